This is an optimization exercise on Yosys and OpenROAD, whose aim is small area, a short achievable clock period and few clock cycles, not a production implementation.
The RTL was checked by simulation tests, not by an equivalence proof against the original design.
Runs are listed by start time; runs that overlapped did not see each other's results, and the first one shown may already differ from the original design.
Some runs may be left out. An edit can pass the tests and still lose a function that they never use.
No activity file was given, so power comes from the tool's default toggle rates.

### config.mk
export PLATFORM = sky130hd
export DESIGN_NAME = CPU
export DESIGN_NICKNAME = CPU
export VERILOG_FILES = /design/flow/design.v
export SDC_FILE = /design/flow/constraint.sdc
export NUM_CORES = 4
export LEC_CHECK = 0
export CAP_MARGIN = 20
export CORE_MARGIN = 2
export CORE_UTILIZATION = 40
export PLACE_DENSITY = 0.6
export SETUP_SLACK_MARGIN = 0.5
export SLEW_MARGIN = 20
### constraint.sdc
create_clock -name core_clock -period 10.0 [get_ports {clk}]
set_input_delay 2.0000 -clock core_clock [delete_from_list [all_inputs] [get_ports {clk}]]
set_output_delay 2.0000 -clock core_clock [all_outputs]
set_load 0.01 [all_outputs]
### design.v
module CPU(
	input clk,
	input rst,
	output reg [15 : 0]PC,
	input  [31 : 0]instr,
	output [15 : 0]mem_addr,
	output [15 : 0]mem_data,
	output write,
	input  [15 : 0]mem_rdata,
	output reg [255 : 0]REGS,
	output halted
);
	reg [2 : 0]CPU_state;
	localparam fetch = 0, decode = 1, execute = 2, memory = 3,
		write_back = 4, PCupdate = 5, stop = 6, error = 7;
	localparam halt = 0, nop = 1, rrmov = 2, irmov = 3, rmmov = 4, mrmov = 5, OPq = 6,
		jxx = 7, call = 8, ret = 9, push = 10, pop = 11;
	localparam aluAdd = 0, aluSub = 1, aluAnd = 2, aluXor = 3;
	localparam jmp = 0, jl = 1, je = 2, jnz = 3;
	localparam irax = 0, irbx = 1, ircx = 2, irdx = 3, irsp = 4, irbp = 5,
    irsi = 6, irdi = 7, ir8 = 8, ir9 = 9, ir10 = 10, ir11 = 11,
    ir12 = 12, ir13 = 13, ir14 = 14, irno = 15;
	wire [3 : 0]icode, ifun, rA, rB;
	wire [15: 0]valC, valP;
	wire instr_valid, need_regids, need_valC;
	wire [3 : 0]srcA, srcB;
	wire [15 : 0]valA, valB;
	wire [15: 0]aluA, aluB;
	wire [3 : 0]alufun;
	wire setCC;
	reg ZF, SF;
	wire [15: 0]valE;
	wire read;
	wire [15: 0]valM;
	wire [3 : 0]dstE, dstM;
	assign halted = CPU_state == stop;
	assign instr_valid = icode > 12 ? 1 : 0;
	assign need_regids = ((icode >= 2 && icode <= 6) || (icode == 10 || icode == 11)) ? 1 : 0;
	assign need_valC = ((icode >= 3 && icode <= 8) && icode != 6) ? 1 : 0;
	assign icode = instr[0+: 4];
	assign ifun = instr[4+: 4];
	assign rA = instr[8+: 4];
	assign rB = instr[12+: 4];
	assign valC = need_regids? instr[16+: 16] : instr[8+: 16];
	assign valP = PC + need_regids * 8 + need_valC * 16 + 8;
	assign srcA = ((icode == rrmov) || (icode == rmmov) || (icode == OPq) || (icode == push)) ? rA :
					((icode == ret || icode == pop)? irsp : 15);
	assign srcB = ((icode == rmmov) || (icode == mrmov) || (icode == OPq)) ? rB :
					(((icode == push) || (icode == pop) || (icode == call) || (icode == ret))? irsp : 15);
	assign valA =  srcA == irno ? 16'd0 : REGS[(srcA * 16)+: 16];
	assign valB =  srcB == irno ? 16'd0 : REGS[(srcB * 16)+: 16];
	assign aluA = ((icode == rrmov)|| (icode == OPq))? valA :
					((icode == irmov || icode == rmmov || icode == mrmov)? valC:
						((icode == call || icode == push)? -8 :
							((icode == pop || icode == ret)? 8 : 1)));
	assign aluB = (icode == rmmov || icode == mrmov || icode == OPq || icode == call || icode == push ||
					icode == ret || icode == pop)? valB : ((icode == rrmov || icode == irmov) ? 0 : 1);
	assign alufun = icode == OPq? ifun : 0;
	assign setCC = icode == OPq? 1 : 0;
	assign valE = alufun == aluAdd? aluA + aluB :
		(alufun == aluSub? aluB - aluA :
			(alufun == aluAnd? aluA & aluB :
				(alufun == aluXor? aluA ^ aluB : 1)));
	assign mem_addr = (icode == rmmov || icode == mrmov || icode == call || icode == push)? valE :
					((icode == pop || icode == ret) ? valA : 1);
	assign mem_data = (icode == rmmov || icode == push)? valA :
					(icode == call? valP : 1);
	assign read = (icode == mrmov || icode == pop || icode == ret)? 1 : 0;
	assign write = (CPU_state == memory) && (icode == rmmov || icode == push || icode == call);
	assign valM = read? mem_rdata : 15;
	assign dstM = (icode == mrmov || icode == pop)? rA : 15;
	assign dstE = (icode == rrmov || icode == irmov || icode == OPq)? rB :
					((icode == push || icode == pop || icode == call || icode == ret)? irsp : 15);
	reg [15 : 0]valM_r;
	always @(posedge clk) begin
		if (rst) begin
			PC <= 0;
			CPU_state <= fetch;
			REGS <= 0;
			ZF <= 0;
			SF <= 0;
			valM_r <= 0;
		end else
		case (CPU_state)
			fetch : begin
				CPU_state <= instr_valid? error : decode;
			end
			decode : begin
				CPU_state <= (icode == halt)? stop : execute;
			end
			execute : begin
				if (setCC) begin
					ZF <= valE == 0;
					SF <= valE[15];
				end
				CPU_state <= memory;
			end
			memory : begin
				valM_r <= valM;
				CPU_state <= write_back;
			end
			write_back : begin
				if (dstE != irno)
					REGS[(dstE * 16)+: 16] <= valE;
				if (dstM != irno)
					REGS[(dstM * 16)+: 16] <= valM_r;
				CPU_state <= PCupdate;
			end
			PCupdate : begin
				PC <= (icode == call ||
					(icode == jxx && (ifun == jmp || (ifun == jnz && ZF == 0) || (ifun == je && ZF == 1) || (ifun == jl && SF == 1))))?
					valC : (icode == ret? valM_r : valP);
				CPU_state <= fetch;
			end
			error : begin
				CPU_state <= fetch;
			end
			default : begin
				CPU_state <= CPU_state;
			end
		endcase
	end
endmodule
### run.sh
#!/bin/bash
# synth_recipe.tcl (not shown) runs the flow's synth.tcl, then flattens the netlist and writes it again
# the make line also repeats each setting of config.mk as NAME=value (left out here)
make -C /OpenROAD-flow-scripts/flow DESIGN_CONFIG=/design/flow/config.mk WORK_HOME=/design/flow/orfs CLKGATE_MAP_FILE= SYNTH_SCRIPT=/design/flow/synth_recipe.tcl finish
==> impl_metrics.json, run 1 <==
{
  "start_util": 0.406,
  "hpwl_mm": 118,
  "detail_route.wl_per_cell_um": 34.3,
  "final.setup_skew_ps": 29.6,
  "setup_viol": 0,
  "period_share": 0.962,
  "netSwitchingPower_mw": 1.79,
  "ctsRootBufferMaster": "clkbuf_16",
  "numClockSinks": 293,
  "r2r_slack_ps": 4270,
  "nets": 3923,
  "numCtsBuffers": 38,
  "grt_pass1_vias": 30822,
  "gp_congestion": 1.08,
  "worst_slew_pin_slew_ps": 1190,
  "drv_cap": 0,
  "areaGrowthSynthToFinish_pct": 35.0,
  "finalNonFillerCells": 4621,
  "die_w_um": 246,
  "pwr-share-comb": 0.357,
  "worstReg2RegStart": "REGS[229]",
  "yosys-top-cells-count": "nand2_1, nor2_1, clkbuf_1",
  "fill_cells": 5436,
  "grt_overflow": 0,
  "start_kind": "primary input",
  "r2r-end": "ZF",
  "pwr_density_cell_nw_per_um2": 141,
  "ff_latch_area_um2": 5870,
  "whs_path_depth": 2,
  "crit_fanout": 8,
  "swShare": 0.402,
  "yosysMostFrequentCell": "nand2_1",
  "leakagePower_nw": 11.3,
  "vias": 33634,
  "path_clk_slew_ps": 60,
  "antenna_found_initial": 6,
  "grt_pass1_wl_mm": 221,
  "syn_avg_cell_area_um2": 6.83,
  "slew_headroom": 0.198,
  "synth_top_cell_by_area": "dfxtp_1",
  "critical_path_class": "primary input to output pin",
  "die-area_um2": 60600,
  "synth_top_area_frac": 0.250,
  "ff2ff_path_depth": 24,
  "first_pass_iters": 9,
  "min_period_ps": 9620,
  "synth_edf_count": 0,
  "die_h_um": 246,
  "synth_area_um2": 23400,
  "crit_required_ps": 8000,
  "antenna_left": 0,
  "peakVddDrop_mv": 0.129,
  "status": "complete, no violations",
  "drive_gt1_frac": 0.151,
  "clock_latency_ps": 590,
  "syn_inst": 3435,
  "ys_seq_area_frac": 0.250,
  "seq_power_share": 0.310,
  "dp_cells": 4533,
  "hp-start": "SF",
  "whs_endpoint": "SF",
  "multi_input_area_um2": 16900,
  "cp_data_arrival_time_ps": 7620,
  "drc": 0,
  "hold_viol": 0,
  "synth-main-ff-cell": "dfxtp_1",
  "netlist_top_cells_area": "dfxtp_1, nand2_1, nor2_1",
  "grt_use_total": 0.499,
  "grt_max_degree": 176,
  "placeableCoreArea_um2": 57800,
  "endpoint_kind": "output pin",
  "port_buffers": 355,
  "clock_path_buffers": 3,
  "io_pins": 356,
  "fmax_mhz": 104,
  "power_mw": 4.45,
  "vias_per_cell": 7.28,
  "ys_async_sr_fraction": 0,
  "rsz0062_at_grt": "true",
  "cts_tree": "done",
  "std_cell_rows": 88,
  "whs_ps": 510,
  "drtIter0Drc": 5867,
  "p_int_mw": 2.67,
  "yosysUniqueCellTypes": 96,
  "yosys_warnings": 1,
  "clock_power_share": 0.333,
  "slew_violations": 0,
  "post-route-util": 0.548,
  "synth_seq_cells": 293,
  "ctsHtreeMaxLevel": 2,
  "hold_class": "register to register",
  "routed_wl_mm": 159
}
-- per-stage QoR --
step / setup WS (ps) / instance area (µm²) / setup TNS [ps]
after floorplan: 661 / 23400 / 0
after global placement: -386 / 29400 / -2890
after detailed placement: -493 / 29400 / -3660
after CTS: 355 / 31100 / 0
after global routing: 270 / 31600 / 0
final: 383 / 31700 / 0
-- flip-flops by register name, indices dropped and copies added, names as in the netlist --
signal / flops
PC: 16
SF: 1
CPU_state: 3
ZF: 1
REGS: 256
valM_r: 16
-- worst max-delay path, stage by stage --
cell and delay (ps):
clkdlybuf4s50_1 460, buf_4 170, or3_4 360, and2_4 230, buf_6 150, buf_4 130, nand2_1 70, a21oi_2 60
a221oi_2 330, nand2_1 100, a31oi_1 200, buf_4 160, o22ai_1 70, a22o_1 220, nor2b_4 130, buf_4 140
fa_2 390, buf_4 170, maj3_1 370, a221oi_2 300, buf_4 160, o31a_1 150, o2111ai_1 100, a32o_1 280
nand2_1 90, o21ai_0 230, dlygate4sd2_1 390
-- cell families after synthesis --
logic type,Yosys count,share of synthesized area
and+or+nand+nor,1377,0.258
AOI/OAI and AO/OA,1250,0.373
buffers and inverters,408,0.0669
DFF,293,0.250
adders and majority gates,51,0.0281
muxes,35,0.0150
xor gates and xnor gates,21,0.00902
-- routing by layer --
layer  routed length [µm]  up-vias  GRT usage
met1                56000    15715      0.612
met2                64200     3313      0.735
met3                24200      977      0.176
met4                14100        8      0.323
li1                     -    13621          -
met5                  118        -          0
-- power groups by stage --
stage / Clock (mW) / Combinational [mW] / Sequential [mW]
CTS: 1.47 / 1.46 / 1.36
global placement: 0 / 1.42 / 1.38
global route: 1.52 / 1.63 / 1.37
floorplan: 0 / 0.713 / 1.32
finish: 1.48 / 1.59 / 1.38
detailed placement: 0 / 1.43 / 1.38
-- cells in the final DEF (no fill, tap or decap), drive strengths merged, types with 62 or more instances in the layout --
master,Yosys,final
clkdlybuf4s50,0,339
inv,60,62
nor2,435,435
a211oi,94,94
o21ai,170,170
buf,44,340
a221oi,71,71
nor3,138,138
dfxtp,293,293
o22ai,107,107
a21oi,279,279
a31oi,87,87
nand2,492,492
nand3,125,125
-- layout make-up --
class | count | share of cell area
multi-input combinational | 2734 | 0.532
antenna | 4 | 0.000316
sequential | 293 | 0.185
clock buffer | 48 | 0.0331
tap | 765 | 0.0302
timing repair buffer | 693 | 0.202
clock inverter | 21 | 0.00850
inverter | 63 | 0.00747
-- worst max path at each step --
stage / cells after the start / from / to
2_1_floorplan: 27 / instr[2] / mem_addr[13]
3_3_place_gp: 27 / instr[1] / mem_addr[12]
3_5_place_dp: 27 / instr[1] / mem_addr[12]
4_1_cts: 31 / instr[2] / mem_addr[13]
5_1_grt: 25 / instr[1] / mem_addr[13]
6_report: 27 / instr[9] / mem_addr[6]
-- what timing repair did --
action / in CTS / in global routing
endpoints found under the setup margin: 14 / 12
pin swaps: 6 / 30
resized for setup: 81 / 92
buffers inserted: 2 / 12
hold buffers: 0 / 0
gates cloned: 0 / 1
Testbench counts, summed over its fixed seeds: cycles 912,238.
==> run 2, diff against run 1 <==
==> design.v (replaced) <==
module CPU(
	input clk,
	input rst,
	output reg [15 : 0]PC,
	input  [31 : 0]instr,
	output [15 : 0]mem_addr,
	output [15 : 0]mem_data,
	output write,
	input  [15 : 0]mem_rdata,
	output [255 : 0]REGS,
	output halted
);
	reg [15 : 0] R [0 : 14];
	reg ZF, SF;
	reg halt_r, stuck_r;
	genvar gi;
	generate
		for (gi = 0; gi < 15; gi = gi + 1) begin : g_regs
			assign REGS[gi*16 +: 16] = R[gi];
		end
	endgenerate
	assign REGS[255 : 240] = 16'd0;
	assign halted = halt_r;
	reg        e_we1, e_we2, e_store, e_usesum, e_setcc, e_cin, e_w4;
	reg [1 : 0] e_op;              
	reg [3 : 0] e_d1, e_d2;
	reg [15 : 0] e_x, e_b, e_d;
	wire [15 : 0] sum = e_x + e_b + {15'd0, e_cin};
	reg  [15 : 0] v1;
	always @(*) begin
		case (e_op)
			2'd0: v1 = sum;
			2'd1: v1 = e_x & e_b;
			2'd2: v1 = e_x ^ e_b;
			default: v1 = 16'd1;
		endcase
	end
	assign mem_addr = e_usesum ? sum : R[4];
	assign mem_data = e_d;
	assign write = e_store;
	wire zf_l = e_setcc ? (v1 == 16'd0) : ZF;
	wire sf_l = e_setcc ? v1[15] : SF;
	wire [3 : 0] icode = instr[3 : 0];
	wire [3 : 0] ifun  = instr[7 : 4];
	wire [3 : 0] rA    = instr[11 : 8];
	wire [3 : 0] rB    = instr[15 : 12];
	wire [15 : 0] valC_r = instr[31 : 16];
	wire [15 : 0] valC_j = instr[23 : 8];
	wire i_halt  = icode == 4'd0;
	wire i_rrmov = icode == 4'd2;
	wire i_irmov = icode == 4'd3;
	wire i_rmmov = icode == 4'd4;
	wire i_mrmov = icode == 4'd5;
	wire i_opq   = icode == 4'd6;
	wire i_jxx   = icode == 4'd7;
	wire i_call  = icode == 4'd8;
	wire i_ret   = icode == 4'd9;
	wire i_push  = icode == 4'd10;
	wire i_pop   = icode == 4'd11;
	wire i_inv   = icode >= 4'd13;
	function [15 : 0] rd;
		input [3 : 0] idx;
		begin
			rd = (idx == 4'd15) ? 16'd0 : R[idx];
		end
	endfunction
	wire [15 : 0] a_eff = (e_we2 && e_d2 == rA) ? mem_rdata :
	                      (e_we1 && e_d1 == rA) ? v1 : rd(rA);
	wire [15 : 0] b_eff = (e_we2 && e_d2 == rB) ? mem_rdata :
	                      (e_we1 && e_d1 == rB) ? v1 : rd(rB);
	wire [15 : 0] s_eff = (e_we2 && e_d2 == 4'd4) ? mem_rdata :
	                      (e_we1 && e_d1 == 4'd4) ? v1 : R[4];
	wire cond = (ifun == 4'd0) || (ifun == 4'd1 && sf_l) ||
	            (ifun == 4'd2 && zf_l) || (ifun == 4'd3 && !zf_l);
	wire ret_stall = i_ret && (e_usesum || e_w4);
	wire run = !halt_r && !stuck_r;
	wire go  = run && !ret_stall;    
	wire [15 : 0] p8  = PC + 16'd8;
	wire [15 : 0] p16 = PC + 16'd16;
	wire [15 : 0] p24 = PC + 16'd24;
	wire [15 : 0] p32 = PC + 16'd32;
	reg  [15 : 0] valP;
	always @(*) begin
		case (icode)
			4'd2, 4'd6, 4'd10, 4'd11: valP = p16;
			4'd3, 4'd4, 4'd5:         valP = p32;
			4'd7, 4'd8:               valP = p24;
			default:                  valP = p8;
		endcase
	end
	wire [15 : 0] pc_next = i_ret ? mem_rdata :
	                        (i_call || (i_jxx && cond)) ? valC_j : valP;
	wire f_sub = i_opq && ifun == 4'd1;
	wire f_we1 = ((i_rrmov || i_irmov || i_opq) && rB != 4'd15) ||
	             i_push || i_pop || i_call || i_ret;
	wire [3 : 0] f_d1 = (i_push || i_pop || i_call || i_ret) ? 4'd4 : rB;
	wire f_we2 = (i_mrmov || i_pop) && rA != 4'd15;
	wire f_store = i_rmmov || i_push || i_call;
	wire f_usesum = i_rmmov || i_mrmov || i_push || i_call;
	wire f_w4 = (f_we1 && f_d1 == 4'd4) || (f_we2 && rA == 4'd4);
	reg [1 : 0] f_op;
	always @(*) begin
		if (i_opq)
			case (ifun)
				4'd0, 4'd1: f_op = 2'd0;
				4'd2: f_op = 2'd1;
				4'd3: f_op = 2'd2;
				default: f_op = 2'd3;
			endcase
		else
			f_op = 2'd0;
	end
	wire [15 : 0] f_x = (i_rrmov || i_opq) ? (a_eff ^ {16{f_sub}}) :
	                    (i_push || i_call) ? 16'hFFF8 :
	                    (i_pop || i_ret) ? 16'd8 : valC_r;
	wire [15 : 0] f_b = (i_rmmov || i_mrmov || i_opq) ? b_eff :
	                    (i_push || i_pop || i_call || i_ret) ? s_eff : 16'd0;
	wire [15 : 0] f_dd = i_call ? p24 : a_eff;
	integer k;
	always @(posedge clk) begin
		if (rst) begin
			PC <= 16'd0;
			halt_r <= 1'b0;
			stuck_r <= 1'b0;
			ZF <= 1'b0;
			SF <= 1'b0;
			e_we1 <= 1'b0;
			e_we2 <= 1'b0;
			e_store <= 1'b0;
			e_usesum <= 1'b0;
			e_setcc <= 1'b0;
			e_w4 <= 1'b0;
			for (k = 0; k < 15; k = k + 1)
				R[k] <= 16'd0;
		end else begin
			if (e_we1)
				R[e_d1] <= v1;
			if (e_we2)
				R[e_d2] <= mem_rdata;
			if (e_setcc) begin
				ZF <= v1 == 16'd0;
				SF <= v1[15];
			end
			if (go) begin
				if (i_halt)
					halt_r <= 1'b1;
				else if (i_inv)
					stuck_r <= 1'b1;
				else
					PC <= pc_next;
			end
			e_we1 <= go && f_we1;
			e_we2 <= go && f_we2;
			e_store <= go && f_store;
			e_usesum <= go && f_usesum;
			e_setcc <= go && i_opq;
			e_w4 <= go && f_w4;
		end
		e_op <= f_op;
		e_cin <= f_sub;
		e_d1 <= f_d1;
		e_d2 <= rA;
		e_x <= f_x;
		e_b <= f_b;
		e_d <= f_dd;
	end
endmodule
==> run 2 against run 1 <==
  * Still clean on timing, DRC and antenna
  * Count of clock-buffer cells in the layout rose by 4
  * Combinational power fell by about 40%
  * Clock power rose by 3%
  * Hold slack got worse by 15 ps
  * Die area fell by 6.0%
  * Largest power group is now sequential cells
  * Highest routed layer is now met4
==> impl_metrics.json, run 2 <==
{
  "clock_path_buffers": 3,
  "vias": 20796,
  "placeableCoreArea_um2": 54100,
  "synth_top_cell_by_area": "edfxtp_1",
  "std_cell_rows": 85,
  "finalInstanceArea_um2": 27300,
  "pwr_density_cell_nw_per_um2": 153,
  "largest_reg_flops": 256,
  "ff2ff_path_depth": 13,
  "ys_seq_area_frac": 0.426,
  "synth-main-ff-cell": "edfxtp_1",
  "synth_area_um2": 22000,
  "ctsRootBufferMaster": "clkbuf_16",
  "slew_violations": 0,
  "regMostFlops": "R",
  "die_w_um": 239,
  "slew_headroom": 0.171,
  "synth_seq_cells": 341,
  "ctsResizeCount": 0,
  "io_pins": 356,
  "grt_pass1_vias": 19666,
  "path_clk_slew_ps": 60,
  "routed_wl_mm": 100,
  "die_h_um": 239,
  "grt_use_total": 0.345,
  "yosysMostFrequentCell": "nand2_1",
  "clock_latency_ps": 590,
  "period_share": 0.577,
  "nets": 2446,
  "cts_setup_buffers": 0,
  "drv_cap": 0,
  "setup_viol": 0,
  "worst_slew_pin_slew_ps": 1240,
  "cp_data_arrival_time_ps": 3770,
  "final.setup_skew_ps": 25.9,
  "areaGrowthSynthToFinish_pct": 23.9,
  "endpoint_kind": "output pin",
  "die-area_um2": 56900,
  "detail_route.wl_per_cell_um": 32.3,
  "hpwl_mm": 71.7,
  "worst_slack_ps": 4230,
  "drc": 0,
  "status": "complete, no violations",
  "yosysUniqueCellTypes": 88,
  "syn_avg_cell_area_um2": 10.2,
  "ctsHtreeMaxLevel": 2,
  "critPathCapture": "mem_addr[14]",
  "numClockSinks": 341,
  "ys_async_sr_fraction": 0,
  "yosys-top-cells-count": "nand2_1, o21ai_0, edfxtp_1",
  "rsz0062_at_grt": "false",
  "vias_per_cell": 6.71,
  "power_mw": 4.18,
  "critical_path_class": "register to output pin",
  "fmax_mhz": 173,
  "antenna_left": 0,
  "start_util": 0.407,
  "antenna_found_initial": 4,
  "drive_gt1_frac": 0.148,
  "fin_setup_tns_ps": 0,
  "syn_inst": 2162,
  "crit_fanout": 4,
  "hp-start": "stuck_r",
  "synth_edf_count": 256,
  "hold_buffers": 0,
  "post-route-util": 0.504,
  "hold_viol": 0,
  "port_buffers": 339,
  "netlist_top_cells_area": "edfxtp_1, mux4_2, dfxtp_1",
  "crit_start": "e_x[0]",
  "yosys_warnings": 1,
  "synth_top_area_frac": 0.349,
  "final_cell_mix": "clkdlybuf4s50_1, nand2_1, o21ai_0",
  "cts_tree": "done",
  "crit_required_ps": 8000,
  "start_kind": "register",
  "numCtsBuffers": 38,
  "r2r_slack_ps": 4970,
  "place_ws_ps": 3900,
  "leakagePower_nw": 9.21,
  "worstReg2RegStart": "e_x[0]",
  "peakVddDrop_mv": 0.119,
  "mostFrequentLayoutCell": "clkdlybuf4s50_1",
  "grt_overflow": 0,
  "gp_congestion": 0.960,
  "placed_area_um2": 25900,
  "min_period_ps": 5770,
  "hold_class": "register to register",
  "r2r-end": "PC[7]",
  "drtIter0Drc": 3385,
  "first_pass_iters": 6,
  "grt_pass1_wl_mm": 142,
  "grt_max_degree": 57
}
[run 2: final cells by class]
class	count	area, µm²
diodes	2	5.00
clock buffers	52	1070
clock inverters	18	259
fillers	4874	26900
inverters	56	210
multi-input cells	1542	11700
flip-flops and latches	341	9390
well taps	696	871
repair buffers	394	3800
[run 2: worst min-delay path by stage]
stage / endpoint / cells after the start
floorplan: stuck_r / 2
global placement: stuck_r / 2
detailed placement: stuck_r / 2
CTS: stuck_r / 2
global route: stuck_r / 2
finish: stuck_r / 2
[run 2: critical path, stage by stage, from the launching register on]
cell and delay, ps:
dfxtp_1 420, fa_1 270, inv_1 70, fa_1 440
nor2b_1 250, o31a_1 270, o2111ai_1 220, o31a_1 350
xnor2_1 150, mux2_2 280, clkdlybuf4s50_1 480
[run 2: metal layers]
metal	global-route usage	share of wire
met4	0.153	0.046
met2	0.533	0.45
met3	0.0784	0.13
met1	0.465	0.37
met5	0	0
[run 2: cell families after synthesis]
| kind of cell | share of synthesized area |
|---|---|
| simple gates | 0.129 |
| flops | 0.426 |
| mux | 0.188 |
| compound gates | 0.165 |
| other cells | 0.000170 |
| buf+inv | 0.0539 |
| fa+ha+maj | 0.0138 |
| xor+xnor | 0.0243 |
[run 2: per-stage QoR]
step,cells,hold WS (ps)
global placement,3027,458
CTS,3097,483
finish,3101,495
floorplan,2177,445
detailed placement,3027,471
global route,3099,534
[run 2: power by group]
| group | switching, mW | internal [mW] |
|---|---|---|
| registers | 0.108 | 1.60 |
| clock network | 0.632 | 0.892 |
| logic | 0.579 | 0.376 |
Testbench counts for the RTL of run 2, summed over its fixed seeds: cycles 157,411.
==> run 3, diff against run 2 <==
--- a/design.v
+++ b/design.v
@@ -23,5 +23,5 @@
 	assign halted = halt_r;
-	reg        e_we1, e_we2, e_store, e_usesum, e_setcc, e_cin, e_w4;
+	reg        e_we1, e_wmem, e_wsp, e_store, e_usesum, e_setcc, e_cin, e_w4;
 	reg [1 : 0] e_op;              
-	reg [3 : 0] e_d1, e_d2;
+	reg [3 : 0] e_d1;
 	reg [15 : 0] e_x, e_b, e_d;
@@ -60,2 +60,3 @@
 	wire i_inv   = icode >= 4'd13;
+	wire [15 : 0] r4v = e_wsp ? sum : R[4];
 	function [15 : 0] rd;
@@ -63,11 +64,9 @@
 		begin
-			rd = (idx == 4'd15) ? 16'd0 : R[idx];
+			rd = (idx == 4'd15) ? 16'd0 : (idx == 4'd4) ? r4v : R[idx];
 		end
 	endfunction
-	wire [15 : 0] a_eff = (e_we2 && e_d2 == rA) ? mem_rdata :
-	                      (e_we1 && e_d1 == rA) ? v1 : rd(rA);
-	wire [15 : 0] b_eff = (e_we2 && e_d2 == rB) ? mem_rdata :
-	                      (e_we1 && e_d1 == rB) ? v1 : rd(rB);
-	wire [15 : 0] s_eff = (e_we2 && e_d2 == 4'd4) ? mem_rdata :
-	                      (e_we1 && e_d1 == 4'd4) ? v1 : R[4];
+	wire [15 : 0] wv = e_wmem ? mem_rdata : v1;
+	wire [15 : 0] a_eff = (e_we1 && e_d1 == rA) ? wv : rd(rA);
+	wire [15 : 0] b_eff = (e_we1 && e_d1 == rB) ? wv : rd(rB);
+	wire [15 : 0] s_eff = (e_we1 && e_d1 == 4'd4) ? wv : r4v;
 	wire cond = (ifun == 4'd0) || (ifun == 4'd1 && sf_l) ||
@@ -93,9 +92,9 @@
 	wire f_sub = i_opq && ifun == 4'd1;
+	wire f_wmem = i_mrmov || i_pop;
 	wire f_we1 = ((i_rrmov || i_irmov || i_opq) && rB != 4'd15) ||
-	             i_push || i_pop || i_call || i_ret;
-	wire [3 : 0] f_d1 = (i_push || i_pop || i_call || i_ret) ? 4'd4 : rB;
-	wire f_we2 = (i_mrmov || i_pop) && rA != 4'd15;
+	             (f_wmem && rA != 4'd15) || i_push || i_call || i_ret;
+	wire [3 : 0] f_d1 = (i_push || i_call || i_ret) ? 4'd4 : f_wmem ? rA : rB;
 	wire f_store = i_rmmov || i_push || i_call;
 	wire f_usesum = i_rmmov || i_mrmov || i_push || i_call;
-	wire f_w4 = (f_we1 && f_d1 == 4'd4) || (f_we2 && rA == 4'd4);
+	wire f_w4 = (f_we1 && f_d1 == 4'd4) || i_pop;
 	reg [1 : 0] f_op;
@@ -118,3 +117,11 @@
 	wire [15 : 0] f_dd = i_call ? p24 : a_eff;
+	wire [15 : 0] wbus = rst ? 16'd0 : wv;
 	integer k;
+	always @(posedge clk) begin
+		for (k = 0; k < 15; k = k + 1)
+			if (rst || (e_we1 && e_d1 == k))
+				R[k] <= wbus;
+			else if (k == 4 && e_wsp)
+				R[k] <= sum;
+	end
 	always @(posedge clk) begin
@@ -127,3 +134,3 @@
 			e_we1 <= 1'b0;
-			e_we2 <= 1'b0;
+			e_wsp <= 1'b0;
 			e_store <= 1'b0;
@@ -132,9 +139,3 @@
 			e_w4 <= 1'b0;
-			for (k = 0; k < 15; k = k + 1)
-				R[k] <= 16'd0;
 		end else begin
-			if (e_we1)
-				R[e_d1] <= v1;
-			if (e_we2)
-				R[e_d2] <= mem_rdata;
 			if (e_setcc) begin
@@ -152,3 +153,3 @@
 			e_we1 <= go && f_we1;
-			e_we2 <= go && f_we2;
+			e_wsp <= go && i_pop;
 			e_store <= go && f_store;
@@ -161,3 +162,3 @@
 		e_d1 <= f_d1;
-		e_d2 <= rA;
+		e_wmem <= f_wmem;
 		e_x <= f_x;
==> run 3 against run 2 <==
  * Setup slack lost 340 ps
  * Clock power shrank 7%
  * Count of clock-buffer cells in the layout shrank 7
  * Combinational power grew 7%
  * Flip-flop and latch count shrank 19
  * Utilization grew 2.9 points
  * Via count shrank 13%
  * Critical path type unchanged
  * Largest cell class is now sequential cells
==> impl_metrics.json, run 3 <==
{
  "vias": 18060,
  "worstReg2RegStart": "e_x[0]",
  "start_kind": "register",
  "netlist_top_cells_area": "edfxtp_1, dfxtp_1, a22oi_1",
  "leakagePower_nw": 8.23,
  "std_cell_rows": 76,
  "place_ws_ps": 4040,
  "whs_ps": 502,
  "ys_async_sr_fraction": 0,
  "synth_edf_count": 224,
  "cp_common_cell": "fa_1",
  "fmax_mhz": 163,
  "ys_seq_area_frac": 0.492,
  "grt_overflow": 0,
  "synth_seq_cells": 322,
  "yosys-top-cells-count": "edfxtp_1, nor2_1, nand2_1",
  "drtIter0Drc": 2992,
  "synth_top_area_frac": 0.381,
  "clock_latency_ps": 600,
  "use_met1": 0.496,
  "slew_violations": 0,
  "met2_usage": 0.600,
  "antenna_left": 0,
  "drv_cap": 0,
  "max_stage_delay_ps": 770,
  "ctsRootBufferMaster": "clkbuf_16",
  "fill_cells": 3976,
  "top_usage_layer": "met2",
  "cts_tree": "done",
  "regMostFlops": "R",
  "period_share": 0.612,
  "io_pins": 356,
  "final.setup_skew_ps": 39.5,
  "critPathSlowestCell": "o41ai_1",
  "cp_cell_sequence": "fa_1, inv_1, fa_1, nor2b_4, o21a_1, o21ai_0, o41ai_1, xor2_1, mux2_2, clkdlybuf4s50_1",
  "crit_fanout": 4,
  "drive_gt1_frac": 0.0940,
  "final_cell_mix": "clkdlybuf4s50_1, edfxtp_1, nor2_1",
  "clock_path_buffers": 3,
  "critical_path_class": "register to output pin",
  "mostFrequentLayoutCell": "clkdlybuf4s50_1",
  "post-route-util": 0.533,
  "peakVddDrop_mv": 0.171,
  "power_mw": 4.24,
  "dp_cells": 2616,
  "worst_slew_pin_slew_ps": 1150,
  "r2r_slack_ps": 5120,
  "port_buffers": 339,
  "grt_pass1_vias": 17110,
  "ctsResizeCount": 0,
  "detail_route.wl_per_cell_um": 33.8,
  "syn_inst": 1769,
  "largest_reg_flops": 240,
  "first_pass_iters": 6,
  "whs_endpoint": "halt_r",
  "die_w_um": 214,
  "crit_required_ps": 8000,
  "syn_avg_cell_area_um2": 9.98,
  "hold_viol": 0,
  "numCtsBuffers": 37,
  "setup_viol": 0,
  "areaGrowthSynthToFinish_pct": 30.9,
  "vias_per_cell": 6.73,
  "grt_use_total": 0.379,
  "grt_pass1_wl_mm": 127,
  "finalNonFillerCells": 2682,
  "hold_class": "register to register",
  "fin_setup_tns_ps": 0,
  "whs_path_depth": 1,
  "antenna_found_initial": 3,
  "min_period_ps": 6120,
  "synth_area_um2": 17700,
  "placeableCoreArea_um2": 43400,
  "hp-start": "halt_r",
  "endpoint_kind": "output pin",
  "start_util": 0.407,
  "cts_setup_buffers": 0,
  "r2r-end": "PC[6]",
  "hold_buffers": 0,
  "placed_area_um2": 21900,
  "routed_wl_mm": 90.7,
  "pwr_density_cell_nw_per_um2": 184,
  "ctsHtreeMaxLevel": 2,
  "drc": 0,
  "met3_usage": 0.0855,
  "die_h_um": 214,
  "die-area_um2": 45900,
  "rsz0062_at_grt": "false",
  "numClockSinks": 322,
  "ff2ff_path_depth": 13,
  "gp_congestion": 0.994,
  "synth_top_cell_by_area": "edfxtp_1",
  "yosysUniqueCellTypes": 88,
  "nets": 2143,
  "grt_max_degree": 44,
  "synth-main-ff-cell": "edfxtp_1",
  "finalInstanceArea_um2": 23100,
  "path_clk_slew_ps": 60,
  "hpwl_mm": 66.6,
  "status": "complete, no violations",
  "slew_headroom": 0.231,
  "worst_slack_ps": 3880,
  "yosysMostFrequentCell": "edfxtp_1",
  "cp_data_arrival_time_ps": 4120,
  "yosys_warnings": 2
}
run 3: cell type report:
cell class / instances / area, µm² / share of cell area
clock inverters: 20 / 274 / 0.0119
repair buffers: 394 / 3800 / 0.164
multi-input cells: 1286 / 8540 / 0.370
diodes: 1 / 2.50 / 0.000108
clock buffers: 45 / 966 / 0.0418
well taps: 585 / 732 / 0.0317
inverters: 29 / 109 / 0.00471
flip-flops and latches: 322 / 8690 / 0.376
run 3: layer usage:
layer  share of wire  up-vias
met1            0.38     8793
met3            0.12      306
met2            0.45     1500
met4           0.054        0
met5               0        -
li1                -     7461
run 3: logic make-up (layout without fill, tap and decap cells):
kind of cell | after synthesis | count (layout) | synth area share
compound gates | 626 | 626 | 0.246
xor+xnor | 51 | 51 | 0.0253
fa+ha+maj | 23 | 23 | 0.0171
buf+inv | 176 | 488 | 0.0412
flops | 322 | 322 | 0.492
mux | 69 | 69 | 0.0412
other cells | 1 | 17 | 0.000212
simple gates | 501 | 501 | 0.137
run 3: where the power goes:
| part | total (mW) | switching, mW | internal [mW] |
|---|---|---|---|
| clock | 1.41 | 0.597 | 0.808 |
| combinational | 1.02 | 0.598 | 0.423 |
| sequential | 1.82 | 0.206 | 1.61 |
run 3: how the worst max path moves through the flow:
stage,end,slack [ps],from,cells past startpoint
after floorplan,e_x[3],5580,instr[8],8
after global placement,e_x[8],4130,instr[9],10
after detailed placement,e_x[8],4040,instr[9],10
after CTS,mem_addr[14],3930,e_x[0],10
after global routing,mem_addr[14],3790,e_cin,10
final,mem_addr[14],3880,e_x[0],10
run 3: worst max-delay path: cells and delay by family (launching register included):
kind	cells	cell delay [ps]
AO/OA/AOI/OAI	3	1170
XOR/XNOR	1	210
adder cells (fa/ha/maj)	2	760
buffers and inverters	2	550
flip-flops	1	360
multiplexers	1	330
AND/OR/NAND/NOR	1	160
Testbench counts for the RTL of run 3, summed over its fixed seeds: cycles 157,411.
==> run 4, diff against run 3 <==
--- a/config.mk
+++ b/config.mk
@@ -10,4 +10,5 @@
 export CORE_UTILIZATION = 40
+export CTS_BUF_LIST = sky130_fd_sc_hd__clkbuf_4 sky130_fd_sc_hd__clkbuf_8
 export PLACE_DENSITY = 0.6
-export SETUP_SLACK_MARGIN = 0.5
+export SETUP_SLACK_MARGIN = 5
 export SLEW_MARGIN = 20
==> run 4 against run 3 <==
  * Still clean on timing, DRC and antenna
  * Clock skew up 10 ps
  * Global-route usage up 0.21 points
  * Die area unchanged
  * Cell count up 1.9%
  * Power down 2.8%
  * Synthesized cell count unchanged
  * Setup slack better by 970 ps
  * Combinational power up 4%
  * Count of clock-buffer cells in the layout up 30
  * Maximum frequency up 19%
  * Via count up 1.2%
  * Final area up 1.3%
  * Largest cell class is now multi-input combinational cells
  * Largest power group unchanged
==> impl_metrics.json, run 4 <==
{
  "numClockSinks": 322,
  "grt_max_degree": 44,
  "grt_use_total": 0.382,
  "crit_start": "e_x[0]",
  "numCtsBuffers": 54,
  "power_mw": 4.12,
  "antennaDiodeCount": 0,
  "use_met1": 0.494,
  "start_util": 0.407,
  "netlist_top_cells_area": "edfxtp_1, dfxtp_1, a22oi_1",
  "drc": 0,
  "port_buffers": 339,
  "pwr_density_cell_nw_per_um2": 176,
  "endpoint_kind": "output pin",
  "cts_tree": "done",
  "first_pass_iters": 7,
  "worstReg2RegStart": "e_x[0]",
  "synth_edf_count": 224,
  "placeableCoreArea_um2": 43400,
  "antenna_found_initial": 3,
  "hold_viol": 0,
  "dp_cells": 2616,
  "largest_reg_flops": 240,
  "detail_route.wl_per_cell_um": 33.4,
  "ctsHtreeMaxLevel": 2,
  "finalNonFillerCells": 2734,
  "final_cell_mix": "clkdlybuf4s50_1, edfxtp_1, nor2_1",
  "leakagePower_nw": 8.45,
  "clock_path_buffers": 3,
  "worst_slew_pin_slew_ps": 1100,
  "start_kind": "register",
  "clock_latency_ps": 670,
  "hold_class": "register to register",
  "synth_top_area_frac": 0.381,
  "crit_required_ps": 8000,
  "die_w_um": 214,
  "antenna_left": 0,
  "placed_area_um2": 21900,
  "synth-main-ff-cell": "edfxtp_1",
  "cp_data_arrival_time_ps": 3150,
  "place_ws_ps": 4040,
  "drtIter0Drc": 2802,
  "drv_cap": 0,
  "final.setup_skew_ps": 49.7,
  "vias_per_cell": 6.69,
  "areaGrowthSynthToFinish_pct": 32.6,
  "yosysMostFrequentCell": "edfxtp_1",
  "grt_pass1_wl_mm": 128,
  "ys_async_sr_fraction": 0,
  "die-area_um2": 45900,
  "syn_inst": 1769,
  "slew_violations": 0,
  "fin_setup_tns_ps": 0,
  "std_cell_rows": 76,
  "io_pins": 356,
  "synth_area_um2": 17700,
  "nets": 2180,
  "ctsRootBufferMaster": "clkbuf_8",
  "fmax_mhz": 194,
  "routed_wl_mm": 91.4,
  "peakVddDrop_mv": 0.129,
  "gp_congestion": 0.994,
  "met3_usage": 0.0854,
  "fill_cells": 3951,
  "crit_fanout": 3,
  "drive_gt1_frac": 0.140,
  "rsz0062_at_grt": "true",
  "top_usage_layer": "met2",
  "grt_overflow": 0,
  "mostFrequentLayoutCell": "clkdlybuf4s50_1",
  "hpwl_mm": 66.6,
  "yosysUniqueCellTypes": 88,
  "synth_seq_cells": 322,
  "slew_headroom": 0.263,
  "worst_slack_ps": 4850,
  "critical_path_class": "register to output pin",
  "finalInstanceArea_um2": 23400,
  "period_share": 0.515,
  "r2r_slack_ps": 5700,
  "regMostFlops": "R",
  "hold_buffers": 0,
  "syn_avg_cell_area_um2": 9.98,
  "path_clk_slew_ps": 60,
  "synth_top_cell_by_area": "edfxtp_1",
  "setup_viol": 0,
  "die_h_um": 214,
  "yosys_warnings": 2,
  "hp-start": "halt_r",
  "met2_usage": 0.598,
  "grt_pass1_vias": 17494,
  "yosys-top-cells-count": "edfxtp_1, nor2_1, nand2_1",
  "ys_seq_area_frac": 0.492,
  "min_period_ps": 5150,
  "status": "complete, no violations",
  "vias": 18278
}
## run 4: cell counts after synthesis
Identical to the previous run, type by type.
## run 4: worst paths after layout
kind                        to  depth (start not counted)
setup / recovery  mem_addr[14]                         11
hold / removal          halt_r                          1
setup reg to reg         PC[6]                         13
hold reg to reg         halt_r                          1
## run 4: logic make-up after synthesis
kind of cell	Yosys count	synth area share
compound gates	626	0.246
simple gates	501	0.137
flops	322	0.492
buf+inv	176	0.0412
mux	69	0.0412
xor+xnor	51	0.0253
fa+ha+maj	23	0.0171
other cells	1	0.000212
## run 4: power by group
group,switching (mW),internal (mW),leakage [nW]
clock network,0.569,0.677,0.579
registers,0.209,1.61,3.10
logic,0.614,0.446,4.77
total,1.39,2.73,8.45
## run 4: per-layer routing
layer  routed length (µm)  vias to the layer above
li1                     -                     7540
met1                34600                     8809
met3                10600                      343
met2                40600                     1582
met4                 5640                        4
met5                   23                        -
## run 4: stage by stage
| stage | hold slack, ps | utilization |
|---|---|---|
| global placement | 492 | 0.504 |
| detailed placement | 496 | 0.504 |
| CTS | 515 | 0.538 |
| finish | 501 | 0.540 |
| global route | 546 | 0.540 |
| floorplan | 460 | - |
## run 4: final cells by class
class | instances | area [µm²] | share of cell area
inverters | 29 | 109 | 0.00465
clock buffers | 75 | 926 | 0.0395
well taps | 585 | 732 | 0.0313
multi-input cells | 1286 | 8830 | 0.377
repair buffers | 414 | 3930 | 0.168
clock inverters | 23 | 194 | 0.00828
flip-flops and latches | 322 | 8700 | 0.371
## run 4: critical path: stages, from the launching register on
cell           delay [ps]
dfxtp_2               350
fa_2                  230
inv_2                  40
fa_2                  390
nor2b_4               150
o21a_4                170
o21ai_4                70
o41ai_2               280
buf_4                 190
xor2_2                 80
mux2_2                270
dlygate4sd2_1         280
## run 4: what timing repair did
| item | 4_1_cts | 5_1_grt |
|---|---|---|
| buffers inserted | 16 | 3 |
| pin swaps | 17 | 9 |
| endpoints found under the setup margin | 21 | 31 |
| gates resized for setup | 80 | 21 |
==> run 5, diff against run 4 <==
--- a/design.v
+++ b/design.v
@@ -23,21 +23,32 @@
 	assign halted = halt_r;
-	reg        e_we1, e_wmem, e_wsp, e_store, e_usesum, e_setcc, e_cin, e_w4;
-	reg [1 : 0] e_op;              
-	reg [3 : 0] e_d1;
+	reg        e_we;        
+	reg        e_wmem;      
+	reg        e_wsp;       
+	reg        e_store;     
+	reg        e_usesum;    
+	reg        e_pop;       
+	reg        e_w4;        
+	reg        e_setcc, e_cin;
+	reg [1 : 0] e_op;       
+	reg [3 : 0] e_dst;
 	reg [15 : 0] e_x, e_b, e_d;
+	reg        m_we, m_wmem, m_wsp, m_store, m_mem, m_rspv;
+	reg [3 : 0] m_dst;
+	reg [15 : 0] m_addr, m_data, m_res;
 	wire [15 : 0] sum = e_x + e_b + {15'd0, e_cin};
-	reg  [15 : 0] v1;
+	reg  [15 : 0] v;
 	always @(*) begin
 		case (e_op)
-			2'd0: v1 = sum;
-			2'd1: v1 = e_x & e_b;
-			2'd2: v1 = e_x ^ e_b;
-			default: v1 = 16'd1;
+			2'd0: v = sum;
+			2'd1: v = e_x & e_b;
+			2'd2: v = e_x ^ e_b;
+			default: v = 16'd1;
 		endcase
 	end
-	assign mem_addr = e_usesum ? sum : R[4];
-	assign mem_data = e_d;
-	assign write = e_store;
-	wire zf_l = e_setcc ? (v1 == 16'd0) : ZF;
-	wire sf_l = e_setcc ? v1[15] : SF;
+	wire zf_l = e_setcc ? (v == 16'd0) : ZF;
+	wire sf_l = e_setcc ? v[15] : SF;
+	assign mem_addr = m_addr;
+	assign mem_data = m_data;
+	assign write = m_store;
+	wire [15 : 0] wv = m_wmem ? mem_rdata : m_res;
 	wire [3 : 0] icode = instr[3 : 0];
@@ -60,18 +71,37 @@
 	wire i_inv   = icode >= 4'd13;
-	wire [15 : 0] r4v = e_wsp ? sum : R[4];
-	function [15 : 0] rd;
+	function [15 : 0] byp;
 		input [3 : 0] idx;
 		begin
-			rd = (idx == 4'd15) ? 16'd0 : (idx == 4'd4) ? r4v : R[idx];
+			if (e_we && !e_wmem && e_dst == idx)
+				byp = v;
+			else if (e_wsp && idx == 4'd4)
+				byp = sum;
+			else if (m_we && m_dst == idx)
+				byp = wv;
+			else if (m_wsp && idx == 4'd4)
+				byp = m_res;
+			else if (idx == 4'd15)
+				byp = 16'd0;
+			else
+				byp = R[idx];
 		end
 	endfunction
-	wire [15 : 0] wv = e_wmem ? mem_rdata : v1;
-	wire [15 : 0] a_eff = (e_we1 && e_d1 == rA) ? wv : rd(rA);
-	wire [15 : 0] b_eff = (e_we1 && e_d1 == rB) ? wv : rd(rB);
-	wire [15 : 0] s_eff = (e_we1 && e_d1 == 4'd4) ? wv : r4v;
+	wire [15 : 0] a_eff = byp(rA);
+	wire [15 : 0] b_eff = byp(rB);
+	wire [15 : 0] s_eff = byp(4'd4);
+	wire e_load = e_we && e_wmem;
+	wire hz_a = e_load && e_dst == rA;
+	wire hz_b = e_load && e_dst == rB;
+	wire hz_s = e_load && e_dst == 4'd4;
+	wire use_a = i_rrmov || i_rmmov || i_opq || i_push;
+	wire use_b = i_rmmov || i_mrmov || i_opq;
+	wire use_s = i_push || i_pop || i_call;
+	wire ret_ok = !m_mem && m_rspv && !e_w4 && !e_store;
+	wire stall = (use_a && hz_a) || (use_b && hz_b) || (use_s && hz_s) ||
+	             (i_ret && !ret_ok) ||
+	             (i_halt && (e_we || e_wsp || e_store));
+	wire run = !halt_r && !stuck_r;
+	wire go  = run && !stall;    
 	wire cond = (ifun == 4'd0) || (ifun == 4'd1 && sf_l) ||
 	            (ifun == 4'd2 && zf_l) || (ifun == 4'd3 && !zf_l);
-	wire ret_stall = i_ret && (e_usesum || e_w4);
-	wire run = !halt_r && !stuck_r;
-	wire go  = run && !ret_stall;    
 	wire [15 : 0] p8  = PC + 16'd8;
@@ -93,8 +123,6 @@
 	wire f_wmem = i_mrmov || i_pop;
-	wire f_we1 = ((i_rrmov || i_irmov || i_opq) && rB != 4'd15) ||
-	             (f_wmem && rA != 4'd15) || i_push || i_call || i_ret;
-	wire [3 : 0] f_d1 = (i_push || i_call || i_ret) ? 4'd4 : f_wmem ? rA : rB;
-	wire f_store = i_rmmov || i_push || i_call;
-	wire f_usesum = i_rmmov || i_mrmov || i_push || i_call;
-	wire f_w4 = (f_we1 && f_d1 == 4'd4) || i_pop;
+	wire f_we = ((i_rrmov || i_irmov || i_opq) && rB != 4'd15) ||
+	            (f_wmem && rA != 4'd15) || i_push || i_call || i_ret;
+	wire [3 : 0] f_dst = (i_push || i_call || i_ret) ? 4'd4 : f_wmem ? rA : rB;
+	wire f_w4 = (f_we && f_dst == 4'd4) || i_pop;
 	reg [1 : 0] f_op;
@@ -121,6 +149,6 @@
 		for (k = 0; k < 15; k = k + 1)
-			if (rst || (e_we1 && e_d1 == k))
+			if (rst || (m_we && m_dst == k))
 				R[k] <= wbus;
-			else if (k == 4 && e_wsp)
-				R[k] <= sum;
+			else if (k == 4 && m_wsp)
+				R[k] <= m_res;
 	end
@@ -133,3 +161,3 @@
 			SF <= 1'b0;
-			e_we1 <= 1'b0;
+			e_we <= 1'b0;
 			e_wsp <= 1'b0;
@@ -137,9 +165,20 @@
 			e_usesum <= 1'b0;
+			e_pop <= 1'b0;
 			e_setcc <= 1'b0;
 			e_w4 <= 1'b0;
+			m_we <= 1'b0;
+			m_wsp <= 1'b0;
+			m_store <= 1'b0;
+			m_mem <= 1'b0;
+			m_rspv <= 1'b0;
 		end else begin
 			if (e_setcc) begin
-				ZF <= v1 == 16'd0;
-				SF <= v1[15];
+				ZF <= v == 16'd0;
+				SF <= v[15];
 			end
+			m_we <= e_we;
+			m_wsp <= e_wsp;
+			m_store <= e_store;
+			m_mem <= e_usesum || e_pop;
+			m_rspv <= !hz_s;
 			if (go) begin
@@ -152,6 +191,7 @@
 			end
-			e_we1 <= go && f_we1;
+			e_we <= go && f_we;
 			e_wsp <= go && i_pop;
-			e_store <= go && f_store;
-			e_usesum <= go && f_usesum;
+			e_store <= go && (i_rmmov || i_push || i_call);
+			e_usesum <= go && (i_rmmov || i_mrmov || i_push || i_call);
+			e_pop <= go && i_pop;
 			e_setcc <= go && i_opq;
@@ -161,3 +201,3 @@
 		e_cin <= f_sub;
-		e_d1 <= f_d1;
+		e_dst <= f_dst;
 		e_wmem <= f_wmem;
@@ -166,2 +206,7 @@
 		e_d <= f_dd;
+		m_dst <= e_dst;
+		m_wmem <= e_wmem;
+		m_res <= v;
+		m_data <= e_d;
+		m_addr <= e_pop ? e_b : e_usesum ? sum : s_eff;
 	end
==> run 5 against run 4 <==
  * Hold slack got worse by 180 ps
  * Combinational power barely moved
  * Power rose by 14%
  * Critical endpoint is now e_x[9]
  * Clock skew fell by 14 ps
  * Global-route usage fell by 2.4 points
  * Critical path depth rose by 1
  * Die area rose by 13%
  * Utilization fell by 1.8 points
  * Final area rose by 11%
  * Clock power rose by 23%
  * Sequential share of layout area rose by 0.70 points
==> impl_metrics.json, run 5 <==
{
  "setup_viol": 0,
  "synth_edf_count": 224,
  "synth_top_area_frac": 0.335,
  "synth-main-ff-cell": "edfxtp_1",
  "ctsHtreeMaxLevel": 3,
  "hold_viol": 0,
  "grt_use_total": 0.358,
  "grt_pass1_vias": 19488,
  "syn_inst": 2070,
  "cp_data_arrival_time_ps": 5460,
  "synth_area_um2": 20100,
  "slew_violations": 0,
  "power_mw": 4.69,
  "critical_path_class": "primary input to register",
  "std_cell_rows": 82,
  "grt_overflow": 0,
  "io_pins": 356,
  "fmax_mhz": 203,
  "detail_route.wl_per_cell_um": 31.1,
  "final.setup_skew_ps": 36.0,
  "gp_congestion": 0.999,
  "r2r-end": "PC[5]",
  "antenna_left": 0,
  "mostFrequentLayoutCell": "clkdlybuf4s50_1",
  "period_share": 0.493,
  "yosysUniqueCellTypes": 92,
  "leakagePower_nw": 9.37,
  "ff2ff_path_depth": 12,
  "ctsRootBufferMaster": "clkbuf_8",
  "grt_pass1_wl_mm": 137,
  "pwr_density_cell_nw_per_um2": 180,
  "path_clk_slew_ps": 60,
  "ys_async_sr_fraction": 0,
  "placeableCoreArea_um2": 49900,
  "crit_start": "instr[8]",
  "worstReg2RegStart": "e_b[0]",
  "vias": 20481,
  "yosysMostFrequentCell": "edfxtp_1",
  "start_kind": "primary input",
  "yosys-top-cells-count": "edfxtp_1, nand2_1, nor2_1",
  "min_period_ps": 4930,
  "endpoint_kind": "register",
  "first_pass_iters": 11,
  "yosys_warnings": 2,
  "fin_setup_tns_ps": 0,
  "hold_class": "register to register",
  "die_w_um": 228,
  "slew_headroom": 0.197,
  "netlist_top_cells_area": "edfxtp_1, dfxtp_1, a22oi_1",
  "r2r_slack_ps": 5420,
  "numClockSinks": 380,
  "synth_top_cell_by_area": "edfxtp_1",
  "numCtsBuffers": 69,
  "hpwl_mm": 68.3,
  "die_h_um": 228,
  "final_cell_mix": "clkdlybuf4s50_1, edfxtp_1, nand2_1",
  "clock_path_buffers": 3,
  "nets": 2465,
  "vias_per_cell": 6.56,
  "peakVddDrop_mv": 0.113,
  "syn_avg_cell_area_um2": 9.69,
  "drive_gt1_frac": 0.123,
  "largest_reg_flops": 240,
  "grt_max_degree": 68,
  "drc": 0,
  "antenna_found_initial": 2,
  "die-area_um2": 51900,
  "clock_latency_ps": 680,
  "worst_slew_pin_slew_ps": 1200,
  "status": "complete, no violations",
  "areaGrowthSynthToFinish_pct": 29.8,
  "port_buffers": 339,
  "ys_seq_area_frac": 0.491,
  "routed_wl_mm": 97.1,
  "cts_tree": "done",
  "rsz0062_at_grt": "false",
  "critPathCapture": "e_x[9]",
  "crit_fanout": 23,
  "regMostFlops": "R",
  "synth_seq_cells": 380,
  "drtIter0Drc": 4082,
  "drv_cap": 0,
  "start_util": 0.402,
  "crit_required_ps": 10540
}
[run 5: cell count changes after synthesis, sizes merged, moves of 19 or more]
cell,previous run,this run
a22oi,106,160
a22o,41,10
a21oi,118,145
buf,30,54
a221oi,40,8
inv,28,47
nor2,142,176
o21ai,119,139
nor3,30,52
nand2,126,191
dfxtp,98,156
[run 5: cell families after synthesis]
| logic type | after synthesis | synth area share |
|---|---|---|
| AO/OA/AOI/OAI | 707 | 0.245 |
| XOR/XNOR | 62 | 0.0271 |
| adder cells (fa/ha/maj) | 23 | 0.0151 |
| buffers and inverters | 230 | 0.0485 |
| flip-flops | 380 | 0.491 |
| multiplexers | 50 | 0.0261 |
| other | 1 | 0.000187 |
| AND/OR/NAND/NOR | 617 | 0.147 |
[run 5: worst min path at each step]
| stage | from | end | cells after the start | slack [ps] |
|---|---|---|---|---|
| floorplan | e_d[0] | m_data[0] | 0 | 310 |
| global placement | e_d[10] | m_data[10] | 0 | 310 |
| detailed placement | e_d[2] | m_data[2] | 0 | 310 |
| CTS | e_d[2] | m_data[2] | 0 | 330 |
| global route | e_d[9] | m_data[9] | 0 | 330 |
| finish | e_d[2] | m_data[2] | 0 | 330 |
[run 5: per-stage QoR]
stage               utilization  setup WS, ps  hold slack [ps]  cells  cell area [µm²]
finish                    0.522          5070              326   3122            26000
global route              0.522          5010              327   3120            26000
CTS                       0.518          4950              326   3104            25800
detailed placement        0.488          3790              312   2973            24400
global placement          0.488          3950              314   2972            24300
floorplan                     -          5570              310   2085            20100
[run 5: critical path, cell delays in order]
cell and delay [ps]:
clkdlybuf4s50_1 460, buf_4 340, and4b_2 520, a22oi_1 270
nand3_1 130, o221ai_2 310, o21ai_0 130, o21ai_0 290
a21oi_1 120, mux2_2 400, xnor2_1 160, a21oi_1 300
[run 5: final cells by class]
class / instances / area, µm²
inverters: 47 / 176
well taps: 672 / 841
repair buffers: 419 / 4070
clock inverters: 38 / 262
clock buffers: 89 / 1140
fillers: 4565 / 23800
flip-flops and latches: 380 / 9850
multi-input cells: 1475 / 9690
diodes: 2 / 5.00
[run 5: what timing repair did]
action | CTS | global route
pin swaps | 1 | 5
setup endpoints to repair | 35 | 29
hold buffers | 0 | 0
resized for setup | 11 | 17
buffers inserted | 4 | 14
[run 5: where the power goes]
part,switching [mW],internal [mW]
Sequential,0.197,1.87
Combinational,0.643,0.435
Clock,0.728,0.813
[run 5: metal layers]
layer | track usage | vias to the layer above | part of all wire
met2 | 0.534 | 1763 | 0.42
met5 | 0 | - | 0.000093
li1 | - | 8578 | -
met1 | 0.472 | 9741 | 0.39
met3 | 0.112 | 397 | 0.13
met4 | 0.168 | 2 | 0.056
Testbench counts for the RTL of run 5, summed over its fixed seeds: cycles 160,804.
==> run 6, diff against run 5 <==
==> flow/run.sh (new file) <==
#!/bin/bash
# Layout flow: the standard ORFS flow, with the port buffers made from
# the smallest buffer cell (instead of the resizer's default pick) and
# smaller clock-tree buffers. Each tool's full output goes to make.log here
# and to the ORFS logs under orfs/logs.
set -euo pipefail
bash standard.sh \
  "BUFFER_PORTS_ARGS=-buffer_cell sky130_fd_sc_hd__buf_1" \
  "CTS_BUF_LIST=sky130_fd_sc_hd__clkbuf_4 sky130_fd_sc_hd__clkbuf_8" \
  SETUP_SLACK_MARGIN=5 \
  finish > make.log 2>&1
==> standard.sh (new file) <==
#!/bin/bash
# synth_recipe.tcl (not shown) runs the flow's synth.tcl, then flattens the netlist and writes it again
# the make line also repeats each setting of config.mk as NAME=value (left out here)
make -C /OpenROAD-flow-scripts/flow DESIGN_CONFIG=/design/flow/config.mk WORK_HOME=/design/flow/orfs CLKGATE_MAP_FILE= SYNTH_SCRIPT=/design/flow/synth_recipe.tcl "${@:-finish}"
--- a/config.mk
+++ b/config.mk
@@ -10,5 +10,3 @@
 export CORE_UTILIZATION = 40
-export CTS_BUF_LIST = sky130_fd_sc_hd__clkbuf_4 sky130_fd_sc_hd__clkbuf_8
 export PLACE_DENSITY = 0.6
-export SETUP_SLACK_MARGIN = 5
 export SLEW_MARGIN = 20
removed: run.sh
==> run 6 against run 5 <==
  * Still clean on timing, DRC and antenna
  * Sequential share of layout area is 3.5 points higher
  * Cell count is 0.70% lower
  * Die area stayed put
  * Critical path depth is 1 lower
  * Via count is 0.98% lower
  * Hold slack better by 1.6 ps
  * First-iteration DRC count is 12% lower
  * Critical endpoint is now PC[8]
==> impl_metrics.json, run 6 <==
{
  "status": "complete, no violations",
  "top_usage_layer": "met2",
  "detail_route.wl_per_cell_um": 29.9,
  "areaGrowthSynthToFinish_pct": 18.8,
  "leakagePower_nw": 8.39,
  "regMostFlops": "R",
  "fill_cells": 4855,
  "hpwl_mm": 65.5,
  "synth_top_area_frac": 0.335,
  "endpoint_kind": "register",
  "synth_area_um2": 20100,
  "largest_reg_flops": 240,
  "whs_ps": 327,
  "power_mw": 4.67,
  "worst_slew_pin_slew_ps": 1270,
  "start_util": 0.402,
  "setup_viol": 0,
  "die_w_um": 228,
  "drive_gt1_frac": 0.112,
  "vias_per_cell": 6.54,
  "clock_latency_ps": 700,
  "die_h_um": 228,
  "met2_usage": 0.508,
  "antennaDiodeCount": 0,
  "drv_cap": 0,
  "cp_data_arrival_time_ps": 5410,
  "first_pass_iters": 10,
  "cts_setup_buffers": 0,
  "grt_pass1_wl_mm": 132,
  "cp_common_cell": "nor3_1",
  "numCtsBuffers": 69,
  "grt_use_total": 0.342,
  "ys_async_sr_fraction": 0,
  "antenna_left": 0,
  "grt_overflow": 0,
  "clock_path_buffers": 3,
  "critPathSlowestCell": "clkdlybuf4s15_1",
  "grt_max_degree": 68,
  "met3_usage": 0.109,
  "grt_pass1_vias": 19049,
  "synth_top_cell_by_area": "edfxtp_1",
  "hold_viol": 0,
  "vias": 20281,
  "pwr_density_cell_nw_per_um2": 196,
  "io_pins": 356,
  "rsz0062_at_grt": "false",
  "period_share": 0.483,
  "synth-main-ff-cell": "edfxtp_1",
  "syn_inst": 2070,
  "hold_buffers": 0,
  "final.setup_skew_ps": 54.6,
  "critical_path_class": "primary input to register",
  "cts_tree": "done",
  "drc": 0,
  "yosysMostFrequentCell": "edfxtp_1",
  "synth_seq_cells": 380,
  "fmax_mhz": 207,
  "antenna_found_initial": 2,
  "syn_avg_cell_area_um2": 9.69,
  "yosys-top-cells-count": "edfxtp_1, nand2_1, nor2_1",
  "min_period_ps": 4830,
  "nets": 2445,
  "gp_congestion": 0.971,
  "hold_class": "register to register",
  "fin_setup_tns_ps": 0,
  "synth_edf_count": 224,
  "netlist_top_cells_area": "edfxtp_1, dfxtp_1, a22oi_1",
  "cp_cell_sequence": "clkdlybuf4s15_1, inv_1, nand2_1, nor3_1, o311a_1, nor3_1, nand2_2, nor2_1, o21a_1, o21ai_1, o211ai_1",
  "port_buffers": 339,
  "std_cell_rows": 82,
  "final_cell_mix": "buf_1, edfxtp_1, nand2_1",
  "path_clk_slew_ps": 70,
  "drtIter0Drc": 3612,
  "ys_seq_area_frac": 0.491,
  "routed_wl_mm": 92.6,
  "finalNonFillerCells": 3100,
  "crit_required_ps": 10580,
  "start_kind": "primary input",
  "max_stage_delay_ps": 630,
  "crit_fanout": 20,
  "placeableCoreArea_um2": 49900,
  "yosysUniqueCellTypes": 92,
  "yosys_warnings": 2,
  "slew_violations": 0,
  "peakVddDrop_mv": 0.112,
  "slew_headroom": 0.151,
  "mostFrequentLayoutCell": "buf_1",
  "die-area_um2": 51900,
  "use_met1": 0.455,
  "numClockSinks": 380,
  "dp_cells": 2973,
  "ctsRootBufferMaster": "clkbuf_8",
  "ctsHtreeMaxLevel": 3
}
run 6: cell counts after synthesis:
Identical to the previous run, type by type.
run 6: worst paths after layout:
| check | start | end | slack, ps | cells past startpoint |
|---|---|---|---|---|
| setup / recovery | instr[0] | PC[8] | 5170 | 11 |
| hold / removal | e_d[0] | m_data[0] | 330 | 0 |
| setup reg to reg | e_b[0] | PC[13] | 5490 | 13 |
| hold reg to reg | e_d[0] | m_data[0] | 330 | 0 |
run 6: metrics by stage:
stage          worst slack [ps]  utilization  area, µm²
6_report                   5170        0.478      23800
2_1_floorplan              5570            -      20100
3_3_place_gp               4430        0.446      22200
4_1_cts                    5060        0.477      23800
3_5_place_dp               4360        0.446      22200
5_1_grt                    5030        0.478      23800
run 6: final cells by class:
cell class              instances  area, µm²  share of cell area
inverters                      47        176             0.00740
flip-flops and latches        380       9850               0.413
well taps                     672        841              0.0353
repair buffers                399       1730              0.0726
multi-input cells            1475       9650               0.405
clock buffers                  87       1130              0.0474
clock inverters                40        450              0.0189
run 6: timing repair:
| item | in CTS | in global routing |
|---|---|---|
| endpoints found under the hold margin | 0 | 0 |
| resized for setup | 0 | 5 |
| endpoints found under the setup margin | 0 | 26 |
run 6: critical path, delay by kind of cell:
family                 cells  cell delay (ps)
buffers and inverters      2              950
AO/OA/AOI/OAI              4              860
AND/OR/NAND/NOR            5             1590
run 6: cell families after synthesis:
group,count (synthesis),synth area share
fa+ha+maj,23,0.0151
mux,50,0.0261
buf+inv,230,0.0485
xor+xnor,62,0.0271
flops,380,0.491
other cells,1,0.000187
simple gates,617,0.147
compound gates,707,0.245
run 6: report_power, final:
group,switching (mW),internal (mW)
combinational,0.634,0.270
clock,0.746,0.965
sequential,0.184,1.87
run 6: per-layer routing:
metal  vias to the layer above  share of wire
met1                      9772           0.39
met3                       316           0.13
met4                         2          0.052
met5                         -        0.00014
met2                      1663           0.43
li1                       8528              -
==> run 7, diff against run 6 <==
--- a/flow/run.sh
+++ b/flow/run.sh
@@ -9,3 +9,3 @@
   "CTS_BUF_LIST=sky130_fd_sc_hd__clkbuf_4 sky130_fd_sc_hd__clkbuf_8" \
-  SETUP_SLACK_MARGIN=5 \
+  SETUP_SLACK_MARGIN=6.6 \
   finish > make.log 2>&1
==> run 7 against run 6 <==
  * Wire length up 16%
  * Global-route usage up 5.3 points
  * Utilization up 9.7 points
  * Critical path type unchanged
  * Sequential power about the same
  * Sequential share of layout area down 6.9 points
  * Still clean on timing, DRC and antenna
  * Critical path depth up 4
  * Count of clock-buffer cells in the layout up 6
==> impl_metrics.json, run 7 <==
{
  "place_ws_ps": 4430,
  "yosys_warnings": 2,
  "netlist_top_cells_area": "edfxtp_1, dfxtp_1, a22oi_1",
  "slew_violations": 0,
  "synthAdderAreaFrac": 0.0151,
  "first_pass_iters": 12,
  "grt_overflow": 0,
  "start_kind": "primary input",
  "rsz0062_at_grt": "true",
  "grt_max_degree": 68,
  "areaGrowthSynthToFinish_pct": 43.1,
  "period_share": 0.388,
  "synth-main-ff-cell": "edfxtp_1",
  "whs_path_depth": 0,
  "port_buffers": 339,
  "worstReg2RegStart": "e_b[0]",
  "critical_path_class": "primary input to register",
  "synth_top_cell_by_area": "edfxtp_1",
  "ys_seq_area_frac": 0.491,
  "synth_top_family_by_area": "compound AO/OA/AOI/OAI gates",
  "pwr_density_cell_nw_per_um2": 172,
  "syn_avg_cell_area_um2": 9.69,
  "final.setup_skew_ps": 60.1,
  "grt_pass1_vias": 21272,
  "path_buf_inv": 6,
  "std_cell_rows": 82,
  "fmax_mhz": 258,
  "antenna_left": 0,
  "min_period_ps": 3880,
  "synth_xor_area_frac": 0.0271,
  "vias_per_cell": 6.74,
  "ys_async_sr_fraction": 0,
  "routed_wl_mm": 107,
  "yosysUniqueCellTypes": 92,
  "detail_route.wl_per_cell_um": 32.1,
  "placeableCoreArea_um2": 49900,
  "drtIter0Drc": 4736,
  "cp_data_arrival_time_ps": 4360,
  "die_w_um": 228,
  "hp-start": "e_d[15]",
  "cp_cell_sequence": "buf_6, buf_12, clkinvlp_4, buf_12, buf_4, nor4b_4, buf_6, a222oi_1, nand3_1, o221ai_2, o21ai_2, o21ai_2, a21oi_1, a21oi_1, o22ai_2",
  "peakVddDrop_mv": 0.150,
  "drive_gt1_frac": 0.299,
  "whs_endpoint": "m_data[15]",
  "die_h_um": 228,
  "hpwl_mm": 67.4,
  "drc": 0,
  "syn_inst": 2070,
  "synth-simple-area-share": 0.147,
  "drv_cap": 0,
  "yosys-top-cells-count": "edfxtp_1, nand2_1, nor2_1",
  "numClockSinks": 380,
  "synth_edf_count": 224,
  "final_cell_mix": "buf_1, edfxtp_1, buf_4",
  "worst_slew_pin_slew_ps": 1180,
  "path_clk_slew_ps": 60,
  "ctsHtreeMaxLevel": 3,
  "grt_pass1_wl_mm": 151,
  "regMostFlops": "R",
  "synth_mux_area_frac": 0.0261,
  "die-area_um2": 51900,
  "synth_seq_cells": 380,
  "post-route-util": 0.575,
  "clock_path_buffers": 3,
  "cts_tree": "done",
  "synth_top_area_frac": 0.335,
  "start_util": 0.402,
  "hold_class": "register to register",
  "crit_fanout": 10,
  "hold_viol": 0,
  "setup_viol": 0,
  "vias": 22549,
  "yosysMostFrequentCell": "edfxtp_1",
  "r2r_slack_ps": 6280,
  "grt_use_total": 0.395,
  "ff2ff_path_depth": 16,
  "critPathSlowestCell": "a222oi_1",
  "worst_slack_ps": 6120,
  "status": "complete, no violations",
  "io_pins": 356,
  "clock_latency_ps": 680,
  "hold_buffers": 0,
  "ctsRootBufferMaster": "clkbuf_8",
  "largest_reg_flops": 240,
  "cp_top_family": "compound AO/OA/AOI/OAI gates",
  "synth-compound-area-share": 0.245,
  "power_mw": 4.94,
  "max_stage_delay_ps": 330,
  "numCtsBuffers": 71,
  "slew_headroom": 0.210,
  "fin_setup_tns_ps": 0,
  "mostFrequentLayoutCell": "buf_1",
  "r2r-end": "PC[6]",
  "crit_required_ps": 10490,
  "synth_area_um2": 20100,
  "nets": 2691,
  "antenna_found_initial": 7,
  "leakagePower_nw": 10.5,
  "gp_congestion": 1.02,
  "endpoint_kind": "register"
}
run 7: cell counts after synthesis:
Identical to the previous run, type by type.
run 7: worst max-delay path by stage:
stage	from	endpoint	slack (ps)	cells past startpoint
finish	instr[14]	e_b[9]	6120	15
global route	instr[10]	e_x[9]	6110	13
CTS	instr[8]	e_x[15]	6280	13
detailed placement	instr[9]	e_x[13]	4430	11
global placement	instr[11]	e_x[13]	4490	11
floorplan	instr[9]	PC[1]	6010	11
run 7: kinds of logic (layout without fill, tap and decap cells):
group / after synthesis / after routing
and+or+nand+nor: 617 / 619
DFF: 380 / 380
buffers and inverters: 230 / 811
muxes: 50 / 50
xor gates and xnor gates: 62 / 62
adders and majority gates: 23 / 23
AOI/OAI and AO/OA: 707 / 708
other: 1 / 19
run 7: cell type report:
class / instances / area [µm²]
inverter: 47 / 188
fill: 4262 / 21200
antenna: 3 / 7.51
clock buffer: 93 / 1190
sequential: 380 / 9880
timing repair buffer: 640 / 4810
multi-input combinational: 1478 / 11500
tap: 672 / 841
clock inverter: 31 / 319
run 7: power breakdown:
group	internal [mW]	switching, mW	total [mW]
clock	0.938	0.746	1.68
combinational	0.426	0.758	1.18
sequential	1.87	0.198	2.07
total	3.24	1.70	4.94
run 7: through the flow:
stage                     instances  area [µm²]  hold slack [ps]
after floorplan                2085       21300              310
after global placement         2970       22700              310
after detailed placement       2970       22700              317
after CTS                      3304       27900              320
after global routing           3344       28700              331
final                          3344       28700              324
run 7: per-layer routing:
metal | track usage | vias up | wire length, µm
met3 | 0.138 | 650 | 15300
met5 | 0 | - | 27
li1 | - | 9045 | -
met4 | 0.247 | 4 | 9070
met1 | 0.489 | 10667 | 37500
met2 | 0.591 | 2183 | 45500
run 7: repair_timing:
| item | 4_1_cts | 5_1_grt |
|---|---|---|
| setup endpoints to repair | 253 | 133 |
| gates resized for setup | 360 | 111 |
| gates cloned | 21 | 1 |
| setup buffers | 189 | 36 |
| pin swaps | 212 | 131 |
| endpoints found under the hold margin | 0 | 0 |
==> run 8, diff against run 7 <==
--- a/design.v
+++ b/design.v
@@ -15,2 +15,3 @@
 	reg halt_r, stuck_r;
+	reg [15 : 0] ras;           
 	genvar gi;
@@ -28,12 +29,22 @@
 	reg        e_usesum;    
-	reg        e_pop;       
-	reg        e_w4;        
-	reg        e_setcc, e_cin;
+	reg        e_addrb;     
+	reg        e_ret;       
+	reg        e_setcc, e_sub;
+	reg        e_m8, e_p8;  
+	reg        e_usec;      
+	reg        e_dc;        
 	reg [1 : 0] e_op;       
 	reg [3 : 0] e_dst;
-	reg [15 : 0] e_x, e_b, e_d;
-	reg        m_we, m_wmem, m_wsp, m_store, m_mem, m_rspv;
+	reg [15 : 0] e_a, e_b, e_c;
+	reg        m_we, m_wmem, m_wsp, m_store, m_ret;
 	reg [3 : 0] m_dst;
 	reg [15 : 0] m_addr, m_data, m_res;
-	wire [15 : 0] sum = e_x + e_b + {15'd0, e_cin};
+	assign mem_addr = m_addr;
+	assign mem_data = m_data;
+	assign write = m_store;
+	wire [15 : 0] wv = m_wmem ? mem_rdata : m_res;
+	wire flush = m_ret && (mem_rdata != m_data);
+	wire [15 : 0] x = e_m8 ? 16'hFFF8 : e_p8 ? 16'h0008 :
+	                  e_usec ? e_c : (e_a ^ {16{e_sub}});
+	wire [15 : 0] sum = x + e_b + {15'd0, e_sub};
 	reg  [15 : 0] v;
@@ -42,4 +53,4 @@
 			2'd0: v = sum;
-			2'd1: v = e_x & e_b;
-			2'd2: v = e_x ^ e_b;
+			2'd1: v = x & e_b;
+			2'd2: v = x ^ e_b;
 			default: v = 16'd1;
@@ -49,6 +60,2 @@
 	wire sf_l = e_setcc ? v[15] : SF;
-	assign mem_addr = m_addr;
-	assign mem_data = m_data;
-	assign write = m_store;
-	wire [15 : 0] wv = m_wmem ? mem_rdata : m_res;
 	wire [3 : 0] icode = instr[3 : 0];
@@ -71,3 +78,3 @@
 	wire i_inv   = icode >= 4'd13;
-	function [15 : 0] byp;
+	function [16 : 0] fwd;    
 		input [3 : 0] idx;
@@ -75,18 +82,25 @@
 			if (e_we && !e_wmem && e_dst == idx)
-				byp = v;
+				fwd = {1'b1, v};
 			else if (e_wsp && idx == 4'd4)
-				byp = sum;
+				fwd = {1'b1, sum};
 			else if (m_we && m_dst == idx)
-				byp = wv;
+				fwd = {1'b1, wv};
 			else if (m_wsp && idx == 4'd4)
-				byp = m_res;
-			else if (idx == 4'd15)
-				byp = 16'd0;
+				fwd = {1'b1, m_res};
 			else
-				byp = R[idx];
+				fwd = 17'd0;
 		end
 	endfunction
-	wire [15 : 0] a_eff = byp(rA);
-	wire [15 : 0] b_eff = byp(rB);
-	wire [15 : 0] s_eff = byp(4'd4);
+	function [15 : 0] rd;
+		input [3 : 0] idx;
+		begin
+			rd = (idx == 4'd15) ? 16'd0 : R[idx];
+		end
+	endfunction
+	wire [16 : 0] fa = fwd(rA);
+	wire [16 : 0] fb = fwd(rB);
+	wire [16 : 0] fs = fwd(4'd4);
+	wire [15 : 0] a_eff = fa[16] ? fa[15 : 0] : rd(rA);
+	wire [15 : 0] b_eff = fb[16] ? fb[15 : 0] : rd(rB);
+	wire [15 : 0] s_eff = fs[16] ? fs[15 : 0] : R[4];
 	wire e_load = e_we && e_wmem;
@@ -97,9 +111,8 @@
 	wire use_b = i_rmmov || i_mrmov || i_opq;
-	wire use_s = i_push || i_pop || i_call;
-	wire ret_ok = !m_mem && m_rspv && !e_w4 && !e_store;
+	wire use_s = i_push || i_pop || i_call || i_ret;
 	wire stall = (use_a && hz_a) || (use_b && hz_b) || (use_s && hz_s) ||
-	             (i_ret && !ret_ok) ||
-	             (i_halt && (e_we || e_wsp || e_store));
+	             (i_halt && (e_we || e_wsp || e_store)) ||
+	             (i_inv && e_ret);
 	wire run = !halt_r && !stuck_r;
-	wire go  = run && !stall;    
+	wire go  = run && !stall && !flush;    
 	wire cond = (ifun == 4'd0) || (ifun == 4'd1 && sf_l) ||
@@ -119,5 +132,4 @@
 	end
-	wire [15 : 0] pc_next = i_ret ? mem_rdata :
+	wire [15 : 0] pc_next = i_ret ? ras :
 	                        (i_call || (i_jxx && cond)) ? valC_j : valP;
-	wire f_sub = i_opq && ifun == 4'd1;
 	wire f_wmem = i_mrmov || i_pop;
@@ -126,3 +138,2 @@
 	wire [3 : 0] f_dst = (i_push || i_call || i_ret) ? 4'd4 : f_wmem ? rA : rB;
-	wire f_w4 = (f_we && f_dst == 4'd4) || i_pop;
 	reg [1 : 0] f_op;
@@ -139,8 +150,5 @@
 	end
-	wire [15 : 0] f_x = (i_rrmov || i_opq) ? (a_eff ^ {16{f_sub}}) :
-	                    (i_push || i_call) ? 16'hFFF8 :
-	                    (i_pop || i_ret) ? 16'd8 : valC_r;
 	wire [15 : 0] f_b = (i_rmmov || i_mrmov || i_opq) ? b_eff :
-	                    (i_push || i_pop || i_call || i_ret) ? s_eff : 16'd0;
-	wire [15 : 0] f_dd = i_call ? p24 : a_eff;
+	                    use_s ? s_eff : 16'd0;
+	wire [15 : 0] f_c = i_call ? p24 : i_ret ? ras : valC_r;
 	wire [15 : 0] wbus = rst ? 16'd0 : wv;
@@ -165,5 +173,5 @@
 			e_usesum <= 1'b0;
-			e_pop <= 1'b0;
+			e_addrb <= 1'b0;
+			e_ret <= 1'b0;
 			e_setcc <= 1'b0;
-			e_w4 <= 1'b0;
 			m_we <= 1'b0;
@@ -171,6 +179,5 @@
 			m_store <= 1'b0;
-			m_mem <= 1'b0;
-			m_rspv <= 1'b0;
+			m_ret <= 1'b0;
 		end else begin
-			if (e_setcc) begin
+			if (e_setcc && !flush) begin
 				ZF <= v == 16'd0;
@@ -178,8 +185,9 @@
 			end
-			m_we <= e_we;
-			m_wsp <= e_wsp;
-			m_store <= e_store;
-			m_mem <= e_usesum || e_pop;
-			m_rspv <= !hz_s;
-			if (go) begin
+			m_we <= e_we && !flush;
+			m_wsp <= e_wsp && !flush;
+			m_store <= e_store && !flush;
+			m_ret <= e_ret && !flush;
+			if (flush)
+				PC <= mem_rdata;
+			else if (go) begin
 				if (i_halt)
@@ -195,13 +203,19 @@
 			e_usesum <= go && (i_rmmov || i_mrmov || i_push || i_call);
-			e_pop <= go && i_pop;
+			e_addrb <= go && (i_pop || i_ret);
+			e_ret <= go && i_ret;
 			e_setcc <= go && i_opq;
-			e_w4 <= go && f_w4;
-		end
+		end
+		if (!rst && go && i_call)
+			ras <= p24;
 		e_op <= f_op;
-		e_cin <= f_sub;
+		e_sub <= i_opq && ifun == 4'd1;
+		e_m8 <= i_push || i_call;
+		e_p8 <= i_pop || i_ret;
+		e_usec <= i_irmov || i_rmmov || i_mrmov;
+		e_dc <= i_call || i_ret;
 		e_dst <= f_dst;
 		e_wmem <= f_wmem;
-		e_x <= f_x;
+		e_a <= a_eff;
 		e_b <= f_b;
-		e_d <= f_dd;
+		e_c <= f_c;
 		m_dst <= e_dst;
@@ -209,4 +223,4 @@
 		m_res <= v;
-		m_data <= e_d;
-		m_addr <= e_pop ? e_b : e_usesum ? sum : s_eff;
+		m_data <= e_dc ? e_c : e_a;
+		m_addr <= e_addrb ? e_b : sum;
 	end
==> run 8 against run 7 <==
  * Combinational power up 25%
  * Synthesized cell count is 1.1% lower
  * Global-route usage fell by 4.1 points
  * Via count decreased by 5.5%
  * Highest routed layer unchanged
==> impl_metrics.json, run 8 <==
{
  "status": "complete, no violations",
  "synth_mux_area_frac": 0.0428,
  "place_ws_ps": 4230,
  "hpwl_mm": 66.9,
  "numCtsBuffers": 72,
  "synth_top_area_frac": 0.366,
  "ys_seq_area_frac": 0.502,
  "crit_fanout": 13,
  "placed_area_um2": 23200,
  "finalInstanceArea_um2": 27300,
  "hold_class": "register to register",
  "placeableCoreArea_um2": 51600,
  "ctsRootBufferMaster": "clkbuf_8",
  "die_h_um": 233,
  "syn_avg_cell_area_um2": 10.3,
  "port_buffers": 339,
  "critical_path_class": "primary input to register",
  "synth_seq_cells": 399,
  "drc": 0,
  "gp_congestion": 0.987,
  "start_kind": "primary input",
  "pwr_density_cell_nw_per_um2": 209,
  "largest_reg_flops": 240,
  "peakVddDrop_mv": 0.149,
  "crit_required_ps": 10500,
  "synth_top_cell_by_area": "edfxtp_1",
  "yosysUniqueCellTypes": 97,
  "slew_violations": 0,
  "antenna_left": 0,
  "synth_xor_area_frac": 0.0342,
  "hold_buffers": 0,
  "fill_cells": 4552,
  "syn_inst": 2047,
  "io_pins": 356,
  "final_cell_mix": "buf_1, edfxtp_1, buf_4",
  "period_share": 0.447,
  "slew_headroom": 0.158,
  "whs_path_depth": 0,
  "vias_per_cell": 6.61,
  "grt_pass1_vias": 20170,
  "grt_max_degree": 59,
  "vias": 21313,
  "drive_gt1_frac": 0.244,
  "fmax_mhz": 224,
  "clock_path_buffers": 3,
  "synth-compound-area-share": 0.232,
  "final.setup_skew_ps": 47.2,
  "yosysMostFrequentCell": "edfxtp_1",
  "ys_async_sr_fraction": 0,
  "power_mw": 5.71,
  "synth-simple-area-share": 0.126,
  "detail_route.wl_per_cell_um": 31.2,
  "nets": 2558,
  "worst_slack_ps": 5530,
  "endpoint_kind": "register",
  "ff_latch_area_um2": 10600,
  "leakagePower_nw": 9.82,
  "netlist_top_cells_area": "edfxtp_1, dfxtp_1, a22oi_1",
  "synth-main-ff-cell": "edfxtp_1",
  "yosys-top-cells-count": "edfxtp_1, nor2_1, a22oi_1",
  "hold_viol": 0,
  "min_period_ps": 4470,
  "grt_pass1_wl_mm": 140,
  "drtIter0Drc": 3690,
  "synth_area_um2": 21000,
  "routed_wl_mm": 101,
  "ctsHtreeMaxLevel": 3,
  "cts_tree": "done",
  "std_cell_rows": 83,
  "clock_latency_ps": 690,
  "start_util": 0.407,
  "numClockSinks": 399,
  "synth_top_family_by_area": "compound AO/OA/AOI/OAI gates",
  "cp_data_arrival_time_ps": 4970,
  "grt_use_total": 0.354,
  "ff2ff_path_depth": 20,
  "multi_input_area_um2": 11000,
  "regMostFlops": "R",
  "rsz0062_at_grt": "true",
  "first_pass_iters": 9,
  "synth_edf_count": 256,
  "worst_slew_pin_slew_ps": 1260,
  "die_w_um": 233,
  "die-area_um2": 54300,
  "antenna_found_initial": 2,
  "yosys_warnings": 2,
  "setup_viol": 0,
  "fin_setup_tns_ps": 0,
  "path_clk_slew_ps": 60,
  "areaGrowthSynthToFinish_pct": 30.2,
  "mostFrequentLayoutCell": "buf_1",
  "grt_overflow": 0,
  "drv_cap": 0,
  "synthAdderAreaFrac": 0.0144
}
[run 8: cell types whose count changed after synthesis, sizes merged, moves of 18 or more]
cell    change
o221ai     -19
nand3      -18
o21ai      -36
edfxtp     +32
nand2      -47
o22ai      +29
mux2i      +22
xor2       +24
[run 8: area by class of cell]
cell class | instances | share of cell area
clock buffers | 88 | 0.0413
diodes | 1 | 0.0000915
well taps | 680 | 0.0311
clock inverters | 45 | 0.0196
flip-flops and latches | 399 | 0.387
multi-input cells | 1458 | 0.401
repair buffers | 520 | 0.114
inverters | 34 | 0.00481
[run 8: worst max-delay path, cell delays in order]
cell	delay [ps]
buf_2	220
nor2b_1	570
nand2_1	330
nand2_1	500
nand4_1	180
or2b_1	260
o211a_4	300
buf_4	150
buf_6	110
a21oi_2	130
nand2b_4	150
a221oi_2	60
[run 8: final timing paths]
| check | slack [ps] | start | to |
|---|---|---|---|
| worst max register to register | 5540 | e_usec | PC[11] |
| worst min-delay path | 360 | e_wmem | m_wmem |
| worst min register to register | 360 | e_wmem | m_wmem |
| worst max-delay path | 5530 | instr[3] | PC[11] |
[run 8: what timing repair did]
| item | 4_1_cts | 5_1_grt |
|---|---|---|
| endpoints found under the setup margin | 130 | 85 |
| resized for setup | 200 | 137 |
| gates cloned | 2 | 3 |
| pin swaps | 55 | 60 |
| setup buffers | 96 | 34 |
[run 8: metal layers]
metal / vias to the layer above / part of all wire / global-route usage
li1: 8806 / - / -
met1: 10147 / 0.37 / 0.464
met2: 1922 / 0.43 / 0.529
met3: 436 / 0.15 / 0.116
met4: 2 / 0.057 / 0.163
met5: - / 0.00018 / 0.00919
[run 8: cells by family (layout without fill, tap and decap cells)]
logic type      after synthesis  in the layout
flops                       399            399
mux                          86             86
buf+inv                     206            687
compound gates              697            697
xor+xnor                     82             82
fa+ha+maj                    23             23
other cells                   1             17
simple gates                553            554
[run 8: metrics by stage]
stage,util,instances,hold slack (ps)
finish,0.530,3225,365
global route,0.530,3224,377
CTS,0.510,3186,369
detailed placement,0.449,2955,366
global placement,0.449,2955,368
floorplan,-,2062,346
[run 8: where the power goes]
group	internal, mW	leakage [nW]	switching, mW
registers	2.09	3.80	0.335
logic	0.517	5.15	0.949
clock network	1.05	0.865	0.767
Testbench counts for the RTL of run 8, summed over its fixed seeds: cycles 154,279.
==> run 9, diff against run 8 <==
--- a/design.v
+++ b/design.v
@@ -48,3 +48,17 @@
 	                  e_usec ? e_c : (e_a ^ {16{e_sub}});
-	wire [15 : 0] sum = x + e_b + {15'd0, e_sub};
+	reg [15 : 0] sum, gk, pk, pp;
+	integer j, d;
+	always @(*) begin
+		pp = x ^ e_b;
+		gk = x & e_b;
+		gk[0] = gk[0] | (pp[0] & e_sub);
+		pk = pp;
+		for (d = 1; d < 16; d = d * 2)
+			for (j = 15; j >= d; j = j - 1) begin
+				gk[j] = gk[j] | (pk[j] & gk[j - d]);
+				pk[j] = pk[j] & pk[j - d];
+			end
+		sum = pp ^ {gk[14 : 0], e_sub};
+	end
+	wire sum_zero = (pp == {x[14 : 0] | e_b[14 : 0], e_sub});
 	reg  [15 : 0] v;
@@ -58,3 +72,12 @@
 	end
-	wire zf_l = e_setcc ? (v == 16'd0) : ZF;
+	reg v_zero;
+	always @(*) begin
+		case (e_op)
+			2'd0: v_zero = sum_zero;
+			2'd1: v_zero = (x & e_b) == 16'd0;
+			2'd2: v_zero = x == e_b;
+			default: v_zero = 1'b0;
+		endcase
+	end
+	wire zf_l = e_setcc ? v_zero : ZF;
 	wire sf_l = e_setcc ? v[15] : SF;
@@ -182,3 +205,3 @@
 			if (e_setcc && !flush) begin
-				ZF <= v == 16'd0;
+				ZF <= v_zero;
 				SF <= v[15];
@@ -207,3 +230,3 @@
 		end
-		if (!rst && go && i_call)
+		if (i_call)
 			ras <= p24;
==> run 9 against run 8 <==
  * Utilization up 1.1 points
  * Flip-flop and latch count did not move
  * First-iteration DRC count grew 1.2%
  * Wire length rose by 3.5%
  * Combinational power up 12%
  * Critical endpoint is now e_b[11]
  * Synthesized cell count is 3.4% higher
  * Power fell by 0.20%
  * Clock power is 9.9% lower
  * Sequential power barely moved
==> impl_metrics.json, run 9 <==
{
  "clock_latency_ps": 690,
  "seq_power_share": 0.425,
  "nets": 2687,
  "yosysMostFrequentCell": "edfxtp_1",
  "period_share": 0.393,
  "pwr-share-comb": 0.288,
  "path_clk_slew_ps": 60,
  "start_util": 0.404,
  "grt_max_degree": 44,
  "std_cell_rows": 84,
  "antenna_found_initial": 4,
  "numClockSinks": 399,
  "synth_edf_count": 256,
  "syn_inst": 2117,
  "status": "complete, no violations",
  "areaGrowthSynthToFinish_pct": 33.9,
  "yosys-top-cells-count": "edfxtp_1, nor2_1, a22oi_1",
  "post-route-util": 0.541,
  "p_int_mw": 3.59,
  "placeableCoreArea_um2": 52600,
  "drive_gt1_frac": 0.270,
  "final.setup_skew_ps": 50.0,
  "min_period_ps": 3930,
  "fin_setup_tns_ps": 0,
  "crit_fanout": 4,
  "endpoint_kind": "register",
  "yosysUniqueCellTypes": 78,
  "grt_overflow": 0,
  "netlist_top_cells_area": "edfxtp_1, dfxtp_1, a22oi_1",
  "hold_viol": 0,
  "synth_seq_cells": 399,
  "hold_buffers": 0,
  "ys_seq_area_frac": 0.497,
  "cp_data_arrival_time_ps": 4420,
  "start_kind": "register",
  "critical_path_class": "register to register",
  "worst_slew_pin_slew_ps": 1210,
  "hpwl_mm": 69.5,
  "ctsRootBufferMaster": "clkbuf_8",
  "die_w_um": 234,
  "synth-main-ff-cell": "edfxtp_1",
  "cts_tree": "done",
  "detail_route.wl_per_cell_um": 31.1,
  "hold_class": "register to register",
  "ctsHtreeMaxLevel": 3,
  "yosys_warnings": 2,
  "die_h_um": 234,
  "crit_required_ps": 10490,
  "first_pass_iters": 13,
  "largest_reg_flops": 240,
  "leakagePower_nw": 10.5,
  "port_buffers": 339,
  "slew_headroom": 0.192,
  "gp_congestion": 0.983,
  "rsz0062_at_grt": "true",
  "drv_cap": 0,
  "pwr_density_cell_nw_per_um2": 200,
  "synth_area_um2": 21200,
  "final_cell_mix": "buf_1, edfxtp_1, buf_4",
  "mostFrequentLayoutCell": "buf_1",
  "die-area_um2": 55000,
  "synth_top_cell_by_area": "edfxtp_1",
  "grt_use_total": 0.367,
  "regMostFlops": "R",
  "drc": 0,
  "ys_async_sr_fraction": 0,
  "netSwitchingPower_mw": 2.11,
  "clock_path_buffers": 3,
  "numCtsBuffers": 71,
  "swShare": 0.370,
  "antenna_left": 0,
  "fmax_mhz": 254,
  "synth_top_area_frac": 0.362,
  "grt_pass1_vias": 20757,
  "grt_pass1_wl_mm": 146,
  "slew_violations": 0,
  "peakVddDrop_mv": 0.127,
  "clock_power_share": 0.287,
  "routed_wl_mm": 104,
  "io_pins": 356,
  "setup_viol": 0,
  "drtIter0Drc": 3733,
  "vias_per_cell": 6.55,
  "syn_avg_cell_area_um2": 10.0,
  "vias": 21884
}
==> run 9: cell types whose count changed after synthesis, sizes merged, moves of 14 or more <==
cell    delta
ha        +15
nand3     +17
inv       +29
mux2i     -14
a221oi    +14
a21oi     -35
a222oi    -18
==> run 9: power by group through the flow <==
stage / clock [mW] / combinational, mW / sequential (mW)
global placement: 0 / 1.24 / 2.43
CTS: 1.65 / 1.46 / 2.40
detailed placement: 0 / 1.24 / 2.43
finish: 1.63 / 1.64 / 2.42
global route: 1.72 / 1.73 / 2.43
floorplan: 0 / 0.681 / 2.37
==> run 9: repair_timing <==
item                                    CTS  global route
endpoints found under the setup margin  102            85
resized for setup                       250           144
gates cloned                              1             1
pin swaps                                98           100
buffers inserted                        122            50
==> run 9: final timing paths <==
kind,depth (start not counted),slack [ps],endpoint,from
worst max-delay path,21,6070,e_b[11],e_sub
worst min-delay path,0,420,m_dst[0],e_dst[0]
worst max register to register,21,6070,e_b[11],e_sub
worst min register to register,0,420,m_dst[0],e_dst[0]
==> run 9: kinds of logic after synthesis <==
family                     Yosys count  share of synthesized area
and+or+nand+nor                    603                      0.135
xor gates and xnor gates            97                     0.0400
DFF                                399                      0.497
AOI/OAI and AO/OA                  667                      0.222
muxes                               69                     0.0341
other                                1                   0.000177
buffers and inverters              243                     0.0487
adders and majority gates           38                     0.0231
==> run 9: final cells by class <==
type | instances | area (µm²)
clock buffers | 97 | 1220
clock inverters | 31 | 269
repair buffers | 575 | 3620
diodes | 1 | 2.50
well taps | 688 | 861
multi-input cells | 1490 | 11600
fillers | 4707 | 24100
inverters | 62 | 244
flip-flops and latches | 399 | 10600
==> run 9: per-stage QoR <==
stage	hold WS [ps]	instances	setup slack [ps]	total power [mW]	area, µm²
floorplan	382	2132	5910	3.05	22100
global placement	403	3039	4790	3.67	23700
detailed placement	401	3040	4780	3.68	23700
CTS	417	3291	6120	5.50	27300
global route	430	3342	5970	5.88	28400
finish	417	3343	6070	5.70	28400
==> run 9: routing by layer <==
layer,wire length [µm],GRT usage,vias up,share of wire
li1,-,-,9049,-
met1,38900,0.479,10543,0.37
met2,45300,0.558,1843,0.44
met3,13800,0.116,447,0.13
met4,5840,0.163,2,0.056
met5,75,0,-,0.00072
==> run 9: critical path: stages, from the launching register on <==
cell      delay, ps
dfxtp_4         370
buf_12          130
buf_6           110
xnor2_2         130
nor2_1           50
a21oi_1         130
nor2_1           60
or2_4           280
inv_4            70
ha_4            210
and2_4          150
a221o_1         360
o211ai_4        250
buf_6           140
buf_6            90
a21oi_4          60
o21a_1          200
nor2_4          200
nor4_2           70
a211o_1         400
o22ai_2         190
o22ai_2         100
Testbench counts for the RTL of run 9, summed over its fixed seeds: cycles 154,279.
==> run 10, diff against run 9 <==
--- a/design.v
+++ b/design.v
@@ -15,2 +15,3 @@
 	reg halt_r, stuck_r;
+	reg halt_p;                 
 	reg [15 : 0] ras;           
@@ -129,12 +130,5 @@
 	wire e_load = e_we && e_wmem;
-	wire hz_a = e_load && e_dst == rA;
-	wire hz_b = e_load && e_dst == rB;
-	wire hz_s = e_load && e_dst == 4'd4;
-	wire use_a = i_rrmov || i_rmmov || i_opq || i_push;
-	wire use_b = i_rmmov || i_mrmov || i_opq;
+	wire stall = e_load && (e_dst == rA || e_dst == rB || e_dst == 4'd4);
 	wire use_s = i_push || i_pop || i_call || i_ret;
-	wire stall = (use_a && hz_a) || (use_b && hz_b) || (use_s && hz_s) ||
-	             (i_halt && (e_we || e_wsp || e_store)) ||
-	             (i_inv && e_ret);
-	wire run = !halt_r && !stuck_r;
+	wire run = !halt_r && !halt_p && !stuck_r;
 	wire go  = run && !stall && !flush;    
@@ -189,2 +183,3 @@
 			halt_r <= 1'b0;
+			halt_p <= 1'b0;
 			stuck_r <= 1'b0;
@@ -214,9 +209,18 @@
 				PC <= mem_rdata;
-			else if (go) begin
-				if (i_halt)
+			else if (go)
+				PC <= pc_next;
+			if (flush) begin
+				halt_p <= 1'b0;
+				stuck_r <= 1'b0;
+			end else begin
+				if (go && i_halt) begin
+					if (e_we || e_wsp || e_store)
+						halt_p <= 1'b1;
+					else
+						halt_r <= 1'b1;
+				end
+				if (halt_p)
 					halt_r <= 1'b1;
-				else if (i_inv)
+				if (go && i_inv)
 					stuck_r <= 1'b1;
-				else
-					PC <= pc_next;
 			end
==> run 10 against run 9 <==
  * Largest cell class unchanged
  * Critical path depth down 8
  * Wire length up 4.8%
  * Sequential share of layout area down 1.1 points
  * Utilization up 1.6 points
  * Combinational power up 7%
==> impl_metrics.json, run 10 <==
{
  "status": "complete, no violations",
  "seq_power_share": 0.403,
  "routed_wl_mm": 109,
  "fin_setup_tns_ps": 0,
  "hold_class": "register to register",
  "worst_slew_pin_slew_ps": 1210,
  "clock_power_share": 0.309,
  "period_share": 0.359,
  "slew_violations": 0,
  "multi_input_area_um2": 11800,
  "netSwitchingPower_mw": 2.24,
  "ys_async_sr_fraction": 0,
  "grt_max_degree": 44,
  "port_buffers": 339,
  "endpoint_kind": "register",
  "vias_per_cell": 6.72,
  "swShare": 0.365,
  "synth_edf_count": 256,
  "drtIter0Drc": 3809,
  "pwr-share-comb": 0.288,
  "cp_data_arrival_time_ps": 4110,
  "nets": 2719,
  "cp_top_family": "buffers and inverters",
  "std_cell_rows": 84,
  "numCtsBuffers": 73,
  "fmax_mhz": 278,
  "io_pins": 356,
  "crit_fanout": 6,
  "synth_top_cell_by_area": "edfxtp_1",
  "gp_congestion": 0.973,
  "areaGrowthSynthToFinish_pct": 36.9,
  "final.setup_skew_ps": 52.3,
  "pwr_density_cell_nw_per_um2": 208,
  "start_kind": "primary input",
  "min_period_ps": 3590,
  "final_cell_mix": "buf_1, edfxtp_1, buf_4",
  "mostFrequentLayoutCell": "buf_1",
  "max_stage_delay_ps": 370,
  "antennaDiodeCount": 0,
  "vias": 22707,
  "syn_avg_cell_area_um2": 10.1,
  "numClockSinks": 400,
  "fill_cells": 4600,
  "setup_viol": 0,
  "grt_use_total": 0.369,
  "die_w_um": 236,
  "hold_viol": 0,
  "cp_cell_sequence": "buf_12, buf_12, buf_12, xor2_4, nor4_4, mux2i_2, buf_4, buf_6, buf_4, a221oi_2, nor3_1, a211oi_1, o22ai_1",
  "hpwl_mm": 70.5,
  "worst_slack_ps": 6410,
  "critical_path_class": "primary input to register",
  "ff_latch_area_um2": 10600,
  "crit_required_ps": 10520,
  "finalNonFillerCells": 3377,
  "yosys-top-cells-count": "edfxtp_1, nor2_1, dfxtp_1",
  "p_int_mw": 3.88,
  "regMostFlops": "R",
  "first_pass_iters": 12,
  "slew_headroom": 0.188,
  "synth-main-ff-cell": "edfxtp_1",
  "yosysUniqueCellTypes": 86,
  "die_h_um": 236,
  "netlist_top_cells_area": "edfxtp_1, dfxtp_1, a22oi_1",
  "cts_tree": "done",
  "antenna_found_initial": 3,
  "cp_common_cell": "buf_12",
  "drive_gt1_frac": 0.284,
  "antenna_left": 0,
  "grt_pass1_vias": 21278,
  "largest_reg_flops": 240,
  "peakVddDrop_mv": 0.139,
  "yosys_warnings": 2,
  "ys_seq_area_frac": 0.492,
  "synth_area_um2": 21500,
  "ctsHtreeMaxLevel": 3,
  "clock_latency_ps": 700,
  "drc": 0,
  "synth_seq_cells": 400,
  "path_buf_inv": 6,
  "dp_cells": 3040,
  "critPathSlowestCell": "nor4_4",
  "detail_route.wl_per_cell_um": 32.3,
  "ctsRootBufferMaster": "clkbuf_8",
  "leakagePower_nw": 11.0,
  "yosysMostFrequentCell": "edfxtp_1",
  "grt_pass1_wl_mm": 151,
  "clock_path_buffers": 3,
  "syn_inst": 2124,
  "grt_overflow": 0,
  "die-area_um2": 55500,
  "synth_top_area_frac": 0.358,
  "place_ws_ps": 4670,
  "placeableCoreArea_um2": 52800,
  "drv_cap": 0,
  "rsz0062_at_grt": "true",
  "path_clk_slew_ps": 70,
  "start_util": 0.407
}
run 10: changes by cell type in the layout (fill, tap and decap cells not counted), sizes merged, moves of 9 or more:
cell	delta
buf	+35
a22oi	-19
nand2	-14
a221oi	+13
nand2b	-12
o22ai	-12
nand3	-11
nor3	-11
bufinv	+10
a21oi	+9
clkbuf	-9
xnor2	-9
run 10: worst register-to-register path: stages, from the launching register on:
cell	delay, ps
dfxtp_4	420
buf_6	150
buf_6	100
xnor2_2	90
nor2_1	60
a21oi_1	130
nor2_1	60
or2_4	270
inv_4	60
ha_4	230
xor2_2	130
nand4_1	190
nor4_4	360
nor4_2	100
o31a_2	340
a21oi_4	170
buf_12	150
buf_6	110
nor3_4	40
a221oi_2	180
o31ai_1	100
run 10: cells by family (layout without fill, tap and decap cells):
| logic type | count (synthesis) | after routing | share of synthesized area |
|---|---|---|---|
| DFF | 400 | 400 | 0.492 |
| xor gates and xnor gates | 92 | 92 | 0.0375 |
| muxes | 74 | 74 | 0.0360 |
| and+or+nand+nor | 592 | 595 | 0.139 |
| buffers and inverters | 252 | 799 | 0.0508 |
| other | 1 | 16 | 0.000175 |
| adders and majority gates | 38 | 38 | 0.0229 |
| AOI/OAI and AO/OA | 675 | 675 | 0.222 |
run 10: final cells by class:
type,instances,area share
clock inverter,39,0.0183
inverter,62,0.00877
sequential,400,0.361
tap,688,0.0293
timing repair buffer,604,0.141
multi-input combinational,1490,0.402
clock buffer,94,0.0404
run 10: path summary, 6_finish.rpt:
| check | startpoint | end | slack, ps | depth (start not counted) |
|---|---|---|---|---|
| min | e_wmem | m_wmem | 410 | 0 |
| max reg2reg | e_sub | PC[3] | 6440 | 20 |
| min reg2reg | e_wmem | m_wmem | 410 | 0 |
| max | instr[15] | e_b[4] | 6410 | 13 |
run 10: power groups by stage:
stage	registers [mW]	logic, mW	clock network (mW)
2_1_floorplan	2.41	0.752	0
3_5_place_dp	2.47	1.36	0
5_1_grt	2.48	1.84	1.97
6_report	2.47	1.76	1.89
4_1_cts	2.44	1.58	1.90
3_3_place_gp	2.46	1.35	0
run 10: repair_timing:
action | 4_1_cts | 5_1_grt
pin swaps | 93 | 113
setup endpoints to repair | 134 | 77
hold endpoints to repair | 0 | 0
resized for setup | 317 | 182
hold buffers | 0 | 0
setup buffers | 124 | 63
gates cloned | 10 | 7
run 10: metal layers:
metal	vias up	GRT usage	wire length (µm)
met5	-	0	25
met3	525	0.119	15300
li1	9192	-	-
met2	2135	0.563	47100
met4	4	0.183	7170
met1	10851	0.471	39300
run 10: through the flow:
step | util | power, mW | hold slack (ps) | cell area, µm²
after detailed placement | 0.449 | 3.82 | 387 | 23700
after CTS | 0.531 | 5.91 | 402 | 28000
after floorplan | - | 3.16 | 352 | 21900
after global placement | 0.449 | 3.81 | 389 | 23700
after global routing | 0.557 | 6.30 | 418 | 29400
final | 0.557 | 6.12 | 410 | 29400
Testbench counts for the RTL of run 10, summed over its fixed seeds: cycles 155,526.
==> run 11, diff against run 10 <==
--- a/design.v
+++ b/design.v
@@ -36,2 +36,3 @@
 	reg        e_dc;        
+	reg        e_fa, e_fb;  
 	reg [1 : 0] e_op;       
@@ -47,4 +48,6 @@
 	wire flush = m_ret && (mem_rdata != m_data);
+	wire [15 : 0] a_op = e_fa ? m_res : e_a;
+	wire [15 : 0] b_op = e_fb ? m_res : e_b;
 	wire [15 : 0] x = e_m8 ? 16'hFFF8 : e_p8 ? 16'h0008 :
-	                  e_usec ? e_c : (e_a ^ {16{e_sub}});
+	                  e_usec ? e_c : (a_op ^ {16{e_sub}});
 	reg [15 : 0] sum, gk, pk, pp;
@@ -52,4 +55,4 @@
 	always @(*) begin
-		pp = x ^ e_b;
-		gk = x & e_b;
+		pp = x ^ b_op;
+		gk = x & b_op;
 		gk[0] = gk[0] | (pp[0] & e_sub);
@@ -63,3 +66,3 @@
 	end
-	wire sum_zero = (pp == {x[14 : 0] | e_b[14 : 0], e_sub});
+	wire sum_zero = (pp == {x[14 : 0] | b_op[14 : 0], e_sub});
 	reg  [15 : 0] v;
@@ -68,4 +71,4 @@
 			2'd0: v = sum;
-			2'd1: v = x & e_b;
-			2'd2: v = x ^ e_b;
+			2'd1: v = x & b_op;
+			2'd2: v = x ^ b_op;
 			default: v = 16'd1;
@@ -77,4 +80,4 @@
 			2'd0: v_zero = sum_zero;
-			2'd1: v_zero = (x & e_b) == 16'd0;
-			2'd2: v_zero = x == e_b;
+			2'd1: v_zero = (x & b_op) == 16'd0;
+			2'd2: v_zero = x == b_op;
 			default: v_zero = 1'b0;
@@ -102,2 +105,8 @@
 	wire i_inv   = icode >= 4'd13;
+	function e_hit;
+		input [3 : 0] idx;
+		begin
+			e_hit = (e_we && !e_wmem && e_dst == idx) || (e_wsp && idx == 4'd4);
+		end
+	endfunction
 	function [16 : 0] fwd;    
@@ -105,7 +114,3 @@
 		begin
-			if (e_we && !e_wmem && e_dst == idx)
-				fwd = {1'b1, v};
-			else if (e_wsp && idx == 4'd4)
-				fwd = {1'b1, sum};
-			else if (m_we && m_dst == idx)
+			if (m_we && m_dst == idx)
 				fwd = {1'b1, wv};
@@ -129,5 +134,8 @@
 	wire [15 : 0] s_eff = fs[16] ? fs[15 : 0] : R[4];
+	wire use_a = i_rrmov || i_rmmov || i_opq || i_push;
+	wire use_b = i_rmmov || i_mrmov || i_opq;
+	wire use_s = i_push || i_pop || i_call || i_ret;
 	wire e_load = e_we && e_wmem;
-	wire stall = e_load && (e_dst == rA || e_dst == rB || e_dst == 4'd4);
-	wire use_s = i_push || i_pop || i_call || i_ret;
+	wire stall = e_load && ((use_a && e_dst == rA) || (use_b && e_dst == rB) ||
+	                        (use_s && e_dst == 4'd4));
 	wire run = !halt_r && !halt_p && !stuck_r;
@@ -245,2 +253,4 @@
 		e_a <= a_eff;
+		e_fa <= e_hit(rA);
+		e_fb <= ((i_rmmov || i_mrmov || i_opq) && e_hit(rB)) || (use_s && e_hit(4'd4));
 		e_b <= f_b;
@@ -250,4 +260,4 @@
 		m_res <= v;
-		m_data <= e_dc ? e_c : e_a;
-		m_addr <= e_addrb ? e_b : sum;
+		m_data <= e_dc ? e_c : a_op;
+		m_addr <= e_addrb ? b_op : sum;
 	end
==> run 11 against run 10 <==
  * Still clean on timing, DRC and antenna
  * Register-to-register slack worse by 330 ps
  * Utilization down 4.3 points
  * Sequential power about the same
  * Via count down 9.4%
  * Wire length down 10%
==> impl_metrics.json, run 11 <==
{
  "placeableCoreArea_um2": 52300,
  "p_int_mw": 3.44,
  "hp-start": "e_wmem",
  "port_buffers": 339,
  "cp_cell_sequence": "buf_12, mux2i_4, xnor2_1, o21ai_1, and2_4, inv_4, fa_2, nor3b_2, nand4_1, nor4_4, buf_4, nor4_4, nor3_4, o31ai_4, buf_12, a21o_1, a32o_1",
  "die_h_um": 233,
  "start_util": 0.402,
  "seq_power_share": 0.451,
  "path_buf_inv": 4,
  "largest_reg_flops": 240,
  "drv_cap": 0,
  "antenna_found_initial": 4,
  "max_stage_delay_ps": 530,
  "nets": 2516,
  "path_clk_slew_ps": 60,
  "hold_viol": 0,
  "netSwitchingPower_mw": 1.96,
  "fin_setup_tns_ps": 0,
  "grt_max_degree": 72,
  "ctsHtreeMaxLevel": 3,
  "status": "complete, no violations",
  "regMostFlops": "R",
  "fmax_mhz": 257,
  "syn_avg_cell_area_um2": 10.3,
  "worstReg2RegStart": "e_fa",
  "clock_power_share": 0.286,
  "whs_endpoint": "m_wmem",
  "die_w_um": 233,
  "whs_ps": 401,
  "ctsRootBufferMaster": "clkbuf_8",
  "r2r_slack_ps": 6110,
  "grt_overflow": 0,
  "numCtsBuffers": 71,
  "yosys_warnings": 2,
  "crit_fanout": 7,
  "clock_latency_ps": 690,
  "hold_class": "register to register",
  "synth_seq_cells": 402,
  "synth_top_cell_by_area": "edfxtp_1",
  "rsz0062_at_grt": "true",
  "antenna_left": 0,
  "grt_use_total": 0.348,
  "start_kind": "register",
  "drc": 0,
  "leakagePower_nw": 9.91,
  "slew_violations": 0,
  "synth_edf_count": 256,
  "yosys-top-cells-count": "edfxtp_1, a22oi_1, nand2_1, nor2_1, dfxtp_1",
  "yosysMostFrequentCell": "edfxtp_1",
  "pwr_density_cell_nw_per_um2": 201,
  "multi_input_area_um2": 10900,
  "peakVddDrop_mv": 0.142,
  "critPathSlowestCell": "fa_2",
  "final_cell_mix": "buf_1, edfxtp_1, a22oi_1",
  "pwr-share-comb": 0.263,
  "ys_async_sr_fraction": 0,
  "grt_pass1_vias": 19519,
  "clock_path_buffers": 3,
  "ff2ff_path_depth": 17,
  "critical_path_class": "register to register",
  "synth_top_area_frac": 0.365,
  "worst_slew_pin_slew_ps": 1220,
  "netlist_top_cells_area": "edfxtp_1, dfxtp_1, a22oi_1",
  "ff_latch_area_um2": 10600,
  "slew_headroom": 0.190,
  "whs_path_depth": 0,
  "first_pass_iters": 10,
  "mostFrequentLayoutCell": "buf_1",
  "drive_gt1_frac": 0.226,
  "swShare": 0.363,
  "crit_start": "e_fa",
  "hold_buffers": 0,
  "endpoint_kind": "register",
  "areaGrowthSynthToFinish_pct": 27.6,
  "gp_congestion": 0.992,
  "synth_area_um2": 21100,
  "fill_cells": 4718,
  "vias": 20566,
  "std_cell_rows": 84,
  "hpwl_mm": 65.8,
  "dp_cells": 2957,
  "final.setup_skew_ps": 54.8,
  "finalNonFillerCells": 3175,
  "vias_per_cell": 6.48,
  "die-area_um2": 54500,
  "min_period_ps": 3890,
  "cp_data_arrival_time_ps": 4450,
  "grt_pass1_wl_mm": 137,
  "crit_required_ps": 10560,
  "yosysUniqueCellTypes": 83,
  "detail_route.wl_per_cell_um": 30.8,
  "routed_wl_mm": 97.7,
  "synth-main-ff-cell": "edfxtp_1",
  "numClockSinks": 402,
  "drtIter0Drc": 3272,
  "cp_top_family": "simple AND/OR/NAND/NOR gates",
  "setup_viol": 0,
  "io_pins": 356,
  "cts_tree": "done",
  "period_share": 0.389,
  "r2r-end": "PC[2]",
  "syn_inst": 2046,
  "ys_seq_area_frac": 0.504
}
## run 11: cell types whose count changed after synthesis, moves of 15 or more
cell	previous run	this run
mux2_2	25	9
a21oi_1	125	110
o221ai_1	17	35
o211ai_1	24	9
o22ai_1	42	24
mux2i_1	49	80
o21ai_0	95	61
nor2_1	168	150
a221oi_1	44	22
a211oi_1	32	1
a22oi_1	138	174
inv_1	60	80
## run 11: cells by family after synthesis
logic type	count (synthesis)	share of synthesized area
other	1	0.000178
multiplexers	89	0.0428
flip-flops	402	0.504
AND/OR/NAND/NOR	558	0.129
AO/OA/AOI/OAI	609	0.211
buffers and inverters	256	0.0514
XOR/XNOR	93	0.0387
adder cells (fa/ha/maj)	38	0.0233
## run 11: what timing repair did
item / in CTS / in global routing
pin swaps: 64 / 37
gates resized for setup: 214 / 94
endpoints found under the setup margin: 112 / 109
setup buffers: 54 / 29
gates cloned: 3 / 0
## run 11: how the worst max path moves through the flow
stage	end	slack [ps]	cells after the start
finish	PC[2]	6110	17
detailed placement	PC[13]	4590	9
floorplan	PC[15]	5830	9
global placement	PC[6]	4740	9
CTS	PC[0]	6190	16
global route	PC[2]	5960	19
## run 11: cell type report
cell class              count  share of cell area
multi-input cells        1403               0.407
flip-flops and latches    402               0.396
repair buffers            467               0.101
clock buffers              98              0.0455
well taps                 688              0.0320
inverters                  83              0.0120
clock inverters            31             0.00694
diodes                      3            0.000279
## run 11: routing by layer
| metal | track usage | up-vias | routed length (µm) |
|---|---|---|---|
| met2 | 0.515 | 1740 | 41600 |
| met4 | 0.189 | 4 | 6590 |
| li1 | - | 8527 | - |
| met1 | 0.443 | 9848 | 36100 |
| met3 | 0.123 | 447 | 13400 |
| met5 | 0 | - | 23 |
## run 11: through the flow
step / worst slack, ps / utilization / power, mW / cell area [µm²]
floorplan: 5830 / - / 3.04 / 21900
detailed placement: 4590 / 0.446 / 3.60 / 23300
global route: 5960 / 0.513 / 5.58 / 26900
CTS: 6190 / 0.501 / 5.29 / 26200
global placement: 4740 / 0.445 / 3.59 / 23300
finish: 6110 / 0.513 / 5.40 / 26900
## run 11: power groups by stage
stage,Combinational [mW],Sequential [mW],Clock [mW]
2_1_floorplan,0.657,2.39,0
3_3_place_gp,1.16,2.43,0
3_5_place_dp,1.16,2.43,0
4_1_cts,1.31,2.42,1.56
5_1_grt,1.51,2.45,1.63
6_report,1.42,2.44,1.55
Testbench counts for the RTL of run 11, summed over its fixed seeds: cycles 154,279.
==> run 12, diff against run 11 <==
--- a/design.v
+++ b/design.v
@@ -33,5 +33,3 @@
 	reg        e_setcc, e_sub;
-	reg        e_m8, e_p8;  
 	reg        e_usec;      
-	reg        e_dc;        
 	reg        e_fa, e_fb;  
@@ -50,4 +48,3 @@
 	wire [15 : 0] b_op = e_fb ? m_res : e_b;
-	wire [15 : 0] x = e_m8 ? 16'hFFF8 : e_p8 ? 16'h0008 :
-	                  e_usec ? e_c : (a_op ^ {16{e_sub}});
+	wire [15 : 0] x = e_usec ? e_c : (a_op ^ {16{e_sub}});
 	reg [15 : 0] sum, gk, pk, pp;
@@ -66,3 +63,5 @@
 	end
-	wire sum_zero = (pp == {x[14 : 0] | b_op[14 : 0], e_sub});
+	wire [15 : 0] ab_x = a_op ^ b_op;
+	wire add_zero = (ab_x == {a_op[14 : 0] | b_op[14 : 0], 1'b0});
+	wire eq_zero = ab_x == 16'd0;
 	reg  [15 : 0] v;
@@ -79,5 +78,5 @@
 		case (e_op)
-			2'd0: v_zero = sum_zero;
-			2'd1: v_zero = (x & b_op) == 16'd0;
-			2'd2: v_zero = x == b_op;
+			2'd0: v_zero = e_sub ? eq_zero : add_zero;
+			2'd1: v_zero = (a_op & b_op) == 16'd0;
+			2'd2: v_zero = eq_zero;
 			default: v_zero = 1'b0;
@@ -144,6 +143,8 @@
 	            (ifun == 4'd2 && zf_l) || (ifun == 4'd3 && !zf_l);
-	wire [15 : 0] p8  = PC + 16'd8;
-	wire [15 : 0] p16 = PC + 16'd16;
-	wire [15 : 0] p24 = PC + 16'd24;
-	wire [15 : 0] p32 = PC + 16'd32;
+	wire [11 : 0] inc4 = PC[15 : 4] + 12'd1;
+	wire [10 : 0] inc5 = PC[15 : 5] + 11'd1;
+	wire [15 : 0] p16 = {inc4, PC[3 : 0]};
+	wire [15 : 0] p32 = {inc5, PC[4 : 0]};
+	wire [15 : 0] p8  = PC[3] ? {inc4, 1'b0, PC[2 : 0]} : {PC[15 : 4], 1'b1, PC[2 : 0]};
+	wire [15 : 0] p24 = PC[3] ? {inc5, PC[4], 1'b0, PC[2 : 0]} : {inc4, 1'b1, PC[2 : 0]};
 	reg  [15 : 0] valP;
@@ -177,3 +178,4 @@
 	                    use_s ? s_eff : 16'd0;
-	wire [15 : 0] f_c = i_call ? p24 : i_ret ? ras : valC_r;
+	wire [15 : 0] f_c = (i_push || i_call) ? 16'hFFF8 : (i_pop || i_ret) ? 16'h0008 : valC_r;
+	wire [15 : 0] f_a = i_call ? p24 : i_ret ? ras : a_eff;
 	wire [15 : 0] wbus = rst ? 16'd0 : wv;
@@ -246,10 +248,7 @@
 		e_sub <= i_opq && ifun == 4'd1;
-		e_m8 <= i_push || i_call;
-		e_p8 <= i_pop || i_ret;
-		e_usec <= i_irmov || i_rmmov || i_mrmov;
-		e_dc <= i_call || i_ret;
+		e_usec <= i_irmov || i_rmmov || i_mrmov || i_push || i_call || i_pop || i_ret;
 		e_dst <= f_dst;
 		e_wmem <= f_wmem;
-		e_a <= a_eff;
-		e_fa <= e_hit(rA);
+		e_a <= f_a;
+		e_fa <= use_a && e_hit(rA);
 		e_fb <= ((i_rmmov || i_mrmov || i_opq) && e_hit(rB)) || (use_s && e_hit(4'd4));
@@ -260,3 +259,3 @@
 		m_res <= v;
-		m_data <= e_dc ? e_c : a_op;
+		m_data <= a_op;
 		m_addr <= e_addrb ? b_op : sum;
==> run 12 against run 11 <==
  * Synthesized area down 0.35%
  * Critical path depth decreased by 3
  * Maximum frequency increased by 4.4%
  * Register-to-register slack better by 160 ps
  * Cell count increased by 0.22%
  * Die area shrank 0.35%
  * Setup slack improved by 160 ps
  * Count of clock-buffer cells in the layout grew 7
  * Critical endpoint is now PC[4]
  * Largest cell class unchanged
  * Highest routed layer unchanged
==> impl_metrics.json, run 12 <==
{
  "final.setup_skew_ps": 39.7,
  "synth_top_area_frac": 0.366,
  "mostFrequentLayoutCell": "buf_1",
  "synth_edf_count": 256,
  "rsz0062_at_grt": "true",
  "use_met1": 0.454,
  "endpoint_kind": "register",
  "multi_input_area_um2": 11100,
  "pwr_density_cell_nw_per_um2": 195,
  "regMostFlops": "R",
  "critical_path_class": "register to register",
  "cp_data_arrival_time_ps": 4300,
  "cts_tree": "done",
  "ys_seq_area_frac": 0.503,
  "slew_headroom": 0.271,
  "std_cell_rows": 83,
  "period_share": 0.373,
  "status": "complete, no violations",
  "synth-main-ff-cell": "edfxtp_1",
  "routed_wl_mm": 102,
  "netlist_top_cells_area": "edfxtp_1, dfxtp_1, a22oi_1",
  "clock_path_buffers": 3,
  "numCtsBuffers": 72,
  "ctsHtreeMaxLevel": 3,
  "power_mw": 5.38,
  "die_w_um": 233,
  "drtIter0Drc": 3452,
  "clock_latency_ps": 690,
  "hold_viol": 0,
  "drv_cap": 0,
  "vias_per_cell": 6.68,
  "fill_cells": 4573,
  "grt_overflow": 0,
  "port_buffers": 339,
  "first_pass_iters": 12,
  "antenna_left": 0,
  "hold_class": "register to register",
  "grt_use_total": 0.362,
  "met3_usage": 0.123,
  "slew_violations": 0,
  "start_util": 0.407,
  "final_cell_mix": "buf_1, edfxtp_1, a22oi_1",
  "synth_top_cell_by_area": "edfxtp_1",
  "die_h_um": 233,
  "detail_route.wl_per_cell_um": 32.1,
  "gp_congestion": 1.00,
  "io_pins": 356,
  "r2r_slack_ps": 6270,
  "synth_area_um2": 21000,
  "crit_fanout": 8,
  "peakVddDrop_mv": 0.127,
  "yosysUniqueCellTypes": 90,
  "grt_pass1_wl_mm": 142,
  "met2_usage": 0.554,
  "drive_gt1_frac": 0.249,
  "grt_pass1_vias": 20229,
  "hpwl_mm": 68.2,
  "antenna_found_initial": 1,
  "top_usage_layer": "met2",
  "synth_seq_cells": 399,
  "numClockSinks": 399,
  "fmax_mhz": 268,
  "ctsRootBufferMaster": "clkbuf_8",
  "ys_async_sr_fraction": 0,
  "yosys-top-cells-count": "edfxtp_1, a22oi_1, dfxtp_1",
  "ff_latch_area_um2": 10600,
  "worst_slew_pin_slew_ps": 1090,
  "vias": 21246,
  "fin_setup_tns_ps": 0,
  "yosys_warnings": 2,
  "min_period_ps": 3730,
  "yosysMostFrequentCell": "edfxtp_1",
  "setup_viol": 0,
  "placeableCoreArea_um2": 51600,
  "path_clk_slew_ps": 70,
  "start_kind": "register",
  "leakagePower_nw": 10.1,
  "syn_avg_cell_area_um2": 10.5,
  "drc": 0,
  "areaGrowthSynthToFinish_pct": 31.4,
  "hold_buffers": 0,
  "crit_required_ps": 10570,
  "grt_max_degree": 53,
  "syn_inst": 1999,
  "largest_reg_flops": 240,
  "nets": 2546,
  "die-area_um2": 54300
}
-- run 12: changes by cell type in the layout (fill, tap and decap cells not counted), moves of 12 or more --
| cell | previous run | this run |
|---|---|---|
| inv_1 | 74 | 53 |
| ha_4 | 16 | 3 |
| mux2i_1 | 60 | 22 |
| nand2_1 | 136 | 122 |
| buf_12 | 20 | 32 |
| buf_4 | 97 | 133 |
| ha_1 | 16 | 41 |
| nor2_1 | 135 | 118 |
| xnor2_1 | 45 | 65 |
-- run 12: path summary, 6_finish.rpt --
check             startpoint  cells past startpoint  endpoint
setup / recovery        e_fa                     14     PC[4]
hold / removal        e_wmem                      0    m_wmem
setup reg to reg        e_fa                     14     PC[4]
hold reg to reg       e_wmem                      0    m_wmem
-- run 12: where the power goes --
group / internal (mW) / leakage (nW) / switching [mW] / total [mW]
clock: 0.832 / 0.763 / 0.750 / 1.58
combinational: 0.512 / 5.54 / 0.831 / 1.34
sequential: 2.08 / 3.80 / 0.375 / 2.46
-- run 12: routing by layer --
metal	routed length [µm]	up-vias
met5	13	-
met1	37100	10285
li1	-	8650
met4	6380	2
met3	13600	426
met2	45000	1883
-- run 12: cell families (layout without fill, tap and decap cells) --
| family | Yosys count | in the layout | share of synthesized area |
|---|---|---|---|
| AO/OA/AOI/OAI | 640 | 641 | 0.224 |
| XOR/XNOR | 86 | 86 | 0.0359 |
| adder cells (fa/ha/maj) | 52 | 52 | 0.0317 |
| buffers and inverters | 235 | 719 | 0.0483 |
| flip-flops | 399 | 399 | 0.503 |
| multiplexers | 62 | 62 | 0.0315 |
| other | 1 | 17 | 0.000179 |
| AND/OR/NAND/NOR | 524 | 526 | 0.126 |
-- run 12: repair_timing --
action                     CTS  global route
gates resized for setup    194           107
cloned                       4             3
buffers inserted            93            42
pin swaps                   49            62
setup endpoints to repair  242           126
-- run 12: final cells by class --
type,count,share of cell area
multi-input cells,1383,0.402
flip-flops and latches,399,0.384
repair buffers,532,0.124
clock buffers,105,0.0467
well taps,680,0.0308
inverters,56,0.00771
clock inverters,26,0.00494
diodes,1,0.0000907
-- run 12: per-stage QoR --
step | instances | hold slack, ps | cell area (µm²) | utilization | setup slack (ps)
final | 3182 | 380 | 27600 | 0.534 | 6270
after global routing | 3181 | 391 | 27600 | 0.534 | 6210
after detailed placement | 2908 | 369 | 23500 | 0.455 | 4700
after global placement | 2905 | 369 | 23400 | 0.454 | 4790
after floorplan | 2014 | 352 | 22100 | - | 6000
after CTS | 3136 | 378 | 26700 | 0.517 | 6280
-- run 12: critical path: stages (launching register included) --
cell and delay, ps:
dfxtp_4 370, buf_12 140, mux2i_4 250, xnor2_1 140, nor2_1 60, a21o_1 210
ha_4 220, nor2b_4 130, o31a_4 300, o221a_4 250, o211ai_4 280, mux2i_4 410
a31oi_4 190, or3_4 420, a311oi_2 230
Testbench counts for the RTL of run 12, summed over its fixed seeds: cycles 154,279.
==> run 13, diff against run 12 <==
==> flow/run.sh (replaced) <==
#!/bin/bash
# Layout flow: the standard ORFS flow, with the port buffers made from
# the smallest buffer cell (instead of the resizer's default pick), smaller
# clock-tree buffers without dummy loads, and timing repair aimed below the
# clock period. Each tool's full output goes to make.log here and to the
# ORFS logs under orfs/logs.
set -euo pipefail
bash standard.sh \
  "BUFFER_PORTS_ARGS=-buffer_cell sky130_fd_sc_hd__buf_1" \
  "CTS_ARGS=-sink_clustering_enable -repair_clock_nets -dont_use_dummy_load -buf_list {sky130_fd_sc_hd__clkbuf_4 sky130_fd_sc_hd__clkbuf_8}" \
  SETUP_SLACK_MARGIN=6.6 \
  finish > make.log 2>&1
==> run 13 against run 12 <==
  * Clock power is 18% lower
  * Register-to-register slack worse by 50 ps
  * Hold slack worse by 3.5 ps
  * Utilization is 0.10 points lower
  * Combinational power hardly changed
  * First-iteration DRC count is 3.5% higher
==> impl_metrics.json, run 13 <==
{
  "crit_required_ps": 10520,
  "synth_top_area_frac": 0.366,
  "worstReg2RegStart": "e_fa",
  "port_buffers": 339,
  "rsz0062_at_grt": "true",
  "die-area_um2": 54300,
  "drv_cap": 0,
  "die_w_um": 233,
  "final.setup_skew_ps": 77.2,
  "path_clk_slew_ps": 60,
  "top_usage_layer": "met2",
  "drtIter0Drc": 3573,
  "cts_tree": "done",
  "r2r_slack_ps": 6220,
  "synth_seq_cells": 399,
  "grt_max_degree": 53,
  "yosys_warnings": 2,
  "start_util": 0.407,
  "numClockSinks": 399,
  "syn_avg_cell_area_um2": 10.5,
  "cp_data_arrival_time_ps": 4300,
  "power_mw": 5.10,
  "placeableCoreArea_um2": 51600,
  "drive_gt1_frac": 0.245,
  "ff2ff_path_depth": 15,
  "detail_route.wl_per_cell_um": 33.0,
  "slew_violations": 0,
  "fin_setup_tns_ps": 0,
  "pwr_density_cell_nw_per_um2": 185,
  "yosys-top-cells-count": "edfxtp_1, a22oi_1, dfxtp_1",
  "nets": 2571,
  "min_period_ps": 3780,
  "synth_area_um2": 21000,
  "worst_slew_pin_slew_ps": 1110,
  "placed_area_um2": 23500,
  "hpwl_mm": 68.2,
  "max_stage_delay_ps": 380,
  "yosysMostFrequentCell": "edfxtp_1",
  "slew_headroom": 0.257,
  "netlist_top_cells_area": "edfxtp_1, dfxtp_1, a22oi_1",
  "final_cell_mix": "buf_1, edfxtp_1, a22oi_1",
  "grt_overflow": 0,
  "critical_path_class": "register to register",
  "peakVddDrop_mv": 0.126,
  "hold_class": "register to register",
  "hp-start": "e_wmem",
  "setup_viol": 0,
  "grt_pass1_wl_mm": 143,
  "r2r-end": "PC[2]",
  "ctsHtreeMaxLevel": 3,
  "grt_use_total": 0.364,
  "die_h_um": 233,
  "drc": 0,
  "numCtsBuffers": 72,
  "syn_inst": 1999,
  "whs_ps": 376,
  "period_share": 0.378,
  "whs_path_depth": 0,
  "ctsRootBufferMaster": "clkbuf_8",
  "largest_reg_flops": 240,
  "grt_pass1_vias": 20124,
  "synth_edf_count": 256,
  "gp_congestion": 1.00,
  "ys_async_sr_fraction": 0,
  "cp_cell_sequence": "buf_12, mux2i_4, xnor2_1, nor2_1, a21o_1, ha_4, nor2b_4, o31a_4, o221a_4, o211ai_4, mux2_4, o31ai_4, buf_6, a21oi_2, o311a_1",
  "yosysUniqueCellTypes": 90,
  "critPathSlowestCell": "mux2_4",
  "antennaDiodeCount": 0,
  "fill_cells": 4521,
  "crit_fanout": 6,
  "antenna_found_initial": 2,
  "clock_path_buffers": 3,
  "status": "complete, no violations",
  "vias": 21353,
  "routed_wl_mm": 104,
  "synth_top_cell_by_area": "edfxtp_1",
  "regMostFlops": "R",
  "hold_buffers": 0,
  "fmax_mhz": 265,
  "met3_usage": 0.122,
  "start_kind": "register",
  "met2_usage": 0.559,
  "cp_top_family": "compound AO/OA/AOI/OAI gates",
  "antenna_left": 0,
  "whs_endpoint": "m_wmem",
  "areaGrowthSynthToFinish_pct": 31.2,
  "path_buf_inv": 2,
  "hold_viol": 0,
  "finalInstanceArea_um2": 27500,
  "std_cell_rows": 83,
  "ys_seq_area_frac": 0.503,
  "mostFrequentLayoutCell": "buf_1",
  "vias_per_cell": 6.79,
  "endpoint_kind": "register",
  "leakagePower_nw": 10.1,
  "use_met1": 0.457,
  "io_pins": 356,
  "first_pass_iters": 13,
  "clock_latency_ps": 680,
  "synth-main-ff-cell": "edfxtp_1"
}
run 13: cell counts after synthesis:
Identical to the previous run, type by type.
run 13: kinds of logic after synthesis:
kind of cell | synth area share
AO/OA/AOI/OAI | 0.224
XOR/XNOR | 0.0359
multiplexers | 0.0315
buffers and inverters | 0.0483
adder cells (fa/ha/maj) | 0.0317
other | 0.000179
flip-flops | 0.503
AND/OR/NAND/NOR | 0.126
run 13: area by class of cell:
type                            count  area (µm²)  share of cell area
Sequential cell                   399       10600               0.384
Multi-Input combinational cell   1384       11200               0.405
Tap cell                          680         851              0.0309
Clock buffer                       72         991              0.0360
Inverter                           56         213             0.00773
Timing Repair Buffer              556        3750               0.136
run 13: report_power, final:
group | switching, mW | internal [mW]
clock network | 0.658 | 0.634
registers | 0.379 | 2.08
logic | 0.833 | 0.516
total | 1.87 | 3.23
run 13: how the worst max path moves through the flow:
| stage | to | slack (ps) | cells past startpoint | start |
|---|---|---|---|---|
| 6_report | PC[2] | 6220 | 15 | e_fa |
| 5_1_grt | PC[7] | 6160 | 15 | e_fa |
| 4_1_cts | PC[14] | 6250 | 8 | instr[4] |
| 3_5_place_dp | PC[2] | 4700 | 8 | instr[2] |
| 3_3_place_gp | PC[0] | 4790 | 8 | instr[2] |
| 2_1_floorplan | PC[8] | 6000 | 9 | instr[4] |
run 13: metrics by stage:
step | worst slack [ps] | util | std cells
finish | 6220 | 0.533 | 3147
global placement | 4790 | 0.454 | 2905
detailed placement | 4700 | 0.455 | 2908
global route | 6160 | 0.533 | 3147
floorplan | 6000 | - | 2014
CTS | 6250 | 0.512 | 3087
run 13: repair_timing:
action,in CTS,in global routing
gates cloned,7,6
pin swaps,49,85
setup buffers,100,54
setup endpoints to repair,242,199
resized for setup,207,119
run 13: metal layers:
metal | wire (µm) | vias to the layer above
li1 | - | 8633
met1 | 37300 | 10310
met2 | 45400 | 1924
met3 | 14200 | 482
met4 | 6780 | 4
met5 | 27 | -
==> run 14, diff against run 13 <==
--- a/design.v
+++ b/design.v
@@ -3,3 +3,3 @@
 	input rst,
-	output reg [15 : 0]PC,
+	output [15 : 0]PC,
 	input  [31 : 0]instr,
@@ -17,2 +17,5 @@
 	reg [15 : 0] ras;           
+	reg [15 : 0] pc_t, pc_n;
+	reg pc_tk;
+	assign PC = pc_tk ? pc_t : pc_n;
 	genvar gi;
@@ -158,4 +161,4 @@
 	end
-	wire [15 : 0] pc_next = i_ret ? ras :
-	                        (i_call || (i_jxx && cond)) ? valC_j : valP;
+	wire [15 : 0] pc_seq = i_ret ? ras : valP;
+	wire take = i_call || (i_jxx && cond);
 	wire f_wmem = i_mrmov || i_pop;
@@ -191,3 +194,4 @@
 		if (rst) begin
-			PC <= 16'd0;
+			pc_n <= 16'd0;
+			pc_tk <= 1'b0;
 			halt_r <= 1'b0;
@@ -218,5 +222,8 @@
 			if (flush)
-				PC <= mem_rdata;
+				pc_n <= mem_rdata;
 			else if (go)
-				PC <= pc_next;
+				pc_n <= pc_seq;
+			else
+				pc_n <= PC;
+			pc_tk <= go && take;
 			if (flush) begin
@@ -246,2 +253,3 @@
 			ras <= p24;
+		pc_t <= valC_j;
 		e_op <= f_op;
==> flow/run.sh (replaced) <==
#!/bin/bash
# Layout flow: the standard ORFS flow, with the port buffers made from
# the smallest buffer cell (instead of the resizer's default pick) and
# smaller clock-tree buffers. Each tool's full output goes to make.log here
# and to the ORFS logs under orfs/logs.
set -euo pipefail
bash standard.sh \
  "BUFFER_PORTS_ARGS=-buffer_cell sky130_fd_sc_hd__buf_1" \
  "CTS_BUF_LIST=sky130_fd_sc_hd__clkbuf_4 sky130_fd_sc_hd__clkbuf_8" \
  SETUP_SLACK_MARGIN=6.6 \
  finish > make.log 2>&1
==> run 14 against run 13 <==
  * Still clean
  * Sequential power up 2%
  * Final area is 1.2% higher
  * Highest routed layer unchanged
  * Wire length down 1.7%
  * Largest cell class unchanged
==> impl_metrics.json, run 14 <==
{
  "ff2ff_path_depth": 13,
  "synthAdderAreaFrac": 0.0297,
  "placeableCoreArea_um2": 54100,
  "peakVddDrop_mv": 0.104,
  "first_pass_iters": 11,
  "r2r_slack_ps": 6730,
  "setup_viol": 0,
  "final_cell_mix": "buf_1, edfxtp_1, a22oi_1",
  "yosys-top-cells-count": "edfxtp_1, a22oi_1, dfxtp_1",
  "synth_xor_area_frac": 0.0401,
  "numClockSinks": 416,
  "die_h_um": 239,
  "ys_async_sr_fraction": 0,
  "finalInstanceArea_um2": 27900,
  "grt_pass1_vias": 20533,
  "grt_pass1_wl_mm": 144,
  "worstReg2RegStart": "e_fa",
  "antenna_found_initial": 4,
  "placed_area_um2": 24200,
  "synth_seq_cells": 416,
  "synth_top_area_frac": 0.349,
  "vias": 21352,
  "grt_use_total": 0.347,
  "crit_required_ps": 8000,
  "drtIter0Drc": 3591,
  "leakagePower_nw": 10.2,
  "crit_fanout": 7,
  "whs_ps": 391,
  "synth_area_um2": 22000,
  "detail_route.wl_per_cell_um": 31.9,
  "grt_max_degree": 50,
  "endpoint_kind": "output pin",
  "ctsHtreeMaxLevel": 3,
  "start_kind": "register",
  "synth-simple-area-share": 0.124,
  "multi_input_area_um2": 11200,
  "netlist_top_cells_area": "edfxtp_1, dfxtp_1, a22oi_1",
  "antenna_left": 0,
  "mostFrequentLayoutCell": "buf_1",
  "fin_setup_tns_ps": 0,
  "slew_violations": 0,
  "hold_class": "register to register",
  "final.setup_skew_ps": 47.8,
  "synth-compound-area-share": 0.217,
  "die-area_um2": 56900,
  "areaGrowthSynthToFinish_pct": 26.6,
  "port_buffers": 339,
  "synth_top_family_by_area": "compound AO/OA/AOI/OAI gates",
  "rsz0062_at_grt": "true",
  "start_util": 0.407,
  "synth_mux_area_frac": 0.0402,
  "cp_data_arrival_time_ps": 1800,
  "antennaDiodeCount": 0,
  "ctsRootBufferMaster": "clkbuf_8",
  "critical_path_class": "register to output pin",
  "nets": 2545,
  "hp-start": "e_wmem",
  "fill_cells": 4877,
  "synth_top_cell_by_area": "edfxtp_1",
  "yosys_warnings": 2,
  "hold_viol": 0,
  "syn_inst": 2009,
  "slew_headroom": 0.211,
  "hpwl_mm": 69.1,
  "period_share": 0.380,
  "clock_path_buffers": 3,
  "synth_edf_count": 256,
  "syn_avg_cell_area_um2": 11.0,
  "die_w_um": 239,
  "drc": 0,
  "drv_cap": 0,
  "numCtsBuffers": 75,
  "ff_latch_area_um2": 10900,
  "clock_latency_ps": 690,
  "status": "complete, no violations",
  "largest_reg_flops": 240,
  "regMostFlops": "R",
  "pwr_density_cell_nw_per_um2": 199,
  "gp_congestion": 0.970,
  "drive_gt1_frac": 0.240,
  "grt_overflow": 0,
  "whs_path_depth": 0,
  "vias_per_cell": 6.67,
  "path_clk_slew_ps": 70,
  "r2r-end": "m_res[13]",
  "fmax_mhz": 263,
  "io_pins": 356,
  "worst_slew_pin_slew_ps": 1180,
  "whs_endpoint": "m_wmem",
  "cts_tree": "done",
  "synth-main-ff-cell": "edfxtp_1",
  "routed_wl_mm": 102,
  "yosysMostFrequentCell": "edfxtp_1",
  "std_cell_rows": 85,
  "min_period_ps": 3800,
  "ys_seq_area_frac": 0.495,
  "yosysUniqueCellTypes": 97
}
## run 14: power by group
part           internal [mW]  total (mW)  switching, mW
clock                  0.900        1.67          0.770
combinational          0.507        1.38          0.877
sequential              2.15        2.50          0.345
total                   3.56        5.55           1.99
## run 14: final cells by class
type                       count  area share
clock inverter                30     0.00804
tap                          696      0.0313
sequential                   416       0.392
timing repair buffer         514       0.111
clock buffer                 106      0.0468
inverter                      58     0.00871
multi-input combinational   1379       0.402
## run 14: worst max-delay path by stage
stage                   start       end
floorplan           instr[13]   e_b[14]
global placement     instr[2]   pc_n[9]
detailed placement   instr[2]  pc_n[10]
CTS                     pc_tk     PC[5]
global route            pc_tk    PC[12]
finish                  pc_tk     PC[5]
## run 14: per-stage QoR
step	std cells	worst slack, ps	utilization	power, mW
floorplan	2024	6350	-	3.11
global placement	2956	4280	0.448	3.70
detailed placement	2956	4130	0.448	3.71
CTS	3164	6180	0.501	5.46
global route	3199	6170	0.515	5.73
finish	3199	6200	0.515	5.55
## run 14: per-layer routing
metal	vias to the layer above	global-route usage	part of all wire
li1	8705	-	-
met1	10256	0.445	0.37
met2	1901	0.532	0.43
met3	488	0.113	0.14
met4	2	0.160	0.058
met5	-	0	0.00013
## run 14: cells by family after synthesis
kind of cell	count (synthesis)
and+or+nand+nor	485
xor gates and xnor gates	94
muxes	79
adders and majority gates	51
buffers and inverters	232
other	1
DFF	416
AOI/OAI and AO/OA	651
## run 14: what timing repair did
item | CTS | global route
pin swaps | 15 | 28
hold endpoints to repair | 0 | 0
resized for setup | 175 | 114
cloned | 4 | 1
endpoints found under the setup margin | 147 | 79
hold buffers | 0 | 0
setup buffers | 68 | 34
## run 14: critical path, stage by stage (launching register included)
cell and delay, ps:
dfxtp_4 410, buf_12 120, buf_16 140, mux2_4 330
buf_6 130
Testbench counts for the RTL of run 14, summed over its fixed seeds: cycles 154,279.
==> run 15, diff against run 14 <==
--- a/design.v
+++ b/design.v
@@ -3,3 +3,3 @@
 	input rst,
-	output [15 : 0]PC,
+	output reg [15 : 0]PC,
 	input  [31 : 0]instr,
@@ -17,5 +17,2 @@
 	reg [15 : 0] ras;           
-	reg [15 : 0] pc_t, pc_n;
-	reg pc_tk;
-	assign PC = pc_tk ? pc_t : pc_n;
 	genvar gi;
@@ -88,3 +85,2 @@
 	wire zf_l = e_setcc ? v_zero : ZF;
-	wire sf_l = e_setcc ? v[15] : SF;
 	wire [3 : 0] icode = instr[3 : 0];
@@ -140,7 +136,8 @@
 	wire e_load = e_we && e_wmem;
-	wire stall = e_load && ((use_a && e_dst == rA) || (use_b && e_dst == rB) ||
-	                        (use_s && e_dst == 4'd4));
+	wire stall = (e_load && ((use_a && e_dst == rA) || (use_b && e_dst == rB) ||
+	                         (use_s && e_dst == 4'd4))) ||
+	             (i_jxx && ifun == 4'd1 && e_setcc);
 	wire run = !halt_r && !halt_p && !stuck_r;
 	wire go  = run && !stall && !flush;    
-	wire cond = (ifun == 4'd0) || (ifun == 4'd1 && sf_l) ||
+	wire cond = (ifun == 4'd0) || (ifun == 4'd1 && SF) ||
 	            (ifun == 4'd2 && zf_l) || (ifun == 4'd3 && !zf_l);
@@ -161,4 +158,4 @@
 	end
-	wire [15 : 0] pc_seq = i_ret ? ras : valP;
-	wire take = i_call || (i_jxx && cond);
+	wire [15 : 0] pc_next = i_ret ? ras :
+	                        (i_call || (i_jxx && cond)) ? valC_j : valP;
 	wire f_wmem = i_mrmov || i_pop;
@@ -194,4 +191,3 @@
 		if (rst) begin
-			pc_n <= 16'd0;
-			pc_tk <= 1'b0;
+			PC <= 16'd0;
 			halt_r <= 1'b0;
@@ -222,8 +218,5 @@
 			if (flush)
-				pc_n <= mem_rdata;
+				PC <= mem_rdata;
 			else if (go)
-				pc_n <= pc_seq;
-			else
-				pc_n <= PC;
-			pc_tk <= go && take;
+				PC <= pc_next;
 			if (flush) begin
@@ -253,3 +246,2 @@
 			ras <= p24;
-		pc_t <= valC_j;
 		e_op <= f_op;
==> run 15 against run 14 <==
  * Setup slack got worse by 180 ps
  * Flip-flop and latch count is 17 lower
  * Synthesized cell count shrank 3.1%
  * Clock power is 6% higher
  * Hold slack lost 3.9 ps
  * Final area is 0.66% lower
  * Non-clock buffer count grew 24
  * Largest power group unchanged
==> impl_metrics.json, run 15 <==
{
  "status": "complete, no violations",
  "yosysUniqueCellTypes": 76,
  "yosys_warnings": 2,
  "whs_path_depth": 0,
  "hold_class": "register to register",
  "setup_viol": 0,
  "finalInstanceArea_um2": 27700,
  "worstReg2RegStart": "e_fa",
  "yosys-top-cells-count": "edfxtp_1, a22oi_1, dfxtp_1, nand2_1, nor2_1",
  "placeableCoreArea_um2": 51000,
  "finalNonFillerCells": 3156,
  "start_util": 0.403,
  "grt_max_degree": 39,
  "place_ws_ps": 4710,
  "dp_cells": 2873,
  "die_h_um": 231,
  "ys_seq_area_frac": 0.514,
  "min_period_ps": 3980,
  "hp-start": "e_wmem",
  "fill_cells": 4372,
  "peakVddDrop_mv": 0.147,
  "swShare": 0.360,
  "clock_power_share": 0.309,
  "gp_congestion": 0.948,
  "synth_seq_cells": 399,
  "routed_wl_mm": 98.9,
  "rsz0062_at_grt": "true",
  "pwr_density_cell_nw_per_um2": 207,
  "std_cell_rows": 83,
  "period_share": 0.398,
  "nets": 2517,
  "pwr-share-comb": 0.263,
  "drv_cap": 0,
  "path_clk_slew_ps": 60,
  "hpwl_mm": 65.2,
  "grt_pass1_wl_mm": 138,
  "port_buffers": 339,
  "regMostFlops": "R",
  "slew_violations": 0,
  "antenna_found_initial": 5,
  "post-route-util": 0.543,
  "cp_data_arrival_time_ps": 4530,
  "drc": 0,
  "ys_async_sr_fraction": 0,
  "die-area_um2": 53100,
  "worst_slack_ps": 6020,
  "clock_latency_ps": 700,
  "vias_per_cell": 6.60,
  "synth-main-ff-cell": "edfxtp_1",
  "clock_path_buffers": 3,
  "synth_area_um2": 20500,
  "seq_power_share": 0.428,
  "leakagePower_nw": 10.2,
  "grt_pass1_vias": 19654,
  "detail_route.wl_per_cell_um": 31.3,
  "synth_edf_count": 256,
  "antenna_left": 0,
  "power_mw": 5.72,
  "netSwitchingPower_mw": 2.06,
  "r2r-end": "PC[4]",
  "areaGrowthSynthToFinish_pct": 34.8,
  "first_pass_iters": 9,
  "whs_ps": 387,
  "placed_area_um2": 23200,
  "netlist_top_cells_area": "edfxtp_1, dfxtp_1, a22oi_1",
  "critical_path_class": "register to register",
  "ff_latch_area_um2": 10600,
  "die_w_um": 231,
  "ctsRootBufferMaster": "clkbuf_8",
  "r2r_slack_ps": 6020,
  "fmax_mhz": 252,
  "synth_top_area_frac": 0.375,
  "syn_avg_cell_area_um2": 10.5,
  "grt_use_total": 0.355,
  "cts_tree": "done",
  "numClockSinks": 399,
  "worst_slew_pin_slew_ps": 1150,
  "final_cell_mix": "buf_1, edfxtp_1, a22oi_1",
  "hold_buffers": 0,
  "multi_input_area_um2": 11000,
  "synth_top_cell_by_area": "edfxtp_1",
  "start_kind": "register",
  "crit_required_ps": 10550,
  "numCtsBuffers": 71,
  "final.setup_skew_ps": 52.1,
  "whs_endpoint": "m_wmem",
  "ff2ff_path_depth": 16,
  "ctsHtreeMaxLevel": 3,
  "largest_reg_flops": 240,
  "drive_gt1_frac": 0.266,
  "grt_overflow": 0,
  "slew_headroom": 0.228,
  "vias": 20841,
  "crit_start": "e_fa",
  "endpoint_kind": "register",
  "p_int_mw": 3.66,
  "yosysMostFrequentCell": "edfxtp_1",
  "mostFrequentLayoutCell": "buf_1",
  "drtIter0Drc": 3449,
  "hold_viol": 0,
  "crit_fanout": 7,
  "fin_setup_tns_ps": 0,
  "syn_inst": 1946,
  "io_pins": 356
}
run 15: changes by cell type in the layout (fill, tap and decap cells not counted), moves of 10 or more:
| cell | before | now |
|---|---|---|
| a22oi_1 | 171 | 158 |
| mux2_2 | 20 | 9 |
| o21ai_0 | 70 | 47 |
| xor2_1 | 27 | 43 |
| nor4b_4 | 11 | 0 |
| dfxtp_1 | 152 | 125 |
| xnor2_1 | 54 | 38 |
| buf_12 | 18 | 31 |
| o21ai_1 | 9 | 22 |
| xor2_2 | 0 | 12 |
| nor2_2 | 2 | 12 |
| o221ai_1 | 20 | 34 |
| ha_4 | 0 | 12 |
run 15: timing repair:
action,4_1_cts,5_1_grt
setup buffers,71,74
resized for setup,172,139
pin swaps,40,70
cloned,4,0
endpoints found under the setup margin,345,96
run 15: worst max path at each step:
| stage | to | slack [ps] |
|---|---|---|
| after floorplan | PC[7] | 6150 |
| after global placement | PC[5] | 4810 |
| after detailed placement | PC[5] | 4710 |
| after CTS | m_addr[14] | 6150 |
| after global routing | PC[4] | 5940 |
| final | PC[4] | 6020 |
run 15: layout make-up:
class,count,share of cell area
well taps,680,0.0307
diodes,3,0.000271
multi-input cells,1347,0.396
inverters,57,0.00859
clock inverters,26,0.0114
flip-flops and latches,399,0.382
repair inverters,1,0.000316
repair buffers,538,0.123
clock buffers,105,0.0472
run 15: routing by layer:
layer / track usage / wire [µm] / vias to the layer above
met2: 0.544 / 43000 / 1871
met4: 0.172 / 6110 / 4
met5: 0 / 26 / -
met1: 0.443 / 35700 / 10015
met3: 0.129 / 14100 / 495
li1: - / - / 8456
run 15: logic make-up after synthesis:
group,Yosys count,share of synthesized area
mux,64,0.0326
other cells,1,0.000183
buf+inv,217,0.0449
xor+xnor,98,0.0418
compound gates,625,0.218
fa+ha+maj,52,0.0324
simple gates,490,0.116
flops,399,0.514
run 15: power groups by stage:
stage	Combinational (mW)	Clock [mW]	Sequential [mW]
2_1_floorplan	0.659	0	2.39
3_3_place_gp	1.18	0	2.43
3_5_place_dp	1.19	0	2.43
4_1_cts	1.33	1.77	2.42
5_1_grt	1.58	1.85	2.46
6_report	1.51	1.77	2.45
run 15: worst max-delay path: stages, from the launching register on:
cell and delay [ps]:
dfxtp_4 350, buf_12 120, buf_6 110, buf_12 130, buf_12 150, mux2i_4 200, ha_4 350, xor2_4 180
nand4_1 140, or4_4 560, o2111a_2 300, mux2i_4 280, buf_6 150, nand3_4 180, mux2i_1 190, a21o_1 200
o31ai_2 260
Testbench counts for the RTL of run 15, summed over its fixed seeds: cycles 154,407.
==> run 16, diff against run 15 <==
--- a/flow/run.sh
+++ b/flow/run.sh
@@ -9,3 +9,3 @@
   "CTS_BUF_LIST=sky130_fd_sc_hd__clkbuf_4 sky130_fd_sc_hd__clkbuf_8" \
-  SETUP_SLACK_MARGIN=6.6 \
+  SETUP_SLACK_MARGIN=7.0 \
   finish > make.log 2>&1
==> run 16 against run 15 <==
  * Flip-flop and latch count did not move
  * First-iteration DRC count rose by 16%
  * Clock power fell by 6%
  * Largest cell class unchanged
  * Non-clock buffer count rose by 370
  * Via count rose by 9.1%
  * Critical path depth fell by 2
  * Wire length rose by 11%
==> impl_metrics.json, run 16 <==
{
  "leakagePower_nw": 13.2,
  "ctsHtreeMaxLevel": 3,
  "gp_congestion": 0.973,
  "start_kind": "register",
  "highest_layer": "met5",
  "start_util": 0.403,
  "critPathSlowestCell": "or4_1",
  "path_clk_slew_ps": 60,
  "detail_route.wl_per_cell_um": 31.0,
  "cp_top_family": "simple AND/OR/NAND/NOR gates",
  "regMostFlops": "R",
  "antenna_left": 0,
  "grt_use_total": 0.389,
  "r2r_slack_ps": 6140,
  "endpoint_kind": "register",
  "status": "complete, no violations",
  "ys_seq_area_frac": 0.514,
  "placeableCoreArea_um2": 51000,
  "wl_met2_mm": 46.3,
  "hpwl_mm": 67.0,
  "largest_reg_flops": 240,
  "worst_slack_ps": 6140,
  "drtIter0Drc": 4009,
  "io_pins": 356,
  "worstReg2RegStart": "e_fa",
  "drc": 0,
  "port_buffers": 339,
  "period_share": 0.386,
  "cts_tree": "done",
  "syn_avg_cell_area_um2": 10.5,
  "ff2ff_path_depth": 14,
  "syn_inst": 1946,
  "hold_class": "register to register",
  "grt_pass1_vias": 21660,
  "drive_gt1_frac": 0.462,
  "final_cell_mix": "buf_4, edfxtp_1, a22oi_1",
  "max_stage_delay_ps": 540,
  "fmax_mhz": 259,
  "path_buf_inv": 3,
  "slew_violations": 0,
  "wl_met3_mm": 16.1,
  "crit_start": "e_fa",
  "synth_seq_cells": 399,
  "synth_top_area_frac": 0.375,
  "die-area_um2": 53100,
  "std_cell_rows": 83,
  "synth-main-ff-cell": "edfxtp_1",
  "yosys_warnings": 2,
  "cp_data_arrival_time_ps": 4420,
  "final.setup_skew_ps": 64.4,
  "peakVddDrop_mv": 0.124,
  "routed_wl_mm": 109,
  "ys_async_sr_fraction": 0,
  "die_w_um": 231,
  "crit_required_ps": 10560,
  "fill_cells": 3914,
  "yosysMostFrequentCell": "edfxtp_1",
  "ctsRootBufferMaster": "clkbuf_8",
  "synth_edf_count": 256,
  "numCtsBuffers": 73,
  "numClockSinks": 399,
  "yosysUniqueCellTypes": 76,
  "cp_num_cells": 14,
  "critical_path_class": "register to register",
  "first_pass_iters": 13,
  "setup_viol": 0,
  "vias": 22736,
  "netlist_top_cells_area": "edfxtp_1, dfxtp_1, a22oi_1",
  "clock_path_buffers": 3,
  "clock_latency_ps": 710,
  "drv_cap": 0,
  "slew_headroom": 0.435,
  "mostFrequentLayoutCell": "buf_4",
  "areaGrowthSynthToFinish_pct": 55.4,
  "fin_setup_tns_ps": 0,
  "hold_buffers": 0,
  "die_h_um": 231,
  "min_period_ps": 3860,
  "crit_fanout": 7,
  "grt_max_degree": 39,
  "synth_top_cell_by_area": "edfxtp_1",
  "nets": 2889,
  "power_mw": 5.99,
  "yosys-top-cells-count": "edfxtp_1, a22oi_1, dfxtp_1, nand2_1, nor2_1",
  "pwr_density_cell_nw_per_um2": 188,
  "wl_met1_mm": 38.6,
  "hold_viol": 0,
  "antenna_found_initial": 7,
  "grt_pass1_wl_mm": 151,
  "grt_overflow": 0,
  "place_ws_ps": 4670,
  "vias_per_cell": 6.44,
  "synth_area_um2": 20500,
  "r2r-end": "PC[4]",
  "cp_cell_sequence": "buf_12, buf_6, mux2i_4, ha_2, nor4_2, nand3_1, or4_1, o2111a_1, mux2i_4, nand3_4, buf_12, mux2i_1, a21o_1, o31ai_1",
  "worst_slew_pin_slew_ps": 838,
  "critPathCapture": "PC[4]",
  "rsz0062_at_grt": "true"
}
==> run 16: cell counts after synthesis <==
Identical to the previous run, type by type.
==> run 16: worst min-delay path by stage <==
stage / end / slack [ps] / start / cells past startpoint
2_1_floorplan: m_wmem / 340 / e_wmem / 0
3_3_place_gp: m_wmem / 360 / e_wmem / 0
3_5_place_dp: m_wmem / 360 / e_wmem / 0
4_1_cts: m_wmem / 370 / e_wmem / 0
5_1_grt: m_wmem / 380 / e_wmem / 0
6_report: m_wmem / 370 / e_wmem / 0
==> run 16: where the power goes <==
part | switching, mW | internal, mW
clock | 0.775 | 0.885
sequential | 0.307 | 2.09
combinational | 1.07 | 0.859
==> run 16: through the flow <==
step           hold slack (ps)   util  instances  instance area, µm²
3_3_place_gp               362  0.456       2863               23300
3_5_place_dp               360  0.456       2863               23300
5_1_grt                    379  0.625       3527               31900
4_1_cts                    370  0.589       3398               30000
6_report                   372  0.625       3529               31900
2_1_floorplan              343      -       1961               22000
==> run 16: layer usage <==
metal,vias to the layer above,global-route usage
met1,10750,0.478
met5,-,0
met2,2106,0.588
met3,644,0.149
li1,9230,-
met4,6,0.213
==> run 16: area by class of cell <==
type	count	area (µm²)	share of cell area
Timing Repair Buffer	908	7540	0.236
Sequential cell	399	10700	0.334
Clock buffer	104	1270	0.0400
Inverter	57	233	0.00730
Tap cell	680	851	0.0267
Antenna cell	4	10.0	0.000314
Multi-Input combinational cell	1348	11100	0.348
Clock inverter	29	229	0.00718
==> run 16: cell families after synthesis <==
kind of cell             share of synthesized area
AO/OA/AOI/OAI                                0.218
other                                     0.000183
XOR/XNOR                                    0.0418
AND/OR/NAND/NOR                              0.116
flip-flops                                   0.514
buffers and inverters                       0.0449
adder cells (fa/ha/maj)                     0.0324
multiplexers                                0.0326
==> run 16: repair_timing <==
| action | in CTS | in global routing |
|---|---|---|
| pin swaps | 82 | 96 |
| buffers inserted | 395 | 124 |
| gates resized for setup | 556 | 289 |
| gates cloned | 7 | 3 |
| endpoints found under the setup margin | 652 | 489 |
==> run 17, diff against run 16 <==
--- a/design.v
+++ b/design.v
@@ -35,2 +35,3 @@
 	reg        e_fa, e_fb;  
+	reg        e_wa, e_wb;  
 	reg [1 : 0] e_op;       
@@ -41,2 +42,3 @@
 	reg [15 : 0] m_addr, m_data, m_res;
+	reg [15 : 0] w1;            
 	assign mem_addr = m_addr;
@@ -46,4 +48,4 @@
 	wire flush = m_ret && (mem_rdata != m_data);
-	wire [15 : 0] a_op = e_fa ? m_res : e_a;
-	wire [15 : 0] b_op = e_fb ? m_res : e_b;
+	wire [15 : 0] a_op = e_fa ? m_res : e_wa ? w1 : e_a;
+	wire [15 : 0] b_op = e_fb ? m_res : e_wb ? w1 : e_b;
 	wire [15 : 0] x = e_usec ? e_c : (a_op ^ {16{e_sub}});
@@ -109,13 +111,9 @@
 	endfunction
-	function [16 : 0] fwd;    
+	function m_hit;
 		input [3 : 0] idx;
 		begin
-			if (m_we && m_dst == idx)
-				fwd = {1'b1, wv};
-			else if (m_wsp && idx == 4'd4)
-				fwd = {1'b1, m_res};
-			else
-				fwd = 17'd0;
+			m_hit = m_we && m_dst == idx && idx != 4'd4;
 		end
 	endfunction
+	wire [15 : 0] s_eff = (m_we && m_dst == 4'd4) ? wv : m_wsp ? m_res : R[4];
 	function [15 : 0] rd;
@@ -123,11 +121,7 @@
 		begin
-			rd = (idx == 4'd15) ? 16'd0 : R[idx];
+			rd = (idx == 4'd15) ? 16'd0 : (idx == 4'd4) ? s_eff : R[idx];
 		end
 	endfunction
-	wire [16 : 0] fa = fwd(rA);
-	wire [16 : 0] fb = fwd(rB);
-	wire [16 : 0] fs = fwd(4'd4);
-	wire [15 : 0] a_eff = fa[16] ? fa[15 : 0] : rd(rA);
-	wire [15 : 0] b_eff = fb[16] ? fb[15 : 0] : rd(rB);
-	wire [15 : 0] s_eff = fs[16] ? fs[15 : 0] : R[4];
+	wire [15 : 0] a_eff = rd(rA);
+	wire [15 : 0] b_eff = rd(rB);
 	wire use_a = i_rrmov || i_rmmov || i_opq || i_push;
@@ -254,2 +248,5 @@
 		e_fb <= ((i_rmmov || i_mrmov || i_opq) && e_hit(rB)) || (use_s && e_hit(4'd4));
+		e_wa <= use_a && m_hit(rA);
+		e_wb <= (i_rmmov || i_mrmov || i_opq) && m_hit(rB);
+		w1 <= wv;
 		e_b <= f_b;
--- a/flow/run.sh
+++ b/flow/run.sh
@@ -9,3 +9,3 @@
   "CTS_BUF_LIST=sky130_fd_sc_hd__clkbuf_4 sky130_fd_sc_hd__clkbuf_8" \
-  SETUP_SLACK_MARGIN=7.0 \
+  SETUP_SLACK_MARGIN=6.6 \
   finish > make.log 2>&1
==> run 17 against run 16 <==
  * Wire length decreased by 9.3%
  * Maximum frequency is 6.7% higher
  * Critical endpoint is now PC[10]
  * Sequential share of layout area is 6.1 points higher
  * Clock power is 2% lower
  * Final area is 15% lower
  * Critical path depth shrank 3
==> impl_metrics.json, run 17 <==
{
  "status": "complete, no violations",
  "synth_top_area_frac": 0.343,
  "vias_per_cell": 6.37,
  "start_util": 0.403,
  "antenna_left": 0,
  "seq_power_share": 0.456,
  "placed_area_um2": 23200,
  "synth_edf_count": 240,
  "ctsRootBufferMaster": "clkbuf_8",
  "drive_gt1_frac": 0.230,
  "ys_seq_area_frac": 0.511,
  "netSwitchingPower_mw": 1.77,
  "largest_reg_flops": 240,
  "antenna_found_initial": 2,
  "vias": 20710,
  "yosysUniqueCellTypes": 97,
  "clock_latency_ps": 660,
  "port_buffers": 339,
  "die-area_um2": 54400,
  "die_w_um": 233,
  "synth_top_cell_by_area": "edfxtp_1",
  "endpoint_kind": "register",
  "worst_slack_ps": 6380,
  "whs_ps": 400,
  "slew_headroom": 0.258,
  "post-route-util": 0.522,
  "clock_power_share": 0.315,
  "slew_violations": 0,
  "path_clk_slew_ps": 60,
  "detail_route.wl_per_cell_um": 30.6,
  "cp_data_arrival_time_ps": 4130,
  "areaGrowthSynthToFinish_pct": 29.6,
  "yosys_warnings": 2,
  "rsz0062_at_grt": "true",
  "grt_pass1_vias": 19935,
  "min_period_ps": 3620,
  "ys_async_sr_fraction": 0,
  "first_pass_iters": 13,
  "start_kind": "primary input",
  "synth-main-ff-cell": "edfxtp_1",
  "routed_wl_mm": 99.4,
  "final_cell_mix": "buf_1, edfxtp_1, nor2_1",
  "leakagePower_nw": 10.4,
  "hold_class": "register to register",
  "mostFrequentLayoutCell": "buf_1",
  "hpwl_mm": 67.6,
  "std_cell_rows": 84,
  "peakVddDrop_mv": 0.111,
  "place_ws_ps": 4870,
  "syn_inst": 2032,
  "wl_met1_mm": 37.3,
  "io_pins": 356,
  "drtIter0Drc": 3547,
  "gp_congestion": 0.962,
  "fmax_mhz": 276,
  "pwr_density_cell_nw_per_um2": 189,
  "grt_max_degree": 47,
  "regMostFlops": "R",
  "critPathSlowestCell": "or4b_4",
  "netlist_top_cells_area": "edfxtp_1, dfxtp_1, a22oi_1",
  "nets": 2607,
  "synth_area_um2": 21000,
  "wl_met3_mm": 12.9,
  "p_int_mw": 3.39,
  "numCtsBuffers": 72,
  "grt_use_total": 0.350,
  "synth_seq_cells": 417,
  "yosys-top-cells-count": "edfxtp_1, dfxtp_1, nor2_1",
  "fin_setup_tns_ps": 0,
  "final.setup_skew_ps": 41.7,
  "drv_cap": 0,
  "syn_avg_cell_area_um2": 10.4,
  "swShare": 0.343,
  "hold_buffers": 0,
  "crit_required_ps": 10510,
  "max_stage_delay_ps": 560,
  "critical_path_class": "primary input to register",
  "period_share": 0.362,
  "grt_pass1_wl_mm": 138,
  "finalInstanceArea_um2": 27300,
  "crit_fanout": 7,
  "cts_tree": "done",
  "cp_cell_sequence": "buf_8, buf_8, or4b_4, buf_12, o21a_4, a21oi_4, o21a_1, o221ai_1, a22o_1, o211ai_2, a311oi_2",
  "die_h_um": 233,
  "placeableCoreArea_um2": 52200,
  "ctsHtreeMaxLevel": 3,
  "highest_layer": "met4",
  "hold_viol": 0,
  "setup_viol": 0,
  "pwr-share-comb": 0.229,
  "drc": 0,
  "numClockSinks": 417,
  "worst_slew_pin_slew_ps": 1110,
  "yosysMostFrequentCell": "edfxtp_1",
  "cp_common_cell": "buf_8",
  "grt_overflow": 0,
  "clock_path_buffers": 3,
  "wl_met2_mm": 43.4
}
==> run 17: cell count changes in the layout (fill, tap and decap cells not counted), moves of 30 or more <==
cell,before,now
buf_4,466,155
nand4_1,42,12
nor2_1,84,166
a22oi_1,148,116
buf_1,58,310
clkbuf_2,143,6
buf_6,142,13
dfxtp_1,97,165
o221ai_1,37,4
buf_12,52,15
==> run 17: logic make-up (layout without fill, tap and decap cells) <==
group | after synthesis | in the layout | share of synthesized area
AO/OA/AOI/OAI | 617 | 617 | 0.207
XOR/XNOR | 93 | 93 | 0.0387
adder cells (fa/ha/maj) | 52 | 52 | 0.0316
buffers and inverters | 218 | 731 | 0.0434
flip-flops | 417 | 417 | 0.511
multiplexers | 76 | 76 | 0.0374
other | 1 | 18 | 0.000178
AND/OR/NAND/NOR | 558 | 559 | 0.130
==> run 17: power groups by stage <==
stage          logic [mW]  clock network, mW  registers [mW]
6_report             1.18               1.62            2.35
4_1_cts              1.09               1.63            2.33
5_1_grt              1.25               1.71            2.36
2_1_floorplan       0.552                  0            2.31
3_3_place_gp        0.992                  0            2.36
3_5_place_dp        0.992                  0            2.36
==> run 17: final cells by class <==
class / instances / area (µm²)
Fill cell: 4703 / 25000
Timing Repair inverter: 1 / 11.3
Clock inverter: 36 / 268
Tap cell: 688 / 861
Inverter: 66 / 284
Sequential cell: 417 / 10800
Clock buffer: 94 / 1190
Antenna cell: 2 / 5.00
Timing Repair Buffer: 534 / 3350
Multi-Input combinational cell: 1413 / 10500
==> run 17: repair_timing <==
item / in CTS / in global routing
pin swaps: 47 / 48
resized for setup: 207 / 117
setup endpoints to repair: 272 / 71
gates cloned: 8 / 7
setup buffers: 84 / 55
==> run 17: critical path, delay by kind of cell <==
| family | cells | cell delay (ps) |
|---|---|---|
| compound gates | 7 | 1200 |
| simple gates | 1 | 560 |
| buf+inv | 3 | 360 |
==> run 17: routing by layer <==
metal / vias to the layer above / GRT usage
li1: 8648 / -
met1: 9876 / 0.458
met2: 1782 / 0.543
met3: 404 / 0.0837
met4: 0 / 0.164
met5: - / 0
==> run 17: worst paths after layout <==
| check | from | endpoint | slack, ps | cells past startpoint |
|---|---|---|---|---|
| min | e_wmem | m_wmem | 400 | 0 |
| max | instr[1] | PC[10] | 6380 | 11 |
| min reg2reg | e_wmem | m_wmem | 400 | 0 |
| max reg2reg | e_wa | PC[7] | 6540 | 16 |
==> run 17: per-stage QoR <==
stage,std cells,power [mW]
CTS,3187,5.06
global route,3249,5.32
global placement,2965,3.35
finish,3251,5.16
detailed placement,2965,3.35
floorplan,2047,2.86
Testbench counts for the RTL of run 17, summed over its fixed seeds: cycles 154,407.
==> run 18, diff against run 17 <==
--- a/design.v
+++ b/design.v
@@ -32,2 +32,5 @@
 	reg        e_ret;       
+	reg        e_jx;        
+	reg [1 : 0] e_jfun;
+	reg        e_zp, e_zpv;  
 	reg        e_setcc, e_sub;
@@ -86,3 +89,4 @@
 	end
-	wire zf_l = e_setcc ? v_zero : ZF;
+	wire mis = e_jx && !((e_jfun == 2'd1 && SF) || (e_jfun == 2'd2 && ZF) ||
+	                     (e_jfun == 2'd3 && !ZF));
 	wire [3 : 0] icode = instr[3 : 0];
@@ -130,9 +134,22 @@
 	wire e_load = e_we && e_wmem;
-	wire stall = (e_load && ((use_a && e_dst == rA) || (use_b && e_dst == rB) ||
-	                         (use_s && e_dst == 4'd4))) ||
-	             (i_jxx && ifun == 4'd1 && e_setcc);
+	wire stall = e_load && ((use_a && e_dst == rA) || (use_b && e_dst == rB) ||
+	                        (use_s && e_dst == 4'd4));
 	wire run = !halt_r && !halt_p && !stuck_r;
-	wire go  = run && !stall && !flush;    
-	wire cond = (ifun == 4'd0) || (ifun == 4'd1 && SF) ||
+	wire go  = run && !stall && !flush && !mis;    
+	wire jcond = ifun == 4'd1 || ifun == 4'd2 || ifun == 4'd3;
+	wire zknown = e_zpv && (ifun == 4'd2 || ifun == 4'd3);
+	wire predict = i_jxx && jcond && e_setcc && !zknown;
+	wire zf_l = e_setcc ? e_zp : ZF;
+	wire cond = (ifun == 4'd0) || predict || (ifun == 4'd1 && SF) ||
 	            (ifun == 4'd2 && zf_l) || (ifun == 4'd3 && !zf_l);
+	wire [15 : 0] fab_x = a_eff ^ b_eff;
+	reg f_zp;
+	always @(*) begin
+		case (ifun)
+			4'd0: f_zp = fab_x == {a_eff[14 : 0] | b_eff[14 : 0], 1'b0};
+			4'd1, 4'd3: f_zp = fab_x == 16'd0;
+			4'd2: f_zp = (a_eff & b_eff) == 16'd0;
+			default: f_zp = 1'b0;
+		endcase
+	end
 	wire [11 : 0] inc4 = PC[15 : 4] + 12'd1;
@@ -172,3 +189,4 @@
 	                    use_s ? s_eff : 16'd0;
-	wire [15 : 0] f_c = (i_push || i_call) ? 16'hFFF8 : (i_pop || i_ret) ? 16'h0008 : valC_r;
+	wire [15 : 0] f_c = (i_push || i_call) ? 16'hFFF8 : (i_pop || i_ret) ? 16'h0008 :
+	                    i_jxx ? valP : valC_r;
 	wire [15 : 0] f_a = i_call ? p24 : i_ret ? ras : a_eff;
@@ -197,2 +215,3 @@
 			e_ret <= 1'b0;
+			e_jx <= 1'b0;
 			e_setcc <= 1'b0;
@@ -213,2 +232,4 @@
 				PC <= mem_rdata;
+			else if (mis)
+				PC <= e_c;
 			else if (go)
@@ -236,2 +257,3 @@
 			e_ret <= go && i_ret;
+			e_jx <= go && predict;
 			e_setcc <= go && i_opq;
@@ -253,2 +275,5 @@
 		e_c <= f_c;
+		e_jfun <= ifun[1 : 0];
+		e_zp <= f_zp;
+		e_zpv <= !(e_hit(rA) || m_hit(rA) || e_hit(rB) || m_hit(rB));
 		m_dst <= e_dst;
==> run 18 against run 17 <==
  * Still clean
  * Die area grew 8.4%
  * Combinational power grew 34%
  * Synthesized cell count grew 9.8%
  * Setup slack lost 730 ps
  * Non-clock buffer count grew 134
  * Clock skew grew 2.0 ps
  * Via count grew 12%
  * Global-route usage grew 1.7 points
  * Wire length grew 17%
  * Utilization grew 2.9 points
  * Cell count grew 11%
  * Synthesized area grew 8.6%
  * Critical path type unchanged
  * Largest cell class is now multi-input combinational cells
  * Highest routed layer is now met5
==> impl_metrics.json, run 18 <==
{
  "areaGrowthSynthToFinish_pct": 36.1,
  "grt_pass1_wl_mm": 157,
  "final_cell_mix": "buf_1, edfxtp_1, buf_4",
  "hold_buffers": 0,
  "setup_viol": 0,
  "syn_avg_cell_area_um2": 10.2,
  "grt_pass1_vias": 21608,
  "finalNonFillerCells": 3623,
  "synth_edf_count": 240,
  "endpoint_kind": "register",
  "synth-main-ff-cell": "edfxtp_1",
  "post-route-util": 0.551,
  "yosysUniqueCellTypes": 97,
  "start_kind": "primary input",
  "pwr_density_cell_nw_per_um2": 179,
  "dp_cells": 3217,
  "min_period_ps": 4340,
  "antenna_left": 0,
  "r2r-end": "e_zp",
  "peakVddDrop_mv": 0.129,
  "numCtsBuffers": 74,
  "critical_path_class": "primary input to register",
  "slew_violations": 0,
  "drc": 0,
  "power_mw": 5.58,
  "synth_seq_cells": 422,
  "cp_data_arrival_time_ps": 4940,
  "clock_path_buffers": 3,
  "yosys-top-cells-count": "edfxtp_1, nand2_1, dfxtp_1",
  "final.setup_skew_ps": 43.8,
  "grt_max_degree": 64,
  "numClockSinks": 422,
  "vias": 23172,
  "placed_area_um2": 25100,
  "ys_async_sr_fraction": 0,
  "hold_class": "register to register",
  "hpwl_mm": 77.7,
  "std_cell_rows": 87,
  "path_clk_slew_ps": 60,
  "grt_overflow": 0,
  "crit_fanout": 7,
  "worstReg2RegStart": "m_we",
  "ys_seq_area_frac": 0.475,
  "rsz0062_at_grt": "true",
  "worst_slack_ps": 5660,
  "nets": 2951,
  "hold_viol": 0,
  "slew_headroom": 0.258,
  "netlist_top_cells_area": "edfxtp_1, dfxtp_1, ha_1",
  "drv_cap": 0,
  "vias_per_cell": 6.40,
  "ctsRootBufferMaster": "clkbuf_8",
  "first_pass_iters": 9,
  "ctsHtreeMaxLevel": 3,
  "port_buffers": 339,
  "finalInstanceArea_um2": 31100,
  "drtIter0Drc": 3503,
  "yosys_warnings": 2,
  "crit_start": "instr[15]",
  "routed_wl_mm": 117,
  "place_ws_ps": 3760,
  "whs_ps": 424,
  "fin_setup_tns_ps": 0,
  "synth_area_um2": 22800,
  "drive_gt1_frac": 0.286,
  "period_share": 0.434,
  "fmax_mhz": 230,
  "critPathCapture": "e_zp",
  "cts_tree": "done",
  "ff2ff_path_depth": 11,
  "largest_reg_flops": 240,
  "die-area_um2": 59000,
  "gp_congestion": 1.01,
  "detail_route.wl_per_cell_um": 32.2,
  "synth_top_area_frac": 0.316,
  "fill_cells": 5021,
  "worst_slew_pin_slew_ps": 1100,
  "r2r_slack_ps": 6510,
  "regMostFlops": "R",
  "status": "complete, no violations",
  "grt_use_total": 0.367,
  "mostFrequentLayoutCell": "buf_1",
  "die_h_um": 243,
  "clock_latency_ps": 700,
  "yosysMostFrequentCell": "edfxtp_1",
  "syn_inst": 2231,
  "io_pins": 356,
  "die_w_um": 243,
  "crit_required_ps": 10590,
  "start_util": 0.405,
  "synth_top_cell_by_area": "edfxtp_1",
  "antenna_found_initial": 1,
  "placeableCoreArea_um2": 56400,
  "leakagePower_nw": 12.1
}
[run 18: changes by cell type in the layout (fill, tap and decap cells not counted), sizes merged, moves of 17 or more]
| cell | before | now |
|---|---|---|
| buf | 512 | 639 |
| xnor2 | 62 | 88 |
| a222oi | 42 | 18 |
| nand3 | 78 | 37 |
| nor2 | 177 | 148 |
| nand2 | 130 | 187 |
| a221oi | 26 | 54 |
| inv | 66 | 85 |
| mux2i | 56 | 73 |
| a22oi | 117 | 95 |
| ha | 50 | 80 |
[run 18: how the worst min path moves through the flow]
stage / to / start / slack (ps) / depth (start not counted)
detailed placement: m_dst[3] / e_dst[3] / 390 / 0
finish: m_dst[3] / e_dst[3] / 420 / 0
global placement: m_dst[3] / e_dst[3] / 390 / 0
floorplan: m_dst[3] / e_dst[3] / 380 / 0
CTS: m_dst[3] / e_dst[3] / 400 / 0
global route: m_ret / e_ret / 440 / 1
[run 18: cell families (layout without fill, tap and decap cells)]
| family | Yosys count | count (layout) | synth area share |
|---|---|---|---|
| AO/OA/AOI/OAI | 635 | 637 | 0.196 |
| XOR/XNOR | 117 | 117 | 0.0449 |
| adder cells (fa/ha/maj) | 83 | 83 | 0.0461 |
| buffers and inverters | 264 | 874 | 0.0533 |
| flip-flops | 422 | 422 | 0.475 |
| multiplexers | 98 | 98 | 0.0443 |
| other | 1 | 17 | 0.000164 |
| AND/OR/NAND/NOR | 611 | 619 | 0.140 |
[run 18: layout make-up]
cell class	count	area, µm²	area share
inverter	83	340	0.0109
sequential	422	10900	0.350
antenna	1	2.50	0.0000805
timing repair buffer	668	4950	0.159
clock inverter	22	121	0.00390
multi-input combinational	1570	12600	0.405
clock buffer	101	1280	0.0411
tap	756	946	0.0304
[run 18: power by group]
group | total, mW | leakage [nW] | internal (mW) | switching [mW]
sequential | 2.41 | 3.96 | 2.12 | 0.286
combinational | 1.58 | 7.42 | 0.643 | 0.939
clock | 1.59 | 0.747 | 0.826 | 0.760
[run 18: critical path, stage by stage]
cell and delay, ps:
buf_12 120, buf_12 130, buf_12 150, nor4b_4 290, buf_6 230, a22o_1 170
a221oi_1 50, and3_4 200, a221oi_4 330, inv_2 80, ha_4 250, or4_4 540
nor3_2 190, nand4_1 110, o211ai_1 100
[run 18: repair_timing]
item	4_1_cts	5_1_grt
pin swaps	68	105
buffers inserted	143	102
endpoints found under the setup margin	119	85
resized for setup	255	240
gates cloned	17	19
[run 18: layer usage]
layer / wire, µm / part of all wire / global-route usage
met1: 43000 / 0.37 / 0.461
met3: 13300 / 0.11 / 0.0881
met2: 52500 / 0.45 / 0.583
met5: 15 / 0.00013 / 0
met4: 8020 / 0.069 / 0.198
Testbench counts for the RTL of run 18, summed over its fixed seeds: cycles 154,530.
==> run 19, diff against run 18 <==
--- a/design.v
+++ b/design.v
@@ -34,3 +34,2 @@
 	reg [1 : 0] e_jfun;
-	reg        e_zp, e_zpv;  
 	reg        e_setcc, e_sub;
@@ -139,17 +138,5 @@
 	wire jcond = ifun == 4'd1 || ifun == 4'd2 || ifun == 4'd3;
-	wire zknown = e_zpv && (ifun == 4'd2 || ifun == 4'd3);
-	wire predict = i_jxx && jcond && e_setcc && !zknown;
-	wire zf_l = e_setcc ? e_zp : ZF;
+	wire predict = i_jxx && jcond && e_setcc;
 	wire cond = (ifun == 4'd0) || predict || (ifun == 4'd1 && SF) ||
-	            (ifun == 4'd2 && zf_l) || (ifun == 4'd3 && !zf_l);
-	wire [15 : 0] fab_x = a_eff ^ b_eff;
-	reg f_zp;
-	always @(*) begin
-		case (ifun)
-			4'd0: f_zp = fab_x == {a_eff[14 : 0] | b_eff[14 : 0], 1'b0};
-			4'd1, 4'd3: f_zp = fab_x == 16'd0;
-			4'd2: f_zp = (a_eff & b_eff) == 16'd0;
-			default: f_zp = 1'b0;
-		endcase
-	end
+	            (ifun == 4'd2 && ZF) || (ifun == 4'd3 && !ZF);
 	wire [11 : 0] inc4 = PC[15 : 4] + 12'd1;
@@ -276,4 +263,2 @@
 		e_jfun <= ifun[1 : 0];
-		e_zp <= f_zp;
-		e_zpv <= !(e_hit(rA) || m_hit(rA) || e_hit(rB) || m_hit(rB));
 		m_dst <= e_dst;
==> run 19 against run 18 <==
  * Hold slack better by 5.0 ps
  * Largest power group unchanged
  * Count of clock-buffer cells in the layout is 10 higher
  * Sequential share of layout area is 4.2 points higher
  * Power is 4.6% lower
  * Still clean on timing, DRC and antenna
  * Register-to-register slack worse by 40 ps
  * Die area is 7.0% lower
==> impl_metrics.json, run 19 <==
{
  "status": "complete, no violations",
  "hold_viol": 0,
  "vias_per_cell": 6.47,
  "ctsRootBufferMaster": "clkbuf_8",
  "ys_async_sr_fraction": 0,
  "final.setup_skew_ps": 48.7,
  "final_cell_mix": "buf_1, edfxtp_1, dfxtp_1, buf_4, nand2_1",
  "mostFrequentLayoutCell": "buf_1",
  "grt_overflow": 0,
  "drive_gt1_frac": 0.221,
  "endpoint_kind": "register",
  "die_w_um": 234,
  "slew_headroom": 0.166,
  "hp-start": "e_dst[2]",
  "std_cell_rows": 84,
  "post-route-util": 0.526,
  "path_clk_slew_ps": 60,
  "yosys_warnings": 2,
  "antenna_found_initial": 3,
  "placeableCoreArea_um2": 52600,
  "whs_path_depth": 0,
  "routed_wl_mm": 102,
  "synth-main-ff-cell": "edfxtp_1",
  "largest_reg_flops": 240,
  "synth_seq_cells": 420,
  "synth_edf_count": 240,
  "port_buffers": 339,
  "yosys-top-cells-count": "edfxtp_1, dfxtp_1, nor2_1",
  "die-area_um2": 54900,
  "hpwl_mm": 68.1,
  "slew_violations": 0,
  "die_h_um": 234,
  "vias": 21323,
  "netlist_top_cells_area": "edfxtp_1, dfxtp_1, a22oi_1",
  "crit_start": "e_wa",
  "grt_use_total": 0.355,
  "grt_pass1_wl_mm": 140,
  "yosysMostFrequentCell": "edfxtp_1",
  "clock_path_buffers": 3,
  "setup_viol": 0,
  "synth_top_area_frac": 0.340,
  "drc": 0,
  "nets": 2648,
  "whs_ps": 429,
  "rsz0062_at_grt": "true",
  "cp_data_arrival_time_ps": 4070,
  "numCtsBuffers": 77,
  "yosysUniqueCellTypes": 86,
  "synth_area_um2": 21200,
  "drtIter0Drc": 3441,
  "areaGrowthSynthToFinish_pct": 30.3,
  "cts_tree": "done",
  "crit_required_ps": 10540,
  "fmax_mhz": 284,
  "clock_latency_ps": 690,
  "start_kind": "register",
  "critical_path_class": "register to register",
  "synth_top_cell_by_area": "edfxtp_1",
  "worstReg2RegStart": "e_wa",
  "grt_max_degree": 42,
  "regMostFlops": "R",
  "crit_fanout": 5,
  "syn_inst": 2057,
  "hold_class": "register to register",
  "min_period_ps": 3530,
  "grt_pass1_vias": 20022,
  "detail_route.wl_per_cell_um": 31.0,
  "numClockSinks": 420,
  "period_share": 0.353,
  "syn_avg_cell_area_um2": 10.3,
  "worst_slew_pin_slew_ps": 1250,
  "leakagePower_nw": 10.6,
  "hold_buffers": 0,
  "antenna_left": 0,
  "antennaDiodeCount": 0,
  "ff2ff_path_depth": 15,
  "io_pins": 356,
  "ys_seq_area_frac": 0.510,
  "gp_congestion": 0.978,
  "peakVddDrop_mv": 0.113,
  "start_util": 0.404,
  "pwr_density_cell_nw_per_um2": 192,
  "ctsHtreeMaxLevel": 3,
  "fin_setup_tns_ps": 0,
  "first_pass_iters": 7,
  "drv_cap": 0
}
-- run 19: area by class of cell --
class / instances / area, µm²
fillers: 4779 / 24900
flip-flops and latches: 420 / 10800
well taps: 688 / 861
inverters: 62 / 259
multi-input cells: 1432 / 10500
clock buffers: 111 / 1350
repair inverters: 2 / 27.5
repair buffers: 551 / 3520
clock inverters: 28 / 256
-- run 19: kinds of logic after synthesis --
logic type	Yosys count	synth area share
simple gates	569	0.135
mux	85	0.0410
flops	420	0.510
xor+xnor	100	0.0413
buf+inv	222	0.0465
compound gates	607	0.195
fa+ha+maj	53	0.0318
other cells	1	0.000177
-- run 19: repair_timing --
item,in CTS,in global routing
setup buffers,61,80
cloned,10,5
pin swaps,44,81
endpoints found under the setup margin,159,84
gates resized for setup,174,119
-- run 19: power breakdown --
| part | total, mW | leakage, nW | switching, mW | internal (mW) |
|---|---|---|---|---|
| combinational | 1.19 | 5.76 | 0.754 | 0.437 |
| sequential | 2.38 | 3.94 | 0.269 | 2.11 |
| clock | 1.75 | 0.848 | 0.779 | 0.975 |
| total | 5.32 | 10.6 | 1.80 | 3.52 |
-- run 19: worst max-delay path, cell delays in order, from the launching register on --
cell and delay (ps):
dfxtp_2 340, buf_12 110, buf_4 150, mux2i_1 270
nor2_1 90, a21oi_2 200, xor2_1 190, o21ai_2 80
ha_2 360, a211o_1 320, o21bai_4 210, a211oi_4 100
or4_1 490, a31o_2 270, xnor2_1 140, o21ai_1 70
-- run 19: worst paths after layout --
path	slack, ps	endpoint
max	6470	m_addr[15]
min	430	m_dst[2]
max reg2reg	6470	m_addr[15]
min reg2reg	430	m_dst[2]
-- run 19: per-stage QoR --
stage	std cells	cell area [µm²]	total power, mW	setup slack, ps
floorplan	2072	21700	2.90	6390
global placement	2999	23500	3.39	4980
detailed placement	2999	23500	3.40	4910
CTS	3209	26500	5.21	6390
global route	3294	27700	5.48	6350
finish	3294	27700	5.32	6470
-- run 19: layer usage --
metal,GRT usage,part of all wire,routed length (µm),up-vias
met3,0.102,0.13,13000,487
met2,0.553,0.44,45000,1875
met1,0.448,0.37,37400,10169
li1,-,-,-,8788
met5,0,0.00026,27,-
met4,0.187,0.066,6790,4
Testbench counts for the RTL of run 19, summed over its fixed seeds: cycles 159,259.
==> run 20, diff against run 19 <==
--- a/design.v
+++ b/design.v
@@ -32,4 +32,2 @@
 	reg        e_ret;       
-	reg        e_jx;        
-	reg [1 : 0] e_jfun;
 	reg        e_setcc, e_sub;
@@ -88,4 +86,3 @@
 	end
-	wire mis = e_jx && !((e_jfun == 2'd1 && SF) || (e_jfun == 2'd2 && ZF) ||
-	                     (e_jfun == 2'd3 && !ZF));
+	wire zf_l = e_setcc ? v_zero : ZF;
 	wire [3 : 0] icode = instr[3 : 0];
@@ -133,10 +130,9 @@
 	wire e_load = e_we && e_wmem;
-	wire stall = e_load && ((use_a && e_dst == rA) || (use_b && e_dst == rB) ||
-	                        (use_s && e_dst == 4'd4));
+	wire stall = (e_load && ((use_a && e_dst == rA) || (use_b && e_dst == rB) ||
+	                         (use_s && e_dst == 4'd4))) ||
+	             (i_jxx && ifun == 4'd1 && e_setcc);
 	wire run = !halt_r && !halt_p && !stuck_r;
-	wire go  = run && !stall && !flush && !mis;    
-	wire jcond = ifun == 4'd1 || ifun == 4'd2 || ifun == 4'd3;
-	wire predict = i_jxx && jcond && e_setcc;
-	wire cond = (ifun == 4'd0) || predict || (ifun == 4'd1 && SF) ||
-	            (ifun == 4'd2 && ZF) || (ifun == 4'd3 && !ZF);
+	wire go  = run && !stall && !flush;    
+	wire cond = (ifun == 4'd0) || (ifun == 4'd1 && SF) ||
+	            (ifun == 4'd2 && zf_l) || (ifun == 4'd3 && !zf_l);
 	wire [11 : 0] inc4 = PC[15 : 4] + 12'd1;
@@ -176,4 +172,3 @@
 	                    use_s ? s_eff : 16'd0;
-	wire [15 : 0] f_c = (i_push || i_call) ? 16'hFFF8 : (i_pop || i_ret) ? 16'h0008 :
-	                    i_jxx ? valP : valC_r;
+	wire [15 : 0] f_c = (i_push || i_call) ? 16'hFFF8 : (i_pop || i_ret) ? 16'h0008 : valC_r;
 	wire [15 : 0] f_a = i_call ? p24 : i_ret ? ras : a_eff;
@@ -202,3 +197,2 @@
 			e_ret <= 1'b0;
-			e_jx <= 1'b0;
 			e_setcc <= 1'b0;
@@ -219,4 +213,2 @@
 				PC <= mem_rdata;
-			else if (mis)
-				PC <= e_c;
 			else if (go)
@@ -244,3 +236,2 @@
 			e_ret <= go && i_ret;
-			e_jx <= go && predict;
 			e_setcc <= go && i_opq;
@@ -262,3 +253,2 @@
 		e_c <= f_c;
-		e_jfun <= ifun[1 : 0];
 		m_dst <= e_dst;
--- a/flow/run.sh
+++ b/flow/run.sh
@@ -9,3 +9,3 @@
   "CTS_BUF_LIST=sky130_fd_sc_hd__clkbuf_4 sky130_fd_sc_hd__clkbuf_8" \
-  SETUP_SLACK_MARGIN=6.6 \
+  SETUP_SLACK_MARGIN=6.2 \
   finish > make.log 2>&1
==> run 20 against run 19 <==
  * Still clean
  * First-iteration DRC count shrank 0.55%
  * Final area decreased by 9.1%
  * Die area decreased by 0.83%
  * Cell count is 5.2% lower
  * Critical path type is now register to output pin
  * Highest routed layer unchanged
==> impl_metrics.json, run 20 <==
{
  "status": "complete, no violations",
  "whs_path_depth": 0,
  "synth_seq_cells": 417,
  "leakagePower_nw": 9.35,
  "regMostFlops": "R",
  "areaGrowthSynthToFinish_pct": 19.5,
  "slew_violations": 0,
  "gp_congestion": 0.967,
  "numCtsBuffers": 74,
  "vias_per_cell": 6.37,
  "crit_fanout": 17,
  "yosys-top-cells-count": "edfxtp_1, dfxtp_1, nor2_1",
  "std_cell_rows": 84,
  "worst_slew_pin_slew_ps": 1130,
  "netSwitchingPower_mw": 1.73,
  "antenna_found_initial": 3,
  "grt_pass1_vias": 18901,
  "syn_avg_cell_area_um2": 10.4,
  "first_pass_iters": 8,
  "setup_viol": 0,
  "clock_latency_ps": 680,
  "synth-simple-area-share": 0.130,
  "final_cell_mix": "buf_1, edfxtp_1, dfxtp_1",
  "finalInstanceArea_um2": 25100,
  "peakVddDrop_mv": 0.0937,
  "hold_buffers": 0,
  "port_buffers": 339,
  "die_w_um": 233,
  "synth_area_um2": 21000,
  "worstReg2RegStart": "e_wa",
  "min_period_ps": 3760,
  "synth_top_area_frac": 0.343,
  "slew_headroom": 0.241,
  "die_h_um": 233,
  "clock_power_share": 0.334,
  "netlist_top_cells_area": "edfxtp_1, dfxtp_1, a22oi_1",
  "start_util": 0.403,
  "yosysUniqueCellTypes": 97,
  "synth-main-ff-cell": "edfxtp_1",
  "synth-compound-area-share": 0.207,
  "critical_path_class": "register to output pin",
  "cp_top_family": "flip-flops",
  "drv_cap": 0,
  "synth_top_family_by_area": "compound AO/OA/AOI/OAI gates",
  "p_int_mw": 3.36,
  "ff2ff_path_depth": 15,
  "io_pins": 356,
  "dp_cells": 2970,
  "power_mw": 5.09,
  "largest_reg_flops": 240,
  "hold_class": "register to register",
  "critPathSlowestCell": "dfxtp_1",
  "cp_data_arrival_time_ps": 1760,
  "antennaDiodeCount": 0,
  "drtIter0Drc": 3422,
  "grt_use_total": 0.338,
  "hpwl_mm": 67.3,
  "ys_async_sr_fraction": 0,
  "detail_route.wl_per_cell_um": 30.2,
  "period_share": 0.376,
  "whs_ps": 396,
  "hold_viol": 0,
  "mostFrequentLayoutCell": "buf_1",
  "start_kind": "register",
  "rsz0062_at_grt": "true",
  "synthAdderAreaFrac": 0.0316,
  "clock_path_buffers": 3,
  "cp_cell_sequence": "buf_1",
  "synth_top_cell_by_area": "edfxtp_1",
  "yosys_warnings": 2,
  "fmax_mhz": 266,
  "whs_endpoint": "m_dst[2]",
  "crit_required_ps": 8000,
  "syn_inst": 2032,
  "multi_input_area_um2": 9820,
  "ctsHtreeMaxLevel": 3,
  "routed_wl_mm": 94.5,
  "endpoint_kind": "output pin",
  "seq_power_share": 0.460,
  "fin_setup_tns_ps": 0,
  "vias": 19897,
  "final.setup_skew_ps": 46.1,
  "grt_overflow": 0,
  "finalNonFillerCells": 3124,
  "r2r-end": "SF",
  "nets": 2480,
  "max_stage_delay_ps": 860,
  "drive_gt1_frac": 0.135,
  "synth_mux_area_frac": 0.0374,
  "synth_edf_count": 240,
  "fill_cells": 4914,
  "placed_area_um2": 23100,
  "ff_latch_area_um2": 10800,
  "cts_tree": "done",
  "path_clk_slew_ps": 60,
  "r2r_slack_ps": 6330,
  "die-area_um2": 54400,
  "grt_max_degree": 72,
  "grt_pass1_wl_mm": 133,
  "pwr_density_cell_nw_per_um2": 203,
  "ys_seq_area_frac": 0.511,
  "drc": 0,
  "swShare": 0.340,
  "synth_xor_area_frac": 0.0387,
  "yosysMostFrequentCell": "edfxtp_1",
  "placeableCoreArea_um2": 52200,
  "hp-start": "e_dst[2]",
  "antenna_left": 0,
  "pwr-share-comb": 0.206,
  "path_buf_inv": 1,
  "numClockSinks": 417,
  "ctsRootBufferMaster": "clkbuf_8"
}
run 20: kinds of logic (layout without fill, tap and decap cells):
logic type / after synthesis / in the layout
flip-flops: 417 / 417
other: 1 / 16
multiplexers: 76 / 76
XOR/XNOR: 93 / 93
AND/OR/NAND/NOR: 558 / 558
buffers and inverters: 218 / 607
adder cells (fa/ha/maj): 52 / 52
AO/OA/AOI/OAI: 617 / 617
run 20: worst max-delay path by stage:
stage | from | endpoint | slack [ps] | depth (start not counted)
2_1_floorplan | instr[1] | PC[10] | 6070 | 10
3_3_place_gp | instr[11] | e_a[4] | 4970 | 10
3_5_place_dp | instr[11] | e_a[4] | 4940 | 10
4_1_cts | e_wa | SF | 6150 | 15
5_1_grt | e_wa | m_res[12] | 6110 | 18
6_report | PC[3] | PC[3] | 6240 | 1
run 20: worst register-to-register path: cells and delay by family, from the launching register on:
family	cells	cell delay, ps
simple gates	2	240
buf+inv	1	180
xor+xnor	1	130
fa+ha+maj	1	280
mux	2	560
compound gates	8	1760
flops	1	360
run 20: cell type report:
type                            count  share of cell area
Inverter                           66             0.00985
Clock buffer                      104              0.0520
Timing Repair Buffer              407              0.0755
Sequential cell                   417               0.428
Clock inverter                     30             0.00995
Multi-Input combinational cell   1412               0.391
Tap cell                          688              0.0342
run 20: what timing repair did:
item | CTS | global route
endpoints found under the setup margin | 56 | 53
gates resized for setup | 43 | 56
setup buffers | 10 | 10
pin swaps | 6 | 7
run 20: through the flow:
| step | utilization | setup WS, ps |
|---|---|---|
| finish | 0.481 | 6240 |
| global route | 0.481 | 6110 |
| CTS | 0.476 | 6150 |
| detailed placement | 0.442 | 4940 |
| global placement | 0.442 | 4970 |
| floorplan | - | 6070 |
run 20: layer usage:
metal  share of wire  wire length, µm  track usage
met4           0.044             4120        0.148
met2            0.44            41700        0.514
met5         0.00014               13            0
met1            0.39            36900        0.455
met3            0.12            11700       0.0830
run 20: power by group through the flow:
stage | clock [mW] | combinational, mW | sequential, mW
after floorplan | 0 | 0.535 | 2.31
after global routing | 1.79 | 1.12 | 2.35
final | 1.70 | 1.05 | 2.34
after global placement | 0 | 0.992 | 2.36
after CTS | 1.71 | 1.01 | 2.33
after detailed placement | 0 | 0.992 | 2.36
Testbench counts for the RTL of run 20, summed over its fixed seeds: cycles 154,407.
==> run 21, diff against run 20 <==
--- a/flow/run.sh
+++ b/flow/run.sh
@@ -9,3 +9,3 @@
   "CTS_BUF_LIST=sky130_fd_sc_hd__clkbuf_4 sky130_fd_sc_hd__clkbuf_8" \
-  SETUP_SLACK_MARGIN=6.2 \
+  SETUP_SLACK_MARGIN=5.8 \
   finish > make.log 2>&1
==> run 21 against run 20 <==
  * Synthesized cell count unchanged
  * Register-to-register slack worse by 360 ps
  * Combinational power about the same
  * Setup slack worse by 520 ps
  * Critical path depth up 10
  * Via count up 1.4%
  * Hold slack worse by 11 ps
  * Sequential share of layout area up 0.55 points
  * Final area down 1.3%
  * First-iteration DRC count down 7.3%
==> impl_metrics.json, run 21 <==
{
  "mostFrequentLayoutCell": "buf_1",
  "path_buf_inv": 5,
  "placeableCoreArea_um2": 52200,
  "setup_viol": 0,
  "final_cell_mix": "buf_1, edfxtp_1, nor2_1",
  "path_clk_slew_ps": 60,
  "numClockSinks": 417,
  "status": "complete, no violations",
  "drv_cap": 0,
  "die_h_um": 233,
  "ff_latch_area_um2": 10800,
  "hpwl_mm": 68.1,
  "synth_edf_count": 240,
  "netlist_top_cells_area": "edfxtp_1, dfxtp_1, a22oi_1",
  "detail_route.wl_per_cell_um": 30.9,
  "gp_congestion": 0.978,
  "endpoint_kind": "register",
  "crit_fanout": 38,
  "hold_buffers": 0,
  "die_w_um": 233,
  "yosys_warnings": 2,
  "finalInstanceArea_um2": 24800,
  "numCtsBuffers": 75,
  "crit_required_ps": 10550,
  "peakVddDrop_mv": 0.113,
  "largest_reg_flops": 240,
  "first_pass_iters": 13,
  "drtIter0Drc": 3172,
  "rsz0062_at_grt": "false",
  "hold_viol": 0,
  "min_period_ps": 4280,
  "syn_avg_cell_area_um2": 10.4,
  "placed_area_um2": 23100,
  "clock_path_buffers": 3,
  "drive_gt1_frac": 0.114,
  "yosys-top-cells-count": "edfxtp_1, dfxtp_1, nor2_1",
  "io_pins": 356,
  "slew_violations": 0,
  "port_buffers": 339,
  "cp_top_family": "buffers and inverters",
  "synth-main-ff-cell": "edfxtp_1",
  "fin_setup_tns_ps": 0,
  "synth_seq_cells": 417,
  "yosysUniqueCellTypes": 97,
  "ys_seq_area_frac": 0.511,
  "cts_tree": "done",
  "cp_data_arrival_time_ps": 4820,
  "clock_latency_ps": 720,
  "grt_pass1_wl_mm": 135,
  "routed_wl_mm": 96.3,
  "multi_input_area_um2": 9630,
  "grt_overflow": 0,
  "hold_class": "register to register",
  "fill_cells": 4888,
  "pwr_density_cell_nw_per_um2": 204,
  "std_cell_rows": 84,
  "max_stage_delay_ps": 420,
  "areaGrowthSynthToFinish_pct": 18.0,
  "post-route-util": 0.475,
  "drc": 0,
  "cp_common_cell": "buf_4",
  "final.setup_skew_ps": 45.5,
  "syn_inst": 2032,
  "worst_slew_pin_slew_ps": 1220,
  "cp_cell_sequence": "clkbuf_2, buf_4, inv_1, buf_4, nor4b_4, buf_4, a22o_1, a221oi_1, nand3_1, nand2_1, a31oi_1",
  "critPathSlowestCell": "buf_4",
  "grt_max_degree": 50,
  "antenna_found_initial": 1,
  "ctsHtreeMaxLevel": 3,
  "grt_pass1_vias": 19359,
  "slew_headroom": 0.185,
  "leakagePower_nw": 9.26,
  "whs_ps": 385,
  "die-area_um2": 54400,
  "start_kind": "primary input",
  "synth_top_area_frac": 0.343,
  "synth_area_um2": 21000,
  "period_share": 0.428,
  "ctsRootBufferMaster": "clkbuf_8",
  "synth_top_cell_by_area": "edfxtp_1",
  "critical_path_class": "primary input to register",
  "nets": 2474,
  "vias_per_cell": 6.48,
  "start_util": 0.403,
  "grt_use_total": 0.345,
  "vias": 20173,
  "yosysMostFrequentCell": "edfxtp_1",
  "ys_async_sr_fraction": 0,
  "regMostFlops": "R",
  "antenna_left": 0,
  "fmax_mhz": 234
}
## run 21: changes by cell type in the layout (fill, tap and decap cells not counted), moves of 4 or more
| cell | delta |
|---|---|
| a21oi_1 | +12 |
| a21oi_2 | -9 |
| buf_12 | -4 |
| buf_6 | -4 |
| clkbuf_2 | -4 |
| o21ai_0 | +13 |
| o21ai_1 | -9 |
| o21ai_2 | -4 |
## run 21: area by class of cell
| type | count | area share |
|---|---|---|
| antenna | 1 | 0.000101 |
| clock buffer | 104 | 0.0524 |
| clock inverter | 24 | 0.00943 |
| inverter | 66 | 0.0102 |
| multi-input combinational | 1412 | 0.388 |
| sequential | 417 | 0.433 |
| tap | 688 | 0.0347 |
| timing repair buffer | 400 | 0.0721 |
## run 21: repair_timing
action,CTS,global route
pin swaps,3,1
gates resized for setup,12,13
endpoints found under the setup margin,25,23
buffers inserted,9,2
## run 21: power by group
group | internal, mW | leakage (nW) | total (mW) | switching [mW]
Clock | 0.925 | 0.804 | 1.69 | 0.768
Sequential | 2.08 | 3.91 | 2.33 | 0.248
Combinational | 0.335 | 4.54 | 1.04 | 0.707
Total | 3.34 | 9.26 | 5.07 | 1.72
## run 21: through the flow
| stage | instances | setup WS (ps) | power (mW) |
|---|---|---|---|
| final | 3112 | 5720 | 5.07 |
| after global routing | 3112 | 5790 | 5.23 |
| after CTS | 3109 | 5820 | 5.03 |
| after detailed placement | 2972 | 4660 | 3.35 |
| after global placement | 2971 | 4890 | 3.35 |
| after floorplan | 2047 | 6020 | 2.84 |
## run 21: metal layers
metal	part of all wire	vias up	track usage
met1	0.37	9752	0.438
met2	0.44	1728	0.533
met4	0.051	0	0.155
li1	-	8350	-
met5	0	-	0
met3	0.14	343	0.114
## run 21: cells by family (layout without fill, tap and decap cells)
family / after synthesis / after routing / synth area share
adder cells (fa/ha/maj): 52 / 52 / 0.0316
AO/OA/AOI/OAI: 617 / 617 / 0.207
other: 1 / 17 / 0.000178
AND/OR/NAND/NOR: 558 / 558 / 0.130
buffers and inverters: 218 / 594 / 0.0434
XOR/XNOR: 93 / 93 / 0.0387
multiplexers: 76 / 76 / 0.0374
flip-flops: 417 / 417 / 0.511
## run 21: final timing paths
check,end,slack [ps],from,cells past startpoint
hold / removal,m_wmem,390,e_wmem,0
setup / recovery,e_a[8],5720,instr[10],11
setup reg to reg,PC[8],5970,e_wb,13
hold reg to reg,m_wmem,390,e_wmem,0
==> run 22, diff against run 21 <==
--- a/design.v
+++ b/design.v
@@ -152,4 +152,19 @@
 	end
-	wire [15 : 0] pc_next = i_ret ? ras :
-	                        (i_call || (i_jxx && cond)) ? valC_j : valP;
+	wire take = i_call || (i_jxx && cond);
+	wire s_fl  = flush;
+	wire s_hd  = !flush && !go;
+	wire s_adv = !flush && go;
+	wire s_ret = s_adv && i_ret;
+	wire s_tk  = s_adv && take;
+	wire s_seq = s_adv && !i_ret && !take;
+	wire s_16 = s_seq && (icode == 4'd2 || icode == 4'd6 || icode == 4'd10 || icode == 4'd11);
+	wire s_32 = s_seq && (icode == 4'd3 || icode == 4'd4 || icode == 4'd5);
+	wire s_24 = s_seq && (icode == 4'd7 || icode == 4'd8);
+	wire s_8  = s_seq && !(icode == 4'd2 || icode == 4'd6 || icode == 4'd10 || icode == 4'd11 ||
+	                       icode == 4'd3 || icode == 4'd4 || icode == 4'd5 || icode == 4'd7 ||
+	                       icode == 4'd8);
+	wire [15 : 0] pc_d = ({16{s_fl}} & mem_rdata) | ({16{s_hd}} & PC) |
+	                     ({16{s_ret}} & ras) | ({16{s_tk}} & valC_j) |
+	                     ({16{s_8}} & p8) | ({16{s_16}} & p16) |
+	                     ({16{s_24}} & p24) | ({16{s_32}} & p32);
 	wire f_wmem = i_mrmov || i_pop;
@@ -211,6 +226,3 @@
 			m_ret <= e_ret && !flush;
-			if (flush)
-				PC <= mem_rdata;
-			else if (go)
-				PC <= pc_next;
+			PC <= pc_d;
 			if (flush) begin
--- a/flow/run.sh
+++ b/flow/run.sh
@@ -9,3 +9,3 @@
   "CTS_BUF_LIST=sky130_fd_sc_hd__clkbuf_4 sky130_fd_sc_hd__clkbuf_8" \
-  SETUP_SLACK_MARGIN=5.8 \
+  SETUP_SLACK_MARGIN=6.2 \
   finish > make.log 2>&1
==> run 22 against run 21 <==
  * Final area grew 4.5%
  * Combinational power shrank 7%
  * Critical path type unchanged
  * First-iteration DRC count grew 20%
  * Synthesized cell count grew 1.9%
  * Highest routed layer is now met5
==> impl_metrics.json, run 22 <==
{
  "final_cell_mix": "buf_1, edfxtp_1, nand2_1",
  "whs_endpoint": "m_wmem",
  "critical_path_class": "primary input to register",
  "ys_async_sr_fraction": 0,
  "start_util": 0.406,
  "power_mw": 4.91,
  "min_period_ps": 3830,
  "worstReg2RegStart": "e_wa",
  "use_met1": 0.449,
  "first_pass_iters": 14,
  "r2r-end": "m_res[15]",
  "r2r_slack_ps": 6220,
  "yosysMostFrequentCell": "edfxtp_1",
  "grt_pass1_wl_mm": 135,
  "endpoint_kind": "register",
  "drive_gt1_frac": 0.170,
  "drtIter0Drc": 3819,
  "hold_class": "register to register",
  "met2_usage": 0.530,
  "std_cell_rows": 83,
  "io_pins": 356,
  "grt_max_degree": 39,
  "met3_usage": 0.0991,
  "vias": 20667,
  "clock_latency_ps": 670,
  "synth_edf_count": 240,
  "worst_slew_pin_slew_ps": 1040,
  "period_share": 0.383,
  "numClockSinks": 417,
  "synth_area_um2": 20900,
  "nets": 2571,
  "antenna_found_initial": 4,
  "finalInstanceArea_um2": 25900,
  "drv_cap": 0,
  "syn_avg_cell_area_um2": 10.1,
  "yosys_warnings": 2,
  "yosysUniqueCellTypes": 76,
  "ys_seq_area_frac": 0.514,
  "drc": 0,
  "synth_seq_cells": 417,
  "areaGrowthSynthToFinish_pct": 23.9,
  "hpwl_mm": 68.4,
  "vias_per_cell": 6.45,
  "hp-start": "e_wmem",
  "peakVddDrop_mv": 0.116,
  "start_kind": "primary input",
  "fmax_mhz": 261,
  "pwr_density_cell_nw_per_um2": 189,
  "largest_reg_flops": 240,
  "synth-main-ff-cell": "edfxtp_1",
  "top_usage_layer": "met2",
  "die-area_um2": 54200,
  "cp_data_arrival_time_ps": 4410,
  "antenna_left": 0,
  "detail_route.wl_per_cell_um": 30.4,
  "slew_headroom": 0.306,
  "clock_path_buffers": 3,
  "placeableCoreArea_um2": 51500,
  "grt_pass1_vias": 19355,
  "hold_buffers": 0,
  "grt_use_total": 0.344,
  "port_buffers": 339,
  "cts_tree": "done",
  "whs_path_depth": 0,
  "numCtsBuffers": 73,
  "slew_violations": 0,
  "setup_viol": 0,
  "worst_slack_ps": 6170,
  "netlist_top_cells_area": "edfxtp_1, dfxtp_1, a22oi_1",
  "leakagePower_nw": 9.61,
  "die_h_um": 233,
  "crit_fanout": 8,
  "routed_wl_mm": 97.5,
  "rsz0062_at_grt": "true",
  "die_w_um": 233,
  "status": "complete, no violations",
  "fin_setup_tns_ps": 0,
  "syn_inst": 2071,
  "crit_required_ps": 10580,
  "synth_top_area_frac": 0.344,
  "place_ws_ps": 4550,
  "ctsHtreeMaxLevel": 3,
  "yosys-top-cells-count": "edfxtp_1, nand2_1, nor2_1",
  "final.setup_skew_ps": 27.3,
  "regMostFlops": "R",
  "ff2ff_path_depth": 16,
  "grt_overflow": 0,
  "synth_top_cell_by_area": "edfxtp_1",
  "path_clk_slew_ps": 60,
  "placed_area_um2": 23100,
  "hold_viol": 0,
  "ctsRootBufferMaster": "clkbuf_8",
  "mostFrequentLayoutCell": "buf_1",
  "gp_congestion": 0.990
}
-- run 22: how the worst max path moves through the flow --
stage                           end  cells past startpoint          from  slack, ps
after floorplan               PC[4]                     11  mem_rdata[3]       6180
after global placement       e_a[7]                      9      instr[3]       4160
after detailed placement     PC[13]                     10      instr[3]       4550
after CTS                    PC[12]                     13          e_wa       6050
after global routing      m_res[15]                     16          e_wa       6080
final                         PC[8]                     12  mem_rdata[8]       6170
-- run 22: metrics by stage --
stage,instances,hold WS [ps],utilization
after floorplan,2086,365,-
final,3204,401,0.504
after global placement,3013,387,0.449
after detailed placement,3013,386,0.449
after global routing,3203,406,0.504
after CTS,3156,396,0.485
-- run 22: routing by layer --
| metal | up-vias | share of wire |
|---|---|---|
| met5 | - | 0.00024 |
| met2 | 1823 | 0.44 |
| met1 | 9839 | 0.37 |
| met3 | 433 | 0.14 |
| met4 | 4 | 0.053 |
| li1 | 8568 | - |
-- run 22: layout make-up --
cell class                 count  area [µm²]
timing repair buffer         456        2480
fill                        4837       25600
antenna                        1        2.50
clock buffer                 106        1290
tap                          680         851
multi-input combinational   1472       10200
inverter                      50         188
sequential                   417       10800
clock inverter                22         191
-- run 22: cells by family after synthesis --
| kind of cell | Yosys count | synth area share |
|---|---|---|
| and+or+nand+nor | 612 | 0.134 |
| AOI/OAI and AO/OA | 609 | 0.197 |
| DFF | 417 | 0.514 |
| buffers and inverters | 199 | 0.0421 |
| xor gates and xnor gates | 106 | 0.0443 |
| muxes | 76 | 0.0377 |
| adders and majority gates | 51 | 0.0312 |
| other | 1 | 0.000179 |
-- run 22: critical path, stage by stage --
cell       delay, ps
clkbuf_4         170
xnor2_2          170
nand4_1          100
o41a_1           430
buf_12           170
nor4_4           380
buf_12           190
nand2_4           60
a21oi_4          230
clkbuf_16        210
a31oi_4           80
a31oi_1          190
-- run 22: repair_timing --
action,4_1_cts,5_1_grt
endpoints found under the setup margin,91,55
endpoints found under the hold margin,0,0
pin swaps,5,37
resized for setup,83,139
setup buffers,15,41
cloned,0,6
-- run 22: power by group --
| group | leakage, nW | switching, mW | total, mW | internal (mW) |
|---|---|---|---|---|
| registers | 3.91 | 0.227 | 2.28 | 2.05 |
| clock network | 0.781 | 0.747 | 1.65 | 0.907 |
| logic | 4.92 | 0.648 | 0.972 | 0.324 |
| total | 9.61 | 1.62 | 4.91 | 3.28 |
Testbench counts for the RTL of run 22, summed over its fixed seeds: cycles 154,407.
==> run 23, diff against run 22 <==
--- a/design.v
+++ b/design.v
@@ -152,19 +152,4 @@
 	end
-	wire take = i_call || (i_jxx && cond);
-	wire s_fl  = flush;
-	wire s_hd  = !flush && !go;
-	wire s_adv = !flush && go;
-	wire s_ret = s_adv && i_ret;
-	wire s_tk  = s_adv && take;
-	wire s_seq = s_adv && !i_ret && !take;
-	wire s_16 = s_seq && (icode == 4'd2 || icode == 4'd6 || icode == 4'd10 || icode == 4'd11);
-	wire s_32 = s_seq && (icode == 4'd3 || icode == 4'd4 || icode == 4'd5);
-	wire s_24 = s_seq && (icode == 4'd7 || icode == 4'd8);
-	wire s_8  = s_seq && !(icode == 4'd2 || icode == 4'd6 || icode == 4'd10 || icode == 4'd11 ||
-	                       icode == 4'd3 || icode == 4'd4 || icode == 4'd5 || icode == 4'd7 ||
-	                       icode == 4'd8);
-	wire [15 : 0] pc_d = ({16{s_fl}} & mem_rdata) | ({16{s_hd}} & PC) |
-	                     ({16{s_ret}} & ras) | ({16{s_tk}} & valC_j) |
-	                     ({16{s_8}} & p8) | ({16{s_16}} & p16) |
-	                     ({16{s_24}} & p24) | ({16{s_32}} & p32);
+	wire [15 : 0] pc_next = i_ret ? ras :
+	                        (i_call || (i_jxx && cond)) ? valC_j : valP;
 	wire f_wmem = i_mrmov || i_pop;
@@ -226,3 +211,6 @@
 			m_ret <= e_ret && !flush;
-			PC <= pc_d;
+			if (flush)
+				PC <= mem_rdata;
+			else if (go)
+				PC <= pc_next;
 			if (flush) begin
--- a/flow/run.sh
+++ b/flow/run.sh
@@ -9,3 +9,3 @@
   "CTS_BUF_LIST=sky130_fd_sc_hd__clkbuf_4 sky130_fd_sc_hd__clkbuf_8" \
-  SETUP_SLACK_MARGIN=6.2 \
+  SETUP_SLACK_MARGIN=6.4 \
   finish > make.log 2>&1
==> run 23 against run 22 <==
  * Cell count down 0.78%
  * Largest power group unchanged
  * Clock power rose by 4%
  * Largest cell class unchanged
  * Synthesized area up 0.48%
  * Critical endpoint is now e_b[14]
  * Still clean
  * Critical path depth fell by 3
  * Synthesized cell count down 1.9%
  * Count of clock-buffer cells in the layout is 8 lower
  * Flip-flop and latch count unchanged
  * Combinational power up 13%
  * First-iteration DRC count down 15%
  * Critical path type unchanged
  * Hold slack got worse by 9.6 ps
  * Power up 5.0%
==> impl_metrics.json, run 23 <==
{
  "die_w_um": 233,
  "cts_tree": "done",
  "fin_setup_tns_ps": 0,
  "yosys_warnings": 2,
  "grt_max_degree": 72,
  "final.setup_skew_ps": 40.5,
  "yosys-top-cells-count": "edfxtp_1, dfxtp_1, nor2_1",
  "ctsRootBufferMaster": "clkbuf_8",
  "detail_route.wl_per_cell_um": 30.0,
  "post-route-util": 0.497,
  "max_stage_delay_ps": 970,
  "slew_headroom": 0.175,
  "vias_per_cell": 6.34,
  "cp_top_family": "simple AND/OR/NAND/NOR gates",
  "wl_met3_mm": 12.3,
  "fill_cells": 4898,
  "fmax_mhz": 268,
  "mostFrequentLayoutCell": "buf_1",
  "final_cell_mix": "buf_1, edfxtp_1, dfxtp_1",
  "status": "complete, no violations",
  "antennaDiodeCount": 0,
  "areaGrowthSynthToFinish_pct": 23.3,
  "drtIter0Drc": 3262,
  "regMostFlops": "R",
  "ys_seq_area_frac": 0.511,
  "syn_inst": 2032,
  "synth_area_um2": 21000,
  "port_buffers": 339,
  "ys_async_sr_fraction": 0,
  "synth_top_cell_by_area": "edfxtp_1",
  "setup_viol": 0,
  "slew_violations": 0,
  "min_period_ps": 3730,
  "peakVddDrop_mv": 0.123,
  "placeableCoreArea_um2": 52200,
  "nets": 2540,
  "hpwl_mm": 66.9,
  "routed_wl_mm": 95.4,
  "grt_pass1_vias": 19450,
  "crit_fanout": 16,
  "wl_met2_mm": 42.1,
  "multi_input_area_um2": 10100,
  "synth_edf_count": 240,
  "drc": 0,
  "vias": 20169,
  "wl_met1_mm": 36.3,
  "die-area_um2": 54400,
  "path_clk_slew_ps": 70,
  "critPathSlowestCell": "nor3_4",
  "synth-main-ff-cell": "edfxtp_1",
  "hold_class": "register to register",
  "antenna_left": 0,
  "start_kind": "primary input",
  "numClockSinks": 417,
  "synth_top_area_frac": 0.343,
  "leakagePower_nw": 9.75,
  "first_pass_iters": 14,
  "grt_overflow": 0,
  "drv_cap": 0,
  "io_pins": 356,
  "grt_pass1_wl_mm": 134,
  "yosysMostFrequentCell": "edfxtp_1",
  "crit_required_ps": 10620,
  "syn_avg_cell_area_um2": 10.4,
  "rsz0062_at_grt": "true",
  "yosysUniqueCellTypes": 97,
  "path_buf_inv": 2,
  "ff_latch_area_um2": 10800,
  "clock_path_buffers": 3,
  "period_share": 0.373,
  "numCtsBuffers": 73,
  "highest_layer": "met5",
  "start_util": 0.403,
  "cp_cell_sequence": "buf_1, buf_4, nand2b_1, nor3_4, a222oi_1, nand3_1, o211ai_1, o21a_1, a21oi_1",
  "std_cell_rows": 84,
  "cp_data_arrival_time_ps": 4360,
  "drive_gt1_frac": 0.174,
  "hold_viol": 0,
  "clock_latency_ps": 690,
  "synth_seq_cells": 417,
  "endpoint_kind": "register",
  "die_h_um": 233,
  "ctsHtreeMaxLevel": 3,
  "antenna_found_initial": 2,
  "grt_use_total": 0.339,
  "largest_reg_flops": 240,
  "worst_slew_pin_slew_ps": 1230,
  "critical_path_class": "primary input to register",
  "pwr_density_cell_nw_per_um2": 199,
  "netlist_top_cells_area": "edfxtp_1, dfxtp_1, a22oi_1",
  "gp_congestion": 0.966
}
run 23: area by class of cell:
type,count,area share
sequential,417,0.415
multi-input combinational,1413,0.388
timing repair buffer,467,0.0945
clock buffer,98,0.0486
tap,688,0.0332
clock inverter,30,0.0107
inverter,66,0.0100
run 23: where the power goes:
| part | switching [mW] | internal (mW) |
|---|---|---|
| Clock | 0.783 | 0.931 |
| Sequential | 0.256 | 2.08 |
| Combinational | 0.711 | 0.388 |
run 23: per-stage QoR:
step	instances	setup slack (ps)	instance area, µm²	power [mW]	hold WS (ps)
after floorplan	2047	6110	21200	2.85	364
after global placement	2970	5050	23100	3.33	383
after detailed placement	2970	4950	23100	3.34	380
after CTS	3133	6380	25300	5.07	388
after global routing	3179	6330	25900	5.31	395
final	3179	6270	25900	5.15	391
run 23: path summary, 6_finish.rpt:
path | from | end | slack, ps | cells past startpoint
worst max-delay path | instr[12] | e_b[14] | 6270 | 9
worst min-delay path | e_wmem | m_wmem | 390 | 0
worst max register to register | e_wa | m_addr[12] | 6460 | 19
worst min register to register | e_wmem | m_wmem | 390 | 0
run 23: timing repair:
item / 4_1_cts / 5_1_grt
setup buffers: 32 / 43
setup endpoints to repair: 74 / 55
hold endpoints to repair: 0 / 0
hold buffers: 0 / 0
pin swaps: 13 / 32
gates cloned: 3 / 3
resized for setup: 97 / 88
run 23: worst reg2reg max path: stages (launching register included):
cell      delay [ps]
dfxtp_4          390
buf_12           140
mux2i_4          270
nor2_2            60
a21oi_2          180
xnor2_1           90
o21ai_1          170
inv_1             80
fa_2             370
inv_2             70
fa_2             210
a21o_1           180
a21oi_4           80
o21a_1           210
o211ai_1         300
a31oi_1          170
buf_4            170
xnor2_2          120
nor2_1            90
a21oi_1           50
run 23: logic make-up (layout without fill, tap and decap cells):
kind of cell | after synthesis | count (layout) | share of synthesized area
mux | 76 | 76 | 0.0374
fa+ha+maj | 52 | 52 | 0.0316
simple gates | 558 | 559 | 0.130
compound gates | 617 | 617 | 0.207
xor+xnor | 93 | 93 | 0.0387
other cells | 1 | 16 | 0.000178
flops | 417 | 417 | 0.511
buf+inv | 218 | 661 | 0.0434
run 23: routing by layer:
metal / track usage / vias to the layer above
met2: 0.523 / 1648
met4: 0.136 / 2
li1: - / 8495
met5: 0 / -
met1: 0.445 / 9665
met3: 0.0984 / 359
Testbench counts for the RTL of run 23, summed over its fixed seeds: cycles 154,407.
==> run 24, diff against run 23 <==
--- a/flow/run.sh
+++ b/flow/run.sh
@@ -9,3 +9,3 @@
   "CTS_BUF_LIST=sky130_fd_sc_hd__clkbuf_4 sky130_fd_sc_hd__clkbuf_8" \
-  SETUP_SLACK_MARGIN=6.4 \
+  SETUP_SLACK_MARGIN=6.6 TNS_END_PERCENT=10 \
   finish > make.log 2>&1
==> run 24 against run 23 <==
  * Synthesized area unchanged
  * Sequential power about the same
  * Sequential share of layout area down 0.66 points
  * Clock power about the same
  * Critical path type unchanged
  * Largest cell class unchanged
==> impl_metrics.json, run 24 <==
{
  "synth_seq_cells": 417,
  "std_cell_rows": 84,
  "io_pins": 356,
  "final.setup_skew_ps": 40.2,
  "grt_pass1_vias": 19369,
  "post-route-util": 0.505,
  "crit_required_ps": 10540,
  "netSwitchingPower_mw": 1.76,
  "slew_violations": 0,
  "start_util": 0.403,
  "pwr_density_cell_nw_per_um2": 197,
  "r2r_slack_ps": 6440,
  "leakagePower_nw": 9.97,
  "nets": 2564,
  "pwr-share-comb": 0.218,
  "swShare": 0.338,
  "grt_use_total": 0.343,
  "first_pass_iters": 10,
  "grt_max_degree": 50,
  "netlist_top_cells_area": "edfxtp_1, dfxtp_1, a22oi_1",
  "critical_path_class": "primary input to register",
  "seq_power_share": 0.449,
  "start_kind": "primary input",
  "synth_top_area_frac": 0.343,
  "synth_area_um2": 21000,
  "worst_slew_pin_slew_ps": 1090,
  "regMostFlops": "R",
  "die-area_um2": 54400,
  "syn_inst": 2032,
  "grt_overflow": 0,
  "r2r-end": "m_res[14]",
  "syn_avg_cell_area_um2": 10.4,
  "ys_seq_area_frac": 0.511,
  "clock_power_share": 0.333,
  "synth_top_cell_by_area": "edfxtp_1",
  "yosys-top-cells-count": "edfxtp_1, dfxtp_1, nor2_1",
  "multi_input_area_um2": 10100,
  "peakVddDrop_mv": 0.108,
  "crit_fanout": 12,
  "finalNonFillerCells": 3209,
  "status": "complete, no violations",
  "hold_viol": 0,
  "vias": 20569,
  "min_period_ps": 3660,
  "rsz0062_at_grt": "true",
  "antenna_left": 0,
  "synth-main-ff-cell": "edfxtp_1",
  "numCtsBuffers": 73,
  "path_clk_slew_ps": 60,
  "placeableCoreArea_um2": 52200,
  "final_cell_mix": "buf_1, edfxtp_1, dfxtp_1, nor2_1, buf_4",
  "numClockSinks": 417,
  "largest_reg_flops": 240,
  "ff_latch_area_um2": 10800,
  "worstReg2RegStart": "e_wa",
  "crit_start": "instr[11]",
  "drive_gt1_frac": 0.192,
  "p_int_mw": 3.44,
  "fmax_mhz": 273,
  "fill_cells": 4847,
  "period_share": 0.366,
  "ctsRootBufferMaster": "clkbuf_8",
  "cp_data_arrival_time_ps": 4210,
  "endpoint_kind": "register",
  "ff2ff_path_depth": 18,
  "dp_cells": 2964,
  "hold_class": "register to register",
  "clock_path_buffers": 3,
  "setup_viol": 0,
  "mostFrequentLayoutCell": "buf_1",
  "antenna_found_initial": 1,
  "hpwl_mm": 66.7,
  "fin_setup_tns_ps": 0,
  "yosys_warnings": 2,
  "grt_pass1_wl_mm": 135,
  "ys_async_sr_fraction": 0,
  "areaGrowthSynthToFinish_pct": 25.4,
  "die_w_um": 233,
  "cts_tree": "done",
  "vias_per_cell": 6.41,
  "die_h_um": 233,
  "whs_ps": 387,
  "yosysMostFrequentCell": "edfxtp_1",
  "hp-start": "e_wmem",
  "yosysUniqueCellTypes": 97,
  "drv_cap": 0,
  "drtIter0Drc": 3498,
  "clock_latency_ps": 670,
  "ctsHtreeMaxLevel": 3,
  "critPathCapture": "e_a[8]",
  "detail_route.wl_per_cell_um": 30.2,
  "hold_buffers": 0,
  "power_mw": 5.20,
  "synth_edf_count": 240,
  "slew_headroom": 0.269,
  "gp_congestion": 0.954,
  "routed_wl_mm": 97.0,
  "drc": 0,
  "antennaDiodeCount": 0,
  "port_buffers": 339
}
## run 24: cell counts after synthesis
No cell type changed its count.
## run 24: critical path, stage by stage
cell and delay [ps]:
clkbuf_4 180, buf_12 180, nor4b_4 460, buf_4 360, a221o_1 220, a221oi_1 50, nand3_1 220, nand2_1 180
a31oi_1 330
## run 24: repair_timing
item | in CTS | in global routing
setup buffers | 70 | 34
cloned | 3 | 4
endpoints found under the setup margin | 147 | 101
resized for setup | 180 | 53
pin swaps | 34 | 32
## run 24: layer usage
layer,up-vias,global-route usage,wire length (µm),part of all wire
met2,1781,0.530,42500,0.44
met3,388,0.0925,12800,0.13
met5,-,0.00184,0,0
met4,0,0.144,4990,0.051
li1,8539,-,-,-
met1,9861,0.454,36700,0.38
## run 24: cell families (layout without fill, tap and decap cells)
group                      after synthesis  in the layout  share of synthesized area
AOI/OAI and AO/OA                      617            617                      0.207
and+or+nand+nor                        558            558                      0.130
DFF                                    417            417                      0.511
buffers and inverters                  218            692                     0.0434
xor gates and xnor gates                93             93                     0.0387
muxes                                   76             76                     0.0374
adders and majority gates               52             52                     0.0316
other                                    1             16                   0.000178
## run 24: area by class of cell
| cell class | instances | area share |
|---|---|---|
| Sequential cell | 417 | 0.408 |
| Tap cell | 688 | 0.0326 |
| Clock buffer | 106 | 0.0494 |
| Multi-Input combinational cell | 1412 | 0.384 |
| Inverter | 66 | 0.0100 |
| Timing Repair Buffer | 492 | 0.105 |
| Clock inverter | 28 | 0.0104 |
## run 24: worst min-delay path by stage
stage	endpoint	slack (ps)	depth (start not counted)
global placement	m_wmem	380	0
detailed placement	m_wmem	380	0
CTS	m_wmem	380	0
finish	m_wmem	390	0
floorplan	m_wmem	360	0
global route	m_wmem	390	0
## run 24: power by group through the flow
stage	Sequential, mW	Clock [mW]	Combinational [mW]
floorplan	2.31	0	0.538
global placement	2.35	0	0.985
detailed placement	2.35	0	0.985
CTS	2.32	1.74	1.06
global route	2.35	1.82	1.20
finish	2.33	1.73	1.13
## run 24: stage by stage
| stage | area, µm² | setup slack [ps] |
|---|---|---|
| 2_1_floorplan | 21200 | 6110 |
| 3_3_place_gp | 23100 | 4800 |
| 3_5_place_dp | 23100 | 4660 |
| 4_1_cts | 25800 | 6410 |
| 5_1_grt | 26400 | 6280 |
| 6_report | 26400 | 6340 |
==> run 25, diff against run 24 <==
--- a/flow/run.sh
+++ b/flow/run.sh
@@ -9,3 +9,3 @@
   "CTS_BUF_LIST=sky130_fd_sc_hd__clkbuf_4 sky130_fd_sc_hd__clkbuf_8" \
-  SETUP_SLACK_MARGIN=6.6 TNS_END_PERCENT=10 \
+  SETUP_SLACK_MARGIN=6.2 TNS_END_PERCENT=10 \
   finish > make.log 2>&1
==> run 25 against run 24 <==
  * Still clean
  * Register-to-register slack got worse by 280 ps
  * Utilization decreased by 2.5 points
  * Hold slack better by 15 ps
  * Critical path type unchanged
  * Largest power group unchanged
==> impl_metrics.json, run 25 <==
{
  "largest_reg_flops": 240,
  "grt_overflow": 0,
  "met2_usage": 0.494,
  "ctsHtreeMaxLevel": 3,
  "die_w_um": 233,
  "detail_route.wl_per_cell_um": 30.0,
  "mostFrequentLayoutCell": "buf_1",
  "antenna_left": 0,
  "numCtsBuffers": 71,
  "yosys_warnings": 2,
  "synth_seq_cells": 417,
  "grt_use_total": 0.335,
  "std_cell_rows": 84,
  "synth_top_area_frac": 0.343,
  "vias_per_cell": 6.39,
  "drv_cap": 0,
  "cp_data_arrival_time_ps": 4380,
  "port_buffers": 339,
  "drive_gt1_frac": 0.134,
  "use_met1": 0.464,
  "die_h_um": 233,
  "hold_class": "register to register",
  "critical_path_class": "primary input to register",
  "crit_required_ps": 10510,
  "ctsRootBufferMaster": "clkbuf_8",
  "whs_path_depth": 0,
  "areaGrowthSynthToFinish_pct": 19.2,
  "drtIter0Drc": 3375,
  "placeableCoreArea_um2": 52200,
  "pwr_density_cell_nw_per_um2": 202,
  "gp_congestion": 0.936,
  "vias": 19923,
  "io_pins": 356,
  "yosysMostFrequentCell": "edfxtp_1",
  "clock_path_buffers": 3,
  "routed_wl_mm": 93.5,
  "drc": 0,
  "status": "complete, no violations",
  "ys_seq_area_frac": 0.511,
  "ff2ff_path_depth": 13,
  "worst_slew_pin_slew_ps": 1120,
  "syn_inst": 2032,
  "grt_pass1_wl_mm": 132,
  "peakVddDrop_mv": 0.107,
  "yosys-top-cells-count": "edfxtp_1, dfxtp_1, nor2_1",
  "hold_buffers": 0,
  "nets": 2476,
  "first_pass_iters": 9,
  "path_clk_slew_ps": 60,
  "start_kind": "primary input",
  "start_util": 0.403,
  "leakagePower_nw": 9.36,
  "hold_viol": 0,
  "slew_headroom": 0.254,
  "final.setup_skew_ps": 45.9,
  "ys_async_sr_fraction": 0,
  "slew_violations": 0,
  "fmax_mhz": 259,
  "min_period_ps": 3860,
  "period_share": 0.386,
  "top_usage_layer": "met2",
  "synth_area_um2": 21000,
  "setup_viol": 0,
  "synth_top_cell_by_area": "edfxtp_1",
  "numClockSinks": 417,
  "grt_max_degree": 72,
  "regMostFlops": "R",
  "synth_edf_count": 240,
  "hpwl_mm": 66.5,
  "endpoint_kind": "register",
  "netlist_top_cells_area": "edfxtp_1, dfxtp_1, a22oi_1",
  "synth-main-ff-cell": "edfxtp_1",
  "syn_avg_cell_area_um2": 10.4,
  "final_cell_mix": "buf_1, edfxtp_1, dfxtp_1",
  "yosysUniqueCellTypes": 97,
  "rsz0062_at_grt": "true",
  "post-route-util": 0.480,
  "met3_usage": 0.0864,
  "antenna_found_initial": 2,
  "clock_latency_ps": 660,
  "grt_pass1_vias": 18859,
  "crit_fanout": 29,
  "fin_setup_tns_ps": 0,
  "die-area_um2": 54400,
  "cts_tree": "done"
}
==> run 25: cell counts after synthesis <==
Identical to the previous run, type by type.
==> run 25: cell type report <==
class                           count  area, µm²
Timing Repair Buffer              405       1870
Fill cell                        4875      27200
Clock buffer                      100       1260
Inverter                           66        264
Multi-Input combinational cell   1413       9780
Antenna cell                        1       2.50
Tap cell                          688        861
Sequential cell                   417      10800
Clock inverter                     28        287
==> run 25: path summary, 6_finish.rpt <==
check / from / endpoint / slack, ps
worst max-delay path: instr[9] / e_a[14] / 6140
worst min-delay path: e_wmem / m_wmem / 400
worst max register to register: e_wa / m_res[15] / 6160
worst min register to register: e_wmem / m_wmem / 400
==> run 25: cells by family (layout without fill, tap and decap cells) <==
group           after synthesis  count (layout)  synth area share
compound gates              617             617             0.207
simple gates                558             559             0.130
flops                       417             417             0.511
buf+inv                     218             599            0.0434
xor+xnor                     93              93            0.0387
mux                          76              76            0.0374
fa+ha+maj                    52              52            0.0316
other cells                   1              17          0.000178
==> run 25: report_power, final <==
group / leakage, nW / switching, mW / internal [mW] / total, mW
sequential: 3.91 / 0.244 / 2.08 / 2.33
combinational: 4.64 / 0.690 / 0.342 / 1.03
clock: 0.811 / 0.762 / 0.948 / 1.71
total: 9.36 / 1.70 / 3.37 / 5.07
==> run 25: per-layer routing <==
metal | wire [µm] | part of all wire
met1 | 37000 | 0.40
met2 | 39700 | 0.42
met3 | 12400 | 0.13
met4 | 4380 | 0.047
met5 | 21 | 0.00022
==> run 25: worst max-delay path, cell delays in order <==
cell and delay, ps:
clkbuf_4 320, and2_2 410, and3_1 430, a222oi_1 420, nand3_1 140, nor2_1 260
a211oi_1 70, a211oi_1 230, a21oi_1 60
==> run 25: stage by stage <==
stage	setup slack (ps)	power, mW	cells	hold slack [ps]	instance area, µm²
after CTS	6070	5.03	3104	398	24800
after global placement	4180	3.32	2966	388	23000
after global routing	6020	5.23	3117	414	25100
final	6140	5.07	3118	403	25100
after detailed placement	4030	3.32	2966	380	23000
after floorplan	6070	2.84	2047	364	21100
==> run 25: timing repair <==
action | 4_1_cts | 5_1_grt
setup endpoints to repair | 69 | 48
resized for setup | 44 | 55
gates cloned | 1 | 0
pin swaps | 5 | 7
buffers inserted | 9 | 12
endpoints found under the hold margin | 0 | 0
==> run 26, diff against run 25 <==
==> flow/run.sh (replaced) <==
#!/bin/bash
# Layout flow: the standard ORFS flow, with the port buffers made from
# the smallest buffer cell (instead of the resizer's default pick), smaller
# clock-tree buffers and no dummy clock loads, and timing repair aimed below
# the clock period. Each tool's full output goes to make.log here and to
# the ORFS logs under orfs/logs.
set -euo pipefail
bash standard.sh \
  "BUFFER_PORTS_ARGS=-buffer_cell sky130_fd_sc_hd__buf_1" \
  "CTS_ARGS=-sink_clustering_enable -repair_clock_nets -dont_use_dummy_load -buf_list {sky130_fd_sc_hd__clkbuf_4 sky130_fd_sc_hd__clkbuf_8}" \
  SETUP_SLACK_MARGIN=6.2 \
  finish > make.log 2>&1
==> run 26 against run 25 <==
  * Clock power down 23%
  * Count of clock-buffer cells in the layout fell by 26
  * Synthesized area did not move
  * Clock skew up 45 ps
  * Non-clock buffer count rose by 8
  * First-iteration DRC count hardly changed
  * Critical path type unchanged
  * Sequential power hardly changed
  * Flip-flop and latch count did not move
  * Combinational power about the same
  * Setup slack better by 90 ps
  * Synthesized cell count stayed put
  * Utilization shrank 0.76 points
  * Critical endpoint is now e_a[8]
==> impl_metrics.json, run 26 <==
{
  "status": "complete, no violations",
  "routed_wl_mm": 94.2,
  "regMostFlops": "R",
  "cp_cell_sequence": "clkbuf_2, clkbuf_8, inv_1, nor4b_4, buf_4, a22o_1, a221oi_1, nand3_1, nand2_1, a31oi_1",
  "syn_inst": 2032,
  "areaGrowthSynthToFinish_pct": 17.3,
  "numCtsBuffers": 74,
  "grt_pass1_wl_mm": 133,
  "hpwl_mm": 67.3,
  "critPathSlowestCell": "nor4b_4",
  "clock_latency_ps": 680,
  "worst_slew_pin_slew_ps": 1130,
  "critical_path_class": "primary input to register",
  "synthAdderAreaFrac": 0.0316,
  "yosysUniqueCellTypes": 97,
  "placeableCoreArea_um2": 52200,
  "crit_required_ps": 10510,
  "max_stage_delay_ps": 410,
  "clock_path_buffers": 3,
  "grt_use_total": 0.337,
  "yosys_warnings": 2,
  "path_clk_slew_ps": 60,
  "min_period_ps": 3770,
  "fin_setup_tns_ps": 0,
  "antennaDiodeCount": 0,
  "synth-simple-area-share": 0.130,
  "synth_seq_cells": 417,
  "first_pass_iters": 7,
  "syn_avg_cell_area_um2": 10.4,
  "largest_reg_flops": 240,
  "die_w_um": 233,
  "worst_slack_ps": 6230,
  "detail_route.wl_per_cell_um": 30.7,
  "vias": 19822,
  "yosysMostFrequentCell": "edfxtp_1",
  "numClockSinks": 417,
  "synth_xor_area_frac": 0.0387,
  "ctsHtreeMaxLevel": 3,
  "cts_tree": "done",
  "synth_top_area_frac": 0.343,
  "grt_max_degree": 72,
  "final_cell_mix": "buf_1, edfxtp_1, dfxtp_1, nor2_1, nand2_1",
  "dp_cells": 2970,
  "ctsRootBufferMaster": "clkbuf_8",
  "hold_buffers": 0,
  "grt_overflow": 0,
  "nets": 2486,
  "place_ws_ps": 4940,
  "drtIter0Drc": 3372,
  "rsz0062_at_grt": "true",
  "synth_top_cell_by_area": "edfxtp_1",
  "start_kind": "primary input",
  "synth-compound-area-share": 0.207,
  "drive_gt1_frac": 0.121,
  "std_cell_rows": 84,
  "mostFrequentLayoutCell": "buf_1",
  "synth_area_um2": 21000,
  "ys_seq_area_frac": 0.511,
  "port_buffers": 339,
  "endpoint_kind": "register",
  "final.setup_skew_ps": 90.5,
  "ys_async_sr_fraction": 0,
  "yosys-top-cells-count": "edfxtp_1, dfxtp_1, nor2_1",
  "grt_pass1_vias": 18822,
  "antenna_left": 0,
  "finalNonFillerCells": 3070,
  "period_share": 0.377,
  "cp_data_arrival_time_ps": 4280,
  "hold_viol": 0,
  "synth_edf_count": 240,
  "hold_class": "register to register",
  "slew_violations": 0,
  "gp_congestion": 0.967,
  "synth_mux_area_frac": 0.0374,
  "drv_cap": 0,
  "synth-main-ff-cell": "edfxtp_1",
  "fmax_mhz": 265,
  "vias_per_cell": 6.46,
  "peakVddDrop_mv": 0.0945,
  "die-area_um2": 54400,
  "antenna_found_initial": 3,
  "die_h_um": 233,
  "setup_viol": 0,
  "crit_fanout": 38,
  "drc": 0,
  "start_util": 0.403,
  "slew_headroom": 0.242,
  "netlist_top_cells_area": "edfxtp_1, dfxtp_1, a22oi_1",
  "synth_top_family_by_area": "compound AO/OA/AOI/OAI gates",
  "io_pins": 356,
  "pwr_density_cell_nw_per_um2": 191,
  "leakagePower_nw": 9.11
}
## run 26: cell counts after synthesis
No cell type changed its count.
## run 26: where the power goes
group	internal (mW)	switching (mW)	total (mW)
Sequential	2.09	0.254	2.34
Combinational	0.350	0.703	1.05
Clock	0.650	0.663	1.31
## run 26: cell families after synthesis
kind of cell / Yosys count
adders and majority gates: 52
muxes: 76
AOI/OAI and AO/OA: 617
buffers and inverters: 218
and+or+nand+nor: 558
xor gates and xnor gates: 93
DFF: 417
other: 1
## run 26: worst paths after layout
path | startpoint | to | slack, ps | cells after the start
worst max register to register | e_wa | SF | 6250 | 13
worst max-delay path | instr[10] | e_a[8] | 6230 | 10
worst min-delay path | e_dst[2] | m_dst[2] | 390 | 0
worst min register to register | e_dst[2] | m_dst[2] | 390 | 0
## run 26: worst max-delay path: cells and delay by family
family	cells	cell delay (ps)
AOI/OAI and AO/OA	3	550
and+or+nand+nor	3	810
buffers and inverters	4	900
## run 26: cell type report
class / count / area, µm²
inverters: 66 / 248
well taps: 688 / 861
repair buffers: 413 / 1970
fillers: 4960 / 27600
flip-flops and latches: 417 / 10800
clock buffers: 74 / 1020
multi-input cells: 1412 / 9820
## run 26: routing by layer
layer,vias up,part of all wire,global-route usage
li1,8308,-,-
met1,9540,0.39,0.457
met2,1645,0.44,0.511
met3,325,0.12,0.0800
met4,4,0.050,0.154
met5,-,0.00031,0
## run 26: what timing repair did
item / in CTS / in global routing
setup buffers: 12 / 13
gates cloned: 0 / 1
gates resized for setup: 47 / 55
setup endpoints to repair: 58 / 61
endpoints found under the hold margin: 0 / 0
pin swaps: 7 / 8
## run 26: metrics by stage
step	power [mW]	hold slack (ps)	cell area, µm²	utilization
4_1_cts	4.66	375	24400	0.466
6_report	4.71	394	24700	0.472
3_3_place_gp	3.35	396	23100	0.442
5_1_grt	4.87	389	24700	0.472
2_1_floorplan	2.85	364	21100	-
3_5_place_dp	3.35	400	23100	0.442
==> run 27, diff against run 26 <==
--- a/flow/run.sh
+++ b/flow/run.sh
@@ -9,3 +9,3 @@
   "BUFFER_PORTS_ARGS=-buffer_cell sky130_fd_sc_hd__buf_1" \
-  "CTS_ARGS=-sink_clustering_enable -repair_clock_nets -dont_use_dummy_load -buf_list {sky130_fd_sc_hd__clkbuf_4 sky130_fd_sc_hd__clkbuf_8}" \
+  "CTS_ARGS=-sink_clustering_enable -repair_clock_nets -dont_use_dummy_load -buf_list {sky130_fd_sc_hd__clkbuf_4}" \
   SETUP_SLACK_MARGIN=6.2 \
==> run 27 against run 26 <==
  * Still clean
  * Die area unchanged
  * Critical path depth unchanged
  * Synthesized area is the same
  * Sequential share of layout area up 0.62 points
  * Sequential power barely moved
  * Final area shrank 1.4%
  * Critical path type unchanged
==> impl_metrics.json, run 27 <==
{
  "wl_met3_mm": 11.7,
  "die-area_um2": 54400,
  "critical_path_class": "primary input to register",
  "path_buf_inv": 2,
  "wl_met1_mm": 36.8,
  "syn_inst": 2032,
  "crit_required_ps": 10740,
  "hp-start": "e_wmem",
  "yosysUniqueCellTypes": 97,
  "slew_headroom": 0.220,
  "period_share": 0.386,
  "std_cell_rows": 84,
  "regMostFlops": "R",
  "detail_route.wl_per_cell_um": 30.3,
  "vias_per_cell": 6.43,
  "power_mw": 4.54,
  "netlist_top_cells_area": "edfxtp_1, dfxtp_1, a22oi_1",
  "fill_cells": 4995,
  "ys_seq_area_frac": 0.511,
  "mostFrequentLayoutCell": "buf_1",
  "die_h_um": 233,
  "synth_seq_cells": 417,
  "cp_data_arrival_time_ps": 4600,
  "cts_tree": "done",
  "drv_cap": 0,
  "gp_congestion": 0.967,
  "start_kind": "primary input",
  "worst_slack_ps": 6140,
  "synth_edf_count": 240,
  "final.setup_skew_ps": 174,
  "max_stage_delay_ps": 540,
  "ctsRootBufferMaster": "clkbuf_4",
  "crit_fanout": 29,
  "pwr_density_cell_nw_per_um2": 186,
  "worstReg2RegStart": "e_wa",
  "highest_layer": "met5",
  "final_cell_mix": "buf_1, edfxtp_1, nor2_1",
  "cp_common_cell": "nand2_1",
  "grt_pass1_wl_mm": 133,
  "grt_overflow": 0,
  "port_buffers": 339,
  "synth_area_um2": 21000,
  "nets": 2517,
  "routed_wl_mm": 94.1,
  "areaGrowthSynthToFinish_pct": 15.7,
  "clock_latency_ps": 920,
  "path_clk_slew_ps": 70,
  "vias": 19953,
  "first_pass_iters": 9,
  "fmax_mhz": 259,
  "whs_path_depth": 0,
  "grt_use_total": 0.337,
  "worst_slew_pin_slew_ps": 1170,
  "ff2ff_path_depth": 13,
  "numCtsBuffers": 111,
  "leakagePower_nw": 9.02,
  "drtIter0Drc": 3505,
  "ys_async_sr_fraction": 0,
  "yosys-top-cells-count": "edfxtp_1, dfxtp_1, nor2_1",
  "largest_reg_flops": 240,
  "fin_setup_tns_ps": 0,
  "peakVddDrop_mv": 0.0960,
  "hpwl_mm": 67.3,
  "ctsHtreeMaxLevel": 3,
  "drive_gt1_frac": 0.128,
  "grt_pass1_vias": 19042,
  "start_util": 0.403,
  "synth_top_cell_by_area": "edfxtp_1",
  "antenna_found_initial": 5,
  "endpoint_kind": "register",
  "place_ws_ps": 4940,
  "wl_met2_mm": 41.5,
  "status": "complete, no violations",
  "grt_max_degree": 72,
  "drc": 0,
  "placeableCoreArea_um2": 52200,
  "clock_path_buffers": 3,
  "rsz0062_at_grt": "true",
  "numClockSinks": 417,
  "r2r_slack_ps": 6310,
  "cp_top_family": "simple AND/OR/NAND/NOR gates",
  "r2r-end": "PC[1]",
  "die_w_um": 233,
  "synth_top_area_frac": 0.343,
  "min_period_ps": 3860,
  "yosysMostFrequentCell": "edfxtp_1",
  "hold_class": "register to register",
  "synth-main-ff-cell": "edfxtp_1",
  "slew_violations": 0,
  "antenna_left": 0,
  "whs_endpoint": "m_wmem",
  "io_pins": 356,
  "cp_cell_sequence": "buf_1, buf_4, or2_2, nor2_4, a22oi_1, nand2_1, a221oi_1, o2111ai_1, nand2_1, a31oi_1",
  "syn_avg_cell_area_um2": 10.4,
  "yosys_warnings": 2,
  "setup_viol": 0,
  "critPathSlowestCell": "nor2_4",
  "hold_viol": 0
}
==> run 27: layer usage <==
metal	global-route usage	up-vias
li1	-	8418
met4	0.138	4
met3	0.0927	309
met5	0	-
met2	0.512	1643
met1	0.453	9579
==> run 27: worst max-delay path by stage <==
stage / from / to / slack [ps] / cells after the start
CTS: e_wa / m_addr[12] / 6210 / 18
detailed placement: instr[11] / e_a[4] / 4940 / 10
global placement: instr[11] / e_a[4] / 4970 / 10
floorplan: instr[1] / PC[10] / 6070 / 10
finish: instr[9] / e_a[4] / 6140 / 10
global route: e_wa / m_res[12] / 6160 / 18
==> run 27: kinds of logic (layout without fill, tap and decap cells) <==
family                   Yosys count  after routing  share of synthesized area
AO/OA/AOI/OAI                    617            617                      0.207
XOR/XNOR                          93             93                     0.0387
adder cells (fa/ha/maj)           52             52                     0.0316
buffers and inverters            218            584                     0.0434
flip-flops                       417            417                      0.511
multiplexers                      76             76                     0.0374
other                              1             19                   0.000178
AND/OR/NAND/NOR                  558            558                      0.130
==> run 27: repair_timing <==
| action | CTS | global route |
|---|---|---|
| gates resized for setup | 34 | 39 |
| setup buffers | 3 | 16 |
| pin swaps | 2 | 10 |
| endpoints found under the setup margin | 54 | 39 |
| cloned | 0 | 1 |
| hold buffers | 0 | 0 |
==> run 27: report_power, final <==
| part | internal, mW | switching (mW) | leakage [nW] | total, mW |
|---|---|---|---|---|
| registers | 2.08 | 0.255 | 3.91 | 2.34 |
| logic | 0.345 | 0.699 | 4.60 | 1.04 |
| clock network | 0.498 | 0.653 | 0.511 | 1.15 |
| total | 2.93 | 1.61 | 9.02 | 4.54 |
==> run 27: cell type report <==
class | count | area (µm²) | share of cell area
Timing Repair Buffer | 407 | 1860 | 0.0763
Clock buffer | 111 | 833 | 0.0342
Multi-Input combinational cell | 1412 | 9760 | 0.401
Antenna cell | 3 | 7.51 | 0.000309
Tap cell | 688 | 861 | 0.0354
Sequential cell | 417 | 10800 | 0.442
Inverter | 66 | 248 | 0.0102
==> run 27: metrics by stage <==
| step | util | cell area [µm²] | instances | hold WS, ps |
|---|---|---|---|---|
| 6_report | 0.466 | 24300 | 3104 | 410 |
| 5_1_grt | 0.466 | 24300 | 3104 | 426 |
| 4_1_cts | 0.460 | 24000 | 3084 | 409 |
| 3_5_place_dp | 0.442 | 23100 | 2970 | 400 |
| 3_3_place_gp | 0.442 | 23100 | 2970 | 396 |
| 2_1_floorplan | - | 21100 | 2047 | 364 |
==> run 28, diff against run 27 <==
--- a/flow/run.sh
+++ b/flow/run.sh
@@ -9,4 +9,4 @@
   "BUFFER_PORTS_ARGS=-buffer_cell sky130_fd_sc_hd__buf_1" \
-  "CTS_ARGS=-sink_clustering_enable -repair_clock_nets -dont_use_dummy_load -buf_list {sky130_fd_sc_hd__clkbuf_4}" \
-  SETUP_SLACK_MARGIN=6.2 \
+  "CTS_ARGS=-sink_clustering_enable -repair_clock_nets -dont_use_dummy_load -buf_list {sky130_fd_sc_hd__clkbuf_4 sky130_fd_sc_hd__clkbuf_8}" \
+  SETUP_SLACK_MARGIN=6.4 \
   finish > make.log 2>&1
==> run 28 against run 27 <==
  * Flip-flop and latch count did not move
  * Count of clock-buffer cells in the layout shrank 38
  * Clock skew is 85 ps lower
  * Setup slack gained 220 ps
  * Critical path depth up 1
  * Wire length grew 1.5%
==> impl_metrics.json, run 28 <==
{
  "grt_pass1_vias": 19348,
  "netlist_top_cells_area": "edfxtp_1, dfxtp_1, a22oi_1",
  "synth_seq_cells": 417,
  "yosys_warnings": 2,
  "finalInstanceArea_um2": 25500,
  "syn_inst": 2032,
  "cp_cell_sequence": "buf_6, buf_6, or4b_4, buf_12, o21a_4, nand2_2, nor2_1, o21ai_1, o2111ai_1, nand3_1, a2111oi_2",
  "synth_top_cell_by_area": "edfxtp_1",
  "drtIter0Drc": 3117,
  "ctsHtreeMaxLevel": 3,
  "antenna_found_initial": 3,
  "cp_data_arrival_time_ps": 4130,
  "yosysUniqueCellTypes": 97,
  "synth_edf_count": 240,
  "ctsRootBufferMaster": "clkbuf_8",
  "hold_viol": 0,
  "yosys-top-cells-count": "edfxtp_1, dfxtp_1, nor2_1",
  "path_buf_inv": 3,
  "placed_area_um2": 23100,
  "fmax_mhz": 275,
  "cp_top_family": "simple AND/OR/NAND/NOR gates",
  "place_ws_ps": 4950,
  "placeableCoreArea_um2": 52200,
  "vias": 20149,
  "vias_per_cell": 6.44,
  "grt_pass1_wl_mm": 134,
  "clock_power_share": 0.277,
  "ys_async_sr_fraction": 0,
  "leakagePower_nw": 9.50,
  "crit_fanout": 6,
  "period_share": 0.364,
  "max_stage_delay_ps": 550,
  "swShare": 0.345,
  "port_buffers": 339,
  "grt_max_degree": 72,
  "dp_cells": 2970,
  "die_h_um": 233,
  "status": "complete, no violations",
  "p_int_mw": 3.11,
  "cp_common_cell": "buf_6",
  "numClockSinks": 417,
  "yosysMostFrequentCell": "edfxtp_1",
  "power_mw": 4.75,
  "path_clk_slew_ps": 60,
  "gp_congestion": 0.966,
  "drc": 0,
  "critical_path_class": "primary input to register",
  "clock_latency_ps": 690,
  "synth_area_um2": 21000,
  "peakVddDrop_mv": 0.116,
  "critPathSlowestCell": "or4b_4",
  "drv_cap": 0,
  "regMostFlops": "R",
  "endpoint_kind": "register",
  "fin_setup_tns_ps": 0,
  "final_cell_mix": "buf_1, edfxtp_1, dfxtp_1",
  "start_util": 0.403,
  "start_kind": "primary input",
  "first_pass_iters": 10,
  "whs_ps": 391,
  "final.setup_skew_ps": 89.0,
  "die_w_um": 233,
  "drive_gt1_frac": 0.162,
  "finalNonFillerCells": 3127,
  "mostFrequentLayoutCell": "buf_1",
  "worst_slew_pin_slew_ps": 1170,
  "antenna_left": 0,
  "synth_top_area_frac": 0.343,
  "hpwl_mm": 66.9,
  "syn_avg_cell_area_um2": 10.4,
  "grt_use_total": 0.340,
  "slew_violations": 0,
  "synth-main-ff-cell": "edfxtp_1",
  "post-route-util": 0.487,
  "routed_wl_mm": 95.4,
  "seq_power_share": 0.493,
  "rsz0062_at_grt": "true",
  "slew_headroom": 0.217,
  "cts_tree": "done",
  "largest_reg_flops": 240,
  "min_period_ps": 3640,
  "detail_route.wl_per_cell_um": 30.5,
  "nets": 2542,
  "worst_slack_ps": 6360,
  "crit_required_ps": 10490,
  "hold_class": "register to register",
  "fill_cells": 4907,
  "std_cell_rows": 84,
  "areaGrowthSynthToFinish_pct": 21.0,
  "die-area_um2": 54400,
  "setup_viol": 0,
  "netSwitchingPower_mw": 1.64,
  "pwr_density_cell_nw_per_um2": 187,
  "grt_overflow": 0,
  "numCtsBuffers": 73,
  "pwr-share-comb": 0.230,
  "clock_path_buffers": 3,
  "io_pins": 356,
  "ys_seq_area_frac": 0.511
}
## run 28: cell types whose count changed in the layout (fill, tap and decap cells not counted), moves of 4 or more
cell	delta
clkbuf_8	+72
o21ai_2	+6
ha_2	+4
buf_4	+44
buf_6	+11
clkbuf_4	-110
buf_12	+5
buf_1	-11
nor2_2	+4
o21ai_0	-7
a21oi_2	+7
a21oi_1	-8
ha_1	-5
clkbuf_2	+6
## run 28: cell families (layout without fill, tap and decap cells)
| group | count (synthesis) | in the layout | synth area share |
|---|---|---|---|
| other | 1 | 17 | 0.000178 |
| buffers and inverters | 218 | 607 | 0.0434 |
| flip-flops | 417 | 417 | 0.511 |
| multiplexers | 76 | 76 | 0.0374 |
| AND/OR/NAND/NOR | 558 | 560 | 0.130 |
| AO/OA/AOI/OAI | 617 | 617 | 0.207 |
| XOR/XNOR | 93 | 93 | 0.0387 |
| adder cells (fa/ha/maj) | 52 | 52 | 0.0316 |
## run 28: power groups by stage
| stage | combinational, mW | sequential, mW | clock, mW |
|---|---|---|---|
| after global placement | 0.982 | 2.35 | 0 |
| after CTS | 1.03 | 2.33 | 1.32 |
| after floorplan | 0.541 | 2.31 | 0 |
| final | 1.09 | 2.34 | 1.31 |
| after detailed placement | 0.984 | 2.35 | 0 |
| after global routing | 1.16 | 2.35 | 1.39 |
## run 28: what timing repair did
item / 4_1_cts / 5_1_grt
cloned: 4 / 3
pin swaps: 16 / 43
hold endpoints to repair: 0 / 0
resized for setup: 99 / 96
endpoints found under the setup margin: 76 / 61
hold buffers: 0 / 0
setup buffers: 37 / 39
## run 28: worst reg2reg max path, cell delays in order, from the launching register on
cell	delay (ps)
dfxtp_4	370
buf_12	140
mux2i_4	270
nor2_2	60
a21oi_2	190
xnor2_1	90
o21ai_1	190
inv_1	90
fa_2	380
inv_2	70
fa_2	210
a21o_1	180
a21oi_4	90
o21a_1	210
o211ai_1	300
a31oi_1	160
buf_4	160
xnor2_2	120
nor2_1	90
a21oi_1	50
## run 28: final cells by class
type                    instances  area (µm²)  area share
repair buffers                468        2480      0.0976
flip-flops and latches        417       10800       0.423
multi-input cells            1414       10100       0.396
inverters                      66         260      0.0102
clock buffers                  73        1000      0.0395
well taps                     688         861      0.0338
diodes                          1        2.50   0.0000983
## run 28: worst paths after layout
| check | end | slack [ps] | startpoint | depth (start not counted) |
|---|---|---|---|---|
| hold reg to reg | m_wmem | 390 | e_wmem | 0 |
| hold / removal | m_wmem | 390 | e_wmem | 0 |
| setup / recovery | PC[7] | 6360 | instr[1] | 11 |
| setup reg to reg | m_addr[12] | 6410 | e_wa | 19 |
## run 28: routing by layer
layer,global-route usage,wire length [µm],up-vias
li1,-,-,8441
met1,0.448,36200,9644
met2,0.523,42200,1686
met3,0.0951,12300,374
met4,0.142,4710,4
met5,0,23,-
==> run 29, diff against run 28 <==
--- a/flow/run.sh
+++ b/flow/run.sh
@@ -9,3 +9,3 @@
   "BUFFER_PORTS_ARGS=-buffer_cell sky130_fd_sc_hd__buf_1" \
-  "CTS_ARGS=-sink_clustering_enable -repair_clock_nets -dont_use_dummy_load -buf_list {sky130_fd_sc_hd__clkbuf_4 sky130_fd_sc_hd__clkbuf_8}" \
+  "CTS_ARGS=-sink_clustering_enable -repair_clock_nets -dont_use_dummy_load -buf_list {sky130_fd_sc_hd__clkbuf_4}" \
   SETUP_SLACK_MARGIN=6.4 \
==> run 29 against run 28 <==
  * Die area is the same
  * Critical path depth is the same
  * Hold slack lost 7.1 ps
  * Synthesized cell count is the same
  * Cell count grew 1.1%
  * Register-to-register slack gained 20 ps
  * Wire length shrank 0.57%
  * Clock power shrank 13%
  * Combinational power is essentially flat
  * Clock skew grew 47 ps
  * Setup slack gained 42 ps
  * Sequential share of layout area grew 0.58 points
  * Critical endpoint is now e_a[4]
==> impl_metrics.json, run 29 <==
{
  "drive_gt1_frac": 0.174,
  "yosysMostFrequentCell": "edfxtp_1",
  "placeableCoreArea_um2": 52200,
  "drc": 0,
  "syn_avg_cell_area_um2": 10.4,
  "power_mw": 4.59,
  "endpoint_kind": "register",
  "areaGrowthSynthToFinish_pct": 19.5,
  "ys_async_sr_fraction": 0,
  "antenna_found_initial": 6,
  "cts_tree": "done",
  "grt_use_total": 0.336,
  "hold_viol": 0,
  "regMostFlops": "R",
  "start_kind": "primary input",
  "slew_violations": 0,
  "clock_path_buffers": 3,
  "synth-main-ff-cell": "edfxtp_1",
  "min_period_ps": 3600,
  "worstReg2RegStart": "e_wa",
  "vias_per_cell": 6.40,
  "synth_top_area_frac": 0.343,
  "die-area_um2": 54400,
  "critical_path_class": "primary input to register",
  "worst_slew_pin_slew_ps": 1230,
  "routed_wl_mm": 94.9,
  "pwr_density_cell_nw_per_um2": 183,
  "fin_setup_tns_ps": 0,
  "largest_reg_flops": 240,
  "path_clk_slew_ps": 60,
  "crit_start": "instr[8]",
  "yosys-top-cells-count": "edfxtp_1, dfxtp_1, nor2_1",
  "std_cell_rows": 84,
  "ys_seq_area_frac": 0.511,
  "setup_viol": 0,
  "period_share": 0.360,
  "synth_top_cell_by_area": "edfxtp_1",
  "post-route-util": 0.481,
  "ctsHtreeMaxLevel": 3,
  "hpwl_mm": 66.9,
  "fmax_mhz": 278,
  "final.setup_skew_ps": 136,
  "synth_area_um2": 21000,
  "drv_cap": 0,
  "mostFrequentLayoutCell": "buf_1",
  "dp_cells": 2970,
  "slew_headroom": 0.180,
  "cp_data_arrival_time_ps": 4270,
  "detail_route.wl_per_cell_um": 30.0,
  "grt_overflow": 0,
  "status": "complete, no violations",
  "r2r-end": "SF",
  "crit_required_ps": 10670,
  "yosysUniqueCellTypes": 97,
  "grt_pass1_wl_mm": 133,
  "rsz0062_at_grt": "true",
  "vias": 20237,
  "yosys_warnings": 2,
  "leakagePower_nw": 9.43,
  "synth_seq_cells": 417,
  "drtIter0Drc": 3149,
  "critPathCapture": "e_a[4]",
  "start_util": 0.403,
  "port_buffers": 339,
  "grt_max_degree": 72,
  "peakVddDrop_mv": 0.101,
  "grt_pass1_vias": 19511,
  "clock_latency_ps": 910,
  "antenna_left": 0,
  "r2r_slack_ps": 6430,
  "io_pins": 356,
  "ff2ff_path_depth": 16,
  "numClockSinks": 417,
  "finalNonFillerCells": 3160,
  "hold_class": "register to register",
  "die_h_um": 233,
  "fill_cells": 4977,
  "nets": 2574,
  "syn_inst": 2032,
  "netlist_top_cells_area": "edfxtp_1, dfxtp_1, a22oi_1",
  "final_cell_mix": "buf_1, edfxtp_1, nor2_1",
  "synth_edf_count": 240,
  "die_w_um": 233,
  "first_pass_iters": 10,
  "ctsRootBufferMaster": "clkbuf_4",
  "numCtsBuffers": 109,
  "gp_congestion": 0.966,
  "crit_fanout": 27
}
[run 29: worst min path at each step]
stage / slack, ps / cells past startpoint / end / from
3_5_place_dp: 380 / 0 / m_wmem / e_wmem
6_report: 380 / 0 / m_wmem / e_wmem
4_1_cts: 380 / 0 / m_wmem / e_wmem
3_3_place_gp: 380 / 0 / m_wmem / e_wmem
5_1_grt: 390 / 0 / m_wmem / e_wmem
2_1_floorplan: 360 / 0 / m_wmem / e_wmem
[run 29: metrics by stage]
stage / setup WS (ps) / cell area [µm²] / hold slack (ps)
floorplan: 6110 / 21200 / 364
CTS: 6400 / 24400 / 384
global placement: 5050 / 23100 / 383
detailed placement: 4950 / 23100 / 380
global route: 6340 / 25100 / 388
finish: 6400 / 25100 / 383
[run 29: power by group]
part,switching (mW),total [mW],internal [mW],leakage (nW)
registers,0.253,2.34,2.09,3.91
clock network,0.654,1.14,0.489,0.501
logic,0.715,1.11,0.395,5.01
total,1.62,4.59,2.97,9.43
[run 29: kinds of logic after synthesis]
family / after synthesis / share of synthesized area
muxes: 76 / 0.0374
adders and majority gates: 52 / 0.0316
DFF: 417 / 0.511
buffers and inverters: 218 / 0.0434
xor gates and xnor gates: 93 / 0.0387
and+or+nand+nor: 558 / 0.130
other: 1 / 0.000178
AOI/OAI and AO/OA: 617 / 0.207
[run 29: area by class of cell]
cell class	count	area, µm²	area share
multi-input combinational	1413	10000	0.399
tap	688	861	0.0342
clock buffer	109	818	0.0326
inverter	66	260	0.0104
timing repair buffer	465	2400	0.0956
antenna	2	5.00	0.000199
sequential	417	10800	0.428
[run 29: layer usage]
metal | global-route usage | up-vias | part of all wire
met2 | 0.516 | 1679 | 0.44
li1 | - | 8529 | -
met4 | 0.144 | 6 | 0.048
met1 | 0.438 | 9662 | 0.38
met3 | 0.104 | 361 | 0.13
met5 | 0 | - | 0.00043
[run 29: timing repair]
action | 4_1_cts | 5_1_grt
pin swaps | 9 | 34
setup buffers | 30 | 46
setup endpoints to repair | 85 | 59
hold buffers | 0 | 0
resized for setup | 87 | 85
cloned | 1 | 1
[run 29: worst max-delay path, cell delays in order]
cell and delay, ps:
buf_1 100, buf_6 280, or2_2 360, nor2_1 190, buf_4 240, a22oi_1 190
nand2_1 70, a221oi_1 270, o2111ai_1 300, nand2_1 140, a31oi_1 80
==> run 30, diff against run 29 <==
--- a/flow/run.sh
+++ b/flow/run.sh
@@ -9,3 +9,3 @@
   "BUFFER_PORTS_ARGS=-buffer_cell sky130_fd_sc_hd__buf_1" \
-  "CTS_ARGS=-sink_clustering_enable -repair_clock_nets -dont_use_dummy_load -buf_list {sky130_fd_sc_hd__clkbuf_4}" \
+  "CTS_ARGS=-sink_clustering_enable -repair_clock_nets -dont_use_dummy_load -buf_list {sky130_fd_sc_hd__clkbuf_4 sky130_fd_sc_hd__clkbuf_8}" \
   SETUP_SLACK_MARGIN=6.4 \
--- a/config.mk
+++ b/config.mk
@@ -9,3 +9,3 @@
 export CORE_MARGIN = 2
-export CORE_UTILIZATION = 40
+export CORE_UTILIZATION = 46
 export PLACE_DENSITY = 0.6
==> run 30 against run 29 <==
  * Register-to-register slack lost 50 ps
  * Hold slack gained 14 ps
  * Via count is essentially flat
  * Synthesized cell count is the same
  * Count of clock-buffer cells in the layout shrank 37
  * Sequential share of layout area shrank 1.4 points
  * Non-clock buffer count grew 28
  * Critical path type unchanged
==> impl_metrics.json, run 30 <==
{
  "pwr-share-comb": 0.238,
  "critical_path_class": "primary input to register",
  "synth-compound-area-share": 0.207,
  "leakagePower_nw": 9.75,
  "synth_area_um2": 21000,
  "drv_cap": 0,
  "io_pins": 356,
  "pwr_density_cell_nw_per_um2": 183,
  "wl_met2_mm": 41.6,
  "routed_wl_mm": 93.6,
  "synth_top_area_frac": 0.343,
  "antenna_found_initial": 0,
  "grt_overflow": 0,
  "nets": 2566,
  "largest_reg_flops": 240,
  "synth_top_family_by_area": "compound AO/OA/AOI/OAI gates",
  "synth_top_cell_by_area": "edfxtp_1",
  "die_w_um": 218,
  "whs_ps": 397,
  "ctsRootBufferMaster": "clkbuf_8",
  "synth_seq_cells": 417,
  "period_share": 0.365,
  "finalInstanceArea_um2": 25900,
  "gp_congestion": 0.963,
  "slew_violations": 0,
  "cp_data_arrival_time_ps": 4120,
  "areaGrowthSynthToFinish_pct": 23.3,
  "placeableCoreArea_um2": 45300,
  "hold_viol": 0,
  "hold_buffers": 0,
  "netlist_top_cells_area": "edfxtp_1, dfxtp_1, a22oi_1",
  "detail_route.wl_per_cell_um": 30.6,
  "syn_inst": 2032,
  "wl_met1_mm": 34.8,
  "start_util": 0.465,
  "regMostFlops": "R",
  "yosys_warnings": 2,
  "yosysMostFrequentCell": "edfxtp_1",
  "highest_layer": "met4",
  "vias_per_cell": 6.60,
  "ctsHtreeMaxLevel": 3,
  "clock_power_share": 0.271,
  "std_cell_rows": 78,
  "netSwitchingPower_mw": 1.62,
  "slew_headroom": 0.222,
  "synth_edf_count": 240,
  "fmax_mhz": 274,
  "drc": 0,
  "wl_met3_mm": 12.0,
  "numClockSinks": 417,
  "die_h_um": 218,
  "peakVddDrop_mv": 0.115,
  "mostFrequentLayoutCell": "buf_1",
  "path_clk_slew_ps": 50,
  "numCtsBuffers": 72,
  "drive_gt1_frac": 0.180,
  "post-route-util": 0.573,
  "ys_async_sr_fraction": 0,
  "clock_path_buffers": 3,
  "grt_use_total": 0.381,
  "status": "complete, no violations",
  "yosys-top-cells-count": "edfxtp_1, dfxtp_1, nor2_1",
  "die-area_um2": 47500,
  "synth_xor_area_frac": 0.0387,
  "worst_slew_pin_slew_ps": 1170,
  "grt_max_degree": 72,
  "syn_avg_cell_area_um2": 10.4,
  "antennaDiodeCount": 0,
  "hpwl_mm": 64.2,
  "endpoint_kind": "register",
  "port_buffers": 339,
  "synth_mux_area_frac": 0.0374,
  "swShare": 0.341,
  "drtIter0Drc": 3026,
  "clock_latency_ps": 690,
  "cts_tree": "done",
  "start_kind": "primary input",
  "p_int_mw": 3.13,
  "synth-main-ff-cell": "edfxtp_1",
  "antenna_left": 0,
  "yosysUniqueCellTypes": 97,
  "hold_class": "register to register",
  "synthAdderAreaFrac": 0.0316,
  "min_period_ps": 3650,
  "placed_area_um2": 23000,
  "crit_required_ps": 10470,
  "rsz0062_at_grt": "true",
  "final_cell_mix": "buf_1, edfxtp_1, dfxtp_1",
  "ys_seq_area_frac": 0.511,
  "first_pass_iters": 10,
  "worst_slack_ps": 6350,
  "final.setup_skew_ps": 87.8,
  "fin_setup_tns_ps": 0,
  "place_ws_ps": 4800,
  "vias": 20220,
  "synth-simple-area-share": 0.130,
  "setup_viol": 0,
  "grt_pass1_wl_mm": 132,
  "crit_fanout": 6,
  "seq_power_share": 0.491,
  "grt_pass1_vias": 19172
}
## run 30: cell counts after synthesis
No cell type changed its count.
## run 30: timing repair
item,CTS,global route
gates resized for setup,127,125
setup endpoints to repair,85,52
endpoints found under the hold margin,0,0
gates cloned,4,4
setup buffers,39,58
pin swaps,17,61
## run 30: power groups by stage
stage	Combinational [mW]	Clock [mW]	Sequential (mW)
global placement	0.971	0	2.34
finish	1.13	1.29	2.33
global route	1.20	1.36	2.35
detailed placement	0.974	0	2.34
floorplan	0.541	0	2.31
CTS	1.03	1.29	2.31
## run 30: logic make-up after synthesis
group           Yosys count
fa+ha+maj                52
other cells               1
buf+inv                 218
simple gates            558
flops                   417
xor+xnor                 93
mux                      76
compound gates          617
## run 30: worst paths after layout
kind | from | end | slack, ps | cells after the start
worst max-delay path | instr[1] | PC[10] | 6350 | 11
worst min-delay path | e_wmem | m_wmem | 400 | 0
worst max register to register | e_wa | SF | 6380 | 16
worst min register to register | e_wmem | m_wmem | 400 | 0
## run 30: stage by stage
step / power, mW / cells
4_1_cts: 4.64 / 3000
6_report: 4.75 / 3062
2_1_floorplan: 2.85 / 2047
5_1_grt: 4.90 / 3062
3_3_place_gp: 3.31 / 2884
3_5_place_dp: 3.31 / 2885
## run 30: routing by layer
layer | GRT usage | vias to the layer above
met5 | 0 | -
met2 | 0.596 | 1655
met4 | 0.154 | 0
met3 | 0.110 | 384
met1 | 0.496 | 9704
li1 | - | 8477
## run 30: layout make-up
class | count | area (µm²)
clock buffers | 72 | 991
inverters | 66 | 260
fillers | 4023 | 19300
repair buffers | 493 | 2850
multi-input cells | 1414 | 10300
well taps | 600 | 751
flip-flops and latches | 417 | 10800
## run 30: critical path, stage by stage
cell and delay [ps]:
buf_8 100, buf_8 120, or4b_4 540, buf_12 160, o21a_4 150, a32oi_4 260, o21a_1 190, o221ai_1 110
a22o_1 210, o211ai_2 170, a311oi_2 110
==> run 31, diff against run 30 <==
--- a/flow/run.sh
+++ b/flow/run.sh
@@ -9,4 +9,4 @@
   "BUFFER_PORTS_ARGS=-buffer_cell sky130_fd_sc_hd__buf_1" \
-  "CTS_ARGS=-sink_clustering_enable -repair_clock_nets -dont_use_dummy_load -buf_list {sky130_fd_sc_hd__clkbuf_4 sky130_fd_sc_hd__clkbuf_8}" \
-  SETUP_SLACK_MARGIN=6.4 \
+  "CTS_ARGS=-sink_clustering_enable -repair_clock_nets -dont_use_dummy_load -buf_list {sky130_fd_sc_hd__clkbuf_4}" \
+  SETUP_SLACK_MARGIN=6.6 \
   finish > make.log 2>&1
--- a/config.mk
+++ b/config.mk
@@ -9,3 +9,3 @@
 export CORE_MARGIN = 2
-export CORE_UTILIZATION = 46
+export CORE_UTILIZATION = 40
 export PLACE_DENSITY = 0.6
==> run 31 against run 30 <==
  * Register-to-register slack better by 80 ps
  * Utilization down 2.4 points
  * Cell count up 14%
  * Power up 3.3%
  * Synthesized area unchanged
  * Count of clock-buffer cells in the layout up 37
  * Sequential share of layout area down 3.7 points
  * Via count up 9.0%
  * Critical path type is now register to output pin
==> impl_metrics.json, run 31 <==
{
  "status": "complete, no violations",
  "max_stage_delay_ps": 490,
  "yosys-top-cells-count": "edfxtp_1, dfxtp_1, nor2_1",
  "crit_fanout": 4,
  "synth_top_cell_by_area": "edfxtp_1",
  "hold_class": "register to register",
  "grt_max_degree": 50,
  "path_clk_slew_ps": 60,
  "synth_edf_count": 240,
  "yosysMostFrequentCell": "edfxtp_1",
  "pwr_density_cell_nw_per_um2": 171,
  "routed_wl_mm": 101,
  "cp_cell_sequence": "buf_6",
  "grt_pass1_vias": 21199,
  "cp_top_family": "flip-flops",
  "final_cell_mix": "buf_4, edfxtp_1, nor2_1",
  "numClockSinks": 417,
  "endpoint_kind": "output pin",
  "slew_violations": 0,
  "leakagePower_nw": 12.0,
  "io_pins": 356,
  "synth_area_um2": 21000,
  "drtIter0Drc": 3966,
  "first_pass_iters": 13,
  "antenna_found_initial": 2,
  "r2r-end": "PC[11]",
  "syn_inst": 2032,
  "min_period_ps": 3550,
  "synth_top_area_frac": 0.343,
  "hp-start": "e_wmem",
  "regMostFlops": "R",
  "power_mw": 4.90,
  "final.setup_skew_ps": 109,
  "fill_cells": 4572,
  "whs_ps": 399,
  "whs_path_depth": 0,
  "setup_viol": 0,
  "grt_use_total": 0.355,
  "worstReg2RegStart": "e_wa",
  "clock_path_buffers": 3,
  "whs_endpoint": "m_wmem",
  "drive_gt1_frac": 0.364,
  "cts_tree": "done",
  "die_h_um": 233,
  "peakVddDrop_mv": 0.116,
  "ctsHtreeMaxLevel": 3,
  "largest_reg_flops": 240,
  "numCtsBuffers": 109,
  "post-route-util": 0.549,
  "fin_setup_tns_ps": 0,
  "path_buf_inv": 1,
  "syn_avg_cell_area_um2": 10.4,
  "start_util": 0.403,
  "ff2ff_path_depth": 16,
  "port_buffers": 339,
  "hpwl_mm": 67.6,
  "yosys_warnings": 2,
  "netlist_top_cells_area": "edfxtp_1, dfxtp_1, a22oi_1",
  "antenna_left": 0,
  "hold_buffers": 0,
  "grt_overflow": 0,
  "cp_data_arrival_time_ps": 1550,
  "drv_cap": 0,
  "r2r_slack_ps": 6460,
  "hold_viol": 0,
  "areaGrowthSynthToFinish_pct": 36.4,
  "critPathSlowestCell": "edfxtp_1",
  "fmax_mhz": 281,
  "drc": 0,
  "rsz0062_at_grt": "true",
  "yosysUniqueCellTypes": 97,
  "mostFrequentLayoutCell": "buf_4",
  "synth-main-ff-cell": "edfxtp_1",
  "std_cell_rows": 84,
  "clock_latency_ps": 890,
  "die-area_um2": 54400,
  "placed_area_um2": 23200,
  "finalInstanceArea_um2": 28700,
  "vias": 22034,
  "placeableCoreArea_um2": 52200,
  "ys_seq_area_frac": 0.511,
  "grt_pass1_wl_mm": 140,
  "slew_headroom": 0.244,
  "ys_async_sr_fraction": 0,
  "die_w_um": 233,
  "nets": 2911,
  "synth_seq_cells": 417,
  "ctsRootBufferMaster": "clkbuf_4",
  "crit_required_ps": 8000,
  "vias_per_cell": 6.30,
  "detail_route.wl_per_cell_um": 29.0,
  "critical_path_class": "register to output pin",
  "period_share": 0.355,
  "worst_slew_pin_slew_ps": 1130,
  "gp_congestion": 0.962,
  "start_kind": "register"
}
run 31: changes by cell type in the layout (fill, tap and decap cells not counted), moves of 30 or more:
cell,delta
clkbuf_2,+133
clkbuf_4,+110
buf_2,+30
buf_1,-193
buf_4,+312
clkbuf_8,-71
run 31: kinds of logic after synthesis:
logic type	count (synthesis)	synth area share
DFF	417	0.511
adders and majority gates	52	0.0316
AOI/OAI and AO/OA	617	0.207
muxes	76	0.0374
xor gates and xnor gates	93	0.0387
and+or+nand+nor	558	0.130
buffers and inverters	218	0.0434
other	1	0.000178
run 31: cell type report:
cell class              count  area, µm²  share of cell area
well taps                 688        861              0.0300
clock buffers             109        818              0.0285
flip-flops and latches    417      10800               0.378
multi-input cells        1414      10300               0.361
diodes                      1       2.50           0.0000872
repair buffers            801       5550               0.193
inverters                  66        267             0.00929
run 31: worst max path at each step:
stage / start / end / slack [ps] / depth (start not counted)
detailed placement: instr[10] / e_a[13] / 4870 / 9
floorplan: instr[1] / PC[10] / 6110 / 10
finish: R[0][1] / REGS[1] / 6450 / 1
CTS: R[0][6] / REGS[6] / 6420 / 1
global route: e_wb / PC[11] / 6360 / 15
global placement: instr[10] / e_a[13] / 4980 / 9
run 31: per-stage QoR:
stage               std cells  worst slack [ps]
floorplan                2047              6110
global placement         2965              4980
detailed placement       2965              4870
CTS                      3397              6420
global route             3496              6360
finish                   3496              6450
run 31: per-layer routing:
metal / vias up / global-route usage / part of all wire
met5: - / 0 / 0.00013
met4: 2 / 0.175 / 0.061
met3: 483 / 0.0980 / 0.13
met2: 1963 / 0.551 / 0.44
met1: 10379 / 0.455 / 0.37
li1: 9207 / - / -
run 31: repair_timing:
| item | in CTS | in global routing |
|---|---|---|
| setup buffers | 317 | 95 |
| resized for setup | 303 | 214 |
| endpoints found under the setup margin | 341 | 355 |
| pin swaps | 53 | 33 |
| endpoints found under the hold margin | 0 | 0 |
| gates cloned | 6 | 3 |
run 31: report_power, final:
part / leakage [nW] / switching, mW / internal (mW) / total [mW]
combinational: 7.55 / 0.856 / 0.609 / 1.46
sequential: 3.93 / 0.199 / 2.08 / 2.28
clock: 0.501 / 0.665 / 0.490 / 1.15
total: 12.0 / 1.72 / 3.18 / 4.90
==> run 32, diff against run 31 <==
--- a/flow/run.sh
+++ b/flow/run.sh
@@ -10,3 +10,3 @@
   "CTS_ARGS=-sink_clustering_enable -repair_clock_nets -dont_use_dummy_load -buf_list {sky130_fd_sc_hd__clkbuf_4}" \
-  SETUP_SLACK_MARGIN=6.6 \
+  SETUP_SLACK_MARGIN=6.5 \
   finish > make.log 2>&1
==> run 32 against run 31 <==
  * Still clean on timing, DRC and antenna
  * Combinational power shrank about 10%
  * Non-clock buffer count is 144 lower
  * Global-route usage fell by 1.2 points
  * Clock skew grew 34 ps
  * Hold slack got worse by 5.8 ps
  * Cell count down 4.1%
==> impl_metrics.json, run 32 <==
{
  "synth_top_cell_by_area": "edfxtp_1",
  "ff_latch_area_um2": 10800,
  "grt_pass1_wl_mm": 136,
  "numCtsBuffers": 109,
  "cts_tree": "done",
  "yosysUniqueCellTypes": 97,
  "clock_latency_ps": 890,
  "period_share": 0.360,
  "grt_max_degree": 72,
  "worst_slew_pin_slew_ps": 1150,
  "ys_async_sr_fraction": 0,
  "hold_viol": 0,
  "gp_congestion": 0.951,
  "antenna_left": 0,
  "netlist_top_cells_area": "edfxtp_1, dfxtp_1, a22oi_1",
  "multi_input_area_um2": 10200,
  "io_pins": 356,
  "clock_path_buffers": 3,
  "fin_setup_tns_ps": 0,
  "ys_seq_area_frac": 0.511,
  "placeableCoreArea_um2": 52200,
  "first_pass_iters": 13,
  "critPathSlowestCell": "or4_4",
  "fmax_mhz": 278,
  "std_cell_rows": 84,
  "path_clk_slew_ps": 50,
  "start_util": 0.403,
  "numClockSinks": 417,
  "synth_edf_count": 240,
  "detail_route.wl_per_cell_um": 28.8,
  "post-route-util": 0.517,
  "path_buf_inv": 2,
  "syn_avg_cell_area_um2": 10.4,
  "vias_per_cell": 6.30,
  "synth-main-ff-cell": "edfxtp_1",
  "peakVddDrop_mv": 0.106,
  "largest_reg_flops": 240,
  "rsz0062_at_grt": "true",
  "drc": 0,
  "setup_viol": 0,
  "hold_class": "register to register",
  "synth_top_area_frac": 0.343,
  "synth_area_um2": 21000,
  "die_w_um": 233,
  "ctsRootBufferMaster": "clkbuf_4",
  "vias": 21119,
  "grt_overflow": 0,
  "grt_pass1_vias": 20166,
  "leakagePower_nw": 10.6,
  "min_period_ps": 3600,
  "status": "complete, no violations",
  "hold_buffers": 0,
  "grt_use_total": 0.342,
  "drtIter0Drc": 3778,
  "routed_wl_mm": 96.5,
  "areaGrowthSynthToFinish_pct": 28.3,
  "final_cell_mix": "buf_4, buf_1, edfxtp_1",
  "synth_seq_cells": 417,
  "port_buffers": 339,
  "cp_cell_sequence": "buf_6, buf_16, mux2i_2, nor2_2, a21oi_2, ha_1, or4_4, a2111oi_4, and4_4, or4_4, nand2_8, or4_4, nand3_2, a2111oi_2",
  "syn_inst": 2032,
  "pwr_density_cell_nw_per_um2": 176,
  "yosys-top-cells-count": "edfxtp_1, dfxtp_1, nor2_1",
  "die-area_um2": 54400,
  "yosys_warnings": 2,
  "final.setup_skew_ps": 143,
  "antenna_found_initial": 3,
  "yosysMostFrequentCell": "edfxtp_1",
  "regMostFlops": "R",
  "ctsHtreeMaxLevel": 3,
  "mostFrequentLayoutCell": "buf_4",
  "power_mw": 4.74,
  "endpoint_kind": "register",
  "crit_fanout": 8,
  "start_kind": "register",
  "max_stage_delay_ps": 550,
  "cp_data_arrival_time_ps": 4250,
  "drv_cap": 0,
  "die_h_um": 233,
  "slew_headroom": 0.230,
  "nets": 2766,
  "slew_violations": 0,
  "cp_common_cell": "or4_4",
  "hpwl_mm": 66.6,
  "fill_cells": 4792,
  "crit_required_ps": 10650,
  "cp_top_family": "simple AND/OR/NAND/NOR gates",
  "critical_path_class": "register to register",
  "drive_gt1_frac": 0.263
}
[run 32: cell counts after synthesis]
No cell type changed its count.
[run 32: metrics by stage]
| step | hold WS [ps] | area (µm²) | std cells | worst slack (ps) |
|---|---|---|---|---|
| 3_3_place_gp | 382 | 23200 | 2976 | 4890 |
| 3_5_place_dp | 376 | 23200 | 2976 | 4740 |
| 5_1_grt | 399 | 27000 | 3351 | 6290 |
| 6_report | 393 | 27000 | 3352 | 6400 |
| 4_1_cts | 385 | 26100 | 3292 | 6420 |
| 2_1_floorplan | 364 | 21300 | 2047 | 6110 |
[run 32: layout make-up]
cell class              instances  area share
diodes                          2    0.000185
repair inverters                1    0.000325
well taps                     688      0.0319
repair buffers                657       0.150
inverters                      66     0.00978
multi-input cells            1412       0.378
clock buffers                 109      0.0303
flip-flops and latches        417       0.400
[run 32: metal layers]
layer  wire [µm]  part of all wire  GRT usage  up-vias
met4        5000             0.052      0.159        0
met5           0                 0          0        -
met3       13000              0.13     0.0905      383
li1            -                 -          -     8907
met2       42300              0.44      0.528     1850
met1       36300              0.38      0.448     9979
[run 32: cell families after synthesis]
kind of cell               synth area share
other                              0.000178
and+or+nand+nor                       0.130
xor gates and xnor gates             0.0387
adders and majority gates            0.0316
AOI/OAI and AO/OA                     0.207
muxes                                0.0374
DFF                                   0.511
buffers and inverters                0.0434
[run 32: final timing paths]
kind	slack, ps	start	cells past startpoint	end
max	6400	e_wa	14	PC[7]
min	390	e_wmem	0	m_wmem
max reg2reg	6400	e_wa	14	PC[7]
min reg2reg	390	e_wmem	0	m_wmem
[run 32: timing repair]
action / in CTS / in global routing
pin swaps: 17 / 55
setup buffers: 205 / 56
cloned: 2 / 2
hold endpoints to repair: 0 / 0
resized for setup: 191 / 113
endpoints found under the setup margin: 250 / 78
[run 32: power by group]
part / switching (mW) / internal (mW) / leakage, nW
combinational: 0.795 / 0.511 / 6.19
sequential: 0.205 / 2.09 / 3.92
clock: 0.655 / 0.489 / 0.501
==> run 33, diff against run 32 <==
--- a/flow/run.sh
+++ b/flow/run.sh
@@ -10,3 +10,3 @@
   "CTS_ARGS=-sink_clustering_enable -repair_clock_nets -dont_use_dummy_load -buf_list {sky130_fd_sc_hd__clkbuf_4}" \
-  SETUP_SLACK_MARGIN=6.5 \
+  SETUP_SLACK_MARGIN=6.3 \
   finish > make.log 2>&1
==> run 33 against run 32 <==
  * Still clean on timing, DRC and antenna
  * Synthesized cell count unchanged
  * Maximum frequency down 3.6%
  * Die area unchanged
  * Largest power group unchanged
==> impl_metrics.json, run 33 <==
{
  "status": "complete, no violations",
  "die_h_um": 233,
  "cp_data_arrival_time_ps": 4440,
  "leakagePower_nw": 9.18,
  "period_share": 0.373,
  "synth_area_um2": 21000,
  "critPathSlowestCell": "o21ai_1",
  "endpoint_kind": "register",
  "gp_congestion": 0.960,
  "synth-compound-area-share": 0.207,
  "pwr_density_cell_nw_per_um2": 186,
  "mostFrequentLayoutCell": "buf_1",
  "io_pins": 356,
  "areaGrowthSynthToFinish_pct": 17.3,
  "synth-simple-area-share": 0.130,
  "netlist_top_cells_area": "edfxtp_1, dfxtp_1, a22oi_1",
  "nets": 2543,
  "synth_xor_area_frac": 0.0387,
  "rsz0062_at_grt": "true",
  "crit_fanout": 27,
  "std_cell_rows": 84,
  "syn_avg_cell_area_um2": 10.4,
  "yosysMostFrequentCell": "edfxtp_1",
  "ff_latch_area_um2": 10800,
  "routed_wl_mm": 95.2,
  "hold_class": "register to register",
  "grt_max_degree": 72,
  "min_period_ps": 3730,
  "grt_use_total": 0.338,
  "synth-main-ff-cell": "edfxtp_1",
  "detail_route.wl_per_cell_um": 30.4,
  "synth_edf_count": 240,
  "peakVddDrop_mv": 0.0977,
  "ctsRootBufferMaster": "clkbuf_4",
  "post-route-util": 0.472,
  "die-area_um2": 54400,
  "largest_reg_flops": 240,
  "ys_seq_area_frac": 0.511,
  "yosys-top-cells-count": "edfxtp_1, dfxtp_1, nor2_1",
  "highest_layer": "met5",
  "numCtsBuffers": 113,
  "die_w_um": 233,
  "setup_viol": 0,
  "clock_latency_ps": 920,
  "drc": 0,
  "cp_cell_sequence": "buf_1, buf_4, and4bb_1, buf_4, a22o_1, a221oi_1, o2111ai_1, o21ai_1, a31oi_1",
  "wl_met3_mm": 12.0,
  "slew_headroom": 0.227,
  "yosys_warnings": 2,
  "fin_setup_tns_ps": 0,
  "placeableCoreArea_um2": 52200,
  "grt_pass1_wl_mm": 134,
  "antenna_found_initial": 3,
  "slew_violations": 0,
  "hpwl_mm": 67.7,
  "synth_top_family_by_area": "compound AO/OA/AOI/OAI gates",
  "cts_tree": "done",
  "cp_common_cell": "buf_4",
  "synth_seq_cells": 417,
  "start_kind": "primary input",
  "wl_met1_mm": 36.5,
  "yosysUniqueCellTypes": 97,
  "regMostFlops": "R",
  "hold_buffers": 0,
  "drtIter0Drc": 3057,
  "max_stage_delay_ps": 430,
  "clock_path_buffers": 3,
  "drive_gt1_frac": 0.147,
  "synth_top_area_frac": 0.343,
  "dp_cells": 2971,
  "syn_inst": 2032,
  "synthAdderAreaFrac": 0.0316,
  "port_buffers": 339,
  "critical_path_class": "primary input to register",
  "ys_async_sr_fraction": 0,
  "fmax_mhz": 268,
  "hold_viol": 0,
  "start_util": 0.403,
  "path_clk_slew_ps": 60,
  "finalNonFillerCells": 3129,
  "fill_cells": 4998,
  "synth_mux_area_frac": 0.0374,
  "vias": 20153,
  "numClockSinks": 417,
  "vias_per_cell": 6.44,
  "final.setup_skew_ps": 154,
  "final_cell_mix": "buf_1, edfxtp_1, nor2_1",
  "ff2ff_path_depth": 15,
  "synth_top_cell_by_area": "edfxtp_1",
  "grt_overflow": 0,
  "worst_slew_pin_slew_ps": 1160,
  "wl_met2_mm": 42.3,
  "grt_pass1_vias": 19253,
  "ctsHtreeMaxLevel": 3,
  "drv_cap": 0,
  "multi_input_area_um2": 9880,
  "crit_required_ps": 10710,
  "whs_path_depth": 0,
  "antenna_left": 0,
  "first_pass_iters": 7
}
[run 33: cell count changes in the layout (fill, tap and decap cells not counted), moves of 11 or more]
cell and delta:
dfxtp_1 +13, buf_2 -25, dfxtp_2 -11, buf_6 -25
clkbuf_2 -11, buf_4 -216, buf_1 +55
[run 33: logic make-up after synthesis]
kind of cell | Yosys count
multiplexers | 76
XOR/XNOR | 93
other | 1
AND/OR/NAND/NOR | 558
AO/OA/AOI/OAI | 617
adder cells (fa/ha/maj) | 52
flip-flops | 417
buffers and inverters | 218
[run 33: worst paths after layout]
check,slack [ps],end,from
hold reg to reg,380,m_wmem,e_wmem
hold / removal,380,m_wmem,e_wmem
setup / recovery,6270,e_a[6],instr[8]
setup reg to reg,6380,m_addr[15],e_wa
[run 33: per-layer routing]
layer  vias to the layer above  global-route usage
met4                         4               0.138
met3                       316              0.0959
li1                       8471                   -
met5                         -                   0
met2                      1659               0.522
met1                      9703               0.445
[run 33: repair_timing]
item                       CTS  global route
setup buffers               23            18
setup endpoints to repair   56            39
pin swaps                    7            22
gates cloned                 0             2
resized for setup           49            57
[run 33: worst max-delay path: cells and delay by family]
kind / cells / cell delay [ps]
and+or+nand+nor: 1 / 260
AOI/OAI and AO/OA: 5 / 1460
buffers and inverters: 3 / 680
[run 33: stage by stage]
step                instance area (µm²)  hold slack (ps)  power [mW]  worst slack, ps
CTS                               24300              381        4.54             6280
finish                            24700              376        4.60             6270
global placement                  23100              379        3.36             4840
detailed placement                23100              374        3.35             4840
floorplan                         21200              364        2.85             6110
global route                      24700              391        4.76             6280
[run 33: layout make-up]
class                           count  area share
Multi-Input combinational cell   1413       0.401
Tap cell                          688      0.0349
Sequential cell                   417       0.436
Timing Repair Buffer              430      0.0832
Antenna cell                        2    0.000203
Inverter                           66      0.0105
Clock buffer                      113      0.0344
[run 33: power by group]
group          switching, mW  internal (mW)
sequential             0.267           2.09
clock                  0.677          0.506
combinational          0.705          0.356
==> run 34, diff against run 33 <==
--- a/flow/run.sh
+++ b/flow/run.sh
@@ -10,3 +10,3 @@
   "CTS_ARGS=-sink_clustering_enable -repair_clock_nets -dont_use_dummy_load -buf_list {sky130_fd_sc_hd__clkbuf_4}" \
-  SETUP_SLACK_MARGIN=6.3 \
+  SETUP_SLACK_MARGIN=6.4 \
   finish > make.log 2>&1
--- a/config.mk
+++ b/config.mk
@@ -10,2 +10,3 @@
 export CORE_UTILIZATION = 40
+export GPL_TIMING_DRIVEN = 0
 export PLACE_DENSITY = 0.6
==> run 34 against run 33 <==
  * Power grew 2.8%
  * Final area is 7.4% higher
  * Utilization grew 3.5 points
  * Synthesized cell count unchanged
  * Sequential power barely moved
  * Cell count increased by 6.7%
  * Largest cell class unchanged
==> impl_metrics.json, run 34 <==
{
  "drive_gt1_frac": 0.226,
  "die-area_um2": 54400,
  "vias": 21365,
  "yosys_warnings": 2,
  "slew_violations": 0,
  "antenna_left": 0,
  "yosys-top-cells-count": "edfxtp_1, dfxtp_1, nor2_1",
  "hpwl_mm": 76.0,
  "hold_viol": 0,
  "clock_path_buffers": 3,
  "io_pins": 356,
  "grt_use_total": 0.373,
  "cts_tree": "done",
  "rsz0062_at_grt": "true",
  "period_share": 0.379,
  "yosysUniqueCellTypes": 97,
  "min_period_ps": 3790,
  "setup_viol": 0,
  "synth_mux_area_frac": 0.0374,
  "synth-main-ff-cell": "edfxtp_1",
  "areaGrowthSynthToFinish_pct": 25.9,
  "synth_top_area_frac": 0.343,
  "grt_pass1_vias": 20383,
  "yosysMostFrequentCell": "edfxtp_1",
  "std_cell_rows": 84,
  "endpoint_kind": "register",
  "synth_top_family_by_area": "compound AO/OA/AOI/OAI gates",
  "cp_cell_sequence": "buf_1, clkbuf_2, nand4_1, o31ai_2, buf_4, clkbuf_4, a222oi_1, nand3_1, nor2_1, o22ai_1",
  "status": "complete, no violations",
  "synthAdderAreaFrac": 0.0316,
  "numCtsBuffers": 111,
  "slew_headroom": 0.207,
  "synth-compound-area-share": 0.207,
  "nets": 2752,
  "crit_fanout": 10,
  "max_stage_delay_ps": 440,
  "port_buffers": 336,
  "post-route-util": 0.507,
  "path_clk_slew_ps": 70,
  "finalNonFillerCells": 3340,
  "fmax_mhz": 264,
  "first_pass_iters": 13,
  "antenna_found_initial": 5,
  "grt_max_degree": 26,
  "gp_congestion": 1.04,
  "die_h_um": 233,
  "grt_overflow": 0,
  "ff_latch_area_um2": 10800,
  "drtIter0Drc": 3695,
  "final.setup_skew_ps": 141,
  "hold_class": "register to register",
  "largest_reg_flops": 240,
  "cp_data_arrival_time_ps": 4450,
  "netlist_top_cells_area": "edfxtp_1, dfxtp_1, a22oi_1",
  "final_cell_mix": "buf_1, edfxtp_1, buf_4",
  "ys_seq_area_frac": 0.511,
  "synth_top_cell_by_area": "edfxtp_1",
  "peakVddDrop_mv": 0.0841,
  "ctsHtreeMaxLevel": 3,
  "worst_slew_pin_slew_ps": 1190,
  "hold_buffers": 0,
  "vias_per_cell": 6.40,
  "mostFrequentLayoutCell": "buf_1",
  "critPathSlowestCell": "a222oi_1",
  "multi_input_area_um2": 10400,
  "pwr_density_cell_nw_per_um2": 178,
  "ctsRootBufferMaster": "clkbuf_4",
  "synth-simple-area-share": 0.130,
  "grt_pass1_wl_mm": 144,
  "fill_cells": 4879,
  "synth_seq_cells": 417,
  "detail_route.wl_per_cell_um": 31.2,
  "die_w_um": 233,
  "synth_edf_count": 240,
  "start_kind": "primary input",
  "dp_cells": 3079,
  "syn_inst": 2032,
  "syn_avg_cell_area_um2": 10.4,
  "whs_ps": 352,
  "fin_setup_tns_ps": 0,
  "leakagePower_nw": 10.1,
  "placeableCoreArea_um2": 52200,
  "synth_xor_area_frac": 0.0387,
  "routed_wl_mm": 104,
  "regMostFlops": "R",
  "numClockSinks": 417,
  "drv_cap": 0,
  "crit_required_ps": 10660,
  "ys_async_sr_fraction": 0,
  "drc": 0,
  "critical_path_class": "primary input to register",
  "start_util": 0.403,
  "clock_latency_ps": 940,
  "synth_area_um2": 21000
}
==> run 34: cell types whose count changed in the layout (fill, tap and decap cells not counted), sizes merged <==
cell	before	now
clkbuf	121	228
buf	422	524
diode	2	4
nand2	130	131
nand2b	21	20
==> run 34: metal layers <==
metal | track usage | part of all wire | wire (µm) | vias up
met3 | 0.116 | 0.13 | 13700 | 489
li1 | - | - | - | 8881
met1 | 0.465 | 0.37 | 38200 | 10122
met5 | 0 | 0 | 0 | -
met2 | 0.576 | 0.43 | 45300 | 1873
met4 | 0.199 | 0.068 | 7050 | 0
==> run 34: final cells by class <==
| cell class | instances | area share |
|---|---|---|
| Sequential cell | 417 | 0.406 |
| Inverter | 66 | 0.00950 |
| Timing Repair Buffer | 489 | 0.0953 |
| Antenna cell | 4 | 0.000378 |
| Multi-Input combinational cell | 1413 | 0.391 |
| Tap cell | 688 | 0.0325 |
| Clock buffer | 111 | 0.0315 |
| Buffer | 152 | 0.0331 |
==> run 34: worst paths after layout <==
path / start / end / slack (ps) / depth (start not counted)
worst max-delay path: instr[15] / e_b[8] / 6210 / 10
worst min-delay path: e_dst[2] / m_dst[2] / 350 / 0
worst max register to register: e_wa / m_res[14] / 6370 / 18
worst min register to register: e_dst[2] / m_dst[2] / 350 / 0
==> run 34: what timing repair did <==
item	in CTS	in global routing
setup buffers	61	83
endpoints found under the setup margin	128	139
pin swaps	26	47
gates resized for setup	181	126
cloned	2	0
==> run 34: where the power goes <==
group          switching (mW)  internal [mW]  total (mW)
registers               0.239           2.09        2.32
logic                   0.785          0.441        1.23
clock network           0.675          0.498        1.17
==> run 34: critical path, delay by kind of cell <==
family | cells | cell delay, ps
compound gates | 3 | 720
simple gates | 3 | 730
buf+inv | 4 | 980
==> run 34: kinds of logic (layout without fill, tap and decap cells) <==
kind of cell | count (synthesis) | count (layout)
AND/OR/NAND/NOR | 558 | 559
other | 1 | 20
multiplexers | 76 | 76
adder cells (fa/ha/maj) | 52 | 52
AO/OA/AOI/OAI | 617 | 617
buffers and inverters | 218 | 818
flip-flops | 417 | 417
XOR/XNOR | 93 | 93
==> run 34: per-stage QoR <==
step,cell area (µm²),setup WS (ps),total power [mW]
CTS,25500,6340,4.60
finish,26500,6210,4.72
global placement,23400,4430,3.36
floorplan,21200,6110,2.85
detailed placement,23600,4630,3.37
global route,26500,6240,4.88

-- what the ideal ports hide --
Ports are ideal in the flow. The routed layouts listed here were re-timed in OpenROAD.
Step 1, drivers: a clkbuf_16 drives clk and a buf_2 each remaining input, both assumed.
Step 2, shift: input delay + t, output delay - t, t = (earliest + latest rising clock arrival at the registers) / 2. This alone moves slack from input paths to output paths.
Three values: no drivers, after step 1, after step 2; two values: the first two.
run | t (ns) | setup slack, ns | worst hold slack (ns) | worst register clock-pin slew, ns
run 1 | 0.652 | 0.383 / 0.358 / 0.358 | 0.510 / 0.510 / 0.510 | 0.07 / 0.07
run 2 | 0.646 | 4.225 / 4.158 / 3.719 | 0.495 / 0.495 / 0.495 | 0.07 / 0.07
run 3 | 0.639 | 3.883 / 3.828 / 3.920 | 0.502 / 0.502 / 0.502 | 0.08 / 0.08
run 4 | 0.700 | 4.854 / 4.798 / 4.341 | 0.501 / 0.501 / 0.501 | 0.07 / 0.07
run 5 | 0.712 | 5.073 / 5.086 / 4.374 | 0.326 / 0.326 / 0.326 | 0.07 / 0.07
run 6 | 0.729 | 5.166 / 5.200 / 4.471 | 0.327 / 0.327 / 0.327 | 0.07 / 0.07
run 7 | 0.711 | 6.124 / 6.035 / 5.325 | 0.324 / 0.324 / 0.324 | 0.08 / 0.08
run 8 | 0.726 | 5.535 / 5.544 / 4.847 | 0.365 / 0.365 / 0.365 | 0.07 / 0.07
run 9 | 0.727 | 6.067 / 6.067 / 5.522 | 0.417 / 0.417 / 0.417 | 0.07 / 0.07
run 10 | 0.724 | 6.408 / 6.412 / 5.687 | 0.410 / 0.410 / 0.410 | 0.08 / 0.08
run 11 | 0.720 | 6.109 / 6.109 / 5.649 | 0.401 / 0.401 / 0.401 | 0.07 / 0.07
run 12 | 0.724 | 6.272 / 6.272 / 5.572 | 0.380 / 0.380 / 0.380 | 0.07 / 0.07
run 13 | 0.697 | 6.223 / 6.223 / 5.620 | 0.376 / 0.376 / 0.376 | 0.07 / 0.07
run 14 | 0.728 | 6.203 / 6.146 / 5.828 | 0.391 / 0.391 / 0.391 | 0.07 / 0.07
run 15 | 0.729 | 6.025 / 6.025 / 5.404 | 0.387 / 0.387 / 0.387 | 0.07 / 0.07
run 16 | 0.732 | 6.139 / 6.139 / 5.507 | 0.372 / 0.372 / 0.372 | 0.07 / 0.07
run 17 | 0.698 | 6.383 / 6.397 / 5.699 | 0.400 / 0.400 / 0.400 | 0.08 / 0.08
run 18 | 0.736 | 5.655 / 5.659 / 4.923 | 0.424 / 0.424 / 0.424 | 0.07 / 0.07
run 19 | 0.718 | 6.474 / 6.474 / 5.794 | 0.429 / 0.429 / 0.429 | 0.07 / 0.07
run 20 | 0.720 | 6.241 / 6.186 / 5.559 | 0.396 / 0.396 / 0.396 | 0.07 / 0.07
run 21 | 0.744 | 5.725 / 5.759 / 5.015 | 0.385 / 0.385 / 0.385 | 0.07 / 0.07
run 22 | 0.712 | 6.172 / 6.207 / 5.495 | 0.401 / 0.401 / 0.401 | 0.07 / 0.07
run 23 | 0.722 | 6.268 / 6.304 / 5.582 | 0.391 / 0.391 / 0.391 | 0.07 / 0.07
run 24 | 0.709 | 6.336 / 6.371 / 5.662 | 0.387 / 0.387 / 0.387 | 0.07 / 0.07
run 25 | 0.697 | 6.138 / 6.158 / 5.475 | 0.403 / 0.403 / 0.403 | 0.07 / 0.07
run 26 | 0.691 | 6.228 / 6.218 / 5.570 | 0.394 / 0.394 / 0.394 | 0.06 / 0.06
run 27 | 0.890 | 6.135 / 6.174 / 5.284 | 0.410 / 0.410 / 0.410 | 0.08 / 0.08
run 28 | 0.697 | 6.359 / 6.385 / 5.689 | 0.391 / 0.391 / 0.391 | 0.07 / 0.07
run 29 | 0.901 | 6.401 / 6.363 / 5.537 | 0.383 / 0.383 / 0.383 | 0.07 / 0.07
run 30 | 0.698 | 6.351 / 6.369 / 5.672 | 0.397 / 0.397 / 0.397 | 0.07 / 0.07
run 31 | 0.883 | 6.447 / 6.391 / 5.638 | 0.399 / 0.399 / 0.399 | 0.07 / 0.07
run 32 | 0.879 | 6.401 / 6.370 / 5.614 | 0.393 / 0.393 / 0.393 | 0.08 / 0.08
run 33 | 0.907 | 6.268 / 6.244 / 5.396 | 0.376 / 0.376 / 0.376 | 0.07 / 0.07
run 34 | 0.915 | 6.212 / 6.241 / 5.326 | 0.352 / 0.352 / 0.352 | 0.08 / 0.08
After both steps setup and hold are still met in every run listed. The setup slack of run 34, which loses most, moves by +0.029 ns with the drivers and by -0.886 ns with both steps.
